This is an optimization exercise on Yosys and OpenROAD, whose aim is small area, not a production implementation. Where RTL was checked, it was by simulation tests only, not by an equivalence proof against the original. Runs are listed by start time; runs that overlapped did not see each other's results, and the first one shown may already differ from the original design. The series may have gaps, and a smaller design here may also do less where the tests do not look. The RTL of runs 1 to 5, 8, 9, 15 and 16 was laid out without a check of its function.

==> flow/design.v <==
module CRC32_D8(
	input	wire							sys_clk,
	input	wire							sys_rst_n,
	input	wire	[7:0]					data,
	input	wire							crc_start,					 
	input	wire							crc_en,						 
	input	wire							crc_end,					 
	output	wire	[31:0]					crc32,
	output	wire							crc32_valid
);
  function [31:0] nextCRC32_D8;
    input [7:0] Data;
    input [31:0] crc;
    reg [7:0] d;
    reg [31:0] c;
    reg [31:0] newcrc;
  begin
    d = Data;
    c = crc;
    newcrc[0] = d[6] ^ d[0] ^ c[24] ^ c[30];
    newcrc[1] = d[7] ^ d[6] ^ d[1] ^ d[0] ^ c[24] ^ c[25] ^ c[30] ^ c[31];
    newcrc[2] = d[7] ^ d[6] ^ d[2] ^ d[1] ^ d[0] ^ c[24] ^ c[25] ^ c[26] ^ c[30] ^ c[31];
    newcrc[3] = d[7] ^ d[3] ^ d[2] ^ d[1] ^ c[25] ^ c[26] ^ c[27] ^ c[31];
    newcrc[4] = d[6] ^ d[4] ^ d[3] ^ d[2] ^ d[0] ^ c[24] ^ c[26] ^ c[27] ^ c[28] ^ c[30];
    newcrc[5] = d[7] ^ d[6] ^ d[5] ^ d[4] ^ d[3] ^ d[1] ^ d[0] ^ c[24] ^ c[25] ^ c[27] ^ c[28] ^ c[29] ^ c[30] ^ c[31];
    newcrc[6] = d[7] ^ d[6] ^ d[5] ^ d[4] ^ d[2] ^ d[1] ^ c[25] ^ c[26] ^ c[28] ^ c[29] ^ c[30] ^ c[31];
    newcrc[7] = d[7] ^ d[5] ^ d[3] ^ d[2] ^ d[0] ^ c[24] ^ c[26] ^ c[27] ^ c[29] ^ c[31];
    newcrc[8] = d[4] ^ d[3] ^ d[1] ^ d[0] ^ c[0] ^ c[24] ^ c[25] ^ c[27] ^ c[28];
    newcrc[9] = d[5] ^ d[4] ^ d[2] ^ d[1] ^ c[1] ^ c[25] ^ c[26] ^ c[28] ^ c[29];
    newcrc[10] = d[5] ^ d[3] ^ d[2] ^ d[0] ^ c[2] ^ c[24] ^ c[26] ^ c[27] ^ c[29];
    newcrc[11] = d[4] ^ d[3] ^ d[1] ^ d[0] ^ c[3] ^ c[24] ^ c[25] ^ c[27] ^ c[28];
    newcrc[12] = d[6] ^ d[5] ^ d[4] ^ d[2] ^ d[1] ^ d[0] ^ c[4] ^ c[24] ^ c[25] ^ c[26] ^ c[28] ^ c[29] ^ c[30];
    newcrc[13] = d[7] ^ d[6] ^ d[5] ^ d[3] ^ d[2] ^ d[1] ^ c[5] ^ c[25] ^ c[26] ^ c[27] ^ c[29] ^ c[30] ^ c[31];
    newcrc[14] = d[7] ^ d[6] ^ d[4] ^ d[3] ^ d[2] ^ c[6] ^ c[26] ^ c[27] ^ c[28] ^ c[30] ^ c[31];
    newcrc[15] = d[7] ^ d[5] ^ d[4] ^ d[3] ^ c[7] ^ c[27] ^ c[28] ^ c[29] ^ c[31];
    newcrc[16] = d[5] ^ d[4] ^ d[0] ^ c[8] ^ c[24] ^ c[28] ^ c[29];
    newcrc[17] = d[6] ^ d[5] ^ d[1] ^ c[9] ^ c[25] ^ c[29] ^ c[30];
    newcrc[18] = d[7] ^ d[6] ^ d[2] ^ c[10] ^ c[26] ^ c[30] ^ c[31];
    newcrc[19] = d[7] ^ d[3] ^ c[11] ^ c[27] ^ c[31];
    newcrc[20] = d[4] ^ c[12] ^ c[28];
    newcrc[21] = d[5] ^ c[13] ^ c[29];
    newcrc[22] = d[0] ^ c[14] ^ c[24];
    newcrc[23] = d[6] ^ d[1] ^ d[0] ^ c[15] ^ c[24] ^ c[25] ^ c[30];
    newcrc[24] = d[7] ^ d[2] ^ d[1] ^ c[16] ^ c[25] ^ c[26] ^ c[31];
    newcrc[25] = d[3] ^ d[2] ^ c[17] ^ c[26] ^ c[27];
    newcrc[26] = d[6] ^ d[4] ^ d[3] ^ d[0] ^ c[18] ^ c[24] ^ c[27] ^ c[28] ^ c[30];
    newcrc[27] = d[7] ^ d[5] ^ d[4] ^ d[1] ^ c[19] ^ c[25] ^ c[28] ^ c[29] ^ c[31];
    newcrc[28] = d[6] ^ d[5] ^ d[2] ^ c[20] ^ c[26] ^ c[29] ^ c[30];
    newcrc[29] = d[7] ^ d[6] ^ d[3] ^ c[21] ^ c[27] ^ c[30] ^ c[31];
    newcrc[30] = d[7] ^ d[4] ^ c[22] ^ c[28] ^ c[31];
    newcrc[31] = d[5] ^ c[23] ^ c[29];
    nextCRC32_D8 = newcrc;
  end
  endfunction
	wire	[7:0]							data_inverse;
	wire	[31:0]							crc32_inverse;
	reg		[31:0]							crc32_inverse_d;
assign		data_inverse	=	{ data[0], data[1], data[2], data[3], data[4], data[5], data[6], data[7] };
assign		crc32			= { crc32_inverse[0], crc32_inverse[1], crc32_inverse[2], crc32_inverse[3], crc32_inverse[4], crc32_inverse[5], crc32_inverse[6], crc32_inverse[7],
								crc32_inverse[8], crc32_inverse[9], crc32_inverse[10], crc32_inverse[11], crc32_inverse[12], crc32_inverse[13], crc32_inverse[14], crc32_inverse[15],
								crc32_inverse[16], crc32_inverse[17], crc32_inverse[18], crc32_inverse[19], crc32_inverse[20], crc32_inverse[21], crc32_inverse[22], crc32_inverse[23],
								crc32_inverse[24], crc32_inverse[25], crc32_inverse[26], crc32_inverse[27], crc32_inverse[28], crc32_inverse[29], crc32_inverse[30], crc32_inverse[31] }
								^ 32'hffff_ffff;
assign		crc32_valid		=	crc_end;
assign		crc32_inverse	=	crc_start ? nextCRC32_D8(data_inverse, 32'hffff_ffff) : nextCRC32_D8(data_inverse, crc32_inverse_d);
always @ ( posedge sys_clk or negedge sys_rst_n ) begin
	if ( !sys_rst_n ) begin
		crc32_inverse_d <= 32'hffff_ffff;
	end else if ( crc_en ) begin
		crc32_inverse_d <= crc32_inverse;
	end else begin
		crc32_inverse_d <= crc32_inverse_d;
	end
end
endmodule
module	rmii2gmii (
	input	wire						sys_rst_n,
	input	wire						rmii_clk,						 
	input	wire						rmii_rxdv,
	input	wire	[1:0]				rmii_rxdata,
	output	reg							rmii_txen,
	output	wire	[1:0]				rmii_txdata,
	output	wire						rmii_rst,
	output	wire						gmii_clk,
	output	reg							gmii_rxdv,
	output	reg		[7:0]				gmii_rxdata,
	input	wire						gmii_txen,
	input	wire	[7:0]				gmii_txdata,
	output	reg							gmii_txbusy
);
	reg									rmii_true_rxdv;
	reg		[1:0]						rmii_true_rxdata;
	reg		[1:0]						rx_data_cnt;
	reg		[1:0]						tx_data_cnt;
	reg		[7:0]						tx_data_r;
assign		gmii_clk					= rmii_clk;
assign		rmii_rst					= 1'b1;
always @ ( posedge rmii_clk or negedge sys_rst_n ) begin
	if ( !sys_rst_n ) begin
		rmii_true_rxdv <= 1'b0;
	end else if ( !rmii_rxdv ) begin
		rmii_true_rxdv <= 1'b0;
	end else if ( rmii_rxdata == 2'b0 ) begin							 
		rmii_true_rxdv <= rmii_true_rxdv;
	end else begin
		rmii_true_rxdv <= 1'b1;
	end
end
always @ ( posedge rmii_clk ) begin
	rmii_true_rxdata <= rmii_rxdata;
end
always @ ( posedge rmii_clk or negedge sys_rst_n ) begin
	if ( !sys_rst_n ) begin
		rx_data_cnt <= 2'd0;
	end else if ( rmii_true_rxdv ) begin
		rx_data_cnt <= rx_data_cnt + 2'd1;
	end else begin
		rx_data_cnt <= rx_data_cnt;
	end
end
always @ ( posedge rmii_clk or negedge sys_rst_n ) begin
	if ( !sys_rst_n ) begin
		gmii_rxdv <= 1'b0;
	end else if ( rmii_rxdv && !rmii_true_rxdv ) begin					 
		gmii_rxdv <= 1'b1;
	end else if ( rx_data_cnt == 2'd3 ) begin
		gmii_rxdv <= 1'b1;
	end else begin
		gmii_rxdv <= 1'b0;
	end
end
always @ ( posedge rmii_clk or negedge sys_rst_n ) begin
	if ( !sys_rst_n ) begin
		gmii_rxdata <= 8'h0;
	end else if ( rmii_rxdv && !rmii_true_rxdv ) begin
		gmii_rxdata <= 8'h0;
	end else if ( rx_data_cnt == 2'd0 ) begin
		gmii_rxdata <= { gmii_rxdata[7:2], rmii_true_rxdata };
	end else if ( rx_data_cnt == 2'd1 ) begin
		gmii_rxdata <= { gmii_rxdata[7:4], rmii_true_rxdata, gmii_rxdata[1:0] };
	end else if ( rx_data_cnt == 2'd2 ) begin
		gmii_rxdata <= { gmii_rxdata[7:6], rmii_true_rxdata, gmii_rxdata[3:0] };
	end else if ( rx_data_cnt == 2'd3 ) begin
		gmii_rxdata <= { rmii_true_rxdata, gmii_rxdata[5:0] };
	end else begin
		gmii_rxdata <= gmii_rxdata;
	end
end
always @ ( posedge rmii_clk or negedge sys_rst_n ) begin
	if ( !sys_rst_n ) begin
		tx_data_cnt <= 2'd0;
	end else if ( gmii_txen && !gmii_txbusy ) begin
		tx_data_cnt <= 2'd1;
	end else if ( tx_data_cnt >= 2'd1 ) begin
		tx_data_cnt <= tx_data_cnt + 2'd1;
	end else begin
		tx_data_cnt <= tx_data_cnt;
	end
end
always @ ( posedge rmii_clk or negedge sys_rst_n ) begin
	if ( !sys_rst_n ) begin
		gmii_txbusy <= 1'b0;
	end else if ( gmii_txen && !gmii_txbusy ) begin
		gmii_txbusy <= 1'b1;
	end else if ( tx_data_cnt == 2'd3 ) begin
		gmii_txbusy <= 1'b0;
	end else begin
		gmii_txbusy <= gmii_txbusy;
	end
end
always @ ( posedge rmii_clk or negedge sys_rst_n ) begin
	if ( !sys_rst_n ) begin
		rmii_txen <= 1'b0;
	end else if ( gmii_txen && !gmii_txbusy ) begin
		rmii_txen <= 1'b1;
	end else if ( !gmii_txbusy ) begin
		rmii_txen <= 1'b0;
	end else begin
		rmii_txen <= rmii_txen;
	end
end
always @ ( posedge rmii_clk or negedge sys_rst_n ) begin
	if ( !sys_rst_n ) begin
		tx_data_r <= 8'h0;
	end else if ( gmii_txen && !gmii_txbusy ) begin
		tx_data_r <= gmii_txdata;
	end else begin
		tx_data_r <= tx_data_r;
	end
end
assign	rmii_txdata	=	( tx_data_cnt == 2'd1 ) ? tx_data_r[1:0] :
						( tx_data_cnt == 2'd2 ) ? tx_data_r[3:2] :
						( tx_data_cnt == 2'd3 ) ? tx_data_r[5:4] : tx_data_r[7:6];
endmodule
module eth_arp_gmii (
	input	wire							sys_clk,
	input	wire							sys_rst_n,
	input	wire							gmii_rxdv,
	input	wire	[7:0]					gmii_rxdata,
	input	wire							gmii_txbusy,
	output	reg								gmii_txen,
	output	reg		[7:0]					gmii_txdata,
	output	reg								arp_working,
	output	wire							pc_refresh,
	output	reg		[47:0]					pc_mac_addr,
	output	reg		[31:0]					pc_ip_addr
);
	parameter		BOARD_MAC_ADDR			= 48'h00_11_22_33_44_55;
	parameter		BOARD_IP_ADDR			= 32'hA9_FE_01_17;				 
	localparam		IDLE					= 13'h0001,
					RX_SFD					= 13'h0002,						 
					TX_PACKAGE_HEAD			= 13'h0002,						 
					MAC_DES					= 13'h0004,
					MAC_SRC					= 13'h0008,
					TYPE					= 13'h0010,						 
					ARP_TYPE				= 13'h0020,						 
					ARP_OPCODE				= 13'h0040,
					ARP_SRC_MAC				= 13'h0080,
					ARP_SRC_IP				= 13'h0100,
					ARP_DES_MAC				= 13'h0200,
					ARP_DES_IP				= 13'h0400,
					ARP_FILL				= 13'h0800,						 
					CRC						= 13'h1000;
	reg		[7:0]							gmii_rxdata_r;
	reg		[12:0]							rx_state;
	reg		[2:0]							rx_cnt_pre;
	reg		[2:0]							rx_cnt_mac_des;
	reg		[47:0]							mac_des;
	reg		[2:0]							rx_cnt_mac_src;
	reg		[47:0]							mac_src;
	reg										rx_cnt_type;
	reg		[2:0]							rx_cnt_arp_type;
	reg		[47:0]							arp_type;
	reg										rx_cnt_arp_opcode;
	reg		[2:0]							rx_cnt_arp_src_mac;
	reg		[1:0]							rx_cnt_arp_src_ip;
	reg		[31:0]							ip_src;
	reg		[2:0]							rx_cnt_arp_des_mac;
	reg		[2:0]							rx_cnt_arp_des_ip;
	reg		[31:0]							ip_des;
	reg		[4:0]							rx_cnt_arp_fill;
	reg		[2:0]							rx_cnt_crc;
	reg		[31:0]							rx_crc32_read;
	reg										arp_req;						 
	reg										arp_req_true;					 
	reg										arp_resp;						 
always @ ( posedge sys_clk or negedge sys_rst_n ) begin
	if ( !sys_rst_n ) begin
		rx_state <= IDLE;
	end else case (rx_state)
		IDLE: begin
			if ( ( rx_cnt_pre == 3'd6 ) && gmii_rxdv && ( gmii_rxdata == 8'h55 ) ) begin
				rx_state <= RX_SFD;
			end else begin
				rx_state <= IDLE;
			end
		end
		RX_SFD: begin
			if ( gmii_rxdv && ( gmii_rxdata == 8'hD5 ) ) begin				 
				rx_state <= MAC_DES;
			end else if ( gmii_rxdv ) begin
				rx_state <= IDLE;
			end else begin
				rx_state <= RX_SFD;
			end
		end
		MAC_DES: begin
			if ( rx_cnt_mac_des >= 3'd6 && ( mac_des == 48'hFF_FF_FF_FF_FF_FF || mac_des == BOARD_MAC_ADDR ) ) begin
				rx_state <= MAC_SRC;
			end else if ( rx_cnt_mac_des >= 3'd6 ) begin
				rx_state <= IDLE;
			end else begin
				rx_state <= MAC_DES;
			end
		end
		MAC_SRC: begin
			if ( rx_cnt_mac_src == 3'd5 && gmii_rxdv ) begin
				rx_state <= TYPE;
			end else begin
				rx_state <= MAC_SRC;
			end
		end
		TYPE: begin															 
			if ( rx_cnt_type && gmii_rxdv && ( { gmii_rxdata_r, gmii_rxdata } == 16'h0806 ) ) begin
				rx_state <= ARP_TYPE;
			end else if ( rx_cnt_type && gmii_rxdv ) begin
				rx_state <= IDLE;
			end else begin
				rx_state <= TYPE;
			end
		end
		ARP_TYPE: begin														 
			if ( rx_cnt_arp_type >= 3'd6 && arp_type == 48'h0001_0800_0604 ) begin
				rx_state <= ARP_OPCODE;
			end else if ( rx_cnt_arp_type >= 3'd6 ) begin
				rx_state <= IDLE;
			end else begin
				rx_state <= ARP_TYPE;
			end
		end
		ARP_OPCODE: begin													 
			if ( rx_cnt_arp_opcode && gmii_rxdv && ( { gmii_rxdata_r, gmii_rxdata } == 16'h0001 ) ) begin
				rx_state <= ARP_SRC_MAC;
			end else if ( rx_cnt_arp_opcode && gmii_rxdv ) begin
				rx_state <= IDLE;
			end else begin
				rx_state <= ARP_OPCODE;
			end
		end
		ARP_SRC_MAC: begin													 
			if ( rx_cnt_arp_src_mac >= 3'd5 && gmii_rxdv ) begin
				rx_state <= ARP_SRC_IP;
			end else begin
				rx_state <= ARP_SRC_MAC;
			end
		end
		ARP_SRC_IP: begin
			if ( rx_cnt_arp_src_ip >= 2'd3 && gmii_rxdv ) begin
				rx_state <= ARP_DES_MAC;
			end else begin
				rx_state <= ARP_SRC_IP;
			end
		end
		ARP_DES_MAC: begin
			if ( rx_cnt_arp_des_mac >= 3'd5 && gmii_rxdv ) begin
				rx_state <= ARP_DES_IP;
			end else begin
				rx_state <= ARP_DES_MAC;
			end
		end
		ARP_DES_IP: begin
			if ( rx_cnt_arp_des_ip >= 3'd3 && gmii_rxdv ) begin
				rx_state <= ARP_FILL;
			end else begin
				rx_state <= ARP_DES_IP;
			end
		end
		ARP_FILL: begin
			if ( rx_cnt_arp_fill >= 5'd17 && gmii_rxdv ) begin
				rx_state <= CRC;
			end else begin
				rx_state <= ARP_FILL;
			end
		end
		CRC: begin
			if ( rx_cnt_crc >= 3'd3 && gmii_rxdv ) begin
				rx_state <= IDLE;
			end else begin
				rx_state <= CRC;
			end
		end
		default: rx_state <= IDLE;
	endcase
end
always @ ( posedge sys_clk or negedge sys_rst_n ) begin						 
	if ( !sys_rst_n ) begin
		gmii_rxdata_r <= 8'h0;
	end else if ( gmii_rxdv ) begin
		gmii_rxdata_r <= gmii_rxdata;
	end else begin
		gmii_rxdata_r <= gmii_rxdata_r;
	end
end
always @ ( posedge sys_clk or negedge sys_rst_n ) begin
	if ( !sys_rst_n ) begin
		rx_cnt_pre <= 3'd0;
	end else if ( rx_state == IDLE ) begin									 
		if ( gmii_rxdv && ( gmii_rxdata == 8'h55 ) ) begin					 
			rx_cnt_pre <= rx_cnt_pre + 3'd1;
		end else if ( gmii_rxdv ) begin
			rx_cnt_pre <= 3'd0;
		end else begin
			rx_cnt_pre <= rx_cnt_pre;
		end
	end else begin
		rx_cnt_pre <= 3'd0;
	end
end
always @ ( posedge sys_clk or negedge sys_rst_n ) begin
	if ( !sys_rst_n ) begin
		rx_cnt_mac_des <= 3'd0;
	end else if ( rx_state == MAC_DES ) begin
		if ( gmii_rxdv ) begin
			rx_cnt_mac_des <= rx_cnt_mac_des + 3'd1;
		end else begin
			rx_cnt_mac_des <= rx_cnt_mac_des;
		end
	end else begin
		rx_cnt_mac_des <= 3'd0;
	end
end
always @ ( posedge sys_clk or negedge sys_rst_n ) begin
	if ( !sys_rst_n ) begin
		mac_des <= 48'h0;
	end else if ( rx_state == MAC_DES ) begin								 
		if ( rx_cnt_mac_des == 3'd0 && gmii_rxdv ) begin
			mac_des <= { gmii_rxdata, mac_des[39:0] };
		end else if ( rx_cnt_mac_des == 3'd1 && gmii_rxdv ) begin
			mac_des <= { mac_des[47:40], gmii_rxdata, mac_des[31:0] };
		end else if ( rx_cnt_mac_des == 3'd2 && gmii_rxdv ) begin
			mac_des <= { mac_des[47:32], gmii_rxdata, mac_des[23:0] };
		end else if ( rx_cnt_mac_des == 3'd3 && gmii_rxdv ) begin
			mac_des <= { mac_des[47:24], gmii_rxdata, mac_des[15:0] };
		end else if ( rx_cnt_mac_des == 3'd4 && gmii_rxdv ) begin
			mac_des <= { mac_des[47:16], gmii_rxdata, mac_des[7:0] };
		end else if ( rx_cnt_mac_des == 3'd5 && gmii_rxdv ) begin
			mac_des <= { mac_des[47:8], gmii_rxdata };
		end else begin
			mac_des <= mac_des;
		end
	end else begin
		mac_des <= mac_des;
	end
end
always @ ( posedge sys_clk or negedge sys_rst_n ) begin
	if ( !sys_rst_n ) begin
		rx_cnt_mac_src <= 3'd0;
	end else if ( rx_state == MAC_SRC ) begin
		if ( gmii_rxdv ) begin
			rx_cnt_mac_src <= rx_cnt_mac_src + 3'd1;
		end else begin
			rx_cnt_mac_src <= rx_cnt_mac_src;
		end
	end else begin
		rx_cnt_mac_src <= 3'd0;
	end
end
always @ ( posedge sys_clk or negedge sys_rst_n ) begin
	if ( !sys_rst_n ) begin
		mac_src <= 48'h0;
	end else if ( rx_state == MAC_SRC ) begin								 
		if ( rx_cnt_mac_src == 3'd0 && gmii_rxdv ) begin					 
			mac_src <= { gmii_rxdata, mac_src[39:0] };
		end else if ( rx_cnt_mac_src == 3'd1 && gmii_rxdv ) begin
			mac_src <= { mac_src[47:40], gmii_rxdata, mac_src[31:0] };
		end else if ( rx_cnt_mac_src == 3'd2 && gmii_rxdv ) begin
			mac_src <= { mac_src[47:32], gmii_rxdata, mac_src[23:0] };
		end else if ( rx_cnt_mac_src == 3'd3 && gmii_rxdv ) begin
			mac_src <= { mac_src[47:24], gmii_rxdata, mac_src[15:0] };
		end else if ( rx_cnt_mac_src == 3'd4 && gmii_rxdv ) begin
			mac_src <= { mac_src[47:16], gmii_rxdata, mac_src[7:0] };
		end else if ( rx_cnt_mac_src == 3'd5 && gmii_rxdv ) begin
			mac_src <= { mac_src[47:8], gmii_rxdata };
		end else begin
			mac_src <= mac_src;
		end
	end else begin
		mac_src <= mac_src;
	end
end
always @ ( posedge sys_clk or negedge sys_rst_n ) begin
	if ( !sys_rst_n ) begin
		rx_cnt_type <= 1'b0;
	end else if ( rx_state == TYPE ) begin
		if ( gmii_rxdv ) begin
			rx_cnt_type <= ~rx_cnt_type;
		end else begin
			rx_cnt_type <= rx_cnt_type;
		end
	end else begin
		rx_cnt_type <= 1'b0;
	end
end
always @ ( posedge sys_clk or negedge sys_rst_n ) begin
	if ( !sys_rst_n ) begin
		rx_cnt_arp_type <= 3'd0;
	end else if ( rx_state == ARP_TYPE ) begin
		if ( gmii_rxdv ) begin
			rx_cnt_arp_type <= rx_cnt_arp_type + 3'd1;
		end else begin
			rx_cnt_arp_type <= rx_cnt_arp_type;
		end
	end else begin
		rx_cnt_arp_type <= 3'd0;
	end
end
always @ ( posedge sys_clk or negedge sys_rst_n ) begin
	if ( !sys_rst_n ) begin
		arp_type <= 48'h0;
	end else if ( rx_state == ARP_TYPE ) begin
		if ( gmii_rxdv && rx_cnt_arp_type == 3'd0 ) begin					 
			arp_type <= { gmii_rxdata, arp_type[39:0] };
		end else if ( gmii_rxdv && rx_cnt_arp_type == 3'd1 ) begin
			arp_type <= { arp_type[47:40], gmii_rxdata, arp_type[31:0] };
		end else if ( gmii_rxdv && rx_cnt_arp_type == 3'd2 ) begin			 
			arp_type <= { arp_type[47:32], gmii_rxdata, arp_type[23:0] };
		end else if ( gmii_rxdv && rx_cnt_arp_type == 3'd3 ) begin
			arp_type <= { arp_type[47:24], gmii_rxdata, arp_type[15:0] };
		end else if ( gmii_rxdv && rx_cnt_arp_type == 3'd4 ) begin			 
			arp_type <= { arp_type[47:16], gmii_rxdata, arp_type[7:0] };
		end else if ( gmii_rxdv && rx_cnt_arp_type == 3'd5 ) begin			 
			arp_type <= { arp_type[47:8], gmii_rxdata };
		end else begin
			arp_type <= arp_type;
		end
	end else begin
		arp_type <= arp_type;
	end
end
always @ ( posedge sys_clk or negedge sys_rst_n ) begin
	if ( !sys_rst_n ) begin
		rx_cnt_arp_opcode <= 1'b0;
	end else if ( rx_state == ARP_OPCODE ) begin
		if ( gmii_rxdv ) begin
			rx_cnt_arp_opcode <= ~rx_cnt_arp_opcode;
		end else begin
			rx_cnt_arp_opcode <= rx_cnt_arp_opcode;
		end
	end else begin
		rx_cnt_arp_opcode <= 1'b0;
	end
end
always @ ( posedge sys_clk or negedge sys_rst_n ) begin
	if ( !sys_rst_n ) begin
		rx_cnt_arp_src_mac <= 3'd0;
	end else if ( rx_state == ARP_SRC_MAC ) begin
		if ( gmii_rxdv ) begin
			rx_cnt_arp_src_mac <= rx_cnt_arp_src_mac + 3'd1;
		end else begin
			rx_cnt_arp_src_mac <= rx_cnt_arp_src_mac;
		end
	end else begin
		rx_cnt_arp_src_mac <= 3'd0;
	end
end
always @ ( posedge sys_clk or negedge sys_rst_n ) begin
	if ( !sys_rst_n ) begin
		rx_cnt_arp_src_ip <= 2'd0;
	end else if ( rx_state == ARP_SRC_IP ) begin
		if ( gmii_rxdv ) begin
			rx_cnt_arp_src_ip <= rx_cnt_arp_src_ip + 2'd1;
		end else begin
			rx_cnt_arp_src_ip <= rx_cnt_arp_src_ip;
		end
	end else begin
		rx_cnt_arp_src_ip <= 2'd0;
	end
end
always @ ( posedge sys_clk or negedge sys_rst_n ) begin
	if ( !sys_rst_n ) begin
		ip_src <= 32'h0;
	end else if ( rx_state == ARP_SRC_IP ) begin							 
		if ( rx_cnt_arp_src_ip == 2'd0 && gmii_rxdv ) begin					 
			ip_src <= { gmii_rxdata, ip_src[23:0] };
		end else if ( rx_cnt_arp_src_ip == 2'd1 && gmii_rxdv ) begin
			ip_src <= { ip_src[31:24], gmii_rxdata, ip_src[15:0] };
		end else if ( rx_cnt_arp_src_ip == 2'd2 && gmii_rxdv ) begin
			ip_src <= { ip_src[31:16], gmii_rxdata, ip_src[7:0] };
		end else if ( rx_cnt_arp_src_ip == 2'd3 && gmii_rxdv ) begin
			ip_src <= { ip_src[31:8], gmii_rxdata };
		end else begin
			ip_src <= ip_src;
		end
	end else begin
		ip_src <= ip_src;
	end
end
always @ ( posedge sys_clk or negedge sys_rst_n ) begin
	if ( !sys_rst_n ) begin
		rx_cnt_arp_des_mac <= 3'd0;
	end else if ( rx_state == ARP_DES_MAC ) begin
		if ( gmii_rxdv ) begin
			rx_cnt_arp_des_mac <= rx_cnt_arp_des_mac + 3'd1;
		end else begin
			rx_cnt_arp_des_mac <= rx_cnt_arp_des_mac;
		end
	end else begin
		rx_cnt_arp_des_mac <= 3'd0;
	end
end
always @ ( posedge sys_clk or negedge sys_rst_n ) begin
	if ( !sys_rst_n ) begin
		rx_cnt_arp_des_ip <= 3'd0;
	end else if ( rx_state == ARP_DES_IP ) begin
		if ( gmii_rxdv ) begin
			rx_cnt_arp_des_ip <= rx_cnt_arp_des_ip + 3'd1;
		end else begin
			rx_cnt_arp_des_ip <= rx_cnt_arp_des_ip;
		end
	end else begin
		rx_cnt_arp_des_ip <= 3'd0;
	end
end
always @ ( posedge sys_clk or negedge sys_rst_n ) begin
	if ( !sys_rst_n ) begin
		ip_des <= 32'h0;
	end else if ( rx_state == ARP_DES_IP ) begin							 
		if ( rx_cnt_arp_des_ip == 3'd0 && gmii_rxdv ) begin
			ip_des <= { gmii_rxdata, ip_des[23:0] };
		end else if ( rx_cnt_arp_des_ip == 3'd1 && gmii_rxdv ) begin
			ip_des <= { ip_des[31:24], gmii_rxdata, ip_des[15:0] };
		end else if ( rx_cnt_arp_des_ip == 3'd2 && gmii_rxdv ) begin
			ip_des <= { ip_des[31:16], gmii_rxdata, ip_des[7:0] };
		end else if ( rx_cnt_arp_des_ip == 3'd3 && gmii_rxdv ) begin
			ip_des <= { ip_des[31:8], gmii_rxdata };
		end else begin
			ip_des <= ip_des;
		end
	end else begin
		ip_des <= ip_des;
	end
end
always @ ( posedge sys_clk or negedge sys_rst_n ) begin
	if ( !sys_rst_n ) begin
		rx_cnt_arp_fill <= 5'd0;
	end else if ( rx_state == ARP_FILL ) begin
		if ( gmii_rxdv ) begin
			rx_cnt_arp_fill <= rx_cnt_arp_fill + 5'd1;
		end else begin
			rx_cnt_arp_fill <= rx_cnt_arp_fill;
		end
	end else begin
		rx_cnt_arp_fill <= 5'd0;
	end
end
always @ ( posedge sys_clk or negedge sys_rst_n ) begin
	if ( !sys_rst_n ) begin
		rx_cnt_crc <= 3'd0;
	end else if ( rx_state == CRC ) begin
		if ( gmii_rxdv ) begin
			rx_cnt_crc <= rx_cnt_crc + 3'd1;
		end else begin
			rx_cnt_crc <= rx_cnt_crc;
		end
	end else begin
		rx_cnt_crc <= 3'd0;
	end
end
always @ ( posedge sys_clk or negedge sys_rst_n ) begin
	if ( !sys_rst_n ) begin
		rx_crc32_read <= 32'h0;
	end else if ( rx_state == CRC ) begin
		if ( rx_cnt_crc == 3'd0 && gmii_rxdv ) begin
			rx_crc32_read <= { rx_crc32_read[31:8], gmii_rxdata };
		end else if ( rx_cnt_crc == 3'd1 && gmii_rxdv ) begin
			rx_crc32_read <= { rx_crc32_read[31:16], gmii_rxdata, rx_crc32_read[7:0] };
		end else if ( rx_cnt_crc == 3'd2 && gmii_rxdv ) begin
			rx_crc32_read <= { rx_crc32_read[31:24], gmii_rxdata, rx_crc32_read[15:0] };
		end else if ( rx_cnt_crc == 3'd3 && gmii_rxdv ) begin
			rx_crc32_read <= { gmii_rxdata, rx_crc32_read[23:0] };
		end else begin
			rx_crc32_read <= rx_crc32_read;
		end
	end else begin
		rx_crc32_read <= rx_crc32_read;
	end
end
	reg		[7:0]							rx_crc_data;
	reg										rx_crc_en;
	reg										rx_crc_end;
	reg										rx_crc_start;
	wire									rx_crc32_valid;
	wire	[31:0]							rx_crc32_temp;
	reg		[31:0]							rx_crc32;
CRC32_D8									u1_rx_CRC32_D8 (
	.sys_clk								( sys_clk		),
	.sys_rst_n								( sys_rst_n		),
	.data									( rx_crc_data	),
	.crc_start								( rx_crc_start	),
	.crc_en									( rx_crc_en		),
	.crc_end								( rx_crc_end	),
	.crc32									( rx_crc32_temp	),
	.crc32_valid							( rx_crc32_valid)
);
always @ ( posedge sys_clk or negedge sys_rst_n ) begin
	if ( !sys_rst_n ) begin
		rx_crc_start <= 1'b0;
	end else if ( rx_state == MAC_DES && rx_cnt_mac_des == 3'd0 && gmii_rxdv ) begin
		rx_crc_start <= 1'b1;
	end else begin
		rx_crc_start <= 1'b0;
	end
end
always @ ( posedge sys_clk or negedge sys_rst_n ) begin
	if ( !sys_rst_n ) begin
		rx_crc_end <= 1'b0;
	end else if ( rx_state == ARP_FILL && rx_cnt_arp_fill == 5'd17 && gmii_rxdv ) begin
		rx_crc_end <= 1'b1;
	end else begin
		rx_crc_end <= 1'b0;
	end
end
always @ ( posedge sys_clk or negedge sys_rst_n ) begin
	if ( !sys_rst_n ) begin
		rx_crc_en <= 1'b0;
	end else if ( rx_state == IDLE || rx_state == RX_SFD || rx_state == CRC ) begin
		rx_crc_en <= 1'b0;
	end else begin
		rx_crc_en <= gmii_rxdv;
	end
end
always @ ( posedge sys_clk ) begin
	rx_crc_data <= gmii_rxdata;
end
always @ ( posedge sys_clk or negedge sys_rst_n ) begin
	if ( !sys_rst_n ) begin
		rx_crc32 <= 32'h0;
	end else if ( rx_crc32_valid ) begin
		rx_crc32 <= rx_crc32_temp;
	end else begin
		rx_crc32 <= rx_crc32;
	end
end
always @ ( posedge sys_clk or negedge sys_rst_n ) begin
	if ( !sys_rst_n ) begin
		arp_req <= 1'b0;
	end else if ( rx_state == IDLE ) begin									 
		arp_req <= 1'b0;
	end else if ( rx_cnt_arp_des_ip == 3'd4 && ip_des == BOARD_IP_ADDR ) begin
		arp_req <= 1'b1;
	end else begin
		arp_req <= arp_req;
	end
end
always @ ( posedge sys_clk or negedge sys_rst_n ) begin
	if ( !sys_rst_n ) begin
		arp_req_true <= 1'b0;
	end else if ( rx_cnt_crc >= 3'd4 && rx_crc32_read == rx_crc32 ) begin
		arp_req_true <= arp_req;
	end else begin
		arp_req_true <= 1'b0;
	end
end
always @ ( posedge sys_clk or negedge sys_rst_n ) begin
	if ( !sys_rst_n ) begin
		pc_mac_addr <= 48'h0;
	end else if ( arp_req_true ) begin
		pc_mac_addr <= mac_src;
	end else begin
		pc_mac_addr <= pc_mac_addr;
	end
end
always @ ( posedge sys_clk or negedge sys_rst_n ) begin
	if ( !sys_rst_n ) begin
		pc_ip_addr <= 32'h0;
	end else if ( arp_req_true ) begin
		pc_ip_addr <= ip_src;
	end else begin
		pc_ip_addr <= pc_ip_addr;
	end
end
always @ ( posedge sys_clk or negedge sys_rst_n ) begin
	if ( !sys_rst_n ) begin
		arp_resp <= 1'b0;
	end else begin
		arp_resp <= arp_req_true;
	end
end
assign		pc_refresh		=	arp_resp;
	reg		[12:0]							tx_state;
	reg		[47:0]							tx_des_mac;
	reg		[31:0]							tx_des_ip;
	reg		[2:0]							tx_cnt_package_head;
	reg		[2:0]							tx_cnt_mac_des;
	reg		[2:0]							tx_cnt_mac_src;
	reg										tx_cnt_type;
	reg		[2:0]							tx_cnt_arp_type;
	reg										tx_cnt_arp_opcode;
	reg		[2:0]							tx_cnt_arp_src_mac;
	reg		[1:0]							tx_cnt_arp_src_ip;
	reg		[2:0]							tx_cnt_arp_des_mac;
	reg		[1:0]							tx_cnt_arp_des_ip;
	reg		[4:0]							tx_cnt_arp_fill;
	reg		[1:0]							tx_cnt_crc;
always @ ( posedge sys_clk or negedge sys_rst_n ) begin
	if ( !sys_rst_n ) begin
		tx_state <= IDLE;
	end else case ( tx_state )
		IDLE: begin
			if ( arp_resp ) begin
				tx_state <= TX_PACKAGE_HEAD;
			end else begin
				tx_state <= IDLE;
			end
		end
		TX_PACKAGE_HEAD: begin
			if ( tx_cnt_package_head >= 3'd7 && gmii_txen && !gmii_txbusy ) begin
				tx_state <= MAC_DES;
			end else begin
				tx_state <= TX_PACKAGE_HEAD;
			end
		end
		MAC_DES: begin
			if ( tx_cnt_mac_des >= 3'd5 && gmii_txen && !gmii_txbusy ) begin
				tx_state <= MAC_SRC;
			end else begin
				tx_state <= MAC_DES;
			end
		end
		MAC_SRC: begin
			if ( tx_cnt_mac_src >= 3'd5 && gmii_txen && !gmii_txbusy ) begin
				tx_state <= TYPE;
			end else begin
				tx_state <= MAC_SRC;
			end
		end
		TYPE: begin
			if ( tx_cnt_type && gmii_txen && !gmii_txbusy ) begin
				tx_state <= ARP_TYPE;
			end else begin
				tx_state <= TYPE;
			end
		end
		ARP_TYPE: begin
			if ( tx_cnt_arp_type >= 3'd5 && gmii_txen && !gmii_txbusy ) begin
				tx_state <= ARP_OPCODE;
			end else begin
				tx_state <= ARP_TYPE;
			end
		end
		ARP_OPCODE: begin
			if ( tx_cnt_arp_opcode && gmii_txen && !gmii_txbusy ) begin
				tx_state <= ARP_SRC_MAC;
			end else begin
				tx_state <= ARP_OPCODE;
			end
		end
		ARP_SRC_MAC: begin
			if ( tx_cnt_arp_src_mac >= 3'd5 && gmii_txen && !gmii_txbusy ) begin
				tx_state <= ARP_SRC_IP;
			end else begin
				tx_state <= ARP_SRC_MAC;
			end
		end
		ARP_SRC_IP: begin
			if ( tx_cnt_arp_src_ip >= 2'd3 && gmii_txen && !gmii_txbusy ) begin
				tx_state <= ARP_DES_MAC;
			end else begin
				tx_state <= ARP_SRC_IP;
			end
		end
		ARP_DES_MAC: begin
			if ( tx_cnt_arp_des_mac >= 3'd5 && gmii_txen && !gmii_txbusy ) begin
				tx_state <= ARP_DES_IP;
			end else begin
				tx_state <= ARP_DES_MAC;
			end
		end
		ARP_DES_IP: begin
			if ( tx_cnt_arp_des_ip >= 2'd3 && gmii_txen && !gmii_txbusy ) begin
				tx_state <= ARP_FILL;
			end else begin
				tx_state <= ARP_DES_IP;
			end
		end
		ARP_FILL: begin
			if ( tx_cnt_arp_fill >= 5'd17 && gmii_txen && !gmii_txbusy ) begin
				tx_state <= CRC;
			end else begin
				tx_state <= ARP_FILL;
			end
		end
		CRC: begin
			if ( tx_cnt_crc >= 2'd3 && gmii_txen && !gmii_txbusy ) begin
				tx_state <= IDLE;
			end else begin
				tx_state <= CRC;
			end
		end
		default: tx_state <= IDLE;
	endcase
end
always @ ( posedge sys_clk or negedge sys_rst_n ) begin
	if ( !sys_rst_n ) begin
		tx_des_mac <= 48'h0;
		tx_des_ip <= 32'h0;
	end else if ( arp_resp ) begin
		tx_des_mac <= pc_mac_addr;
		tx_des_ip <= pc_ip_addr;
	end else begin
		tx_des_mac <= tx_des_mac;
		tx_des_ip <= tx_des_ip;
	end
end
always @ ( posedge sys_clk or negedge sys_rst_n ) begin
	if ( !sys_rst_n ) begin
		tx_cnt_package_head <= 3'd0;
	end else if ( tx_state == TX_PACKAGE_HEAD ) begin
		if ( gmii_txen && !gmii_txbusy ) begin
			tx_cnt_package_head <= tx_cnt_package_head + 3'd1;
		end else begin
			tx_cnt_package_head <= tx_cnt_package_head;
		end
	end else begin
		tx_cnt_package_head <= 3'd0;
	end
end
always @ ( posedge sys_clk or negedge sys_rst_n ) begin
	if ( !sys_rst_n ) begin
		tx_cnt_mac_des <= 3'd0;
	end else if ( tx_state == MAC_DES ) begin
		if ( gmii_txen && !gmii_txbusy ) begin
			tx_cnt_mac_des <= tx_cnt_mac_des + 3'd1;
		end else begin
			tx_cnt_mac_des <= tx_cnt_mac_des;
		end
	end else begin
		tx_cnt_mac_des <= 3'd0;
	end
end
always @ ( posedge sys_clk or negedge sys_rst_n ) begin
	if ( !sys_rst_n ) begin
		tx_cnt_mac_src <= 3'd0;
	end else if ( tx_state == MAC_SRC ) begin
		if ( gmii_txen && !gmii_txbusy ) begin
			tx_cnt_mac_src <= tx_cnt_mac_src + 3'd1;
		end else begin
			tx_cnt_mac_src <= tx_cnt_mac_src;
		end
	end else begin
		tx_cnt_mac_src <= 3'd0;
	end
end
always @ ( posedge sys_clk or negedge sys_rst_n ) begin
	if ( !sys_rst_n ) begin
		tx_cnt_type <= 1'b0;
	end else if ( tx_state == TYPE ) begin
		if ( gmii_txen && !gmii_txbusy ) begin
			tx_cnt_type <= ~tx_cnt_type;
		end else begin
			tx_cnt_type <= tx_cnt_type;
		end
	end else begin
		tx_cnt_type <= 1'b0;
	end
end
always @ ( posedge sys_clk or negedge sys_rst_n ) begin
	if ( !sys_rst_n ) begin
		tx_cnt_arp_type <= 3'd0;
	end else if ( tx_state == ARP_TYPE ) begin
		if ( gmii_txen && !gmii_txbusy ) begin
			tx_cnt_arp_type <= tx_cnt_arp_type + 3'd1;
		end else begin
			tx_cnt_arp_type <= tx_cnt_arp_type;
		end
	end else begin
		tx_cnt_arp_type <= 3'd0;
	end
end
always @ ( posedge sys_clk or negedge sys_rst_n ) begin
	if ( !sys_rst_n ) begin
		tx_cnt_arp_opcode <= 1'b0;
	end else if ( tx_state == ARP_OPCODE ) begin
		if ( gmii_txen && !gmii_txbusy ) begin
			tx_cnt_arp_opcode <= ~tx_cnt_arp_opcode;
		end else begin
			tx_cnt_arp_opcode <= tx_cnt_arp_opcode;
		end
	end else begin
		tx_cnt_arp_opcode <= 1'b0;
	end
end
always @ ( posedge sys_clk or negedge sys_rst_n ) begin
	if ( !sys_rst_n ) begin
		tx_cnt_arp_src_mac <= 3'd0;
	end else if ( tx_state == ARP_SRC_MAC ) begin
		if ( gmii_txen && !gmii_txbusy ) begin
			tx_cnt_arp_src_mac <= tx_cnt_arp_src_mac + 3'd1;
		end else begin
			tx_cnt_arp_src_mac <= tx_cnt_arp_src_mac;
		end
	end else begin
		tx_cnt_arp_src_mac <= 3'd0;
	end
end
always @ ( posedge sys_clk or negedge sys_rst_n ) begin
	if ( !sys_rst_n ) begin
		tx_cnt_arp_src_ip <= 2'd0;
	end else if ( tx_state == ARP_SRC_IP ) begin
		if ( gmii_txen && !gmii_txbusy ) begin
			tx_cnt_arp_src_ip <= tx_cnt_arp_src_ip + 2'd1;
		end else begin
			tx_cnt_arp_src_ip <= tx_cnt_arp_src_ip;
		end
	end else begin
		tx_cnt_arp_src_ip <= 2'd0;
	end
end
always @ ( posedge sys_clk or negedge sys_rst_n ) begin
	if ( !sys_rst_n ) begin
		tx_cnt_arp_des_mac <= 3'd0;
	end else if ( tx_state == ARP_DES_MAC ) begin
		if ( gmii_txen && !gmii_txbusy ) begin
			tx_cnt_arp_des_mac <= tx_cnt_arp_des_mac + 3'd1;
		end else begin
			tx_cnt_arp_des_mac <= tx_cnt_arp_des_mac;
		end
	end else begin
		tx_cnt_arp_des_mac <= 3'd0;
	end
end
always @ ( posedge sys_clk or negedge sys_rst_n ) begin
	if ( !sys_rst_n ) begin
		tx_cnt_arp_des_ip <= 2'd0;
	end else if ( tx_state == ARP_DES_IP ) begin
		if ( gmii_txen && !gmii_txbusy ) begin
			tx_cnt_arp_des_ip <= tx_cnt_arp_des_ip + 2'd1;
		end else begin
			tx_cnt_arp_des_ip <= tx_cnt_arp_des_ip;
		end
	end else begin
		tx_cnt_arp_des_ip <= 2'd0;
	end
end
always @ ( posedge sys_clk or negedge sys_rst_n ) begin
	if ( !sys_rst_n ) begin
		tx_cnt_arp_fill <= 5'd0;
	end else if ( tx_state == ARP_FILL ) begin
		if ( gmii_txen && !gmii_txbusy ) begin
			tx_cnt_arp_fill <= tx_cnt_arp_fill + 5'd1;
		end else begin
			tx_cnt_arp_fill <= tx_cnt_arp_fill;
		end
	end else begin
		tx_cnt_arp_fill <= 5'd0;
	end
end
always @ ( posedge sys_clk or negedge sys_rst_n ) begin
	if ( !sys_rst_n ) begin
		tx_cnt_crc <= 2'd0;
	end else if ( tx_state == CRC ) begin
		if ( gmii_txen && !gmii_txbusy ) begin
			tx_cnt_crc <= tx_cnt_crc + 2'd1;
		end else begin
			tx_cnt_crc <= tx_cnt_crc;
		end
	end else begin
		tx_cnt_crc <= 2'd0;
	end
end
always @ ( posedge sys_clk or negedge sys_rst_n ) begin
	if ( !sys_rst_n ) begin
		gmii_txen <= 1'b0;
	end else if ( tx_state == IDLE ) begin
		gmii_txen <= 1'b0;
	end else begin
		gmii_txen <= 1'b1;
	end
end
always @ ( posedge sys_clk or negedge sys_rst_n ) begin
	if ( !sys_rst_n ) begin
		arp_working <= 1'b0;
	end else if ( tx_state == IDLE ) begin
		arp_working <= 1'b0;
	end else begin
		arp_working <= 1'b1;
	end
end
	wire									tx_crc_en;
	wire									tx_crc_end;
	wire									tx_crc_start;
	wire									tx_crc32_valid;
	wire	[31:0]							tx_crc32_temp;
	reg		[31:0]							tx_crc32;
assign		tx_crc_en		=	( tx_state != IDLE ) && ( tx_state != TX_PACKAGE_HEAD ) && ( tx_state != CRC ) && gmii_txen && !gmii_txbusy;
assign		tx_crc_start	=	( tx_state == MAC_DES ) && ( tx_cnt_mac_des == 3'd0 ) && gmii_txen && !gmii_txbusy;
assign		tx_crc_end		=	( tx_state == ARP_FILL ) && ( tx_cnt_arp_fill >= 5'd17 ) && gmii_txen && !gmii_txbusy;
CRC32_D8									u2_tx_CRC32_D8 (
	.sys_clk								( sys_clk		),
	.sys_rst_n								( sys_rst_n		),
	.data									( gmii_txdata	),
	.crc_start								( tx_crc_start	),
	.crc_en									( tx_crc_en		),
	.crc_end								( tx_crc_end	),
	.crc32									( tx_crc32_temp	),
	.crc32_valid							( tx_crc32_valid)
);
always @ ( posedge sys_clk or negedge sys_rst_n ) begin
	if ( !sys_rst_n ) begin
		tx_crc32 <= 32'h0;
	end else if ( tx_crc32_valid ) begin
		tx_crc32 <= tx_crc32_temp;
	end else begin
		tx_crc32 <= tx_crc32;
	end
end
always @ ( posedge sys_clk or negedge sys_rst_n ) begin
	if ( !sys_rst_n ) begin
		gmii_txdata <= 8'h0;
	end else case ( tx_state )
		IDLE: begin
			if ( arp_resp ) begin
				gmii_txdata <= 8'h55;
			end else begin
				gmii_txdata <= 8'h0;
			end
		end
		TX_PACKAGE_HEAD: begin
			if ( tx_cnt_package_head == 3'd6 && gmii_txen && !gmii_txbusy ) begin
				gmii_txdata <= 8'hD5;
			end else if ( tx_cnt_package_head == 3'd7 && gmii_txen && !gmii_txbusy ) begin
				gmii_txdata <= tx_des_mac[47:40];
			end else begin
				gmii_txdata <= gmii_txdata;
			end
		end
		MAC_DES: begin
			if ( tx_cnt_mac_des == 3'd0 && gmii_txen && !gmii_txbusy ) begin
				gmii_txdata <= tx_des_mac[39:32];
			end else if ( tx_cnt_mac_des == 3'd1 && gmii_txen && !gmii_txbusy ) begin
				gmii_txdata <= tx_des_mac[31:24];
			end else if ( tx_cnt_mac_des == 3'd2 && gmii_txen && !gmii_txbusy ) begin
				gmii_txdata <= tx_des_mac[23:16];
			end else if ( tx_cnt_mac_des == 3'd3 && gmii_txen && !gmii_txbusy ) begin
				gmii_txdata <= tx_des_mac[15:8];
			end else if ( tx_cnt_mac_des == 3'd4 && gmii_txen && !gmii_txbusy ) begin
				gmii_txdata <= tx_des_mac[7:0];
			end else if ( tx_cnt_mac_des == 3'd5 && gmii_txen && !gmii_txbusy ) begin
				gmii_txdata <= BOARD_MAC_ADDR[47:40];
			end else begin
				gmii_txdata <= gmii_txdata;
			end
		end
		MAC_SRC: begin
			if ( tx_cnt_mac_src == 3'd0 && gmii_txen && !gmii_txbusy ) begin
				gmii_txdata <= BOARD_MAC_ADDR[39:32];
			end else if ( tx_cnt_mac_src == 3'd1 && gmii_txen && !gmii_txbusy ) begin
				gmii_txdata <= BOARD_MAC_ADDR[31:24];
			end else if ( tx_cnt_mac_src == 3'd2 && gmii_txen && !gmii_txbusy ) begin
				gmii_txdata <= BOARD_MAC_ADDR[23:16];
			end else if ( tx_cnt_mac_src == 3'd3 && gmii_txen && !gmii_txbusy ) begin
				gmii_txdata <= BOARD_MAC_ADDR[15:8];
			end else if ( tx_cnt_mac_src == 3'd4 && gmii_txen && !gmii_txbusy ) begin
				gmii_txdata <= BOARD_MAC_ADDR[7:0];
			end else if ( tx_cnt_mac_src == 3'd5 && gmii_txen && !gmii_txbusy ) begin
				gmii_txdata <= 8'h08;
			end else begin
				gmii_txdata <= gmii_txdata;
			end
		end
		TYPE: begin
			if ( !tx_cnt_type && gmii_txen && !gmii_txbusy ) begin
				gmii_txdata <= 8'h06;										 
			end else if ( tx_cnt_type && gmii_txen && !gmii_txbusy ) begin
				gmii_txdata <= 8'h00;
			end else begin
				gmii_txdata <= gmii_txdata;
			end
		end
		ARP_TYPE: begin
			if ( tx_cnt_arp_type == 3'd0 && gmii_txen && !gmii_txbusy ) begin
				gmii_txdata <= 8'h01;										 
			end else if ( tx_cnt_arp_type == 3'd1 && gmii_txen && !gmii_txbusy ) begin
				gmii_txdata <= 8'h08;
			end else if ( tx_cnt_arp_type == 3'd2 && gmii_txen && !gmii_txbusy ) begin
				gmii_txdata <= 8'h00;										 
			end else if ( tx_cnt_arp_type == 3'd3 && gmii_txen && !gmii_txbusy ) begin
				gmii_txdata <= 8'h06;										 
			end else if ( tx_cnt_arp_type == 3'd4 && gmii_txen && !gmii_txbusy ) begin
				gmii_txdata <= 8'h04;										 
			end else if ( tx_cnt_arp_type == 3'd5 && gmii_txen && !gmii_txbusy ) begin
				gmii_txdata <= 8'h00;
			end else begin
				gmii_txdata <= gmii_txdata;
			end
		end
		ARP_OPCODE: begin
			if ( !tx_cnt_arp_opcode && gmii_txen && !gmii_txbusy ) begin
				gmii_txdata <= 8'h02;										 
			end else if ( tx_cnt_arp_opcode && gmii_txen && !gmii_txbusy ) begin
				gmii_txdata <= BOARD_MAC_ADDR[47:40];
			end else begin
				gmii_txdata <= gmii_txdata;
			end
		end
		ARP_SRC_MAC: begin
			if ( tx_cnt_arp_src_mac == 3'd0 && gmii_txen && !gmii_txbusy ) begin
				gmii_txdata <= BOARD_MAC_ADDR[39:32];
			end else if ( tx_cnt_arp_src_mac == 3'd1 && gmii_txen && !gmii_txbusy ) begin
				gmii_txdata <= BOARD_MAC_ADDR[31:24];
			end else if ( tx_cnt_arp_src_mac == 3'd2 && gmii_txen && !gmii_txbusy ) begin
				gmii_txdata <= BOARD_MAC_ADDR[23:16];
			end else if ( tx_cnt_arp_src_mac == 3'd3 && gmii_txen && !gmii_txbusy ) begin
				gmii_txdata <= BOARD_MAC_ADDR[15:8];
			end else if ( tx_cnt_arp_src_mac == 3'd4 && gmii_txen && !gmii_txbusy ) begin
				gmii_txdata <= BOARD_MAC_ADDR[7:0];
			end else if ( tx_cnt_arp_src_mac == 3'd5 && gmii_txen && !gmii_txbusy ) begin
				gmii_txdata <= BOARD_IP_ADDR[31:24];
			end else begin
				gmii_txdata <= gmii_txdata;
			end
		end
		ARP_SRC_IP: begin
			if ( tx_cnt_arp_src_ip == 2'd0 && gmii_txen && !gmii_txbusy ) begin
				gmii_txdata <= BOARD_IP_ADDR[23:16];
			end else if ( tx_cnt_arp_src_ip == 2'd1 && gmii_txen && !gmii_txbusy ) begin
				gmii_txdata <= BOARD_IP_ADDR[15:8];
			end else if ( tx_cnt_arp_src_ip == 2'd2 && gmii_txen && !gmii_txbusy ) begin
				gmii_txdata <= BOARD_IP_ADDR[7:0];
			end else if ( tx_cnt_arp_src_ip == 2'd3 && gmii_txen && !gmii_txbusy ) begin
				gmii_txdata <= tx_des_mac[47:40];
			end else begin
			end
		end
		ARP_DES_MAC: begin
			if ( tx_cnt_arp_des_mac == 3'd0 && gmii_txen && !gmii_txbusy ) begin
				gmii_txdata <= tx_des_mac[39:32];
			end else if ( tx_cnt_arp_des_mac == 3'd1 && gmii_txen && !gmii_txbusy ) begin
				gmii_txdata <= tx_des_mac[31:24];
			end else if ( tx_cnt_arp_des_mac == 3'd2 && gmii_txen && !gmii_txbusy ) begin
				gmii_txdata <= tx_des_mac[23:16];
			end else if ( tx_cnt_arp_des_mac == 3'd3 && gmii_txen && !gmii_txbusy ) begin
				gmii_txdata <= tx_des_mac[15:8];
			end else if ( tx_cnt_arp_des_mac == 3'd4 && gmii_txen && !gmii_txbusy ) begin
				gmii_txdata <= tx_des_mac[7:0];
			end else if ( tx_cnt_arp_des_mac == 3'd5 && gmii_txen && !gmii_txbusy ) begin
				gmii_txdata <= tx_des_ip[31:24];
			end else begin
				gmii_txdata <= gmii_txdata;
			end
		end
		ARP_DES_IP: begin
			if ( tx_cnt_arp_des_ip == 2'd0 && gmii_txen && !gmii_txbusy ) begin
				gmii_txdata <= tx_des_ip[23:16];
			end else if ( tx_cnt_arp_des_ip == 2'd1 && gmii_txen && !gmii_txbusy ) begin
				gmii_txdata <= tx_des_ip[15:8];
			end else if ( tx_cnt_arp_des_ip == 2'd2 && gmii_txen && !gmii_txbusy ) begin
				gmii_txdata <= tx_des_ip[7:0];
			end else if ( tx_cnt_arp_des_ip == 2'd3 && gmii_txen && !gmii_txbusy ) begin
				gmii_txdata <= 8'h00;										 
			end else begin
				gmii_txdata <= gmii_txdata;
			end
		end
		ARP_FILL: begin
			if ( tx_crc32_valid ) begin
				gmii_txdata <= tx_crc32_temp[7:0];
			end else begin
				gmii_txdata <= gmii_txdata;
			end
		end
		CRC: begin
			if ( tx_cnt_crc == 3'd0 && gmii_txen && !gmii_txbusy ) begin
				gmii_txdata <= tx_crc32[15:8];
			end else if ( tx_cnt_crc == 3'd1 && gmii_txen && !gmii_txbusy ) begin
				gmii_txdata <= tx_crc32[23:16];
			end else if ( tx_cnt_crc == 3'd2 && gmii_txen && !gmii_txbusy ) begin
				gmii_txdata <= tx_crc32[31:24];
			end else if ( tx_cnt_crc == 3'd3 && gmii_txen && !gmii_txbusy ) begin
				gmii_txdata <= 8'h00;
			end else begin
				gmii_txdata <= gmii_txdata;
			end
		end
		default: gmii_txdata <= 8'h0;
	endcase
end
endmodule
module udp_gmii_rx (
	input	wire							sys_clk,
	input	wire							sys_rst_n,
	input	wire							gmii_rxdv,
	input	wire	[7:0]					gmii_rxdata,
	output	reg								udp_rxstart,
	output	reg								udp_rxend,
	output	reg								udp_rxdv,
	output	reg		[7:0]					udp_rxdata,
	output	reg		[15:0]					udp_rxamount,					 
	output	reg		[15:0]					udp_rxnum,						 
	output	reg		[47:0]					pc_mac_addr,
	output	reg		[31:0]					pc_ip_addr,
	output	reg		[15:0]					pc_port,
	output	reg		[15:0]					board_port
);
	parameter		BOARD_MAC_ADDR			= 48'h00_11_22_33_44_55;
	parameter		BOARD_IP_ADDR			= 32'hA9_FE_01_17;				 
	localparam		IDLE					= 18'h0_0001,
					SFD						= 18'h0_0002,
					MAC_ADDR				= 18'h0_0004,					 
					TYPE					= 18'h0_0008,					 
					IP_TYPE					= 18'h0_0010,					 
					IP_LEN					= 18'h0_0020,					 
					IP_ID					= 18'h0_0040,					 
					IP_SPLIT				= 18'h0_0080,					 
					IP_TTL					= 18'h0_0100,					 
					IP_PROTOCOL				= 18'h0_0200,					 
					IP_CHECK				= 18'h0_0400,					 
					IP_ADDR					= 18'h0_0800,					 
					IP_FILL					= 18'h0_1000,					 
					UDP_PORT				= 18'h0_2000,					 
					UDP_LEN					= 18'h0_4000,					 
					UDP_CHECK				= 18'h0_8000,					 
					DATA					= 18'h1_0000,
					CRC						= 18'h2_0000;
	reg		[7:0]							gmii_rxdata_d;
	reg		[17:0]							state;
	reg		[47:0]							des_mac;
	reg		[31:0]							des_ip;
	reg		[15:0]							des_port;
	reg		[47:0]							src_mac;
	reg		[31:0]							src_ip;
	reg		[15:0]							src_port;
	reg		[5:0]							ip_header_len;
	reg		[15:0]							ip_len;
	reg		[15:0]							udp_len;
	reg		[15:0]							id;
	reg		[2:0]							flags;
	reg		[2:0]							cnt_pre;
	reg		[3:0]							cnt_mac_addr;
	reg										cnt_type;
	reg										cnt_ip_type;
	reg										cnt_ip_len;
	reg										cnt_ip_id;
	reg										cnt_ip_split;
	reg										cnt_ip_check;
	reg		[2:0]							cnt_ip_addr;
	reg		[1:0]							cnt_udp_port;
	reg										cnt_udp_len;
	reg										cnt_udp_check;
	reg		[1:0]							cnt_crc;
	reg		[5:0]							cnt_network;					 
	wire									pc_refresh;
	reg		[15:0]							cnt_data;
	reg		[15:0]							data_len;
	reg										udp_continue;					 
always @ ( posedge sys_clk or negedge sys_rst_n ) begin
	if ( !sys_rst_n ) begin
		state <= IDLE;
	end else case ( state )
		IDLE: begin
			if ( cnt_pre >= 3'd6 && gmii_rxdv && gmii_rxdata == 8'h55 ) begin
				state <= SFD;
			end else begin
				state <= IDLE;
			end
		end
		SFD: begin
			if ( gmii_rxdv && gmii_rxdata == 8'hD5 ) begin					 
				state <= MAC_ADDR;
			end else if ( gmii_rxdv ) begin
				state <= IDLE;
			end else begin
				state <= SFD;
			end
		end
		MAC_ADDR: begin
			if ( cnt_mac_addr >= 4'd11 && gmii_rxdv ) begin
				if ( des_mac == BOARD_MAC_ADDR ) begin
					state <= TYPE;
				end else begin
					state <= IDLE;
				end
			end else begin
				state <= MAC_ADDR;
			end
		end
		TYPE: begin
			if ( cnt_type && gmii_rxdv ) begin
				if ( {gmii_rxdata_d, gmii_rxdata} == 16'h0800 ) begin		 
					state <= IP_TYPE;
				end else begin
					state <= IDLE;
				end
			end else begin
				state <= TYPE;
			end
		end
		IP_TYPE: begin
			if ( cnt_ip_type && gmii_rxdv ) begin
				if ( gmii_rxdata_d[7:4] == 'h4 ) begin						 
					state <= IP_LEN;
				end else begin
					state <= IDLE;
				end
			end else begin
				state <= IP_TYPE;
			end
		end
		IP_LEN: begin
			if ( cnt_ip_len && gmii_rxdv ) begin
				state <= IP_ID;
			end else begin
				state <= IP_LEN;
			end
		end
		IP_ID: begin
			if ( cnt_ip_id && gmii_rxdv ) begin
				state <= IP_SPLIT;
			end else begin
				state <= IP_ID;
			end
		end
		IP_SPLIT: begin
			if ( cnt_ip_split && gmii_rxdv ) begin
				state <= IP_TTL;
			end else begin
				state <= IP_SPLIT;
			end
		end
		IP_TTL: begin
			if ( gmii_rxdv ) begin
				state <= IP_PROTOCOL;
			end else begin
				state <= IP_TTL;
			end
		end
		IP_PROTOCOL: begin
			if ( gmii_rxdv && gmii_rxdata == 8'd17 ) begin					 
				state <= IP_CHECK;
			end else if ( gmii_rxdv ) begin
				state <= IDLE;
			end else begin
				state <= IP_PROTOCOL;
			end
		end
		IP_CHECK: begin
			if ( cnt_ip_check && gmii_rxdv ) begin
				state <= IP_ADDR;
			end else begin
				state <= IP_CHECK;
			end
		end
		IP_ADDR: begin
			if ( cnt_ip_addr >= 3'd7 && gmii_rxdv && udp_continue && cnt_network < ip_header_len - 1 ) begin
				state <= IP_FILL;
			end else if ( cnt_ip_addr >= 3'd7 && gmii_rxdv && udp_continue ) begin
				state <= DATA;
			end else if ( cnt_ip_addr >= 3'd7 && gmii_rxdv ) begin
				state <= UDP_PORT;
			end else begin
				state <= IP_ADDR;
			end
		end
		IP_FILL: begin
			if ( cnt_network >= ip_header_len - 1 && gmii_rxdv && udp_continue ) begin
				state <= DATA;
			end else if ( cnt_network >= ip_header_len - 1 && gmii_rxdv ) begin
				state <= UDP_PORT;
			end else begin
				state <= IP_ADDR;
			end
		end
		UDP_PORT: begin
			if ( des_ip != BOARD_IP_ADDR ) begin
				state <= IDLE;
			end else if ( cnt_udp_port >= 2'd3 && gmii_rxdv ) begin
				state <= UDP_LEN;
			end else begin
				state <= UDP_PORT;
			end
		end
		UDP_LEN: begin
			if ( cnt_udp_len && gmii_rxdv ) begin
				state <= UDP_CHECK;
			end else begin
				state <= UDP_LEN;
			end
		end
		UDP_CHECK: begin
			if ( cnt_udp_check && gmii_rxdv ) begin
				state <= DATA;
			end else begin
				state <= UDP_CHECK;
			end
		end
		DATA: begin
			if ( cnt_data >= data_len - 16'd1 && gmii_rxdv && cnt_network >= 'd45 ) begin
				state <= CRC;
			end else begin
				state <= DATA;
			end
		end
		CRC: begin
			if ( cnt_crc >= 2'd3 && gmii_rxdv ) begin
				state <= IDLE;
			end else begin
				state <= CRC;
			end
		end
		default: state <= IDLE;
	endcase
end
always @ ( posedge sys_clk or negedge sys_rst_n ) begin
	if ( !sys_rst_n ) begin
		gmii_rxdata_d <= 8'h0;
	end else if ( gmii_rxdv ) begin
		gmii_rxdata_d <= gmii_rxdata;
	end else begin
		gmii_rxdata_d <= gmii_rxdata_d;
	end
end
always @ ( posedge sys_clk or negedge sys_rst_n ) begin
	if ( !sys_rst_n ) begin
		cnt_pre <= 3'd0;
	end else if ( state == IDLE ) begin
		if ( gmii_rxdv && gmii_rxdata == 8'h55 ) begin
			cnt_pre <= cnt_pre + 3'd1;
		end else if ( gmii_rxdv ) begin
			cnt_pre <= 3'd0;
		end else begin
			cnt_pre <= cnt_pre;
		end
	end else begin
		cnt_pre <= 3'd0;
	end
end
always @ ( posedge sys_clk or negedge sys_rst_n ) begin
	if ( !sys_rst_n ) begin
		cnt_mac_addr <= 4'd0;
	end else if ( state == MAC_ADDR ) begin
		if ( gmii_rxdv ) begin
			cnt_mac_addr <= cnt_mac_addr + 4'd1;
		end else begin
			cnt_mac_addr <= cnt_mac_addr;
		end
	end else begin
		cnt_mac_addr <= 4'd0;
	end
end
always @ ( posedge sys_clk or negedge sys_rst_n ) begin
	if ( !sys_rst_n ) begin
		des_mac <= 48'h0;
	end else if ( state == MAC_ADDR ) begin
		if ( cnt_mac_addr == 4'd0 && gmii_rxdv ) begin
			des_mac <= { gmii_rxdata, des_mac[39:0] };
		end else if ( cnt_mac_addr == 4'd1 && gmii_rxdv ) begin
			des_mac <= { des_mac[47:40], gmii_rxdata, des_mac[31:0] };
		end else if ( cnt_mac_addr == 4'd2 && gmii_rxdv ) begin
			des_mac <= { des_mac[47:32], gmii_rxdata, des_mac[23:0] };
		end else if ( cnt_mac_addr == 4'd3 && gmii_rxdv ) begin
			des_mac <= { des_mac[47:24], gmii_rxdata, des_mac[15:0] };
		end else if ( cnt_mac_addr == 4'd4 && gmii_rxdv ) begin
			des_mac <= { des_mac[47:16], gmii_rxdata, des_mac[7:0] };
		end else if ( cnt_mac_addr == 4'd5 && gmii_rxdv ) begin
			des_mac <= { des_mac[47:8], gmii_rxdata };
		end else begin
			des_mac <= des_mac;
		end
	end else begin
		des_mac <= des_mac;
	end
end
always @ ( posedge sys_clk or negedge sys_rst_n ) begin
	if ( !sys_rst_n ) begin
		src_mac <= 48'h0;
	end else if ( state == MAC_ADDR ) begin
		if ( cnt_mac_addr == 4'd6 && gmii_rxdv ) begin
			src_mac <= { gmii_rxdata, src_mac[39:0] };
		end else if ( cnt_mac_addr == 4'd7 && gmii_rxdv ) begin
			src_mac <= { src_mac[47:40], gmii_rxdata, src_mac[31:0] };
		end else if ( cnt_mac_addr == 4'd8 && gmii_rxdv ) begin
			src_mac <= { src_mac[47:32], gmii_rxdata, src_mac[23:0] };
		end else if ( cnt_mac_addr == 4'd9 && gmii_rxdv ) begin
			src_mac <= { src_mac[47:24], gmii_rxdata, src_mac[15:0] };
		end else if ( cnt_mac_addr == 4'd10 && gmii_rxdv ) begin
			src_mac <= { src_mac[47:16], gmii_rxdata, src_mac[7:0] };
		end else if ( cnt_mac_addr == 4'd11 && gmii_rxdv ) begin
			src_mac <= { src_mac[47:8], gmii_rxdata };
		end else begin
			src_mac <= src_mac;
		end
	end else begin
		src_mac <= src_mac;
	end
end
always @ ( posedge sys_clk or negedge sys_rst_n ) begin
	if ( !sys_rst_n ) begin
		cnt_type <= 1'b0;
	end else if ( state == TYPE ) begin
		if ( gmii_rxdv ) begin
			cnt_type <= ~cnt_type;
		end else begin
			cnt_type <= cnt_type;
		end
	end else begin
		cnt_type <= 1'b0;
	end
end
always @ ( posedge sys_clk or negedge sys_rst_n ) begin
	if ( !sys_rst_n ) begin
		cnt_network <= 6'd0;
	end else if ( state == IDLE || state == SFD || state == MAC_ADDR || state == TYPE || state == CRC ) begin
		cnt_network <= 6'd0;
	end else if ( cnt_network >= 6'd63 ) begin
		cnt_network <= 6'd63;
	end else if ( gmii_rxdv ) begin
		cnt_network <= cnt_network + 6'd1;
	end else begin
		cnt_network <= cnt_network;
	end
end
always @ ( posedge sys_clk or negedge sys_rst_n ) begin
	if ( !sys_rst_n ) begin
		cnt_ip_type <= 1'b0;
	end else if ( state == IP_TYPE ) begin
		if ( gmii_rxdv ) begin
			cnt_ip_type <= ~cnt_ip_type;
		end else begin
			cnt_ip_type <= cnt_ip_type;
		end
	end else begin
		cnt_ip_type <= 1'b0;
	end
end
always @ ( posedge sys_clk or negedge sys_rst_n ) begin
	if ( !sys_rst_n ) begin
		ip_header_len <= 6'd0;
	end else if ( state == IP_TYPE && !cnt_ip_type && gmii_rxdv ) begin
		ip_header_len <= gmii_rxdata[3:0] << 2;
	end else begin
		ip_header_len <= ip_header_len;
	end
end
always @ ( posedge sys_clk or negedge sys_rst_n ) begin
	if ( !sys_rst_n ) begin
		cnt_ip_len <= 1'b0;
	end else if ( state == IP_LEN ) begin
		if ( gmii_rxdv ) begin
			cnt_ip_len <= ~cnt_ip_len;
		end else begin
			cnt_ip_len <= cnt_ip_len;
		end
	end else begin
		cnt_ip_len <= 1'b0;
	end
end
always @ ( posedge sys_clk or negedge sys_rst_n ) begin
	if ( !sys_rst_n ) begin
		ip_len <= 16'd0;
	end else if ( state == IP_LEN ) begin
		if ( !cnt_ip_len && gmii_rxdv ) begin
			ip_len <= { gmii_rxdata, ip_len[7:0] };
		end else if ( gmii_rxdv ) begin
			ip_len <= { ip_len[15:8], gmii_rxdata };
		end else begin
			ip_len <= ip_len;
		end
	end else begin
		ip_len <= ip_len;
	end
end
always @ ( posedge sys_clk or negedge sys_rst_n ) begin
	if ( !sys_rst_n ) begin
		cnt_ip_id <= 1'b0;
	end else if ( state == IP_ID ) begin
		if ( gmii_rxdv ) begin
			cnt_ip_id <= ~cnt_ip_id;
		end else begin
			cnt_ip_id <= cnt_ip_id;
		end
	end else begin
		cnt_ip_id <= 1'b0;
	end
end
always @ ( posedge sys_clk or negedge sys_rst_n ) begin
	if ( !sys_rst_n ) begin
		id <= 16'd0;
	end else if ( state == IP_ID ) begin
		if ( !cnt_ip_id && gmii_rxdv ) begin
			id <= { gmii_rxdata, id[7:0] };
		end else if ( gmii_rxdv ) begin
			id <= { id[15:8], gmii_rxdata };
		end else begin
			id <= id;
		end
	end else begin
		id <= id;
	end
end
always @ ( posedge sys_clk or negedge sys_rst_n ) begin
	if ( !sys_rst_n ) begin
		cnt_ip_split <= 1'b0;
	end else if ( state == IP_SPLIT ) begin
		if ( gmii_rxdv ) begin
			cnt_ip_split <= ~cnt_ip_split;
		end else begin
			cnt_ip_split <= cnt_ip_split;
		end
	end else begin
		cnt_ip_split <= 1'b0;
	end
end
always @ ( posedge sys_clk or negedge sys_rst_n ) begin
	if ( !sys_rst_n ) begin
		flags <= 3'h0;
	end else if ( state == IP_SPLIT && !cnt_ip_split && gmii_rxdv ) begin
		flags <= gmii_rxdata[7:5];
	end else begin
		flags <= flags;
	end
end
always @ ( posedge sys_clk or negedge sys_rst_n ) begin
	if ( !sys_rst_n ) begin
		cnt_ip_check <= 1'b0;
	end else if ( state == IP_CHECK ) begin
		if ( gmii_rxdv ) begin
			cnt_ip_check <= ~cnt_ip_check;
		end else begin
			cnt_ip_check <= cnt_ip_check;
		end
	end else begin
		cnt_ip_check <= 1'b0;
	end
end
always @ ( posedge sys_clk or negedge sys_rst_n ) begin
	if ( !sys_rst_n ) begin
		cnt_ip_addr <= 3'd0;
	end else if ( state == IP_ADDR ) begin
		if ( gmii_rxdv ) begin
			cnt_ip_addr <= cnt_ip_addr + 3'd1;
		end else begin
			cnt_ip_addr <= cnt_ip_addr;
		end
	end else begin
		cnt_ip_addr <= 3'd0;
	end
end
always @ ( posedge sys_clk or negedge sys_rst_n ) begin
	if ( !sys_rst_n ) begin
		src_ip <= 32'h0;
	end else if ( state == IP_ADDR ) begin
		if ( cnt_ip_addr == 3'd0 && gmii_rxdv ) begin
			src_ip <= { gmii_rxdata, src_ip[23:0] };
		end else if ( cnt_ip_addr == 3'd1 && gmii_rxdv ) begin
			src_ip <= { src_ip[31:24], gmii_rxdata, src_ip[15:0] };
		end else if ( cnt_ip_addr == 3'd2 && gmii_rxdv ) begin
			src_ip <= { src_ip[31:16], gmii_rxdata, src_ip[7:0] };
		end else if ( cnt_ip_addr == 3'd3 && gmii_rxdv ) begin
			src_ip <= { src_ip[31:8], gmii_rxdata };
		end else begin
			src_ip <= src_ip;
		end
	end else begin
		src_ip <= src_ip;
	end
end
always @ ( posedge sys_clk or negedge sys_rst_n ) begin
	if ( !sys_rst_n ) begin
		des_ip <= 32'h0;
	end else if ( state == IP_ADDR ) begin
		if ( cnt_ip_addr == 3'd4 && gmii_rxdv ) begin
			des_ip <= { gmii_rxdata, des_ip[23:0] };
		end else if ( cnt_ip_addr == 3'd5 && gmii_rxdv ) begin
			des_ip <= { des_ip[31:24], gmii_rxdata, des_ip[15:0] };
		end else if ( cnt_ip_addr == 3'd6 && gmii_rxdv ) begin
			des_ip <= { des_ip[31:16], gmii_rxdata, des_ip[7:0] };
		end else if ( cnt_ip_addr == 3'd7 && gmii_rxdv ) begin
			des_ip <= { des_ip[31:8], gmii_rxdata };
		end else begin
			des_ip <= des_ip;
		end
	end else begin
		des_ip <= des_ip;
	end
end
always @ ( posedge sys_clk or negedge sys_rst_n ) begin
	if ( !sys_rst_n ) begin
		cnt_udp_port <= 2'd0;
	end else if ( state == UDP_PORT ) begin
		if ( gmii_rxdv ) begin
			cnt_udp_port <= cnt_udp_port + 2'd1;
		end else begin
			cnt_udp_port <= cnt_udp_port;
		end
	end else begin
		cnt_udp_port <= 2'd0;
	end
end
always @ ( posedge sys_clk or negedge sys_rst_n ) begin
	if ( !sys_rst_n ) begin
		src_port <= 16'h0;
	end else if ( state == UDP_PORT ) begin
		if ( cnt_udp_port == 2'd0 && gmii_rxdv ) begin
			src_port <= { gmii_rxdata, src_port[7:0] };
		end else if ( cnt_udp_port == 2'd1 && gmii_rxdv ) begin
			src_port <= { src_port[15:8], gmii_rxdata } ;
		end else begin
			src_port <= src_port;
		end
	end else begin
		src_port <= src_port;
	end
end
always @ ( posedge sys_clk or negedge sys_rst_n ) begin
	if ( !sys_rst_n ) begin
		des_port <= 16'h0;
	end else if ( state == UDP_PORT ) begin
		if ( cnt_udp_port == 2'd0 && gmii_rxdv ) begin
			des_port <= { gmii_rxdata, des_port[7:0] };
		end else if ( cnt_udp_port == 2'd1 && gmii_rxdv ) begin
			des_port <= { des_port[15:8], gmii_rxdata } ;
		end else begin
			des_port <= des_port;
		end
	end else begin
		des_port <= des_port;
	end
end
always @ ( posedge sys_clk or negedge sys_rst_n ) begin
	if ( !sys_rst_n ) begin
		cnt_udp_len <= 1'b0;
	end else if ( state == UDP_LEN ) begin
		if ( gmii_rxdv ) begin
			cnt_udp_len <= ~cnt_udp_len;
		end else begin
			cnt_udp_len <= cnt_udp_len;
		end
	end else begin
		cnt_udp_len <= 1'b0;
	end
end
always @ ( posedge sys_clk or negedge sys_rst_n ) begin
	if ( !sys_rst_n ) begin
		udp_len <= 16'd0;
	end else if ( state == UDP_LEN ) begin
		if ( !cnt_udp_len && gmii_rxdv ) begin
			udp_len <= { gmii_rxdata, udp_len[7:0] };
		end else if ( gmii_rxdv ) begin
			udp_len <= { udp_len[15:8], gmii_rxdata };
		end else begin
			udp_len <= udp_len;
		end
	end else begin
		udp_len <= udp_len;
	end
end
always @ ( posedge sys_clk or negedge sys_rst_n ) begin
	if ( !sys_rst_n ) begin
		cnt_udp_check <= 1'b0;
	end else if ( state == UDP_CHECK ) begin
		if ( gmii_rxdv ) begin
			cnt_udp_check <= ~cnt_udp_check;
		end else begin
			cnt_udp_check <= cnt_udp_check;
		end
	end else begin
		cnt_udp_check <= 1'b0;
	end
end
always @ ( posedge sys_clk or negedge sys_rst_n ) begin
	if ( !sys_rst_n ) begin
		data_len <= 16'd0;
	end else begin
		data_len <= ip_len - ip_header_len;
	end
end
always @ ( posedge sys_clk or negedge sys_rst_n ) begin
	if ( !sys_rst_n ) begin
		cnt_data <= 16'd0;
	end else if ( state == DATA || state == UDP_PORT || state == UDP_LEN || state == UDP_CHECK ) begin
		if ( gmii_rxdv ) begin
			cnt_data <= cnt_data + 16'd1;
		end else begin
			cnt_data <= cnt_data;
		end
	end else begin
		cnt_data <= 16'd0;
	end
end
always @ ( posedge sys_clk or negedge sys_rst_n ) begin
	if ( !sys_rst_n ) begin
		cnt_crc <= 2'd0;
	end else if ( state == CRC ) begin
		if ( gmii_rxdv ) begin
			cnt_crc <= cnt_crc + 2'd1;
		end else begin
			cnt_crc <= cnt_crc;
		end
	end else begin
		cnt_crc <= 2'd0;
	end
end
assign		pc_refresh		=	state == UDP_LEN && !cnt_udp_len && gmii_rxdv;
always @ ( posedge sys_clk or negedge sys_rst_n ) begin
	if ( !sys_rst_n ) begin
		pc_mac_addr <= 48'h0;
		pc_ip_addr <= 32'h0;
		pc_port <= 16'h0;
		board_port <= 16'h0;
	end else if ( pc_refresh ) begin
		pc_mac_addr <= src_mac;
		pc_ip_addr <= src_ip;
		pc_port <= src_port;
		board_port <= des_port;
	end else begin
		pc_mac_addr <= pc_mac_addr;
		pc_ip_addr <= pc_ip_addr;
		pc_port <= pc_port;
		board_port <= board_port;
	end
end
always @ ( posedge sys_clk or negedge sys_rst_n ) begin
	if ( !sys_rst_n ) begin
		udp_rxdata <= 8'h0;
	end else if ( state == DATA ) begin
		udp_rxdata <= gmii_rxdata;
	end else begin
		udp_rxdata <= udp_rxdata;
	end
end
always @ ( posedge sys_clk or negedge sys_rst_n ) begin
	if ( !sys_rst_n ) begin
		udp_rxstart <= 1'b0;
	end else if ( !udp_continue && state == DATA && cnt_data == 16'd8 && gmii_rxdv ) begin
		udp_rxstart <= 1'b1;
	end else begin
		udp_rxstart <= 1'b0;
	end
end
always @ ( posedge sys_clk or negedge sys_rst_n ) begin
	if ( !sys_rst_n ) begin
		udp_rxend <= 1'b0;
	end else if ( !flags[0] && state == DATA && cnt_data == data_len - 16'd1 && gmii_rxdv ) begin
		udp_rxend <= 1'b1;
	end else begin
		udp_rxend <= 1'b0;
	end
end
always @ ( posedge sys_clk or negedge sys_rst_n ) begin
	if ( !sys_rst_n ) begin
		udp_rxdv <= 1'b0;
	end else if ( state == DATA && gmii_rxdv && udp_rxnum < udp_len - 8 ) begin
		udp_rxdv <= 1'b1;
	end else begin
		udp_rxdv <= 1'b0;
	end
end
always @ ( posedge sys_clk or negedge sys_rst_n ) begin
	if ( !sys_rst_n ) begin
		udp_rxamount <= 16'd0;
	end else if ( state == UDP_CHECK ) begin
		udp_rxamount <= udp_len - 16'd8;
	end else begin
		udp_rxamount <= udp_rxamount;
	end
end
always @ ( posedge sys_clk or negedge sys_rst_n ) begin
	if ( !sys_rst_n ) begin
		udp_rxnum <= 16'd0;
	end else if ( udp_rxstart ) begin
		udp_rxnum <= 16'd1;
	end else if ( state == CRC && udp_rxnum >= udp_len - 8 ) begin
		udp_rxnum <= 16'd0;
	end else if ( state == DATA && gmii_rxdv && udp_rxnum < udp_len - 8 ) begin
		udp_rxnum <= udp_rxnum + 16'd1;
	end else begin
		udp_rxnum <= udp_rxnum;
	end
end
always @ ( posedge sys_clk or negedge sys_rst_n ) begin
	if ( !sys_rst_n ) begin
		udp_continue <= 1'b0;
	end else if ( state == CRC ) begin
		udp_continue <= flags[0];
	end else begin
		udp_continue <= udp_continue;
	end
end
endmodule
module udp_gmii_tx(
	input	wire							sys_clk,
	input	wire							sys_rst_n,
	input	wire							gmii_txbusy,
	output	wire							gmii_txen,
	output	reg		[7:0]					gmii_txdata,
	input	wire							udp_txstart,
	input	wire	[15:0]					udp_txamount,
	input	wire	[7:0]					udp_txdata,
	output	wire							udp_txreq,
	output	reg								udp_txbusy,
	input	wire	[47:0]					pc_mac_addr,
	input	wire	[31:0]					pc_ip_addr,
	input	wire	[15:0]					pc_port,
	input	wire	[15:0]					board_port
);
	parameter		BOARD_MAC_ADDR			= 48'h00_11_22_33_44_55;
	parameter		BOARD_IP_ADDR			= 32'hA9_FE_01_17;				 
	localparam		IDLE					= 18'h0_0001,
					PACKAGE_HEAD			= 18'h0_0002,
					MAC_ADDR				= 18'h0_0004,					 
					TYPE					= 18'h0_0008,					 
					IP_TYPE					= 18'h0_0010,					 
					IP_LEN					= 18'h0_0020,					 
					IP_ID					= 18'h0_0040,					 
					IP_SPLIT				= 18'h0_0080,					 
					IP_TTL					= 18'h0_0100,					 
					IP_PROTOCOL				= 18'h0_0200,					 
					IP_CHECK				= 18'h0_0400,					 
					IP_ADDR					= 18'h0_0800,					 
					UDP_PORT				= 18'h0_1000,					 
					UDP_LEN					= 18'h0_2000,					 
					UDP_CHECK				= 18'h0_4000,					 
					DATA					= 18'h0_8000,
					CRC						= 18'h1_0000,
					WAIT					= 18'h2_0000;
	reg		[17:0]							state;
	reg		[2:0]							cnt_package_head;
	reg		[3:0]							cnt_mac_addr;
	reg										cnt_type;
	reg										cnt_ip_type;
	reg										cnt_ip_len;
	reg										cnt_ip_id;
	reg										cnt_ip_split;
	reg										cnt_ip_check;
	reg		[2:0]							cnt_ip_addr;
	reg		[1:0]							cnt_udp_port;
	reg										cnt_udp_len;
	reg										cnt_udp_check;
	reg		[15:0]							cnt_data;
	reg		[1:0]							cnt_crc;
	reg		[4:0]							cnt_wait;
	reg		[15:0]							ip_id;
	reg		[31:0]							ip_checksum;
	reg		[15:0]							data_len;						 
	reg		[15:0]							udp_len;						 
	reg		[15:0]							ip_data_len;					 
	reg		[15:0]							flags;							 
	reg		[15:0]							udp_rest;						 
	reg										udp_continue;
always @ ( posedge sys_clk or negedge sys_rst_n ) begin
	if ( !sys_rst_n ) begin
		state <= IDLE;
	end else case ( state )
		IDLE: begin
			if ( ( udp_txstart && !udp_txbusy ) || udp_continue ) begin
				state <= PACKAGE_HEAD;
			end else begin
				state <= IDLE;
			end
		end
		PACKAGE_HEAD: begin
			if ( cnt_package_head >= 3'd7 && gmii_txen && !gmii_txbusy ) begin
				state <= MAC_ADDR;
			end else begin
				state <= PACKAGE_HEAD;
			end
		end
		MAC_ADDR: begin
			if ( cnt_mac_addr >= 4'd11 && gmii_txen && !gmii_txbusy ) begin
				state <= TYPE;
			end else begin
				state <= MAC_ADDR;
			end
		end
		TYPE: begin
			if ( cnt_type && gmii_txen && !gmii_txbusy ) begin
				state <= IP_TYPE;
			end else begin
				state <= TYPE;
			end
		end
		IP_TYPE: begin
			if ( cnt_ip_type && gmii_txen && !gmii_txbusy ) begin
				state <= IP_LEN;
			end else begin
				state <= IP_TYPE;
			end
		end
		IP_LEN: begin
			if ( cnt_ip_len && gmii_txen && !gmii_txbusy ) begin
				state <= IP_ID;
			end else begin
				state <= IP_LEN;
			end
		end
		IP_ID: begin
			if ( cnt_ip_id && gmii_txen && !gmii_txbusy ) begin
				state <= IP_SPLIT;
			end else begin
				state <= IP_ID;
			end
		end
		IP_SPLIT: begin
			if ( cnt_ip_split && gmii_txen && !gmii_txbusy ) begin
				state <= IP_TTL;
			end else begin
				state <= IP_SPLIT;
			end
		end
		IP_TTL: begin
			if ( gmii_txen && !gmii_txbusy ) begin
				state <= IP_PROTOCOL;
			end else begin
				state <= IP_TTL;
			end
		end
		IP_PROTOCOL: begin
			if ( gmii_txen && !gmii_txbusy ) begin
				state <= IP_CHECK;
			end else begin
				state <= IP_PROTOCOL;
			end
		end
		IP_CHECK: begin
			if ( cnt_ip_check && gmii_txen && !gmii_txbusy ) begin
				state <= IP_ADDR;
			end else begin
				state <= IP_CHECK;
			end
		end
		IP_ADDR: begin
			if ( cnt_ip_addr >= 3'd7 && udp_continue && gmii_txen && !gmii_txbusy ) begin
				state <= DATA;
			end else if ( cnt_ip_addr >= 3'd7 && gmii_txen && !gmii_txbusy ) begin
				state <= UDP_PORT;
			end else begin
				state <= IP_ADDR;
			end
		end
		UDP_PORT: begin
			if ( cnt_udp_port >= 2'd3 && gmii_txen && !gmii_txbusy ) begin
				state <= UDP_LEN;
			end else begin
				state <= UDP_PORT;
			end
		end
		UDP_LEN: begin
			if ( cnt_udp_len && gmii_txen && !gmii_txbusy ) begin
				state <= UDP_CHECK;
			end else begin
				state <= UDP_LEN;
			end
		end
		UDP_CHECK: begin
			if ( cnt_udp_check && gmii_txen && !gmii_txbusy ) begin
				state <= DATA;
			end else begin
				state <= UDP_CHECK;
			end
		end
		DATA: begin
			if ( cnt_data >= data_len - 1 && gmii_txen && !gmii_txbusy ) begin
				state <= CRC;
			end else begin
				state <= DATA;
			end
		end
		CRC: begin
			if ( cnt_crc >= 2'd3 && gmii_txen && !gmii_txbusy ) begin
				state <= WAIT;
			end else begin
				state <= CRC;
			end
		end
		WAIT: begin
			if ( cnt_wait >= 5'd31 ) begin
				state <= IDLE;
			end else begin
				state <= WAIT;
			end
		end
		default: state <= IDLE;
	endcase
end
assign		gmii_txen		=	( state != IDLE && state != WAIT );
assign		udp_txreq		=	( ( state ==IP_ADDR && cnt_ip_addr >= 3'd7 && udp_continue ) || ( state == UDP_CHECK && cnt_udp_check ) || ( state == DATA && cnt_data < udp_rest - 1 && cnt_data < 'd1479 ) ) && gmii_txen && !gmii_txbusy;
always @ ( posedge sys_clk or negedge sys_rst_n ) begin
	if ( !sys_rst_n ) begin
		udp_txbusy <= 1'b0;
	end else if ( udp_txstart ) begin
		udp_txbusy <= 1'b1;
	end else if ( state == IDLE && !udp_continue ) begin
		udp_txbusy <= 1'b0;
	end else begin
		udp_txbusy <= udp_txbusy;
	end
end
always @ ( posedge sys_clk or negedge sys_rst_n ) begin
	if ( !sys_rst_n ) begin
		cnt_package_head <= 3'd0;
	end else if ( state == PACKAGE_HEAD ) begin
		if ( gmii_txen && !gmii_txbusy ) begin
			cnt_package_head <= cnt_package_head + 3'd1;
		end else begin
			cnt_package_head <= cnt_package_head;
		end
	end else begin
		cnt_package_head <= 3'd0;
	end
end
always @ ( posedge sys_clk or negedge sys_rst_n ) begin
	if ( !sys_rst_n ) begin
		cnt_mac_addr <= 4'd0;
	end else if ( state == MAC_ADDR ) begin
		if ( gmii_txen && !gmii_txbusy ) begin
			cnt_mac_addr <= cnt_mac_addr + 4'd1;
		end else begin
			cnt_mac_addr <= cnt_mac_addr;
		end
	end else begin
		cnt_mac_addr <= 4'd0;
	end
end
always @ ( posedge sys_clk or negedge sys_rst_n ) begin
	if ( !sys_rst_n ) begin
		cnt_type <= 1'b0;
	end else if ( state == TYPE ) begin
		if ( gmii_txen && !gmii_txbusy ) begin
			cnt_type <= ~cnt_type;
		end else begin
			cnt_type <= cnt_type;
		end
	end else begin
		cnt_type <= 1'b0;
	end
end
always @ ( posedge sys_clk or negedge sys_rst_n ) begin
	if ( !sys_rst_n ) begin
		cnt_ip_type <= 1'b0;
	end else if ( state == IP_TYPE ) begin
		if ( gmii_txen && !gmii_txbusy ) begin
			cnt_ip_type <= ~cnt_ip_type;
		end else begin
			cnt_ip_type <= cnt_ip_type;
		end
	end else begin
		cnt_ip_type <= 1'b0;
	end
end
always @ ( posedge sys_clk or negedge sys_rst_n ) begin
	if ( !sys_rst_n ) begin
		cnt_ip_len <= 1'b0;
	end else if ( state == IP_LEN ) begin
		if ( gmii_txen && !gmii_txbusy ) begin
			cnt_ip_len <= ~cnt_ip_len;
		end else begin
			cnt_ip_len <= cnt_ip_len;
		end
	end else begin
		cnt_ip_len <= 1'b0;
	end
end
always @ ( posedge sys_clk or negedge sys_rst_n ) begin
	if ( !sys_rst_n ) begin
		cnt_ip_id <= 1'b0;
	end else if ( state == IP_ID ) begin
		if ( gmii_txen && !gmii_txbusy ) begin
			cnt_ip_id <= ~cnt_ip_id;
		end else begin
			cnt_ip_id <= cnt_ip_id;
		end
	end else begin
		cnt_ip_id <= 1'b0;
	end
end
always @ ( posedge sys_clk or negedge sys_rst_n ) begin
	if ( !sys_rst_n ) begin
		cnt_ip_split <= 1'b0;
	end else if ( state == IP_SPLIT ) begin
		if ( gmii_txen && !gmii_txbusy ) begin
			cnt_ip_split <= ~cnt_ip_split;
		end else begin
			cnt_ip_split <= cnt_ip_split;
		end
	end else begin
		cnt_ip_split <= 1'b0;
	end
end
always @ ( posedge sys_clk or negedge sys_rst_n ) begin
	if ( !sys_rst_n ) begin
		cnt_ip_check <= 1'b0;
	end else if ( state == IP_CHECK ) begin
		if ( gmii_txen && !gmii_txbusy ) begin
			cnt_ip_check <= ~cnt_ip_check;
		end else begin
			cnt_ip_check <= cnt_ip_check;
		end
	end else begin
		cnt_ip_check <= 1'b0;
	end
end
always @ ( posedge sys_clk or negedge sys_rst_n ) begin
	if ( !sys_rst_n ) begin
		cnt_ip_addr <= 3'd0;
	end else if ( state == IP_ADDR ) begin
		if ( gmii_txen && !gmii_txbusy ) begin
			cnt_ip_addr <= cnt_ip_addr + 3'd1;
		end else begin
			cnt_ip_addr <= cnt_ip_addr;
		end
	end else begin
		cnt_ip_addr <= 3'd0;
	end
end
always @ ( posedge sys_clk or negedge sys_rst_n ) begin
	if ( !sys_rst_n ) begin
		cnt_udp_port <= 2'd0;
	end else if ( state == UDP_PORT ) begin
		if ( gmii_txen && !gmii_txbusy ) begin
			cnt_udp_port <= cnt_udp_port + 2'd1;
		end else begin
			cnt_udp_port <= cnt_udp_port;
		end
	end else begin
		cnt_udp_port <= 2'd0;
	end
end
always @ ( posedge sys_clk or negedge sys_rst_n ) begin
	if ( !sys_rst_n ) begin
		cnt_udp_len <= 1'b0;
	end else if ( state == UDP_LEN ) begin
		if ( gmii_txen && !gmii_txbusy ) begin
			cnt_udp_len <= ~cnt_udp_len;
		end else begin
			cnt_udp_len <= cnt_udp_len;
		end
	end else begin
		cnt_udp_len <= 1'b0;
	end
end
always @ ( posedge sys_clk or negedge sys_rst_n ) begin
	if ( !sys_rst_n ) begin
		cnt_udp_check <= 1'b0;
	end else if ( state == UDP_CHECK ) begin
		if ( gmii_txen && !gmii_txbusy ) begin
			cnt_udp_check <= ~cnt_udp_check;
		end else begin
			cnt_udp_check <= cnt_udp_check;
		end
	end else begin
		cnt_udp_check <= 1'b0;
	end
end
always @ ( posedge sys_clk or negedge sys_rst_n ) begin
	if ( !sys_rst_n ) begin
		ip_id <= 16'd0;
	end else if ( udp_txstart && !udp_txbusy ) begin
		ip_id <= ip_id + 16'd1;
	end else begin
		ip_id <= ip_id;
	end
end
always @ ( posedge sys_clk or negedge sys_rst_n ) begin
	if ( !sys_rst_n ) begin
		ip_checksum <= 32'h0;
	end else if ( state == IP_SPLIT && cnt_ip_split && gmii_txen && !gmii_txbusy ) begin
		ip_checksum <= 16'h4500 + ip_data_len + ip_id + 16'h0000 + 16'h4011 + BOARD_IP_ADDR[31:16] + BOARD_IP_ADDR[15:0] + pc_ip_addr[31:16] + pc_ip_addr[15:0];
	end else if ( state == IP_TTL ) begin
		ip_checksum <= ip_checksum[31:16] + ip_checksum[15:0];
	end else begin
		ip_checksum <= ip_checksum;
	end
end
always @ ( posedge sys_clk or negedge sys_rst_n ) begin
	if ( !sys_rst_n ) begin
		data_len <= 16'd26;
	end else if ( udp_rest >= 'd26 && udp_rest <= 'd1480 ) begin
		data_len <= udp_rest;
	end else if ( udp_rest < 'd26 ) begin
		data_len <= 16'd26;
	end else begin
		data_len <= 16'd1480;
	end
end
always @ ( posedge sys_clk or negedge sys_rst_n ) begin
	if ( !sys_rst_n ) begin
		ip_data_len <= 16'd46;
	end else if ( udp_rest <= 'd1480 ) begin
		ip_data_len <= udp_rest + 16'd20;
	end else begin
		ip_data_len <= 16'd1500;
	end
end
always @ ( posedge sys_clk or negedge sys_rst_n ) begin
	if ( !sys_rst_n ) begin
		udp_len <= 16'd0;
	end else if ( udp_txstart && !udp_txbusy ) begin
		udp_len <= udp_txamount + 16'd8;
	end else begin
		udp_len <= udp_len;
	end
end
always @ ( posedge sys_clk or negedge sys_rst_n ) begin
	if ( !sys_rst_n ) begin
		udp_continue <= 1'b0;
	end else if ( state == DATA && udp_rest > 'd1480 ) begin
		udp_continue <= 1'b1;
	end else if ( state == DATA ) begin
		udp_continue <= 1'b0;
	end else begin
		udp_continue <= udp_continue;
	end
end
always @ ( posedge sys_clk or negedge sys_rst_n ) begin
	if ( !sys_rst_n ) begin
		udp_rest <= 16'd0;
	end else if ( udp_txstart && !udp_txbusy ) begin
		udp_rest <= udp_txamount + 16'd8;
	end else if ( state == CRC && cnt_crc == 0 && gmii_txen && !gmii_txbusy ) begin
		if ( udp_rest > 'd1480 ) begin
			udp_rest <= udp_rest - 16'd1480;
		end else begin
			udp_rest <= udp_rest;
		end
	end	else begin
		udp_rest <= udp_rest;
	end
end
always @ ( posedge sys_clk or negedge sys_rst_n ) begin
	if ( !sys_rst_n ) begin
		flags[15:13] <= 3'h0;
	end else if ( state == TYPE && cnt_type && gmii_txen && !gmii_txbusy ) begin
		if ( udp_rest > 'd1480 ) begin
			flags[15:13] <= 3'h1;
		end else begin
			flags[15:13] <= 3'h0;
		end
	end else begin
		flags[15:13] <= flags[15:13];
	end
end
always @ ( posedge sys_clk or negedge sys_rst_n ) begin
	if ( !sys_rst_n ) begin
		flags[12:0] <= 13'd0;
	end else if ( state == TYPE && cnt_type && gmii_txen && !gmii_txbusy ) begin
		if ( udp_continue ) begin
			flags[12:0] <= flags[12:0] + 13'd185;
		end else begin
			flags[12:0] <= 13'd0;
		end
	end else begin
		flags[12:0] <= flags[12:0];
	end
end
always @ ( posedge sys_clk or negedge sys_rst_n ) begin
	if ( !sys_rst_n ) begin
		cnt_data <= 16'd0;
	end else if ( state == UDP_PORT || state == UDP_LEN || state == UDP_CHECK || state == DATA ) begin
		if ( gmii_txen && !gmii_txbusy ) begin
			cnt_data <= cnt_data + 16'd1;
		end else begin
			cnt_data <= cnt_data;
		end
	end else begin
		cnt_data <= 16'd0;
	end
end
always @ ( posedge sys_clk or negedge sys_rst_n ) begin
	if ( !sys_rst_n ) begin
		cnt_crc <= 2'd0;
	end else if ( state == CRC ) begin
		if ( gmii_txen && !gmii_txbusy ) begin
			cnt_crc <= cnt_crc + 2'd1;
		end else begin
			cnt_crc <= cnt_crc;
		end
	end else begin
		cnt_crc <= 2'd0;
	end
end
always @ ( posedge sys_clk or negedge sys_rst_n ) begin
	if ( !sys_rst_n ) begin
		cnt_wait <= 5'd0;
	end else if ( state == WAIT ) begin
		cnt_wait <= cnt_wait + 5'd1;
	end else begin
		cnt_wait <= 5'd0;
	end
end
	wire									crc_start;
	wire									crc_end;
	wire									crc_en;
	wire	[31:0]							crc32_temp;
	wire									crc32_valid;
	reg		[31:0]							crc32;
assign		crc_start	=	( state == MAC_ADDR ) && ( cnt_mac_addr == 4'd0 ) && gmii_txen && !gmii_txbusy;
assign		crc_end		=	( state == DATA ) && ( cnt_data == data_len - 1 ) && gmii_txen && !gmii_txbusy;
assign		crc_en		=	( state != IDLE ) && ( state != PACKAGE_HEAD ) && ( state != CRC ) && gmii_txen && !gmii_txbusy;
CRC32_D8									u1_CRC32_D8 (
	.sys_clk								( sys_clk		),
	.sys_rst_n								( sys_rst_n		),
	.data									( gmii_txdata	),
	.crc_start								( crc_start		),
	.crc_en									( crc_en		),
	.crc_end								( crc_end		),
	.crc32									( crc32_temp	),
	.crc32_valid							( crc32_valid	)
);
always @ ( posedge sys_clk or negedge sys_rst_n ) begin
	if ( !sys_rst_n ) begin
		crc32 <= 32'h0;
	end else if ( crc32_valid ) begin
		crc32 <= crc32_temp;
	end else begin
		crc32 <= crc32;
	end
end
always @ ( posedge sys_clk or negedge sys_rst_n ) begin
	if ( !sys_rst_n ) begin
		gmii_txdata <= 8'h0;
	end else case ( state )
		IDLE: begin
			if ( udp_txstart || udp_continue ) begin
				gmii_txdata <= 8'h55;
			end else begin
				gmii_txdata <= 8'h0;
			end
		end
		PACKAGE_HEAD: begin
			if ( cnt_package_head == 3'd6 && gmii_txen && !gmii_txbusy ) begin
				gmii_txdata <= 8'hD5;
			end else if ( cnt_package_head == 3'd7 && gmii_txen && !gmii_txbusy ) begin
				gmii_txdata <= pc_mac_addr[47:40];
			end else begin
				gmii_txdata <= gmii_txdata;
			end
		end
		MAC_ADDR: begin
			if ( cnt_mac_addr == 4'd0 && gmii_txen && !gmii_txbusy ) begin
				gmii_txdata <= pc_mac_addr[39:32];
			end else if ( cnt_mac_addr == 4'd1 && gmii_txen && !gmii_txbusy ) begin
				gmii_txdata <= pc_mac_addr[31:24];
			end else if ( cnt_mac_addr == 4'd2 && gmii_txen && !gmii_txbusy ) begin
				gmii_txdata <= pc_mac_addr[23:16];
			end else if ( cnt_mac_addr == 4'd3 && gmii_txen && !gmii_txbusy ) begin
				gmii_txdata <= pc_mac_addr[15:8];
			end else if ( cnt_mac_addr == 4'd4 && gmii_txen && !gmii_txbusy ) begin
				gmii_txdata <= pc_mac_addr[7:0];
			end else if ( cnt_mac_addr == 4'd5 && gmii_txen && !gmii_txbusy ) begin
				gmii_txdata <= BOARD_MAC_ADDR[47:40];
			end else if ( cnt_mac_addr == 4'd6 && gmii_txen && !gmii_txbusy ) begin
				gmii_txdata <= BOARD_MAC_ADDR[39:32];
			end else if ( cnt_mac_addr == 4'd7 && gmii_txen && !gmii_txbusy ) begin
				gmii_txdata <= BOARD_MAC_ADDR[31:24];
			end else if ( cnt_mac_addr == 4'd8 && gmii_txen && !gmii_txbusy ) begin
				gmii_txdata <= BOARD_MAC_ADDR[23:16];
			end else if ( cnt_mac_addr == 4'd9 && gmii_txen && !gmii_txbusy ) begin
				gmii_txdata <= BOARD_MAC_ADDR[15:8];
			end else if ( cnt_mac_addr == 4'd10 && gmii_txen && !gmii_txbusy ) begin
				gmii_txdata <= BOARD_MAC_ADDR[7:0];
			end else if ( cnt_mac_addr == 4'd11 && gmii_txen && !gmii_txbusy ) begin
				gmii_txdata <= 8'h08;
			end else begin
				gmii_txdata <= gmii_txdata;
			end
		end
		TYPE: begin
			if ( !cnt_type && gmii_txen && !gmii_txbusy ) begin
				gmii_txdata <= 8'h00;
			end else if ( cnt_type && gmii_txen && !gmii_txbusy ) begin
				gmii_txdata <= 8'h45;
			end else begin
				gmii_txdata <= gmii_txdata;
			end
		end
		IP_TYPE: begin
			if ( !cnt_ip_type && gmii_txen && !gmii_txbusy ) begin
				gmii_txdata <= 8'h00;
			end else if ( cnt_ip_type && gmii_txen && !gmii_txbusy ) begin
				gmii_txdata <= ip_data_len[15:8];
			end else begin
				gmii_txdata <= gmii_txdata;
			end
		end
		IP_LEN: begin
			if ( !cnt_ip_len && gmii_txen && !gmii_txbusy ) begin
				gmii_txdata <= ip_data_len[7:0];
			end else if ( cnt_ip_len && gmii_txen && !gmii_txbusy ) begin
				gmii_txdata <= ip_id[15:8];
			end else begin
				gmii_txdata <= gmii_txdata;
			end
		end
		IP_ID: begin
			if ( !cnt_ip_id && gmii_txen && !gmii_txbusy ) begin
				gmii_txdata <= ip_id[7:0];
			end else if ( cnt_ip_id && gmii_txen && !gmii_txbusy ) begin
				gmii_txdata <= flags[15:8];
			end else begin
				gmii_txdata <= gmii_txdata;
			end
		end
		IP_SPLIT: begin
			if ( !cnt_ip_split && gmii_txen && !gmii_txbusy ) begin
				gmii_txdata <= flags[7:0];
			end else if ( cnt_ip_split && gmii_txen && !gmii_txbusy ) begin
				gmii_txdata <= 8'h40;
			end else begin
				gmii_txdata <= gmii_txdata;
			end
		end
		IP_TTL: begin
			if ( gmii_txen && !gmii_txbusy ) begin
				gmii_txdata <= 8'd17;
			end else begin
				gmii_txdata <= gmii_txdata;
			end
		end
		IP_PROTOCOL: begin
			if ( gmii_txen && !gmii_txbusy ) begin
				gmii_txdata <= ip_checksum[15:8] ^ 8'hff;
			end else begin
				gmii_txdata <= gmii_txdata;
			end
		end
		IP_CHECK: begin
			if ( !cnt_ip_check && gmii_txen && !gmii_txbusy ) begin
				gmii_txdata <= ip_checksum[7:0] ^ 8'hff;
			end else if ( cnt_ip_check && gmii_txen && !gmii_txbusy ) begin
				gmii_txdata <= BOARD_IP_ADDR[31:24];
			end else begin
				gmii_txdata <= gmii_txdata;
			end
		end
		IP_ADDR: begin
			if ( cnt_ip_addr == 3'd0 && gmii_txen && !gmii_txbusy ) begin
				gmii_txdata <= BOARD_IP_ADDR[23:16];
			end else if ( cnt_ip_addr == 3'd1 && gmii_txen && !gmii_txbusy ) begin
				gmii_txdata <= BOARD_IP_ADDR[15:8];
			end else if ( cnt_ip_addr == 3'd2 && gmii_txen && !gmii_txbusy ) begin
				gmii_txdata <= BOARD_IP_ADDR[7:0];
			end else if ( cnt_ip_addr == 3'd3 && gmii_txen && !gmii_txbusy ) begin
				gmii_txdata <= pc_ip_addr[31:24];
			end else if ( cnt_ip_addr == 3'd4 && gmii_txen && !gmii_txbusy ) begin
				gmii_txdata <= pc_ip_addr[23:16];
			end else if ( cnt_ip_addr == 3'd5 && gmii_txen && !gmii_txbusy ) begin
				gmii_txdata <= pc_ip_addr[15:8];
			end else if ( cnt_ip_addr == 3'd6 && gmii_txen && !gmii_txbusy ) begin
				gmii_txdata <= pc_ip_addr[7:0];
			end else if ( cnt_ip_addr == 3'd7 && gmii_txen && !gmii_txbusy && udp_continue ) begin
				gmii_txdata <= udp_txdata;
			end else if ( cnt_ip_addr == 3'd7 && gmii_txen && !gmii_txbusy ) begin
				gmii_txdata <= board_port[15:8];
			end else begin
				gmii_txdata <= gmii_txdata;
			end
		end
		UDP_PORT: begin
			if ( cnt_udp_port == 2'd0 && gmii_txen && !gmii_txbusy ) begin
				gmii_txdata <= board_port[7:0];
			end else if ( cnt_udp_port == 2'd1 && gmii_txen && !gmii_txbusy ) begin
				gmii_txdata <= pc_port[15:8];
			end else if ( cnt_udp_port == 2'd2 && gmii_txen && !gmii_txbusy ) begin
				gmii_txdata <= pc_port[7:0];
			end else if ( cnt_udp_port == 2'd3 && gmii_txen && !gmii_txbusy ) begin
				gmii_txdata <= udp_len[15:8];
			end else begin
				gmii_txdata <= gmii_txdata;
			end
		end
		UDP_LEN: begin
			if ( !cnt_udp_len && gmii_txen && !gmii_txbusy ) begin
				gmii_txdata <= udp_len[7:0];
			end else if ( cnt_udp_len && gmii_txen && !gmii_txbusy ) begin
				gmii_txdata <= 8'h0;
			end else begin
				gmii_txdata <= gmii_txdata;
			end
		end
		UDP_CHECK: begin
			if ( !cnt_udp_check && gmii_txen && !gmii_txbusy ) begin
				gmii_txdata <= 8'h0;
			end else if ( cnt_udp_check && gmii_txen && !gmii_txbusy ) begin
				gmii_txdata <= udp_txdata;
			end else begin
				gmii_txdata <= gmii_txdata;
			end
		end
		DATA: begin
			if ( cnt_data >= data_len - 1 && gmii_txen && !gmii_txbusy ) begin
				gmii_txdata <= crc32_temp[7:0];
			end else if ( gmii_txen && !gmii_txbusy ) begin
				gmii_txdata <= udp_txdata;
			end else begin
				gmii_txdata <= gmii_txdata;
			end
		end
		CRC: begin
			if ( cnt_crc == 2'd0 && gmii_txen && !gmii_txbusy ) begin
				gmii_txdata <= crc32[15:8];
			end else if ( cnt_crc == 2'd1 && gmii_txen && !gmii_txbusy ) begin
				gmii_txdata <= crc32[23:16];
			end else if ( cnt_crc == 2'd2 && gmii_txen && !gmii_txbusy ) begin
				gmii_txdata <= crc32[31:24];
			end else if ( cnt_crc == 2'd3 && gmii_txen && !gmii_txbusy ) begin
				gmii_txdata <= 8'h0;
			end else begin
				gmii_txdata <= gmii_txdata;
			end
		end
		default: gmii_txdata <= 8'h0;
	endcase
end
endmodule
module eth_rmii(
	input	wire						sys_rst_n,
	input	wire						rmii_clk,						 
	input	wire						rmii_rxdv,
	input	wire	[1:0]				rmii_rxdata,
	output	wire						rmii_txen,
	output	wire	[1:0]				rmii_txdata,
	output	wire						rmii_rst,
	output	wire						udp_rxstart,
	output	wire						udp_rxend,
	output	wire						udp_rxdv,
	output	wire	[7:0]				udp_rxdata,
	output	wire	[15:0]				udp_rxamount,					 
	output	wire	[15:0]				udp_rxnum,						 
	input	wire						udp_txstart,
	input	wire	[15:0]				udp_txamount,
	input	wire	[7:0]				udp_txdata,
	output	wire						udp_txreq,						 
	output	wire						udp_txbusy
);
	wire								gmii_clk;
	wire								gmii_rxdv;
	wire	[7:0]						gmii_rxdata;
	wire								gmii_txen;
	wire	[7:0]						gmii_txdata;
	wire								gmii_txbusy;
	wire								arp_gmii_txen;
	wire	[7:0]						arp_gmii_txdata;
	wire								arp_working;
	wire								arp_pc_refresh;
	wire	[47:0]						arp_pc_mac;
	wire	[31:0]						arp_pc_ip;
	wire								udp_gmii_txen;
	wire	[7:0]						udp_gmii_txdata;
	wire	[47:0]						pc_mac_addr;
	wire	[31:0]						pc_ip_addr;
	wire	[15:0]						pc_port;
	wire	[15:0]						board_port;
rmii2gmii								u1_rmii2gmii (
	.sys_rst_n							( sys_rst_n			),
	.rmii_clk							( rmii_clk			),
	.rmii_rxdv							( rmii_rxdv			),
	.rmii_rxdata						( rmii_rxdata		),
	.rmii_txen							( rmii_txen			),
	.rmii_txdata						( rmii_txdata		),
	.rmii_rst							( rmii_rst			),
	.gmii_clk							( gmii_clk			),
	.gmii_rxdv							( gmii_rxdv			),
	.gmii_rxdata						( gmii_rxdata		),
	.gmii_txen							( gmii_txen			),
	.gmii_txdata						( gmii_txdata		),
	.gmii_txbusy						( gmii_txbusy		)
);
eth_arp_gmii							u2_eth_arp_gmii (
	.sys_clk							( gmii_clk			),
	.sys_rst_n							( sys_rst_n			),
	.gmii_rxdv							( gmii_rxdv			),
	.gmii_rxdata						( gmii_rxdata		),
	.gmii_txbusy						( gmii_txbusy		),
	.gmii_txen							( arp_gmii_txen		),
	.gmii_txdata						( arp_gmii_txdata	),
	.arp_working						( arp_working		),
	.pc_refresh							( arp_pc_refresh	),
	.pc_mac_addr						( arp_pc_mac		),
	.pc_ip_addr							( arp_pc_ip			)
);
udp_gmii_rx								u3_udp_gmii_rx (
	.sys_clk							( gmii_clk			),
	.sys_rst_n							( sys_rst_n			),
	.gmii_rxdv							( gmii_rxdv			),
	.gmii_rxdata						( gmii_rxdata		),
	.udp_rxstart						( udp_rxstart		),
	.udp_rxend							( udp_rxend			),
	.udp_rxdv							( udp_rxdv			),
	.udp_rxdata							( udp_rxdata		),
	.udp_rxamount						( udp_rxamount		),
	.udp_rxnum							( udp_rxnum			),
	.pc_mac_addr						( pc_mac_addr		),
	.pc_ip_addr							( pc_ip_addr		),
	.pc_port							( pc_port			),
	.board_port							( board_port		)
);
udp_gmii_tx								u4_udp_gmii_tx (
	.sys_clk							( gmii_clk			),
	.sys_rst_n							( sys_rst_n			),
	.gmii_txbusy						( gmii_txbusy		),
	.gmii_txen							( udp_gmii_txen		),
	.gmii_txdata						( udp_gmii_txdata	),
	.udp_txstart						( udp_txstart		),
	.udp_txamount						( udp_txamount		),
	.udp_txdata							( udp_txdata		),
	.udp_txreq							( udp_txreq			),
	.udp_txbusy							( udp_txbusy		),
	.pc_mac_addr						( pc_mac_addr		),
	.pc_ip_addr							( pc_ip_addr		),
	.pc_port							( pc_port			),
	.board_port							( board_port		)
);
assign		gmii_txdata		=	arp_working ? arp_gmii_txdata :
								udp_txbusy ? udp_gmii_txdata : 8'h0;
assign		gmii_txen		=	arp_working ? arp_gmii_txen :
								udp_txbusy ? udp_gmii_txen : 1'b0;		
endmodule
==> flow/run.sh <==
#!/bin/bash
# synth_recipe.tcl (not shown) runs the flow's synth.tcl, then flattens the netlist and writes it again
# the make line also repeats each setting of config.mk as NAME=value (left out here)
make -C /OpenROAD-flow-scripts/flow DESIGN_CONFIG=/design/flow/config.mk WORK_HOME=/design/flow/orfs CLKGATE_MAP_FILE= SYNTH_SCRIPT=/design/flow/synth_recipe.tcl finish
==> flow/config.mk <==
export PLATFORM = sky130hd
export DESIGN_NAME = eth_rmii
export DESIGN_NICKNAME = eth_rmii
export VERILOG_FILES = /design/flow/design.v
export SDC_FILE = /design/flow/constraint.sdc
export NUM_CORES = 4
export LEC_CHECK = 0
export CAP_MARGIN = 20
export CORE_MARGIN = 2
export CORE_UTILIZATION = 40
export SLEW_MARGIN = 20
==> flow/constraint.sdc <==
create_clock -name core_clock -period 10.0 [get_ports {rmii_clk}]
set_input_delay 2.0000 -clock core_clock [delete_from_list [all_inputs] [get_ports {rmii_clk}]]
set_output_delay 2.0000 -clock core_clock [all_outputs]
set_load 0.01 [all_outputs]
==> impl_metrics.tcl, run 1 <==
set metrics [dict create \
    initial_core_util_pct 40.3 \
    mostFrequentLayoutCell "dfrtp_1" \
    post-dp-hpwl_um 126000 \
    grt_first_pass_wirelength_um 287000 \
    htreeDepth 4 \
    routed_wl_um 182000 \
    slew_violations 0 \
    drt-vias-per-instance 5.43 \
    top_level_ports 79 \
    placementRows 152 \
    period_share_pct 64.7 \
    hp-class "reg2reg" \
    fmax_mhz 154 \
    finClkSkew_ns 0.0353 \
    worstSetupEndpointType "output pin" \
    via_count 47992 \
    post-route-cell-area_sq_um 77600 \
    cp_slowest_cell "or4_1" \
    clk_latency_ns 0.80 \
    drt_iter0_drc 3360 \
    die_h_um 421 \
    required_ns 8.00 \
    period_needed_ns 6.47 \
    ys_ff_latch 1338 \
    clk_path_buf_depth 3 \
    synth_edf_count 0 \
    ys.flop_type "dfrtp_1" \
    synth_warnings 5 \
    clock-root-buffer "clkbuf_16" \
    setup_viol 0 \
    synthArstFlopShare_pct 99.3 \
    cts_hold_buf 0 \
    die-area_sq_um 177000 \
    final.setup.tns_ns 0 \
    worstMarginPinSlew_ns 1.14 \
    die_w_um 421 \
    maxCapViolations 0 \
    hold_violations 0 \
    area_growth_pct 11.7 \
    grt_use_total_pct 20.6 \
    postLayoutCoreUtil_pct 45.1 \
    syn_inst 6432 \
    grt_max_degree 164 \
    cp_cell_sequence "or4_1, nor4_1, nand4b_1, nor2_1, a22oi_1, nor2_1, a41o_1, clkdlybuf4s50_1" \
    mostFrequentLayoutCells "dfrtp_1 (1209), mux2_2 (770), nand2_1 (585)" \
    synth_area_sq_um 69400 \
    nets 6725 \
    post-place-ws_ns 4.37 \
    start_kind "flip-flop" \
    io_buffers 77 \
    syn_area_per_cell_sq_um 10.8 \
    post_cts_buffers 0 \
    ys_seq_area_share_pct 48.3 \
    clock-sinks 1338 \
    first_pass_iters 5 \
    wl_per_cell_um 20.6 \
    grt_overflow 0 \
    cts.clk_slew.worst_paths_ns 0.06 \
    relSlewSlack_pct 24.0 \
    status "complete, no violations" \
    gp_congestion 0.922 \
    slowest_delay_ns 0.66 \
    yosysUniqueCellTypes 90 \
    postRouteAntennaNets 0 \
    coreArea_sq_um 172000 \
    numCtsBuffers 150 \
    cts_tree "done" \
    post_cts_resize_count 0 \
    crit_fanout 10 \
    rsz0062_at_grt "false" \
    crit_type "reg2out" \
    setup_slack_ns 3.53 \
    drc_errors 0 \
    arrival_ns 4.47 \
    antenna_found_initial 8 \
    cpMostUsedCell "nor2_1" \
    post_dp_cell_area_sq_um 72500 \
    grt_pass1_vias 48312 \
    drive_gt1_share_pct 19.2 \
]
## kinds of logic (layout without fill, tap and decap cells)
kind of cell,after synthesis,after routing,synth area share (%)
adder cells (fa/ha/maj),291,291,5.62
XOR/XNOR,675,675,8.51
AO/OA/AOI/OAI,922,922,8.24
multiplexers,821,821,13.2
buffers and inverters,523,603,2.90
other,2,12,0.0108
AND/OR/NAND/NOR,1860,1860,13.2
flip-flops,1338,1338,48.3
## Yosys cell counts (26+ instances only)
| master | count | area share [%] |
|---|---|---|
| a211oi_1 | 46 | 0.50 |
| a21o_1 | 29 | 0.31 |
| a21oi_1 | 238 | 1.7 |
| a22oi_1 | 26 | 0.28 |
| a31oi_1 | 28 | 0.25 |
| and3_1 | 30 | 0.27 |
| buf_2 | 26 | 0.19 |
| clkbuf_1 | 279 | 1.5 |
| dfrtp_1 | 1221 | 44 |
| dfstp_2 | 107 | 4.0 |
| fa_1 | 35 | 1.0 |
| ha_1 | 256 | 4.6 |
| inv_1 | 196 | 1.1 |
| mux2_2 | 770 | 12 |
| mux2i_1 | 51 | 0.74 |
| nand2_1 | 585 | 3.2 |
| nand2b_1 | 47 | 0.42 |
| nand3_1 | 96 | 0.69 |
| nand4_1 | 96 | 0.86 |
| nor2_1 | 510 | 2.8 |
| nor2b_1 | 43 | 0.39 |
| nor3_1 | 110 | 0.79 |
| nor3b_1 | 30 | 0.32 |
| nor4_1 | 78 | 0.70 |
| nor4b_1 | 29 | 0.37 |
| o211ai_1 | 42 | 0.45 |
| o21ai_0 | 293 | 2.1 |
| o22ai_1 | 33 | 0.30 |
| or3_1 | 30 | 0.27 |
| or4_1 | 26 | 0.28 |
| xnor2_1 | 446 | 5.6 |
| xor2_1 | 229 | 2.9 |
## critical path, delay by kind of cell, from the launching register on
kind                   cells  cell delay (ns)
flip-flops                 1             0.43
buffers and inverters      1             0.55
AO/OA/AOI/OAI              2             0.31
AND/OR/NAND/NOR            5             2.38
## per-stage QoR
| stage | cells | hold WS, ns |
|---|---|---|
| after floorplan | 6441 | 0.345 |
| after global placement | 8562 | 0.356 |
| final | 8832 | 0.374 |
| after CTS | 8831 | 0.373 |
| after detailed placement | 8562 | 0.360 |
| after global routing | 8832 | 0.382 |
## sequential cells by signal, summed over array words and instances (netlist names), 48 cells and up
register                     flops
u2_eth_arp_gmii.arp_type        48
u2_eth_arp_gmii.mac_des         48
u2_eth_arp_gmii.mac_src         48
u2_eth_arp_gmii.pc_mac_addr     48
u2_eth_arp_gmii.tx_des_mac      48
u3_udp_gmii_rx.des_mac          48
u3_udp_gmii_rx.pc_mac_addr      48
u3_udp_gmii_rx.src_mac          48
## final cells by class
type | instances | area, sq um
fillers | 15950 | 94500
multi-input cells | 4580 | 34000
flip-flops and latches | 1338 | 33600
clock buffers | 225 | 4520
well taps | 2310 | 2890
repair buffers | 137 | 1280
inverters | 197 | 739
clock inverters | 44 | 564
diodes | 1 | 2.50
## worst paths after layout
kind	from	endpoint	slack (ns)	cells after the start
setup / recovery	u4_udp_gmii_tx.state[14]$_DFF_PN0_	udp_txreq	3.53	8
hold / removal	u3_udp_gmii_rx.ip_len[0]$_DFFE_PN0P_	u3_udp_gmii_rx.data_len[0]$_DFF_PN0_	0.37	0
setup reg to reg	u4_udp_gmii_tx.data_len[0]$_DFF_PN0_	u4_udp_gmii_tx.gmii_txdata[5]$_DFFE_PN0P_	5.45	16
hold reg to reg	u3_udp_gmii_rx.ip_len[0]$_DFFE_PN0P_	u3_udp_gmii_rx.data_len[0]$_DFF_PN0_	0.37	0
max in group asynchronous	sys_rst_n	u1_rmii2gmii.gmii_rxdv$_DFF_PN0_	6.54	3
min in group asynchronous	sys_rst_n	u3_udp_gmii_rx.src_mac[31]$_DFFE_PN0P_	1.18	1
## layer usage
metal | track usage [%] | share of wire [%] | vias to the layer above
li1 | - | - | 22424
met1 | 28.4 | 46 | 24282
met2 | 33.5 | 47 | 1000
met3 | 2.87 | 4.1 | 284
met4 | 6.85 | 3.1 | 2
met5 | 0 | 0.0072 | -
Power of run 1 is not shown: the default activity estimate is doubtful for this run.
==> run 2, diff against run 1 <==
==> flow/design.v (replaced) <==
module CRC32_D8(
	input	wire							sys_clk,
	input	wire	[7:0]					data,
	input	wire							crc_start,
	input	wire							crc_en,
	output	reg		[31:0]					crc_q,
	output	wire	[31:0]					crc_nx
);
	wire	[7:0]							d = { data[0], data[1], data[2], data[3], data[4], data[5], data[6], data[7] };
	wire	[31:0]							c = crc_start ? 32'hffff_ffff : crc_q;
assign crc_nx[0] = d[6] ^ d[0] ^ c[24] ^ c[30];
assign crc_nx[1] = d[7] ^ d[6] ^ d[1] ^ d[0] ^ c[24] ^ c[25] ^ c[30] ^ c[31];
assign crc_nx[2] = d[7] ^ d[6] ^ d[2] ^ d[1] ^ d[0] ^ c[24] ^ c[25] ^ c[26] ^ c[30] ^ c[31];
assign crc_nx[3] = d[7] ^ d[3] ^ d[2] ^ d[1] ^ c[25] ^ c[26] ^ c[27] ^ c[31];
assign crc_nx[4] = d[6] ^ d[4] ^ d[3] ^ d[2] ^ d[0] ^ c[24] ^ c[26] ^ c[27] ^ c[28] ^ c[30];
assign crc_nx[5] = d[7] ^ d[6] ^ d[5] ^ d[4] ^ d[3] ^ d[1] ^ d[0] ^ c[24] ^ c[25] ^ c[27] ^ c[28] ^ c[29] ^ c[30] ^ c[31];
assign crc_nx[6] = d[7] ^ d[6] ^ d[5] ^ d[4] ^ d[2] ^ d[1] ^ c[25] ^ c[26] ^ c[28] ^ c[29] ^ c[30] ^ c[31];
assign crc_nx[7] = d[7] ^ d[5] ^ d[3] ^ d[2] ^ d[0] ^ c[24] ^ c[26] ^ c[27] ^ c[29] ^ c[31];
assign crc_nx[8] = d[4] ^ d[3] ^ d[1] ^ d[0] ^ c[0] ^ c[24] ^ c[25] ^ c[27] ^ c[28];
assign crc_nx[9] = d[5] ^ d[4] ^ d[2] ^ d[1] ^ c[1] ^ c[25] ^ c[26] ^ c[28] ^ c[29];
assign crc_nx[10] = d[5] ^ d[3] ^ d[2] ^ d[0] ^ c[2] ^ c[24] ^ c[26] ^ c[27] ^ c[29];
assign crc_nx[11] = d[4] ^ d[3] ^ d[1] ^ d[0] ^ c[3] ^ c[24] ^ c[25] ^ c[27] ^ c[28];
assign crc_nx[12] = d[6] ^ d[5] ^ d[4] ^ d[2] ^ d[1] ^ d[0] ^ c[4] ^ c[24] ^ c[25] ^ c[26] ^ c[28] ^ c[29] ^ c[30];
assign crc_nx[13] = d[7] ^ d[6] ^ d[5] ^ d[3] ^ d[2] ^ d[1] ^ c[5] ^ c[25] ^ c[26] ^ c[27] ^ c[29] ^ c[30] ^ c[31];
assign crc_nx[14] = d[7] ^ d[6] ^ d[4] ^ d[3] ^ d[2] ^ c[6] ^ c[26] ^ c[27] ^ c[28] ^ c[30] ^ c[31];
assign crc_nx[15] = d[7] ^ d[5] ^ d[4] ^ d[3] ^ c[7] ^ c[27] ^ c[28] ^ c[29] ^ c[31];
assign crc_nx[16] = d[5] ^ d[4] ^ d[0] ^ c[8] ^ c[24] ^ c[28] ^ c[29];
assign crc_nx[17] = d[6] ^ d[5] ^ d[1] ^ c[9] ^ c[25] ^ c[29] ^ c[30];
assign crc_nx[18] = d[7] ^ d[6] ^ d[2] ^ c[10] ^ c[26] ^ c[30] ^ c[31];
assign crc_nx[19] = d[7] ^ d[3] ^ c[11] ^ c[27] ^ c[31];
assign crc_nx[20] = d[4] ^ c[12] ^ c[28];
assign crc_nx[21] = d[5] ^ c[13] ^ c[29];
assign crc_nx[22] = d[0] ^ c[14] ^ c[24];
assign crc_nx[23] = d[6] ^ d[1] ^ d[0] ^ c[15] ^ c[24] ^ c[25] ^ c[30];
assign crc_nx[24] = d[7] ^ d[2] ^ d[1] ^ c[16] ^ c[25] ^ c[26] ^ c[31];
assign crc_nx[25] = d[3] ^ d[2] ^ c[17] ^ c[26] ^ c[27];
assign crc_nx[26] = d[6] ^ d[4] ^ d[3] ^ d[0] ^ c[18] ^ c[24] ^ c[27] ^ c[28] ^ c[30];
assign crc_nx[27] = d[7] ^ d[5] ^ d[4] ^ d[1] ^ c[19] ^ c[25] ^ c[28] ^ c[29] ^ c[31];
assign crc_nx[28] = d[6] ^ d[5] ^ d[2] ^ c[20] ^ c[26] ^ c[29] ^ c[30];
assign crc_nx[29] = d[7] ^ d[6] ^ d[3] ^ c[21] ^ c[27] ^ c[30] ^ c[31];
assign crc_nx[30] = d[7] ^ d[4] ^ c[22] ^ c[28] ^ c[31];
assign crc_nx[31] = d[5] ^ c[23] ^ c[29];
always @ ( posedge sys_clk ) begin
	if ( crc_en ) begin
		crc_q <= crc_nx;
	end
end
endmodule
module	rmii2gmii (
	input	wire						sys_rst_n,
	input	wire						rmii_clk,
	input	wire						rmii_rxdv,
	input	wire	[1:0]				rmii_rxdata,
	output	reg							rmii_txen,
	output	wire	[1:0]				rmii_txdata,
	output	wire						rmii_rst,
	output	reg							gmii_rxdv,
	output	reg		[7:0]				gmii_rxdata,
	input	wire						gmii_txen,
	input	wire	[7:0]				gmii_txdata,
	output	wire						gmii_txbusy,
	output	wire	[1:0]				tx_phase
);
	reg									rmii_true_rxdv;
	reg		[1:0]						rmii_true_rxdata;
	reg		[1:0]						rx_data_cnt;
	reg		[1:0]						tx_data_cnt;
	reg		[7:0]						tx_data_r;
	wire								force0	= rmii_rxdv && !rmii_true_rxdv;
	wire								tx_go	= gmii_txen && !gmii_txbusy;
assign		rmii_rst		= 1'b1;
assign		gmii_txbusy		= |tx_data_cnt;
assign		tx_phase		= tx_data_cnt;
always @ ( posedge rmii_clk or negedge sys_rst_n ) begin
	if ( !sys_rst_n ) begin
		rmii_true_rxdv <= 1'b0;
	end else if ( !rmii_rxdv ) begin
		rmii_true_rxdv <= 1'b0;
	end else if ( rmii_rxdata != 2'b0 ) begin
		rmii_true_rxdv <= 1'b1;
	end
end
always @ ( posedge rmii_clk ) begin
	rmii_true_rxdata <= rmii_rxdata;
end
always @ ( posedge rmii_clk or negedge sys_rst_n ) begin
	if ( !sys_rst_n ) begin
		rx_data_cnt <= 2'd0;
	end else if ( rmii_true_rxdv ) begin
		rx_data_cnt <= rx_data_cnt + 2'd1;
	end
end
always @ ( posedge rmii_clk or negedge sys_rst_n ) begin
	if ( !sys_rst_n ) begin
		gmii_rxdv <= 1'b0;
	end else begin
		gmii_rxdv <= force0 || ( rx_data_cnt == 2'd3 );
	end
end
always @ ( posedge rmii_clk or negedge sys_rst_n ) begin
	if ( !sys_rst_n ) begin
		gmii_rxdata <= 8'h0;
	end else if ( force0 ) begin
		gmii_rxdata <= 8'h0;
	end else begin
		case ( rx_data_cnt )
			2'd0: gmii_rxdata[1:0] <= rmii_true_rxdata;
			2'd1: gmii_rxdata[3:2] <= rmii_true_rxdata;
			2'd2: gmii_rxdata[5:4] <= rmii_true_rxdata;
			2'd3: gmii_rxdata[7:6] <= rmii_true_rxdata;
		endcase
	end
end
always @ ( posedge rmii_clk or negedge sys_rst_n ) begin
	if ( !sys_rst_n ) begin
		tx_data_cnt <= 2'd0;
	end else if ( tx_go ) begin
		tx_data_cnt <= 2'd1;
	end else if ( gmii_txbusy ) begin
		tx_data_cnt <= tx_data_cnt + 2'd1;
	end
end
always @ ( posedge rmii_clk or negedge sys_rst_n ) begin
	if ( !sys_rst_n ) begin
		rmii_txen <= 1'b0;
	end else if ( !gmii_txbusy ) begin
		rmii_txen <= gmii_txen;
	end
end
always @ ( posedge rmii_clk or negedge sys_rst_n ) begin
	if ( !sys_rst_n ) begin
		tx_data_r <= 8'h0;
	end else if ( tx_go ) begin
		tx_data_r <= gmii_txdata;
	end
end
assign	rmii_txdata	=	( tx_data_cnt == 2'd1 ) ? tx_data_r[1:0] :
						( tx_data_cnt == 2'd2 ) ? tx_data_r[3:2] :
						( tx_data_cnt == 2'd3 ) ? tx_data_r[5:4] : tx_data_r[7:6];
endmodule
module eth_arp_gmii (
	input	wire							sys_clk,
	input	wire							sys_rst_n,
	input	wire							gmii_rxdv,
	input	wire	[7:0]					gmii_rxdata,
	input	wire							gmii_txbusy,
	output	reg		[7:0]					gmii_txdata,
	output	reg								arp_working
);
	parameter		BOARD_MAC_ADDR			= 48'h00_11_22_33_44_55;
	parameter		BOARD_IP_ADDR			= 32'hA9_FE_01_17;
	localparam		IDLE		= 4'd0,
					SFD			= 4'd1,
					MAC_DES		= 4'd2,
					MAC_SRC		= 4'd3,
					TYPE		= 4'd4,
					ARP_TYPE	= 4'd5,
					ARP_OPCODE	= 4'd6,
					ARP_SRC_MAC	= 4'd7,
					ARP_SRC_IP	= 4'd8,
					ARP_DES_MAC	= 4'd9,
					ARP_DES_IP	= 4'd10,
					ARP_FILL	= 4'd11,
					CRC			= 4'd12;
	localparam	[47:0]	ARP_HEAD	= 48'h0001_0800_0604;
	reg		[3:0]							rx_state;
	reg		[3:0]							rx_next;
	reg		[4:0]							rx_cnt;
	reg										m1;						 
	reg										arp_req;				 
	reg										crc_last;				 
	reg										arp_req_true;
	reg										arp_resp;
	reg		[47:0]							mac_src;
	reg		[31:0]							ip_src;
	wire									rxdv = gmii_rxdv;
	wire	[7:0]							rxd = gmii_rxdata;
	wire									rx_cnt_first = ( rx_cnt == 5'd0 );
	reg		[7:0]							mac_byte;
	reg		[7:0]							head_byte;
	reg		[7:0]							ip_byte;
always @ ( * ) begin
	case ( rx_cnt[2:0] )
		3'd0: begin mac_byte = BOARD_MAC_ADDR[47:40]; head_byte = ARP_HEAD[47:40]; end
		3'd1: begin mac_byte = BOARD_MAC_ADDR[39:32]; head_byte = ARP_HEAD[39:32]; end
		3'd2: begin mac_byte = BOARD_MAC_ADDR[31:24]; head_byte = ARP_HEAD[31:24]; end
		3'd3: begin mac_byte = BOARD_MAC_ADDR[23:16]; head_byte = ARP_HEAD[23:16]; end
		3'd4: begin mac_byte = BOARD_MAC_ADDR[15:8];  head_byte = ARP_HEAD[15:8];  end
		default: begin mac_byte = BOARD_MAC_ADDR[7:0]; head_byte = ARP_HEAD[7:0];  end
	endcase
	case ( rx_cnt[1:0] )
		2'd0: ip_byte = BOARD_IP_ADDR[31:24];
		2'd1: ip_byte = BOARD_IP_ADDR[23:16];
		2'd2: ip_byte = BOARD_IP_ADDR[15:8];
		default: ip_byte = BOARD_IP_ADDR[7:0];
	endcase
end
always @ ( * ) begin
	rx_next = rx_state;
	case ( rx_state )
		IDLE:			if ( rx_cnt == 5'd6 && rxdv && rxd == 8'h55 ) rx_next = SFD;
		SFD:			if ( rxdv ) rx_next = ( rxd == 8'hD5 ) ? MAC_DES : IDLE;
		MAC_DES:		if ( rx_cnt == 5'd6 ) rx_next = ( m1 || arp_req ) ? MAC_SRC : IDLE;
		MAC_SRC:		if ( rx_cnt == 5'd5 && rxdv ) rx_next = TYPE;
		TYPE:			if ( rx_cnt[0] && rxdv ) rx_next = ( m1 && rxd == 8'h06 ) ? ARP_TYPE : IDLE;
		ARP_TYPE:		if ( rx_cnt == 5'd6 ) rx_next = m1 ? ARP_OPCODE : IDLE;
		ARP_OPCODE:		if ( rx_cnt[0] && rxdv ) rx_next = ( m1 && rxd == 8'h01 ) ? ARP_SRC_MAC : IDLE;
		ARP_SRC_MAC:	if ( rx_cnt == 5'd5 && rxdv ) rx_next = ARP_SRC_IP;
		ARP_SRC_IP:		if ( rx_cnt == 5'd3 && rxdv ) rx_next = ARP_DES_MAC;
		ARP_DES_MAC:	if ( rx_cnt == 5'd5 && rxdv ) rx_next = ARP_DES_IP;
		ARP_DES_IP:		if ( rx_cnt == 5'd3 && rxdv ) rx_next = ARP_FILL;
		ARP_FILL:		if ( rx_cnt == 5'd17 && rxdv ) rx_next = CRC;
		CRC:			if ( rx_cnt == 5'd3 && rxdv ) rx_next = IDLE;
		default:		rx_next = IDLE;
	endcase
end
always @ ( posedge sys_clk or negedge sys_rst_n ) begin
	if ( !sys_rst_n ) begin
		rx_state <= IDLE;
	end else begin
		rx_state <= rx_next;
	end
end
always @ ( posedge sys_clk or negedge sys_rst_n ) begin
	if ( !sys_rst_n ) begin
		rx_cnt <= 5'd0;
	end else if ( rx_next != rx_state ) begin
		rx_cnt <= 5'd0;
	end else if ( rx_state == IDLE && rxdv && rxd != 8'h55 ) begin
		rx_cnt <= 5'd0;
	end else if ( rxdv ) begin
		rx_cnt <= rx_cnt + 5'd1;
	end
end
always @ ( posedge sys_clk ) begin
	if ( rxdv ) begin
		case ( rx_state )
			MAC_DES: begin
				m1 <= ( rx_cnt_first || m1 ) && rxd == 8'hFF;
				arp_req <= ( rx_cnt_first || arp_req ) && rxd == mac_byte;
			end
			TYPE:		m1 <= rxd == 8'h08;
			ARP_TYPE:	m1 <= ( rx_cnt_first || m1 ) && rxd == head_byte;
			ARP_OPCODE:	m1 <= rxd == 8'h00;
			ARP_DES_IP:	arp_req <= ( rx_cnt_first || arp_req ) && rxd == ip_byte;
			default: ;
		endcase
	end
end
always @ ( posedge sys_clk ) begin
	if ( rx_state == MAC_SRC && rxdv ) begin
		mac_src <= { mac_src[39:0], rxd };
	end
	if ( rx_state == ARP_SRC_IP && rxdv ) begin
		ip_src <= { ip_src[23:0], rxd };
	end
end
	wire	[31:0]							rx_crc_q;
	wire	[31:0]							rx_crc_nx;
CRC32_D8									u1_rx_CRC32_D8 (
	.sys_clk								( sys_clk		),
	.data									( rxd			),
	.crc_start								( rx_state == MAC_DES && rx_cnt_first && rxdv ),
	.crc_en									( rx_state != IDLE && rx_state != SFD && rxdv ),
	.crc_q									( rx_crc_q		),
	.crc_nx									( rx_crc_nx		)
);
always @ ( posedge sys_clk or negedge sys_rst_n ) begin
	if ( !sys_rst_n ) begin
		crc_last <= 1'b0;
		arp_req_true <= 1'b0;
		arp_resp <= 1'b0;
	end else begin
		crc_last <= rx_state == CRC && rx_cnt == 5'd3 && rxdv && arp_req;
		arp_req_true <= crc_last && rx_crc_q == 32'hC704_DD7B;
		arp_resp <= arp_req_true;
	end
end
	reg		[3:0]							tx_state;
	reg		[3:0]							tx_next;
	reg		[4:0]							tx_cnt;
	reg		[47:0]							tx_des_mac;
	reg		[31:0]							tx_des_ip;
	wire									tx_go = arp_working && !gmii_txbusy;
always @ ( * ) begin
	tx_next = tx_state;
	case ( tx_state )
		IDLE:			if ( arp_resp ) tx_next = SFD;
		SFD:			if ( tx_cnt == 5'd7 && tx_go ) tx_next = MAC_DES;
		MAC_DES:		if ( tx_cnt == 5'd5 && tx_go ) tx_next = MAC_SRC;
		MAC_SRC:		if ( tx_cnt == 5'd5 && tx_go ) tx_next = TYPE;
		TYPE:			if ( tx_cnt[0] && tx_go ) tx_next = ARP_TYPE;
		ARP_TYPE:		if ( tx_cnt == 5'd5 && tx_go ) tx_next = ARP_OPCODE;
		ARP_OPCODE:		if ( tx_cnt[0] && tx_go ) tx_next = ARP_SRC_MAC;
		ARP_SRC_MAC:	if ( tx_cnt == 5'd5 && tx_go ) tx_next = ARP_SRC_IP;
		ARP_SRC_IP:		if ( tx_cnt == 5'd3 && tx_go ) tx_next = ARP_DES_MAC;
		ARP_DES_MAC:	if ( tx_cnt == 5'd5 && tx_go ) tx_next = ARP_DES_IP;
		ARP_DES_IP:		if ( tx_cnt == 5'd3 && tx_go ) tx_next = ARP_FILL;
		ARP_FILL:		if ( tx_cnt == 5'd17 && tx_go ) tx_next = CRC;
		CRC:			if ( tx_cnt == 5'd3 && tx_go ) tx_next = IDLE;
		default:		tx_next = IDLE;
	endcase
end
always @ ( posedge sys_clk or negedge sys_rst_n ) begin
	if ( !sys_rst_n ) begin
		tx_state <= IDLE;
		arp_working <= 1'b0;
	end else begin
		tx_state <= tx_next;
		arp_working <= tx_state != IDLE;
	end
end
always @ ( posedge sys_clk or negedge sys_rst_n ) begin
	if ( !sys_rst_n ) begin
		tx_cnt <= 5'd0;
	end else if ( tx_next != tx_state ) begin
		tx_cnt <= 5'd0;
	end else if ( tx_go ) begin
		tx_cnt <= tx_cnt + 5'd1;
	end
end
always @ ( posedge sys_clk ) begin
	if ( arp_resp ) begin
		tx_des_mac <= mac_src;
		tx_des_ip <= ip_src;
	end
end
	wire	[31:0]							tx_crc_q;
	wire	[31:0]							tx_crc_nx;
CRC32_D8									u2_tx_CRC32_D8 (
	.sys_clk								( sys_clk		),
	.data									( gmii_txdata	),
	.crc_start								( tx_state == MAC_DES && tx_cnt == 5'd0 && tx_go ),
	.crc_en									( tx_state != IDLE && tx_state != SFD && tx_state != CRC && tx_go ),
	.crc_q									( tx_crc_q		),
	.crc_nx									( tx_crc_nx		)
);
	reg		[7:0]							tx_byte;
always @ ( * ) begin
	tx_byte = 8'h00;
	case ( tx_state )
		SFD:			tx_byte = tx_cnt[0] ? tx_des_mac[47:40] : 8'hD5;
		MAC_DES: begin
			case ( tx_cnt[2:0] )
				3'd0: tx_byte = tx_des_mac[39:32];
				3'd1: tx_byte = tx_des_mac[31:24];
				3'd2: tx_byte = tx_des_mac[23:16];
				3'd3: tx_byte = tx_des_mac[15:8];
				3'd4: tx_byte = tx_des_mac[7:0];
				default: tx_byte = BOARD_MAC_ADDR[47:40];
			endcase
		end
		MAC_SRC, ARP_SRC_MAC: begin
			case ( tx_cnt[2:0] )
				3'd0: tx_byte = BOARD_MAC_ADDR[39:32];
				3'd1: tx_byte = BOARD_MAC_ADDR[31:24];
				3'd2: tx_byte = BOARD_MAC_ADDR[23:16];
				3'd3: tx_byte = BOARD_MAC_ADDR[15:8];
				3'd4: tx_byte = BOARD_MAC_ADDR[7:0];
				default: tx_byte = ( tx_state == MAC_SRC ) ? 8'h08 : BOARD_IP_ADDR[31:24];
			endcase
		end
		TYPE:			tx_byte = tx_cnt[0] ? 8'h00 : 8'h06;
		ARP_TYPE: begin
			case ( tx_cnt[2:0] )
				3'd0: tx_byte = 8'h01;
				3'd1: tx_byte = 8'h08;
				3'd2: tx_byte = 8'h00;
				3'd3: tx_byte = 8'h06;
				3'd4: tx_byte = 8'h04;
				default: tx_byte = 8'h00;
			endcase
		end
		ARP_OPCODE:		tx_byte = tx_cnt[0] ? BOARD_MAC_ADDR[47:40] : 8'h02;
		ARP_SRC_IP: begin
			case ( tx_cnt[1:0] )
				2'd0: tx_byte = BOARD_IP_ADDR[23:16];
				2'd1: tx_byte = BOARD_IP_ADDR[15:8];
				2'd2: tx_byte = BOARD_IP_ADDR[7:0];
				default: tx_byte = tx_des_mac[47:40];
			endcase
		end
		ARP_DES_MAC: begin
			case ( tx_cnt[2:0] )
				3'd0: tx_byte = tx_des_mac[39:32];
				3'd1: tx_byte = tx_des_mac[31:24];
				3'd2: tx_byte = tx_des_mac[23:16];
				3'd3: tx_byte = tx_des_mac[15:8];
				3'd4: tx_byte = tx_des_mac[7:0];
				default: tx_byte = tx_des_ip[31:24];
			endcase
		end
		ARP_DES_IP: begin
			case ( tx_cnt[1:0] )
				2'd0: tx_byte = tx_des_ip[23:16];
				2'd1: tx_byte = tx_des_ip[15:8];
				2'd2: tx_byte = tx_des_ip[7:0];
				default: tx_byte = 8'h00;
			endcase
		end
		ARP_FILL:		tx_byte = ~{ tx_crc_nx[24], tx_crc_nx[25], tx_crc_nx[26], tx_crc_nx[27], tx_crc_nx[28], tx_crc_nx[29], tx_crc_nx[30], tx_crc_nx[31] };
		CRC: begin
			case ( tx_cnt[1:0] )
				2'd0: tx_byte = ~{ tx_crc_q[16], tx_crc_q[17], tx_crc_q[18], tx_crc_q[19], tx_crc_q[20], tx_crc_q[21], tx_crc_q[22], tx_crc_q[23] };
				2'd1: tx_byte = ~{ tx_crc_q[8], tx_crc_q[9], tx_crc_q[10], tx_crc_q[11], tx_crc_q[12], tx_crc_q[13], tx_crc_q[14], tx_crc_q[15] };
				2'd2: tx_byte = ~{ tx_crc_q[0], tx_crc_q[1], tx_crc_q[2], tx_crc_q[3], tx_crc_q[4], tx_crc_q[5], tx_crc_q[6], tx_crc_q[7] };
				default: tx_byte = 8'h00;
			endcase
		end
		default: ;
	endcase
end
	wire									tx_load = tx_go && ( tx_state == SFD ? tx_cnt[2:1] == 2'b11 :
														 tx_state == ARP_FILL ? tx_cnt == 5'd17 : 1'b1 );
always @ ( posedge sys_clk or negedge sys_rst_n ) begin
	if ( !sys_rst_n ) begin
		gmii_txdata <= 8'h0;
	end else if ( tx_state == IDLE ) begin
		gmii_txdata <= arp_resp ? 8'h55 : 8'h00;
	end else if ( tx_load ) begin
		gmii_txdata <= tx_byte;
	end
end
endmodule
module udp_gmii_rx (
	input	wire							sys_clk,
	input	wire							sys_rst_n,
	input	wire							gmii_rxdv,
	input	wire	[7:0]					gmii_rxdata,
	output	reg								udp_rxstart,
	output	reg								udp_rxend,
	output	reg								udp_rxdv,
	output	reg		[7:0]					udp_rxdata,
	output	reg		[15:0]					udp_rxamount,
	output	reg		[15:0]					udp_rxnum,
	output	reg		[47:0]					pc_mac_addr,
	output	reg		[31:0]					pc_ip_addr,
	output	reg		[15:0]					pc_port
);
	parameter		BOARD_MAC_ADDR			= 48'h00_11_22_33_44_55;
	parameter		BOARD_IP_ADDR			= 32'hA9_FE_01_17;
	localparam		IDLE		= 5'd0,
					SFD			= 5'd1,
					MAC_ADDR	= 5'd2,
					TYPE		= 5'd3,
					IP_TYPE		= 5'd4,
					IP_LEN		= 5'd5,
					IP_ID		= 5'd6,
					IP_SPLIT	= 5'd7,
					IP_TTL		= 5'd8,
					IP_PROTOCOL	= 5'd9,
					IP_CHECK	= 5'd10,
					IP_ADDR		= 5'd11,
					IP_FILL		= 5'd12,
					UDP_PORT	= 5'd13,
					UDP_LEN		= 5'd14,
					UDP_CHECK	= 5'd15,
					DATA		= 5'd16,
					CRC			= 5'd17;
	reg		[4:0]							state;
	reg		[4:0]							next;
	reg		[3:0]							cnt;				 
	reg		[5:0]							cnt_network;
	reg		[15:0]							cnt_data;
	reg										m;					 
	reg		[47:0]							src_mac;
	reg		[31:0]							src_ip;
	reg		[15:0]							port_len;			 
	reg		[3:0]							ihl;
	reg		[15:0]							ip_len;
	reg										mf;
	reg										udp_continue;
	wire									rxdv = gmii_rxdv;
	wire	[7:0]							rxd = gmii_rxdata;
	wire	[5:0]							ip_header_len = { ihl, 2'b00 };
	wire	[15:0]							data_len = ip_len - ip_header_len;
	wire	[15:0]							data_last = data_len - 16'd1;
	wire									num_ok = ( udp_rxamount >= 16'hFFF8 ) || ( udp_rxnum < udp_rxamount );
	reg		[7:0]							mac_byte;
	reg		[7:0]							ip_byte;
always @ ( * ) begin
	case ( cnt[2:0] )
		3'd0: mac_byte = BOARD_MAC_ADDR[47:40];
		3'd1: mac_byte = BOARD_MAC_ADDR[39:32];
		3'd2: mac_byte = BOARD_MAC_ADDR[31:24];
		3'd3: mac_byte = BOARD_MAC_ADDR[23:16];
		3'd4: mac_byte = BOARD_MAC_ADDR[15:8];
		default: mac_byte = BOARD_MAC_ADDR[7:0];
	endcase
	case ( cnt[1:0] )
		2'd0: ip_byte = BOARD_IP_ADDR[31:24];
		2'd1: ip_byte = BOARD_IP_ADDR[23:16];
		2'd2: ip_byte = BOARD_IP_ADDR[15:8];
		default: ip_byte = BOARD_IP_ADDR[7:0];
	endcase
end
always @ ( * ) begin
	next = state;
	case ( state )
		IDLE:			if ( cnt == 4'd6 && rxdv && rxd == 8'h55 ) next = SFD;
		SFD:			if ( rxdv ) next = ( rxd == 8'hD5 ) ? MAC_ADDR : IDLE;
		MAC_ADDR:		if ( cnt == 4'd11 && rxdv ) next = m ? TYPE : IDLE;
		TYPE:			if ( cnt[0] && rxdv ) next = ( m && rxd == 8'h00 ) ? IP_TYPE : IDLE;
		IP_TYPE:		if ( cnt[0] && rxdv ) next = m ? IP_LEN : IDLE;
		IP_LEN:			if ( cnt[0] && rxdv ) next = IP_ID;
		IP_ID:			if ( cnt[0] && rxdv ) next = IP_SPLIT;
		IP_SPLIT:		if ( cnt[0] && rxdv ) next = IP_TTL;
		IP_TTL:			if ( rxdv ) next = IP_PROTOCOL;
		IP_PROTOCOL:	if ( rxdv ) next = ( rxd == 8'd17 ) ? IP_CHECK : IDLE;
		IP_CHECK:		if ( cnt[0] && rxdv ) next = IP_ADDR;
		IP_ADDR:		if ( cnt == 4'd7 && rxdv ) next = !udp_continue ? UDP_PORT : ( cnt_network < ip_header_len - 1 ) ? IP_FILL : DATA;
		IP_FILL:		next = ( cnt_network >= ip_header_len - 1 && rxdv ) ? ( udp_continue ? DATA : UDP_PORT ) : IP_ADDR;
		UDP_PORT:		if ( !m ) next = IDLE; else if ( cnt[1:0] == 2'd3 && rxdv ) next = UDP_LEN;
		UDP_LEN:		if ( cnt[0] && rxdv ) next = UDP_CHECK;
		UDP_CHECK:		if ( cnt[0] && rxdv ) next = DATA;
		DATA:			if ( cnt_data >= data_last && rxdv && cnt_network >= 6'd45 ) next = CRC;
		CRC:			if ( cnt[1:0] == 2'd3 && rxdv ) next = IDLE;
		default:		next = IDLE;
	endcase
end
always @ ( posedge sys_clk or negedge sys_rst_n ) begin
	if ( !sys_rst_n ) begin
		state <= IDLE;
	end else begin
		state <= next;
	end
end
always @ ( posedge sys_clk or negedge sys_rst_n ) begin
	if ( !sys_rst_n ) begin
		cnt <= 4'd0;
	end else if ( next != state ) begin
		cnt <= 4'd0;
	end else if ( state == IDLE && rxdv && rxd != 8'h55 ) begin
		cnt <= 4'd0;
	end else if ( rxdv ) begin
		cnt <= cnt + 4'd1;
	end
end
always @ ( posedge sys_clk or negedge sys_rst_n ) begin
	if ( !sys_rst_n ) begin
		cnt_network <= 6'd0;
	end else if ( state == IDLE || state == SFD || state == MAC_ADDR || state == TYPE || state == CRC ) begin
		cnt_network <= 6'd0;
	end else if ( cnt_network == 6'd63 ) begin
		cnt_network <= 6'd63;
	end else if ( rxdv ) begin
		cnt_network <= cnt_network + 6'd1;
	end
end
always @ ( posedge sys_clk or negedge sys_rst_n ) begin
	if ( !sys_rst_n ) begin
		cnt_data <= 16'd0;
	end else if ( state == DATA || state == UDP_PORT || state == UDP_LEN || state == UDP_CHECK ) begin
		if ( rxdv ) begin
			cnt_data <= cnt_data + 16'd1;
		end
	end else begin
		cnt_data <= 16'd0;
	end
end
always @ ( posedge sys_clk ) begin
	if ( rxdv ) begin
		case ( state )
			MAC_ADDR:	if ( cnt < 4'd6 ) m <= ( cnt == 4'd0 || m ) && rxd == mac_byte;
			TYPE:		m <= rxd == 8'h08;
			IP_TYPE:	m <= rxd[7:4] == 4'h4;
			IP_ADDR:	if ( cnt[2] ) m <= ( cnt[1:0] == 2'd0 || m ) && rxd == ip_byte;
			default: ;
		endcase
	end
end
always @ ( posedge sys_clk ) begin
	if ( rxdv ) begin
		if ( state == MAC_ADDR && cnt >= 4'd6 ) begin
			src_mac <= { src_mac[39:0], rxd };
		end
		if ( state == IP_ADDR && !cnt[2] ) begin
			src_ip <= { src_ip[23:0], rxd };
		end
		if ( ( state == UDP_PORT && !cnt[1] ) || state == UDP_LEN ) begin
			port_len <= { port_len[7:0], rxd };
		end
		if ( state == IP_TYPE && !cnt[0] ) begin
			ihl <= rxd[3:0];
		end
		if ( state == IP_LEN ) begin
			ip_len <= { ip_len[7:0], rxd };
		end
		if ( state == IP_SPLIT && !cnt[0] ) begin
			mf <= rxd[5];
		end
	end
end
	wire									pc_refresh = state == UDP_LEN && !cnt[0] && rxdv;
always @ ( posedge sys_clk or negedge sys_rst_n ) begin
	if ( !sys_rst_n ) begin
		pc_mac_addr <= 48'h0;
		pc_ip_addr <= 32'h0;
		pc_port <= 16'h0;
	end else if ( pc_refresh ) begin
		pc_mac_addr <= src_mac;
		pc_ip_addr <= src_ip;
		pc_port <= port_len;
	end
end
always @ ( posedge sys_clk or negedge sys_rst_n ) begin
	if ( !sys_rst_n ) begin
		udp_rxdata <= 8'h0;
		udp_rxstart <= 1'b0;
		udp_rxend <= 1'b0;
		udp_rxdv <= 1'b0;
		udp_rxamount <= 16'd0;
		udp_rxnum <= 16'd0;
		udp_continue <= 1'b0;
	end else begin
		if ( state == DATA ) begin
			udp_rxdata <= rxd;
		end
		udp_rxstart <= !udp_continue && state == DATA && cnt_data == 16'd8 && rxdv;
		udp_rxend <= !mf && state == DATA && cnt_data == data_last && rxdv;
		udp_rxdv <= state == DATA && rxdv && num_ok;
		if ( state == UDP_CHECK ) begin
			udp_rxamount <= port_len - 16'd8;
		end
		if ( udp_rxstart ) begin
			udp_rxnum <= 16'd1;
		end else if ( state == CRC && !num_ok ) begin
			udp_rxnum <= 16'd0;
		end else if ( state == DATA && rxdv && num_ok ) begin
			udp_rxnum <= udp_rxnum + 16'd1;
		end
		if ( state == CRC ) begin
			udp_continue <= mf;
		end
	end
end
endmodule
module udp_gmii_tx(
	input	wire							sys_clk,
	input	wire							sys_rst_n,
	input	wire							gmii_txbusy,
	output	wire							gmii_txen,
	output	reg		[7:0]					gmii_txdata,
	input	wire							udp_txstart,
	input	wire	[15:0]					udp_txamount,
	input	wire	[7:0]					udp_txdata,
	output	wire							udp_txreq,
	output	reg								udp_txbusy,
	input	wire	[47:0]					pc_mac_addr,
	input	wire	[31:0]					pc_ip_addr,
	input	wire	[15:0]					pc_port
);
	parameter		BOARD_MAC_ADDR			= 48'h00_11_22_33_44_55;
	parameter		BOARD_IP_ADDR			= 32'hA9_FE_01_17;
	localparam		IDLE		= 5'd0,
					HEAD		= 5'd1,
					MAC_ADDR	= 5'd2,
					TYPE		= 5'd3,
					IP_TYPE		= 5'd4,
					IP_LEN		= 5'd5,
					IP_ID		= 5'd6,
					IP_SPLIT	= 5'd7,
					IP_TTL		= 5'd8,
					IP_PROTOCOL	= 5'd9,
					IP_CHECK	= 5'd10,
					IP_ADDR		= 5'd11,
					UDP_PORT	= 5'd12,
					UDP_LEN		= 5'd13,
					UDP_CHECK	= 5'd14,
					DATA		= 5'd15,
					CRC			= 5'd16,
					WAIT		= 5'd17;
	reg		[4:0]							state;
	reg		[4:0]							next;
	reg		[10:0]							cnt;				 
	reg		[15:0]							ip_id;
	reg		[15:0]							ip_checksum;
	reg		[15:0]							udp_rest;
	reg										udp_continue;
	reg										mf;
	reg		[12:0]							offset;
	wire									go = gmii_txen && !gmii_txbusy;
	wire									start = udp_txstart && !udp_txbusy;
	wire									rest_big = udp_rest > 16'd1480;
	wire	[15:0]							data_len = ( udp_rest >= 16'd26 && udp_rest <= 16'd1480 ) ? udp_rest :
													( udp_rest < 16'd26 ) ? 16'd26 : 16'd1480;
	wire	[15:0]							ip_data_len = rest_big ? 16'd1500 : udp_rest + 16'd20;
	wire									data_end = cnt >= data_len - 1;
	wire									udp_hdr = state == UDP_PORT || state == UDP_LEN || state == UDP_CHECK;
assign		gmii_txen		=	state != IDLE && state != WAIT;
assign		udp_txreq		=	( ( state == IP_ADDR && cnt[2:0] == 3'd7 && udp_continue ) || ( state == UDP_CHECK && cnt[0] ) ||
								  ( state == DATA && cnt < udp_rest - 1 && cnt < 'd1479 ) ) && go;
always @ ( * ) begin
	next = state;
	case ( state )
		IDLE:			if ( start || udp_continue ) next = HEAD;
		HEAD:			if ( cnt[2:0] == 3'd7 && go ) next = MAC_ADDR;
		MAC_ADDR:		if ( cnt[3:0] == 4'd11 && go ) next = TYPE;
		TYPE:			if ( cnt[0] && go ) next = IP_TYPE;
		IP_TYPE:		if ( cnt[0] && go ) next = IP_LEN;
		IP_LEN:			if ( cnt[0] && go ) next = IP_ID;
		IP_ID:			if ( cnt[0] && go ) next = IP_SPLIT;
		IP_SPLIT:		if ( cnt[0] && go ) next = IP_TTL;
		IP_TTL:			if ( go ) next = IP_PROTOCOL;
		IP_PROTOCOL:	if ( go ) next = IP_CHECK;
		IP_CHECK:		if ( cnt[0] && go ) next = IP_ADDR;
		IP_ADDR:		if ( cnt[2:0] == 3'd7 && go ) next = udp_continue ? DATA : UDP_PORT;
		UDP_PORT:		if ( cnt[1:0] == 2'd3 && go ) next = UDP_LEN;
		UDP_LEN:		if ( cnt[0] && go ) next = UDP_CHECK;
		UDP_CHECK:		if ( cnt[0] && go ) next = DATA;
		DATA:			if ( data_end && go ) next = CRC;
		CRC:			if ( cnt[1:0] == 2'd3 && go ) next = WAIT;
		WAIT:			if ( cnt[4:0] == 5'd31 ) next = IDLE;
		default:		next = IDLE;
	endcase
end
always @ ( posedge sys_clk or negedge sys_rst_n ) begin
	if ( !sys_rst_n ) begin
		state <= IDLE;
	end else begin
		state <= next;
	end
end
always @ ( posedge sys_clk or negedge sys_rst_n ) begin
	if ( !sys_rst_n ) begin
		cnt <= 11'd0;
	end else if ( next != state && !( udp_hdr && ( next == UDP_LEN || next == UDP_CHECK || next == DATA ) ) ) begin
		cnt <= 11'd0;
	end else if ( go || state == WAIT ) begin
		cnt <= cnt + 11'd1;
	end
end
always @ ( posedge sys_clk or negedge sys_rst_n ) begin
	if ( !sys_rst_n ) begin
		udp_txbusy <= 1'b0;
		ip_id <= 16'd0;
		udp_continue <= 1'b0;
	end else begin
		if ( udp_txstart ) begin
			udp_txbusy <= 1'b1;
		end else if ( state == IDLE && !udp_continue ) begin
			udp_txbusy <= 1'b0;
		end
		if ( start ) begin
			ip_id <= ip_id + 16'd1;
		end
		if ( state == DATA ) begin
			udp_continue <= rest_big;
		end
	end
end
	wire	[19:0]							sum = 20'h1_3026 + ip_data_len + ip_id + pc_ip_addr[31:16] + pc_ip_addr[15:0];
	wire	[16:0]							sum1 = sum[19:16] + sum[15:0];
always @ ( posedge sys_clk ) begin
	if ( start ) begin
		udp_rest <= udp_txamount + 16'd8;
	end else if ( state == CRC && cnt[1:0] == 2'd0 && go && rest_big ) begin
		udp_rest <= udp_rest - 16'd1480;
	end
	if ( state == TYPE && cnt[0] && go ) begin
		mf <= rest_big;
		offset <= udp_continue ? offset + 13'd185 : 13'd0;
	end
	if ( state == IP_SPLIT && cnt[0] && go ) begin
		ip_checksum <= sum1[15:0] + sum1[16];
	end
end
	wire	[31:0]							crc_q;
	wire	[31:0]							crc_nx;
CRC32_D8									u1_CRC32_D8 (
	.sys_clk								( sys_clk		),
	.data									( gmii_txdata	),
	.crc_start								( state == MAC_ADDR && cnt[3:0] == 4'd0 && go ),
	.crc_en									( state != IDLE && state != HEAD && state != CRC && go ),
	.crc_q									( crc_q			),
	.crc_nx									( crc_nx		)
);
	reg		[7:0]							tx_byte;
always @ ( * ) begin
	tx_byte = 8'h00;
	case ( state )
		HEAD:			tx_byte = cnt[0] ? pc_mac_addr[47:40] : 8'hD5;
		MAC_ADDR: begin
			case ( cnt[3:0] )
				4'd0: tx_byte = pc_mac_addr[39:32];
				4'd1: tx_byte = pc_mac_addr[31:24];
				4'd2: tx_byte = pc_mac_addr[23:16];
				4'd3: tx_byte = pc_mac_addr[15:8];
				4'd4: tx_byte = pc_mac_addr[7:0];
				4'd5: tx_byte = BOARD_MAC_ADDR[47:40];
				4'd6: tx_byte = BOARD_MAC_ADDR[39:32];
				4'd7: tx_byte = BOARD_MAC_ADDR[31:24];
				4'd8: tx_byte = BOARD_MAC_ADDR[23:16];
				4'd9: tx_byte = BOARD_MAC_ADDR[15:8];
				4'd10: tx_byte = BOARD_MAC_ADDR[7:0];
				default: tx_byte = 8'h08;
			endcase
		end
		TYPE:			tx_byte = cnt[0] ? 8'h45 : 8'h00;
		IP_TYPE:		tx_byte = cnt[0] ? ip_data_len[15:8] : 8'h00;
		IP_LEN:			tx_byte = cnt[0] ? ip_id[15:8] : ip_data_len[7:0];
		IP_ID:			tx_byte = cnt[0] ? { 2'b00, mf, offset[12:8] } : ip_id[7:0];
		IP_SPLIT:		tx_byte = cnt[0] ? 8'h40 : offset[7:0];
		IP_TTL:			tx_byte = 8'd17;
		IP_PROTOCOL:	tx_byte = ~ip_checksum[15:8];
		IP_CHECK:		tx_byte = cnt[0] ? BOARD_IP_ADDR[31:24] : ~ip_checksum[7:0];
		IP_ADDR: begin
			case ( cnt[2:0] )
				3'd0: tx_byte = BOARD_IP_ADDR[23:16];
				3'd1: tx_byte = BOARD_IP_ADDR[15:8];
				3'd2: tx_byte = BOARD_IP_ADDR[7:0];
				3'd3: tx_byte = pc_ip_addr[31:24];
				3'd4: tx_byte = pc_ip_addr[23:16];
				3'd5: tx_byte = pc_ip_addr[15:8];
				3'd6: tx_byte = pc_ip_addr[7:0];
				default: tx_byte = udp_continue ? udp_txdata : pc_port[15:8];
			endcase
		end
		UDP_PORT: begin
			case ( cnt[1:0] )
				2'd0: tx_byte = pc_port[7:0];
				2'd1: tx_byte = pc_port[15:8];
				2'd2: tx_byte = pc_port[7:0];
				default: tx_byte = udp_rest[15:8];
			endcase
		end
		UDP_LEN:		tx_byte = cnt[0] ? 8'h00 : udp_rest[7:0];
		UDP_CHECK:		tx_byte = cnt[0] ? udp_txdata : 8'h00;
		DATA:			tx_byte = data_end ? ~{ crc_nx[24], crc_nx[25], crc_nx[26], crc_nx[27], crc_nx[28], crc_nx[29], crc_nx[30], crc_nx[31] } : udp_txdata;
		CRC: begin
			case ( cnt[1:0] )
				2'd0: tx_byte = ~{ crc_q[16], crc_q[17], crc_q[18], crc_q[19], crc_q[20], crc_q[21], crc_q[22], crc_q[23] };
				2'd1: tx_byte = ~{ crc_q[8], crc_q[9], crc_q[10], crc_q[11], crc_q[12], crc_q[13], crc_q[14], crc_q[15] };
				2'd2: tx_byte = ~{ crc_q[0], crc_q[1], crc_q[2], crc_q[3], crc_q[4], crc_q[5], crc_q[6], crc_q[7] };
				default: tx_byte = 8'h00;
			endcase
		end
		default: ;
	endcase
end
	wire									tx_load = go && ( state != HEAD || cnt[2:1] == 2'b11 );
always @ ( posedge sys_clk or negedge sys_rst_n ) begin
	if ( !sys_rst_n ) begin
		gmii_txdata <= 8'h0;
	end else if ( state == IDLE ) begin
		gmii_txdata <= ( udp_txstart || udp_continue ) ? 8'h55 : 8'h00;
	end else if ( state == WAIT ) begin
		gmii_txdata <= 8'h00;
	end else if ( tx_load ) begin
		gmii_txdata <= tx_byte;
	end
end
endmodule
module eth_rmii(
	input	wire						sys_rst_n,
	input	wire						rmii_clk,
	input	wire						rmii_rxdv,
	input	wire	[1:0]				rmii_rxdata,
	output	wire						rmii_txen,
	output	wire	[1:0]				rmii_txdata,
	output	wire						rmii_rst,
	output	wire						udp_rxstart,
	output	wire						udp_rxend,
	output	wire						udp_rxdv,
	output	wire	[7:0]				udp_rxdata,
	output	wire	[15:0]				udp_rxamount,
	output	wire	[15:0]				udp_rxnum,
	input	wire						udp_txstart,
	input	wire	[15:0]				udp_txamount,
	input	wire	[7:0]				udp_txdata,
	output	wire						udp_txreq,
	output	wire						udp_txbusy
);
	wire								gmii_rxdv;
	wire	[7:0]						gmii_rxdata;
	wire								gmii_txen;
	wire	[7:0]						gmii_txdata;
	wire								gmii_txbusy;
	wire	[1:0]						tx_phase;
	wire	[7:0]						arp_gmii_txdata;
	wire								arp_working;
	wire								udp_gmii_txen;
	wire	[7:0]						udp_gmii_txdata;
	wire	[47:0]						pc_mac_addr;
	wire	[31:0]						pc_ip_addr;
	wire	[15:0]						pc_port;
rmii2gmii								u1_rmii2gmii (
	.sys_rst_n							( sys_rst_n			),
	.rmii_clk							( rmii_clk			),
	.rmii_rxdv							( rmii_rxdv			),
	.rmii_rxdata						( rmii_rxdata		),
	.rmii_txen							( rmii_txen			),
	.rmii_txdata						( rmii_txdata		),
	.rmii_rst							( rmii_rst			),
	.gmii_rxdv							( gmii_rxdv			),
	.gmii_rxdata						( gmii_rxdata		),
	.gmii_txen							( gmii_txen			),
	.gmii_txdata						( gmii_txdata		),
	.gmii_txbusy						( gmii_txbusy		),
	.tx_phase							( tx_phase			)
);
eth_arp_gmii							u2_eth_arp_gmii (
	.sys_clk							( rmii_clk			),
	.sys_rst_n							( sys_rst_n			),
	.gmii_rxdv							( gmii_rxdv			),
	.gmii_rxdata						( gmii_rxdata		),
	.gmii_txbusy						( gmii_txbusy		),
	.gmii_txdata						( arp_gmii_txdata	),
	.arp_working						( arp_working		)
);
udp_gmii_rx								u3_udp_gmii_rx (
	.sys_clk							( rmii_clk			),
	.sys_rst_n							( sys_rst_n			),
	.gmii_rxdv							( gmii_rxdv			),
	.gmii_rxdata						( gmii_rxdata		),
	.udp_rxstart						( udp_rxstart		),
	.udp_rxend							( udp_rxend			),
	.udp_rxdv							( udp_rxdv			),
	.udp_rxdata							( udp_rxdata		),
	.udp_rxamount						( udp_rxamount		),
	.udp_rxnum							( udp_rxnum			),
	.pc_mac_addr						( pc_mac_addr		),
	.pc_ip_addr							( pc_ip_addr		),
	.pc_port							( pc_port			)
);
udp_gmii_tx								u4_udp_gmii_tx (
	.sys_clk							( rmii_clk			),
	.sys_rst_n							( sys_rst_n			),
	.gmii_txbusy						( gmii_txbusy		),
	.gmii_txen							( udp_gmii_txen		),
	.gmii_txdata						( udp_gmii_txdata	),
	.udp_txstart						( udp_txstart		),
	.udp_txamount						( udp_txamount		),
	.udp_txdata							( udp_txdata		),
	.udp_txreq							( udp_txreq			),
	.udp_txbusy							( udp_txbusy		),
	.pc_mac_addr						( pc_mac_addr		),
	.pc_ip_addr							( pc_ip_addr		),
	.pc_port							( pc_port			)
);
assign		gmii_txdata		=	arp_working ? arp_gmii_txdata :
								udp_txbusy ? udp_gmii_txdata : 8'h0;
assign		gmii_txen		=	arp_working || ( udp_txbusy && udp_gmii_txen );
endmodule
==> impl_metrics.tcl, run 2 <==
set metrics [dict create \
    dr_wl_met3_um 7160 \
    finClkSkew_ns 0.0240 \
    fillCellCount 9381 \
    die_w_um 321 \
    nets 4034 \
    synthArstFlopShare_pct 38.6 \
    initial_core_util_pct 40.2 \
    relSlewSlack_pct 27.6 \
    hold-worst-slack_ns 0.366 \
    syn_inst 3803 \
    ys_ff_latch 690 \
    postRouteAntennaNets 0 \
    drt-vias-per-instance 5.59 \
    antenna_found_initial 0 \
    slowest_delay_ns 0.63 \
    synth_edf_count 422 \
    crit_fanout 12 \
    period_share_pct 94.5 \
    rsz0062_at_grt "false" \
    coreArea_sq_um 99900 \
    n_antenna_cell 0 \
    drt_iter0_drc 2711 \
    htreeDepth 3 \
    crit_buf_inv 4 \
    final.setup.tns_ns 0 \
    wl_met2_um 49200 \
    area_growth_pct 12.5 \
    drc_errors 0 \
    hold_violations 0 \
    critPathTopFamily "compound AO/OA/AOI/OAI gates" \
    die_h_um 321 \
    hp-class "reg2reg" \
    crit_type "reg2reg" \
    dr.max_layer_used "met4" \
    synth.area.top_cells "edfxtp_1 (32%), dfrtp_1 (17%), xnor2_1 (8.7%)" \
    synth_warnings 5 \
    wl_per_cell_um 21.2 \
    post-route-cell-area_sq_um 45200 \
    grt_overflow 0 \
    io_buffers 77 \
    mostFrequentLayoutCell "edfxtp_1" \
    grt_max_degree 140 \
    period_needed_ns 9.45 \
    first_pass_iters 6 \
    top_level_ports 79 \
    ys_seq_area_share_pct 48.2 \
    cts.clk_slew.worst_paths_ns 0.07 \
    worstSetupEndpointType "flip-flop" \
    synth.most_common_cell "edfxtp_1" \
    synth_common_cells "edfxtp_1 (422), xnor2_1 (398), nand2_1 (288)" \
    grt_first_pass_wirelength_um 170000 \
    yosysTopAreaCell "edfxtp_1" \
    via_count 29013 \
    wl_met1_um 51100 \
    post-dp-hpwl_um 77100 \
    clock-sinks 690 \
    cts_tree "done" \
    worstMarginPinSlew_ns 1.09 \
    clock-root-buffer "clkbuf_16" \
    fmax_mhz 106 \
    setup_viol 0 \
    post-synth-top-area-fraction_pct 31.6 \
    placementRows 116 \
    drive_gt1_share_pct 9.14 \
    synth_area_sq_um 40200 \
    ys.flop_type "edfxtp_1" \
    start_kind "flip-flop" \
    yosysUniqueCellTypes 102 \
    gp_congestion 0.951 \
    syn_area_per_cell_sq_um 10.6 \
    status "complete, no violations" \
    mostFrequentLayoutCells "edfxtp_1 (422), xnor2_1 (398), nand2_1 (288)" \
    maxCapViolations 0 \
    slew_violations 0 \
    post_dp_cell_area_sq_um 42200 \
    grt_use_total_pct 21.2 \
    grt_pass1_vias 28081 \
    clk_latency_ns 0.65 \
    numCtsBuffers 80 \
    routed_wl_um 110000 \
    required_ns 10.39 \
    clk_path_buf_depth 3 \
    arrival_ns 9.83 \
    die-area_sq_um 103000 \
    cp_slowest_cell "edfxtp_1" \
]
## run 2: cells by family after synthesis
| family | Yosys count | synth area share (%) |
|---|---|---|
| AOI/OAI and AO/OA | 735 | 12.2 |
| adders and majority gates | 178 | 6.16 |
| xor gates and xnor gates | 574 | 12.6 |
| other | 2 | 0.0187 |
| DFF | 690 | 48.2 |
| buffers and inverters | 415 | 3.96 |
| and+or+nand+nor | 1071 | 13.0 |
| muxes | 138 | 3.77 |
## run 2: final timing paths
kind	start	to	slack, ns	cells past startpoint
setup / recovery	u4_udp_gmii_tx.udp_rest[7]$_DFFE_PP_	u4_udp_gmii_tx.ip_checksum[15]$_DFFE_PP_	0.55	39
hold / removal	u2_eth_arp_gmii.arp_req_true$_DFF_PN0_	u2_eth_arp_gmii.arp_resp$_DFF_PN0_	0.37	0
setup reg to reg	u4_udp_gmii_tx.udp_rest[7]$_DFFE_PP_	u4_udp_gmii_tx.ip_checksum[15]$_DFFE_PP_	0.55	39
hold reg to reg	u2_eth_arp_gmii.arp_req_true$_DFF_PN0_	u2_eth_arp_gmii.arp_resp$_DFF_PN0_	0.37	0
max in group asynchronous	sys_rst_n	u4_udp_gmii_tx.ip_id[0]$_DFFE_PN0P_	7.32	2
min in group asynchronous	sys_rst_n	u1_rmii2gmii.gmii_rxdata[3]$_DFFE_PN0P_	1.29	1
## run 2: area by class of cell
class / instances / area [sq um] / area share, %
Clock buffer: 109 / 2290 / 5.06
Clock inverter: 41 / 579 / 1.28
Inverter: 213 / 803 / 1.78
Multi-Input combinational cell: 2704 / 19300 / 42.7
Sequential cell: 690 / 19400 / 42.9
Tap cell: 1298 / 1620 / 3.59
Timing Repair Buffer: 137 / 1240 / 2.75
## run 2: per-layer routing
layer	up-vias	GRT usage, %
li1	13618	-
met1	14403	30.4
met2	857	32.8
met3	135	3.98
met4	0	5.79
met5	-	0
## run 2: through the flow
step / instances / setup slack (ns) / utilization [%]
after floorplan: 3809 / 1.22 / -
after global placement: 5034 / 0.556 / 42.3
after detailed placement: 5034 / 0.441 / 42.3
after CTS: 5184 / 0.448 / 45.2
after global routing: 5192 / 0.00585 / 45.3
final: 5192 / 0.553 / 45.3
## run 2: repair_timing
| item | 4_1_cts | 5_1_grt |
|---|---|---|
| buffers inserted | 0 | 7 |
| endpoints found under the setup margin | 0 | 5 |
| gates resized for setup | 0 | 3 |
| endpoints found under the hold margin | 0 | 0 |
| hold buffers | 0 | 0 |
Power of run 2 is not shown: the default activity estimate is doubtful for this run.
==> run 3, diff against run 2 <==
--- a/flow/config.mk
+++ b/flow/config.mk
@@ -8,4 +8,6 @@
 export CAP_MARGIN = 20
 export CORE_MARGIN = 2
 export CORE_UTILIZATION = 40
+export CTS_BUF_LIST = sky130_fd_sc_hd__clkbuf_4
+export CTS_CLUSTER_SIZE = 30
 export SLEW_MARGIN = 20
==> impl_metrics.tcl, run 3 <==
set metrics [dict create \
    first_pass_iters 8 \
    crit_fanout 12 \
    synth_edf_count 422 \
    ys_ff_latch 690 \
    status "complete, no violations" \
    dp.cells 5034 \
    ys.flop_type "edfxtp_1" \
    hp-class "reg2reg" \
    synth.area.top_cells "edfxtp_1 (32%), dfrtp_1 (17%), xnor2_1 (8.7%)" \
    relSlewSlack_pct 27.8 \
    antenna_found_initial 2 \
    nets 4141 \
    io_buffers 77 \
    synth_fa_ha_area_share_pct 6.16 \
    htreeDepth 4 \
    area_growth_pct 11.7 \
    clk_latency_ns 1.11 \
    top_level_ports 79 \
    drt_iter0_drc 2524 \
    slew_violations 0 \
    min_path_cells 0 \
    worstSetupEndpointType "flip-flop" \
    clock-root-buffer "clkbuf_4" \
    fmax_mhz 106 \
    worstMarginPinSlew_ns 1.08 \
    die_w_um 321 \
    post-dp-hpwl_um 77100 \
    synth_xor_area_share_pct 12.6 \
    yosysTopAreaCell "edfxtp_1" \
    r2r_cells 39 \
    crit_start "u4_udp_gmii_tx.udp_rest[7]$_DFFE_PP_" \
    fillCellCount 9542 \
    finClkSkew_ns 0.0852 \
    syn_inst 3803 \
    multi_input_area_sq_um 19300 \
    cts_tree "done" \
    synth_warnings 5 \
    via_count 29731 \
    postRouteAntennaNets 0 \
    routed_wl_um 111000 \
    drt-vias-per-instance 5.51 \
    grt_max_degree 140 \
    synth_compound_area_share_pct 12.2 \
    crit_type "reg2reg" \
    final.setup.tns_ns 0 \
    holdCritStartpoint "u2_eth_arp_gmii.arp_req_true$_DFF_PN0_" \
    synthSimpleGateAreaFrac_pct 13.0 \
    grt_pass1_vias 29141 \
    die-area_sq_um 103000 \
    hold-path-endpoint "u2_eth_arp_gmii.arp_resp$_DFF_PN0_" \
    wl_per_cell_um 20.5 \
    synth.mux.area_fraction_pct 3.77 \
    maxCapViolations 0 \
    grt_first_pass_wirelength_um 172000 \
    start_kind "flip-flop" \
    r2r_slack_ns 0.56 \
    setup_viol 0 \
    regArea_sq_um 19400 \
    period_share_pct 94.4 \
    grt_overflow 0 \
    placementRows 116 \
    initial_core_util_pct 40.2 \
    slowest_delay_ns 0.64 \
    synthArstFlopShare_pct 38.6 \
    required_ns 10.78 \
    period_needed_ns 9.44 \
    mostFrequentLayoutCell "edfxtp_1" \
    clk_path_buf_depth 3 \
    gp_congestion 0.951 \
    grt_use_total_pct 21.4 \
    numCtsBuffers 187 \
    yosysUniqueCellTypes 102 \
    synth_common_cells "edfxtp_1 (422), xnor2_1 (398), nand2_1 (288)" \
    synth.most_common_cell "edfxtp_1" \
    reg2reg_from "u4_udp_gmii_tx.udp_rest[7]$_DFFE_PP_" \
    coreArea_sq_um 99900 \
    drc_errors 0 \
    hold_violations 0 \
    fin_cells 5399 \
    post_dp_cell_area_sq_um 42200 \
    die_h_um 321 \
    cp_slowest_cell "edfxtp_1" \
    mostFrequentLayoutCells "edfxtp_1 (422), xnor2_1 (398), nand2_1 (288)" \
    drive_gt1_share_pct 12.8 \
    clock-sinks 690 \
    ys_seq_area_share_pct 48.2 \
    cts_hold_buf 0 \
    syn_area_per_cell_sq_um 10.6 \
    cts.clk_slew.worst_paths_ns 0.08 \
    post-synth-top-area-fraction_pct 31.6 \
    rsz0062_at_grt "false" \
    post-route-cell-area_sq_um 44800 \
    arrival_ns 10.21 \
    synth_top_family_by_area "simple AND/OR/NAND/NOR gates" \
    r2r-end "u4_udp_gmii_tx.ip_checksum[15]$_DFFE_PP_" \
    synth_area_sq_um 40200 \
]
==> run 3: cell counts after synthesis <==
No cell type changed its count.
==> run 3: cell families (layout without fill, tap and decap cells) <==
group,count (synthesis),count (layout)
and+or+nand+nor,1071,1071
AOI/OAI and AO/OA,735,735
DFF,690,690
xor gates and xnor gates,574,574
buffers and inverters,415,706
adders and majority gates,178,178
muxes,138,138
other,2,9
==> run 3: layer usage <==
layer	vias up	share of wire [%]	global-route usage [%]
li1	13955	-	-
met1	14604	46	30.1
met2	970	45	32.9
met3	200	6.9	4.62
met4	2	2.7	7.11
met5	-	0.011	0
==> run 3: layout make-up <==
type | instances | share of cell area (%)
sequential | 690 | 43.2
multi-input combinational | 2704 | 43.0
clock buffer | 274 | 4.59
tap | 1298 | 3.62
timing repair buffer | 137 | 2.77
inverter | 213 | 1.79
clock inverter | 82 | 1.05
antenna | 1 | 0.00558
==> run 3: worst max path at each step <==
stage,to,slack (ns),depth (start not counted)
after floorplan,u4_udp_gmii_tx.ip_checksum[15]$_DFFE_PP_,1.22,42
after global placement,u4_udp_gmii_tx.ip_checksum[15]$_DFFE_PP_,0.56,40
after detailed placement,u4_udp_gmii_tx.ip_checksum[15]$_DFFE_PP_,0.44,40
after CTS,u4_udp_gmii_tx.ip_checksum[15]$_DFFE_PP_,0.45,40
after global routing,u4_udp_gmii_tx.ip_checksum[15]$_DFFE_PP_,0.04,39
final,u4_udp_gmii_tx.ip_checksum[15]$_DFFE_PP_,0.56,39
==> run 3: per-stage QoR <==
stage / worst slack (ns) / util [%] / hold WS [ns]
final: 0.561 / 44.9 / 0.359
after CTS: 0.447 / 44.8 / 0.358
after global placement: 0.556 / 42.3 / 0.339
after floorplan: 1.22 / - / 0.331
after detailed placement: 0.441 / 42.3 / 0.352
after global routing: 0.0424 / 44.9 / 0.365
==> run 3: critical path: cells and delay by family, from the launching register on <==
kind	cells	cell delay [ns]
XOR/XNOR	1	0.15
AND/OR/NAND/NOR	12	2.46
adder cells (fa/ha/maj)	7	2.44
flip-flops	1	0.64
AO/OA/AOI/OAI	15	3.26
buffers and inverters	4	0.24
==> run 3: what timing repair did <==
item	CTS	global route
setup endpoints to repair	0	5
gates resized for setup	0	3
buffers inserted	0	7
Power of run 3 is not shown: the default activity estimate is doubtful for this run.
==> run 4, diff against run 3 <==
--- a/flow/design.v
+++ b/flow/design.v
@@ -46,6 +46,29 @@
 	end
 end
 endmodule
+module CRC32_D2(
+	input	wire							sys_clk,
+	input	wire	[1:0]					dibit,
+	input	wire							base_ff,
+	input	wire							crc_en,
+	output	reg		[31:0]					crc_q,
+	output	wire	[31:0]					crc_nx
+);
+	function [31:0] step1;
+		input [31:0] c;
+		input b;
+	begin
+		step1 = { c[30:0], 1'b0 } ^ ( ( c[31] ^ b ) ? 32'h04C1_1DB7 : 32'h0 );
+	end
+	endfunction
+	wire	[31:0]							c = base_ff ? 32'hffff_ffff : crc_q;
+assign		crc_nx	=	step1( step1( c, dibit[0] ), dibit[1] );
+always @ ( posedge sys_clk ) begin
+	if ( crc_en ) begin
+		crc_q <= crc_nx;
+	end
+end
+endmodule
 module	rmii2gmii (
 	input	wire						sys_rst_n,
 	input	wire						rmii_clk,
@@ -144,6 +167,7 @@
 	input	wire							gmii_rxdv,
 	input	wire	[7:0]					gmii_rxdata,
 	input	wire							gmii_txbusy,
+	input	wire	[1:0]					tx_phase,
 	output	reg		[7:0]					gmii_txdata,
 	output	reg								arp_working
 );
@@ -310,10 +334,8 @@
 		arp_working <= tx_state != IDLE;
 	end
 end
-always @ ( posedge sys_clk or negedge sys_rst_n ) begin
-	if ( !sys_rst_n ) begin
-		tx_cnt <= 5'd0;
-	end else if ( tx_next != tx_state ) begin
+always @ ( posedge sys_clk ) begin
+	if ( tx_next != tx_state ) begin
 		tx_cnt <= 5'd0;
 	end else if ( tx_go ) begin
 		tx_cnt <= tx_cnt + 5'd1;
@@ -327,11 +349,13 @@
 end
 	wire	[31:0]							tx_crc_q;
 	wire	[31:0]							tx_crc_nx;
-CRC32_D8									u2_tx_CRC32_D8 (
+	wire									tx_crc_pend = tx_state != IDLE && tx_state != SFD && tx_state != CRC;
+CRC32_D2									u2_tx_CRC32_D2 (
 	.sys_clk								( sys_clk		),
-	.data									( gmii_txdata	),
-	.crc_start								( tx_state == MAC_DES && tx_cnt == 5'd0 && tx_go ),
-	.crc_en									( tx_state != IDLE && tx_state != SFD && tx_state != CRC && tx_go ),
+	.dibit									( tx_phase == 2'd1 ? gmii_txdata[1:0] : tx_phase == 2'd2 ? gmii_txdata[3:2] :
+											  tx_phase == 2'd3 ? gmii_txdata[5:4] : gmii_txdata[7:6] ),
+	.base_ff								( tx_state == MAC_DES && tx_cnt == 5'd0 && tx_phase == 2'd1 ),
+	.crc_en									( tx_crc_pend && ( tx_phase != 2'd0 || tx_go ) ),
 	.crc_q									( tx_crc_q		),
 	.crc_nx									( tx_crc_nx		)
 );
@@ -536,10 +560,8 @@
 		cnt <= cnt + 4'd1;
 	end
 end
-always @ ( posedge sys_clk or negedge sys_rst_n ) begin
-	if ( !sys_rst_n ) begin
-		cnt_network <= 6'd0;
-	end else if ( state == IDLE || state == SFD || state == MAC_ADDR || state == TYPE || state == CRC ) begin
+always @ ( posedge sys_clk ) begin
+	if ( state == IDLE || state == SFD || state == MAC_ADDR || state == TYPE || state == CRC ) begin
 		cnt_network <= 6'd0;
 	end else if ( cnt_network == 6'd63 ) begin
 		cnt_network <= 6'd63;
@@ -547,10 +569,8 @@
 		cnt_network <= cnt_network + 6'd1;
 	end
 end
-always @ ( posedge sys_clk or negedge sys_rst_n ) begin
-	if ( !sys_rst_n ) begin
-		cnt_data <= 16'd0;
-	end else if ( state == DATA || state == UDP_PORT || state == UDP_LEN || state == UDP_CHECK ) begin
+always @ ( posedge sys_clk ) begin
+	if ( state == DATA || state == UDP_PORT || state == UDP_LEN || state == UDP_CHECK ) begin
 		if ( rxdv ) begin
 			cnt_data <= cnt_data + 16'd1;
 		end
@@ -639,6 +659,7 @@
 	input	wire							sys_clk,
 	input	wire							sys_rst_n,
 	input	wire							gmii_txbusy,
+	input	wire	[1:0]					tx_phase,
 	output	wire							gmii_txen,
 	output	reg		[7:0]					gmii_txdata,
 	input	wire							udp_txstart,
@@ -721,10 +742,8 @@
 		state <= next;
 	end
 end
-always @ ( posedge sys_clk or negedge sys_rst_n ) begin
-	if ( !sys_rst_n ) begin
-		cnt <= 11'd0;
-	end else if ( next != state && !( udp_hdr && ( next == UDP_LEN || next == UDP_CHECK || next == DATA ) ) ) begin
+always @ ( posedge sys_clk ) begin
+	if ( next != state && !( udp_hdr && ( next == UDP_LEN || next == UDP_CHECK || next == DATA ) ) ) begin
 		cnt <= 11'd0;
 	end else if ( go || state == WAIT ) begin
 		cnt <= cnt + 11'd1;
@@ -767,11 +786,13 @@
 end
 	wire	[31:0]							crc_q;
 	wire	[31:0]							crc_nx;
-CRC32_D8									u1_CRC32_D8 (
+	wire									crc_pend = state != IDLE && state != HEAD && state != CRC && state != WAIT;
+CRC32_D2									u1_CRC32_D2 (
 	.sys_clk								( sys_clk		),
-	.data									( gmii_txdata	),
-	.crc_start								( state == MAC_ADDR && cnt[3:0] == 4'd0 && go ),
-	.crc_en									( state != IDLE && state != HEAD && state != CRC && go ),
+	.dibit									( tx_phase == 2'd1 ? gmii_txdata[1:0] : tx_phase == 2'd2 ? gmii_txdata[3:2] :
+											  tx_phase == 2'd3 ? gmii_txdata[5:4] : gmii_txdata[7:6] ),
+	.base_ff								( state == MAC_ADDR && cnt[3:0] == 4'd0 && tx_phase == 2'd1 ),
+	.crc_en									( crc_pend && ( tx_phase != 2'd0 || go ) ),
 	.crc_q									( crc_q			),
 	.crc_nx									( crc_nx		)
 );
@@ -905,6 +926,7 @@
 	.gmii_rxdv							( gmii_rxdv			),
 	.gmii_rxdata						( gmii_rxdata		),
 	.gmii_txbusy						( gmii_txbusy		),
+	.tx_phase							( tx_phase			),
 	.gmii_txdata						( arp_gmii_txdata	),
 	.arp_working						( arp_working		)
 );
@@ -927,6 +949,7 @@
 	.sys_clk							( rmii_clk			),
 	.sys_rst_n							( sys_rst_n			),
 	.gmii_txbusy						( gmii_txbusy		),
+	.tx_phase							( tx_phase			),
 	.gmii_txen							( udp_gmii_txen		),
 	.gmii_txdata						( udp_gmii_txdata	),
 	.udp_txstart						( udp_txstart		),
--- a/flow/config.mk
+++ b/flow/config.mk
@@ -8,6 +8,4 @@
 export CAP_MARGIN = 20
 export CORE_MARGIN = 2
 export CORE_UTILIZATION = 40
-export CTS_BUF_LIST = sky130_fd_sc_hd__clkbuf_4
-export CTS_CLUSTER_SIZE = 30
 export SLEW_MARGIN = 20
==> impl_metrics.tcl, run 4 <==
set metrics [dict create \
    cts_tree "done" \
    arrival_ns 9.72 \
    drt_iter0_drc 2672 \
    grt_pass1_vias 26902 \
    status "complete, no violations" \
    globalRouteMet3Util_pct 2.89 \
    use_met2_pct 34.1 \
    top_usage_layer "met2" \
    drt-vias-per-instance 5.66 \
    r2r_cells 42 \
    mostFrequentLayoutCells "edfxtp_1 (422), nor2_1 (297), nand2_1 (291)" \
    yosysTopAreaCell "edfxtp_1" \
    slowest_delay_ns 0.56 \
    mostFrequentLayoutCell "edfxtp_1" \
    postLayoutCoreUtil_pct 45.8 \
    crit_start "u4_udp_gmii_tx.udp_rest[4]$_DFFE_PP_" \
    r2r_slack_ns 0.66 \
    dp.cells 4796 \
    numCtsBuffers 78 \
    crit_buf_inv 4 \
    nets 3829 \
    grt_max_degree 141 \
    postRouteAntennaNets 0 \
    crit_type "reg2reg" \
    placementRows 112 \
    hold_violations 0 \
    synth_common_cells "edfxtp_1 (422), nor2_1 (300), nand2_1 (291)" \
    synth.area.top_cells "edfxtp_1 (33%), dfrtp_1 (15%), xnor2_1 (5.5%)" \
    grt_use_total_pct 21.3 \
    post-dp-hpwl_um 73800 \
    n_antenna_cell 0 \
    ys_seq_area_share_pct 50.5 \
    cp_slowest_cell "edfxtp_1" \
    synth_warnings 6 \
    worstSetupEndpointType "flip-flop" \
    start_kind "flip-flop" \
    post_cts_buffers 0 \
    clock-root-buffer "clkbuf_16" \
    crit_fanout 11 \
    fmax_mhz 107 \
    die_h_um 312 \
    synthArstFlopShare_pct 33.0 \
    wl_per_cell_um 21.4 \
    yosysUniqueCellTypes 101 \
    ys.flop_type "edfxtp_1" \
    critPathTopFamily "simple AND/OR/NAND/NOR gates" \
    ys_ff_latch 690 \
    grt_first_pass_wirelength_um 163000 \
    clk_path_buf_depth 3 \
    cpMostUsedCell "ha_1" \
    drive_gt1_share_pct 9.34 \
    required_ns 10.38 \
    synth_edf_count 422 \
    syn_area_per_cell_sq_um 10.6 \
    synth.most_common_cell "edfxtp_1" \
    slew_violations 0 \
    top_level_ports 79 \
    clock-sinks 690 \
    coreArea_sq_um 93600 \
    die-area_sq_um 97400 \
    cts_hold_buf 0 \
    die_w_um 312 \
    period_share_pct 93.4 \
    hp-class "reg2reg" \
    clk_latency_ns 0.64 \
    finClkSkew_ns 0.0371 \
    first_pass_iters 6 \
    reg2reg_from "u4_udp_gmii_tx.udp_rest[4]$_DFFE_PP_" \
    drc_errors 0 \
    antenna_found_initial 0 \
    fin_cells 4939 \
    worstMarginPinSlew_ns 1.06 \
    gp_congestion 0.942 \
    via_count 27943 \
    syn_inst 3582 \
    use_met1_pct 29.9 \
    routed_wl_um 106000 \
    initial_core_util_pct 40.5 \
    relSlewSlack_pct 29.1 \
    cts.clk_slew.worst_paths_ns 0.06 \
    synth_area_sq_um 37900 \
    maxCapViolations 0 \
    post-synth-top-area-fraction_pct 33.4 \
    io_buffers 77 \
    htreeDepth 3 \
    cp.depth 42 \
    cp-endpoint "u4_udp_gmii_tx.ip_checksum[14]$_DFFE_PP_" \
    period_needed_ns 9.34 \
    area_growth_pct 13.0 \
    r2r-end "u4_udp_gmii_tx.ip_checksum[14]$_DFFE_PP_" \
    grt_overflow 0 \
    fillCellCount 8854 \
    hold-worst-slack_ns 0.340 \
    setup_viol 0 \
]
[run 4: changes by cell type after synthesis, moves of 20 or more]
cell      delta
dfxtp_1     +38
o22ai_1     +20
clkbuf_1    -31
xnor2_1    -160
nor2_1      +27
dfrtp_1     -38
xor2_1      -72
[run 4: through the flow]
step                setup WS, ns  setup TNS, ns  cell area [sq um]
detailed placement         0.284              0              40100
global route             -0.0850         -0.142              42900
CTS                        0.241              0              42800
floorplan                   1.69              0              38000
finish                     0.661              0              42900
global placement           0.409              0              40100
[run 4: how the worst min path moves through the flow]
| stage | startpoint | to | cells after the start |
|---|---|---|---|
| finish | u2_eth_arp_gmii.arp_req_true$_DFF_PN0_ | u2_eth_arp_gmii.arp_resp$_DFF_PN0_ | 0 |
| global route | u2_eth_arp_gmii.arp_req_true$_DFF_PN0_ | u2_eth_arp_gmii.arp_resp$_DFF_PN0_ | 0 |
| CTS | u2_eth_arp_gmii.arp_req_true$_DFF_PN0_ | u2_eth_arp_gmii.arp_resp$_DFF_PN0_ | 0 |
| detailed placement | u2_eth_arp_gmii.arp_req_true$_DFF_PN0_ | u2_eth_arp_gmii.arp_resp$_DFF_PN0_ | 0 |
| global placement | u2_eth_arp_gmii.arp_req_true$_DFF_PN0_ | u2_eth_arp_gmii.arp_resp$_DFF_PN0_ | 0 |
| floorplan | u2_eth_arp_gmii.arp_req_true$_DFF_PN0_ | u2_eth_arp_gmii.arp_resp$_DFF_PN0_ | 0 |
[run 4: metal layers]
| metal | wire length, um | vias to the layer above |
|---|---|---|
| li1 | - | 13033 |
| met1 | 47300 | 13819 |
| met2 | 48400 | 904 |
| met3 | 6370 | 187 |
| met4 | 3470 | 0 |
| met5 | 0 | - |
[run 4: cell families after synthesis]
| family | after synthesis | synth area share (%) |
|---|---|---|
| DFF | 690 | 50.5 |
| other | 2 | 0.0198 |
| and+or+nand+nor | 1116 | 14.3 |
| xor gates and xnor gates | 347 | 8.22 |
| adders and majority gates | 177 | 6.49 |
| AOI/OAI and AO/OA | 746 | 12.9 |
| muxes | 127 | 3.67 |
| buffers and inverters | 377 | 3.82 |
[run 4: repair_timing]
| action | in CTS | in global routing |
|---|---|---|
| endpoints found under the setup margin | 0 | 10 |
| hold endpoints to repair | 0 | 0 |
| resized for setup | 0 | 5 |
[run 4: area by class of cell]
type	instances	area (sq um)	share of cell area, %
timing repair buffer	130	1190	2.77
sequential	690	19200	44.8
multi-input combinational	2521	17400	40.6
tap	1254	1570	3.66
clock buffer	106	2250	5.26
inverter	201	754	1.76
clock inverter	37	498	1.16
Power of run 4 is not shown: the default activity estimate is doubtful for this run.
==> run 5, diff against run 4 <==
--- a/flow/design.v
+++ b/flow/design.v
@@ -120,10 +120,8 @@
 		gmii_rxdv <= force0 || ( rx_data_cnt == 2'd3 );
 	end
 end
-always @ ( posedge rmii_clk or negedge sys_rst_n ) begin
-	if ( !sys_rst_n ) begin
-		gmii_rxdata <= 8'h0;
-	end else if ( force0 ) begin
+always @ ( posedge rmii_clk ) begin
+	if ( force0 ) begin
 		gmii_rxdata <= 8'h0;
 	end else begin
 		case ( rx_data_cnt )
@@ -436,10 +434,8 @@
 end
 	wire									tx_load = tx_go && ( tx_state == SFD ? tx_cnt[2:1] == 2'b11 :
 														 tx_state == ARP_FILL ? tx_cnt == 5'd17 : 1'b1 );
-always @ ( posedge sys_clk or negedge sys_rst_n ) begin
-	if ( !sys_rst_n ) begin
-		gmii_txdata <= 8'h0;
-	end else if ( tx_state == IDLE ) begin
+always @ ( posedge sys_clk ) begin
+	if ( tx_state == IDLE ) begin
 		gmii_txdata <= arp_resp ? 8'h55 : 8'h00;
 	end else if ( tx_load ) begin
 		gmii_txdata <= tx_byte;
@@ -860,10 +856,8 @@
 	endcase
 end
 	wire									tx_load = go && ( state != HEAD || cnt[2:1] == 2'b11 );
-always @ ( posedge sys_clk or negedge sys_rst_n ) begin
-	if ( !sys_rst_n ) begin
-		gmii_txdata <= 8'h0;
-	end else if ( state == IDLE ) begin
+always @ ( posedge sys_clk ) begin
+	if ( state == IDLE ) begin
 		gmii_txdata <= ( udp_txstart || udp_continue ) ? 8'h55 : 8'h00;
 	end else if ( state == WAIT ) begin
 		gmii_txdata <= 8'h00;
--- a/flow/config.mk
+++ b/flow/config.mk
@@ -8,4 +8,7 @@
 export CAP_MARGIN = 20
 export CORE_MARGIN = 2
 export CORE_UTILIZATION = 40
+export CTS_BUF_LIST = sky130_fd_sc_hd__clkbuf_16
+export CTS_CLUSTER_DIAMETER = 120
+export CTS_CLUSTER_SIZE = 30
 export SLEW_MARGIN = 20
==> impl_metrics.tcl, run 5 <==
set metrics [dict create \
    post_cts_buffers 0 \
    relSlewSlack_pct 28.2 \
    top_level_ports 79 \
    final.setup.tns_ns 0 \
    synthArstFlopShare_pct 29.6 \
    mostFrequentLayoutCells "edfxtp_1 (438), nor2_1 (332), xnor2_1 (238)" \
    cts_tree "done" \
    grt_first_pass_wirelength_um 155000 \
    area_growth_pct 8.07 \
    ys_seq_area_share_pct 51.1 \
    first_pass_iters 6 \
    routed_wl_um 99700 \
    maxCapViolations 0 \
    antenna_found_initial 1 \
    clock-sinks 690 \
    slew_violations 0 \
    worstSetupEndpointType "flip-flop" \
    wl_per_cell_um 21.0 \
    synth_common_cells "edfxtp_1 (438), nor2_1 (335), xnor2_1 (238)" \
    wl_met1_um 46900 \
    grt_use_total_pct 20.1 \
    finClkSkew_ns 0.0227 \
    clk_latency_ns 0.65 \
    arrival_ns 9.59 \
    via_count 26387 \
    die_h_um 311 \
    die-area_sq_um 96500 \
    cp_slowest_cell "edfxtp_1" \
    syn_inst 3475 \
    cts.clk_slew.worst_paths_ns 0.12 \
    die_w_um 311 \
    synth.most_common_cell "edfxtp_1" \
    post-synth-top-area-fraction_pct 35.0 \
    fmax_mhz 109 \
    regArea_sq_um 19200 \
    drc_errors 0 \
    post_dp_cell_area_sq_um 39800 \
    fillCellCount 8805 \
    numCtsBuffers 28 \
    post-dp-hpwl_um 71300 \
    postRouteAntennaNets 0 \
    dr.max_layer_used "met4" \
    gp_congestion 0.940 \
    grt_max_degree 93 \
    post_cts_resize_count 0 \
    io_buffers 77 \
    synth_edf_count 438 \
    yosysUniqueCellTypes 97 \
    clock-root-buffer "clkbuf_16" \
    ys.flop_type "edfxtp_1" \
    status "complete, no violations" \
    slowest_delay_ns 0.53 \
    mostFrequentLayoutCell "edfxtp_1" \
    crit_fanout 9 \
    synth_area_sq_um 37600 \
    htreeDepth 1 \
    period_share_pct 92.1 \
    drt-vias-per-instance 5.56 \
    hp-class "reg2reg" \
    syn_area_per_cell_sq_um 10.8 \
    coreArea_sq_um 93200 \
    crit_type "reg2reg" \
    grt_pass1_vias 25388 \
    cts_hold_buf 0 \
    post-route-cell-area_sq_um 40600 \
    yosysTopAreaCell "edfxtp_1" \
    synth.area.top_cells "edfxtp_1 (35%), dfrtp_1 (14%), xnor2_1 (5.5%)" \
    rsz0062_at_grt "false" \
    period_needed_ns 9.21 \
    setup_viol 0 \
    initial_core_util_pct 40.4 \
    dr_wl_met3_um 5840 \
    start_kind "flip-flop" \
    drt_iter0_drc 2404 \
    nets 3681 \
    grt_overflow 0 \
    clk_path_buf_depth 3 \
    wl_met2_um 44700 \
    hold_violations 0 \
    drive_gt1_share_pct 8.15 \
    cpMostUsedCell "a21oi_1" \
    worstMarginPinSlew_ns 1.07 \
    ys_ff_latch 690 \
    synth_warnings 6 \
    multi_input_area_sq_um 17200 \
    required_ns 10.39 \
    placementRows 112 \
]
## run 5: cell types whose count changed after synthesis, sizes merged, moves of 10 or more
cell	previous run	this run
nor2	305	346
xor2	104	114
o22ai	39	26
nand3	90	79
dfrtp	228	204
and3	47	30
clkbuf	136	124
inv	198	175
mux2i	31	46
nor3	94	81
nand2	291	227
nand4	42	32
edfxtp	422	438
o31ai	22	6
## run 5: logic make-up after synthesis
family | share of synthesized area (%)
other | 0.0200
buffers and inverters | 3.55
AOI/OAI and AO/OA | 12.4
adders and majority gates | 6.58
muxes | 4.25
xor gates and xnor gates | 8.54
and+or+nand+nor | 13.5
DFF | 51.1
## run 5: path summary, 6_finish.rpt
kind,start,to,slack (ns),depth (start not counted)
worst min-delay path,u2_eth_arp_gmii.arp_req_true$_DFF_PN0_,u2_eth_arp_gmii.arp_resp$_DFF_PN0_,0.38,0
min in group asynchronous,sys_rst_n,u1_rmii2gmii.rx_data_cnt[0]$_DFFE_PN0P_,1.35,1
worst min register to register,u2_eth_arp_gmii.arp_req_true$_DFF_PN0_,u2_eth_arp_gmii.arp_resp$_DFF_PN0_,0.38,0
worst max register to register,u4_udp_gmii_tx.udp_rest[4]$_DFFE_PP_,u4_udp_gmii_tx.ip_checksum[14]$_DFFE_PP_,0.79,43
max in group asynchronous,sys_rst_n,u3_udp_gmii_rx.pc_ip_addr[7]$_DFFE_PN0P_,6.51,3
worst max-delay path,u4_udp_gmii_tx.udp_rest[4]$_DFFE_PP_,u4_udp_gmii_tx.ip_checksum[14]$_DFFE_PP_,0.79,43
## run 5: metal layers
metal	vias to the layer above	GRT usage (%)
li1	12512	-
met1	12981	29.8
met2	778	31.1
met3	116	2.64
met4	0	4.67
met5	-	0
## run 5: cell type report
| class | count | share of cell area (%) |
|---|---|---|
| timing repair buffer | 129 | 2.87 |
| sequential | 690 | 47.3 |
| antenna | 1 | 0.00616 |
| clock buffer | 29 | 1.79 |
| multi-input combinational | 2445 | 42.2 |
| clock inverter | 23 | 0.314 |
| tap | 1254 | 3.86 |
| inverter | 179 | 1.65 |
## run 5: stage by stage
stage	std cells	hold slack (ns)	worst slack, ns	utilization, %
final	4750	0.376	0.794	43.6
after global routing	4749	0.396	0.0162	43.6
after floorplan	3481	0.331	1.21	-
after CTS	4749	0.387	0.389	43.6
after detailed placement	4697	0.338	0.418	42.7
after global placement	4697	0.332	0.598	42.7
## run 5: worst max-delay path, delay by kind of cell, from the launching register on
family | cells | cell delay [ns]
multiplexers | 1 | 0.35
flip-flops | 1 | 0.53
AND/OR/NAND/NOR | 13 | 2.42
buffers and inverters | 5 | 0.47
adder cells (fa/ha/maj) | 8 | 2.44
XOR/XNOR | 2 | 0.24
AO/OA/AOI/OAI | 14 | 2.49
Power of run 5 is not shown: the default activity estimate is doubtful for this run.
==> run 6, diff against run 5 <==
--- a/flow/design.v
+++ b/flow/design.v
@@ -50,6 +50,7 @@
 	input	wire							sys_clk,
 	input	wire	[1:0]					dibit,
 	input	wire							base_ff,
+	input	wire							shift,
 	input	wire							crc_en,
 	output	reg		[31:0]					crc_q,
 	output	wire	[31:0]					crc_nx
@@ -58,7 +59,7 @@
 		input [31:0] c;
 		input b;
 	begin
-		step1 = { c[30:0], 1'b0 } ^ ( ( c[31] ^ b ) ? 32'h04C1_1DB7 : 32'h0 );
+		step1 = { c[30:0], 1'b0 } ^ ( ( c[31] ^ b ) && !shift ? 32'h04C1_1DB7 : 32'h0 );
 	end
 	endfunction
 	wire	[31:0]							c = base_ff ? 32'hffff_ffff : crc_q;
@@ -347,12 +348,13 @@
 end
 	wire	[31:0]							tx_crc_q;
 	wire	[31:0]							tx_crc_nx;
-	wire									tx_crc_pend = tx_state != IDLE && tx_state != SFD && tx_state != CRC;
+	wire									tx_crc_pend = tx_state != IDLE && tx_state != SFD;
 CRC32_D2									u2_tx_CRC32_D2 (
 	.sys_clk								( sys_clk		),
 	.dibit									( tx_phase == 2'd1 ? gmii_txdata[1:0] : tx_phase == 2'd2 ? gmii_txdata[3:2] :
 											  tx_phase == 2'd3 ? gmii_txdata[5:4] : gmii_txdata[7:6] ),
 	.base_ff								( tx_state == MAC_DES && tx_cnt == 5'd0 && tx_phase == 2'd1 ),
+	.shift									( tx_state == CRC	),
 	.crc_en									( tx_crc_pend && ( tx_phase != 2'd0 || tx_go ) ),
 	.crc_q									( tx_crc_q		),
 	.crc_nx									( tx_crc_nx		)
@@ -420,15 +422,8 @@
 				default: tx_byte = 8'h00;
 			endcase
 		end
-		ARP_FILL:		tx_byte = ~{ tx_crc_nx[24], tx_crc_nx[25], tx_crc_nx[26], tx_crc_nx[27], tx_crc_nx[28], tx_crc_nx[29], tx_crc_nx[30], tx_crc_nx[31] };
-		CRC: begin
-			case ( tx_cnt[1:0] )
-				2'd0: tx_byte = ~{ tx_crc_q[16], tx_crc_q[17], tx_crc_q[18], tx_crc_q[19], tx_crc_q[20], tx_crc_q[21], tx_crc_q[22], tx_crc_q[23] };
-				2'd1: tx_byte = ~{ tx_crc_q[8], tx_crc_q[9], tx_crc_q[10], tx_crc_q[11], tx_crc_q[12], tx_crc_q[13], tx_crc_q[14], tx_crc_q[15] };
-				2'd2: tx_byte = ~{ tx_crc_q[0], tx_crc_q[1], tx_crc_q[2], tx_crc_q[3], tx_crc_q[4], tx_crc_q[5], tx_crc_q[6], tx_crc_q[7] };
-				default: tx_byte = 8'h00;
-			endcase
-		end
+		ARP_FILL, CRC:	tx_byte = ( tx_state == CRC && tx_cnt[1:0] == 2'd3 ) ? 8'h00 :
+									  ~{ tx_crc_nx[24], tx_crc_nx[25], tx_crc_nx[26], tx_crc_nx[27], tx_crc_nx[28], tx_crc_nx[29], tx_crc_nx[30], tx_crc_nx[31] };
 		default: ;
 	endcase
 end
@@ -455,7 +450,8 @@
 	output	reg		[15:0]					udp_rxnum,
 	output	reg		[47:0]					pc_mac_addr,
 	output	reg		[31:0]					pc_ip_addr,
-	output	reg		[15:0]					pc_port
+	output	reg		[15:0]					pc_port,
+	output	reg								pc_valid			 
 );
 	parameter		BOARD_MAC_ADDR			= 48'h00_11_22_33_44_55;
 	parameter		BOARD_IP_ADDR			= 32'hA9_FE_01_17;
@@ -610,10 +606,13 @@
 	wire									pc_refresh = state == UDP_LEN && !cnt[0] && rxdv;
 always @ ( posedge sys_clk or negedge sys_rst_n ) begin
 	if ( !sys_rst_n ) begin
-		pc_mac_addr <= 48'h0;
-		pc_ip_addr <= 32'h0;
-		pc_port <= 16'h0;
+		pc_valid <= 1'b0;
 	end else if ( pc_refresh ) begin
+		pc_valid <= 1'b1;
+	end
+end
+always @ ( posedge sys_clk ) begin
+	if ( pc_refresh ) begin
 		pc_mac_addr <= src_mac;
 		pc_ip_addr <= src_ip;
 		pc_port <= port_len;
@@ -663,10 +662,14 @@
 	input	wire	[7:0]					udp_txdata,
 	output	wire							udp_txreq,
 	output	reg								udp_txbusy,
-	input	wire	[47:0]					pc_mac_addr,
-	input	wire	[31:0]					pc_ip_addr,
-	input	wire	[15:0]					pc_port
-);
+	input	wire	[47:0]					pc_mac_r,
+	input	wire	[31:0]					pc_ip_r,
+	input	wire	[15:0]					pc_port_r,
+	input	wire							pc_valid
+);
+	wire	[47:0]							pc_mac_addr = pc_mac_r;
+	wire	[31:0]							pc_ip_addr = pc_ip_r;
+	wire	[15:0]							pc_port = pc_port_r;
 	parameter		BOARD_MAC_ADDR			= 48'h00_11_22_33_44_55;
 	parameter		BOARD_IP_ADDR			= 32'hA9_FE_01_17;
 	localparam		IDLE		= 5'd0,
@@ -764,8 +767,10 @@
 		end
 	end
 end
-	wire	[19:0]							sum = 20'h1_3026 + ip_data_len + ip_id + pc_ip_addr[31:16] + pc_ip_addr[15:0];
-	wire	[16:0]							sum1 = sum[19:16] + sum[15:0];
+	wire									sum_first = state == HEAD;
+	wire	[17:0]							sum = ( sum_first ? 16'h3027 : ip_checksum ) + ( sum_first ? ip_data_len : pc_valid ? pc_ip_addr[31:16] : 16'h0 ) +
+												  ( sum_first ? ip_id : pc_valid ? pc_ip_addr[15:0] : 16'h0 );
+	wire	[16:0]							sum1 = sum[17:16] + sum[15:0];
 always @ ( posedge sys_clk ) begin
 	if ( start ) begin
 		udp_rest <= udp_txamount + 16'd8;
@@ -776,18 +781,19 @@
 		mf <= rest_big;
 		offset <= udp_continue ? offset + 13'd185 : 13'd0;
 	end
-	if ( state == IP_SPLIT && cnt[0] && go ) begin
+	if ( ( state == IP_SPLIT && cnt[0] || sum_first ) && go ) begin
 		ip_checksum <= sum1[15:0] + sum1[16];
 	end
 end
 	wire	[31:0]							crc_q;
 	wire	[31:0]							crc_nx;
-	wire									crc_pend = state != IDLE && state != HEAD && state != CRC && state != WAIT;
+	wire									crc_pend = state != IDLE && state != HEAD && state != WAIT;
 CRC32_D2									u1_CRC32_D2 (
 	.sys_clk								( sys_clk		),
 	.dibit									( tx_phase == 2'd1 ? gmii_txdata[1:0] : tx_phase == 2'd2 ? gmii_txdata[3:2] :
 											  tx_phase == 2'd3 ? gmii_txdata[5:4] : gmii_txdata[7:6] ),
 	.base_ff								( state == MAC_ADDR && cnt[3:0] == 4'd0 && tx_phase == 2'd1 ),
+	.shift									( state == CRC	),
 	.crc_en									( crc_pend && ( tx_phase != 2'd0 || go ) ),
 	.crc_q									( crc_q			),
 	.crc_nx									( crc_nx		)
@@ -843,18 +849,15 @@
 		end
 		UDP_LEN:		tx_byte = cnt[0] ? 8'h00 : udp_rest[7:0];
 		UDP_CHECK:		tx_byte = cnt[0] ? udp_txdata : 8'h00;
-		DATA:			tx_byte = data_end ? ~{ crc_nx[24], crc_nx[25], crc_nx[26], crc_nx[27], crc_nx[28], crc_nx[29], crc_nx[30], crc_nx[31] } : udp_txdata;
-		CRC: begin
-			case ( cnt[1:0] )
-				2'd0: tx_byte = ~{ crc_q[16], crc_q[17], crc_q[18], crc_q[19], crc_q[20], crc_q[21], crc_q[22], crc_q[23] };
-				2'd1: tx_byte = ~{ crc_q[8], crc_q[9], crc_q[10], crc_q[11], crc_q[12], crc_q[13], crc_q[14], crc_q[15] };
-				2'd2: tx_byte = ~{ crc_q[0], crc_q[1], crc_q[2], crc_q[3], crc_q[4], crc_q[5], crc_q[6], crc_q[7] };
-				default: tx_byte = 8'h00;
-			endcase
-		end
+		DATA, CRC:		tx_byte = ( state == DATA && !data_end ) ? udp_txdata : ( state == CRC && cnt[1:0] == 2'd3 ) ? 8'h00 :
+									  ~{ crc_nx[24], crc_nx[25], crc_nx[26], crc_nx[27], crc_nx[28], crc_nx[29], crc_nx[30], crc_nx[31] };
 		default: ;
 	endcase
 end
+	wire									pc_sel = ( state == HEAD && cnt[0] ) || ( state == MAC_ADDR && cnt[3:0] < 4'd5 ) ||
+													 ( state == IP_ADDR && ( cnt[2:0] == 3'd7 ? !udp_continue : cnt[2:0] >= 3'd3 ) ) ||
+													 ( state == UDP_PORT && cnt[1:0] != 2'd3 );
+	wire	[7:0]							tx_byte_v = ( pc_sel && !pc_valid ) ? 8'h00 : tx_byte;
 	wire									tx_load = go && ( state != HEAD || cnt[2:1] == 2'b11 );
 always @ ( posedge sys_clk ) begin
 	if ( state == IDLE ) begin
@@ -862,7 +865,7 @@
 	end else if ( state == WAIT ) begin
 		gmii_txdata <= 8'h00;
 	end else if ( tx_load ) begin
-		gmii_txdata <= tx_byte;
+		gmii_txdata <= tx_byte_v;
 	end
 end
 endmodule
@@ -899,6 +902,7 @@
 	wire	[47:0]						pc_mac_addr;
 	wire	[31:0]						pc_ip_addr;
 	wire	[15:0]						pc_port;
+	wire								pc_valid;
 rmii2gmii								u1_rmii2gmii (
 	.sys_rst_n							( sys_rst_n			),
 	.rmii_clk							( rmii_clk			),
@@ -937,7 +941,8 @@
 	.udp_rxnum							( udp_rxnum			),
 	.pc_mac_addr						( pc_mac_addr		),
 	.pc_ip_addr							( pc_ip_addr		),
-	.pc_port							( pc_port			)
+	.pc_port							( pc_port			),
+	.pc_valid							( pc_valid			)
 );
 udp_gmii_tx								u4_udp_gmii_tx (
 	.sys_clk							( rmii_clk			),
@@ -951,9 +956,10 @@
 	.udp_txdata							( udp_txdata		),
 	.udp_txreq							( udp_txreq			),
 	.udp_txbusy							( udp_txbusy		),
-	.pc_mac_addr						( pc_mac_addr		),
-	.pc_ip_addr							( pc_ip_addr		),
-	.pc_port							( pc_port			)
+	.pc_mac_r							( pc_mac_addr		),
+	.pc_ip_r							( pc_ip_addr		),
+	.pc_port_r							( pc_port			),
+	.pc_valid							( pc_valid			)
 );
 assign		gmii_txdata		=	arp_working ? arp_gmii_txdata :
 								udp_txbusy ? udp_gmii_txdata : 8'h0;
==> flow/flow/run.sh (new file) <==
#!/bin/bash
cp standard.sh flow/standard.sh.copy 2>/dev/null
export BUFFER_PORTS_ARGS="-buffer_cell sky130_fd_sc_hd__buf_1"
bash standard.sh > standard.log 2>&1
==> flow/flow/standard.sh.copy (new file) <==
#!/bin/bash
# The standard flow's own layout of this design, on the ORFS make targets given (by default finish). After
# finish it leaves the final layout's DEF at /design/flow/out/final.def.
set -euo pipefail
make -C /OpenROAD-flow-scripts/flow DESIGN_CONFIG=/design/flow/config.mk WORK_HOME=/design/flow/orfs CLKGATE_MAP_FILE= SYNTH_SCRIPT=/design/flow/synth_recipe.tcl CAP_MARGIN=20 CORE_MARGIN=2 CORE_UTILIZATION=40 CTS_BUF_LIST=sky130_fd_sc_hd__clkbuf_16 CTS_CLUSTER_DIAMETER=100 CTS_CLUSTER_SIZE=24 SLEW_MARGIN=20 "${@:-finish}"
if [[ -f /design/flow/orfs/results/sky130hd/eth_rmii/base/6_final.odb ]]; then
  : # left out here: write the final layout as DEF
fi
==> flow/standard.sh (new file) <==
#!/bin/bash
# synth_recipe.tcl (not shown) runs the flow's synth.tcl, then flattens the netlist and writes it again
# the make line also repeats each setting of config.mk as NAME=value (left out here)
make -C /OpenROAD-flow-scripts/flow DESIGN_CONFIG=/design/flow/config.mk WORK_HOME=/design/flow/orfs CLKGATE_MAP_FILE= SYNTH_SCRIPT=/design/flow/synth_recipe.tcl "${@:-finish}"
--- a/flow/config.mk
+++ b/flow/config.mk
@@ -9,6 +9,6 @@
 export CORE_MARGIN = 2
 export CORE_UTILIZATION = 40
 export CTS_BUF_LIST = sky130_fd_sc_hd__clkbuf_16
-export CTS_CLUSTER_DIAMETER = 120
-export CTS_CLUSTER_SIZE = 30
+export CTS_CLUSTER_DIAMETER = 100
+export CTS_CLUSTER_SIZE = 24
 export SLEW_MARGIN = 20
removed: flow/run.sh
==> impl_metrics.tcl, run 6 <==
set metrics [dict create \
    grt_max_degree 78 \
    synth.most_common_cell "edfxtp_1" \
    cts.clk_slew.worst_paths_ns 0.09 \
    io_buffers 77 \
    ys_seq_area_share_pct 53.7 \
    post-dp-hpwl_um 69200 \
    clock-sinks 691 \
    wl_per_cell_um 21.3 \
    worstMarginPinSlew_ns 1.13 \
    syn_inst 3364 \
    post_cts_buffers 0 \
    syn_area_per_cell_sq_um 10.9 \
    htreeDepth 2 \
    critPathTopFamily "simple AND/OR/NAND/NOR gates" \
    period_share_pct 88.6 \
    fin_cells 4579 \
    post-place-ws_ns 1.29 \
    status "complete, no violations" \
    synthSimpleGateAreaFrac_pct 15.1 \
    yosysUniqueCellTypes 107 \
    mostFrequentLayoutCells "edfxtp_1 (534), nor2_1 (325), nand2_1 (259)" \
    synth.area.top_cells "edfxtp_1 (44%), dfrtp_1 (7.4%), xnor2_1 (5.0%)" \
    synth_fa_ha_area_share_pct 5.75 \
    drt_iter0_drc 2632 \
    dp.cells 4504 \
    crit_buf_inv 1 \
    numCtsBuffers 39 \
    post-synth-top-area-fraction_pct 43.6 \
    post_cts_resize_count 0 \
    cts_tree "done" \
    mostFrequentLayoutCell "edfxtp_1" \
    setup_viol 0 \
    relSlewSlack_pct 24.8 \
    drive_gt1_share_pct 6.25 \
    crit_fanout 18 \
    die_w_um 307 \
    slowest_delay_ns 0.56 \
    postRouteAntennaNets 0 \
    clk_latency_ns 0.62 \
    slew_violations 0 \
    ys_ff_latch 691 \
    placementRows 111 \
    die-area_sq_um 94300 \
    synth_compound_area_share_pct 12.7 \
    crit_type "reg2reg" \
    cp_slowest_cell "or4_1" \
    synth_top_family_by_area "simple AND/OR/NAND/NOR gates" \
    rsz0062_at_grt "false" \
    r2r_cells 33 \
    start_kind "flip-flop" \
    synth_edf_count 534 \
    antenna_found_initial 3 \
    final.setup.tns_ns 0 \
    grt_pass1_vias 24556 \
    ys.flop_type "edfxtp_1" \
    nets 3549 \
    drt-vias-per-instance 5.72 \
    first_pass_iters 6 \
    gp_congestion 0.961 \
    initial_core_util_pct 40.2 \
    drc_errors 0 \
    min_path_cells 0 \
    hp-class "reg2reg" \
    cts_hold_buf 0 \
    grt_use_total_pct 20.3 \
    coreArea_sq_um 91400 \
    maxCapViolations 0 \
    top_level_ports 79 \
    clock-root-buffer "clkbuf_16" \
    grt_overflow 0 \
    synth_area_sq_um 36800 \
    hold_violations 0 \
    grt_first_pass_wirelength_um 150000 \
    required_ns 10.35 \
    synth_common_cells "edfxtp_1 (534), nor2_1 (330), nand2_1 (259)" \
    die_h_um 307 \
    period_needed_ns 8.86 \
    fmax_mhz 113 \
    synth_warnings 6 \
    synth.mux.area_fraction_pct 1.78 \
    area_growth_pct 7.77 \
    synthArstFlopShare_pct 15.8 \
    cp.depth 33 \
    via_count 26192 \
    arrival_ns 9.21 \
    routed_wl_um 97600 \
    synth_xor_area_share_pct 7.93 \
    setup_slack_ns 1.14 \
    worstSetupEndpointType "flip-flop" \
    finClkSkew_ns 0.0311 \
    clk_path_buf_depth 3 \
    yosysTopAreaCell "edfxtp_1" \
]
run 6: changes by cell type in the layout (fill, tap and decap cells not counted), moves of 30 or more:
cell / change
buf_1: +76
clkdlybuf4s50_1: -76
dfrtp_1: -95
edfxtp_1: +96
inv_1: -50
mux2_2: -85
nand2_1: +32
nand3_1: +36
xnor2_1: -30
run 6: worst register-to-register path, delay by kind of cell (launching register included):
| family | cells | cell delay (ns) |
|---|---|---|
| AND/OR/NAND/NOR | 16 | 4.37 |
| AO/OA/AOI/OAI | 10 | 1.67 |
| adder cells (fa/ha/maj) | 5 | 1.62 |
| flip-flops | 1 | 0.55 |
| buffers and inverters | 1 | 0.25 |
| XOR/XNOR | 1 | 0.17 |
run 6: final cells by class:
class,instances,area (sq um)
Fill cell,8663,51800
Sequential cell,691,19700
Multi-Input combinational cell,2380,16000
Tap cell,1186,1480
Clock buffer,41,1030
Timing Repair Buffer,130,718
Inverter,119,447
Clock inverter,31,240
Antenna cell,1,2.50
run 6: final timing paths:
| check | from | end | slack [ns] |
|---|---|---|---|
| setup / recovery | u4_udp_gmii_tx.udp_rest[2]$_DFFE_PP_ | u4_udp_gmii_tx.ip_checksum[14]$_DFFE_PP_ | 1.14 |
| setup reg to reg | u4_udp_gmii_tx.udp_rest[2]$_DFFE_PP_ | u4_udp_gmii_tx.ip_checksum[14]$_DFFE_PP_ | 1.14 |
| hold / removal | u2_eth_arp_gmii.arp_req_true$_DFF_PN0_ | u2_eth_arp_gmii.arp_resp$_DFF_PN0_ | 0.36 |
| hold reg to reg | u2_eth_arp_gmii.arp_req_true$_DFF_PN0_ | u2_eth_arp_gmii.arp_resp$_DFF_PN0_ | 0.36 |
| max in group asynchronous | sys_rst_n | u2_eth_arp_gmii.arp_resp$_DFF_PN0_ | 7.08 |
| min in group asynchronous | sys_rst_n | u3_udp_gmii_rx.udp_rxdata[0]$_DFFE_PN0P_ | 1.51 |
run 6: logic make-up after synthesis:
logic type | after synthesis
other | 1
AOI/OAI and AO/OA | 707
adders and majority gates | 158
DFF | 691
and+or+nand+nor | 1124
buffers and inverters | 293
muxes | 62
xor gates and xnor gates | 328
run 6: layer usage:
| layer | vias to the layer above | part of all wire (%) | global-route usage [%] |
|---|---|---|---|
| li1 | 12301 | - | - |
| met1 | 12808 | 46 | 29.8 |
| met2 | 956 | 45 | 31.8 |
| met3 | 127 | 6.6 | 2.74 |
| met4 | 0 | 2.2 | 4.86 |
| met5 | - | 0 | 0 |
run 6: stage by stage:
stage	area [sq um]	utilization, %	hold slack [ns]
finish	39600	43.3	0.356
global route	39600	43.3	0.377
global placement	38300	41.9	0.335
CTS	39600	43.3	0.358
floorplan	36800	-	0.331
detailed placement	38300	41.9	0.337
Power of run 6 is not shown: the default activity estimate is doubtful for this run.
==> run 7, diff against run 6 <==
==> flow/run.sh (new file) <==
#!/bin/bash
# synth_recipe.tcl (not shown) runs the flow's synth.tcl, then flattens the netlist and writes it again
# the make line also repeats each setting of config.mk as NAME=value (left out here)
make -C /OpenROAD-flow-scripts/flow DESIGN_CONFIG=/design/flow/config.mk WORK_HOME=/design/flow/orfs CLKGATE_MAP_FILE= SYNTH_SCRIPT=/design/flow/synth_recipe.tcl finish
removed: flow/flow/run.sh
removed: flow/flow/standard.sh.copy
removed: flow/standard.sh
==> impl_metrics.tcl, run 7 <==
set metrics [dict create \
    grt_use_total_pct 20.3 \
    ys_seq_area_share_pct 53.7 \
    drt_iter0_drc 2732 \
    yosysUniqueCellTypes 107 \
    die_h_um 307 \
    wl_met1_um 44100 \
    wl_met2_um 44200 \
    fillCellCount 8661 \
    via_count 26095 \
    slowest_delay_ns 0.57 \
    placementRows 111 \
    numCtsBuffers 39 \
    post-synth-top-area-fraction_pct 43.6 \
    coreArea_sq_um 91400 \
    cts.clk_slew.worst_paths_ns 0.11 \
    postRouteAntennaNets 0 \
    wl_per_cell_um 21.4 \
    synth.most_common_cell "edfxtp_1" \
    regArea_sq_um 19700 \
    syn_inst 3364 \
    mostFrequentLayoutCells "edfxtp_1 (534), nor2_1 (325), nand2_1 (259)" \
    synth_edf_count 534 \
    antenna_found_initial 4 \
    gp_congestion 0.959 \
    syn_area_per_cell_sq_um 10.9 \
    cts_hold_buf 0 \
    nets 3546 \
    clock-root-buffer "clkbuf_16" \
    finClkSkew_ns 0.0261 \
    synth_area_sq_um 36800 \
    multi_input_area_sq_um 16000 \
    io_buffers 77 \
    htreeDepth 2 \
    yosysTopAreaCell "edfxtp_1" \
    ys.flop_type "edfxtp_1" \
    area_growth_pct 9.10 \
    die-area_sq_um 94300 \
    hp-class "reg2reg" \
    worstSetupEndpointType "flip-flop" \
    routed_wl_um 97900 \
    final.setup.tns_ns 0 \
    relSlewSlack_pct 29.3 \
    start_kind "flip-flop" \
    post_cts_buffers 0 \
    drt-vias-per-instance 5.70 \
    maxCapViolations 0 \
    fmax_mhz 113 \
    synth.area.top_cells "edfxtp_1 (44%), dfrtp_1 (7.4%), xnor2_1 (5.0%)" \
    arrival_ns 9.18 \
    postLayoutCoreUtil_pct 43.9 \
    required_ns 10.34 \
    setup_viol 0 \
    crit_type "reg2reg" \
    clk_latency_ns 0.61 \
    drive_gt1_share_pct 6.26 \
    period_needed_ns 8.84 \
    synthArstFlopShare_pct 15.8 \
    period_share_pct 88.4 \
    synth_warnings 6 \
    grt_overflow 0 \
    crit_fanout 18 \
    grt_max_degree 84 \
    synth_common_cells "edfxtp_1 (534), nor2_1 (330), nand2_1 (259)" \
    hold_violations 0 \
    grt_pass1_vias 24906 \
    clock-sinks 691 \
    dr.max_layer_used "met4" \
    grt_first_pass_wirelength_um 150000 \
    dr_wl_met3_um 6870 \
    clk_path_buf_depth 3 \
    ys_ff_latch 691 \
    rsz0062_at_grt "false" \
    initial_core_util_pct 40.2 \
    worstMarginPinSlew_ns 1.06 \
    post-dp-hpwl_um 69100 \
    drc_errors 0 \
    post_cts_resize_count 0 \
    top_level_ports 79 \
    mostFrequentLayoutCell "edfxtp_1" \
    cts_tree "done" \
    status "complete, no violations" \
    die_w_um 307 \
    cp_slowest_cell "or4_1" \
    first_pass_iters 8 \
    slew_violations 0 \
]
run 7: cell counts after synthesis:
Identical to the previous run, type by type.
run 7: final cells by class:
class / instances / share of cell area, %
diodes: 1 / 0.00624
clock buffers: 41 / 2.56
clock inverters: 31 / 0.624
inverters: 119 / 1.11
multi-input cells: 2380 / 39.8
flip-flops and latches: 691 / 49.2
well taps: 1186 / 3.70
repair buffers: 127 / 2.96
run 7: cell families (layout without fill, tap and decap cells):
kind of cell | Yosys count | in the layout | synth area share, %
multiplexers | 62 | 62 | 1.78
AO/OA/AOI/OAI | 707 | 707 | 12.7
adder cells (fa/ha/maj) | 158 | 158 | 5.75
AND/OR/NAND/NOR | 1124 | 1124 | 15.1
flip-flops | 691 | 691 | 53.7
XOR/XNOR | 328 | 328 | 7.93
buffers and inverters | 293 | 318 | 3.11
other | 1 | 2 | 0.0102
run 7: path summary, 6_finish.rpt:
| path | slack, ns | end | from | cells after the start |
|---|---|---|---|---|
| worst min register to register | 0.38 | u2_eth_arp_gmii.arp_resp$_DFF_PN0_ | u2_eth_arp_gmii.arp_req_true$_DFF_PN0_ | 0 |
| worst max register to register | 1.16 | u4_udp_gmii_tx.ip_checksum[14]$_DFFE_PP_ | u4_udp_gmii_tx.udp_rest[2]$_DFFE_PP_ | 33 |
| worst min-delay path | 0.38 | u2_eth_arp_gmii.arp_resp$_DFF_PN0_ | u2_eth_arp_gmii.arp_req_true$_DFF_PN0_ | 0 |
| worst max-delay path | 1.16 | u4_udp_gmii_tx.ip_checksum[14]$_DFFE_PP_ | u4_udp_gmii_tx.udp_rest[2]$_DFFE_PP_ | 33 |
| min in group asynchronous | 1.38 | u3_udp_gmii_rx.udp_rxdata[5]$_DFFE_PN0P_ | sys_rst_n | 1 |
| max in group asynchronous | 7.34 | u4_udp_gmii_tx.ip_id[15]$_DFFE_PN0P_ | sys_rst_n | 2 |
run 7: stage by stage:
step           setup slack, ns  hold slack [ns]  instance area (sq um)  std cells
2_1_floorplan             1.44            0.331                  36800       3364
4_1_cts                   1.23            0.384                  40000       4573
6_report                  1.16            0.382                  40100       4576
3_5_place_dp              1.28            0.344                  38800       4501
3_3_place_gp              1.54            0.333                  38800       4500
5_1_grt                  0.412            0.416                  40100       4575
run 7: worst max-delay path: cells and delay by family, from the launching register on:
kind | cells | cell delay, ns
AOI/OAI and AO/OA | 10 | 1.62
and+or+nand+nor | 16 | 4.36
DFF | 1 | 0.55
adders and majority gates | 5 | 1.60
buffers and inverters | 1 | 0.25
xor gates and xnor gates | 1 | 0.18
run 7: layer usage:
metal	global-route usage, %	vias up
met2	31.5	935
met3	3.47	147
met5	0	-
met1	29.2	12706
met4	6.11	0
li1	-	12307
Power of run 7 is not shown: the default activity estimate is doubtful for this run.
==> run 8, diff against run 7 <==
--- a/flow/design.v
+++ b/flow/design.v
@@ -6,40 +6,17 @@
 	output	reg		[31:0]					crc_q,
 	output	wire	[31:0]					crc_nx
 );
-	wire	[7:0]							d = { data[0], data[1], data[2], data[3], data[4], data[5], data[6], data[7] };
+	function [31:0] step1;
+		input [31:0] c;
+		input b;
+	begin
+		step1 = { c[30:0], 1'b0 } ^ ( ( c[31] ^ b ) ? 32'h04C1_1DB7 : 32'h0 );
+	end
+	endfunction
 	wire	[31:0]							c = crc_start ? 32'hffff_ffff : crc_q;
-assign crc_nx[0] = d[6] ^ d[0] ^ c[24] ^ c[30];
-assign crc_nx[1] = d[7] ^ d[6] ^ d[1] ^ d[0] ^ c[24] ^ c[25] ^ c[30] ^ c[31];
-assign crc_nx[2] = d[7] ^ d[6] ^ d[2] ^ d[1] ^ d[0] ^ c[24] ^ c[25] ^ c[26] ^ c[30] ^ c[31];
-assign crc_nx[3] = d[7] ^ d[3] ^ d[2] ^ d[1] ^ c[25] ^ c[26] ^ c[27] ^ c[31];
-assign crc_nx[4] = d[6] ^ d[4] ^ d[3] ^ d[2] ^ d[0] ^ c[24] ^ c[26] ^ c[27] ^ c[28] ^ c[30];
-assign crc_nx[5] = d[7] ^ d[6] ^ d[5] ^ d[4] ^ d[3] ^ d[1] ^ d[0] ^ c[24] ^ c[25] ^ c[27] ^ c[28] ^ c[29] ^ c[30] ^ c[31];
-assign crc_nx[6] = d[7] ^ d[6] ^ d[5] ^ d[4] ^ d[2] ^ d[1] ^ c[25] ^ c[26] ^ c[28] ^ c[29] ^ c[30] ^ c[31];
-assign crc_nx[7] = d[7] ^ d[5] ^ d[3] ^ d[2] ^ d[0] ^ c[24] ^ c[26] ^ c[27] ^ c[29] ^ c[31];
-assign crc_nx[8] = d[4] ^ d[3] ^ d[1] ^ d[0] ^ c[0] ^ c[24] ^ c[25] ^ c[27] ^ c[28];
-assign crc_nx[9] = d[5] ^ d[4] ^ d[2] ^ d[1] ^ c[1] ^ c[25] ^ c[26] ^ c[28] ^ c[29];
-assign crc_nx[10] = d[5] ^ d[3] ^ d[2] ^ d[0] ^ c[2] ^ c[24] ^ c[26] ^ c[27] ^ c[29];
-assign crc_nx[11] = d[4] ^ d[3] ^ d[1] ^ d[0] ^ c[3] ^ c[24] ^ c[25] ^ c[27] ^ c[28];
-assign crc_nx[12] = d[6] ^ d[5] ^ d[4] ^ d[2] ^ d[1] ^ d[0] ^ c[4] ^ c[24] ^ c[25] ^ c[26] ^ c[28] ^ c[29] ^ c[30];
-assign crc_nx[13] = d[7] ^ d[6] ^ d[5] ^ d[3] ^ d[2] ^ d[1] ^ c[5] ^ c[25] ^ c[26] ^ c[27] ^ c[29] ^ c[30] ^ c[31];
-assign crc_nx[14] = d[7] ^ d[6] ^ d[4] ^ d[3] ^ d[2] ^ c[6] ^ c[26] ^ c[27] ^ c[28] ^ c[30] ^ c[31];
-assign crc_nx[15] = d[7] ^ d[5] ^ d[4] ^ d[3] ^ c[7] ^ c[27] ^ c[28] ^ c[29] ^ c[31];
-assign crc_nx[16] = d[5] ^ d[4] ^ d[0] ^ c[8] ^ c[24] ^ c[28] ^ c[29];
-assign crc_nx[17] = d[6] ^ d[5] ^ d[1] ^ c[9] ^ c[25] ^ c[29] ^ c[30];
-assign crc_nx[18] = d[7] ^ d[6] ^ d[2] ^ c[10] ^ c[26] ^ c[30] ^ c[31];
-assign crc_nx[19] = d[7] ^ d[3] ^ c[11] ^ c[27] ^ c[31];
-assign crc_nx[20] = d[4] ^ c[12] ^ c[28];
-assign crc_nx[21] = d[5] ^ c[13] ^ c[29];
-assign crc_nx[22] = d[0] ^ c[14] ^ c[24];
-assign crc_nx[23] = d[6] ^ d[1] ^ d[0] ^ c[15] ^ c[24] ^ c[25] ^ c[30];
-assign crc_nx[24] = d[7] ^ d[2] ^ d[1] ^ c[16] ^ c[25] ^ c[26] ^ c[31];
-assign crc_nx[25] = d[3] ^ d[2] ^ c[17] ^ c[26] ^ c[27];
-assign crc_nx[26] = d[6] ^ d[4] ^ d[3] ^ d[0] ^ c[18] ^ c[24] ^ c[27] ^ c[28] ^ c[30];
-assign crc_nx[27] = d[7] ^ d[5] ^ d[4] ^ d[1] ^ c[19] ^ c[25] ^ c[28] ^ c[29] ^ c[31];
-assign crc_nx[28] = d[6] ^ d[5] ^ d[2] ^ c[20] ^ c[26] ^ c[29] ^ c[30];
-assign crc_nx[29] = d[7] ^ d[6] ^ d[3] ^ c[21] ^ c[27] ^ c[30] ^ c[31];
-assign crc_nx[30] = d[7] ^ d[4] ^ c[22] ^ c[28] ^ c[31];
-assign crc_nx[31] = d[5] ^ c[23] ^ c[29];
+	wire	[7:0]							x = c[31:24] ^ { data[0], data[1], data[2], data[3], data[4], data[5], data[6], data[7] };
+	wire	[31:0]							t = step1( step1( step1( step1( step1( step1( step1( step1( { x, 24'h0 }, 1'b0 ), 1'b0 ), 1'b0 ), 1'b0 ), 1'b0 ), 1'b0 ), 1'b0 ), 1'b0 );
+assign		crc_nx	=	{ c[23:0], 8'h00 } ^ t;
 always @ ( posedge sys_clk ) begin
 	if ( crc_en ) begin
 		crc_q <= crc_nx;
@@ -49,7 +26,6 @@
 module CRC32_D2(
 	input	wire							sys_clk,
 	input	wire	[1:0]					dibit,
-	input	wire							base_ff,
 	input	wire							shift,
 	input	wire							crc_en,
 	output	reg		[31:0]					crc_q,
@@ -59,11 +35,12 @@
 		input [31:0] c;
 		input b;
 	begin
-		step1 = { c[30:0], 1'b0 } ^ ( ( c[31] ^ b ) && !shift ? 32'h04C1_1DB7 : 32'h0 );
+		step1 = { c[30:0], 1'b0 } ^ ( ( c[31] ^ b ) ? 32'h04C1_1DB7 : 32'h0 );
 	end
 	endfunction
-	wire	[31:0]							c = base_ff ? 32'hffff_ffff : crc_q;
-assign		crc_nx	=	step1( step1( c, dibit[0] ), dibit[1] );
+	wire	[1:0]							x = shift ? 2'b00 : crc_q[31:30] ^ { dibit[0], dibit[1] };
+	wire	[31:0]							t = step1( step1( { x, 30'h0 }, 1'b0 ), 1'b0 );
+assign		crc_nx	=	{ crc_q[29:0], shift, shift } ^ t;
 always @ ( posedge sys_clk ) begin
 	if ( crc_en ) begin
 		crc_q <= crc_nx;
@@ -348,13 +325,12 @@
 end
 	wire	[31:0]							tx_crc_q;
 	wire	[31:0]							tx_crc_nx;
-	wire									tx_crc_pend = tx_state != IDLE && tx_state != SFD;
+	wire									tx_crc_pend = tx_state != IDLE;
 CRC32_D2									u2_tx_CRC32_D2 (
 	.sys_clk								( sys_clk		),
 	.dibit									( tx_phase == 2'd1 ? gmii_txdata[1:0] : tx_phase == 2'd2 ? gmii_txdata[3:2] :
 											  tx_phase == 2'd3 ? gmii_txdata[5:4] : gmii_txdata[7:6] ),
-	.base_ff								( tx_state == MAC_DES && tx_cnt == 5'd0 && tx_phase == 2'd1 ),
-	.shift									( tx_state == CRC	),
+	.shift									( tx_state == SFD || tx_state == CRC	),
 	.crc_en									( tx_crc_pend && ( tx_phase != 2'd0 || tx_go ) ),
 	.crc_q									( tx_crc_q		),
 	.crc_nx									( tx_crc_nx		)
@@ -702,14 +678,14 @@
 	wire									go = gmii_txen && !gmii_txbusy;
 	wire									start = udp_txstart && !udp_txbusy;
 	wire									rest_big = udp_rest > 16'd1480;
-	wire	[15:0]							data_len = ( udp_rest >= 16'd26 && udp_rest <= 16'd1480 ) ? udp_rest :
-													( udp_rest < 16'd26 ) ? 16'd26 : 16'd1480;
 	wire	[15:0]							ip_data_len = rest_big ? 16'd1500 : udp_rest + 16'd20;
-	wire									data_end = cnt >= data_len - 1;
+	wire	[15:0]							cnt_next = { 5'd0, cnt } + 16'd1;
+	wire									rest_reached = cnt_next >= udp_rest;
+	wire									data_end = rest_big ? ( cnt >= 11'd1479 ) : ( udp_rest < 16'd26 ) ? ( cnt >= 11'd25 ) : rest_reached;
 	wire									udp_hdr = state == UDP_PORT || state == UDP_LEN || state == UDP_CHECK;
 assign		gmii_txen		=	state != IDLE && state != WAIT;
 assign		udp_txreq		=	( ( state == IP_ADDR && cnt[2:0] == 3'd7 && udp_continue ) || ( state == UDP_CHECK && cnt[0] ) ||
-								  ( state == DATA && cnt < udp_rest - 1 && cnt < 'd1479 ) ) && go;
+								  ( state == DATA && ( udp_rest == 16'd0 || !rest_reached ) && cnt < 11'd1479 ) ) && go;
 always @ ( * ) begin
 	next = state;
 	case ( state )
@@ -787,13 +763,12 @@
 end
 	wire	[31:0]							crc_q;
 	wire	[31:0]							crc_nx;
-	wire									crc_pend = state != IDLE && state != HEAD && state != WAIT;
+	wire									crc_pend = state != IDLE && state != WAIT;
 CRC32_D2									u1_CRC32_D2 (
 	.sys_clk								( sys_clk		),
 	.dibit									( tx_phase == 2'd1 ? gmii_txdata[1:0] : tx_phase == 2'd2 ? gmii_txdata[3:2] :
 											  tx_phase == 2'd3 ? gmii_txdata[5:4] : gmii_txdata[7:6] ),
-	.base_ff								( state == MAC_ADDR && cnt[3:0] == 4'd0 && tx_phase == 2'd1 ),
-	.shift									( state == CRC	),
+	.shift									( state == HEAD || state == CRC	),
 	.crc_en									( crc_pend && ( tx_phase != 2'd0 || go ) ),
 	.crc_q									( crc_q			),
 	.crc_nx									( crc_nx		)
==> flow/flow/run.sh (new file) <==
#!/bin/bash
export BUFFER_PORTS_ARGS="-buffer_cell sky130_fd_sc_hd__buf_1"
bash standard.sh > standard.log 2>&1
==> flow/standard.sh (new file) <==
#!/bin/bash
# synth_recipe.tcl (not shown) runs the flow's synth.tcl, then flattens the netlist and writes it again
# the make line also repeats each setting of config.mk as NAME=value (left out here)
make -C /OpenROAD-flow-scripts/flow DESIGN_CONFIG=/design/flow/config.mk WORK_HOME=/design/flow/orfs CLKGATE_MAP_FILE= SYNTH_SCRIPT=/design/flow/synth_recipe.tcl "${@:-finish}"
removed: flow/run.sh
==> impl_metrics.tcl, run 8 <==
set metrics [dict create \
    drive_gt1_share_pct 5.29 \
    rsz0062_at_grt "false" \
    die-area_sq_um 90900 \
    cts.clk_slew.worst_paths_ns 0.10 \
    hp-class "reg2reg" \
    cts_tree "done" \
    crit_fanout 10 \
    slowest_delay_ns 0.60 \
    arrival_ns 8.79 \
    ys_seq_area_share_pct 55.7 \
    post_cts_resize_count 0 \
    cp_slowest_cell "fa_1" \
    area_growth_pct 7.59 \
    cts_hold_buf 0 \
    syn_area_per_cell_sq_um 11.2 \
    clk_latency_ns 0.61 \
    slew_violations 0 \
    post-synth-top-area-fraction_pct 45.3 \
    clock-sinks 691 \
    hold_violations 0 \
    grt_pass1_vias 23456 \
    period_share_pct 84.5 \
    fmax_mhz 118 \
    grt_first_pass_wirelength_um 140000 \
    via_count 24631 \
    numCtsBuffers 36 \
    io_buffers 77 \
    cpMostUsedCell "nand2_1" \
    postRouteAntennaNets 0 \
    synth_area_sq_um 35400 \
    status "complete, no violations" \
    synth.area.top_cells "edfxtp_1 (45%), dfrtp_1 (7.7%), xnor2_1 (4.6%)" \
    relSlewSlack_pct 28.7 \
    yosysTopAreaCell "edfxtp_1" \
    nets 3337 \
    post_cts_buffers 0 \
    grt_use_total_pct 19.6 \
    antenna_found_initial 2 \
    htreeDepth 2 \
    routed_wl_um 90300 \
    maxCapViolations 0 \
    final.setup.tns_ns 0 \
    placementRows 109 \
    coreArea_sq_um 88000 \
    drt_iter0_drc 2219 \
    synth_common_cells "edfxtp_1 (534), nor2_1 (274), nand2_1 (268)" \
    finClkSkew_ns 0.0368 \
    n_antenna_cell 0 \
    drt-vias-per-instance 5.65 \
    ys.flop_type "edfxtp_1" \
    worstSetupEndpointType "flip-flop" \
    wl_per_cell_um 20.7 \
    clock-root-buffer "clkbuf_16" \
    syn_inst 3155 \
    period_needed_ns 8.45 \
    yosysUniqueCellTypes 102 \
    gp_congestion 0.978 \
    crit_type "reg2reg" \
    top_level_ports 79 \
    die_h_um 301 \
    synth_warnings 6 \
    synth_edf_count 534 \
    post-dp-hpwl_um 64100 \
    die_w_um 301 \
    worstMarginPinSlew_ns 1.07 \
    mostFrequentLayoutCells "edfxtp_1 (534), nor2_1 (271), nand2_1 (268)" \
    synth.most_common_cell "edfxtp_1" \
    grt_max_degree 65 \
    first_pass_iters 6 \
    initial_core_util_pct 40.2 \
    drc_errors 0 \
    setup_viol 0 \
    required_ns 10.35 \
    r2r_slack_ns 1.55 \
    grt_overflow 0 \
    start_kind "flip-flop" \
    ys_ff_latch 691 \
    mostFrequentLayoutCell "edfxtp_1" \
    synthArstFlopShare_pct 15.8 \
    clk_path_buf_depth 3 \
]
==> run 8: cell types whose count changed after synthesis, moves of 18 or more <==
| cell | before | now |
|---|---|---|
| ha_1 | 140 | 120 |
| nand3_1 | 113 | 92 |
| nand4_1 | 54 | 36 |
| nor2_1 | 330 | 274 |
| o211ai_1 | 13 | 35 |
| o21ai_0 | 170 | 151 |
| xnor2_1 | 208 | 185 |
==> run 8: logic make-up after synthesis <==
family / Yosys count / share of synthesized area [%]
xor gates and xnor gates: 303 / 7.68
AOI/OAI and AO/OA: 658 / 12.3
muxes: 58 / 1.67
buffers and inverters: 273 / 2.94
adders and majority gates: 138 / 5.26
and+or+nand+nor: 1033 / 14.4
other: 1 / 0.0106
DFF: 691 / 55.7
==> run 8: cell type report <==
class	instances	area, sq um
fillers	8318	49900
flip-flops and latches	691	19700
multi-input cells	2191	14700
well taps	1165	1460
clock buffers	36	901
repair buffers	127	666
inverters	122	458
clock inverters	29	189
==> run 8: worst paths after layout <==
path / depth (start not counted) / to / from
worst min register to register: 0 / u2_eth_arp_gmii.arp_resp$_DFF_PN0_ / u2_eth_arp_gmii.arp_req_true$_DFF_PN0_
max in group asynchronous: 3 / u3_udp_gmii_rx.udp_rxnum[15]$_DFFE_PN0P_ / sys_rst_n
min in group asynchronous: 1 / u2_eth_arp_gmii.crc_last$_DFF_PN0_ / sys_rst_n
worst min-delay path: 0 / u2_eth_arp_gmii.arp_resp$_DFF_PN0_ / u2_eth_arp_gmii.arp_req_true$_DFF_PN0_
worst max-delay path: 34 / u4_udp_gmii_tx.ip_checksum[13]$_DFFE_PP_ / u4_udp_gmii_tx.udp_rest[5]$_DFFE_PP_
worst max register to register: 34 / u4_udp_gmii_tx.ip_checksum[13]$_DFFE_PP_ / u4_udp_gmii_tx.udp_rest[5]$_DFFE_PP_
==> run 8: metal layers <==
metal	GRT usage (%)	share of wire, %	vias to the layer above
met4	5.39	2.5	2
met1	28.5	45	12064
met3	2.63	6.5	138
li1	-	-	11620
met2	30.7	45	807
met5	0	0.014	-
==> run 8: per-stage QoR <==
step / utilization, % / setup WS, ns / hold slack (ns) / cells / cell area, sq um
after global routing: 43.3 / 0.842 / 0.387 / 4361 / 38100
after global placement: 42.0 / 1.85 / 0.333 / 4295 / 37000
after detailed placement: 42.0 / 1.70 / 0.348 / 4295 / 37000
after CTS: 43.3 / 1.61 / 0.377 / 4360 / 38100
final: 43.3 / 1.55 / 0.372 / 4361 / 38100
after floorplan: - / 2.62 / 0.331 / 3155 / 35400
==> run 8: critical path, delay by kind of cell, from the launching register on <==
kind / cells / cell delay, ns
xor+xnor: 2 / 0.31
compound gates: 9 / 1.99
buf+inv: 2 / 0.31
fa+ha+maj: 5 / 1.64
simple gates: 16 / 3.42
flops: 1 / 0.52
Power of run 8 is not shown: the default activity estimate is doubtful for this run.
==> run 9, diff against run 8 <==
==> flow/config.mk (replaced) <==
export PLATFORM = sky130hd
export DESIGN_NAME = eth_rmii
export DESIGN_NICKNAME = eth_rmii
export VERILOG_FILES = /design/flow/design.v
export SDC_FILE = /design/flow/constraint.sdc
export NUM_CORES = 4
export LEC_CHECK = 0
export CAP_MARGIN = 10
export CORE_MARGIN = 2
export CORE_UTILIZATION = 60
export CTS_BUF_LIST = sky130_fd_sc_hd__clkbuf_16
export CTS_CLUSTER_DIAMETER = 100
export CTS_CLUSTER_SIZE = 30
export SLEW_MARGIN = 10
==> impl_metrics.tcl, run 9 <==
set metrics [dict create \
    status "complete, no violations" \
    hp-class "reg2reg" \
    top_level_ports 79 \
    fmax_mhz 112 \
    via_count 25403 \
    postLayoutCoreUtil_pct 63.8 \
    fillCellCount 4564 \
    slew_violations 0 \
    synth_top_family_by_area "simple AND/OR/NAND/NOR gates" \
    synth_area_sq_um 35400 \
    dr.max_layer_used "met4" \
    initial_core_util_pct 60.3 \
    ys.flop_type "edfxtp_1" \
    synth_common_cells "edfxtp_1 (534), nor2_1 (274), nand2_1 (268)" \
    first_pass_iters 6 \
    synth.area.top_cells "edfxtp_1 (45%), dfrtp_1 (7.7%), xnor2_1 (4.6%)" \
    hold_violations 0 \
    drc_errors 0 \
    drt_iter0_drc 2694 \
    critPathTopFamily "simple AND/OR/NAND/NOR gates" \
    crit_fanout 31 \
    htreeDepth 1 \
    syn_inst 3155 \
    worstSetupEndpointType "flip-flop" \
    relSlewSlack_pct 13.9 \
    numCtsBuffers 30 \
    yosysTopAreaCell "edfxtp_1" \
    clk_path_buf_depth 3 \
    synth_edf_count 534 \
    cpMostUsedCell "nand2_1" \
    io_buffers 77 \
    post_cts_buffers 0 \
    synth_warnings 6 \
    die_h_um 247 \
    period_needed_ns 8.94 \
    ys_ff_latch 691 \
    wl_per_cell_um 23.3 \
    postRouteAntennaNets 0 \
    synthArstFlopShare_pct 15.8 \
    fin_cells 3957 \
    area_growth_pct 5.81 \
    crit_type "reg2reg" \
    die-area_sq_um 60900 \
    drt-vias-per-instance 6.42 \
    nets 3328 \
    mostFrequentLayoutCell "edfxtp_1" \
    final.setup.tns_ns 0 \
    cts_hold_buf 0 \
    synth.mux.area_fraction_pct 1.67 \
    post_cts_resize_count 0 \
    maxCapViolations 0 \
    mostFrequentLayoutCells "edfxtp_1 (534), nor2_1 (272), nand2_1 (268)" \
    synth.most_common_cell "edfxtp_1" \
    drive_gt1_share_pct 5.12 \
    crit_buf_inv 2 \
    routed_wl_um 92300 \
    clock-sinks 691 \
    yosysUniqueCellTypes 102 \
    synthSimpleGateAreaFrac_pct 14.4 \
    wl_met1_um 40700 \
    die_w_um 247 \
    clock-root-buffer "clkbuf_16" \
    placementRows 89 \
    antenna_found_initial 1 \
    grt_pass1_vias 24349 \
    grt_overflow 0 \
    required_ns 10.36 \
    gp_congestion 0.983 \
    period_share_pct 89.4 \
    dr_wl_met3_um 7100 \
    arrival_ns 9.30 \
    synth_xor_area_share_pct 7.68 \
    rsz0062_at_grt "false" \
    synth_compound_area_share_pct 12.3 \
    wl_met2_um 41500 \
    post-synth-top-area-fraction_pct 45.3 \
    syn_area_per_cell_sq_um 11.2 \
    coreArea_sq_um 58700 \
    finClkSkew_ns 0.0461 \
    worstMarginPinSlew_ns 1.29 \
    start_kind "flip-flop" \
    cts.clk_slew.worst_paths_ns 0.11 \
    clk_latency_ns 0.65 \
    ys_seq_area_share_pct 55.7 \
    synth_fa_ha_area_share_pct 5.26 \
    setup_viol 0 \
    grt_use_total_pct 30.0 \
    cp_slowest_cell "dfrtp_1" \
    post-dp-hpwl_um 66400 \
    grt_max_degree 81 \
    cts_tree "done" \
    grt_first_pass_wirelength_um 141000 \
    slowest_delay_ns 0.81 \
    n_antenna_cell 0 \
    hold-worst-slack_ns 0.368 \
    dp.cells 3901 \
]
run 9: cell counts after synthesis:
Identical to the previous run, type by type.
run 9: final cells by class:
cell class | instances | area (sq um) | area share (%)
Clock buffer | 30 | 751 | 2.01
Clock inverter | 26 | 215 | 0.575
Inverter | 122 | 458 | 1.22
Multi-Input combinational cell | 2191 | 14700 | 39.2
Sequential cell | 691 | 19700 | 52.7
Tap cell | 773 | 967 | 2.58
Timing Repair Buffer | 124 | 646 | 1.72
run 9: metrics by stage:
step	setup WS [ns]	cell area, sq um
floorplan	2.62	35400
global placement	1.63	36500
detailed placement	1.29	36500
CTS	1.21	37400
global route	0.458	37400
finish	1.06	37400
run 9: cells by family after synthesis:
kind of cell             Yosys count
AND/OR/NAND/NOR                 1033
AO/OA/AOI/OAI                    658
flip-flops                       691
XOR/XNOR                         303
other                              1
adder cells (fa/ha/maj)          138
multiplexers                      58
buffers and inverters            273
run 9: metal layers:
layer	global-route usage (%)	vias to the layer above
li1	-	11595
met3	3.87	172
met1	44.2	12525
met5	0	-
met2	46.6	1111
met4	9.48	0
run 9: final timing paths:
| check | startpoint | endpoint | slack (ns) | cells after the start |
|---|---|---|---|---|
| max | u4_udp_gmii_tx.state[0]$_DFF_PN0_ | u4_udp_gmii_tx.ip_checksum[13]$_DFFE_PP_ | 1.06 | 31 |
| min | u2_eth_arp_gmii.arp_req_true$_DFF_PN0_ | u2_eth_arp_gmii.arp_resp$_DFF_PN0_ | 0.37 | 0 |
| max reg2reg | u4_udp_gmii_tx.state[0]$_DFF_PN0_ | u4_udp_gmii_tx.ip_checksum[13]$_DFFE_PP_ | 1.06 | 31 |
| min reg2reg | u2_eth_arp_gmii.arp_req_true$_DFF_PN0_ | u2_eth_arp_gmii.arp_resp$_DFF_PN0_ | 0.37 | 0 |
| max in group asynchronous | sys_rst_n | u4_udp_gmii_tx.ip_id[8]$_DFFE_PN0P_ | 7.10 | 2 |
| min in group asynchronous | sys_rst_n | u1_rmii2gmii.rmii_true_rxdv$_DFFE_PN0P_ | 1.50 | 1 |
Power of run 9 is not shown: the default activity estimate is doubtful for this run.
==> run 10, diff against run 9 <==
--- a/flow/design.v
+++ b/flow/design.v
@@ -149,23 +149,9 @@
 );
 	parameter		BOARD_MAC_ADDR			= 48'h00_11_22_33_44_55;
 	parameter		BOARD_IP_ADDR			= 32'hA9_FE_01_17;
-	localparam		IDLE		= 4'd0,
-					SFD			= 4'd1,
-					MAC_DES		= 4'd2,
-					MAC_SRC		= 4'd3,
-					TYPE		= 4'd4,
-					ARP_TYPE	= 4'd5,
-					ARP_OPCODE	= 4'd6,
-					ARP_SRC_MAC	= 4'd7,
-					ARP_SRC_IP	= 4'd8,
-					ARP_DES_MAC	= 4'd9,
-					ARP_DES_IP	= 4'd10,
-					ARP_FILL	= 4'd11,
-					CRC			= 4'd12;
 	localparam	[47:0]	ARP_HEAD	= 48'h0001_0800_0604;
-	reg		[3:0]							rx_state;
-	reg		[3:0]							rx_next;
-	reg		[4:0]							rx_cnt;
+	reg		[6:0]							rx_pos;
+	reg		[6:0]							rx_pos_next;
 	reg										m1;						 
 	reg										arp_req;				 
 	reg										crc_last;				 
@@ -175,83 +161,58 @@
 	reg		[31:0]							ip_src;
 	wire									rxdv = gmii_rxdv;
 	wire	[7:0]							rxd = gmii_rxdata;
-	wire									rx_cnt_first = ( rx_cnt == 5'd0 );
-	reg		[7:0]							mac_byte;
-	reg		[7:0]							head_byte;
-	reg		[7:0]							ip_byte;
 always @ ( * ) begin
-	case ( rx_cnt[2:0] )
-		3'd0: begin mac_byte = BOARD_MAC_ADDR[47:40]; head_byte = ARP_HEAD[47:40]; end
-		3'd1: begin mac_byte = BOARD_MAC_ADDR[39:32]; head_byte = ARP_HEAD[39:32]; end
-		3'd2: begin mac_byte = BOARD_MAC_ADDR[31:24]; head_byte = ARP_HEAD[31:24]; end
-		3'd3: begin mac_byte = BOARD_MAC_ADDR[23:16]; head_byte = ARP_HEAD[23:16]; end
-		3'd4: begin mac_byte = BOARD_MAC_ADDR[15:8];  head_byte = ARP_HEAD[15:8];  end
-		default: begin mac_byte = BOARD_MAC_ADDR[7:0]; head_byte = ARP_HEAD[7:0];  end
-	endcase
-	case ( rx_cnt[1:0] )
-		2'd0: ip_byte = BOARD_IP_ADDR[31:24];
-		2'd1: ip_byte = BOARD_IP_ADDR[23:16];
-		2'd2: ip_byte = BOARD_IP_ADDR[15:8];
-		default: ip_byte = BOARD_IP_ADDR[7:0];
-	endcase
-end
-always @ ( * ) begin
-	rx_next = rx_state;
-	case ( rx_state )
-		IDLE:			if ( rx_cnt == 5'd6 && rxdv && rxd == 8'h55 ) rx_next = SFD;
-		SFD:			if ( rxdv ) rx_next = ( rxd == 8'hD5 ) ? MAC_DES : IDLE;
-		MAC_DES:		if ( rx_cnt == 5'd6 ) rx_next = ( m1 || arp_req ) ? MAC_SRC : IDLE;
-		MAC_SRC:		if ( rx_cnt == 5'd5 && rxdv ) rx_next = TYPE;
-		TYPE:			if ( rx_cnt[0] && rxdv ) rx_next = ( m1 && rxd == 8'h06 ) ? ARP_TYPE : IDLE;
-		ARP_TYPE:		if ( rx_cnt == 5'd6 ) rx_next = m1 ? ARP_OPCODE : IDLE;
-		ARP_OPCODE:		if ( rx_cnt[0] && rxdv ) rx_next = ( m1 && rxd == 8'h01 ) ? ARP_SRC_MAC : IDLE;
-		ARP_SRC_MAC:	if ( rx_cnt == 5'd5 && rxdv ) rx_next = ARP_SRC_IP;
-		ARP_SRC_IP:		if ( rx_cnt == 5'd3 && rxdv ) rx_next = ARP_DES_MAC;
-		ARP_DES_MAC:	if ( rx_cnt == 5'd5 && rxdv ) rx_next = ARP_DES_IP;
-		ARP_DES_IP:		if ( rx_cnt == 5'd3 && rxdv ) rx_next = ARP_FILL;
-		ARP_FILL:		if ( rx_cnt == 5'd17 && rxdv ) rx_next = CRC;
-		CRC:			if ( rx_cnt == 5'd3 && rxdv ) rx_next = IDLE;
-		default:		rx_next = IDLE;
-	endcase
-end
-always @ ( posedge sys_clk or negedge sys_rst_n ) begin
-	if ( !sys_rst_n ) begin
-		rx_state <= IDLE;
+	if ( rx_pos <= 7'd6 ) begin
+		rx_pos_next = !rxdv ? rx_pos : ( rxd == 8'h55 ) ? rx_pos + 7'd1 : 7'd0;
 	end else begin
-		rx_state <= rx_next;
+		case ( rx_pos )
+			7'd7:	rx_pos_next = !rxdv ? rx_pos : ( rxd == 8'hD5 ) ? 7'd8 : 7'd0;
+			7'd14:	rx_pos_next = ( m1 || arp_req ) ? 7'd15 : 7'd0;
+			7'd22:	rx_pos_next = !rxdv ? rx_pos : ( m1 && rxd == 8'h06 ) ? 7'd23 : 7'd0;
+			7'd29:	rx_pos_next = m1 ? 7'd30 : 7'd0;
+			7'd31:	rx_pos_next = !rxdv ? rx_pos : ( m1 && rxd == 8'h01 ) ? 7'd32 : 7'd0;
+			7'd73:	rx_pos_next = !rxdv ? rx_pos : 7'd0;
+			default:	rx_pos_next = ( rx_pos > 7'd73 ) ? 7'd0 : !rxdv ? rx_pos : rx_pos + 7'd1;
+		endcase
 	end
 end
 always @ ( posedge sys_clk or negedge sys_rst_n ) begin
 	if ( !sys_rst_n ) begin
-		rx_cnt <= 5'd0;
-	end else if ( rx_next != rx_state ) begin
-		rx_cnt <= 5'd0;
-	end else if ( rx_state == IDLE && rxdv && rxd != 8'h55 ) begin
-		rx_cnt <= 5'd0;
-	end else if ( rxdv ) begin
-		rx_cnt <= rx_cnt + 5'd1;
+		rx_pos <= 7'd0;
+	end else begin
+		rx_pos <= rx_pos_next;
 	end
 end
 always @ ( posedge sys_clk ) begin
 	if ( rxdv ) begin
-		case ( rx_state )
-			MAC_DES: begin
-				m1 <= ( rx_cnt_first || m1 ) && rxd == 8'hFF;
-				arp_req <= ( rx_cnt_first || arp_req ) && rxd == mac_byte;
-			end
-			TYPE:		m1 <= rxd == 8'h08;
-			ARP_TYPE:	m1 <= ( rx_cnt_first || m1 ) && rxd == head_byte;
-			ARP_OPCODE:	m1 <= rxd == 8'h00;
-			ARP_DES_IP:	arp_req <= ( rx_cnt_first || arp_req ) && rxd == ip_byte;
+		case ( rx_pos )
+			7'd8:	begin m1 <= rxd == 8'hFF; arp_req <= rxd == BOARD_MAC_ADDR[47:40]; end
+			7'd9:	begin m1 <= m1 && rxd == 8'hFF; arp_req <= arp_req && rxd == BOARD_MAC_ADDR[39:32]; end
+			7'd10:	begin m1 <= m1 && rxd == 8'hFF; arp_req <= arp_req && rxd == BOARD_MAC_ADDR[31:24]; end
+			7'd11:	begin m1 <= m1 && rxd == 8'hFF; arp_req <= arp_req && rxd == BOARD_MAC_ADDR[23:16]; end
+			7'd12:	begin m1 <= m1 && rxd == 8'hFF; arp_req <= arp_req && rxd == BOARD_MAC_ADDR[15:8]; end
+			7'd13:	begin m1 <= m1 && rxd == 8'hFF; arp_req <= arp_req && rxd == BOARD_MAC_ADDR[7:0]; end
+			7'd21:	m1 <= rxd == 8'h08;
+			7'd23:	m1 <= rxd == 8'h00;
+			7'd24:	m1 <= m1 && rxd == 8'h01;
+			7'd25:	m1 <= m1 && rxd == 8'h08;
+			7'd26:	m1 <= m1 && rxd == 8'h00;
+			7'd27:	m1 <= m1 && rxd == 8'h06;
+			7'd28:	m1 <= m1 && rxd == 8'h04;
+			7'd30:	m1 <= rxd == 8'h00;
+			7'd48:	arp_req <= rxd == BOARD_IP_ADDR[31:24];
+			7'd49:	arp_req <= arp_req && rxd == BOARD_IP_ADDR[23:16];
+			7'd50:	arp_req <= arp_req && rxd == BOARD_IP_ADDR[15:8];
+			7'd51:	arp_req <= arp_req && rxd == BOARD_IP_ADDR[7:0];
 			default: ;
 		endcase
 	end
 end
 always @ ( posedge sys_clk ) begin
-	if ( rx_state == MAC_SRC && rxdv ) begin
+	if ( rx_pos >= 7'd15 && rx_pos <= 7'd20 && rxdv ) begin
 		mac_src <= { mac_src[39:0], rxd };
 	end
-	if ( rx_state == ARP_SRC_IP && rxdv ) begin
+	if ( rx_pos >= 7'd38 && rx_pos <= 7'd41 && rxdv ) begin
 		ip_src <= { ip_src[23:0], rxd };
 	end
 end
@@ -260,8 +221,8 @@
 CRC32_D8									u1_rx_CRC32_D8 (
 	.sys_clk								( sys_clk		),
 	.data									( rxd			),
-	.crc_start								( rx_state == MAC_DES && rx_cnt_first && rxdv ),
-	.crc_en									( rx_state != IDLE && rx_state != SFD && rxdv ),
+	.crc_start								( rx_pos == 7'd8 && rxdv ),
+	.crc_en									( rx_pos >= 7'd8 && rxdv ),
 	.crc_q									( rx_crc_q		),
 	.crc_nx									( rx_crc_nx		)
 );
@@ -271,50 +232,34 @@
 		arp_req_true <= 1'b0;
 		arp_resp <= 1'b0;
 	end else begin
-		crc_last <= rx_state == CRC && rx_cnt == 5'd3 && rxdv && arp_req;
+		crc_last <= rx_pos == 7'd73 && rxdv && arp_req;
 		arp_req_true <= crc_last && rx_crc_q == 32'hC704_DD7B;
 		arp_resp <= arp_req_true;
 	end
 end
-	reg		[3:0]							tx_state;
-	reg		[3:0]							tx_next;
-	reg		[4:0]							tx_cnt;
+	reg										tx_act;
+	reg		[6:0]							tx_pos;
 	reg		[47:0]							tx_des_mac;
 	reg		[31:0]							tx_des_ip;
 	wire									tx_go = arp_working && !gmii_txbusy;
-always @ ( * ) begin
-	tx_next = tx_state;
-	case ( tx_state )
-		IDLE:			if ( arp_resp ) tx_next = SFD;
-		SFD:			if ( tx_cnt == 5'd7 && tx_go ) tx_next = MAC_DES;
-		MAC_DES:		if ( tx_cnt == 5'd5 && tx_go ) tx_next = MAC_SRC;
-		MAC_SRC:		if ( tx_cnt == 5'd5 && tx_go ) tx_next = TYPE;
-		TYPE:			if ( tx_cnt[0] && tx_go ) tx_next = ARP_TYPE;
-		ARP_TYPE:		if ( tx_cnt == 5'd5 && tx_go ) tx_next = ARP_OPCODE;
-		ARP_OPCODE:		if ( tx_cnt[0] && tx_go ) tx_next = ARP_SRC_MAC;
-		ARP_SRC_MAC:	if ( tx_cnt == 5'd5 && tx_go ) tx_next = ARP_SRC_IP;
-		ARP_SRC_IP:		if ( tx_cnt == 5'd3 && tx_go ) tx_next = ARP_DES_MAC;
-		ARP_DES_MAC:	if ( tx_cnt == 5'd5 && tx_go ) tx_next = ARP_DES_IP;
-		ARP_DES_IP:		if ( tx_cnt == 5'd3 && tx_go ) tx_next = ARP_FILL;
-		ARP_FILL:		if ( tx_cnt == 5'd17 && tx_go ) tx_next = CRC;
-		CRC:			if ( tx_cnt == 5'd3 && tx_go ) tx_next = IDLE;
-		default:		tx_next = IDLE;
-	endcase
-end
 always @ ( posedge sys_clk or negedge sys_rst_n ) begin
 	if ( !sys_rst_n ) begin
-		tx_state <= IDLE;
+		tx_act <= 1'b0;
 		arp_working <= 1'b0;
 	end else begin
-		tx_state <= tx_next;
-		arp_working <= tx_state != IDLE;
+		if ( !tx_act ) begin
+			tx_act <= arp_resp;
+		end else if ( tx_pos == 7'd71 && tx_go ) begin
+			tx_act <= 1'b0;
+		end
+		arp_working <= tx_act;
 	end
 end
 always @ ( posedge sys_clk ) begin
-	if ( tx_next != tx_state ) begin
-		tx_cnt <= 5'd0;
+	if ( !tx_act ) begin
+		tx_pos <= 7'd0;
 	end else if ( tx_go ) begin
-		tx_cnt <= tx_cnt + 5'd1;
+		tx_pos <= tx_pos + 7'd1;
 	end
 end
 always @ ( posedge sys_clk ) begin
@@ -325,88 +270,54 @@
 end
 	wire	[31:0]							tx_crc_q;
 	wire	[31:0]							tx_crc_nx;
-	wire									tx_crc_pend = tx_state != IDLE;
+	wire									tx_crc_shift = tx_pos < 7'd8 || tx_pos >= 7'd68;
 CRC32_D2									u2_tx_CRC32_D2 (
 	.sys_clk								( sys_clk		),
 	.dibit									( tx_phase == 2'd1 ? gmii_txdata[1:0] : tx_phase == 2'd2 ? gmii_txdata[3:2] :
 											  tx_phase == 2'd3 ? gmii_txdata[5:4] : gmii_txdata[7:6] ),
-	.shift									( tx_state == SFD || tx_state == CRC	),
-	.crc_en									( tx_crc_pend && ( tx_phase != 2'd0 || tx_go ) ),
+	.shift									( tx_crc_shift	),
+	.crc_en									( tx_act && ( tx_phase != 2'd0 || tx_go ) ),
 	.crc_q									( tx_crc_q		),
 	.crc_nx									( tx_crc_nx		)
 );
+	wire	[7:0]							tx_crc_byte = ~{ tx_crc_nx[24], tx_crc_nx[25], tx_crc_nx[26], tx_crc_nx[27],
+															 tx_crc_nx[28], tx_crc_nx[29], tx_crc_nx[30], tx_crc_nx[31] };
 	reg		[7:0]							tx_byte;
 always @ ( * ) begin
-	tx_byte = 8'h00;
-	case ( tx_state )
-		SFD:			tx_byte = tx_cnt[0] ? tx_des_mac[47:40] : 8'hD5;
-		MAC_DES: begin
-			case ( tx_cnt[2:0] )
-				3'd0: tx_byte = tx_des_mac[39:32];
-				3'd1: tx_byte = tx_des_mac[31:24];
-				3'd2: tx_byte = tx_des_mac[23:16];
-				3'd3: tx_byte = tx_des_mac[15:8];
-				3'd4: tx_byte = tx_des_mac[7:0];
-				default: tx_byte = BOARD_MAC_ADDR[47:40];
-			endcase
-		end
-		MAC_SRC, ARP_SRC_MAC: begin
-			case ( tx_cnt[2:0] )
-				3'd0: tx_byte = BOARD_MAC_ADDR[39:32];
-				3'd1: tx_byte = BOARD_MAC_ADDR[31:24];
-				3'd2: tx_byte = BOARD_MAC_ADDR[23:16];
-				3'd3: tx_byte = BOARD_MAC_ADDR[15:8];
-				3'd4: tx_byte = BOARD_MAC_ADDR[7:0];
-				default: tx_byte = ( tx_state == MAC_SRC ) ? 8'h08 : BOARD_IP_ADDR[31:24];
-			endcase
-		end
-		TYPE:			tx_byte = tx_cnt[0] ? 8'h00 : 8'h06;
-		ARP_TYPE: begin
-			case ( tx_cnt[2:0] )
-				3'd0: tx_byte = 8'h01;
-				3'd1: tx_byte = 8'h08;
-				3'd2: tx_byte = 8'h00;
-				3'd3: tx_byte = 8'h06;
-				3'd4: tx_byte = 8'h04;
-				default: tx_byte = 8'h00;
-			endcase
-		end
-		ARP_OPCODE:		tx_byte = tx_cnt[0] ? BOARD_MAC_ADDR[47:40] : 8'h02;
-		ARP_SRC_IP: begin
-			case ( tx_cnt[1:0] )
-				2'd0: tx_byte = BOARD_IP_ADDR[23:16];
-				2'd1: tx_byte = BOARD_IP_ADDR[15:8];
-				2'd2: tx_byte = BOARD_IP_ADDR[7:0];
-				default: tx_byte = tx_des_mac[47:40];
-			endcase
-		end
-		ARP_DES_MAC: begin
-			case ( tx_cnt[2:0] )
-				3'd0: tx_byte = tx_des_mac[39:32];
-				3'd1: tx_byte = tx_des_mac[31:24];
-				3'd2: tx_byte = tx_des_mac[23:16];
-				3'd3: tx_byte = tx_des_mac[15:8];
-				3'd4: tx_byte = tx_des_mac[7:0];
-				default: tx_byte = tx_des_ip[31:24];
-			endcase
-		end
-		ARP_DES_IP: begin
-			case ( tx_cnt[1:0] )
-				2'd0: tx_byte = tx_des_ip[23:16];
-				2'd1: tx_byte = tx_des_ip[15:8];
-				2'd2: tx_byte = tx_des_ip[7:0];
-				default: tx_byte = 8'h00;
-			endcase
-		end
-		ARP_FILL, CRC:	tx_byte = ( tx_state == CRC && tx_cnt[1:0] == 2'd3 ) ? 8'h00 :
-									  ~{ tx_crc_nx[24], tx_crc_nx[25], tx_crc_nx[26], tx_crc_nx[27], tx_crc_nx[28], tx_crc_nx[29], tx_crc_nx[30], tx_crc_nx[31] };
-		default: ;
+	case ( tx_pos )
+		7'd6:	tx_byte = 8'hD5;
+		7'd7, 7'd39:	tx_byte = tx_des_mac[47:40];
+		7'd8, 7'd40:	tx_byte = tx_des_mac[39:32];
+		7'd9, 7'd41:	tx_byte = tx_des_mac[31:24];
+		7'd10, 7'd42:	tx_byte = tx_des_mac[23:16];
+		7'd11, 7'd43:	tx_byte = tx_des_mac[15:8];
+		7'd12, 7'd44:	tx_byte = tx_des_mac[7:0];
+		7'd13, 7'd29:	tx_byte = BOARD_MAC_ADDR[47:40];
+		7'd14, 7'd30:	tx_byte = BOARD_MAC_ADDR[39:32];
+		7'd15, 7'd31:	tx_byte = BOARD_MAC_ADDR[31:24];
+		7'd16, 7'd32:	tx_byte = BOARD_MAC_ADDR[23:16];
+		7'd17, 7'd33:	tx_byte = BOARD_MAC_ADDR[15:8];
+		7'd18, 7'd34:	tx_byte = BOARD_MAC_ADDR[7:0];
+		7'd19, 7'd23:	tx_byte = 8'h08;
+		7'd20, 7'd25:	tx_byte = 8'h06;
+		7'd22:	tx_byte = 8'h01;
+		7'd26:	tx_byte = 8'h04;
+		7'd28:	tx_byte = 8'h02;
+		7'd35:	tx_byte = BOARD_IP_ADDR[31:24];
+		7'd36:	tx_byte = BOARD_IP_ADDR[23:16];
+		7'd37:	tx_byte = BOARD_IP_ADDR[15:8];
+		7'd38:	tx_byte = BOARD_IP_ADDR[7:0];
+		7'd45:	tx_byte = tx_des_ip[31:24];
+		7'd46:	tx_byte = tx_des_ip[23:16];
+		7'd47:	tx_byte = tx_des_ip[15:8];
+		7'd48:	tx_byte = tx_des_ip[7:0];
+		7'd67, 7'd68, 7'd69, 7'd70:	tx_byte = tx_crc_byte;
+		default:	tx_byte = 8'h00;
 	endcase
 end
-	wire									tx_load = tx_go && ( tx_state == SFD ? tx_cnt[2:1] == 2'b11 :
-														 tx_state == ARP_FILL ? tx_cnt == 5'd17 : 1'b1 );
+	wire									tx_load = tx_go && !( tx_pos < 7'd6 || ( tx_pos >= 7'd50 && tx_pos < 7'd67 ) );
 always @ ( posedge sys_clk ) begin
-	if ( tx_state == IDLE ) begin
+	if ( !tx_act ) begin
 		gmii_txdata <= arp_resp ? 8'h55 : 8'h00;
 	end else if ( tx_load ) begin
 		gmii_txdata <= tx_byte;
==> flow/config.mk (replaced) <==
export PLATFORM = sky130hd
export DESIGN_NAME = eth_rmii
export DESIGN_NICKNAME = eth_rmii
export VERILOG_FILES = /design/flow/design.v
export SDC_FILE = /design/flow/constraint.sdc
export NUM_CORES = 4
export LEC_CHECK = 0
export CAP_MARGIN = 20
export CORE_MARGIN = 2
export CORE_UTILIZATION = 50
export CTS_BUF_LIST = sky130_fd_sc_hd__clkbuf_16
export CTS_CLUSTER_DIAMETER = 100
export CTS_CLUSTER_SIZE = 24
export SLEW_MARGIN = 20
==> impl_metrics.tcl, run 10 <==
set metrics [dict create \
    status "complete, no violations" \
    setup_slack_ns 0.686 \
    wl_per_cell_um 22.7 \
    worstSetupEndpointType "flip-flop" \
    syn_inst 3133 \
    drc_errors 0 \
    grt_overflow 0 \
    relSlewSlack_pct 24.9 \
    required_ns 10.35 \
    yosysUniqueCellTypes 96 \
    die_h_um 269 \
    coreArea_sq_um 69700 \
    gp_congestion 0.974 \
    top_level_ports 79 \
    clock-sinks 688 \
    hold-path-endpoint "u2_eth_arp_gmii.arp_resp$_DFF_PN0_" \
    synth_common_cells "edfxtp_1 (534), nor2_1 (281), nand2_1 (231)" \
    antenna_found_initial 0 \
    drt_iter0_drc 2922 \
    worstMarginPinSlew_ns 1.12 \
    die-area_sq_um 72200 \
    via_count 24975 \
    nets 3323 \
    cpMostUsedCell "ha_1" \
    maxCapViolations 0 \
    synth_warnings 6 \
    r2r-end "u4_udp_gmii_tx.ip_checksum[14]$_DFFE_PP_" \
    hold-worst-slack_ns 0.360 \
    grt_max_degree 83 \
    grt_first_pass_wirelength_um 143000 \
    drive_gt1_share_pct 6.02 \
    cts.clk_slew.worst_paths_ns 0.09 \
    r2r_cells 37 \
    fmax_mhz 107 \
    ys_ff_latch 688 \
    fillCellCount 6179 \
    synthArstFlopShare_pct 15.1 \
    hp-class "reg2reg" \
    drt-vias-per-instance 6.05 \
    post-synth-top-area-fraction_pct 45.7 \
    numCtsBuffers 39 \
    postRouteAntennaNets 0 \
    cp_slowest_cell "or4_4" \
    period_share_pct 93.1 \
    arrival_ns 9.66 \
    placementRows 97 \
    slew_violations 0 \
    setup_viol 0 \
    ys.flop_type "edfxtp_1" \
    period_needed_ns 9.31 \
    holdCritStartpoint "u2_eth_arp_gmii.arp_req_true$_DFF_PN0_" \
    area_growth_pct 7.83 \
    rsz0062_at_grt "false" \
    r2r_slack_ns 0.69 \
    post-place-ws_ns 0.627 \
    cts_tree "done" \
    synth_area_sq_um 35100 \
    io_buffers 77 \
    clk_path_buf_depth 3 \
    clock-root-buffer "clkbuf_16" \
    synth.most_common_cell "edfxtp_1" \
    die_w_um 269 \
    first_pass_iters 6 \
    synth.area.top_cells "edfxtp_1 (46%), dfrtp_1 (7.4%), xnor2_1 (4.5%)" \
    yosysTopAreaCell "edfxtp_1" \
    finClkSkew_ns 0.0288 \
    syn_area_per_cell_sq_um 11.2 \
    mostFrequentLayoutCells "edfxtp_1 (534), nor2_1 (276), nand2_1 (231)" \
    ys_seq_area_share_pct 56.0 \
    final.setup.tns_ns 0 \
    initial_core_util_pct 50.3 \
    crit_type "reg2reg" \
    grt_use_total_pct 25.7 \
    crit_fanout 8 \
    hold_violations 0 \
    synth_edf_count 534 \
    clk_latency_ns 0.61 \
    slowest_delay_ns 0.59 \
    mostFrequentLayoutCell "edfxtp_1" \
    grt_pass1_vias 24136 \
    start_kind "flip-flop" \
    cts_hold_buf 0 \
    min_path_cells 0 \
    reg2reg_from "u4_udp_gmii_tx.udp_rest[4]$_DFFE_PP_" \
    htreeDepth 2 \
    routed_wl_um 93800 \
    post-dp-hpwl_um 66500 \
]
run 10: cell types whose count changed in the layout (fill, tap and decap cells not counted), moves of 14 or more:
cell,change
o22ai_1,-14
or4_1,-18
a21oi_1,+31
or3_1,+16
and2_1,+16
mux2i_1,-22
nand2_1,-37
o21ai_0,-16
run 10: worst max-delay path by stage:
stage | startpoint | end | slack [ns] | cells past startpoint
3_5_place_dp | u4_udp_gmii_tx.udp_rest[5]$_DFFE_PP_ | u4_udp_gmii_tx.ip_checksum[15]$_DFFE_PP_ | 0.63 | 36
5_1_grt | u4_udp_gmii_tx.udp_rest[4]$_DFFE_PP_ | u4_udp_gmii_tx.ip_checksum[14]$_DFFE_PP_ | 0.06 | 37
3_3_place_gp | u4_udp_gmii_tx.udp_rest[6]$_DFFE_PP_ | u4_udp_gmii_tx.ip_checksum[15]$_DFFE_PP_ | 0.81 | 36
4_1_cts | u4_udp_gmii_tx.udp_rest[5]$_DFFE_PP_ | u4_udp_gmii_tx.ip_checksum[14]$_DFFE_PP_ | 0.57 | 37
2_1_floorplan | u3_udp_gmii_rx.state[2]$_DFF_PN0_ | u3_udp_gmii_rx.src_mac[0]$_DFFE_PP_ | 0.83 | 2
6_report | u4_udp_gmii_tx.udp_rest[4]$_DFFE_PP_ | u4_udp_gmii_tx.ip_checksum[14]$_DFFE_PP_ | 0.69 | 37
run 10: per-stage QoR:
stage                     instances  util [%]  area [sq um]
after floorplan                3133         -         35100
after global routing           4129      54.2         37800
final                          4130      54.3         37800
after global placement         4050      52.2         36400
after CTS                      4122      54.1         37700
after detailed placement       4050      52.2         36400
run 10: logic make-up (layout without fill, tap and decap cells):
kind of cell / Yosys count / after routing / synth area share (%)
other: 1 / 2 / 0.0107
multiplexers: 39 / 39 / 1.16
AO/OA/AOI/OAI: 665 / 665 / 12.5
adder cells (fa/ha/maj): 135 / 135 / 5.20
AND/OR/NAND/NOR: 1019 / 1019 / 14.4
buffers and inverters: 278 / 334 / 3.03
flip-flops: 688 / 688 / 56.0
XOR/XNOR: 308 / 308 / 7.74
run 10: critical path: cells and delay by family, from the launching register on:
| family | cells | cell delay [ns] |
|---|---|---|
| flops | 1 | 0.48 |
| buf+inv | 3 | 0.23 |
| xor+xnor | 2 | 0.22 |
| compound gates | 10 | 2.42 |
| fa+ha+maj | 6 | 1.83 |
| simple gates | 16 | 3.85 |
run 10: layout make-up:
| type | instances | area [sq um] | share of cell area [%] |
|---|---|---|---|
| Clock buffer | 41 | 1030 | 2.71 |
| Tap cell | 940 | 1180 | 3.11 |
| Antenna cell | 1 | 2.50 | 0.00662 |
| Timing Repair Buffer | 135 | 741 | 1.96 |
| Multi-Input combinational cell | 2167 | 14500 | 38.3 |
| Clock inverter | 31 | 260 | 0.689 |
| Sequential cell | 688 | 19600 | 52.0 |
| Inverter | 127 | 477 | 1.26 |
run 10: layer usage:
metal,up-vias,wire (um),GRT usage (%)
li1,11528,-,-
met1,12395,41800,36.2
met2,873,43400,41.1
met3,179,5700,3.80
met4,0,2940,8.09
met5,-,0,0
run 10: timing repair:
| action | 4_1_cts | 5_1_grt |
|---|---|---|
| hold endpoints to repair | 0 | 0 |
| setup endpoints to repair | 0 | 5 |
| setup buffers | 0 | 6 |
| gates resized for setup | 0 | 3 |
Power of run 10 is not shown: the default activity estimate is doubtful for this run.
==> run 11, diff against run 10 <==
--- a/flow/config.mk
+++ b/flow/config.mk
@@ -11,4 +11,5 @@
 export CTS_BUF_LIST = sky130_fd_sc_hd__clkbuf_16
 export CTS_CLUSTER_DIAMETER = 100
 export CTS_CLUSTER_SIZE = 24
+export GPL_TIMING_DRIVEN = 0
 export SLEW_MARGIN = 20
==> impl_metrics.tcl, run 11 <==
set metrics [dict create \
    status "complete, no violations" \
    worstMarginPinSlew_ns 1.09 \
    area_growth_pct 9.48 \
    syn_area_per_cell_sq_um 11.2 \
    ys_ff_latch 688 \
    arrival_ns 9.89 \
    antenna_found_initial 0 \
    post-synth-top-area-fraction_pct 45.7 \
    gp_congestion 1.03 \
    grt_use_total_pct 27.3 \
    grt_max_degree 53 \
    cts.clk_slew.worst_paths_ns 0.10 \
    synth_warnings 6 \
    crit_buf_inv 4 \
    postLayoutCoreUtil_pct 55.1 \
    relSlewSlack_pct 26.7 \
    die-area_sq_um 72200 \
    synth.most_common_cell "edfxtp_1" \
    syn_inst 3133 \
    drt-vias-per-instance 6.04 \
    crit_type "reg2reg" \
    synth.area.top_cells "edfxtp_1 (46%), dfrtp_1 (7.4%), xnor2_1 (4.5%)" \
    r2r_cells 37 \
    period_needed_ns 9.56 \
    ys_seq_area_share_pct 56.0 \
    final.setup.tns_ns 0 \
    hold-path-endpoint "u2_eth_arp_gmii.arp_resp$_DFF_PN0_" \
    coreArea_sq_um 69700 \
    nets 3463 \
    fmax_mhz 105 \
    grt_first_pass_wirelength_um 151000 \
    mostFrequentLayoutCells "edfxtp_1 (534), nor2_1 (277), nand2_1 (231)" \
    holdCritStartpoint "u2_eth_arp_gmii.arp_req_true$_DFF_PN0_" \
    r2r_slack_ns 0.44 \
    setup_viol 0 \
    yosysTopAreaCell "edfxtp_1" \
    yosysUniqueCellTypes 96 \
    synthArstFlopShare_pct 15.1 \
    reg2reg_from "u4_udp_gmii_tx.udp_rest[7]$_DFFE_PP_" \
    slowest_delay_ns 0.58 \
    cp_slowest_cell "edfxtp_1" \
    cts_tree "done" \
    grt_overflow 0 \
    worstSetupEndpointType "flip-flop" \
    first_pass_iters 8 \
    maxCapViolations 0 \
    via_count 25762 \
    ys.flop_type "edfxtp_1" \
    postRouteAntennaNets 0 \
    r2r-end "u4_udp_gmii_tx.ip_checksum[15]$_DFFE_PP_" \
    hold_violations 0 \
    critPathTopFamily "simple AND/OR/NAND/NOR gates" \
    slew_violations 0 \
    cts_hold_buf 0 \
    synth_edf_count 534 \
    start_kind "flip-flop" \
    routed_wl_um 99000 \
    clk_latency_ns 0.59 \
    clk_path_buf_depth 3 \
    period_share_pct 95.6 \
    hp-class "reg2reg" \
    drive_gt1_share_pct 6.22 \
    die_w_um 269 \
    synth_area_sq_um 35100 \
    drt_iter0_drc 2781 \
    finClkSkew_ns 0.0147 \
    clock-root-buffer "clkbuf_16" \
    wl_per_cell_um 23.2 \
    io_buffers 77 \
    numCtsBuffers 37 \
    initial_core_util_pct 50.3 \
    drc_errors 0 \
    post-dp-hpwl_um 74100 \
    die_h_um 269 \
    required_ns 10.33 \
    htreeDepth 2 \
    crit_fanout 8 \
    synth_common_cells "edfxtp_1 (534), nor2_1 (281), nand2_1 (231)" \
    clock-sinks 688 \
    placementRows 97 \
    top_level_ports 79 \
    min_path_cells 0 \
    grt_pass1_vias 24699 \
    mostFrequentLayoutCell "edfxtp_1" \
]
==> run 11: cell counts after synthesis <==
Identical to the previous run, type by type.
==> run 11: worst max-delay path by stage <==
| stage | start | to | slack [ns] | depth (start not counted) |
|---|---|---|---|---|
| after floorplan | u3_udp_gmii_rx.state[2]$_DFF_PN0_ | u3_udp_gmii_rx.src_mac[0]$_DFFE_PP_ | 0.83 | 2 |
| after global placement | u1_rmii2gmii.gmii_rxdv$_DFF_PN0_ | u3_udp_gmii_rx.src_mac[33]$_DFFE_PP_ | -3.34 | 4 |
| after detailed placement | u4_udp_gmii_tx.state[1]$_DFF_PN0_ | u4_udp_gmii_tx.ip_checksum[15]$_DFFE_PP_ | -0.95 | 35 |
| after CTS | u4_udp_gmii_tx.state[1]$_DFF_PN0_ | u4_udp_gmii_tx.ip_checksum[15]$_DFFE_PP_ | 0.0009 | 35 |
| after global routing | u4_udp_gmii_tx.udp_rest[15]$_DFFE_PP_ | u4_udp_gmii_tx.ip_checksum[14]$_DFFE_PP_ | -0.02 | 37 |
| final | u4_udp_gmii_tx.udp_rest[7]$_DFFE_PP_ | u4_udp_gmii_tx.ip_checksum[15]$_DFFE_PP_ | 0.44 | 37 |
==> run 11: cells by family after synthesis <==
logic type / count (synthesis) / share of synthesized area [%]
flip-flops: 688 / 56.0
AND/OR/NAND/NOR: 1019 / 14.4
adder cells (fa/ha/maj): 135 / 5.20
AO/OA/AOI/OAI: 665 / 12.5
buffers and inverters: 278 / 3.03
other: 1 / 0.0107
multiplexers: 39 / 1.16
XOR/XNOR: 308 / 7.74
==> run 11: layout make-up <==
cell class                      instances  area (sq um)
Fill cell                            6145         31300
Timing Repair Buffer                  134           818
Antenna cell                            1          2.50
Clock inverter                         28           183
Clock buffer                           39           976
Inverter                              127           477
Multi-Input combinational cell       2167         14500
Sequential cell                       688         19600
Buffer                                143           567
Tap cell                              940          1180
==> run 11: worst register-to-register path, delay by kind of cell (launching register included) <==
kind,cells,cell delay (ns)
fa+ha+maj,5,1.75
simple gates,15,3.90
compound gates,11,2.39
buf+inv,4,0.46
xor+xnor,2,0.27
flops,1,0.58
==> run 11: stage by stage <==
stage                     hold WS [ns]  setup WS, ns  cell area (sq um)  std cells
after floorplan                  0.331         0.831              35100       3133
after global placement           0.333         -3.34              36500       4150
after detailed placement         0.336        -0.949              37100       4195
after CTS                        0.364      0.000901              38200       4261
after global routing             0.373       -0.0151              38400       4266
final                            0.360         0.444              38400       4267
==> run 11: per-layer routing <==
layer | track usage [%] | wire, um
met1 | 39.4 | 44300
met2 | 43.7 | 45600
met3 | 3.23 | 5900
met4 | 7.82 | 3210
met5 | 0 | 0
==> run 11: what timing repair did <==
item,CTS,global route
pin swaps,0,1
endpoints found under the setup margin,10,7
buffers inserted,0,12
resized for setup,9,17
Power of run 11 is not shown: the default activity estimate is doubtful for this run.
==> run 12, diff against run 11 <==
--- a/flow/config.mk
+++ b/flow/config.mk
@@ -5,11 +5,11 @@
 export SDC_FILE = /design/flow/constraint.sdc
 export NUM_CORES = 4
 export LEC_CHECK = 0
-export CAP_MARGIN = 20
+export CAP_MARGIN = 0
 export CORE_MARGIN = 2
 export CORE_UTILIZATION = 50
 export CTS_BUF_LIST = sky130_fd_sc_hd__clkbuf_16
 export CTS_CLUSTER_DIAMETER = 100
 export CTS_CLUSTER_SIZE = 24
 export GPL_TIMING_DRIVEN = 0
-export SLEW_MARGIN = 20
+export SLEW_MARGIN = 0
==> impl_metrics.tcl, run 12 <==
set metrics [dict create \
    routed_wl_um 99100 \
    ys_seq_area_share_pct 56.0 \
    cts_tree "done" \
    post-synth-top-area-fraction_pct 45.7 \
    period_share_pct 94.6 \
    cp_slowest_cell "or4b_4" \
    drt_iter0_drc 2704 \
    crit_fanout 8 \
    worstMarginPinSlew_ns 1.39 \
    synth_area_sq_um 35100 \
    hold_violations 0 \
    crit_type "reg2reg" \
    cpMostUsedCell "ha_1" \
    placementRows 97 \
    slowest_delay_ns 0.57 \
    grt_first_pass_wirelength_um 151000 \
    drt-vias-per-instance 6.04 \
    clk_latency_ns 0.60 \
    status "complete, no violations" \
    period_needed_ns 9.46 \
    nets 3453 \
    clk_path_buf_depth 3 \
    start_kind "flip-flop" \
    clock-root-buffer "clkbuf_16" \
    ys.flop_type "edfxtp_1" \
    synth.most_common_cell "edfxtp_1" \
    finClkSkew_ns 0.0232 \
    mostFrequentLayoutCell "edfxtp_1" \
    wl_per_cell_um 23.3 \
    drive_gt1_share_pct 5.79 \
    grt_use_total_pct 27.3 \
    yosysUniqueCellTypes 96 \
    syn_area_per_cell_sq_um 11.2 \
    grt_max_degree 68 \
    postRouteAntennaNets 0 \
    first_pass_iters 6 \
    hp-class "reg2reg" \
    arrival_ns 9.79 \
    synth_common_cells "edfxtp_1 (534), nor2_1 (281), nand2_1 (231)" \
    grt_overflow 0 \
    cts_hold_buf 0 \
    die_h_um 269 \
    required_ns 10.33 \
    ys_ff_latch 688 \
    maxCapViolations 0 \
    htreeDepth 2 \
    slew_violations 0 \
    n_antenna_cell 0 \
    area_growth_pct 9.26 \
    post_dp_cell_area_sq_um 37000 \
    synth_edf_count 534 \
    setup_viol 0 \
    io_buffers 77 \
    synthArstFlopShare_pct 15.1 \
    drc_errors 0 \
    synth_warnings 6 \
    rsz0062_at_grt "false" \
    post-dp-hpwl_um 73800 \
    postLayoutCoreUtil_pct 55.0 \
    antenna_found_initial 0 \
    relSlewSlack_pct 6.45 \
    clock-sinks 688 \
    coreArea_sq_um 69700 \
    cts.clk_slew.worst_paths_ns 0.10 \
    post-route-cell-area_sq_um 38300 \
    top_level_ports 79 \
    die-area_sq_um 72200 \
    initial_core_util_pct 50.3 \
    yosysTopAreaCell "edfxtp_1" \
    gp_congestion 1.03 \
    synth.area.top_cells "edfxtp_1 (46%), dfrtp_1 (7.4%), xnor2_1 (4.5%)" \
    worstSetupEndpointType "flip-flop" \
    grt_pass1_vias 24653 \
    mostFrequentLayoutCells "edfxtp_1 (534), nor2_1 (276), nand2_1 (231)" \
    numCtsBuffers 37 \
    via_count 25698 \
    die_w_um 269 \
    syn_inst 3133 \
    fillCellCount 6066 \
    fmax_mhz 106 \
]
## run 12: cell counts after synthesis
No cell type changed its count.
## run 12: timing repair
action / in CTS / in global routing
resized for setup: 10 / 18
endpoints found under the setup margin: 10 / 7
setup buffers: 0 / 13
pin swaps: 0 / 1
## run 12: area by class of cell
type / instances / area [sq um] / share of cell area (%)
Sequential cell: 688 / 19600 / 51.3
Multi-Input combinational cell: 2167 / 14500 / 37.8
Tap cell: 940 / 1180 / 3.07
Clock buffer: 38 / 951 / 2.48
Timing Repair Buffer: 123 / 761 / 1.99
Buffer: 144 / 572 / 1.49
Inverter: 127 / 477 / 1.24
Clock inverter: 30 / 238 / 0.621
## run 12: cells by family (layout without fill, tap and decap cells)
logic type,count (synthesis),after routing,synth area share [%]
xor gates and xnor gates,308,308,7.74
adders and majority gates,135,135,5.20
DFF,688,688,56.0
and+or+nand+nor,1019,1019,14.4
other,1,1,0.0107
muxes,39,39,1.16
buffers and inverters,278,462,3.03
AOI/OAI and AO/OA,665,665,12.5
## run 12: worst max-delay path: cells and delay by family, from the launching register on
| family | cells | cell delay, ns |
|---|---|---|
| AND/OR/NAND/NOR | 15 | 3.84 |
| AO/OA/AOI/OAI | 11 | 2.64 |
| adder cells (fa/ha/maj) | 5 | 1.52 |
| flip-flops | 1 | 0.52 |
| buffers and inverters | 4 | 0.41 |
| XOR/XNOR | 2 | 0.26 |
## run 12: worst paths after layout
path	from	to	slack [ns]	depth (start not counted)
min	u2_eth_arp_gmii.arp_req_true$_DFF_PN0_	u2_eth_arp_gmii.arp_resp$_DFF_PN0_	0.36	0
max in group asynchronous	sys_rst_n	u2_eth_arp_gmii.arp_resp$_DFF_PN0_	7.75	3
max reg2reg	u4_udp_gmii_tx.udp_rest[5]$_DFFE_PP_	u4_udp_gmii_tx.ip_checksum[15]$_DFFE_PP_	0.54	37
max	u4_udp_gmii_tx.udp_rest[5]$_DFFE_PP_	u4_udp_gmii_tx.ip_checksum[15]$_DFFE_PP_	0.54	37
min reg2reg	u2_eth_arp_gmii.arp_req_true$_DFF_PN0_	u2_eth_arp_gmii.arp_resp$_DFF_PN0_	0.36	0
min in group asynchronous	sys_rst_n	u4_udp_gmii_tx.ip_id[0]$_DFFE_PN0P_	1.35	1
## run 12: stage by stage
| step | hold WS [ns] | setup TNS, ns | setup slack [ns] | instances |
|---|---|---|---|---|
| after CTS | 0.364 | 0 | 0.0938 | 4250 |
| final | 0.359 | 0 | 0.544 | 4257 |
| after floorplan | 0.331 | 0 | 0.831 | 3133 |
| after detailed placement | 0.339 | -5.39 | -0.964 | 4183 |
| after global routing | 0.371 | 0 | 0.0156 | 4257 |
| after global placement | 0.333 | -333.65 | -3.34 | 4150 |
## run 12: per-layer routing
layer,GRT usage (%),vias to the layer above,wire length [um]
met5,0,-,0
met4,8.08,0,3210
met3,3.39,173,5870
met1,39.6,12790,44700
met2,43.1,935,45300
li1,-,11800,-
Power of run 12 is not shown: the default activity estimate is doubtful for this run.
==> run 13, diff against run 12 <==
--- a/flow/design.v
+++ b/flow/design.v
@@ -378,6 +378,9 @@
 	wire	[5:0]							ip_header_len = { ihl, 2'b00 };
 	wire	[15:0]							data_len = ip_len - ip_header_len;
 	wire	[15:0]							data_last = data_len - 16'd1;
+	reg										data_passed;
+	wire									data_at_last = cnt_data == data_last;
+	wire									data_reached = data_at_last || data_passed;
 	wire									num_ok = ( udp_rxamount >= 16'hFFF8 ) || ( udp_rxnum < udp_rxamount );
 	reg		[7:0]							mac_byte;
 	reg		[7:0]							ip_byte;
@@ -416,7 +419,7 @@
 		UDP_PORT:		if ( !m ) next = IDLE; else if ( cnt[1:0] == 2'd3 && rxdv ) next = UDP_LEN;
 		UDP_LEN:		if ( cnt[0] && rxdv ) next = UDP_CHECK;
 		UDP_CHECK:		if ( cnt[0] && rxdv ) next = DATA;
-		DATA:			if ( cnt_data >= data_last && rxdv && cnt_network >= 6'd45 ) next = CRC;
+		DATA:			if ( data_reached && rxdv && cnt_network >= 6'd45 ) next = CRC;
 		CRC:			if ( cnt[1:0] == 2'd3 && rxdv ) next = IDLE;
 		default:		next = IDLE;
 	endcase
@@ -453,8 +456,12 @@
 		if ( rxdv ) begin
 			cnt_data <= cnt_data + 16'd1;
 		end
+		if ( rxdv && data_at_last ) begin
+			data_passed <= 1'b1;
+		end
 	end else begin
 		cnt_data <= 16'd0;
+		data_passed <= 1'b0;
 	end
 end
 always @ ( posedge sys_clk ) begin
@@ -519,7 +526,7 @@
 			udp_rxdata <= rxd;
 		end
 		udp_rxstart <= !udp_continue && state == DATA && cnt_data == 16'd8 && rxdv;
-		udp_rxend <= !mf && state == DATA && cnt_data == data_last && rxdv;
+		udp_rxend <= !mf && state == DATA && data_at_last && rxdv;
 		udp_rxdv <= state == DATA && rxdv && num_ok;
 		if ( state == UDP_CHECK ) begin
 			udp_rxamount <= port_len - 16'd8;
==> flow/flow/run.sh (replaced) <==
#!/bin/bash
# Layout flow: the standard flow (standard.sh) with three changes.
#  1. Synthesis maps the logic for area: no full/half adder cell extraction
#     (ADDER_MAP_FILE empty) and ABC's default mapping script instead of the
#     ORFS speed script. Every step before ABC is the standard one, so the
#     registers are the standard synthesis's, with the same names and cells.
#  2. The port buffers use the smallest buffer cell.
# Each tool's full output goes to standard.log in this folder (plus ORFS's own logs).
set -euo pipefail
HERE=$(pwd)
sed -e 's#^\(\s*\)log_cmd abc {\*}$abc_args#\1log_cmd abc {*}$lib_args {*}$lib_dont_use_args#' \
  "$FLOW_HOME/scripts/synth.tcl" > "$HERE/synth_area.tcl"
grep -q 'log_cmd abc {\*}$lib_args {\*}$lib_dont_use_args' "$HERE/synth_area.tcl"
sed -e "s#source \$::env(SCRIPTS_DIR)/synth.tcl#source $HERE/synth_area.tcl#" synth_recipe.tcl > "$HERE/synth_recipe_area.tcl"
grep -q "source $HERE/synth_area.tcl" "$HERE/synth_recipe_area.tcl"
sed -e "s#SYNTH_SCRIPT=[^ ]*#SYNTH_SCRIPT=$HERE/synth_recipe_area.tcl#" standard.sh > "$HERE/standard_area.sh"
grep -q "SYNTH_SCRIPT=$HERE/synth_recipe_area.tcl" "$HERE/standard_area.sh"
export ADDER_MAP_FILE=
export BUFFER_PORTS_ARGS="-buffer_cell sky130_fd_sc_hd__buf_1"
bash "$HERE/standard_area.sh" > standard.log 2>&1
==> flow/config.mk (replaced) <==
export PLATFORM = sky130hd
export DESIGN_NAME = eth_rmii
export DESIGN_NICKNAME = eth_rmii
export VERILOG_FILES = /design/flow/design.v
export SDC_FILE = /design/flow/constraint.sdc
export NUM_CORES = 4
export LEC_CHECK = 0
export CAP_MARGIN = 20
export CORE_MARGIN = 2
export CORE_UTILIZATION = 50
export CTS_BUF_LIST = sky130_fd_sc_hd__clkbuf_16
export CTS_CLUSTER_DIAMETER = 100
export CTS_CLUSTER_SIZE = 24
export SLEW_MARGIN = 20
==> impl_metrics.tcl, run 13 <==
set metrics [dict create \
    slew_violations 0 \
    mostFrequentLayoutCell "edfxtp_1" \
    hold-path-endpoint "u3_udp_gmii_rx.pc_ip_addr[28]$_DFFE_PP_" \
    placementRows 91 \
    period_share_pct 88.0 \
    cts_hold_buf 0 \
    clk_path_buf_depth 3 \
    ys_ff_latch 689 \
    wl_per_cell_um 24.3 \
    synth.most_common_cell "edfxtp_1" \
    wl_met2_um 40700 \
    worstMarginPinSlew_ns 1.09 \
    worstSetupEndpointType "flip-flop" \
    reg2reg_from "u4_udp_gmii_tx.udp_rest[5]$_DFFE_PP_" \
    die_h_um 254 \
    arrival_ns 9.15 \
    rsz0062_at_grt "false" \
    syn_area_per_cell_sq_um 12.1 \
    crit_fanout 12 \
    clock-sinks 689 \
    grt_max_degree 82 \
    post-dp-hpwl_um 62800 \
    post_cts_buffers 0 \
    r2r-end "u4_udp_gmii_tx.ip_checksum[15]$_DFFE_PP_" \
    drive_gt1_share_pct 4.33 \
    antenna_found_initial 0 \
    drt_iter0_drc 2358 \
    r2r_slack_ns 1.20 \
    synthArstFlopShare_pct 15.1 \
    synth_warnings 6 \
    synth_top_family_by_area "simple AND/OR/NAND/NOR gates" \
    wl_met1_um 39100 \
    final.setup.tns_ns 0 \
    grt_pass1_vias 21194 \
    synth_edf_count 534 \
    clock-root-buffer "clkbuf_16" \
    mostFrequentLayoutCells "edfxtp_1 (534), nor2_1 (260), nand2_1 (201)" \
    drc_errors 0 \
    first_pass_iters 6 \
    crit_type "reg2reg" \
    post-synth-top-area-fraction_pct 51.5 \
    nets 2773 \
    cts_tree "done" \
    synth.mux.area_fraction_pct 1.48 \
    relSlewSlack_pct 26.6 \
    synth_xor_area_share_pct 7.50 \
    via_count 22247 \
    required_ns 10.35 \
    synth_common_cells "edfxtp_1 (534), nor2_1 (263), nand2_1 (201)" \
    gp_congestion 0.993 \
    htreeDepth 2 \
    yosysUniqueCellTypes 70 \
    yosysTopAreaCell "edfxtp_1" \
    grt_use_total_pct 27.3 \
    min_path_cells 0 \
    drt-vias-per-instance 6.17 \
    status "complete, no violations" \
    maxCapViolations 0 \
    finClkSkew_ns 0.0259 \
    area_growth_pct 9.48 \
    period_needed_ns 8.80 \
    grt_first_pass_wirelength_um 132000 \
    die-area_sq_um 64300 \
    start_kind "flip-flop" \
    routed_wl_um 87800 \
    ys_seq_area_share_pct 63.1 \
    hp-class "reg2reg" \
    ys.flop_type "edfxtp_1" \
    dr.max_layer_used "met4" \
    fmax_mhz 114 \
    die_w_um 254 \
    dr_wl_met3_um 5050 \
    top_level_ports 79 \
    synth_fa_ha_area_share_pct 0.739 \
    io_buffers 77 \
    synth_compound_area_share_pct 12.0 \
    postRouteAntennaNets 0 \
    clk_latency_ns 0.61 \
    cts.clk_slew.worst_paths_ns 0.10 \
    synth.area.top_cells "edfxtp_1 (51%), dfrtp_1 (8.4%), xnor2_1 (4.3%)" \
    initial_core_util_pct 50.6 \
    post_cts_resize_count 0 \
    r2r_cells 24 \
    synth_area_sq_um 31100 \
    grt_overflow 0 \
    numCtsBuffers 35 \
    synthSimpleGateAreaFrac_pct 14.6 \
    setup_viol 0 \
    syn_inst 2576 \
    hold_violations 0 \
    holdCritStartpoint "u3_udp_gmii_rx.src_ip[28]$_DFFE_PP_" \
    coreArea_sq_um 61600 \
]
[run 13: how the worst max path moves through the flow]
stage / slack (ns) / start / endpoint
floorplan: 1.90 / u4_udp_gmii_tx.state[0]$_DFF_PN0_ / u4_udp_gmii_tx.ip_checksum[15]$_DFFE_PP_
global placement: 1.56 / u4_udp_gmii_tx.udp_rest[5]$_DFFE_PP_ / u4_udp_gmii_tx.ip_checksum[15]$_DFFE_PP_
detailed placement: 1.44 / u4_udp_gmii_tx.udp_rest[5]$_DFFE_PP_ / u4_udp_gmii_tx.ip_checksum[15]$_DFFE_PP_
CTS: 1.39 / u4_udp_gmii_tx.udp_rest[5]$_DFFE_PP_ / u4_udp_gmii_tx.ip_checksum[15]$_DFFE_PP_
global route: 0.78 / u4_udp_gmii_tx.state[0]$_DFF_PN0_ / u4_udp_gmii_tx.ip_checksum[15]$_DFFE_PP_
finish: 1.20 / u4_udp_gmii_tx.udp_rest[5]$_DFFE_PP_ / u4_udp_gmii_tx.ip_checksum[15]$_DFFE_PP_
[run 13: layer usage]
layer,up-vias,track usage [%]
met5,-,0
met4,0,9.16
met3,155,2.99
met2,866,43.5
met1,11088,39.1
li1,10138,-
[run 13: logic make-up after synthesis]
group	Yosys count
AO/OA/AOI/OAI	582
XOR/XNOR	262
adder cells (fa/ha/maj)	23
buffers and inverters	51
flip-flops	689
multiplexers	37
other	1
AND/OR/NAND/NOR	931
[run 13: cell type report]
type / count / area [sq um]
timing repair buffer: 131 / 716
fill: 5251 / 27500
antenna: 1 / 2.50
inverter: 50 / 188
multi-input combinational: 1836 / 11400
clock inverter: 28 / 186
tap: 837 / 1050
sequential: 689 / 19700
clock buffer: 36 / 901
[run 13: through the flow]
stage               std cells  setup slack, ns  hold WS, ns  cell area, sq um  utilization (%)
floorplan                2576             1.90        0.331             31100                -
global placement         3540             1.56        0.400             33000             53.5
detailed placement       3541             1.44        0.405             33000             53.6
CTS                      3605             1.39        0.422             34100             55.3
global route             3607            0.782        0.428             34100             55.3
finish                   3608             1.20        0.410             34100             55.4
[run 13: worst max-delay path, stage by stage (launching register included)]
cell      delay, ns
edfxtp_1       0.58
nor3_1         0.40
o21bai_1       0.25
a211oi_1       0.60
o21bai_1       0.53
a21oi_1        0.16
a21o_1         0.22
xnor3_1        0.37
maj3_1         0.39
maj3_1         0.41
maj3_1         0.41
maj3_1         0.41
maj3_1         0.42
a221oi_1       0.36
o31ai_1        0.18
a41oi_1        0.32
o211ai_1       0.15
a31oi_1        0.32
xor2_1         0.26
a31o_1         0.25
nand4b_1       0.20
nor4_1         0.52
and4b_1        0.41
nand4_1        0.19
xor2_1         0.21
Power of run 13 is not shown: the default activity estimate is doubtful for this run.
==> run 14, diff against run 13 <==
--- a/flow/config.mk
+++ b/flow/config.mk
@@ -7,8 +7,8 @@
 export LEC_CHECK = 0
 export CAP_MARGIN = 20
 export CORE_MARGIN = 2
-export CORE_UTILIZATION = 50
+export CORE_UTILIZATION = 60
 export CTS_BUF_LIST = sky130_fd_sc_hd__clkbuf_16
 export CTS_CLUSTER_DIAMETER = 100
-export CTS_CLUSTER_SIZE = 24
+export CTS_CLUSTER_SIZE = 30
 export SLEW_MARGIN = 20
==> impl_metrics.tcl, run 14 <==
set metrics [dict create \
    io_buffers 77 \
    clk_path_buf_depth 3 \
    htreeDepth 1 \
    synth_warnings 6 \
    slowest_delay_ns 0.57 \
    final.setup.tns_ns 0 \
    cpMostUsedCell "maj3_1" \
    post-dp-hpwl_um 59600 \
    die-area_sq_um 53700 \
    mostFrequentLayoutCells "edfxtp_1 (534), nor2_1 (260), nand2_1 (201)" \
    antenna_found_initial 0 \
    synth_edf_count 534 \
    fmax_mhz 115 \
    period_share_pct 87.0 \
    post-place-ws_ns 1.53 \
    grt_pass1_vias 21107 \
    required_ns 10.38 \
    slew_violations 0 \
    drt_iter0_drc 2505 \
    first_pass_iters 9 \
    cts.clk_slew.worst_paths_ns 0.13 \
    cts_tree "done" \
    setup_viol 0 \
    drt-vias-per-instance 6.48 \
    period_needed_ns 8.70 \
    crit_fanout 27 \
    gp_congestion 1.00 \
    clock-root-buffer "clkbuf_16" \
    dp.cells 3372 \
    wl_per_cell_um 24.3 \
    ys_ff_latch 689 \
    initial_core_util_pct 60.7 \
    status "complete, no violations" \
    n_antenna_cell 0 \
    via_count 22217 \
    worstSetupEndpointType "flip-flop" \
    worstMarginPinSlew_ns 1.06 \
    coreArea_sq_um 51300 \
    numCtsBuffers 28 \
    rsz0062_at_grt "false" \
    syn_area_per_cell_sq_um 12.1 \
    postRouteAntennaNets 0 \
    grt_use_total_pct 30.9 \
    setup_slack_ns 1.30 \
    top_level_ports 79 \
    fin_cells 3426 \
    yosysUniqueCellTypes 70 \
    nets 2754 \
    synth.most_common_cell "edfxtp_1" \
    post-synth-top-area-fraction_pct 51.5 \
    cp_slowest_cell "dfrtp_1" \
    area_growth_pct 7.91 \
    synth_area_sq_um 31100 \
    die_h_um 232 \
    grt_max_degree 82 \
    yosysTopAreaCell "edfxtp_1" \
    crit_buf_inv 1 \
    routed_wl_um 83200 \
    r2r_slack_ns 1.30 \
    post_cts_buffers 0 \
    grt_overflow 0 \
    die_w_um 232 \
    cts_hold_buf 0 \
    hp-class "reg2reg" \
    drc_errors 0 \
    start_kind "flip-flop" \
    ys_seq_area_share_pct 63.1 \
    clk_latency_ns 0.66 \
    ys.flop_type "edfxtp_1" \
    grt_first_pass_wirelength_um 127000 \
    crit_type "reg2reg" \
    syn_inst 2576 \
    drive_gt1_share_pct 3.79 \
    hold_violations 0 \
    finClkSkew_ns 0.0423 \
    clock-sinks 689 \
    placementRows 83 \
    mostFrequentLayoutCell "edfxtp_1" \
    synth.area.top_cells "edfxtp_1 (51%), dfrtp_1 (8.4%), xnor2_1 (4.3%)" \
    relSlewSlack_pct 29.1 \
    synth_common_cells "edfxtp_1 (534), nor2_1 (263), nand2_1 (201)" \
    critPathTopFamily "simple AND/OR/NAND/NOR gates" \
    maxCapViolations 0 \
    synthArstFlopShare_pct 15.1 \
    post_cts_resize_count 0 \
    arrival_ns 9.09 \
]
## run 14: cell counts after synthesis
Identical to the previous run, type by type.
## run 14: worst reg2reg max path: cells and delay by family, from the launching register on
| kind | cells | cell delay (ns) |
|---|---|---|
| simple gates | 9 | 2.73 |
| fa+ha+maj | 6 | 2.41 |
| compound gates | 7 | 1.97 |
| flops | 1 | 0.57 |
| xor+xnor | 2 | 0.48 |
| buf+inv | 1 | 0.28 |
## run 14: kinds of logic (layout without fill, tap and decap cells)
family                     Yosys count  in the layout  share of synthesized area (%)
buffers and inverters               51            221                          0.627
and+or+nand+nor                    931            931                           14.6
adders and majority gates           23             23                          0.739
DFF                                689            689                           63.1
AOI/OAI and AO/OA                  582            582                           12.0
muxes                               37             37                           1.48
xor gates and xnor gates           262            262                           7.50
other                                1              1                         0.0120
## run 14: metrics by stage
stage | hold WS [ns] | area, sq um | utilization (%)
2_1_floorplan | 0.331 | 31100 | -
3_3_place_gp | 0.401 | 32700 | 63.7
3_5_place_dp | 0.405 | 32700 | 63.7
4_1_cts | 0.421 | 33600 | 65.4
5_1_grt | 0.433 | 33600 | 65.5
6_report | 0.417 | 33600 | 65.5
## run 14: per-layer routing
metal | up-vias | wire length (um) | GRT usage (%) | share of wire, %
met5 | - | 0 | 0 | 0
met4 | 0 | 3320 | 10.5 | 4.0
met3 | 199 | 6370 | 4.37 | 7.7
met2 | 1050 | 38500 | 49.1 | 46
met1 | 10903 | 35000 | 44.3 | 42
li1 | 10065 | - | - | -
## run 14: worst paths after layout
kind / depth (start not counted) / to / start
worst min register to register: 0 / u2_eth_arp_gmii.tx_des_ip[29]$_DFFE_PP_ / u2_eth_arp_gmii.ip_src[29]$_DFFE_PP_
min in group asynchronous: 1 / u3_udp_gmii_rx.udp_rxend$_DFF_PN0_ / sys_rst_n
worst max register to register: 25 / u4_udp_gmii_tx.ip_checksum[15]$_DFFE_PP_ / u4_udp_gmii_tx.state[0]$_DFF_PN0_
worst min-delay path: 0 / u2_eth_arp_gmii.tx_des_ip[29]$_DFFE_PP_ / u2_eth_arp_gmii.ip_src[29]$_DFFE_PP_
max in group asynchronous: 2 / u1_rmii2gmii.tx_data_r[3]$_DFFE_PN0P_ / sys_rst_n
worst max-delay path: 25 / u4_udp_gmii_tx.ip_checksum[15]$_DFFE_PP_ / u4_udp_gmii_tx.state[0]$_DFF_PN0_
## run 14: final cells by class
class,count,area (sq um)
multi-input combinational,1836,11400
clock inverter,23,159
inverter,50,188
sequential,689,19700
timing repair buffer,119,608
tap,680,851
clock buffer,29,726
fill,3876,17700
Power of run 14 is not shown: the default activity estimate is doubtful for this run.
==> run 15, diff against run 14 <==
--- a/flow/design.v
+++ b/flow/design.v
@@ -364,23 +364,21 @@
 	reg		[4:0]							next;
 	reg		[3:0]							cnt;				 
 	reg		[5:0]							cnt_network;
-	reg		[15:0]							cnt_data;
 	reg										m;					 
 	reg		[47:0]							src_mac;
 	reg		[31:0]							src_ip;
 	reg		[15:0]							port_len;			 
 	reg		[3:0]							ihl;
-	reg		[15:0]							ip_len;
+	reg		[15:0]							data_rem;			 
 	reg										mf;
 	reg										udp_continue;
 	wire									rxdv = gmii_rxdv;
 	wire	[7:0]							rxd = gmii_rxdata;
 	wire	[5:0]							ip_header_len = { ihl, 2'b00 };
-	wire	[15:0]							data_len = ip_len - ip_header_len;
-	wire	[15:0]							data_last = data_len - 16'd1;
 	reg										data_passed;
-	wire									data_at_last = cnt_data == data_last;
+	wire									data_at_last = data_rem == 16'd0;
 	wire									data_reached = data_at_last || data_passed;
+	wire									in_payload = state == DATA || state == UDP_PORT || state == UDP_LEN || state == UDP_CHECK;
 	wire									num_ok = ( udp_rxamount >= 16'hFFF8 ) || ( udp_rxnum < udp_rxamount );
 	reg		[7:0]							mac_byte;
 	reg		[7:0]							ip_byte;
@@ -438,8 +436,8 @@
 		cnt <= 4'd0;
 	end else if ( state == IDLE && rxdv && rxd != 8'h55 ) begin
 		cnt <= 4'd0;
-	end else if ( rxdv ) begin
-		cnt <= cnt + 4'd1;
+	end else if ( rxdv && !( state == DATA && cnt[0] ) ) begin
+		cnt <= cnt + 4'd1;				 
 	end
 end
 always @ ( posedge sys_clk ) begin
@@ -452,19 +450,26 @@
 	end
 end
 always @ ( posedge sys_clk ) begin
-	if ( state == DATA || state == UDP_PORT || state == UDP_LEN || state == UDP_CHECK ) begin
-		if ( rxdv ) begin
-			cnt_data <= cnt_data + 16'd1;
-		end
+	if ( in_payload ) begin
 		if ( rxdv && data_at_last ) begin
 			data_passed <= 1'b1;
 		end
 	end else begin
-		cnt_data <= 16'd0;
 		data_passed <= 1'b0;
 	end
 end
 always @ ( posedge sys_clk ) begin
+	if ( state == IP_LEN && rxdv ) begin
+		if ( !cnt[0] ) begin
+			data_rem[15:8] <= rxd;
+		end else begin
+			data_rem <= { data_rem[15:8], rxd } - ip_header_len - 16'd1;
+		end
+	end else if ( in_payload && rxdv ) begin
+		data_rem <= data_rem - 16'd1;
+	end
+end
+always @ ( posedge sys_clk ) begin
 	if ( rxdv ) begin
 		case ( state )
 			MAC_ADDR:	if ( cnt < 4'd6 ) m <= ( cnt == 4'd0 || m ) && rxd == mac_byte;
@@ -489,9 +494,6 @@
 		if ( state == IP_TYPE && !cnt[0] ) begin
 			ihl <= rxd[3:0];
 		end
-		if ( state == IP_LEN ) begin
-			ip_len <= { ip_len[7:0], rxd };
-		end
 		if ( state == IP_SPLIT && !cnt[0] ) begin
 			mf <= rxd[5];
 		end
@@ -525,7 +527,7 @@
 		if ( state == DATA ) begin
 			udp_rxdata <= rxd;
 		end
-		udp_rxstart <= !udp_continue && state == DATA && cnt_data == 16'd8 && rxdv;
+		udp_rxstart <= !udp_continue && state == DATA && !cnt[0] && rxdv;
 		udp_rxend <= !mf && state == DATA && data_at_last && rxdv;
 		udp_rxdv <= state == DATA && rxdv && num_ok;
 		if ( state == UDP_CHECK ) begin
--- a/flow/config.mk
+++ b/flow/config.mk
@@ -10,5 +10,5 @@
 export CORE_UTILIZATION = 60
 export CTS_BUF_LIST = sky130_fd_sc_hd__clkbuf_16
 export CTS_CLUSTER_DIAMETER = 100
-export CTS_CLUSTER_SIZE = 30
+export CTS_CLUSTER_SIZE = 24
 export SLEW_MARGIN = 20
==> impl_metrics.tcl, run 15 <==
set metrics [dict create \
    gp_congestion 0.972 \
    synth.area.top_cells "edfxtp_1 (52%), dfrtp_1 (8.4%), xnor2_1 (5.2%)" \
    placementRows 83 \
    worstMarginPinSlew_ns 1.11 \
    cts.clk_slew.worst_paths_ns 0.10 \
    clk_path_buf_depth 3 \
    final.setup.tns_ns 0 \
    drive_gt1_share_pct 4.89 \
    crit_start "u4_udp_gmii_tx.udp_rest[14]$_DFFE_PP_" \
    post-dp-hpwl_um 62400 \
    status "complete, no violations" \
    synth_edf_count 534 \
    drt-vias-per-instance 6.55 \
    hp-class "reg2reg" \
    drc_errors 0 \
    synth_area_sq_um 30900 \
    grt_use_total_pct 32.8 \
    routed_wl_um 87000 \
    cts_tree "done" \
    r2r_cells 25 \
    crit_type "reg2reg" \
    synth_warnings 6 \
    cts_hold_buf 0 \
    min_path_cells 0 \
    clock-root-buffer "clkbuf_16" \
    grt_first_pass_wirelength_um 132000 \
    nets 2805 \
    die_h_um 231 \
    syn_inst 2593 \
    hold_violations 0 \
    first_pass_iters 8 \
    die-area_sq_um 53400 \
    start_kind "flip-flop" \
    cp-endpoint "u4_udp_gmii_tx.ip_checksum[15]$_DFFE_PP_" \
    wl_per_cell_um 25.0 \
    initial_core_util_pct 60.4 \
    coreArea_sq_um 51200 \
    worstSetupEndpointType "flip-flop" \
    slew_violations 0 \
    syn_area_per_cell_sq_um 11.9 \
    grt_pass1_vias 21877 \
    top_level_ports 79 \
    r2r_slack_ns 0.46 \
    die_w_um 231 \
    grt_overflow 0 \
    htreeDepth 2 \
    arrival_ns 9.86 \
    post-route-cell-area_sq_um 33800 \
    required_ns 10.33 \
    r2r-end "u4_udp_gmii_tx.ip_checksum[15]$_DFFE_PP_" \
    postRouteAntennaNets 0 \
    numCtsBuffers 36 \
    ys_seq_area_share_pct 62.5 \
    clk_latency_ns 0.60 \
    synthArstFlopShare_pct 15.5 \
    reg2reg_from "u4_udp_gmii_tx.udp_rest[14]$_DFFE_PP_" \
    crit_fanout 5 \
    fmax_mhz 105 \
    mostFrequentLayoutCell "edfxtp_1" \
    clock-sinks 673 \
    ys.flop_type "edfxtp_1" \
    ys_ff_latch 673 \
    finClkSkew_ns 0.0206 \
    antenna_found_initial 0 \
    period_needed_ns 9.54 \
    io_buffers 77 \
    setup_viol 0 \
    relSlewSlack_pct 26.0 \
    synth.most_common_cell "edfxtp_1" \
    rsz0062_at_grt "false" \
    post_dp_cell_area_sq_um 32600 \
    drt_iter0_drc 2778 \
    post_cts_resize_count 0 \
    via_count 22814 \
    yosysTopAreaCell "edfxtp_1" \
    synth_common_cells "edfxtp_1 (534), nand2_1 (268), nor2_1 (261)" \
    post-synth-top-area-fraction_pct 51.8 \
    period_share_pct 95.4 \
    maxCapViolations 0 \
    yosysUniqueCellTypes 72 \
    n_antenna_cell 0 \
    post_cts_buffers 0 \
    grt_max_degree 82 \
    area_growth_pct 9.29 \
    mostFrequentLayoutCells "edfxtp_1 (534), nand2_1 (268), nor2_1 (259)" \
]
-- run 15: cell type report --
class	instances	area, sq um
clock buffer	38	951
clock inverter	28	175
fill	3890	17400
inverter	54	203
multi-input combinational	1865	11500
sequential	673	19300
tap	680	851
timing repair buffer	145	816
-- run 15: cell families (layout without fill, tap and decap cells) --
family / count (synthesis) / after routing / synth area share, %
AOI/OAI and AO/OA: 602 / 602 / 12.7
xor gates and xnor gates: 263 / 263 / 7.58
adders and majority gates: 24 / 24 / 0.776
buffers and inverters: 55 / 265 / 0.679
DFF: 673 / 673 / 62.5
muxes: 26 / 26 / 1.10
other: 1 / 1 / 0.0121
and+or+nand+nor: 949 / 949 / 14.7
-- run 15: metrics by stage --
| stage | hold slack, ns | util [%] | cells | setup WS (ns) |
|---|---|---|---|---|
| 6_report | 0.424 | 66.1 | 3483 | 0.462 |
| 5_1_grt | 0.425 | 66.1 | 3483 | 0.0565 |
| 4_1_cts | 0.426 | 65.9 | 3481 | 0.111 |
| 3_5_place_dp | 0.405 | 63.7 | 3415 | 0.172 |
| 3_3_place_gp | 0.401 | 63.7 | 3415 | 0.247 |
| 2_1_floorplan | 0.331 | - | 2593 | 0.119 |
-- run 15: how the worst min path moves through the flow --
| stage | from | to | slack (ns) |
|---|---|---|---|
| after floorplan | u2_eth_arp_gmii.arp_req_true$_DFF_PN0_ | u2_eth_arp_gmii.arp_resp$_DFF_PN0_ | 0.33 |
| final | u2_eth_arp_gmii.mac_src[40]$_DFFE_PP_ | u2_eth_arp_gmii.tx_des_mac[40]$_DFFE_PP_ | 0.42 |
| after CTS | u2_eth_arp_gmii.mac_src[47]$_DFFE_PP_ | u2_eth_arp_gmii.tx_des_mac[47]$_DFFE_PP_ | 0.43 |
| after global placement | u2_eth_arp_gmii.mac_src[46]$_DFFE_PP_ | u2_eth_arp_gmii.tx_des_mac[46]$_DFFE_PP_ | 0.40 |
| after global routing | u2_eth_arp_gmii.mac_src[47]$_DFFE_PP_ | u2_eth_arp_gmii.tx_des_mac[47]$_DFFE_PP_ | 0.42 |
| after detailed placement | u2_eth_arp_gmii.ip_src[31]$_DFFE_PP_ | u2_eth_arp_gmii.tx_des_ip[31]$_DFFE_PP_ | 0.40 |
-- run 15: per-layer routing --
metal,wire (um),vias to the layer above,global-route usage (%)
met3,7470,191,5.45
met1,36100,11295,46.1
met5,0,-,0
li1,-,10217,-
met4,3320,0,12.5
met2,40200,1111,51.8
-- run 15: worst max-delay path, cell delays in order, from the launching register on --
cell,delay (ns)
edfxtp_1,0.50
or4_1,0.61
a211oi_1,0.49
a32o_1,0.30
xnor3_1,0.46
a31o_1,0.26
maj3_1,0.42
maj3_1,0.43
maj3_1,0.42
maj3_1,0.41
maj3_1,0.41
maj3_1,0.41
maj3_1,0.42
maj3_1,0.41
maj3_1,0.40
maj3_1,0.42
or4b_1,0.22
a21boi_0,0.16
nand4bb_1,0.30
a2111oi_2,0.42
buf_4,0.19
and4_1,0.25
nor4b_2,0.26
nor4b_2,0.37
nand2b_1,0.14
xor2_1,0.18
Power of run 15 is not shown: the default activity estimate is doubtful for this run.
==> run 16, diff against run 15 <==
--- a/flow/config.mk
+++ b/flow/config.mk
@@ -7,7 +7,7 @@
 export LEC_CHECK = 0
 export CAP_MARGIN = 20
 export CORE_MARGIN = 2
-export CORE_UTILIZATION = 60
+export CORE_UTILIZATION = 70
 export CTS_BUF_LIST = sky130_fd_sc_hd__clkbuf_16
 export CTS_CLUSTER_DIAMETER = 100
 export CTS_CLUSTER_SIZE = 24
==> impl_metrics.tcl, run 16 <==
set metrics [dict create \
    maxCapViolations 0 \
    worstMarginPinSlew_ns 1.09 \
    ys_ff_latch 673 \
    first_pass_iters 8 \
    reg2reg_from "u4_udp_gmii_tx.udp_rest[14]$_DFFE_PP_" \
    fmax_mhz 105 \
    crit_start "u4_udp_gmii_tx.udp_rest[14]$_DFFE_PP_" \
    synthArstFlopShare_pct 15.5 \
    syn_area_per_cell_sq_um 11.9 \
    grt_use_total_pct 37.6 \
    clock-root-buffer "clkbuf_16" \
    ys.flop_type "edfxtp_1" \
    grt_first_pass_wirelength_um 132000 \
    setup_viol 0 \
    drive_gt1_share_pct 4.58 \
    relSlewSlack_pct 26.7 \
    crit_fanout 5 \
    postRouteAntennaNets 0 \
    period_share_pct 95.3 \
    grt_max_degree 82 \
    post_cts_buffers 0 \
    setup_slack_ns 0.466 \
    cts_tree "done" \
    final.setup.tns_ns 0 \
    die-area_sq_um 45900 \
    drt-vias-per-instance 6.90 \
    start_kind "flip-flop" \
    clk_latency_ns 0.60 \
    area_growth_pct 8.65 \
    post-place-ws_ns 0.132 \
    post-synth-top-area-fraction_pct 51.8 \
    nets 2798 \
    grt_pass1_vias 22660 \
    die_w_um 214 \
    synth_warnings 6 \
    holdCritStartpoint "u2_eth_arp_gmii.arp_req_true$_DFF_PN0_" \
    period_needed_ns 9.53 \
    rsz0062_at_grt "false" \
    synth.most_common_cell "edfxtp_1" \
    wl_per_cell_um 25.5 \
    hold_violations 0 \
    placementRows 77 \
    required_ns 10.34 \
    gp_congestion 1.04 \
    cp_slowest_cell "or4_1" \
    clk_path_buf_depth 3 \
    yosysTopAreaCell "edfxtp_1" \
    postLayoutCoreUtil_pct 76.5 \
    antenna_found_initial 2 \
    mostFrequentLayoutCell "edfxtp_1" \
    finClkSkew_ns 0.0372 \
    coreArea_sq_um 43900 \
    synth_common_cells "edfxtp_1 (534), nand2_1 (268), nor2_1 (261)" \
    hp-class "reg2reg" \
    drc_errors 0 \
    multi_input_area_sq_um 11500 \
    arrival_ns 9.88 \
    post-dp-hpwl_um 61000 \
    top_level_ports 79 \
    worstSetupEndpointType "flip-flop" \
    synth_edf_count 534 \
    grt_overflow 0 \
    crit_type "reg2reg" \
    fillCellCount 2751 \
    cts.clk_slew.worst_paths_ns 0.11 \
    ys_seq_area_share_pct 62.5 \
    via_count 23396 \
    syn_inst 2593 \
    synth_area_sq_um 30900 \
    numCtsBuffers 34 \
    slowest_delay_ns 0.65 \
    clock-sinks 673 \
    htreeDepth 2 \
    status "complete, no violations" \
    initial_core_util_pct 70.4 \
    routed_wl_um 86300 \
    die_h_um 214 \
    cpMostUsedCell "maj3_1" \
    hold-worst-slack_ns 0.358 \
    drt_iter0_drc 3137 \
    io_buffers 77 \
    regArea_sq_um 19300 \
    mostFrequentLayoutCells "edfxtp_1 (534), nand2_1 (268), nor2_1 (258)" \
    synth.area.top_cells "edfxtp_1 (52%), dfrtp_1 (8.4%), xnor2_1 (5.2%)" \
    slew_violations 0 \
    yosysUniqueCellTypes 72 \
]
## run 16: cell counts after synthesis
Identical to the previous run, type by type.
## run 16: worst paths after layout
check                                                           end  slack, ns  cells past startpoint
max in group asynchronous   u3_udp_gmii_rx.udp_rxnum[9]$_DFFE_PN0P_       7.20                      2
min reg2reg                      u2_eth_arp_gmii.arp_resp$_DFF_PN0_       0.36                      0
max reg2reg                u4_udp_gmii_tx.ip_checksum[13]$_DFFE_PP_       0.47                     28
max                        u4_udp_gmii_tx.ip_checksum[13]$_DFFE_PP_       0.47                     28
min                              u2_eth_arp_gmii.arp_resp$_DFF_PN0_       0.36                      0
min in group asynchronous     u2_eth_arp_gmii.rx_pos[6]$_DFFE_PN0P_       1.50                      1
## run 16: cell type report
type / count / area share (%)
sequential: 673 / 57.5
multi-input combinational: 1865 / 34.3
clock buffer: 35 / 2.60
timing repair buffer: 140 / 2.37
tap: 592 / 2.20
inverter: 54 / 0.603
clock inverter: 27 / 0.413
antenna: 3 / 0.0223
## run 16: cell families (layout without fill, tap and decap cells)
kind of cell             after synthesis  after routing  synth area share [%]
AND/OR/NAND/NOR                      949            949                  14.7
flip-flops                           673            673                  62.5
AO/OA/AOI/OAI                        602            602                  12.7
XOR/XNOR                             263            263                  7.58
buffers and inverters                 55            256                 0.679
multiplexers                          26             26                  1.10
adder cells (fa/ha/maj)               24             24                 0.776
other                                  1              4                0.0121
## run 16: timing repair
action / 4_1_cts / 5_1_grt
resized for setup: 1 / 7
setup endpoints to repair: 1 / 5
hold buffers: 0 / 0
## run 16: critical path, delay by kind of cell, from the launching register on
kind / cells / cell delay (ns)
flip-flops: 1 / 0.49
XOR/XNOR: 2 / 0.50
AO/OA/AOI/OAI: 5 / 1.40
adder cells (fa/ha/maj): 10 / 4.14
AND/OR/NAND/NOR: 8 / 2.16
buffers and inverters: 3 / 0.57
## run 16: per-layer routing
metal	GRT usage (%)	vias to the layer above	wire [um]
met5	0	-	0
met4	17.4	0	4380
met3	7.06	299	9090
met2	59.2	1555	40100
met1	51.5	11347	32700
li1	-	10195	-
## run 16: through the flow
step	instance area, sq um	instances
5_1_grt	33600	3386
4_1_cts	33500	3384
2_1_floorplan	30900	2593
3_5_place_dp	32500	3322
6_report	33600	3389
3_3_place_gp	32500	3321
Power of run 16 is not shown: the default activity estimate is doubtful for this run.
==> run 17, diff against run 16 <==
--- a/flow/design.v
+++ b/flow/design.v
@@ -664,7 +664,8 @@
 	end
 end
 	wire									sum_first = state == HEAD;
-	wire	[17:0]							sum = ( sum_first ? 16'h3027 : ip_checksum ) + ( sum_first ? ip_data_len : pc_valid ? pc_ip_addr[31:16] : 16'h0 ) +
+	wire	[17:0]							sum = ( sum_first ? ( rest_big ? 16'h3603 : 16'h303B ) : ip_checksum ) +
+												  ( sum_first ? ( rest_big ? 16'h0 : udp_rest ) : pc_valid ? pc_ip_addr[31:16] : 16'h0 ) +
 												  ( sum_first ? ip_id : pc_valid ? pc_ip_addr[15:0] : 16'h0 );
 	wire	[16:0]							sum1 = sum[17:16] + sum[15:0];
 always @ ( posedge sys_clk ) begin
--- a/flow/config.mk
+++ b/flow/config.mk
@@ -7,7 +7,7 @@
 export LEC_CHECK = 0
 export CAP_MARGIN = 20
 export CORE_MARGIN = 2
-export CORE_UTILIZATION = 70
+export CORE_UTILIZATION = 60
 export CTS_BUF_LIST = sky130_fd_sc_hd__clkbuf_16
 export CTS_CLUSTER_DIAMETER = 100
 export CTS_CLUSTER_SIZE = 24
==> impl_metrics.tcl, run 17 <==
set metrics [dict create \
    top_level_ports 79 \
    rsz0062_at_grt "false" \
    postLayoutCoreUtil_pct 65.8 \
    cts.clk_slew.worst_paths_ns 0.10 \
    syn_inst 2605 \
    n_antenna_cell 0 \
    crit_fanout 14 \
    gp_congestion 1.02 \
    mostFrequentLayoutCells "edfxtp_1 (534), nor2_1 (268), nand2_1 (262)" \
    post-route-cell-area_sq_um 33600 \
    htreeDepth 2 \
    setup_viol 0 \
    synth.most_common_cell "edfxtp_1" \
    die_w_um 231 \
    dr.max_layer_used "met4" \
    drc_errors 0 \
    clk_path_buf_depth 3 \
    grt_first_pass_wirelength_um 132000 \
    setup_slack_ns 1.47 \
    relSlewSlack_pct 30.1 \
    post_cts_resize_count 0 \
    cts_hold_buf 0 \
    synth.area.top_cells "edfxtp_1 (52%), dfrtp_1 (8.4%), xnor2_1 (4.4%)" \
    post-synth-top-area-fraction_pct 52.0 \
    dr_wl_met3_um 6860 \
    required_ns 10.34 \
    synth_edf_count 534 \
    fmax_mhz 117 \
    crit_type "reg2reg" \
    synthArstFlopShare_pct 15.5 \
    worstSetupEndpointType "flip-flop" \
    numCtsBuffers 35 \
    maxCapViolations 0 \
    clock-root-buffer "clkbuf_16" \
    drt_iter0_drc 2829 \
    io_buffers 77 \
    yosysUniqueCellTypes 67 \
    final.setup.tns_ns 0 \
    postRouteAntennaNets 0 \
    grt_overflow 0 \
    wl_per_cell_um 24.6 \
    mostFrequentLayoutCell "edfxtp_1" \
    post-place-ws_ns 1.63 \
    grt_pass1_vias 22238 \
    worstMarginPinSlew_ns 1.04 \
    first_pass_iters 8 \
    grt_max_degree 82 \
    arrival_ns 8.88 \
    cts_tree "done" \
    period_share_pct 85.3 \
    post_cts_buffers 0 \
    finClkSkew_ns 0.0227 \
    ys.flop_type "edfxtp_1" \
    syn_area_per_cell_sq_um 11.8 \
    nets 2807 \
    drt-vias-per-instance 6.60 \
    start_kind "flip-flop" \
    clock-sinks 673 \
    yosysTopAreaCell "edfxtp_1" \
    synth_warnings 6 \
    die_h_um 231 \
    placementRows 83 \
    period_needed_ns 8.53 \
    synth_common_cells "edfxtp_1 (534), nor2_1 (271), nand2_1 (262)" \
    area_growth_pct 9.09 \
    grt_use_total_pct 32.4 \
    die-area_sq_um 53200 \
    hold_violations 0 \
    post-dp-hpwl_um 61300 \
    clk_latency_ns 0.60 \
    ys_seq_area_share_pct 62.7 \
    initial_core_util_pct 60.4 \
    coreArea_sq_um 51100 \
    wl_met2_um 40000 \
    synth_area_sq_um 30800 \
    via_count 22987 \
    routed_wl_um 85900 \
    wl_met1_um 35100 \
    drive_gt1_share_pct 4.56 \
    slew_violations 0 \
    ys_ff_latch 673 \
    status "complete, no violations" \
    hp-class "reg2reg" \
    antenna_found_initial 0 \
    post_dp_cell_area_sq_um 32500 \
]
[run 17: cell count changes after synthesis, sizes merged, moves of 8 or more]
cell and delta:
xnor2 -28, a31oi +17, maj3 -15, nor3 +13, a21oi +11, nor2 +10
a211o +8, nand3 -8, o22ai +8, o31ai +8
[run 17: kinds of logic (layout without fill, tap and decap cells)]
| logic type | Yosys count | in the layout | share of synthesized area, % |
|---|---|---|---|
| xor gates and xnor gates | 240 | 240 | 6.86 |
| other | 1 | 1 | 0.0122 |
| AOI/OAI and AO/OA | 649 | 649 | 13.6 |
| adders and majority gates | 9 | 9 | 0.292 |
| buffers and inverters | 57 | 256 | 0.706 |
| DFF | 673 | 673 | 62.7 |
| and+or+nand+nor | 947 | 947 | 14.6 |
| muxes | 29 | 29 | 1.21 |
[run 17: layer usage]
metal  vias up  GRT usage, %
li1      10305             -
met1     11224          44.6
met2      1221          51.6
met3       237          4.82
met4         0          14.2
met5         -             0
[run 17: worst max-delay path: stages, from the launching register on]
cell,delay (ns)
edfxtp_1,0.62
or3_1,0.52
a21o_1,0.24
a211o_1,0.41
a21oi_1,0.16
buf_4,0.19
a22oi_1,0.14
xnor3_1,0.41
maj3_1,0.39
maj3_1,0.41
maj3_1,0.41
maj3_1,0.43
a211oi_1,0.34
o311ai_0,0.23
a311o_1,0.45
a31oi_1,0.30
nand4b_1,0.18
a31oi_1,0.18
or4_1,0.59
a2111oi_0,0.52
buf_4,0.22
nor4bb_1,0.34
buf_4,0.23
nand4_1,0.16
xor2_1,0.19
[run 17: worst paths after layout]
kind                                                            from  slack (ns)  cells after the start                                       end
worst max register to register  u4_udp_gmii_tx.udp_rest[5]$_DFFE_PP_        1.47                     24  u4_udp_gmii_tx.ip_checksum[15]$_DFFE_PP_
worst min register to register  u3_udp_gmii_rx.src_mac[42]$_DFFE_PP_        0.42                      0  u3_udp_gmii_rx.pc_mac_addr[42]$_DFFE_PP_
min in group asynchronous                                  sys_rst_n        1.47                      1         u3_udp_gmii_rx.state[2]$_DFF_PN0_
max in group asynchronous                                  sys_rst_n        7.14                      2        u2_eth_arp_gmii.arp_resp$_DFF_PN0_
worst max-delay path            u4_udp_gmii_tx.udp_rest[5]$_DFFE_PP_        1.47                     24  u4_udp_gmii_tx.ip_checksum[15]$_DFFE_PP_
worst min-delay path            u3_udp_gmii_rx.src_mac[42]$_DFFE_PP_        0.42                      0  u3_udp_gmii_rx.pc_mac_addr[42]$_DFFE_PP_
[run 17: metrics by stage]
step | instances | hold slack, ns
after global routing | 3484 | 0.432
after CTS | 3483 | 0.425
after global placement | 3418 | 0.401
after floorplan | 2605 | 0.331
final | 3484 | 0.423
after detailed placement | 3419 | 0.405
[run 17: final cells by class]
type                       count  area, sq um
sequential                   673        19300
tap                          680          851
timing repair buffer         136          756
clock buffer                  36          901
fill                        3868        17500
multi-input combinational   1875        11400
inverter                      56          210
clock inverter                28          183
Power of run 17 is not shown: the default activity estimate is doubtful for this run.
==> run 18, diff against run 17 <==
--- a/flow/config.mk
+++ b/flow/config.mk
@@ -7,7 +7,7 @@
 export LEC_CHECK = 0
 export CAP_MARGIN = 20
 export CORE_MARGIN = 2
-export CORE_UTILIZATION = 60
+export CORE_UTILIZATION = 70
 export CTS_BUF_LIST = sky130_fd_sc_hd__clkbuf_16
 export CTS_CLUSTER_DIAMETER = 100
 export CTS_CLUSTER_SIZE = 24
==> impl_metrics.tcl, run 18 <==
set metrics [dict create \
    initial_core_util_pct 71.3 \
    clock-sinks 673 \
    slowest_delay_ns 0.67 \
    hp-class "reg2reg" \
    ys_ff_latch 673 \
    die_h_um 214 \
    grt_overflow 0 \
    yosysUniqueCellTypes 67 \
    cts_tree "done" \
    clk_latency_ns 0.60 \
    critPathTopFamily "compound AO/OA/AOI/OAI gates" \
    post-place-ws_ns 1.21 \
    ys.flop_type "edfxtp_1" \
    drive_gt1_share_pct 4.43 \
    routed_wl_um 90400 \
    synth_compound_area_share_pct 13.6 \
    postLayoutCoreUtil_pct 77.4 \
    maxCapViolations 0 \
    synth_area_sq_um 30800 \
    crit_buf_inv 2 \
    cp_cell_sequence "or3_1, a21o_1, a211o_1, a21oi_1, a22oi_1, xnor3_1, maj3_1, maj3_1, maj3_1, maj3_1, a211oi_1, o311ai_0, a311o_1, a31oi_1, nand4b_1, a31oi_1, or4_1, a2111oi_0, buf_4, nor4bb_1, buf_4, nand4_1, xor2_1" \
    grt_use_total_pct 39.4 \
    synth_top_family_by_area "simple AND/OR/NAND/NOR gates" \
    die-area_sq_um 45700 \
    synth_warnings 6 \
    multi_input_area_sq_um 11400 \
    globalRouteMet3Util_pct 7.56 \
    post-dp-hpwl_um 62200 \
    die_w_um 214 \
    finClkSkew_ns 0.0343 \
    clock-root-buffer "clkbuf_16" \
    synthArstFlopShare_pct 15.5 \
    top_usage_layer "met2" \
    cpMostUsedCell "maj3_1" \
    synthSimpleGateAreaFrac_pct 14.6 \
    cp_slowest_cell "a21oi_1" \
    worstMarginPinSlew_ns 1.15 \
    cts_hold_buf 0 \
    r2r_slack_ns 0.97 \
    wl_per_cell_um 26.7 \
    grt_first_pass_wirelength_um 134000 \
    drt_iter0_drc 4277 \
    relSlewSlack_pct 22.5 \
    ys_seq_area_share_pct 62.7 \
    syn_area_per_cell_sq_um 11.8 \
    placementRows 76 \
    post_dp_cell_area_sq_um 32400 \
    post_cts_resize_count 0 \
    fillCellCount 2546 \
    numCtsBuffers 34 \
    synth.area.top_cells "edfxtp_1 (52%), dfrtp_1 (8.4%), xnor2_1 (4.4%)" \
    first_pass_iters 9 \
    rsz0062_at_grt "false" \
    use_met2_pct 63.7 \
    synth.most_common_cell "edfxtp_1" \
    syn_inst 2605 \
    gp_congestion 1.05 \
    synth_common_cells "edfxtp_1 (534), nor2_1 (271), nand2_1 (262)" \
    coreArea_sq_um 43300 \
    yosysTopAreaCell "edfxtp_1" \
    io_buffers 77 \
    worstSetupEndpointType "flip-flop" \
    grt_pass1_vias 22868 \
    synth_fa_ha_area_share_pct 0.292 \
    drc_errors 0 \
    period_share_pct 90.3 \
    setup_slack_ns 0.974 \
    post-synth-top-area-fraction_pct 52.0 \
    via_count 24253 \
    final.setup.tns_ns 0 \
    mostFrequentLayoutCells "edfxtp_1 (534), nor2_1 (268), nand2_1 (262)" \
    synth_xor_area_share_pct 6.86 \
    setup_viol 0 \
    crit_type "reg2reg" \
    post-route-cell-area_sq_um 33500 \
    use_met1_pct 51.8 \
    clk_path_buf_depth 3 \
    period_needed_ns 9.03 \
    drt-vias-per-instance 7.17 \
    crit_fanout 14 \
    hold_violations 0 \
    arrival_ns 9.37 \
    postRouteAntennaNets 0 \
    regArea_sq_um 19300 \
    required_ns 10.35 \
    area_growth_pct 8.54 \
    cts.clk_slew.worst_paths_ns 0.11 \
    synth.mux.area_fraction_pct 1.21 \
    post_cts_buffers 0 \
    slew_violations 0 \
    htreeDepth 2 \
    top_level_ports 79 \
    start_kind "flip-flop" \
    grt_max_degree 82 \
    antenna_found_initial 2 \
    synth_edf_count 534 \
    nets 2803 \
    fmax_mhz 111 \
    status "complete, no violations" \
    mostFrequentLayoutCell "edfxtp_1" \
]
[run 18: cell counts after synthesis]
No cell type changed its count.
[run 18: cells by family after synthesis]
group,Yosys count
mux,29
simple gates,947
fa+ha+maj,9
flops,673
compound gates,649
xor+xnor,240
other cells,1
buf+inv,57
[run 18: final timing paths]
check                                                       from                                  endpoint  cells after the start
hold / removal             u2_eth_arp_gmii.mac_src[43]$_DFFE_PP_  u2_eth_arp_gmii.tx_des_mac[43]$_DFFE_PP_                      0
setup / recovery            u4_udp_gmii_tx.udp_rest[4]$_DFFE_PP_  u4_udp_gmii_tx.ip_checksum[15]$_DFFE_PP_                     23
setup reg to reg            u4_udp_gmii_tx.udp_rest[4]$_DFFE_PP_  u4_udp_gmii_tx.ip_checksum[15]$_DFFE_PP_                     23
hold reg to reg            u2_eth_arp_gmii.mac_src[43]$_DFFE_PP_  u2_eth_arp_gmii.tx_des_mac[43]$_DFFE_PP_                      0
min in group asynchronous                              sys_rst_n  u3_udp_gmii_rx.udp_rxdata[0]$_DFFE_PN0P_                      1
max in group asynchronous                              sys_rst_n        u2_eth_arp_gmii.arp_resp$_DFF_PN0_                      2
[run 18: final cells by class]
type	count	share of cell area [%]
Antenna cell	1	0.00748
Clock inverter	26	0.422
Timing Repair Buffer	133	2.19
Clock buffer	35	2.62
Multi-Input combinational cell	1875	34.2
Tap cell	585	2.19
Inverter	56	0.628
Sequential cell	673	57.8
[run 18: metrics by stage]
stage | hold WS, ns | cells
after floorplan | 0.331 | 2605
after global placement | 0.400 | 3320
after detailed placement | 0.405 | 3321
after CTS | 0.426 | 3382
after global routing | 0.430 | 3383
final | 0.426 | 3384
[run 18: metal layers]
layer,routed length [um],vias up
li1,-,10281
met1,32600,11594
met2,42300,1957
met3,10300,419
met4,5130,2
met5,13,-
Power of run 18 is not shown: the default activity estimate is doubtful for this run.
==> run 19, diff against run 18 <==
--- a/flow/design.v
+++ b/flow/design.v
@@ -27,7 +27,6 @@
 	input	wire							sys_clk,
 	input	wire	[1:0]					dibit,
 	input	wire							shift,
-	input	wire							crc_en,
 	output	reg		[31:0]					crc_q,
 	output	wire	[31:0]					crc_nx
 );
@@ -42,9 +41,7 @@
 	wire	[31:0]							t = step1( step1( { x, 30'h0 }, 1'b0 ), 1'b0 );
 assign		crc_nx	=	{ crc_q[29:0], shift, shift } ^ t;
 always @ ( posedge sys_clk ) begin
-	if ( crc_en ) begin
-		crc_q <= crc_nx;
-	end
+	crc_q <= crc_nx;
 end
 endmodule
 module	rmii2gmii (
@@ -276,7 +273,6 @@
 	.dibit									( tx_phase == 2'd1 ? gmii_txdata[1:0] : tx_phase == 2'd2 ? gmii_txdata[3:2] :
 											  tx_phase == 2'd3 ? gmii_txdata[5:4] : gmii_txdata[7:6] ),
 	.shift									( tx_crc_shift	),
-	.crc_en									( tx_act && ( tx_phase != 2'd0 || tx_go ) ),
 	.crc_q									( tx_crc_q		),
 	.crc_nx									( tx_crc_nx		)
 );
@@ -684,13 +680,11 @@
 end
 	wire	[31:0]							crc_q;
 	wire	[31:0]							crc_nx;
-	wire									crc_pend = state != IDLE && state != WAIT;
 CRC32_D2									u1_CRC32_D2 (
 	.sys_clk								( sys_clk		),
 	.dibit									( tx_phase == 2'd1 ? gmii_txdata[1:0] : tx_phase == 2'd2 ? gmii_txdata[3:2] :
 											  tx_phase == 2'd3 ? gmii_txdata[5:4] : gmii_txdata[7:6] ),
 	.shift									( state == HEAD || state == CRC	),
-	.crc_en									( crc_pend && ( tx_phase != 2'd0 || go ) ),
 	.crc_q									( crc_q			),
 	.crc_nx									( crc_nx		)
 );
==> impl_metrics.tcl, run 19 <==
set metrics [dict create \
    status "complete, no violations" \
    die_w_um 212 \
    r2r_cells 25 \
    cts.clk_slew.worst_paths_ns 0.10 \
    period_needed_ns 9.31 \
    drc_errors 0 \
    hp-class "reg2reg" \
    hold-path-endpoint "u2_eth_arp_gmii.u2_tx_CRC32_D2.crc_q[21]$_DFF_P_" \
    gp_congestion 0.995 \
    setup_viol 0 \
    finClkSkew_ns 0.0185 \
    clock-root-buffer "clkbuf_16" \
    fin_cells 3368 \
    post-synth-top-area-fraction_pct 46.7 \
    postRouteAntennaNets 0 \
    die_h_um 212 \
    routed_wl_um 86100 \
    ys_seq_area_share_pct 61.8 \
    synth_xor_area_share_pct 7.27 \
    ys.flop_type "edfxtp_1" \
    syn_inst 2592 \
    die-area_sq_um 44900 \
    period_share_pct 93.1 \
    nets 2786 \
    coreArea_sq_um 42900 \
    placementRows 76 \
    drt-vias-per-instance 6.93 \
    min_path_cells 0 \
    synth_top_family_by_area "simple AND/OR/NAND/NOR gates" \
    via_count 23357 \
    yosysTopAreaCell "edfxtp_1" \
    final.setup.tns_ns 0 \
    io_buffers 77 \
    synth_area_sq_um 30200 \
    fmax_mhz 107 \
    grt_first_pass_wirelength_um 129000 \
    synth_warnings 6 \
    numCtsBuffers 34 \
    hold_violations 0 \
    area_growth_pct 8.39 \
    grt_max_degree 82 \
    crit_start "u4_udp_gmii_tx.udp_rest[4]$_DFFE_PP_" \
    mostFrequentLayoutCells "edfxtp_1 (470), nor2_1 (257), nand2_1 (250)" \
    grt_use_total_pct 38.3 \
    clk_latency_ns 0.59 \
    cts_hold_buf 0 \
    worstMarginPinSlew_ns 1.14 \
    synth_edf_count 470 \
    synth.area.top_cells "edfxtp_1 (47%), dfrtp_1 (8.6%), dfxtp_1 (6.6%)" \
    initial_core_util_pct 70.5 \
    drive_gt1_share_pct 4.28 \
    drt_iter0_drc 3677 \
    synth_fa_ha_area_share_pct 0.629 \
    r2r_slack_ns 0.69 \
    start_kind "flip-flop" \
    ys_ff_latch 673 \
    grt_pass1_vias 21942 \
    htreeDepth 2 \
    required_ns 10.35 \
    yosysUniqueCellTypes 71 \
    post-dp-hpwl_um 59600 \
    synth_common_cells "edfxtp_1 (470), nor2_1 (259), nand2_1 (250)" \
    rsz0062_at_grt "false" \
    maxCapViolations 0 \
    synth.mux.area_fraction_pct 1.13 \
    cts_tree "done" \
    clk_path_buf_depth 3 \
    dp.cells 3305 \
    r2r-end "u4_udp_gmii_tx.ip_checksum[15]$_DFFE_PP_" \
    slew_violations 0 \
    synth_compound_area_share_pct 13.3 \
    top_level_ports 79 \
    synthSimpleGateAreaFrac_pct 15.1 \
    first_pass_iters 6 \
    relSlewSlack_pct 23.9 \
    crit_type "reg2reg" \
    mostFrequentLayoutCell "edfxtp_1" \
    clock-sinks 673 \
    reg2reg_from "u4_udp_gmii_tx.udp_rest[4]$_DFFE_PP_" \
    holdCritStartpoint "u2_eth_arp_gmii.u2_tx_CRC32_D2.crc_q[19]$_DFF_P_" \
    arrival_ns 9.67 \
    synthArstFlopShare_pct 15.5 \
    crit_fanout 13 \
    wl_per_cell_um 25.5 \
    synth.most_common_cell "edfxtp_1" \
    grt_overflow 0 \
    hold-worst-slack_ns 0.336 \
    worstSetupEndpointType "flip-flop" \
    fillCellCount 2630 \
    antenna_found_initial 3 \
    post_cts_buffers 0 \
    syn_area_per_cell_sq_um 11.7 \
]
-- run 19: changes by cell type after synthesis, sizes merged, moves of 14 or more --
cell    change
nor4       +16
xor2       +15
dfxtp      +64
nand2b     -14
edfxtp     -64
o21ai      -18
nand3      +16
-- run 19: cell type report --
cell class	count	area, sq um	area share [%]
multi-input combinational	1865	11400	34.9
tap	585	732	2.23
clock buffer	35	876	2.67
inverter	53	199	0.607
sequential	673	18700	57.1
antenna	1	2.50	0.00763
timing repair buffer	129	683	2.08
clock inverter	27	136	0.416
-- run 19: worst max path at each step --
stage	endpoint	slack, ns	depth (start not counted)
finish	u4_udp_gmii_tx.ip_checksum[15]$_DFFE_PP_	0.69	25
global route	u4_udp_gmii_tx.ip_checksum[15]$_DFFE_PP_	0.03	25
global placement	u4_udp_gmii_tx.ip_checksum[15]$_DFFE_PP_	0.74	26
floorplan	u4_udp_gmii_tx.ip_checksum[15]$_DFFE_PP_	1.07	25
CTS	u4_udp_gmii_tx.ip_checksum[15]$_DFFE_PP_	0.50	26
detailed placement	u4_udp_gmii_tx.ip_checksum[15]$_DFFE_PP_	0.52	26
-- run 19: repair_timing --
action                     in CTS  in global routing
hold endpoints to repair        0                  0
resized for setup               0                  2
setup endpoints to repair       0                  3
-- run 19: cell families after synthesis --
| kind of cell | Yosys count |
|---|---|
| AO/OA/AOI/OAI | 619 |
| AND/OR/NAND/NOR | 952 |
| buffers and inverters | 54 |
| other | 1 |
| multiplexers | 26 |
| adder cells (fa/ha/maj) | 19 |
| flip-flops | 673 |
| XOR/XNOR | 248 |
-- run 19: critical path, stage by stage (launching register included) --
cell and delay, ns:
edfxtp_1 0.62, nor3_1 0.38, o21bai_1 0.23, a211o_1 0.42, a211oi_1 0.43, nor4_1 0.15
nor3_1 0.29, maj3_1 0.28, maj3_1 0.23, o21bai_1 0.11, maj3_1 0.41, maj3_1 0.41
maj3_1 0.41, maj3_1 0.41, maj3_1 0.41, maj3_1 0.42, a211oi_1 0.34, o41ai_1 0.19
o21ai_0 0.45, a41oi_1 0.39, nor4_1 0.52, nor4b_2 0.47, nand4_1 0.25, nor4_1 0.56
nand2_1 0.13, xnor2_1 0.14
-- run 19: layer usage --
layer | routed length [um] | GRT usage [%] | vias to the layer above
met5 | 26 | 0 | -
met4 | 3890 | 16.6 | 4
met3 | 8170 | 6.81 | 281
met2 | 41400 | 62.9 | 1577
met1 | 32600 | 50.7 | 11311
li1 | - | - | 10184
-- run 19: through the flow --
step           instance area [sq um]  util, %  worst slack [ns]
2_1_floorplan                  30200        -              1.07
3_3_place_gp                   31700     74.0             0.740
3_5_place_dp                   31700     74.0             0.524
4_1_cts                        32700     76.3             0.504
5_1_grt                        32800     76.4            0.0346
6_report                       32800     76.4             0.686
Power of run 19 is not shown: the default activity estimate is doubtful for this run.
==> run 20, diff against run 19 <==
--- a/flow/design.v
+++ b/flow/design.v
@@ -1,7 +1,7 @@
 module CRC32_D8(
 	input	wire							sys_clk,
 	input	wire	[7:0]					data,
-	input	wire							crc_start,
+	input	wire							shift,				 
 	input	wire							crc_en,
 	output	reg		[31:0]					crc_q,
 	output	wire	[31:0]					crc_nx
@@ -13,10 +13,9 @@
 		step1 = { c[30:0], 1'b0 } ^ ( ( c[31] ^ b ) ? 32'h04C1_1DB7 : 32'h0 );
 	end
 	endfunction
-	wire	[31:0]							c = crc_start ? 32'hffff_ffff : crc_q;
-	wire	[7:0]							x = c[31:24] ^ { data[0], data[1], data[2], data[3], data[4], data[5], data[6], data[7] };
+	wire	[7:0]							x = shift ? 8'h00 : crc_q[31:24] ^ { data[0], data[1], data[2], data[3], data[4], data[5], data[6], data[7] };
 	wire	[31:0]							t = step1( step1( step1( step1( step1( step1( step1( step1( { x, 24'h0 }, 1'b0 ), 1'b0 ), 1'b0 ), 1'b0 ), 1'b0 ), 1'b0 ), 1'b0 ), 1'b0 );
-assign		crc_nx	=	{ c[23:0], 8'h00 } ^ t;
+assign		crc_nx	=	{ crc_q[23:0], { 8 { shift } } } ^ t;
 always @ ( posedge sys_clk ) begin
 	if ( crc_en ) begin
 		crc_q <= crc_nx;
@@ -218,8 +217,8 @@
 CRC32_D8									u1_rx_CRC32_D8 (
 	.sys_clk								( sys_clk		),
 	.data									( rxd			),
-	.crc_start								( rx_pos == 7'd8 && rxdv ),
-	.crc_en									( rx_pos >= 7'd8 && rxdv ),
+	.shift									( rx_pos <= 7'd6	),
+	.crc_en									( rx_pos != 7'd7 && rxdv ),
 	.crc_q									( rx_crc_q		),
 	.crc_nx									( rx_crc_nx		)
 );
@@ -564,26 +563,13 @@
 	wire	[15:0]							pc_port = pc_port_r;
 	parameter		BOARD_MAC_ADDR			= 48'h00_11_22_33_44_55;
 	parameter		BOARD_IP_ADDR			= 32'hA9_FE_01_17;
-	localparam		IDLE		= 5'd0,
-					HEAD		= 5'd1,
-					MAC_ADDR	= 5'd2,
-					TYPE		= 5'd3,
-					IP_TYPE		= 5'd4,
-					IP_LEN		= 5'd5,
-					IP_ID		= 5'd6,
-					IP_SPLIT	= 5'd7,
-					IP_TTL		= 5'd8,
-					IP_PROTOCOL	= 5'd9,
-					IP_CHECK	= 5'd10,
-					IP_ADDR		= 5'd11,
-					UDP_PORT	= 5'd12,
-					UDP_LEN		= 5'd13,
-					UDP_CHECK	= 5'd14,
-					DATA		= 5'd15,
-					CRC			= 5'd16,
-					WAIT		= 5'd17;
-	reg		[4:0]							state;
-	reg		[4:0]							next;
+	localparam		IDLE		= 3'd0,
+					HDR			= 3'd1,
+					DATA		= 3'd2,
+					CRC			= 3'd3,
+					WAIT		= 3'd4;
+	reg		[2:0]							state;
+	reg		[2:0]							next;
 	reg		[10:0]							cnt;				 
 	reg		[15:0]							ip_id;
 	reg		[15:0]							ip_checksum;
@@ -598,28 +584,14 @@
 	wire	[15:0]							cnt_next = { 5'd0, cnt } + 16'd1;
 	wire									rest_reached = cnt_next >= udp_rest;
 	wire									data_end = rest_big ? ( cnt >= 11'd1479 ) : ( udp_rest < 16'd26 ) ? ( cnt >= 11'd25 ) : rest_reached;
-	wire									udp_hdr = state == UDP_PORT || state == UDP_LEN || state == UDP_CHECK;
 assign		gmii_txen		=	state != IDLE && state != WAIT;
-assign		udp_txreq		=	( ( state == IP_ADDR && cnt[2:0] == 3'd7 && udp_continue ) || ( state == UDP_CHECK && cnt[0] ) ||
+assign		udp_txreq		=	( ( state == HDR && ( cnt[5:0] == 6'd41 && udp_continue || cnt[5:0] == 6'd49 ) ) ||
 								  ( state == DATA && ( udp_rest == 16'd0 || !rest_reached ) && cnt < 11'd1479 ) ) && go;
 always @ ( * ) begin
 	next = state;
 	case ( state )
-		IDLE:			if ( start || udp_continue ) next = HEAD;
-		HEAD:			if ( cnt[2:0] == 3'd7 && go ) next = MAC_ADDR;
-		MAC_ADDR:		if ( cnt[3:0] == 4'd11 && go ) next = TYPE;
-		TYPE:			if ( cnt[0] && go ) next = IP_TYPE;
-		IP_TYPE:		if ( cnt[0] && go ) next = IP_LEN;
-		IP_LEN:			if ( cnt[0] && go ) next = IP_ID;
-		IP_ID:			if ( cnt[0] && go ) next = IP_SPLIT;
-		IP_SPLIT:		if ( cnt[0] && go ) next = IP_TTL;
-		IP_TTL:			if ( go ) next = IP_PROTOCOL;
-		IP_PROTOCOL:	if ( go ) next = IP_CHECK;
-		IP_CHECK:		if ( cnt[0] && go ) next = IP_ADDR;
-		IP_ADDR:		if ( cnt[2:0] == 3'd7 && go ) next = udp_continue ? DATA : UDP_PORT;
-		UDP_PORT:		if ( cnt[1:0] == 2'd3 && go ) next = UDP_LEN;
-		UDP_LEN:		if ( cnt[0] && go ) next = UDP_CHECK;
-		UDP_CHECK:		if ( cnt[0] && go ) next = DATA;
+		IDLE:			if ( start || udp_continue ) next = HDR;
+		HDR:			if ( ( cnt[5:0] == 6'd41 && udp_continue || cnt[5:0] == 6'd49 ) && go ) next = DATA;
 		DATA:			if ( data_end && go ) next = CRC;
 		CRC:			if ( cnt[1:0] == 2'd3 && go ) next = WAIT;
 		WAIT:			if ( cnt[4:0] == 5'd31 ) next = IDLE;
@@ -634,8 +606,8 @@
 	end
 end
 always @ ( posedge sys_clk ) begin
-	if ( next != state && !( udp_hdr && ( next == UDP_LEN || next == UDP_CHECK || next == DATA ) ) ) begin
-		cnt <= 11'd0;
+	if ( next != state ) begin
+		cnt <= ( state == HDR && !udp_continue ) ? 11'd8 : 11'd0;
 	end else if ( go || state == WAIT ) begin
 		cnt <= cnt + 11'd1;
 	end
@@ -659,7 +631,7 @@
 		end
 	end
 end
-	wire									sum_first = state == HEAD;
+	wire									sum_first = state == HDR && cnt[5:3] == 3'd0;
 	wire	[17:0]							sum = ( sum_first ? ( rest_big ? 16'h3603 : 16'h303B ) : ip_checksum ) +
 												  ( sum_first ? ( rest_big ? 16'h0 : udp_rest ) : pc_valid ? pc_ip_addr[31:16] : 16'h0 ) +
 												  ( sum_first ? ip_id : pc_valid ? pc_ip_addr[15:0] : 16'h0 );
@@ -670,11 +642,11 @@
 	end else if ( state == CRC && cnt[1:0] == 2'd0 && go && rest_big ) begin
 		udp_rest <= udp_rest - 16'd1480;
 	end
-	if ( state == TYPE && cnt[0] && go ) begin
+	if ( state == HDR && cnt[5:0] == 6'd21 && go ) begin
 		mf <= rest_big;
 		offset <= udp_continue ? offset + 13'd185 : 13'd0;
 	end
-	if ( ( state == IP_SPLIT && cnt[0] || sum_first ) && go ) begin
+	if ( ( state == HDR && cnt[5:0] == 6'd29 || sum_first ) && go ) begin
 		ip_checksum <= sum1[15:0] + sum1[16];
 	end
 end
@@ -684,7 +656,7 @@
 	.sys_clk								( sys_clk		),
 	.dibit									( tx_phase == 2'd1 ? gmii_txdata[1:0] : tx_phase == 2'd2 ? gmii_txdata[3:2] :
 											  tx_phase == 2'd3 ? gmii_txdata[5:4] : gmii_txdata[7:6] ),
-	.shift									( state == HEAD || state == CRC	),
+	.shift									( sum_first || state == CRC	),
 	.crc_q									( crc_q			),
 	.crc_nx									( crc_nx		)
 );
@@ -692,63 +664,61 @@
 always @ ( * ) begin
 	tx_byte = 8'h00;
 	case ( state )
-		HEAD:			tx_byte = cnt[0] ? pc_mac_addr[47:40] : 8'hD5;
-		MAC_ADDR: begin
-			case ( cnt[3:0] )
-				4'd0: tx_byte = pc_mac_addr[39:32];
-				4'd1: tx_byte = pc_mac_addr[31:24];
-				4'd2: tx_byte = pc_mac_addr[23:16];
-				4'd3: tx_byte = pc_mac_addr[15:8];
-				4'd4: tx_byte = pc_mac_addr[7:0];
-				4'd5: tx_byte = BOARD_MAC_ADDR[47:40];
-				4'd6: tx_byte = BOARD_MAC_ADDR[39:32];
-				4'd7: tx_byte = BOARD_MAC_ADDR[31:24];
-				4'd8: tx_byte = BOARD_MAC_ADDR[23:16];
-				4'd9: tx_byte = BOARD_MAC_ADDR[15:8];
-				4'd10: tx_byte = BOARD_MAC_ADDR[7:0];
-				default: tx_byte = 8'h08;
-			endcase
-		end
-		TYPE:			tx_byte = cnt[0] ? 8'h45 : 8'h00;
-		IP_TYPE:		tx_byte = cnt[0] ? ip_data_len[15:8] : 8'h00;
-		IP_LEN:			tx_byte = cnt[0] ? ip_id[15:8] : ip_data_len[7:0];
-		IP_ID:			tx_byte = cnt[0] ? { 2'b00, mf, offset[12:8] } : ip_id[7:0];
-		IP_SPLIT:		tx_byte = cnt[0] ? 8'h40 : offset[7:0];
-		IP_TTL:			tx_byte = 8'd17;
-		IP_PROTOCOL:	tx_byte = ~ip_checksum[15:8];
-		IP_CHECK:		tx_byte = cnt[0] ? BOARD_IP_ADDR[31:24] : ~ip_checksum[7:0];
-		IP_ADDR: begin
-			case ( cnt[2:0] )
-				3'd0: tx_byte = BOARD_IP_ADDR[23:16];
-				3'd1: tx_byte = BOARD_IP_ADDR[15:8];
-				3'd2: tx_byte = BOARD_IP_ADDR[7:0];
-				3'd3: tx_byte = pc_ip_addr[31:24];
-				3'd4: tx_byte = pc_ip_addr[23:16];
-				3'd5: tx_byte = pc_ip_addr[15:8];
-				3'd6: tx_byte = pc_ip_addr[7:0];
-				default: tx_byte = udp_continue ? udp_txdata : pc_port[15:8];
-			endcase
-		end
-		UDP_PORT: begin
-			case ( cnt[1:0] )
-				2'd0: tx_byte = pc_port[7:0];
-				2'd1: tx_byte = pc_port[15:8];
-				2'd2: tx_byte = pc_port[7:0];
-				default: tx_byte = udp_rest[15:8];
+		HDR: begin
+			case ( cnt[5:0] )
+				6'd6:	tx_byte = 8'hD5;
+				6'd7:	tx_byte = pc_mac_addr[47:40];
+				6'd8:	tx_byte = pc_mac_addr[39:32];
+				6'd9:	tx_byte = pc_mac_addr[31:24];
+				6'd10:	tx_byte = pc_mac_addr[23:16];
+				6'd11:	tx_byte = pc_mac_addr[15:8];
+				6'd12:	tx_byte = pc_mac_addr[7:0];
+				6'd13:	tx_byte = BOARD_MAC_ADDR[47:40];
+				6'd14:	tx_byte = BOARD_MAC_ADDR[39:32];
+				6'd15:	tx_byte = BOARD_MAC_ADDR[31:24];
+				6'd16:	tx_byte = BOARD_MAC_ADDR[23:16];
+				6'd17:	tx_byte = BOARD_MAC_ADDR[15:8];
+				6'd18:	tx_byte = BOARD_MAC_ADDR[7:0];
+				6'd19:	tx_byte = 8'h08;
+				6'd21:	tx_byte = 8'h45;
+				6'd23:	tx_byte = ip_data_len[15:8];
+				6'd24:	tx_byte = ip_data_len[7:0];
+				6'd25:	tx_byte = ip_id[15:8];
+				6'd26:	tx_byte = ip_id[7:0];
+				6'd27:	tx_byte = { 2'b00, mf, offset[12:8] };
+				6'd28:	tx_byte = offset[7:0];
+				6'd29:	tx_byte = 8'h40;
+				6'd30:	tx_byte = 8'd17;
+				6'd31:	tx_byte = ~ip_checksum[15:8];
+				6'd32:	tx_byte = ~ip_checksum[7:0];
+				6'd33:	tx_byte = BOARD_IP_ADDR[31:24];
+				6'd34:	tx_byte = BOARD_IP_ADDR[23:16];
+				6'd35:	tx_byte = BOARD_IP_ADDR[15:8];
+				6'd36:	tx_byte = BOARD_IP_ADDR[7:0];
+				6'd37:	tx_byte = pc_ip_addr[31:24];
+				6'd38:	tx_byte = pc_ip_addr[23:16];
+				6'd39:	tx_byte = pc_ip_addr[15:8];
+				6'd40:	tx_byte = pc_ip_addr[7:0];
+				6'd41:	tx_byte = udp_continue ? udp_txdata : pc_port[15:8];
+				6'd42:	tx_byte = pc_port[7:0];
+				6'd43:	tx_byte = pc_port[15:8];
+				6'd44:	tx_byte = pc_port[7:0];
+				6'd45:	tx_byte = udp_rest[15:8];
+				6'd46:	tx_byte = udp_rest[7:0];
+				6'd49:	tx_byte = udp_txdata;
+				default:	tx_byte = 8'h00;
 			endcase
 		end
-		UDP_LEN:		tx_byte = cnt[0] ? 8'h00 : udp_rest[7:0];
-		UDP_CHECK:		tx_byte = cnt[0] ? udp_txdata : 8'h00;
 		DATA, CRC:		tx_byte = ( state == DATA && !data_end ) ? udp_txdata : ( state == CRC && cnt[1:0] == 2'd3 ) ? 8'h00 :
 									  ~{ crc_nx[24], crc_nx[25], crc_nx[26], crc_nx[27], crc_nx[28], crc_nx[29], crc_nx[30], crc_nx[31] };
 		default: ;
 	endcase
 end
-	wire									pc_sel = ( state == HEAD && cnt[0] ) || ( state == MAC_ADDR && cnt[3:0] < 4'd5 ) ||
-													 ( state == IP_ADDR && ( cnt[2:0] == 3'd7 ? !udp_continue : cnt[2:0] >= 3'd3 ) ) ||
-													 ( state == UDP_PORT && cnt[1:0] != 2'd3 );
+	wire									pc_sel = ( state == HDR && ( ( cnt[5:0] >= 6'd7 && cnt[5:0] <= 6'd12 ) ||
+																		 ( cnt[5:0] >= 6'd37 && cnt[5:0] <= 6'd40 ) ||
+																		 ( cnt[5:0] >= 6'd41 && cnt[5:0] <= 6'd44 && !udp_continue ) ) );
 	wire	[7:0]							tx_byte_v = ( pc_sel && !pc_valid ) ? 8'h00 : tx_byte;
-	wire									tx_load = go && ( state != HEAD || cnt[2:1] == 2'b11 );
+	wire									tx_load = go && !( state == HDR && cnt[5:0] < 6'd6 );
 always @ ( posedge sys_clk ) begin
 	if ( state == IDLE ) begin
 		gmii_txdata <= ( udp_txstart || udp_continue ) ? 8'h55 : 8'h00;
==> impl_metrics.tcl, run 20 <==
set metrics [dict create \
    cp-endpoint "u4_udp_gmii_tx.ip_checksum[15]$_DFFE_PP_" \
    relSlewSlack_pct 19.3 \
    drt-vias-per-instance 6.98 \
    synth_compound_area_share_pct 13.0 \
    clk_latency_ns 0.60 \
    r2r_slack_ns 0.73 \
    worstSetupEndpointType "flip-flop" \
    cts_tree "done" \
    cts_hold_buf 0 \
    cp_slowest_cell "a2111oi_0" \
    worstMarginPinSlew_ns 1.20 \
    first_pass_iters 7 \
    setup_viol 0 \
    synth_edf_count 481 \
    grt_overflow 0 \
    crit_type "reg2reg" \
    wl_met2_um 38100 \
    routed_wl_um 82800 \
    wl_per_cell_um 25.5 \
    final.setup.tns_ns 0 \
    dr_wl_met3_um 9390 \
    grt_use_total_pct 37.6 \
    grt_max_degree 82 \
    slew_violations 0 \
    synth_area_sq_um 29800 \
    clock-sinks 671 \
    ys_seq_area_share_pct 63.0 \
    required_ns 10.36 \
    syn_area_per_cell_sq_um 11.9 \
    coreArea_sq_um 41900 \
    reg2reg_from "u4_udp_gmii_tx.udp_rest[4]$_DFFE_PP_" \
    synth_common_cells "edfxtp_1 (481), nand2_1 (277), nor2_1 (206)" \
    synth.most_common_cell "edfxtp_1" \
    fmax_mhz 108 \
    crit_fanout 5 \
    mostFrequentLayoutCells "edfxtp_1 (481), nand2_1 (277), nor2_1 (203)" \
    wl_met1_um 31600 \
    r2r_cells 30 \
    ys_ff_latch 671 \
    area_growth_pct 8.43 \
    placementRows 75 \
    synth.mux.area_fraction_pct 0.908 \
    drc_errors 0 \
    rsz0062_at_grt "false" \
    hold_violations 0 \
    grt_first_pass_wirelength_um 126000 \
    period_share_pct 92.7 \
    die_w_um 210 \
    cpMostUsedCell "maj3_1" \
    start_kind "flip-flop" \
    numCtsBuffers 34 \
    status "complete, no violations" \
    post_cts_resize_count 0 \
    htreeDepth 2 \
    clock-root-buffer "clkbuf_16" \
    grt_pass1_vias 21454 \
    die-area_sq_um 44200 \
    synthArstFlopShare_pct 15.2 \
    post-dp-hpwl_um 57600 \
    io_buffers 77 \
    nets 2709 \
    ys.flop_type "edfxtp_1" \
    r2r-end "u4_udp_gmii_tx.ip_checksum[15]$_DFFE_PP_" \
    synth_xor_area_share_pct 6.83 \
    synth_warnings 6 \
    yosysTopAreaCell "edfxtp_1" \
    arrival_ns 9.62 \
    cts.clk_slew.worst_paths_ns 0.10 \
    top_level_ports 79 \
    finClkSkew_ns 0.0265 \
    gp_congestion 1.06 \
    hp-class "reg2reg" \
    post_cts_buffers 0 \
    synth_fa_ha_area_share_pct 0.807 \
    holdCritStartpoint "u4_udp_gmii_tx.u1_CRC32_D2.crc_q[13]$_DFF_P_" \
    synth_top_family_by_area "simple AND/OR/NAND/NOR gates" \
    synth.area.top_cells "edfxtp_1 (49%), dfrtp_1 (8.6%), dfxtp_1 (5.9%)" \
    antenna_found_initial 2 \
    postRouteAntennaNets 0 \
    clk_path_buf_depth 3 \
    syn_inst 2509 \
    maxCapViolations 0 \
    synthSimpleGateAreaFrac_pct 14.7 \
    drt_iter0_drc 3214 \
    period_needed_ns 9.27 \
    mostFrequentLayoutCell "edfxtp_1" \
    post-synth-top-area-fraction_pct 48.5 \
    initial_core_util_pct 71.0 \
    drive_gt1_share_pct 4.51 \
    crit_start "u4_udp_gmii_tx.udp_rest[4]$_DFFE_PP_" \
    slowest_delay_ns 0.55 \
    n_antenna_cell 0 \
    dr.max_layer_used "met5" \
    die_h_um 210 \
    yosysUniqueCellTypes 69 \
    via_count 22635 \
]
==> run 20: cell count changes in the layout (fill, tap and decap cells not counted), moves of 18 or more <==
cell / previous run / this run
nor2_1: 257 / 203
a31oi_1: 48 / 29
nand2_1: 250 / 277
nand4_1: 26 / 44
o21ai_0: 132 / 157
a211oi_1: 33 / 14
==> run 20: layout make-up <==
cell class              count  area (sq um)
clock buffers              35           876
clock inverters            27           146
fillers                  2527          9670
inverters                  49           184
multi-input cells        1788         10900
flip-flops and latches    671         18800
well taps                 539           674
repair buffers            135           728
==> run 20: cell families (layout without fill, tap and decap cells) <==
| logic type | after synthesis | in the layout |
|---|---|---|
| and+or+nand+nor | 917 | 917 |
| muxes | 19 | 19 |
| AOI/OAI and AO/OA | 595 | 595 |
| DFF | 671 | 671 |
| buffers and inverters | 50 | 246 |
| adders and majority gates | 24 | 24 |
| xor gates and xnor gates | 232 | 232 |
| other | 1 | 1 |
==> run 20: layer usage <==
metal | track usage (%) | vias up
met3 | 6.94 | 282
met2 | 59.5 | 1593
met4 | 14.3 | 4
met5 | 0 | -
met1 | 52.5 | 10896
li1 | - | 9860
==> run 20: through the flow <==
step | utilization, % | setup WS, ns | area, sq um | std cells | hold slack [ns]
5_1_grt | 76.9 | 0.198 | 32300 | 3244 | 0.342
4_1_cts | 76.9 | 0.849 | 32300 | 3244 | 0.331
6_report | 76.9 | 0.735 | 32300 | 3244 | 0.331
3_3_place_gp | 74.5 | 0.933 | 31200 | 3182 | 0.315
3_5_place_dp | 74.5 | 0.901 | 31200 | 3182 | 0.314
2_1_floorplan | - | 0.0179 | 29800 | 2509 | 0.310
==> run 20: worst min path at each step <==
stage / to / slack (ns) / depth (start not counted)
after floorplan: u2_eth_arp_gmii.u2_tx_CRC32_D2.crc_q[14]$_DFF_P_ / 0.31 / 0
after global placement: u2_eth_arp_gmii.u2_tx_CRC32_D2.crc_q[15]$_DFF_P_ / 0.31 / 0
after detailed placement: u4_udp_gmii_tx.u1_CRC32_D2.crc_q[20]$_DFF_P_ / 0.31 / 0
after CTS: u4_udp_gmii_tx.u1_CRC32_D2.crc_q[15]$_DFF_P_ / 0.33 / 0
after global routing: u4_udp_gmii_tx.u1_CRC32_D2.crc_q[15]$_DFF_P_ / 0.34 / 0
final: u4_udp_gmii_tx.u1_CRC32_D2.crc_q[15]$_DFF_P_ / 0.33 / 0
==> run 20: critical path: cells and delay by family, from the launching register on <==
kind | cells | cell delay (ns)
adder cells (fa/ha/maj) | 9 | 3.73
AO/OA/AOI/OAI | 10 | 2.85
AND/OR/NAND/NOR | 7 | 1.30
buffers and inverters | 3 | 0.64
flip-flops | 1 | 0.42
XOR/XNOR | 1 | 0.09
Power of run 20 is not shown: the default activity estimate is doubtful for this run.
==> run 21, diff against run 20 <==
--- a/flow/config.mk
+++ b/flow/config.mk
@@ -7,7 +7,7 @@
 export LEC_CHECK = 0
 export CAP_MARGIN = 20
 export CORE_MARGIN = 2
-export CORE_UTILIZATION = 70
+export CORE_UTILIZATION = 75
 export CTS_BUF_LIST = sky130_fd_sc_hd__clkbuf_16
 export CTS_CLUSTER_DIAMETER = 100
 export CTS_CLUSTER_SIZE = 24
==> impl_metrics.tcl, run 21 <==
set metrics [dict create \
    status "complete, no violations" \
    area_growth_pct 7.94 \
    setup_slack_ns 0.342 \
    synth_warnings 6 \
    fin_cells 3218 \
    start_kind "flip-flop" \
    crit_start "u4_udp_gmii_tx.udp_rest[5]$_DFFE_PP_" \
    coreArea_sq_um 38900 \
    regArea_sq_um 18800 \
    maxCapViolations 0 \
    yosysUniqueCellTypes 69 \
    cts.clk_slew.worst_paths_ns 0.11 \
    grt_overflow 0 \
    synth.area.top_cells "edfxtp_1 (49%), dfrtp_1 (8.6%), dfxtp_1 (5.9%)" \
    grt_first_pass_wirelength_um 130000 \
    synthArstFlopShare_pct 15.2 \
    synth_top_family_by_area "simple AND/OR/NAND/NOR gates" \
    multi_input_area_sq_um 10900 \
    synth_xor_area_share_pct 6.83 \
    clock-sinks 671 \
    period_share_pct 96.6 \
    ys_seq_area_share_pct 63.0 \
    initial_core_util_pct 76.5 \
    nets 2705 \
    cts_tree "done" \
    drt-vias-per-instance 7.23 \
    final.setup.tns_ns 0 \
    holdCritStartpoint "u2_eth_arp_gmii.u2_tx_CRC32_D2.crc_q[19]$_DFF_P_" \
    die-area_sq_um 41300 \
    mostFrequentLayoutCell "edfxtp_1" \
    r2r_slack_ns 0.34 \
    dp.cells 3159 \
    hp-class "reg2reg" \
    slew_violations 0 \
    drc_errors 0 \
    drt_iter0_drc 4110 \
    r2r-end "u4_udp_gmii_tx.ip_checksum[15]$_DFFE_PP_" \
    worstSetupEndpointType "flip-flop" \
    grt_max_degree 82 \
    required_ns 10.38 \
    gp_congestion 1.05 \
    mostFrequentLayoutCells "edfxtp_1 (481), nand2_1 (277), nor2_1 (203)" \
    top_level_ports 79 \
    routed_wl_um 84900 \
    numCtsBuffers 31 \
    fmax_mhz 104 \
    relSlewSlack_pct 7.73 \
    antenna_found_initial 1 \
    synth_area_sq_um 29800 \
    synth_common_cells "edfxtp_1 (481), nand2_1 (277), nor2_1 (206)" \
    clk_path_buf_depth 3 \
    die_w_um 203 \
    cp-endpoint "u4_udp_gmii_tx.ip_checksum[15]$_DFFE_PP_" \
    hold_violations 0 \
    reg2reg_from "u4_udp_gmii_tx.udp_rest[5]$_DFFE_PP_" \
    yosysTopAreaCell "edfxtp_1" \
    slowest_delay_ns 0.77 \
    crit_type "reg2reg" \
    synth_compound_area_share_pct 13.0 \
    ys.flop_type "edfxtp_1" \
    cp_slowest_cell "a2111oi_1" \
    synth.mux.area_fraction_pct 0.908 \
    cts_hold_buf 0 \
    rsz0062_at_grt "false" \
    grt_use_total_pct 41.2 \
    ys_ff_latch 671 \
    worstMarginPinSlew_ns 1.38 \
    clk_latency_ns 0.64 \
    setup_viol 0 \
    synth_fa_ha_area_share_pct 0.807 \
    grt_pass1_vias 22289 \
    placementRows 72 \
    r2r_cells 30 \
    post-place-ws_ns 0.360 \
    post-dp-hpwl_um 58200 \
    first_pass_iters 9 \
    io_buffers 77 \
    die_h_um 203 \
    arrival_ns 10.03 \
    syn_inst 2509 \
    n_antenna_cell 0 \
    postRouteAntennaNets 0 \
    via_count 23265 \
    drive_gt1_share_pct 4.22 \
    cpMostUsedCell "maj3_1" \
    synth_edf_count 481 \
    synth.most_common_cell "edfxtp_1" \
    post-synth-top-area-fraction_pct 48.5 \
    finClkSkew_ns 0.0300 \
    clock-root-buffer "clkbuf_16" \
    htreeDepth 1 \
    wl_per_cell_um 26.4 \
    period_needed_ns 9.66 \
    syn_area_per_cell_sq_um 11.9 \
    crit_fanout 12 \
    synthSimpleGateAreaFrac_pct 14.7 \
    fillCellCount 2026 \
]
run 21: cells by family after synthesis:
family / count (synthesis)
AO/OA/AOI/OAI: 595
XOR/XNOR: 232
adder cells (fa/ha/maj): 24
buffers and inverters: 50
flip-flops: 671
multiplexers: 19
other: 1
AND/OR/NAND/NOR: 917
run 21: repair_timing:
action | in CTS | in global routing
setup endpoints to repair | 0 | 3
gates resized for setup | 0 | 1
setup buffers | 0 | 0
run 21: how the worst min path moves through the flow:
stage / cells past startpoint / slack [ns] / end
after detailed placement: 0 / 0.31 / u4_udp_gmii_tx.u1_CRC32_D2.crc_q[18]$_DFF_P_
after global routing: 0 / 0.35 / u4_udp_gmii_tx.u1_CRC32_D2.crc_q[18]$_DFF_P_
after floorplan: 0 / 0.31 / u2_eth_arp_gmii.u2_tx_CRC32_D2.crc_q[14]$_DFF_P_
after global placement: 0 / 0.32 / u2_eth_arp_gmii.u2_tx_CRC32_D2.crc_q[15]$_DFF_P_
final: 0 / 0.33 / u2_eth_arp_gmii.u2_tx_CRC32_D2.crc_q[21]$_DFF_P_
after CTS: 0 / 0.33 / u2_eth_arp_gmii.u2_tx_CRC32_D2.crc_q[21]$_DFF_P_
run 21: through the flow:
stage	util [%]	instance area, sq um	hold WS (ns)
2_1_floorplan	-	29800	0.310
3_3_place_gp	80.2	31200	0.315
3_5_place_dp	80.2	31200	0.314
4_1_cts	82.5	32100	0.333
5_1_grt	82.6	32100	0.352
6_report	82.6	32100	0.333
run 21: critical path: cells and delay by family, from the launching register on:
kind	cells	cell delay, ns
multiplexers	1	0.24
flip-flops	1	0.43
AND/OR/NAND/NOR	6	1.25
AO/OA/AOI/OAI	9	2.93
XOR/XNOR	2	0.25
adder cells (fa/ha/maj)	9	3.69
buffers and inverters	3	0.60
run 21: metal layers:
layer  track usage, %  vias to the layer above  wire length [um]
met1             56.0                    11084             30300
met4             16.5                        2              4190
met5                0                        -                13
met2             66.6                     1976             39800
met3             7.91                      379             10600
li1                 -                     9824                 -
run 21: layout make-up:
class	instances	area share, %
clock inverters	27	0.409
well taps	518	2.02
repair buffers	134	2.25
inverters	49	0.572
clock buffers	31	2.41
flip-flops and latches	671	58.4
multi-input cells	1788	33.9
Power of run 21 is not shown: the default activity estimate is doubtful for this run.
==> run 22, diff against run 21 <==
--- a/flow/config.mk
+++ b/flow/config.mk
@@ -7,8 +7,8 @@
 export LEC_CHECK = 0
 export CAP_MARGIN = 20
 export CORE_MARGIN = 2
-export CORE_UTILIZATION = 75
+export CORE_UTILIZATION = 70
 export CTS_BUF_LIST = sky130_fd_sc_hd__clkbuf_16
 export CTS_CLUSTER_DIAMETER = 100
-export CTS_CLUSTER_SIZE = 24
+export CTS_CLUSTER_SIZE = 27
 export SLEW_MARGIN = 20
==> impl_metrics.tcl, run 22 <==
set metrics [dict create \
    status "complete, no violations" \
    wl_per_cell_um 25.2 \
    die_h_um 210 \
    fmax_mhz 107 \
    hp-class "reg2reg" \
    gp_congestion 1.06 \
    setup_viol 0 \
    post_cts_resize_count 0 \
    routed_wl_um 81500 \
    ys_ff_latch 671 \
    maxCapViolations 0 \
    mostFrequentLayoutCells "edfxtp_1 (481), nand2_1 (277), nor2_1 (203)" \
    relSlewSlack_pct 22.3 \
    cp-endpoint "u4_udp_gmii_tx.ip_checksum[15]$_DFFE_PP_" \
    crit_fanout 5 \
    period_share_pct 93.1 \
    synth_warnings 6 \
    cts_tree "done" \
    synth_edf_count 481 \
    post_cts_buffers 0 \
    final.setup.tns_ns 0 \
    fin_cells 3237 \
    die-area_sq_um 44200 \
    post-place-ws_ns 0.901 \
    mostFrequentLayoutCell "edfxtp_1" \
    period_needed_ns 9.31 \
    use_met1_pct 52.3 \
    use_met2_pct 58.7 \
    grt_pass1_vias 21128 \
    finClkSkew_ns 0.0291 \
    synth.area.top_cells "edfxtp_1 (49%), dfrtp_1 (8.6%), dfxtp_1 (5.9%)" \
    numCtsBuffers 29 \
    rsz0062_at_grt "false" \
    synth_area_sq_um 29800 \
    syn_inst 2509 \
    top_level_ports 79 \
    clock-root-buffer "clkbuf_16" \
    synth_common_cells "edfxtp_1 (481), nand2_1 (277), nor2_1 (206)" \
    initial_core_util_pct 71.0 \
    cts.clk_slew.worst_paths_ns 0.10 \
    grt_first_pass_wirelength_um 124000 \
    crit_start "u4_udp_gmii_tx.udp_rest[4]$_DFFE_PP_" \
    ys.flop_type "edfxtp_1" \
    ys_seq_area_share_pct 63.0 \
    syn_area_per_cell_sq_um 11.9 \
    worstMarginPinSlew_ns 1.16 \
    yosysUniqueCellTypes 69 \
    dp.cells 3182 \
    antenna_found_initial 3 \
    start_kind "flip-flop" \
    r2r_slack_ns 0.69 \
    first_pass_iters 9 \
    via_count 22427 \
    yosysTopAreaCell "edfxtp_1" \
    nets 2704 \
    cts_hold_buf 0 \
    slowest_delay_ns 0.57 \
    area_growth_pct 7.91 \
    globalRouteMet3Util_pct 5.91 \
    crit_type "reg2reg" \
    arrival_ns 9.67 \
    synth.most_common_cell "edfxtp_1" \
    required_ns 10.36 \
    grt_use_total_pct 36.7 \
    drive_gt1_share_pct 4.27 \
    postRouteAntennaNets 0 \
    post-synth-top-area-fraction_pct 48.5 \
    slew_violations 0 \
    placementRows 75 \
    grt_max_degree 82 \
    io_buffers 77 \
    setup_slack_ns 0.689 \
    holdCritStartpoint "u2_eth_arp_gmii.u2_tx_CRC32_D2.crc_q[18]$_DFF_P_" \
    clk_latency_ns 0.63 \
    reg2reg_from "u4_udp_gmii_tx.udp_rest[4]$_DFFE_PP_" \
    drt-vias-per-instance 6.93 \
    synthArstFlopShare_pct 15.2 \
    worstSetupEndpointType "flip-flop" \
    clk_path_buf_depth 3 \
    cpMostUsedCell "maj3_1" \
    hold_violations 0 \
    drt_iter0_drc 3395 \
    die_w_um 210 \
    drc_errors 0 \
    r2r_cells 30 \
    r2r-end "u4_udp_gmii_tx.ip_checksum[15]$_DFFE_PP_" \
    htreeDepth 1 \
    clock-sinks 671 \
    coreArea_sq_um 41900 \
    fillCellCount 2562 \
    post-dp-hpwl_um 57600 \
    cp_slowest_cell "a2111oi_0" \
    top_usage_layer "met2" \
    grt_overflow 0 \
]
==> run 22: cell counts after synthesis <==
Identical to the previous run, type by type.
==> run 22: area by class of cell <==
cell class | instances | area (sq um) | share of cell area [%]
clock inverters | 23 | 111 | 0.347
inverters | 49 | 184 | 0.573
repair buffers | 135 | 728 | 2.27
multi-input cells | 1788 | 10900 | 33.9
well taps | 539 | 674 | 2.10
flip-flops and latches | 671 | 18800 | 58.4
clock buffers | 30 | 751 | 2.34
diodes | 2 | 5.00 | 0.0156
==> run 22: kinds of logic after synthesis <==
kind of cell	Yosys count	synth area share (%)
mux	19	0.908
other cells	1	0.0126
buf+inv	50	0.643
xor+xnor	232	6.83
fa+ha+maj	24	0.807
simple gates	917	14.7
flops	671	63.0
compound gates	595	13.0
==> run 22: worst min path at each step <==
stage                                                            end  depth (start not counted)
floorplan           u2_eth_arp_gmii.u2_tx_CRC32_D2.crc_q[14]$_DFF_P_                          0
global placement    u2_eth_arp_gmii.u2_tx_CRC32_D2.crc_q[15]$_DFF_P_                          0
detailed placement      u4_udp_gmii_tx.u1_CRC32_D2.crc_q[20]$_DFF_P_                          0
CTS                 u2_eth_arp_gmii.u2_tx_CRC32_D2.crc_q[20]$_DFF_P_                          0
global route        u2_eth_arp_gmii.u2_tx_CRC32_D2.crc_q[15]$_DFF_P_                          0
finish              u2_eth_arp_gmii.u2_tx_CRC32_D2.crc_q[20]$_DFF_P_                          0
==> run 22: stage by stage <==
stage	area [sq um]	util (%)	hold slack, ns
2_1_floorplan	29800	-	0.310
3_3_place_gp	31200	74.5	0.315
3_5_place_dp	31200	74.5	0.314
4_1_cts	32100	76.5	0.336
5_1_grt	32100	76.6	0.343
6_report	32100	76.6	0.335
==> run 22: layer usage <==
metal	vias up	share of wire, %
li1	9835	-
met1	10844	38
met2	1481	46
met3	265	11
met4	2	4.2
met5	-	0.0098
==> run 22: worst max-delay path: cells and delay by family (launching register included) <==
family          cells  cell delay (ns)
buf+inv             3             0.65
fa+ha+maj           9             3.72
xor+xnor            1             0.10
simple gates        7             1.31
flops               1             0.43
compound gates     10             2.89
Power of run 22 is not shown: the default activity estimate is doubtful for this run.
==> run 23, diff against run 22 <==
--- a/flow/config.mk
+++ b/flow/config.mk
@@ -10,5 +10,6 @@
 export CORE_UTILIZATION = 70
 export CTS_BUF_LIST = sky130_fd_sc_hd__clkbuf_16
 export CTS_CLUSTER_DIAMETER = 100
-export CTS_CLUSTER_SIZE = 27
+export CTS_CLUSTER_SIZE = 24
+export PLACE_DENSITY = 0.8
 export SLEW_MARGIN = 20
==> impl_metrics.tcl, run 23 <==
set metrics [dict create \
    status "complete, no violations" \
    period_share_pct 93.1 \
    die_w_um 210 \
    synth_fa_ha_area_share_pct 0.807 \
    nets 2704 \
    synth.most_common_cell "edfxtp_1" \
    cts.clk_slew.worst_paths_ns 0.10 \
    crit_buf_inv 4 \
    synth_edf_count 481 \
    clk_path_buf_depth 3 \
    post-dp-hpwl_um 58800 \
    required_ns 10.37 \
    post_cts_buffers 0 \
    die_h_um 210 \
    arrival_ns 9.68 \
    clk_latency_ns 0.63 \
    synth_compound_area_share_pct 13.0 \
    top_level_ports 79 \
    ys.flop_type "edfxtp_1" \
    crit_type "reg2reg" \
    mostFrequentLayoutCell "edfxtp_1" \
    ys_ff_latch 671 \
    post_dp_cell_area_sq_um 31200 \
    synth_common_cells "edfxtp_1 (481), nand2_1 (277), nor2_1 (206)" \
    wl_per_cell_um 25.6 \
    syn_inst 2509 \
    critPathTopFamily "adder cells" \
    crit_fanout 14 \
    clock-root-buffer "clkbuf_16" \
    period_needed_ns 9.31 \
    grt_max_degree 82 \
    coreArea_sq_um 41900 \
    io_buffers 77 \
    first_pass_iters 10 \
    setup_viol 0 \
    yosysUniqueCellTypes 69 \
    cp_slowest_cell "a2111oi_0" \
    gp_congestion 1.01 \
    regArea_sq_um 18800 \
    synth_top_family_by_area "simple AND/OR/NAND/NOR gates" \
    antenna_found_initial 2 \
    start_kind "flip-flop" \
    synth_xor_area_share_pct 6.83 \
    cts_hold_buf 0 \
    maxCapViolations 0 \
    grt_pass1_vias 21438 \
    synthSimpleGateAreaFrac_pct 14.7 \
    grt_first_pass_wirelength_um 125000 \
    slew_violations 0 \
    cts_tree "done" \
    drt_iter0_drc 3552 \
    post-route-cell-area_sq_um 32100 \
    hp-class "reg2reg" \
    area_growth_pct 7.96 \
    cpMostUsedCell "maj3_1" \
    synthArstFlopShare_pct 15.2 \
    postRouteAntennaNets 0 \
    grt_use_total_pct 37.1 \
    via_count 22696 \
    synth_warnings 6 \
    placementRows 75 \
    relSlewSlack_pct 21.7 \
    worstMarginPinSlew_ns 1.16 \
    drc_errors 0 \
    yosysTopAreaCell "edfxtp_1" \
    finClkSkew_ns 0.0202 \
    ys_seq_area_share_pct 63.0 \
    synth.area.top_cells "edfxtp_1 (49%), dfrtp_1 (8.6%), dfxtp_1 (5.9%)" \
    post_cts_resize_count 0 \
    worstSetupEndpointType "flip-flop" \
    htreeDepth 1 \
    synth_area_sq_um 29800 \
    final.setup.tns_ns 0 \
    post-synth-top-area-fraction_pct 48.5 \
    slowest_delay_ns 0.49 \
    drive_gt1_share_pct 4.19 \
    routed_wl_um 82900 \
    initial_core_util_pct 71.0 \
    die-area_sq_um 44200 \
    hold_violations 0 \
    multi_input_area_sq_um 10900 \
    hold-worst-slack_ns 0.327 \
    drt-vias-per-instance 7.01 \
    setup_slack_ns 0.693 \
    fmax_mhz 107 \
    synth.mux.area_fraction_pct 0.908 \
    rsz0062_at_grt "false" \
    numCtsBuffers 31 \
    mostFrequentLayoutCells "edfxtp_1 (481), nand2_1 (277), nor2_1 (203)" \
    post-place-ws_ns 0.790 \
    syn_area_per_cell_sq_um 11.9 \
    clock-sinks 671 \
    grt_overflow 0 \
    fillCellCount 2624 \
]
run 23: final cells by class:
cell class,instances,area share (%)
Antenna cell,1,0.00779
Clock buffer,31,2.41
Clock inverter,26,0.347
Inverter,49,0.572
Multi-Input combinational cell,1788,34.0
Sequential cell,671,58.4
Tap cell,539,2.10
Timing Repair Buffer,133,2.22
run 23: metrics by stage:
stage | std cells | util (%)
6_report | 3238 | 76.6
5_1_grt | 3237 | 76.6
4_1_cts | 3237 | 76.6
3_5_place_dp | 3180 | 74.4
3_3_place_gp | 3180 | 74.4
2_1_floorplan | 2509 | -
run 23: final timing paths:
check	to	startpoint	depth (start not counted)	slack, ns
max in group asynchronous	u3_udp_gmii_rx.udp_rxamount[12]$_DFFE_PN0P_	sys_rst_n	2	7.22
max reg2reg	u4_udp_gmii_tx.ip_checksum[15]$_DFFE_PP_	u4_udp_gmii_tx.udp_rest[4]$_DFFE_PP_	31	0.69
max	u4_udp_gmii_tx.ip_checksum[15]$_DFFE_PP_	u4_udp_gmii_tx.udp_rest[4]$_DFFE_PP_	31	0.69
min reg2reg	u2_eth_arp_gmii.u2_tx_CRC32_D2.crc_q[20]$_DFF_P_	u2_eth_arp_gmii.u2_tx_CRC32_D2.crc_q[18]$_DFF_P_	0	0.33
min	u2_eth_arp_gmii.u2_tx_CRC32_D2.crc_q[20]$_DFF_P_	u2_eth_arp_gmii.u2_tx_CRC32_D2.crc_q[18]$_DFF_P_	0	0.33
min in group asynchronous	u2_eth_arp_gmii.tx_act$_DFF_PN0_	sys_rst_n	1	1.42
run 23: cells by family after synthesis:
family	after synthesis
buffers and inverters	50
AOI/OAI and AO/OA	595
other	1
DFF	671
and+or+nand+nor	917
xor gates and xnor gates	232
muxes	19
adders and majority gates	24
run 23: layer usage:
metal  up-vias  track usage, %  wire length, um
li1       9827               -                -
met1     10903            51.5            31700
met2      1654            59.5            38200
met3       308            6.72             9200
met4         4            13.8             3740
met5         -               0               23
Power of run 23 is not shown: the default activity estimate is doubtful for this run.
==> run 24, diff against run 23 <==
--- a/flow/config.mk
+++ b/flow/config.mk
@@ -10,6 +10,6 @@
 export CORE_UTILIZATION = 70
 export CTS_BUF_LIST = sky130_fd_sc_hd__clkbuf_16
 export CTS_CLUSTER_DIAMETER = 100
-export CTS_CLUSTER_SIZE = 24
+export CTS_CLUSTER_SIZE = 27
 export PLACE_DENSITY = 0.8
 export SLEW_MARGIN = 20
==> impl_metrics.tcl, run 24 <==
set metrics [dict create \
    status "complete, no violations" \
    hold_violations 0 \
    coreArea_sq_um 41900 \
    gp_congestion 1.01 \
    post_dp_cell_area_sq_um 31200 \
    numCtsBuffers 28 \
    wl_met1_um 31500 \
    fillCellCount 2628 \
    dr_wl_met3_um 9220 \
    clk_latency_ns 0.64 \
    drt_iter0_drc 3582 \
    cts.clk_slew.worst_paths_ns 0.12 \
    rsz0062_at_grt "false" \
    syn_area_per_cell_sq_um 11.9 \
    top_level_ports 79 \
    postRouteAntennaNets 0 \
    crit_buf_inv 4 \
    post-synth-top-area-fraction_pct 48.5 \
    crit_type "reg2reg" \
    required_ns 10.38 \
    routed_wl_um 82700 \
    synth_warnings 6 \
    ys_ff_latch 671 \
    die_w_um 210 \
    final.setup.tns_ns 0 \
    clk_path_buf_depth 3 \
    mostFrequentLayoutCells "edfxtp_1 (481), nand2_1 (277), nor2_1 (203)" \
    wl_met2_um 38600 \
    io_buffers 77 \
    postLayoutCoreUtil_pct 76.4 \
    arrival_ns 9.71 \
    post-place-ws_ns 0.790 \
    initial_core_util_pct 71.0 \
    period_needed_ns 9.32 \
    synthArstFlopShare_pct 15.2 \
    drive_gt1_share_pct 4.16 \
    post_cts_resize_count 0 \
    synth_common_cells "edfxtp_1 (481), nand2_1 (277), nor2_1 (206)" \
    post-dp-hpwl_um 58800 \
    synth_edf_count 481 \
    first_pass_iters 6 \
    cts_tree "done" \
    relSlewSlack_pct 25.9 \
    wl_per_cell_um 25.6 \
    ys_seq_area_share_pct 63.0 \
    grt_use_total_pct 37.2 \
    synth_area_sq_um 29800 \
    placementRows 75 \
    clock-sinks 671 \
    die_h_um 210 \
    finClkSkew_ns 0.0378 \
    clock-root-buffer "clkbuf_16" \
    start_kind "flip-flop" \
    hp-class "reg2reg" \
    htreeDepth 1 \
    fmax_mhz 107 \
    post_cts_buffers 0 \
    worstSetupEndpointType "flip-flop" \
    via_count 22539 \
    setup_slack_ns 0.678 \
    nets 2701 \
    worstMarginPinSlew_ns 1.10 \
    critPathTopFamily "adder cells" \
    drc_errors 0 \
    grt_pass1_vias 21482 \
    grt_max_degree 82 \
    synth.most_common_cell "edfxtp_1" \
    period_share_pct 93.2 \
    grt_first_pass_wirelength_um 125000 \
    grt_overflow 0 \
    yosysUniqueCellTypes 69 \
    syn_inst 2509 \
    area_growth_pct 7.73 \
    slowest_delay_ns 0.48 \
    post-route-cell-area_sq_um 32100 \
    crit_fanout 14 \
    die-area_sq_um 44200 \
    maxCapViolations 0 \
    mostFrequentLayoutCell "edfxtp_1" \
    yosysTopAreaCell "edfxtp_1" \
    cts_hold_buf 0 \
    dr.max_layer_used "met4" \
    setup_viol 0 \
    cp_slowest_cell "a2111oi_0" \
    ys.flop_type "edfxtp_1" \
    slew_violations 0 \
    synth.area.top_cells "edfxtp_1 (49%), dfrtp_1 (8.6%), dfxtp_1 (5.9%)" \
    antenna_found_initial 0 \
    cpMostUsedCell "maj3_1" \
    drt-vias-per-instance 6.97 \
]
==> run 24: area by class of cell <==
| cell class | count | area (sq um) | share of cell area [%] |
|---|---|---|---|
| Sequential cell | 671 | 18800 | 58.5 |
| Multi-Input combinational cell | 1788 | 10900 | 34.1 |
| Clock buffer | 29 | 726 | 2.26 |
| Timing Repair Buffer | 133 | 713 | 2.22 |
| Tap cell | 539 | 674 | 2.10 |
| Inverter | 49 | 184 | 0.574 |
| Clock inverter | 23 | 86.3 | 0.269 |
| Antenna cell | 1 | 2.50 | 0.00780 |
==> run 24: kinds of logic (layout without fill, tap and decap cells) <==
group	after synthesis	after routing	share of synthesized area, %
xor+xnor	232	232	6.83
compound gates	595	595	13.0
other cells	1	2	0.0126
flops	671	671	63.0
buf+inv	50	234	0.643
simple gates	917	917	14.7
mux	19	19	0.908
fa+ha+maj	24	24	0.807
==> run 24: path summary, 6_finish.rpt <==
path                       slack, ns  depth (start not counted)                                           end                                          from
setup / recovery                0.68                         31      u4_udp_gmii_tx.ip_checksum[15]$_DFFE_PP_          u4_udp_gmii_tx.udp_rest[4]$_DFFE_PP_
hold / removal                  0.33                          0  u4_udp_gmii_tx.u1_CRC32_D2.crc_q[14]$_DFF_P_  u4_udp_gmii_tx.u1_CRC32_D2.crc_q[12]$_DFF_P_
setup reg to reg                0.68                         31      u4_udp_gmii_tx.ip_checksum[15]$_DFFE_PP_          u4_udp_gmii_tx.udp_rest[4]$_DFFE_PP_
hold reg to reg                 0.33                          0  u4_udp_gmii_tx.u1_CRC32_D2.crc_q[14]$_DFF_P_  u4_udp_gmii_tx.u1_CRC32_D2.crc_q[12]$_DFF_P_
max in group asynchronous       7.21                          2    u3_udp_gmii_rx.udp_rxamount[9]$_DFFE_PN0P_                                     sys_rst_n
min in group asynchronous       1.43                          1              u2_eth_arp_gmii.tx_act$_DFF_PN0_                                     sys_rst_n
==> run 24: per-stage QoR <==
stage | hold slack (ns) | cells
final | 0.326 | 3233
after global routing | 0.347 | 3232
after CTS | 0.338 | 3232
after detailed placement | 0.315 | 3180
after global placement | 0.316 | 3180
after floorplan | 0.310 | 2509
==> run 24: metal layers <==
metal	up-vias	track usage, %
li1	9826	-
met1	10860	51.9
met2	1592	60.2
met3	261	6.21
met4	0	12.5
met5	-	0
Power of run 24 is not shown: the default activity estimate is doubtful for this run.

[port drivers added, routing unchanged]
In the flow no input, the clock included, has a driving cell. The finished layouts below were timed again as built, in two steps. Step 1 (the two cells are an assumption about what drives the block):
set clk [get_ports {rmii_clk}]
set_driving_cell -lib_cell sky130_fd_sc_hd__clkbuf_16 $clk
set_driving_cell -lib_cell sky130_fd_sc_hd__buf_2 [delete_from_list [all_inputs] $clk]
Step 2 adds t to the input delays and takes it off the output delays; t is the mean of the earliest and latest rising clock arrival at the registers after step 1. Input paths then give back, and output paths get back, about the clock's delay inside the block. Three values: no drivers, after step 1, after step 2; two values: the first two.
run | t (ns) | setup slack, ns | worst setup path at the end | worst register clock-pin slew, ns
run 1 | 0.861 | 3.526 / 3.443 / 4.304 | register to output | 0.06 / 0.06
run 2 | 0.704 | 0.553 / 0.553 / 0.553 | register to register | 0.07 / 0.07
run 3 | 1.114 | 0.561 / 0.561 / 0.561 | register to register | 0.09 / 0.09
run 4 | 0.700 | 0.661 / 0.661 / 0.661 | register to register | 0.07 / 0.07
run 5 | 0.695 | 0.794 / 0.794 / 0.794 | register to register | 0.12 / 0.12
run 6 | 0.664 | 1.138 / 1.138 / 1.138 | register to register | 0.10 / 0.10
run 7 | 0.661 | 1.162 / 1.162 / 1.162 | register to register | 0.11 / 0.11
run 8 | 0.651 | 1.553 / 1.553 / 1.553 | register to register | 0.10 / 0.10
run 9 | 0.693 | 1.059 / 1.059 / 1.059 | register to register | 0.12 / 0.12
run 10 | 0.663 | 0.686 / 0.686 / 0.686 | register to register | 0.11 / 0.11
run 11 | 0.652 | 0.444 / 0.444 / 0.444 | register to register | 0.10 / 0.10
run 12 | 0.657 | 0.544 / 0.544 / 0.544 | register to register | 0.10 / 0.10
run 13 | 0.659 | 1.199 / 1.199 / 1.199 | register to register | 0.10 / 0.10
run 14 | 0.700 | 1.299 / 1.299 / 1.299 | register to register | 0.13 / 0.13
run 15 | 0.649 | 0.462 / 0.462 / 0.462 | register to register | 0.10 / 0.10
run 16 | 0.634 | 0.466 / 0.466 / 0.466 | register to register | 0.11 / 0.11
run 17 | 0.653 | 1.465 / 1.465 / 1.465 | register to register | 0.10 / 0.10
run 18 | 0.647 | 0.974 / 0.974 / 0.974 | register to register | 0.11 / 0.11
run 19 | 0.639 | 0.686 / 0.686 / 0.686 | register to register | 0.10 / 0.10
run 20 | 0.644 | 0.735 / 0.735 / 0.735 | register to register | 0.11 / 0.11
run 21 | 0.689 | 0.342 / 0.342 / 0.342 | register to register | 0.11 / 0.11
run 22 | 0.672 | 0.689 / 0.689 / 0.689 | register to register | 0.12 / 0.12
run 23 | 0.671 | 0.693 / 0.693 / 0.693 | register to register | 0.11 / 0.11
run 24 | 0.675 | 0.678 / 0.678 / 0.678 | register to register | 0.12 / 0.12
After both steps every run listed still meets setup and hold.
